Source: an optimization exercise on an open RTL-to-GDS flow (aim: small area, a short achievable clock period and few clock cycles per item). Production flows keep margins and buffers that such runs may drop.
RTL that was checked went through simulation tests only; none was proved equivalent to the original.
The runs stand in the order in which they began. Some may have run side by side, so a run need not build on the results above it, and the first need not be the original design.
Not every run is shown, and edits may drop behaviour that the tests do not exercise.
The RTL of runs 2 to 5, 10 to 15, 19, 21 and 28 was laid out without a check of its function.

==> flow/run.sh <==
#!/bin/bash
# synth_recipe.tcl (not shown) runs the flow's synth.tcl, then flattens the netlist and writes it again
# the make line also repeats each setting of config.mk as NAME=value (left out here)
make -C /OpenROAD-flow-scripts/flow DESIGN_CONFIG=/design/flow/config.mk WORK_HOME=/design/flow/orfs CLKGATE_MAP_FILE= SYNTH_SCRIPT=/design/flow/synth_recipe.tcl finish
==> flow/config.mk <==
export PLATFORM = sky130hd
export DESIGN_NAME = ml_accel
export DESIGN_NICKNAME = ml_accel
export VERILOG_FILES = /design/flow/design.v
export SDC_FILE = /design/flow/constraint.sdc
export NUM_CORES = 4
export LEC_CHECK = 0
export CAP_MARGIN = 20
export CORE_MARGIN = 2
export CORE_UTILIZATION = 40
export SLEW_MARGIN = 20
==> flow/constraint.sdc <==
create_clock -name core_clock -period 10.0 [get_ports {clk}]
set_input_delay 2.0000 -clock core_clock [delete_from_list [all_inputs] [get_ports {clk}]]
set_output_delay 2.0000 -clock core_clock [all_outputs]
set_load 0.01 [all_outputs]
==> flow/design.v <==
module ml_accel(
    input wire clk,
    input wire rst,
    input wire w_en,  
    input wire r_en,  
    input wire [5:0] addr,  
    input wire [31:0] w_data,  
    output reg [31:0] r_data,  
    output reg done  
    );
    reg [31:0] vec_a [0:3];
    reg [31:0] vec_b [0:3];
    reg [31:0] result;
    parameter IDLE = 2'b00;
    parameter COMPUTE = 2'b01;
    parameter DONE = 2'b10;
    reg [1:0] state, next_state;
    always @(posedge clk or posedge rst) begin
        if (rst)
            state <= IDLE;
        else
            state <= next_state;
    end
    always @(*) begin
        case (state)
            IDLE: next_state = (w_en && addr == 6'h20) ? COMPUTE : IDLE;
            COMPUTE: next_state = DONE;
            DONE: next_state = IDLE;    
            default: next_state = IDLE;
        endcase
    end
    always @(posedge clk) begin
        if (rst) begin
            result <= 32'd0;
            done <= 1'b0;
        end
        else begin
            case (state)
                COMPUTE: begin
                    result <= vec_a[0]*vec_b[0] + vec_a[1]*vec_b[1] + vec_a[2]*vec_b[2] + vec_a[3]*vec_b[3];
                    done <= 1'b1;
                end
                DONE: begin
                    done <= 1'b0;
                end
            endcase
        end
    end
    always @(posedge clk) begin
        if(w_en) begin
            case (addr)
                8'h00: vec_a[0] <= w_data;
                8'h04: vec_a[1] <= w_data;
                8'h08: vec_a[2] <= w_data;
                8'h0C: vec_a[3] <= w_data;
                8'h10: vec_b[0] <= w_data;
                8'h14: vec_b[1] <= w_data;
                8'h18: vec_b[2] <= w_data;
                8'h1C: vec_b[3] <= w_data;
            endcase
        end
    end
    always @(*) begin
        if (r_en && addr == 6'h24)
            r_data = result;
        else
            r_data = 32'd0;
    end
endmodule
==> results of run 1 <==
-- worst max-delay path, delay by kind of cell, from the launching register on --
kind | cells | cell delay [ps]
buffers and inverters | 6 | 580
AO/OA/AOI/OAI | 1 | 220
XOR/XNOR | 9 | 2070
adder cells (fa/ha/maj) | 11 | 5890
flip-flops | 1 | 630
AND/OR/NAND/NOR | 1 | 150
-- synthesized netlist by cell type, types with 2 or more instances --
library cell,number
a31oi_1,4
clkbuf_1,329
a21oi_1,24
dfrtp_1,2
and2_1,920
edfxtp_1,256
xnor3_1,3
nand3_1,4
nand3b_1,4
xor2_1,43
nor3_1,4
o21ai_0,13
inv_1,2036
dfxtp_1,33
nor4_1,2
or4_1,3
mux2i_1,19
and3_1,3
buf_2,20
fa_1,1799
o31ai_1,2
a21o_1,16
o21a_1,2
a21oi_2,2
ha_1,495
a211oi_1,7
xnor2_1,228
a22o_1,2
nand2b_1,6
nor2_1,51
nor2b_1,3
buf_1,8
o21bai_1,2
nand2_1,1235
or3_1,3
-- state kept, by name (all words and copies together) (netlist names) --
signal  cells
done        1
result     32
state       2
vec_a     128
vec_b     128
-- cell families after synthesis --
kind of cell / Yosys count
AND/OR/NAND/NOR: 2243
AO/OA/AOI/OAI: 87
flip-flops: 291
adder cells (fa/ha/maj): 2294
XOR/XNOR: 274
multiplexers: 19
buffers and inverters: 2394
-- metal layers --
metal | track usage | vias to the layer above | wire (microns)
met5 | 0 | - | 0
met1 | 0.3363 | 26280 | 93550
li1 | - | 21430 | -
met4 | 0.09242 | 0 | 10270
met3 | 0.03072 | 337 | 14890
met2 | 0.4228 | 1728 | 110800
-- how the worst max path moves through the flow --
stage	slack [ps]	depth (start not counted)	end	from
6_report	350	28	result[31]$_SDFFE_PP0P_	vec_b[0][14]$_DFFE_PP_
5_1_grt	-0.2	29	result[30]$_SDFFE_PP0P_	vec_a[0][12]$_DFFE_PP_
4_1_cts	250	29	result[31]$_SDFFE_PP0P_	vec_b[2][1]$_DFFE_PP_
3_5_place_dp	320	29	result[31]$_SDFFE_PP0P_	vec_b[2][1]$_DFFE_PP_
3_3_place_gp	350	29	result[31]$_SDFFE_PP0P_	vec_b[2][1]$_DFFE_PP_
2_1_floorplan	1180	31	result[30]$_SDFFE_PP0P_	vec_b[3][3]$_DFFE_PP_
-- cells in the final DEF (no fill, tap or decap), types with 13 or more instances in the layout --
master and n:
fa_1 1799, and2_1 920, clkdlybuf4s50_1 71, o21ai_0 13, xor2_1 43, nand2_1 1235, mux2i_1 19, clkbuf_16 39
dfxtp_1 33, buf_12 28, a21o_1 16, xnor2_1 228, buf_4 206, inv_1 2036, nor2_1 43, ha_1 494
a21oi_1 23, edfxtp_1 256
-- final cells by class --
cell class,count,area (sq um),area share
antenna,1,2.502,0.00003140
clock buffer,47,1016,0.01275
clock inverter,24,251.5,0.003156
inverter,2036,7642,0.09590
multi-input combinational,4917,56320,0.7067
sequential,291,8398,0.1054
tap,2464,3083,0.03869
timing repair buffer,319,2979,0.03738
-- per-stage QoR --
stage | setup slack, ps | area, sq um | util
finish | 347.5 | 79690 | 0.4353
global route | -0.1856 | 79690 | 0.4353
floorplan | 1179 | 73660 | -
CTS | 249.9 | 79050 | 0.4318
global placement | 349.0 | 77780 | 0.4248
detailed placement | 321.6 | 77780 | 0.4249
-- repair_timing --
item | CTS | global route
buffers inserted | 0 | 44
resized for setup | 0 | 3
setup endpoints to repair | 0 | 4
hold buffers | 0 | 0
==> flow_summary_export.csv, run 1 <==
group,metric,value,unit
yosys,syn_area,73660,sq um
global_route,grt_pass1_vias,54380,
drt,wl,229.6,mm
timing,hold_viol,0,
timing,finClkSkew,52.38,ps
drt,vias,49780,
setup_path,cpMostUsedCell,"fa_1",
timing,slew_headroom,0.1928,
timing,finalCritPeriodShare,0.9653,
worst_hold_path,hold_end,"result[26]$_SDFFE_PP0P_",
floorplanning,start_util,0.4024,
setup_path,cp_slowest_stage_delay,630,ps
floorplanning,die_h,433.1,microns
floorplanning,dieArea,187600,sq um
global_route,grt_use_total,0.2522,
yosys,synth_area_leaders,"fa_1 49%, edfxtp_1 10%, inv_1 10%, ha_1 8.4%, and2_1 7.8%",
setup_path,critical-path-slowest-cell,"edfxtp_1",
yosys,synth_top_cell_by_area,"fa_1",
setup_path,regToRegSetupSlack,350,ps
floorplanning,die_x,433.1,microns
timing,report.final.slew_viol_count,0,
layout,drive_gt1_frac,0.04283,
setup_path,critPathRequiredTime,10520,ps
floorplanning,pin_count,75,
drt,post_drt_wl_per_cell,22.73,microns
timing,holdWs,466.7,ps
yosys,yosys.area_share.xor_xnor,0.03314,
clock_network,numCtsBuffers,39,
floorplanning,core,183100,sq um
clock_network,cts.path.max_buffers,3,
setup_path,reg2reg_depth,28,
clock_network,root_buffer,"clkbuf_16",
clock_network,htreeDepth,2,
yosys,synth-async-reset-ratio,0.006873,
yosys,ys.flop_type,"edfxtp_1",
layout,fin_cells,10100,
setup_path,end_kind,"flop",
placed_design,gp_congestion,0.9604,
drt,drtAntennaViolNets,0,
yosys,ys_warn_count,3,
clock_network,numClockSinks,291,
yosys,ys_types,54,
yosys,synth_top_area_share,0.4889,
global_route,grt_pass1_wl,348.3,mm
worst_hold_path,hold_depth,2,
timing,fin_crit,9653,ps
timing,setup_tns,0,ps
yosys,synth_cells,7602,
yosys,synth_mux_area_frac,0.002582,
clock_network,clk_latency,640,ps
setup_path,reg2reg_to,"result[31]$_SDFFE_PP0P_",
global_route,grt_remaining_overflow,0,
placed_design,dp_cells,9981,
clock_network,cts_tree,"done",
yosys,avgSynthCellArea,9.690,sq um
placed_design,io_buffer_count,74,
yosys,synth_compound_area_frac,0.007983,
timing,fmax,0.1036,GHz
yosys,synth_top_family_by_area,"adder cells",
floorplanning,num_rows,157,
clock_network,clkTransAtPathRegs,60,ps
global_route,grt_start_max_net_pins,40,
drt,via_per_inst,4.929,
yosys,synthAdderAreaFrac,0.5730,
drt,drc,0,
setup_path,r2r-start,"vec_b[0][14]$_DFFE_PP_",
drt,dr.pass1.iters,6,
layout,fillCellCount,17970,
placed_design,place_hpwl,196.5,mm
setup_path,worstPathArrival,10170,ps
setup_path,cp-start-kind,"flop",
global_route,antenna_found_initial,4,
timing,finalSetupViolCount,0,
yosys,ys_seq_elements,291,
yosys,synth-simple-area-share,0.1470,
drt,drtIter0Drc,3768,
timing,worst_pin_slew,1207,ps
flow_run,maxCapViolations,0,
yosys,synth-edff-count,256,
worst_hold_path,min_path_type,"reg2reg",
layout,area_delta_synth_final,8.185,%
outcome,status,"complete, no violations",
setup_path,path_max_fanout,12,
setup_path,timing_worst_setup_path_type,"reg2reg",
layout,nets,9940,
worst_hold_path,min-delay-start,"result[26]$_SDFFE_PP0P_",
yosys,ys_seq_area_frac,0.1140,
Testbench counts, summed over its fixed seeds: cycles 34,962, items 4,000.
Power of run 1 is not shown: the default activity estimate is doubtful for this run.
==> run 2: changes to the inputs <==
==> flow/design.v (replaced) <==
module ml_accel(
    input wire clk,
    input wire rst,
    input wire w_en,
    input wire r_en,
    input wire [5:0] addr,
    input wire [31:0] w_data,
    output reg [31:0] r_data,
    output reg done
    );
    reg [31:0] vec_a [0:3];
    reg [31:0] vec_b [0:3];
    reg [3:0] va, vb;           
    reg [31:0] diff;            
    reg [31:0] other;           
    reg [31:0] acc;             
    reg [31:0] result;          
    wire [1:0] idx = addr[3:2];
    wire vec_wr = w_en && !addr[5] && addr[1:0] == 2'b00;
    wire start  = w_en && addr == 6'h20;
    wire [31:0] a_sel = vec_a[idx] & {32{va[idx]}};
    wire [31:0] b_sel = vec_b[idx] & {32{vb[idx]}};
    wire [31:0] old_v = addr[4] ? b_sel : a_sel;
    wire [31:0] oth_v = addr[4] ? a_sel : b_sel;
    wire [31:0] acc_next = acc + diff * other;
    always @(posedge clk) begin
        if (w_en) begin
            case (addr)
                6'h00: vec_a[0] <= w_data;
                6'h04: vec_a[1] <= w_data;
                6'h08: vec_a[2] <= w_data;
                6'h0C: vec_a[3] <= w_data;
                6'h10: vec_b[0] <= w_data;
                6'h14: vec_b[1] <= w_data;
                6'h18: vec_b[2] <= w_data;
                6'h1C: vec_b[3] <= w_data;
            endcase
        end
    end
    always @(posedge clk) begin
        diff  <= vec_wr ? (w_data - old_v) : 32'd0;
        other <= oth_v;
    end
    always @(posedge clk or posedge rst) begin
        if (rst) begin
            va <= 4'd0;
            vb <= 4'd0;
            acc <= 32'd0;
            result <= 32'd0;
            done <= 1'b0;
        end else begin
            if (vec_wr) begin
                if (addr[4]) vb[idx] <= 1'b1;
                else         va[idx] <= 1'b1;
            end
            acc <= acc_next;
            if (start) result <= acc_next;
            done <= start;
        end
    end
    always @(*) begin
        if (r_en && addr == 6'h24)
            r_data = result;
        else
            r_data = 32'd0;
    end
endmodule
==> run 2 against run 1 <==
- first-iteration DRC count fell by 60%
- critical path depth fell by 5
- global-route usage fell by 4.1 points
- clock-buffer cell count rose by 9
- flip-flop and latch count rose by 102
- final area fell by 55%
- register-to-register slack improved by 1400 ps
- fmax rose by 17%
- setup slack improved by 1400 ps
- final cell count fell by 60%
- non-clock buffer count fell by 206
- die area fell by 56%
- critical path type unchanged
==> flow_summary_export.csv, run 2 <==
group,metric,value,unit
drt,drtAntennaViolNets,0,
drt,vias,20600,
global_route,use_met2,0.3611,
setup_path,end_kind,"flop",
yosys,synth_top_family_by_area,"adder cells",
yosys,ys_seq_elements,393,
yosys,yosysMostFrequentCell,"inv_1",
setup_path,r2r-start,"other[2]$_DFF_P_",
layout,drive_gt1_frac,0.07771,
layout,insertedDiodeCount,0,
timing,report.final.slew_viol_count,0,
setup_path,reg2reg_depth,23,
clock_network,clk_latency,610,ps
placed_design,io_buffer_count,74,
clock_network,cts_tree,"done",
clock_network,ctsHoldBuffers,0,
yosys,synth-async-reset-ratio,0.1858,
layout,fillCellCount,7449,
timing,worst_pin_slew,1111,ps
floorplanning,num_rows,104,
timing,finClkSkew,42.94,ps
layout,area_delta_synth_final,10.14,%
yosys,ys_warn_count,3,
setup_path,critical-path-slowest-cell,"dfxtp_1",
timing,finalCritPeriodShare,0.8237,
clock_network,cts.path.max_buffers,3,
timing,rsz0062_at_grt,"false",
clock_network,postCtsSetupBuffers,0,
drt,drc,0,
setup_path,timing_worst_setup_path_type,"reg2reg",
floorplanning,die_x,288.6,microns
yosys,synth_top_cell_by_area,"fa_1",
clock_network,numClockSinks,393,
global_route,antenna_found_initial,2,
yosys,synthAdderAreaFrac,0.3312,
setup_path,critPathRequiredTime,10470,ps
floorplanning,pin_count,75,
yosys,synth_mux_area_frac,0.05706,
setup_path,regToRegSetupSlack,1760,ps
setup_path,crit_buf_inv,6,
yosys,syn_area,32390,sq um
drt,dr.pass1.iters,7,
global_route,grt_busiest_layer,"met2",
drt,wl,85.23,mm
setup_path,cpMostUsedCell,"fa_1",
yosys,ys_top_cells_by_count,"484 x inv_1, 439 x fa_1, 345 x nand2_1",
global_route,grt_start_max_net_pins,76,
drt,drtIter0Drc,1490,
outcome,status,"complete, no violations",
setup_path,path_cells,"and2_1 -> fa_1 -> fa_1 -> fa_1 -> inv_1 -> fa_1 -> inv_1 -> fa_1 -> inv_1 -> fa_1 -> inv_1 -> fa_1 -> inv_1 -> fa_1 -> inv_1 -> ha_1 -> a211o_1 -> or4_1 -> or3_4 -> a211o_1 -> a311oi_2 -> xor2_1 -> mux2_2",
timing,fmax,0.1214,GHz
worst_hold_path,min-delay-start,"result[13]$_DFFE_PP0P_",
global_route,grt_use_met3,0.02899,
floorplanning,die_h,288.6,microns
global_route,grt_use_total,0.2112,
clock_network,root_buffer,"clkbuf_16",
yosys,avgSynthCellArea,11.18,sq um
setup_path,cp_slowest_stage_delay,1050,ps
worst_hold_path,min_path_type,"reg2reg",
yosys,yosys.area_share.xor_xnor,0.02855,
yosys,synth_cells,2898,
timing,slew_headroom,0.2585,
placed_design,dpl_worst_slack,1812,ps
floorplanning,start_util,0.4034,
timing,setup_tns,0,ps
layout,layout_common_cells,"483 x inv_1, 439 x fa_1, 345 x nand2_1, 309 x and2_1, 256 x edfxtp_1",
floorplanning,core,80290,sq um
timing,finalSetupViolCount,0,
timing,hold_viol,0,
global_route,grt_use_met1,0.2743,
yosys,synth_area_leaders,"fa_1 27%, edfxtp_1 24%, ha_1 6.0%, and2_1 6.0%, dfrtp_1 5.6%",
setup_path,worstPathArrival,8710,ps
timing,worst_slack,1763,ps
placed_design,place_hpwl,64.91,mm
yosys,synth-simple-area-share,0.1305,
layout,final_common_cell,"inv_1",
floorplanning,dieArea,83260,sq um
placed_design,gp_congestion,0.8975,
yosys,synth_compound_area_frac,0.04609,
drt,post_drt_wl_per_cell,21.27,microns
clock_network,htreeDepth,2,
layout,reg_top3,"vec_a: 128 flops, vec_b: 128 flops",
global_route,grt_pass1_wl,132.4,mm
global_route,grt_pass1_vias,22310,
layout,nets,3551,
yosys,ys_types,68,
clock_network,clkTransAtPathRegs,60,ps
setup_path,path_max_fanout,30,
worst_hold_path,hold_end,"result[13]$_DFFE_PP0P_",
yosys,ys.flop_type,"edfxtp_1",
worst_hold_path,hold_depth,2,
drt,via_per_inst,5.140,
timing,fin_crit,8237,ps
clock_network,numCtsBuffers,44,
yosys,synth-edff-count,256,
setup_path,cpLargestDelayFamily,"adder cells",
global_route,grt_remaining_overflow,0,
setup_path,cp-start-kind,"flop",
setup_path,reg2reg_to,"result[31]$_DFFE_PP0P_",
yosys,synth_top_area_share,0.2714,
clock_network,cts_resized,0,
yosys,ys_seq_area_frac,0.3333,
flow_run,maxCapViolations,0,
## run 2: cell count changes in the layout (fill, tap and decap cells not counted), moves of 30 or more
cell / previous run / this run
dfxtp_1: 33 / 64
o21ai_0: 13 / 57
dfrtp_1: 2 / 73
and2_1: 920 / 309
nand2_1: 1235 / 345
fa_1: 1799 / 439
inv_1: 2036 / 483
xnor2_1: 228 / 73
buf_4: 206 / 41
mux4_2: 0 / 66
ha_1: 494 / 155
nand3_1: 4 / 44
nor2_1: 43 / 73
## run 2: final cells by class
class | instances | area (sq um) | share of cell area
clock buffers | 56 | 1177 | 0.03301
inverters | 486 | 1826 | 0.05118
multi-input cells | 1877 | 19280 | 0.5405
clock inverters | 22 | 244.0 | 0.006840
flip-flops and latches | 393 | 10800 | 0.3026
well taps | 1060 | 1326 | 0.03718
repair buffers | 113 | 1023 | 0.02869
## run 2: through the flow
step	util	area [sq um]	std cells	hold WS, ps
6_report	0.4443	35670	4007	462.4
4_1_cts	0.4443	35670	4007	468.6
2_1_floorplan	-	32390	2898	433.7
3_5_place_dp	0.4266	34250	3929	454.3
3_3_place_gp	0.4266	34250	3929	446.9
5_1_grt	0.4443	35670	4007	486.2
## run 2: worst max path at each step
stage / start / endpoint / slack, ps / cells after the start
6_report: other[2]$_DFF_P_ / result[31]$_DFFE_PP0P_ / 1760 / 23
3_3_place_gp: other[2]$_DFF_P_ / result[31]$_DFFE_PP0P_ / 1890 / 23
5_1_grt: other[2]$_DFF_P_ / result[31]$_DFFE_PP0P_ / 1490 / 23
4_1_cts: other[2]$_DFF_P_ / result[31]$_DFFE_PP0P_ / 1820 / 23
3_5_place_dp: other[2]$_DFF_P_ / result[31]$_DFFE_PP0P_ / 1810 / 23
2_1_floorplan: other[4]$_DFF_P_ / result[31]$_DFFE_PP0P_ / 2580 / 26
## run 2: kinds of logic after synthesis
logic type	Yosys count
AOI/OAI and AO/OA	229
xor gates and xnor gates	104
adders and majority gates	594
buffers and inverters	628
DFF	393
muxes	99
and+or+nand+nor	851
## run 2: layer usage
metal / vias up / share of wire / routed length, microns
li1: 9245 / - / -
met2: 519 / 0.50 / 42640
met4: 2 / 0.038 / 3266
met5: - / 0.00011 / 9
met3: 132 / 0.047 / 4019
met1: 10700 / 0.41 / 35290
## run 2: worst register-to-register path, cell delays in order, from the launching register on
cell and delay [ps]:
dfxtp_1 1050, and2_1 290, fa_1 410, fa_1 460, fa_1 500, inv_1 60, fa_1 540, inv_1 50
fa_1 500, inv_1 60, fa_1 530, inv_1 60, fa_1 480, inv_1 60, fa_1 490, inv_1 50
ha_1 360, a211o_1 310, or4_1 390, or3_4 360, a211o_1 390, a311oi_2 330, xor2_1 120, mux2_2 270
Power of run 2 is not shown: the default activity estimate is doubtful for this run.
==> run 3: changes to the inputs <==
==> flow/design.v (replaced) <==
module ml_accel(
    input wire clk,
    input wire rst,
    input wire w_en,
    input wire r_en,
    input wire [5:0] addr,
    input wire [31:0] w_data,
    output reg [31:0] r_data,
    output reg done
    );
    reg [31:0] vec_a [0:3];
    reg [31:0] vec_b [0:3];
    reg [3:0] va, vb;           
    reg [31:0] diff;            
    reg [31:0] other;           
    reg [31:0] acc_s, acc_c;    
    reg [31:0] result;          
    wire [1:0] idx = addr[3:2];
    wire vec_wr = w_en && !addr[5] && addr[1:0] == 2'b00;
    wire start  = w_en && addr == 6'h20;
    wire [31:0] a_sel = vec_a[idx] & {32{va[idx]}};
    wire [31:0] b_sel = vec_b[idx] & {32{vb[idx]}};
    wire [31:0] old_v = addr[4] ? b_sel : a_sel;
    wire [31:0] oth_v = addr[4] ? a_sel : b_sel;
    wire [31:0] sum_s, sum_c;
    wire bo0 = other[0] ^ 1'b0;
    wire bt0 = (other[1] & ~other[0] & ~1'b0) | (~other[1] & other[0] & 1'b0);
    wire bn0 = other[1];
    wire pp0_0 = (bo0 & diff[0]) ^ bn0;
    wire pp0_1 = ((bo0 & diff[1]) | (bt0 & diff[0])) ^ bn0;
    wire pp0_2 = ((bo0 & diff[2]) | (bt0 & diff[1])) ^ bn0;
    wire pp0_3 = ((bo0 & diff[3]) | (bt0 & diff[2])) ^ bn0;
    wire pp0_4 = ((bo0 & diff[4]) | (bt0 & diff[3])) ^ bn0;
    wire pp0_5 = ((bo0 & diff[5]) | (bt0 & diff[4])) ^ bn0;
    wire pp0_6 = ((bo0 & diff[6]) | (bt0 & diff[5])) ^ bn0;
    wire pp0_7 = ((bo0 & diff[7]) | (bt0 & diff[6])) ^ bn0;
    wire pp0_8 = ((bo0 & diff[8]) | (bt0 & diff[7])) ^ bn0;
    wire pp0_9 = ((bo0 & diff[9]) | (bt0 & diff[8])) ^ bn0;
    wire pp0_10 = ((bo0 & diff[10]) | (bt0 & diff[9])) ^ bn0;
    wire pp0_11 = ((bo0 & diff[11]) | (bt0 & diff[10])) ^ bn0;
    wire pp0_12 = ((bo0 & diff[12]) | (bt0 & diff[11])) ^ bn0;
    wire pp0_13 = ((bo0 & diff[13]) | (bt0 & diff[12])) ^ bn0;
    wire pp0_14 = ((bo0 & diff[14]) | (bt0 & diff[13])) ^ bn0;
    wire pp0_15 = ((bo0 & diff[15]) | (bt0 & diff[14])) ^ bn0;
    wire pp0_16 = ((bo0 & diff[16]) | (bt0 & diff[15])) ^ bn0;
    wire pp0_17 = ((bo0 & diff[17]) | (bt0 & diff[16])) ^ bn0;
    wire pp0_18 = ((bo0 & diff[18]) | (bt0 & diff[17])) ^ bn0;
    wire pp0_19 = ((bo0 & diff[19]) | (bt0 & diff[18])) ^ bn0;
    wire pp0_20 = ((bo0 & diff[20]) | (bt0 & diff[19])) ^ bn0;
    wire pp0_21 = ((bo0 & diff[21]) | (bt0 & diff[20])) ^ bn0;
    wire pp0_22 = ((bo0 & diff[22]) | (bt0 & diff[21])) ^ bn0;
    wire pp0_23 = ((bo0 & diff[23]) | (bt0 & diff[22])) ^ bn0;
    wire pp0_24 = ((bo0 & diff[24]) | (bt0 & diff[23])) ^ bn0;
    wire pp0_25 = ((bo0 & diff[25]) | (bt0 & diff[24])) ^ bn0;
    wire pp0_26 = ((bo0 & diff[26]) | (bt0 & diff[25])) ^ bn0;
    wire pp0_27 = ((bo0 & diff[27]) | (bt0 & diff[26])) ^ bn0;
    wire pp0_28 = ((bo0 & diff[28]) | (bt0 & diff[27])) ^ bn0;
    wire pp0_29 = ((bo0 & diff[29]) | (bt0 & diff[28])) ^ bn0;
    wire pp0_30 = ((bo0 & diff[30]) | (bt0 & diff[29])) ^ bn0;
    wire pp0_31 = ((bo0 & diff[31]) | (bt0 & diff[30])) ^ bn0;
    wire bo1 = other[2] ^ other[1];
    wire bt1 = (other[3] & ~other[2] & ~other[1]) | (~other[3] & other[2] & other[1]);
    wire bn1 = other[3];
    wire pp1_0 = (bo1 & diff[0]) ^ bn1;
    wire pp1_1 = ((bo1 & diff[1]) | (bt1 & diff[0])) ^ bn1;
    wire pp1_2 = ((bo1 & diff[2]) | (bt1 & diff[1])) ^ bn1;
    wire pp1_3 = ((bo1 & diff[3]) | (bt1 & diff[2])) ^ bn1;
    wire pp1_4 = ((bo1 & diff[4]) | (bt1 & diff[3])) ^ bn1;
    wire pp1_5 = ((bo1 & diff[5]) | (bt1 & diff[4])) ^ bn1;
    wire pp1_6 = ((bo1 & diff[6]) | (bt1 & diff[5])) ^ bn1;
    wire pp1_7 = ((bo1 & diff[7]) | (bt1 & diff[6])) ^ bn1;
    wire pp1_8 = ((bo1 & diff[8]) | (bt1 & diff[7])) ^ bn1;
    wire pp1_9 = ((bo1 & diff[9]) | (bt1 & diff[8])) ^ bn1;
    wire pp1_10 = ((bo1 & diff[10]) | (bt1 & diff[9])) ^ bn1;
    wire pp1_11 = ((bo1 & diff[11]) | (bt1 & diff[10])) ^ bn1;
    wire pp1_12 = ((bo1 & diff[12]) | (bt1 & diff[11])) ^ bn1;
    wire pp1_13 = ((bo1 & diff[13]) | (bt1 & diff[12])) ^ bn1;
    wire pp1_14 = ((bo1 & diff[14]) | (bt1 & diff[13])) ^ bn1;
    wire pp1_15 = ((bo1 & diff[15]) | (bt1 & diff[14])) ^ bn1;
    wire pp1_16 = ((bo1 & diff[16]) | (bt1 & diff[15])) ^ bn1;
    wire pp1_17 = ((bo1 & diff[17]) | (bt1 & diff[16])) ^ bn1;
    wire pp1_18 = ((bo1 & diff[18]) | (bt1 & diff[17])) ^ bn1;
    wire pp1_19 = ((bo1 & diff[19]) | (bt1 & diff[18])) ^ bn1;
    wire pp1_20 = ((bo1 & diff[20]) | (bt1 & diff[19])) ^ bn1;
    wire pp1_21 = ((bo1 & diff[21]) | (bt1 & diff[20])) ^ bn1;
    wire pp1_22 = ((bo1 & diff[22]) | (bt1 & diff[21])) ^ bn1;
    wire pp1_23 = ((bo1 & diff[23]) | (bt1 & diff[22])) ^ bn1;
    wire pp1_24 = ((bo1 & diff[24]) | (bt1 & diff[23])) ^ bn1;
    wire pp1_25 = ((bo1 & diff[25]) | (bt1 & diff[24])) ^ bn1;
    wire pp1_26 = ((bo1 & diff[26]) | (bt1 & diff[25])) ^ bn1;
    wire pp1_27 = ((bo1 & diff[27]) | (bt1 & diff[26])) ^ bn1;
    wire pp1_28 = ((bo1 & diff[28]) | (bt1 & diff[27])) ^ bn1;
    wire pp1_29 = ((bo1 & diff[29]) | (bt1 & diff[28])) ^ bn1;
    wire bo2 = other[4] ^ other[3];
    wire bt2 = (other[5] & ~other[4] & ~other[3]) | (~other[5] & other[4] & other[3]);
    wire bn2 = other[5];
    wire pp2_0 = (bo2 & diff[0]) ^ bn2;
    wire pp2_1 = ((bo2 & diff[1]) | (bt2 & diff[0])) ^ bn2;
    wire pp2_2 = ((bo2 & diff[2]) | (bt2 & diff[1])) ^ bn2;
    wire pp2_3 = ((bo2 & diff[3]) | (bt2 & diff[2])) ^ bn2;
    wire pp2_4 = ((bo2 & diff[4]) | (bt2 & diff[3])) ^ bn2;
    wire pp2_5 = ((bo2 & diff[5]) | (bt2 & diff[4])) ^ bn2;
    wire pp2_6 = ((bo2 & diff[6]) | (bt2 & diff[5])) ^ bn2;
    wire pp2_7 = ((bo2 & diff[7]) | (bt2 & diff[6])) ^ bn2;
    wire pp2_8 = ((bo2 & diff[8]) | (bt2 & diff[7])) ^ bn2;
    wire pp2_9 = ((bo2 & diff[9]) | (bt2 & diff[8])) ^ bn2;
    wire pp2_10 = ((bo2 & diff[10]) | (bt2 & diff[9])) ^ bn2;
    wire pp2_11 = ((bo2 & diff[11]) | (bt2 & diff[10])) ^ bn2;
    wire pp2_12 = ((bo2 & diff[12]) | (bt2 & diff[11])) ^ bn2;
    wire pp2_13 = ((bo2 & diff[13]) | (bt2 & diff[12])) ^ bn2;
    wire pp2_14 = ((bo2 & diff[14]) | (bt2 & diff[13])) ^ bn2;
    wire pp2_15 = ((bo2 & diff[15]) | (bt2 & diff[14])) ^ bn2;
    wire pp2_16 = ((bo2 & diff[16]) | (bt2 & diff[15])) ^ bn2;
    wire pp2_17 = ((bo2 & diff[17]) | (bt2 & diff[16])) ^ bn2;
    wire pp2_18 = ((bo2 & diff[18]) | (bt2 & diff[17])) ^ bn2;
    wire pp2_19 = ((bo2 & diff[19]) | (bt2 & diff[18])) ^ bn2;
    wire pp2_20 = ((bo2 & diff[20]) | (bt2 & diff[19])) ^ bn2;
    wire pp2_21 = ((bo2 & diff[21]) | (bt2 & diff[20])) ^ bn2;
    wire pp2_22 = ((bo2 & diff[22]) | (bt2 & diff[21])) ^ bn2;
    wire pp2_23 = ((bo2 & diff[23]) | (bt2 & diff[22])) ^ bn2;
    wire pp2_24 = ((bo2 & diff[24]) | (bt2 & diff[23])) ^ bn2;
    wire pp2_25 = ((bo2 & diff[25]) | (bt2 & diff[24])) ^ bn2;
    wire pp2_26 = ((bo2 & diff[26]) | (bt2 & diff[25])) ^ bn2;
    wire pp2_27 = ((bo2 & diff[27]) | (bt2 & diff[26])) ^ bn2;
    wire bo3 = other[6] ^ other[5];
    wire bt3 = (other[7] & ~other[6] & ~other[5]) | (~other[7] & other[6] & other[5]);
    wire bn3 = other[7];
    wire pp3_0 = (bo3 & diff[0]) ^ bn3;
    wire pp3_1 = ((bo3 & diff[1]) | (bt3 & diff[0])) ^ bn3;
    wire pp3_2 = ((bo3 & diff[2]) | (bt3 & diff[1])) ^ bn3;
    wire pp3_3 = ((bo3 & diff[3]) | (bt3 & diff[2])) ^ bn3;
    wire pp3_4 = ((bo3 & diff[4]) | (bt3 & diff[3])) ^ bn3;
    wire pp3_5 = ((bo3 & diff[5]) | (bt3 & diff[4])) ^ bn3;
    wire pp3_6 = ((bo3 & diff[6]) | (bt3 & diff[5])) ^ bn3;
    wire pp3_7 = ((bo3 & diff[7]) | (bt3 & diff[6])) ^ bn3;
    wire pp3_8 = ((bo3 & diff[8]) | (bt3 & diff[7])) ^ bn3;
    wire pp3_9 = ((bo3 & diff[9]) | (bt3 & diff[8])) ^ bn3;
    wire pp3_10 = ((bo3 & diff[10]) | (bt3 & diff[9])) ^ bn3;
    wire pp3_11 = ((bo3 & diff[11]) | (bt3 & diff[10])) ^ bn3;
    wire pp3_12 = ((bo3 & diff[12]) | (bt3 & diff[11])) ^ bn3;
    wire pp3_13 = ((bo3 & diff[13]) | (bt3 & diff[12])) ^ bn3;
    wire pp3_14 = ((bo3 & diff[14]) | (bt3 & diff[13])) ^ bn3;
    wire pp3_15 = ((bo3 & diff[15]) | (bt3 & diff[14])) ^ bn3;
    wire pp3_16 = ((bo3 & diff[16]) | (bt3 & diff[15])) ^ bn3;
    wire pp3_17 = ((bo3 & diff[17]) | (bt3 & diff[16])) ^ bn3;
    wire pp3_18 = ((bo3 & diff[18]) | (bt3 & diff[17])) ^ bn3;
    wire pp3_19 = ((bo3 & diff[19]) | (bt3 & diff[18])) ^ bn3;
    wire pp3_20 = ((bo3 & diff[20]) | (bt3 & diff[19])) ^ bn3;
    wire pp3_21 = ((bo3 & diff[21]) | (bt3 & diff[20])) ^ bn3;
    wire pp3_22 = ((bo3 & diff[22]) | (bt3 & diff[21])) ^ bn3;
    wire pp3_23 = ((bo3 & diff[23]) | (bt3 & diff[22])) ^ bn3;
    wire pp3_24 = ((bo3 & diff[24]) | (bt3 & diff[23])) ^ bn3;
    wire pp3_25 = ((bo3 & diff[25]) | (bt3 & diff[24])) ^ bn3;
    wire bo4 = other[8] ^ other[7];
    wire bt4 = (other[9] & ~other[8] & ~other[7]) | (~other[9] & other[8] & other[7]);
    wire bn4 = other[9];
    wire pp4_0 = (bo4 & diff[0]) ^ bn4;
    wire pp4_1 = ((bo4 & diff[1]) | (bt4 & diff[0])) ^ bn4;
    wire pp4_2 = ((bo4 & diff[2]) | (bt4 & diff[1])) ^ bn4;
    wire pp4_3 = ((bo4 & diff[3]) | (bt4 & diff[2])) ^ bn4;
    wire pp4_4 = ((bo4 & diff[4]) | (bt4 & diff[3])) ^ bn4;
    wire pp4_5 = ((bo4 & diff[5]) | (bt4 & diff[4])) ^ bn4;
    wire pp4_6 = ((bo4 & diff[6]) | (bt4 & diff[5])) ^ bn4;
    wire pp4_7 = ((bo4 & diff[7]) | (bt4 & diff[6])) ^ bn4;
    wire pp4_8 = ((bo4 & diff[8]) | (bt4 & diff[7])) ^ bn4;
    wire pp4_9 = ((bo4 & diff[9]) | (bt4 & diff[8])) ^ bn4;
    wire pp4_10 = ((bo4 & diff[10]) | (bt4 & diff[9])) ^ bn4;
    wire pp4_11 = ((bo4 & diff[11]) | (bt4 & diff[10])) ^ bn4;
    wire pp4_12 = ((bo4 & diff[12]) | (bt4 & diff[11])) ^ bn4;
    wire pp4_13 = ((bo4 & diff[13]) | (bt4 & diff[12])) ^ bn4;
    wire pp4_14 = ((bo4 & diff[14]) | (bt4 & diff[13])) ^ bn4;
    wire pp4_15 = ((bo4 & diff[15]) | (bt4 & diff[14])) ^ bn4;
    wire pp4_16 = ((bo4 & diff[16]) | (bt4 & diff[15])) ^ bn4;
    wire pp4_17 = ((bo4 & diff[17]) | (bt4 & diff[16])) ^ bn4;
    wire pp4_18 = ((bo4 & diff[18]) | (bt4 & diff[17])) ^ bn4;
    wire pp4_19 = ((bo4 & diff[19]) | (bt4 & diff[18])) ^ bn4;
    wire pp4_20 = ((bo4 & diff[20]) | (bt4 & diff[19])) ^ bn4;
    wire pp4_21 = ((bo4 & diff[21]) | (bt4 & diff[20])) ^ bn4;
    wire pp4_22 = ((bo4 & diff[22]) | (bt4 & diff[21])) ^ bn4;
    wire pp4_23 = ((bo4 & diff[23]) | (bt4 & diff[22])) ^ bn4;
    wire bo5 = other[10] ^ other[9];
    wire bt5 = (other[11] & ~other[10] & ~other[9]) | (~other[11] & other[10] & other[9]);
    wire bn5 = other[11];
    wire pp5_0 = (bo5 & diff[0]) ^ bn5;
    wire pp5_1 = ((bo5 & diff[1]) | (bt5 & diff[0])) ^ bn5;
    wire pp5_2 = ((bo5 & diff[2]) | (bt5 & diff[1])) ^ bn5;
    wire pp5_3 = ((bo5 & diff[3]) | (bt5 & diff[2])) ^ bn5;
    wire pp5_4 = ((bo5 & diff[4]) | (bt5 & diff[3])) ^ bn5;
    wire pp5_5 = ((bo5 & diff[5]) | (bt5 & diff[4])) ^ bn5;
    wire pp5_6 = ((bo5 & diff[6]) | (bt5 & diff[5])) ^ bn5;
    wire pp5_7 = ((bo5 & diff[7]) | (bt5 & diff[6])) ^ bn5;
    wire pp5_8 = ((bo5 & diff[8]) | (bt5 & diff[7])) ^ bn5;
    wire pp5_9 = ((bo5 & diff[9]) | (bt5 & diff[8])) ^ bn5;
    wire pp5_10 = ((bo5 & diff[10]) | (bt5 & diff[9])) ^ bn5;
    wire pp5_11 = ((bo5 & diff[11]) | (bt5 & diff[10])) ^ bn5;
    wire pp5_12 = ((bo5 & diff[12]) | (bt5 & diff[11])) ^ bn5;
    wire pp5_13 = ((bo5 & diff[13]) | (bt5 & diff[12])) ^ bn5;
    wire pp5_14 = ((bo5 & diff[14]) | (bt5 & diff[13])) ^ bn5;
    wire pp5_15 = ((bo5 & diff[15]) | (bt5 & diff[14])) ^ bn5;
    wire pp5_16 = ((bo5 & diff[16]) | (bt5 & diff[15])) ^ bn5;
    wire pp5_17 = ((bo5 & diff[17]) | (bt5 & diff[16])) ^ bn5;
    wire pp5_18 = ((bo5 & diff[18]) | (bt5 & diff[17])) ^ bn5;
    wire pp5_19 = ((bo5 & diff[19]) | (bt5 & diff[18])) ^ bn5;
    wire pp5_20 = ((bo5 & diff[20]) | (bt5 & diff[19])) ^ bn5;
    wire pp5_21 = ((bo5 & diff[21]) | (bt5 & diff[20])) ^ bn5;
    wire bo6 = other[12] ^ other[11];
    wire bt6 = (other[13] & ~other[12] & ~other[11]) | (~other[13] & other[12] & other[11]);
    wire bn6 = other[13];
    wire pp6_0 = (bo6 & diff[0]) ^ bn6;
    wire pp6_1 = ((bo6 & diff[1]) | (bt6 & diff[0])) ^ bn6;
    wire pp6_2 = ((bo6 & diff[2]) | (bt6 & diff[1])) ^ bn6;
    wire pp6_3 = ((bo6 & diff[3]) | (bt6 & diff[2])) ^ bn6;
    wire pp6_4 = ((bo6 & diff[4]) | (bt6 & diff[3])) ^ bn6;
    wire pp6_5 = ((bo6 & diff[5]) | (bt6 & diff[4])) ^ bn6;
    wire pp6_6 = ((bo6 & diff[6]) | (bt6 & diff[5])) ^ bn6;
    wire pp6_7 = ((bo6 & diff[7]) | (bt6 & diff[6])) ^ bn6;
    wire pp6_8 = ((bo6 & diff[8]) | (bt6 & diff[7])) ^ bn6;
    wire pp6_9 = ((bo6 & diff[9]) | (bt6 & diff[8])) ^ bn6;
    wire pp6_10 = ((bo6 & diff[10]) | (bt6 & diff[9])) ^ bn6;
    wire pp6_11 = ((bo6 & diff[11]) | (bt6 & diff[10])) ^ bn6;
    wire pp6_12 = ((bo6 & diff[12]) | (bt6 & diff[11])) ^ bn6;
    wire pp6_13 = ((bo6 & diff[13]) | (bt6 & diff[12])) ^ bn6;
    wire pp6_14 = ((bo6 & diff[14]) | (bt6 & diff[13])) ^ bn6;
    wire pp6_15 = ((bo6 & diff[15]) | (bt6 & diff[14])) ^ bn6;
    wire pp6_16 = ((bo6 & diff[16]) | (bt6 & diff[15])) ^ bn6;
    wire pp6_17 = ((bo6 & diff[17]) | (bt6 & diff[16])) ^ bn6;
    wire pp6_18 = ((bo6 & diff[18]) | (bt6 & diff[17])) ^ bn6;
    wire pp6_19 = ((bo6 & diff[19]) | (bt6 & diff[18])) ^ bn6;
    wire bo7 = other[14] ^ other[13];
    wire bt7 = (other[15] & ~other[14] & ~other[13]) | (~other[15] & other[14] & other[13]);
    wire bn7 = other[15];
    wire pp7_0 = (bo7 & diff[0]) ^ bn7;
    wire pp7_1 = ((bo7 & diff[1]) | (bt7 & diff[0])) ^ bn7;
    wire pp7_2 = ((bo7 & diff[2]) | (bt7 & diff[1])) ^ bn7;
    wire pp7_3 = ((bo7 & diff[3]) | (bt7 & diff[2])) ^ bn7;
    wire pp7_4 = ((bo7 & diff[4]) | (bt7 & diff[3])) ^ bn7;
    wire pp7_5 = ((bo7 & diff[5]) | (bt7 & diff[4])) ^ bn7;
    wire pp7_6 = ((bo7 & diff[6]) | (bt7 & diff[5])) ^ bn7;
    wire pp7_7 = ((bo7 & diff[7]) | (bt7 & diff[6])) ^ bn7;
    wire pp7_8 = ((bo7 & diff[8]) | (bt7 & diff[7])) ^ bn7;
    wire pp7_9 = ((bo7 & diff[9]) | (bt7 & diff[8])) ^ bn7;
    wire pp7_10 = ((bo7 & diff[10]) | (bt7 & diff[9])) ^ bn7;
    wire pp7_11 = ((bo7 & diff[11]) | (bt7 & diff[10])) ^ bn7;
    wire pp7_12 = ((bo7 & diff[12]) | (bt7 & diff[11])) ^ bn7;
    wire pp7_13 = ((bo7 & diff[13]) | (bt7 & diff[12])) ^ bn7;
    wire pp7_14 = ((bo7 & diff[14]) | (bt7 & diff[13])) ^ bn7;
    wire pp7_15 = ((bo7 & diff[15]) | (bt7 & diff[14])) ^ bn7;
    wire pp7_16 = ((bo7 & diff[16]) | (bt7 & diff[15])) ^ bn7;
    wire pp7_17 = ((bo7 & diff[17]) | (bt7 & diff[16])) ^ bn7;
    wire bo8 = other[16] ^ other[15];
    wire bt8 = (other[17] & ~other[16] & ~other[15]) | (~other[17] & other[16] & other[15]);
    wire bn8 = other[17];
    wire pp8_0 = (bo8 & diff[0]) ^ bn8;
    wire pp8_1 = ((bo8 & diff[1]) | (bt8 & diff[0])) ^ bn8;
    wire pp8_2 = ((bo8 & diff[2]) | (bt8 & diff[1])) ^ bn8;
    wire pp8_3 = ((bo8 & diff[3]) | (bt8 & diff[2])) ^ bn8;
    wire pp8_4 = ((bo8 & diff[4]) | (bt8 & diff[3])) ^ bn8;
    wire pp8_5 = ((bo8 & diff[5]) | (bt8 & diff[4])) ^ bn8;
    wire pp8_6 = ((bo8 & diff[6]) | (bt8 & diff[5])) ^ bn8;
    wire pp8_7 = ((bo8 & diff[7]) | (bt8 & diff[6])) ^ bn8;
    wire pp8_8 = ((bo8 & diff[8]) | (bt8 & diff[7])) ^ bn8;
    wire pp8_9 = ((bo8 & diff[9]) | (bt8 & diff[8])) ^ bn8;
    wire pp8_10 = ((bo8 & diff[10]) | (bt8 & diff[9])) ^ bn8;
    wire pp8_11 = ((bo8 & diff[11]) | (bt8 & diff[10])) ^ bn8;
    wire pp8_12 = ((bo8 & diff[12]) | (bt8 & diff[11])) ^ bn8;
    wire pp8_13 = ((bo8 & diff[13]) | (bt8 & diff[12])) ^ bn8;
    wire pp8_14 = ((bo8 & diff[14]) | (bt8 & diff[13])) ^ bn8;
    wire pp8_15 = ((bo8 & diff[15]) | (bt8 & diff[14])) ^ bn8;
    wire bo9 = other[18] ^ other[17];
    wire bt9 = (other[19] & ~other[18] & ~other[17]) | (~other[19] & other[18] & other[17]);
    wire bn9 = other[19];
    wire pp9_0 = (bo9 & diff[0]) ^ bn9;
    wire pp9_1 = ((bo9 & diff[1]) | (bt9 & diff[0])) ^ bn9;
    wire pp9_2 = ((bo9 & diff[2]) | (bt9 & diff[1])) ^ bn9;
    wire pp9_3 = ((bo9 & diff[3]) | (bt9 & diff[2])) ^ bn9;
    wire pp9_4 = ((bo9 & diff[4]) | (bt9 & diff[3])) ^ bn9;
    wire pp9_5 = ((bo9 & diff[5]) | (bt9 & diff[4])) ^ bn9;
    wire pp9_6 = ((bo9 & diff[6]) | (bt9 & diff[5])) ^ bn9;
    wire pp9_7 = ((bo9 & diff[7]) | (bt9 & diff[6])) ^ bn9;
    wire pp9_8 = ((bo9 & diff[8]) | (bt9 & diff[7])) ^ bn9;
    wire pp9_9 = ((bo9 & diff[9]) | (bt9 & diff[8])) ^ bn9;
    wire pp9_10 = ((bo9 & diff[10]) | (bt9 & diff[9])) ^ bn9;
    wire pp9_11 = ((bo9 & diff[11]) | (bt9 & diff[10])) ^ bn9;
    wire pp9_12 = ((bo9 & diff[12]) | (bt9 & diff[11])) ^ bn9;
    wire pp9_13 = ((bo9 & diff[13]) | (bt9 & diff[12])) ^ bn9;
    wire bo10 = other[20] ^ other[19];
    wire bt10 = (other[21] & ~other[20] & ~other[19]) | (~other[21] & other[20] & other[19]);
    wire bn10 = other[21];
    wire pp10_0 = (bo10 & diff[0]) ^ bn10;
    wire pp10_1 = ((bo10 & diff[1]) | (bt10 & diff[0])) ^ bn10;
    wire pp10_2 = ((bo10 & diff[2]) | (bt10 & diff[1])) ^ bn10;
    wire pp10_3 = ((bo10 & diff[3]) | (bt10 & diff[2])) ^ bn10;
    wire pp10_4 = ((bo10 & diff[4]) | (bt10 & diff[3])) ^ bn10;
    wire pp10_5 = ((bo10 & diff[5]) | (bt10 & diff[4])) ^ bn10;
    wire pp10_6 = ((bo10 & diff[6]) | (bt10 & diff[5])) ^ bn10;
    wire pp10_7 = ((bo10 & diff[7]) | (bt10 & diff[6])) ^ bn10;
    wire pp10_8 = ((bo10 & diff[8]) | (bt10 & diff[7])) ^ bn10;
    wire pp10_9 = ((bo10 & diff[9]) | (bt10 & diff[8])) ^ bn10;
    wire pp10_10 = ((bo10 & diff[10]) | (bt10 & diff[9])) ^ bn10;
    wire pp10_11 = ((bo10 & diff[11]) | (bt10 & diff[10])) ^ bn10;
    wire bo11 = other[22] ^ other[21];
    wire bt11 = (other[23] & ~other[22] & ~other[21]) | (~other[23] & other[22] & other[21]);
    wire bn11 = other[23];
    wire pp11_0 = (bo11 & diff[0]) ^ bn11;
    wire pp11_1 = ((bo11 & diff[1]) | (bt11 & diff[0])) ^ bn11;
    wire pp11_2 = ((bo11 & diff[2]) | (bt11 & diff[1])) ^ bn11;
    wire pp11_3 = ((bo11 & diff[3]) | (bt11 & diff[2])) ^ bn11;
    wire pp11_4 = ((bo11 & diff[4]) | (bt11 & diff[3])) ^ bn11;
    wire pp11_5 = ((bo11 & diff[5]) | (bt11 & diff[4])) ^ bn11;
    wire pp11_6 = ((bo11 & diff[6]) | (bt11 & diff[5])) ^ bn11;
    wire pp11_7 = ((bo11 & diff[7]) | (bt11 & diff[6])) ^ bn11;
    wire pp11_8 = ((bo11 & diff[8]) | (bt11 & diff[7])) ^ bn11;
    wire pp11_9 = ((bo11 & diff[9]) | (bt11 & diff[8])) ^ bn11;
    wire bo12 = other[24] ^ other[23];
    wire bt12 = (other[25] & ~other[24] & ~other[23]) | (~other[25] & other[24] & other[23]);
    wire bn12 = other[25];
    wire pp12_0 = (bo12 & diff[0]) ^ bn12;
    wire pp12_1 = ((bo12 & diff[1]) | (bt12 & diff[0])) ^ bn12;
    wire pp12_2 = ((bo12 & diff[2]) | (bt12 & diff[1])) ^ bn12;
    wire pp12_3 = ((bo12 & diff[3]) | (bt12 & diff[2])) ^ bn12;
    wire pp12_4 = ((bo12 & diff[4]) | (bt12 & diff[3])) ^ bn12;
    wire pp12_5 = ((bo12 & diff[5]) | (bt12 & diff[4])) ^ bn12;
    wire pp12_6 = ((bo12 & diff[6]) | (bt12 & diff[5])) ^ bn12;
    wire pp12_7 = ((bo12 & diff[7]) | (bt12 & diff[6])) ^ bn12;
    wire bo13 = other[26] ^ other[25];
    wire bt13 = (other[27] & ~other[26] & ~other[25]) | (~other[27] & other[26] & other[25]);
    wire bn13 = other[27];
    wire pp13_0 = (bo13 & diff[0]) ^ bn13;
    wire pp13_1 = ((bo13 & diff[1]) | (bt13 & diff[0])) ^ bn13;
    wire pp13_2 = ((bo13 & diff[2]) | (bt13 & diff[1])) ^ bn13;
    wire pp13_3 = ((bo13 & diff[3]) | (bt13 & diff[2])) ^ bn13;
    wire pp13_4 = ((bo13 & diff[4]) | (bt13 & diff[3])) ^ bn13;
    wire pp13_5 = ((bo13 & diff[5]) | (bt13 & diff[4])) ^ bn13;
    wire bo14 = other[28] ^ other[27];
    wire bt14 = (other[29] & ~other[28] & ~other[27]) | (~other[29] & other[28] & other[27]);
    wire bn14 = other[29];
    wire pp14_0 = (bo14 & diff[0]) ^ bn14;
    wire pp14_1 = ((bo14 & diff[1]) | (bt14 & diff[0])) ^ bn14;
    wire pp14_2 = ((bo14 & diff[2]) | (bt14 & diff[1])) ^ bn14;
    wire pp14_3 = ((bo14 & diff[3]) | (bt14 & diff[2])) ^ bn14;
    wire bo15 = other[30] ^ other[29];
    wire bt15 = (other[31] & ~other[30] & ~other[29]) | (~other[31] & other[30] & other[29]);
    wire bn15 = other[31];
    wire pp15_0 = (bo15 & diff[0]) ^ bn15;
    wire pp15_1 = ((bo15 & diff[1]) | (bt15 & diff[0])) ^ bn15;
    wire hs1 = pp0_20 ^ pp1_18;
    wire hc2 = pp0_20 & pp1_18;
    wire hs3 = pp0_21 ^ pp1_19;
    wire hc4 = pp0_21 & pp1_19;
    wire fs5 = pp0_22 ^ pp1_20 ^ pp2_18;
    wire fc6 = (pp0_22 & pp1_20) | (pp0_22 & pp2_18) | (pp1_20 & pp2_18);
    wire hs7 = pp3_16 ^ pp4_14;
    wire hc8 = pp3_16 & pp4_14;
    wire fs9 = pp0_23 ^ pp1_21 ^ pp2_19;
    wire fc10 = (pp0_23 & pp1_21) | (pp0_23 & pp2_19) | (pp1_21 & pp2_19);
    wire hs11 = pp3_17 ^ pp4_15;
    wire hc12 = pp3_17 & pp4_15;
    wire fs13 = pp0_24 ^ pp1_22 ^ pp2_20;
    wire fc14 = (pp0_24 & pp1_22) | (pp0_24 & pp2_20) | (pp1_22 & pp2_20);
    wire fs15 = pp3_18 ^ pp4_16 ^ pp5_14;
    wire fc16 = (pp3_18 & pp4_16) | (pp3_18 & pp5_14) | (pp4_16 & pp5_14);
    wire hs17 = pp6_12 ^ pp7_10;
    wire hc18 = pp6_12 & pp7_10;
    wire fs19 = pp0_25 ^ pp1_23 ^ pp2_21;
    wire fc20 = (pp0_25 & pp1_23) | (pp0_25 & pp2_21) | (pp1_23 & pp2_21);
    wire fs21 = pp3_19 ^ pp4_17 ^ pp5_15;
    wire fc22 = (pp3_19 & pp4_17) | (pp3_19 & pp5_15) | (pp4_17 & pp5_15);
    wire hs23 = pp6_13 ^ pp7_11;
    wire hc24 = pp6_13 & pp7_11;
    wire fs25 = pp0_26 ^ pp1_24 ^ pp2_22;
    wire fc26 = (pp0_26 & pp1_24) | (pp0_26 & pp2_22) | (pp1_24 & pp2_22);
    wire fs27 = pp3_20 ^ pp4_18 ^ pp5_16;
    wire fc28 = (pp3_20 & pp4_18) | (pp3_20 & pp5_16) | (pp4_18 & pp5_16);
    wire fs29 = pp6_14 ^ pp7_12 ^ pp8_10;
    wire fc30 = (pp6_14 & pp7_12) | (pp6_14 & pp8_10) | (pp7_12 & pp8_10);
    wire hs31 = pp9_8 ^ pp10_6;
    wire hc32 = pp9_8 & pp10_6;
    wire fs33 = pp0_27 ^ pp1_25 ^ pp2_23;
    wire fc34 = (pp0_27 & pp1_25) | (pp0_27 & pp2_23) | (pp1_25 & pp2_23);
    wire fs35 = pp3_21 ^ pp4_19 ^ pp5_17;
    wire fc36 = (pp3_21 & pp4_19) | (pp3_21 & pp5_17) | (pp4_19 & pp5_17);
    wire fs37 = pp6_15 ^ pp7_13 ^ pp8_11;
    wire fc38 = (pp6_15 & pp7_13) | (pp6_15 & pp8_11) | (pp7_13 & pp8_11);
    wire hs39 = pp9_9 ^ pp10_7;
    wire hc40 = pp9_9 & pp10_7;
    wire fs41 = pp0_28 ^ pp1_26 ^ pp2_24;
    wire fc42 = (pp0_28 & pp1_26) | (pp0_28 & pp2_24) | (pp1_26 & pp2_24);
    wire fs43 = pp3_22 ^ pp4_20 ^ pp5_18;
    wire fc44 = (pp3_22 & pp4_20) | (pp3_22 & pp5_18) | (pp4_20 & pp5_18);
    wire fs45 = pp6_16 ^ pp7_14 ^ pp8_12;
    wire fc46 = (pp6_16 & pp7_14) | (pp6_16 & pp8_12) | (pp7_14 & pp8_12);
    wire fs47 = pp9_10 ^ pp10_8 ^ pp11_6;
    wire fc48 = (pp9_10 & pp10_8) | (pp9_10 & pp11_6) | (pp10_8 & pp11_6);
    wire hs49 = pp12_4 ^ pp13_2;
    wire hc50 = pp12_4 & pp13_2;
    wire fs51 = pp0_29 ^ pp1_27 ^ pp2_25;
    wire fc52 = (pp0_29 & pp1_27) | (pp0_29 & pp2_25) | (pp1_27 & pp2_25);
    wire fs53 = pp3_23 ^ pp4_21 ^ pp5_19;
    wire fc54 = (pp3_23 & pp4_21) | (pp3_23 & pp5_19) | (pp4_21 & pp5_19);
    wire fs55 = pp6_17 ^ pp7_15 ^ pp8_13;
    wire fc56 = (pp6_17 & pp7_15) | (pp6_17 & pp8_13) | (pp7_15 & pp8_13);
    wire fs57 = pp9_11 ^ pp10_9 ^ pp11_7;
    wire fc58 = (pp9_11 & pp10_9) | (pp9_11 & pp11_7) | (pp10_9 & pp11_7);
    wire hs59 = pp12_5 ^ pp13_3;
    wire hc60 = pp12_5 & pp13_3;
    wire fs61 = pp0_30 ^ pp1_28 ^ pp2_26;
    wire fc62 = (pp0_30 & pp1_28) | (pp0_30 & pp2_26) | (pp1_28 & pp2_26);
    wire fs63 = pp3_24 ^ pp4_22 ^ pp5_20;
    wire fc64 = (pp3_24 & pp4_22) | (pp3_24 & pp5_20) | (pp4_22 & pp5_20);
    wire fs65 = pp6_18 ^ pp7_16 ^ pp8_14;
    wire fc66 = (pp6_18 & pp7_16) | (pp6_18 & pp8_14) | (pp7_16 & pp8_14);
    wire fs67 = pp9_12 ^ pp10_10 ^ pp11_8;
    wire fc68 = (pp9_12 & pp10_10) | (pp9_12 & pp11_8) | (pp10_10 & pp11_8);
    wire fs69 = pp12_6 ^ pp13_4 ^ pp14_2;
    wire fc70 = (pp12_6 & pp13_4) | (pp12_6 & pp14_2) | (pp13_4 & pp14_2);
    wire hs71 = pp15_0 ^ bn15;
    wire hc72 = pp15_0 & bn15;
    wire fs73 = pp0_31 ^ pp1_29 ^ pp2_27;
    wire fs75 = pp3_25 ^ pp4_23 ^ pp5_21;
    wire fs77 = pp6_19 ^ pp7_17 ^ pp8_15;
    wire fs79 = pp9_13 ^ pp10_11 ^ pp11_9;
    wire fs81 = pp12_7 ^ pp13_5 ^ pp14_3;
    wire hs83 = pp15_1 ^ acc_s[31];
    wire hs85 = pp0_12 ^ pp1_10;
    wire hc86 = pp0_12 & pp1_10;
    wire hs87 = pp0_13 ^ pp1_11;
    wire hc88 = pp0_13 & pp1_11;
    wire fs89 = pp0_14 ^ pp1_12 ^ pp2_10;
    wire fc90 = (pp0_14 & pp1_12) | (pp0_14 & pp2_10) | (pp1_12 & pp2_10);
    wire hs91 = pp3_8 ^ pp4_6;
    wire hc92 = pp3_8 & pp4_6;
    wire fs93 = pp0_15 ^ pp1_13 ^ pp2_11;
    wire fc94 = (pp0_15 & pp1_13) | (pp0_15 & pp2_11) | (pp1_13 & pp2_11);
    wire hs95 = pp3_9 ^ pp4_7;
    wire hc96 = pp3_9 & pp4_7;
    wire fs97 = pp0_16 ^ pp1_14 ^ pp2_12;
    wire fc98 = (pp0_16 & pp1_14) | (pp0_16 & pp2_12) | (pp1_14 & pp2_12);
    wire fs99 = pp3_10 ^ pp4_8 ^ pp5_6;
    wire fc100 = (pp3_10 & pp4_8) | (pp3_10 & pp5_6) | (pp4_8 & pp5_6);
    wire hs101 = pp6_4 ^ pp7_2;
    wire hc102 = pp6_4 & pp7_2;
    wire fs103 = pp0_17 ^ pp1_15 ^ pp2_13;
    wire fc104 = (pp0_17 & pp1_15) | (pp0_17 & pp2_13) | (pp1_15 & pp2_13);
    wire fs105 = pp3_11 ^ pp4_9 ^ pp5_7;
    wire fc106 = (pp3_11 & pp4_9) | (pp3_11 & pp5_7) | (pp4_9 & pp5_7);
    wire hs107 = pp6_5 ^ pp7_3;
    wire hc108 = pp6_5 & pp7_3;
    wire fs109 = pp0_18 ^ pp1_16 ^ pp2_14;
    wire fc110 = (pp0_18 & pp1_16) | (pp0_18 & pp2_14) | (pp1_16 & pp2_14);
    wire fs111 = pp3_12 ^ pp4_10 ^ pp5_8;
    wire fc112 = (pp3_12 & pp4_10) | (pp3_12 & pp5_8) | (pp4_10 & pp5_8);
    wire fs113 = pp6_6 ^ pp7_4 ^ pp8_2;
    wire fc114 = (pp6_6 & pp7_4) | (pp6_6 & pp8_2) | (pp7_4 & pp8_2);
    wire hs115 = pp9_0 ^ bn9;
    wire hc116 = pp9_0 & bn9;
    wire fs117 = pp0_19 ^ pp1_17 ^ pp2_15;
    wire fc118 = (pp0_19 & pp1_17) | (pp0_19 & pp2_15) | (pp1_17 & pp2_15);
    wire fs119 = pp3_13 ^ pp4_11 ^ pp5_9;
    wire fc120 = (pp3_13 & pp4_11) | (pp3_13 & pp5_9) | (pp4_11 & pp5_9);
    wire fs121 = pp6_7 ^ pp7_5 ^ pp8_3;
    wire fc122 = (pp6_7 & pp7_5) | (pp6_7 & pp8_3) | (pp7_5 & pp8_3);
    wire hs123 = pp9_1 ^ acc_s[19];
    wire hc124 = pp9_1 & acc_s[19];
    wire fs125 = hs1 ^ pp2_16 ^ pp3_14;
    wire fc126 = (hs1 & pp2_16) | (hs1 & pp3_14) | (pp2_16 & pp3_14);
    wire fs127 = pp4_12 ^ pp5_10 ^ pp6_8;
    wire fc128 = (pp4_12 & pp5_10) | (pp4_12 & pp6_8) | (pp5_10 & pp6_8);
    wire fs129 = pp7_6 ^ pp8_4 ^ pp9_2;
    wire fc130 = (pp7_6 & pp8_4) | (pp7_6 & pp9_2) | (pp8_4 & pp9_2);
    wire fs131 = pp10_0 ^ bn10 ^ acc_s[20];
    wire fc132 = (pp10_0 & bn10) | (pp10_0 & acc_s[20]) | (bn10 & acc_s[20]);
    wire fs133 = hs3 ^ pp2_17 ^ pp3_15;
    wire fc134 = (hs3 & pp2_17) | (hs3 & pp3_15) | (pp2_17 & pp3_15);
    wire fs135 = pp4_13 ^ pp5_11 ^ pp6_9;
    wire fc136 = (pp4_13 & pp5_11) | (pp4_13 & pp6_9) | (pp5_11 & pp6_9);
    wire fs137 = pp7_7 ^ pp8_5 ^ pp9_3;
    wire fc138 = (pp7_7 & pp8_5) | (pp7_7 & pp9_3) | (pp8_5 & pp9_3);
    wire fs139 = pp10_1 ^ acc_s[21] ^ acc_c[21];
    wire fc140 = (pp10_1 & acc_s[21]) | (pp10_1 & acc_c[21]) | (acc_s[21] & acc_c[21]);
    wire fs141 = fs5 ^ hs7 ^ pp5_12;
    wire fc142 = (fs5 & hs7) | (fs5 & pp5_12) | (hs7 & pp5_12);
    wire fs143 = pp6_10 ^ pp7_8 ^ pp8_6;
    wire fc144 = (pp6_10 & pp7_8) | (pp6_10 & pp8_6) | (pp7_8 & pp8_6);
    wire fs145 = pp9_4 ^ pp10_2 ^ pp11_0;
    wire fc146 = (pp9_4 & pp10_2) | (pp9_4 & pp11_0) | (pp10_2 & pp11_0);
    wire fs147 = bn11 ^ acc_s[22] ^ acc_c[22];
    wire fc148 = (bn11 & acc_s[22]) | (bn11 & acc_c[22]) | (acc_s[22] & acc_c[22]);
    wire fs149 = fs9 ^ hs11 ^ pp5_13;
    wire fc150 = (fs9 & hs11) | (fs9 & pp5_13) | (hs11 & pp5_13);
    wire fs151 = pp6_11 ^ pp7_9 ^ pp8_7;
    wire fc152 = (pp6_11 & pp7_9) | (pp6_11 & pp8_7) | (pp7_9 & pp8_7);
    wire fs153 = pp9_5 ^ pp10_3 ^ pp11_1;
    wire fc154 = (pp9_5 & pp10_3) | (pp9_5 & pp11_1) | (pp10_3 & pp11_1);
    wire fs155 = acc_s[23] ^ acc_c[23] ^ fc6;
    wire fc156 = (acc_s[23] & acc_c[23]) | (acc_s[23] & fc6) | (acc_c[23] & fc6);
    wire fs157 = fs13 ^ fs15 ^ hs17;
    wire fc158 = (fs13 & fs15) | (fs13 & hs17) | (fs15 & hs17);
    wire fs159 = pp8_8 ^ pp9_6 ^ pp10_4;
    wire fc160 = (pp8_8 & pp9_6) | (pp8_8 & pp10_4) | (pp9_6 & pp10_4);
    wire fs161 = pp11_2 ^ pp12_0 ^ bn12;
    wire fc162 = (pp11_2 & pp12_0) | (pp11_2 & bn12) | (pp12_0 & bn12);
    wire fs163 = acc_s[24] ^ acc_c[24] ^ fc10;
    wire fc164 = (acc_s[24] & acc_c[24]) | (acc_s[24] & fc10) | (acc_c[24] & fc10);
    wire fs165 = fs19 ^ fs21 ^ hs23;
    wire fc166 = (fs19 & fs21) | (fs19 & hs23) | (fs21 & hs23);
    wire fs167 = pp8_9 ^ pp9_7 ^ pp10_5;
    wire fc168 = (pp8_9 & pp9_7) | (pp8_9 & pp10_5) | (pp9_7 & pp10_5);
    wire fs169 = pp11_3 ^ pp12_1 ^ acc_s[25];
    wire fc170 = (pp11_3 & pp12_1) | (pp11_3 & acc_s[25]) | (pp12_1 & acc_s[25]);
    wire fs171 = acc_c[25] ^ fc14 ^ fc16;
    wire fc172 = (acc_c[25] & fc14) | (acc_c[25] & fc16) | (fc14 & fc16);
    wire fs173 = fs25 ^ fs27 ^ fs29;
    wire fc174 = (fs25 & fs27) | (fs25 & fs29) | (fs27 & fs29);
    wire fs175 = hs31 ^ pp11_4 ^ pp12_2;
    wire fc176 = (hs31 & pp11_4) | (hs31 & pp12_2) | (pp11_4 & pp12_2);
    wire fs177 = pp13_0 ^ bn13 ^ acc_s[26];
    wire fc178 = (pp13_0 & bn13) | (pp13_0 & acc_s[26]) | (bn13 & acc_s[26]);
    wire fs179 = acc_c[26] ^ fc20 ^ fc22;
    wire fc180 = (acc_c[26] & fc20) | (acc_c[26] & fc22) | (fc20 & fc22);
    wire fs181 = fs33 ^ fs35 ^ fs37;
    wire fc182 = (fs33 & fs35) | (fs33 & fs37) | (fs35 & fs37);
    wire fs183 = hs39 ^ pp11_5 ^ pp12_3;
    wire fc184 = (hs39 & pp11_5) | (hs39 & pp12_3) | (pp11_5 & pp12_3);
    wire fs185 = pp13_1 ^ acc_s[27] ^ acc_c[27];
    wire fc186 = (pp13_1 & acc_s[27]) | (pp13_1 & acc_c[27]) | (acc_s[27] & acc_c[27]);
    wire fs187 = fc26 ^ fc28 ^ fc30;
    wire fc188 = (fc26 & fc28) | (fc26 & fc30) | (fc28 & fc30);
    wire fs189 = fs41 ^ fs43 ^ fs45;
    wire fc190 = (fs41 & fs43) | (fs41 & fs45) | (fs43 & fs45);
    wire fs191 = fs47 ^ hs49 ^ pp14_0;
    wire fc192 = (fs47 & hs49) | (fs47 & pp14_0) | (hs49 & pp14_0);
    wire fs193 = bn14 ^ acc_s[28] ^ acc_c[28];
    wire fc194 = (bn14 & acc_s[28]) | (bn14 & acc_c[28]) | (acc_s[28] & acc_c[28]);
    wire fs195 = fc34 ^ fc36 ^ fc38;
    wire fc196 = (fc34 & fc36) | (fc34 & fc38) | (fc36 & fc38);
    wire fs197 = fs51 ^ fs53 ^ fs55;
    wire fc198 = (fs51 & fs53) | (fs51 & fs55) | (fs53 & fs55);
    wire fs199 = fs57 ^ hs59 ^ pp14_1;
    wire fc200 = (fs57 & hs59) | (fs57 & pp14_1) | (hs59 & pp14_1);
    wire fs201 = acc_s[29] ^ acc_c[29] ^ fc42;
    wire fc202 = (acc_s[29] & acc_c[29]) | (acc_s[29] & fc42) | (acc_c[29] & fc42);
    wire fs203 = fc44 ^ fc46 ^ fc48;
    wire fc204 = (fc44 & fc46) | (fc44 & fc48) | (fc46 & fc48);
    wire fs205 = fs61 ^ fs63 ^ fs65;
    wire fc206 = (fs61 & fs63) | (fs61 & fs65) | (fs63 & fs65);
    wire fs207 = fs67 ^ fs69 ^ hs71;
    wire fc208 = (fs67 & fs69) | (fs67 & hs71) | (fs69 & hs71);
    wire fs209 = acc_s[30] ^ acc_c[30] ^ fc52;
    wire fc210 = (acc_s[30] & acc_c[30]) | (acc_s[30] & fc52) | (acc_c[30] & fc52);
    wire fs211 = fc54 ^ fc56 ^ fc58;
    wire fc212 = (fc54 & fc56) | (fc54 & fc58) | (fc56 & fc58);
    wire fs213 = fs73 ^ fs75 ^ fs77;
    wire fs215 = fs79 ^ fs81 ^ hs83;
    wire fs217 = acc_c[31] ^ fc62 ^ fc64;
    wire fs219 = fc66 ^ fc68 ^ fc70;
    wire hs221 = pp0_6 ^ pp1_4;
    wire hc222 = pp0_6 & pp1_4;
    wire hs223 = pp0_7 ^ pp1_5;
    wire hc224 = pp0_7 & pp1_5;
    wire fs225 = pp0_8 ^ pp1_6 ^ pp2_4;
    wire fc226 = (pp0_8 & pp1_6) | (pp0_8 & pp2_4) | (pp1_6 & pp2_4);
    wire hs227 = pp3_2 ^ pp4_0;
    wire hc228 = pp3_2 & pp4_0;
    wire fs229 = pp0_9 ^ pp1_7 ^ pp2_5;
    wire fc230 = (pp0_9 & pp1_7) | (pp0_9 & pp2_5) | (pp1_7 & pp2_5);
    wire hs231 = pp3_3 ^ pp4_1;
    wire hc232 = pp3_3 & pp4_1;
    wire fs233 = pp0_10 ^ pp1_8 ^ pp2_6;
    wire fc234 = (pp0_10 & pp1_8) | (pp0_10 & pp2_6) | (pp1_8 & pp2_6);
    wire fs235 = pp3_4 ^ pp4_2 ^ pp5_0;
    wire fc236 = (pp3_4 & pp4_2) | (pp3_4 & pp5_0) | (pp4_2 & pp5_0);
    wire hs237 = bn5 ^ acc_s[10];
    wire hc238 = bn5 & acc_s[10];
    wire fs239 = pp0_11 ^ pp1_9 ^ pp2_7;
    wire fc240 = (pp0_11 & pp1_9) | (pp0_11 & pp2_7) | (pp1_9 & pp2_7);
    wire fs241 = pp3_5 ^ pp4_3 ^ pp5_1;
    wire fc242 = (pp3_5 & pp4_3) | (pp3_5 & pp5_1) | (pp4_3 & pp5_1);
    wire hs243 = acc_s[11] ^ acc_c[11];
    wire hc244 = acc_s[11] & acc_c[11];
    wire fs245 = hs85 ^ pp2_8 ^ pp3_6;
    wire fc246 = (hs85 & pp2_8) | (hs85 & pp3_6) | (pp2_8 & pp3_6);
    wire fs247 = pp4_4 ^ pp5_2 ^ pp6_0;
    wire fc248 = (pp4_4 & pp5_2) | (pp4_4 & pp6_0) | (pp5_2 & pp6_0);
    wire fs249 = bn6 ^ acc_s[12] ^ acc_c[12];
    wire fc250 = (bn6 & acc_s[12]) | (bn6 & acc_c[12]) | (acc_s[12] & acc_c[12]);
    wire fs251 = hs87 ^ pp2_9 ^ pp3_7;
    wire fc252 = (hs87 & pp2_9) | (hs87 & pp3_7) | (pp2_9 & pp3_7);
    wire fs253 = pp4_5 ^ pp5_3 ^ pp6_1;
    wire fc254 = (pp4_5 & pp5_3) | (pp4_5 & pp6_1) | (pp5_3 & pp6_1);
    wire fs255 = acc_s[13] ^ acc_c[13] ^ hc86;
    wire fc256 = (acc_s[13] & acc_c[13]) | (acc_s[13] & hc86) | (acc_c[13] & hc86);
    wire fs257 = fs89 ^ hs91 ^ pp5_4;
    wire fc258 = (fs89 & hs91) | (fs89 & pp5_4) | (hs91 & pp5_4);
    wire fs259 = pp6_2 ^ pp7_0 ^ bn7;
    wire fc260 = (pp6_2 & pp7_0) | (pp6_2 & bn7) | (pp7_0 & bn7);
    wire fs261 = acc_s[14] ^ acc_c[14] ^ hc88;
    wire fc262 = (acc_s[14] & acc_c[14]) | (acc_s[14] & hc88) | (acc_c[14] & hc88);
    wire fs263 = fs93 ^ hs95 ^ pp5_5;
    wire fc264 = (fs93 & hs95) | (fs93 & pp5_5) | (hs95 & pp5_5);
    wire fs265 = pp6_3 ^ pp7_1 ^ acc_s[15];
    wire fc266 = (pp6_3 & pp7_1) | (pp6_3 & acc_s[15]) | (pp7_1 & acc_s[15]);
    wire fs267 = acc_c[15] ^ fc90 ^ hc92;
    wire fc268 = (acc_c[15] & fc90) | (acc_c[15] & hc92) | (fc90 & hc92);
    wire fs269 = fs97 ^ fs99 ^ hs101;
    wire fc270 = (fs97 & fs99) | (fs97 & hs101) | (fs99 & hs101);
    wire fs271 = pp8_0 ^ bn8 ^ acc_s[16];
    wire fc272 = (pp8_0 & bn8) | (pp8_0 & acc_s[16]) | (bn8 & acc_s[16]);
    wire fs273 = acc_c[16] ^ fc94 ^ hc96;
    wire fc274 = (acc_c[16] & fc94) | (acc_c[16] & hc96) | (fc94 & hc96);
    wire fs275 = fs103 ^ fs105 ^ hs107;
    wire fc276 = (fs103 & fs105) | (fs103 & hs107) | (fs105 & hs107);
    wire fs277 = pp8_1 ^ acc_s[17] ^ acc_c[17];
    wire fc278 = (pp8_1 & acc_s[17]) | (pp8_1 & acc_c[17]) | (acc_s[17] & acc_c[17]);
    wire fs279 = fc98 ^ fc100 ^ hc102;
    wire fc280 = (fc98 & fc100) | (fc98 & hc102) | (fc100 & hc102);
    wire fs281 = fs109 ^ fs111 ^ fs113;
    wire fc282 = (fs109 & fs111) | (fs109 & fs113) | (fs111 & fs113);
    wire fs283 = hs115 ^ acc_s[18] ^ acc_c[18];
    wire fc284 = (hs115 & acc_s[18]) | (hs115 & acc_c[18]) | (acc_s[18] & acc_c[18]);
    wire fs285 = fc104 ^ fc106 ^ hc108;
    wire fc286 = (fc104 & fc106) | (fc104 & hc108) | (fc106 & hc108);
    wire fs287 = fs117 ^ fs119 ^ fs121;
    wire fc288 = (fs117 & fs119) | (fs117 & fs121) | (fs119 & fs121);
    wire fs289 = hs123 ^ acc_c[19] ^ fc110;
    wire fc290 = (hs123 & acc_c[19]) | (hs123 & fc110) | (acc_c[19] & fc110);
    wire fs291 = fc112 ^ fc114 ^ hc116;
    wire fc292 = (fc112 & fc114) | (fc112 & hc116) | (fc114 & hc116);
    wire fs293 = fs125 ^ fs127 ^ fs129;
    wire fc294 = (fs125 & fs127) | (fs125 & fs129) | (fs127 & fs129);
    wire fs295 = fs131 ^ acc_c[20] ^ fc118;
    wire fc296 = (fs131 & acc_c[20]) | (fs131 & fc118) | (acc_c[20] & fc118);
    wire fs297 = fc120 ^ fc122 ^ hc124;
    wire fc298 = (fc120 & fc122) | (fc120 & hc124) | (fc122 & hc124);
    wire fs299 = fs133 ^ fs135 ^ fs137;
    wire fc300 = (fs133 & fs135) | (fs133 & fs137) | (fs135 & fs137);
    wire fs301 = fs139 ^ hc2 ^ fc126;
    wire fc302 = (fs139 & hc2) | (fs139 & fc126) | (hc2 & fc126);
    wire fs303 = fc128 ^ fc130 ^ fc132;
    wire fc304 = (fc128 & fc130) | (fc128 & fc132) | (fc130 & fc132);
    wire fs305 = fs141 ^ fs143 ^ fs145;
    wire fc306 = (fs141 & fs143) | (fs141 & fs145) | (fs143 & fs145);
    wire fs307 = fs147 ^ hc4 ^ fc134;
    wire fc308 = (fs147 & hc4) | (fs147 & fc134) | (hc4 & fc134);
    wire fs309 = fc136 ^ fc138 ^ fc140;
    wire fc310 = (fc136 & fc138) | (fc136 & fc140) | (fc138 & fc140);
    wire fs311 = fs149 ^ fs151 ^ fs153;
    wire fc312 = (fs149 & fs151) | (fs149 & fs153) | (fs151 & fs153);
    wire fs313 = fs155 ^ hc8 ^ fc142;
    wire fc314 = (fs155 & hc8) | (fs155 & fc142) | (hc8 & fc142);
    wire fs315 = fc144 ^ fc146 ^ fc148;
    wire fc316 = (fc144 & fc146) | (fc144 & fc148) | (fc146 & fc148);
    wire fs317 = fs157 ^ fs159 ^ fs161;
    wire fc318 = (fs157 & fs159) | (fs157 & fs161) | (fs159 & fs161);
    wire fs319 = fs163 ^ hc12 ^ fc150;
    wire fc320 = (fs163 & hc12) | (fs163 & fc150) | (hc12 & fc150);
    wire fs321 = fc152 ^ fc154 ^ fc156;
    wire fc322 = (fc152 & fc154) | (fc152 & fc156) | (fc154 & fc156);
    wire fs323 = fs165 ^ fs167 ^ fs169;
    wire fc324 = (fs165 & fs167) | (fs165 & fs169) | (fs167 & fs169);
    wire fs325 = fs171 ^ hc18 ^ fc158;
    wire fc326 = (fs171 & hc18) | (fs171 & fc158) | (hc18 & fc158);
    wire fs327 = fc160 ^ fc162 ^ fc164;
    wire fc328 = (fc160 & fc162) | (fc160 & fc164) | (fc162 & fc164);
    wire fs329 = fs173 ^ fs175 ^ fs177;
    wire fc330 = (fs173 & fs175) | (fs173 & fs177) | (fs175 & fs177);
    wire fs331 = fs179 ^ hc24 ^ fc166;
    wire fc332 = (fs179 & hc24) | (fs179 & fc166) | (hc24 & fc166);
    wire fs333 = fc168 ^ fc170 ^ fc172;
    wire fc334 = (fc168 & fc170) | (fc168 & fc172) | (fc170 & fc172);
    wire fs335 = fs181 ^ fs183 ^ fs185;
    wire fc336 = (fs181 & fs183) | (fs181 & fs185) | (fs183 & fs185);
    wire fs337 = fs187 ^ hc32 ^ fc174;
    wire fc338 = (fs187 & hc32) | (fs187 & fc174) | (hc32 & fc174);
    wire fs339 = fc176 ^ fc178 ^ fc180;
    wire fc340 = (fc176 & fc178) | (fc176 & fc180) | (fc178 & fc180);
    wire fs341 = fs189 ^ fs191 ^ fs193;
    wire fc342 = (fs189 & fs191) | (fs189 & fs193) | (fs191 & fs193);
    wire fs343 = fs195 ^ hc40 ^ fc182;
    wire fc344 = (fs195 & hc40) | (fs195 & fc182) | (hc40 & fc182);
    wire fs345 = fc184 ^ fc186 ^ fc188;
    wire fc346 = (fc184 & fc186) | (fc184 & fc188) | (fc186 & fc188);
    wire fs347 = fs197 ^ fs199 ^ fs201;
    wire fc348 = (fs197 & fs199) | (fs197 & fs201) | (fs199 & fs201);
    wire fs349 = fs203 ^ hc50 ^ fc190;
    wire fc350 = (fs203 & hc50) | (fs203 & fc190) | (hc50 & fc190);
    wire fs351 = fc192 ^ fc194 ^ fc196;
    wire fc352 = (fc192 & fc194) | (fc192 & fc196) | (fc194 & fc196);
    wire fs353 = fs205 ^ fs207 ^ fs209;
    wire fc354 = (fs205 & fs207) | (fs205 & fs209) | (fs207 & fs209);
    wire fs355 = fs211 ^ hc60 ^ fc198;
    wire fc356 = (fs211 & hc60) | (fs211 & fc198) | (hc60 & fc198);
    wire fs357 = fc200 ^ fc202 ^ fc204;
    wire fc358 = (fc200 & fc202) | (fc200 & fc204) | (fc202 & fc204);
    wire fs359 = fs213 ^ fs215 ^ fs217;
    wire fs361 = fs219 ^ hc72 ^ fc206;
    wire fs363 = fc208 ^ fc210 ^ fc212;
    wire hs365 = pp0_2 ^ pp1_0;
    wire hc366 = pp0_2 & pp1_0;
    wire hs367 = pp0_3 ^ pp1_1;
    wire hc368 = pp0_3 & pp1_1;
    wire fs369 = pp0_4 ^ pp1_2 ^ pp2_0;
    wire fc370 = (pp0_4 & pp1_2) | (pp0_4 & pp2_0) | (pp1_2 & pp2_0);
    wire hs371 = bn2 ^ acc_s[4];
    wire hc372 = bn2 & acc_s[4];
    wire fs373 = pp0_5 ^ pp1_3 ^ pp2_1;
    wire fc374 = (pp0_5 & pp1_3) | (pp0_5 & pp2_1) | (pp1_3 & pp2_1);
    wire hs375 = acc_s[5] ^ acc_c[5];
    wire hc376 = acc_s[5] & acc_c[5];
    wire fs377 = hs221 ^ pp2_2 ^ pp3_0;
    wire fc378 = (hs221 & pp2_2) | (hs221 & pp3_0) | (pp2_2 & pp3_0);
    wire fs379 = bn3 ^ acc_s[6] ^ acc_c[6];
    wire fc380 = (bn3 & acc_s[6]) | (bn3 & acc_c[6]) | (acc_s[6] & acc_c[6]);
    wire fs381 = hs223 ^ pp2_3 ^ pp3_1;
    wire fc382 = (hs223 & pp2_3) | (hs223 & pp3_1) | (pp2_3 & pp3_1);
    wire fs383 = acc_s[7] ^ acc_c[7] ^ hc222;
    wire fc384 = (acc_s[7] & acc_c[7]) | (acc_s[7] & hc222) | (acc_c[7] & hc222);
    wire fs385 = fs225 ^ hs227 ^ bn4;
    wire fc386 = (fs225 & hs227) | (fs225 & bn4) | (hs227 & bn4);
    wire fs387 = acc_s[8] ^ acc_c[8] ^ hc224;
    wire fc388 = (acc_s[8] & acc_c[8]) | (acc_s[8] & hc224) | (acc_c[8] & hc224);
    wire fs389 = fs229 ^ hs231 ^ acc_s[9];
    wire fc390 = (fs229 & hs231) | (fs229 & acc_s[9]) | (hs231 & acc_s[9]);
    wire fs391 = acc_c[9] ^ fc226 ^ hc228;
    wire fc392 = (acc_c[9] & fc226) | (acc_c[9] & hc228) | (fc226 & hc228);
    wire fs393 = fs233 ^ fs235 ^ hs237;
    wire fc394 = (fs233 & fs235) | (fs233 & hs237) | (fs235 & hs237);
    wire fs395 = acc_c[10] ^ fc230 ^ hc232;
    wire fc396 = (acc_c[10] & fc230) | (acc_c[10] & hc232) | (fc230 & hc232);
    wire fs397 = fs239 ^ fs241 ^ hs243;
    wire fc398 = (fs239 & fs241) | (fs239 & hs243) | (fs241 & hs243);
    wire fs399 = fc234 ^ fc236 ^ hc238;
    wire fc400 = (fc234 & fc236) | (fc234 & hc238) | (fc236 & hc238);
    wire fs401 = fs245 ^ fs247 ^ fs249;
    wire fc402 = (fs245 & fs247) | (fs245 & fs249) | (fs247 & fs249);
    wire fs403 = fc240 ^ fc242 ^ hc244;
    wire fc404 = (fc240 & fc242) | (fc240 & hc244) | (fc242 & hc244);
    wire fs405 = fs251 ^ fs253 ^ fs255;
    wire fc406 = (fs251 & fs253) | (fs251 & fs255) | (fs253 & fs255);
    wire fs407 = fc246 ^ fc248 ^ fc250;
    wire fc408 = (fc246 & fc248) | (fc246 & fc250) | (fc248 & fc250);
    wire fs409 = fs257 ^ fs259 ^ fs261;
    wire fc410 = (fs257 & fs259) | (fs257 & fs261) | (fs259 & fs261);
    wire fs411 = fc252 ^ fc254 ^ fc256;
    wire fc412 = (fc252 & fc254) | (fc252 & fc256) | (fc254 & fc256);
    wire fs413 = fs263 ^ fs265 ^ fs267;
    wire fc414 = (fs263 & fs265) | (fs263 & fs267) | (fs265 & fs267);
    wire fs415 = fc258 ^ fc260 ^ fc262;
    wire fc416 = (fc258 & fc260) | (fc258 & fc262) | (fc260 & fc262);
    wire fs417 = fs269 ^ fs271 ^ fs273;
    wire fc418 = (fs269 & fs271) | (fs269 & fs273) | (fs271 & fs273);
    wire fs419 = fc264 ^ fc266 ^ fc268;
    wire fc420 = (fc264 & fc266) | (fc264 & fc268) | (fc266 & fc268);
    wire fs421 = fs275 ^ fs277 ^ fs279;
    wire fc422 = (fs275 & fs277) | (fs275 & fs279) | (fs277 & fs279);
    wire fs423 = fc270 ^ fc272 ^ fc274;
    wire fc424 = (fc270 & fc272) | (fc270 & fc274) | (fc272 & fc274);
    wire fs425 = fs281 ^ fs283 ^ fs285;
    wire fc426 = (fs281 & fs283) | (fs281 & fs285) | (fs283 & fs285);
    wire fs427 = fc276 ^ fc278 ^ fc280;
    wire fc428 = (fc276 & fc278) | (fc276 & fc280) | (fc278 & fc280);
    wire fs429 = fs287 ^ fs289 ^ fs291;
    wire fc430 = (fs287 & fs289) | (fs287 & fs291) | (fs289 & fs291);
    wire fs431 = fc282 ^ fc284 ^ fc286;
    wire fc432 = (fc282 & fc284) | (fc282 & fc286) | (fc284 & fc286);
    wire fs433 = fs293 ^ fs295 ^ fs297;
    wire fc434 = (fs293 & fs295) | (fs293 & fs297) | (fs295 & fs297);
    wire fs435 = fc288 ^ fc290 ^ fc292;
    wire fc436 = (fc288 & fc290) | (fc288 & fc292) | (fc290 & fc292);
    wire fs437 = fs299 ^ fs301 ^ fs303;
    wire fc438 = (fs299 & fs301) | (fs299 & fs303) | (fs301 & fs303);
    wire fs439 = fc294 ^ fc296 ^ fc298;
    wire fc440 = (fc294 & fc296) | (fc294 & fc298) | (fc296 & fc298);
    wire fs441 = fs305 ^ fs307 ^ fs309;
    wire fc442 = (fs305 & fs307) | (fs305 & fs309) | (fs307 & fs309);
    wire fs443 = fc300 ^ fc302 ^ fc304;
    wire fc444 = (fc300 & fc302) | (fc300 & fc304) | (fc302 & fc304);
    wire fs445 = fs311 ^ fs313 ^ fs315;
    wire fc446 = (fs311 & fs313) | (fs311 & fs315) | (fs313 & fs315);
    wire fs447 = fc306 ^ fc308 ^ fc310;
    wire fc448 = (fc306 & fc308) | (fc306 & fc310) | (fc308 & fc310);
    wire fs449 = fs317 ^ fs319 ^ fs321;
    wire fc450 = (fs317 & fs319) | (fs317 & fs321) | (fs319 & fs321);
    wire fs451 = fc312 ^ fc314 ^ fc316;
    wire fc452 = (fc312 & fc314) | (fc312 & fc316) | (fc314 & fc316);
    wire fs453 = fs323 ^ fs325 ^ fs327;
    wire fc454 = (fs323 & fs325) | (fs323 & fs327) | (fs325 & fs327);
    wire fs455 = fc318 ^ fc320 ^ fc322;
    wire fc456 = (fc318 & fc320) | (fc318 & fc322) | (fc320 & fc322);
    wire fs457 = fs329 ^ fs331 ^ fs333;
    wire fc458 = (fs329 & fs331) | (fs329 & fs333) | (fs331 & fs333);
    wire fs459 = fc324 ^ fc326 ^ fc328;
    wire fc460 = (fc324 & fc326) | (fc324 & fc328) | (fc326 & fc328);
    wire fs461 = fs335 ^ fs337 ^ fs339;
    wire fc462 = (fs335 & fs337) | (fs335 & fs339) | (fs337 & fs339);
    wire fs463 = fc330 ^ fc332 ^ fc334;
    wire fc464 = (fc330 & fc332) | (fc330 & fc334) | (fc332 & fc334);
    wire fs465 = fs341 ^ fs343 ^ fs345;
    wire fc466 = (fs341 & fs343) | (fs341 & fs345) | (fs343 & fs345);
    wire fs467 = fc336 ^ fc338 ^ fc340;
    wire fc468 = (fc336 & fc338) | (fc336 & fc340) | (fc338 & fc340);
    wire fs469 = fs347 ^ fs349 ^ fs351;
    wire fc470 = (fs347 & fs349) | (fs347 & fs351) | (fs349 & fs351);
    wire fs471 = fc342 ^ fc344 ^ fc346;
    wire fc472 = (fc342 & fc344) | (fc342 & fc346) | (fc344 & fc346);
    wire fs473 = fs353 ^ fs355 ^ fs357;
    wire fc474 = (fs353 & fs355) | (fs353 & fs357) | (fs355 & fs357);
    wire fs475 = fc348 ^ fc350 ^ fc352;
    wire fc476 = (fc348 & fc350) | (fc348 & fc352) | (fc350 & fc352);
    wire fs477 = fs359 ^ fs361 ^ fs363;
    wire fs479 = fc354 ^ fc356 ^ fc358;
    wire hs481 = pp0_0 ^ bn0;
    wire hc482 = pp0_0 & bn0;
    wire hs483 = pp0_1 ^ acc_s[1];
    wire hc484 = pp0_1 & acc_s[1];
    wire fs485 = hs365 ^ bn1 ^ acc_s[2];
    wire fc486 = (hs365 & bn1) | (hs365 & acc_s[2]) | (bn1 & acc_s[2]);
    wire fs487 = hs367 ^ acc_s[3] ^ acc_c[3];
    wire fc488 = (hs367 & acc_s[3]) | (hs367 & acc_c[3]) | (acc_s[3] & acc_c[3]);
    wire fs489 = fs369 ^ hs371 ^ acc_c[4];
    wire fc490 = (fs369 & hs371) | (fs369 & acc_c[4]) | (hs371 & acc_c[4]);
    wire fs491 = fs373 ^ hs375 ^ fc370;
    wire fc492 = (fs373 & hs375) | (fs373 & fc370) | (hs375 & fc370);
    wire fs493 = fs377 ^ fs379 ^ fc374;
    wire fc494 = (fs377 & fs379) | (fs377 & fc374) | (fs379 & fc374);
    wire fs495 = fs381 ^ fs383 ^ fc378;
    wire fc496 = (fs381 & fs383) | (fs381 & fc378) | (fs383 & fc378);
    wire fs497 = fs385 ^ fs387 ^ fc382;
    wire fc498 = (fs385 & fs387) | (fs385 & fc382) | (fs387 & fc382);
    wire fs499 = fs389 ^ fs391 ^ fc386;
    wire fc500 = (fs389 & fs391) | (fs389 & fc386) | (fs391 & fc386);
    wire fs501 = fs393 ^ fs395 ^ fc390;
    wire fc502 = (fs393 & fs395) | (fs393 & fc390) | (fs395 & fc390);
    wire fs503 = fs397 ^ fs399 ^ fc394;
    wire fc504 = (fs397 & fs399) | (fs397 & fc394) | (fs399 & fc394);
    wire fs505 = fs401 ^ fs403 ^ fc398;
    wire fc506 = (fs401 & fs403) | (fs401 & fc398) | (fs403 & fc398);
    wire fs507 = fs405 ^ fs407 ^ fc402;
    wire fc508 = (fs405 & fs407) | (fs405 & fc402) | (fs407 & fc402);
    wire fs509 = fs409 ^ fs411 ^ fc406;
    wire fc510 = (fs409 & fs411) | (fs409 & fc406) | (fs411 & fc406);
    wire fs511 = fs413 ^ fs415 ^ fc410;
    wire fc512 = (fs413 & fs415) | (fs413 & fc410) | (fs415 & fc410);
    wire fs513 = fs417 ^ fs419 ^ fc414;
    wire fc514 = (fs417 & fs419) | (fs417 & fc414) | (fs419 & fc414);
    wire fs515 = fs421 ^ fs423 ^ fc418;
    wire fc516 = (fs421 & fs423) | (fs421 & fc418) | (fs423 & fc418);
    wire fs517 = fs425 ^ fs427 ^ fc422;
    wire fc518 = (fs425 & fs427) | (fs425 & fc422) | (fs427 & fc422);
    wire fs519 = fs429 ^ fs431 ^ fc426;
    wire fc520 = (fs429 & fs431) | (fs429 & fc426) | (fs431 & fc426);
    wire fs521 = fs433 ^ fs435 ^ fc430;
    wire fc522 = (fs433 & fs435) | (fs433 & fc430) | (fs435 & fc430);
    wire fs523 = fs437 ^ fs439 ^ fc434;
    wire fc524 = (fs437 & fs439) | (fs437 & fc434) | (fs439 & fc434);
    wire fs525 = fs441 ^ fs443 ^ fc438;
    wire fc526 = (fs441 & fs443) | (fs441 & fc438) | (fs443 & fc438);
    wire fs527 = fs445 ^ fs447 ^ fc442;
    wire fc528 = (fs445 & fs447) | (fs445 & fc442) | (fs447 & fc442);
    wire fs529 = fs449 ^ fs451 ^ fc446;
    wire fc530 = (fs449 & fs451) | (fs449 & fc446) | (fs451 & fc446);
    wire fs531 = fs453 ^ fs455 ^ fc450;
    wire fc532 = (fs453 & fs455) | (fs453 & fc450) | (fs455 & fc450);
    wire fs533 = fs457 ^ fs459 ^ fc454;
    wire fc534 = (fs457 & fs459) | (fs457 & fc454) | (fs459 & fc454);
    wire fs535 = fs461 ^ fs463 ^ fc458;
    wire fc536 = (fs461 & fs463) | (fs461 & fc458) | (fs463 & fc458);
    wire fs537 = fs465 ^ fs467 ^ fc462;
    wire fc538 = (fs465 & fs467) | (fs465 & fc462) | (fs467 & fc462);
    wire fs539 = fs469 ^ fs471 ^ fc466;
    wire fc540 = (fs469 & fs471) | (fs469 & fc466) | (fs471 & fc466);
    wire fs541 = fs473 ^ fs475 ^ fc470;
    wire fc542 = (fs473 & fs475) | (fs473 & fc470) | (fs475 & fc470);
    wire fs543 = fs477 ^ fs479 ^ fc474;
    wire hs545 = hs481 ^ acc_s[0];
    wire hc546 = hs481 & acc_s[0];
    wire fs547 = hs483 ^ acc_c[1] ^ hc482;
    wire fc548 = (hs483 & acc_c[1]) | (hs483 & hc482) | (acc_c[1] & hc482);
    wire fs549 = fs485 ^ acc_c[2] ^ hc484;
    wire fc550 = (fs485 & acc_c[2]) | (fs485 & hc484) | (acc_c[2] & hc484);
    wire fs551 = fs487 ^ hc366 ^ fc486;
    wire fc552 = (fs487 & hc366) | (fs487 & fc486) | (hc366 & fc486);
    wire fs553 = fs489 ^ hc368 ^ fc488;
    wire fc554 = (fs489 & hc368) | (fs489 & fc488) | (hc368 & fc488);
    wire fs555 = fs491 ^ hc372 ^ fc490;
    wire fc556 = (fs491 & hc372) | (fs491 & fc490) | (hc372 & fc490);
    wire fs557 = fs493 ^ hc376 ^ fc492;
    wire fc558 = (fs493 & hc376) | (fs493 & fc492) | (hc376 & fc492);
    wire fs559 = fs495 ^ fc380 ^ fc494;
    wire fc560 = (fs495 & fc380) | (fs495 & fc494) | (fc380 & fc494);
    wire fs561 = fs497 ^ fc384 ^ fc496;
    wire fc562 = (fs497 & fc384) | (fs497 & fc496) | (fc384 & fc496);
    wire fs563 = fs499 ^ fc388 ^ fc498;
    wire fc564 = (fs499 & fc388) | (fs499 & fc498) | (fc388 & fc498);
    wire fs565 = fs501 ^ fc392 ^ fc500;
    wire fc566 = (fs501 & fc392) | (fs501 & fc500) | (fc392 & fc500);
    wire fs567 = fs503 ^ fc396 ^ fc502;
    wire fc568 = (fs503 & fc396) | (fs503 & fc502) | (fc396 & fc502);
    wire fs569 = fs505 ^ fc400 ^ fc504;
    wire fc570 = (fs505 & fc400) | (fs505 & fc504) | (fc400 & fc504);
    wire fs571 = fs507 ^ fc404 ^ fc506;
    wire fc572 = (fs507 & fc404) | (fs507 & fc506) | (fc404 & fc506);
    wire fs573 = fs509 ^ fc408 ^ fc508;
    wire fc574 = (fs509 & fc408) | (fs509 & fc508) | (fc408 & fc508);
    wire fs575 = fs511 ^ fc412 ^ fc510;
    wire fc576 = (fs511 & fc412) | (fs511 & fc510) | (fc412 & fc510);
    wire fs577 = fs513 ^ fc416 ^ fc512;
    wire fc578 = (fs513 & fc416) | (fs513 & fc512) | (fc416 & fc512);
    wire fs579 = fs515 ^ fc420 ^ fc514;
    wire fc580 = (fs515 & fc420) | (fs515 & fc514) | (fc420 & fc514);
    wire fs581 = fs517 ^ fc424 ^ fc516;
    wire fc582 = (fs517 & fc424) | (fs517 & fc516) | (fc424 & fc516);
    wire fs583 = fs519 ^ fc428 ^ fc518;
    wire fc584 = (fs519 & fc428) | (fs519 & fc518) | (fc428 & fc518);
    wire fs585 = fs521 ^ fc432 ^ fc520;
    wire fc586 = (fs521 & fc432) | (fs521 & fc520) | (fc432 & fc520);
    wire fs587 = fs523 ^ fc436 ^ fc522;
    wire fc588 = (fs523 & fc436) | (fs523 & fc522) | (fc436 & fc522);
    wire fs589 = fs525 ^ fc440 ^ fc524;
    wire fc590 = (fs525 & fc440) | (fs525 & fc524) | (fc440 & fc524);
    wire fs591 = fs527 ^ fc444 ^ fc526;
    wire fc592 = (fs527 & fc444) | (fs527 & fc526) | (fc444 & fc526);
    wire fs593 = fs529 ^ fc448 ^ fc528;
    wire fc594 = (fs529 & fc448) | (fs529 & fc528) | (fc448 & fc528);
    wire fs595 = fs531 ^ fc452 ^ fc530;
    wire fc596 = (fs531 & fc452) | (fs531 & fc530) | (fc452 & fc530);
    wire fs597 = fs533 ^ fc456 ^ fc532;
    wire fc598 = (fs533 & fc456) | (fs533 & fc532) | (fc456 & fc532);
    wire fs599 = fs535 ^ fc460 ^ fc534;
    wire fc600 = (fs535 & fc460) | (fs535 & fc534) | (fc460 & fc534);
    wire fs601 = fs537 ^ fc464 ^ fc536;
    wire fc602 = (fs537 & fc464) | (fs537 & fc536) | (fc464 & fc536);
    wire fs603 = fs539 ^ fc468 ^ fc538;
    wire fc604 = (fs539 & fc468) | (fs539 & fc538) | (fc468 & fc538);
    wire fs605 = fs541 ^ fc472 ^ fc540;
    wire fc606 = (fs541 & fc472) | (fs541 & fc540) | (fc472 & fc540);
    wire fs607 = fs543 ^ fc476 ^ fc542;
    assign sum_s[0] = hs545;
    assign sum_c[0] = acc_c[0];
    assign sum_s[1] = fs547;
    assign sum_c[1] = hc546;
    assign sum_s[2] = fs549;
    assign sum_c[2] = fc548;
    assign sum_s[3] = fs551;
    assign sum_c[3] = fc550;
    assign sum_s[4] = fs553;
    assign sum_c[4] = fc552;
    assign sum_s[5] = fs555;
    assign sum_c[5] = fc554;
    assign sum_s[6] = fs557;
    assign sum_c[6] = fc556;
    assign sum_s[7] = fs559;
    assign sum_c[7] = fc558;
    assign sum_s[8] = fs561;
    assign sum_c[8] = fc560;
    assign sum_s[9] = fs563;
    assign sum_c[9] = fc562;
    assign sum_s[10] = fs565;
    assign sum_c[10] = fc564;
    assign sum_s[11] = fs567;
    assign sum_c[11] = fc566;
    assign sum_s[12] = fs569;
    assign sum_c[12] = fc568;
    assign sum_s[13] = fs571;
    assign sum_c[13] = fc570;
    assign sum_s[14] = fs573;
    assign sum_c[14] = fc572;
    assign sum_s[15] = fs575;
    assign sum_c[15] = fc574;
    assign sum_s[16] = fs577;
    assign sum_c[16] = fc576;
    assign sum_s[17] = fs579;
    assign sum_c[17] = fc578;
    assign sum_s[18] = fs581;
    assign sum_c[18] = fc580;
    assign sum_s[19] = fs583;
    assign sum_c[19] = fc582;
    assign sum_s[20] = fs585;
    assign sum_c[20] = fc584;
    assign sum_s[21] = fs587;
    assign sum_c[21] = fc586;
    assign sum_s[22] = fs589;
    assign sum_c[22] = fc588;
    assign sum_s[23] = fs591;
    assign sum_c[23] = fc590;
    assign sum_s[24] = fs593;
    assign sum_c[24] = fc592;
    assign sum_s[25] = fs595;
    assign sum_c[25] = fc594;
    assign sum_s[26] = fs597;
    assign sum_c[26] = fc596;
    assign sum_s[27] = fs599;
    assign sum_c[27] = fc598;
    assign sum_s[28] = fs601;
    assign sum_c[28] = fc600;
    assign sum_s[29] = fs603;
    assign sum_c[29] = fc602;
    assign sum_s[30] = fs605;
    assign sum_c[30] = fc604;
    assign sum_s[31] = fs607;
    assign sum_c[31] = fc606;
    wire [31:0] acc_val = acc_s + acc_c;
    always @(posedge clk) begin
        if (w_en) begin
            case (addr)
                6'h00: vec_a[0] <= w_data;
                6'h04: vec_a[1] <= w_data;
                6'h08: vec_a[2] <= w_data;
                6'h0C: vec_a[3] <= w_data;
                6'h10: vec_b[0] <= w_data;
                6'h14: vec_b[1] <= w_data;
                6'h18: vec_b[2] <= w_data;
                6'h1C: vec_b[3] <= w_data;
            endcase
        end
    end
    always @(posedge clk) begin
        diff  <= vec_wr ? (w_data - old_v) : 32'd0;
        other <= oth_v;
    end
    always @(posedge clk or posedge rst) begin
        if (rst) begin
            va <= 4'd0;
            vb <= 4'd0;
            acc_s <= 32'd0;
            acc_c <= 32'd0;
            result <= 32'd0;
            done <= 1'b0;
        end else begin
            if (vec_wr) begin
                if (addr[4]) vb[idx] <= 1'b1;
                else         va[idx] <= 1'b1;
            end
            acc_s <= sum_s;
            acc_c <= sum_c;
            if (done) result <= acc_val;
            done <= start;
        end
    end
    always @(*) begin
        if (r_en && addr == 6'h24)
            r_data = done ? acc_val : result;
        else
            r_data = 32'd0;
    end
endmodule
==> run 3 against run 2 <==
- non-clock buffer count is 25 higher
- routed wire length is 18% higher
- core utilization is 0.57 points lower
- first-iteration DRC count is 85% higher
- die area is 7.9% higher
- critical endpoint is now r_data[23]
- global-route usage is 1.2 points higher
- via count is 32% higher
- still clean on timing, DRC and antenna
- final cell count is 19% higher
- setup slack better by 1200 ps
- sequential share of layout area is 0.25 points higher
- register-to-register slack better by 2100 ps
- highest routed layer is now met4
- synthesized cell count is 30% higher
==> flow_summary_export.csv, run 3 <==
group,metric,value,unit
drt,post_drt_wl_per_cell,20.96,microns
timing,fin_crit,7032,ps
yosys,synth-simple-area-share,0.1303,
clock_network,clkTransAtPathRegs,60,ps
global_route,grt_use_met1,0.3196,
setup_path,timing_worst_setup_path_type,"in2out",
setup_path,worstPathArrival,5030,ps
setup_path,crit_start,"addr[4]",
layout,reg_top3,"vec_a: 128 flops, vec_b: 128 flops",
timing,rsz0062_at_grt,"false",
global_route,grt_use_total,0.2230,
drt,via_per_inst,5.670,
yosys,ys_top_cells_by_count,"461 x nand2_1, 298 x inv_1, 294 x a21oi_1",
floorplanning,dieArea,89860,sq um
layout,fin_util,0.4386,
layout,final_common_cell,"nand2_1",
clock_network,cts_resized,0,
clock_network,numCtsBuffers,48,
clock_network,postCtsSetupBuffers,0,
global_route,use_met2,0.3522,
yosys,synth_top_family_by_area,"adder cells",
yosys,synth_area_leaders,"edfxtp_1 22%, fa_1 14%, dfrtp_1 7.4%, nand2_1 4.9%, mux4_2 4.2%",
yosys,synth-async-reset-ratio,0.2453,
setup_path,cpLargestDelayFamily,"buffers and inverters",
timing,worst_pin_slew,1075,ps
global_route,grt_pass1_wl,155.9,mm
setup_path,reg2reg_depth,20,
layout,nets,3973,
global_route,grt_pass1_vias,25550,
global_route,grt_remaining_overflow,0,
yosys,synth_top_area_share,0.2197,
setup_path,critPathRequiredTime,8000,ps
setup_path,regToRegSetupSlack,3850,ps
timing,finalSetupViolCount,0,
placed_design,io_buffer_count,74,
outcome,status,"complete, no violations",
layout,insertedDiodeCount,0,
yosys,synth_compound_area_frac,0.1809,
setup_path,cp_slowest_stage_delay,850,ps
drt,drtAntennaViolNets,0,
layout,area_delta_synth_final,8.750,%
yosys,ys.flop_type,"edfxtp_1",
timing,finClkSkew,35.72,ps
setup_path,path_depth,8,
flow_run,maxCapViolations,0,
timing,setup_tns,0,ps
clock_network,clk_latency,640,ps
clock_network,ctsHoldBuffers,0,
floorplanning,die_x,299.8,microns
yosys,ys_seq_area_frac,0.3307,
setup_path,reg2reg_to,"acc_s[31]$_DFF_PP0_",
yosys,ys_types,76,
floorplanning,core,86750,sq um
setup_path,crit_end,"r_data[23]",
placed_design,gp_congestion,0.8908,
drt,drtIter0Drc,2762,
yosys,synth_mux_area_frac,0.05471,
drt,wl,100.2,mm
drt,vias,27120,
clock_network,cts.path.max_buffers,3,
worst_hold_path,min_path_type,"reg2reg",
global_route,grt_use_met3,0.02558,
clock_network,root_buffer,"clkbuf_16",
global_route,grt_busiest_layer,"met2",
floorplanning,start_util,0.4033,
setup_path,cp-start-kind,"input pin",
yosys,synth_cells,3762,
yosys,ys_seq_elements,424,
floorplanning,die_h,299.8,microns
yosys,yosysMostFrequentCell,"nand2_1",
drt,dr.pass1.iters,6,
setup_path,end_kind,"primary output",
yosys,syn_area,34990,sq um
global_route,antenna_found_initial,0,
timing,hold_viol,0,
layout,layout_common_cells,"461 x nand2_1, 296 x inv_1, 294 x a21oi_1, 256 x edfxtp_1, 252 x fa_1",
layout,fillCellCount,8379,
timing,report.final.slew_viol_count,0,
setup_path,path_cells,"buf_2 -> buf_4 -> inv_2 -> buf_4 -> nand2_1 -> or3_2 -> a211oi_1 -> clkdlybuf4s50_1",
yosys,yosys.area_share.xor_xnor,0.03079,
yosys,ys_warn_count,3,
layout,drive_gt1_frac,0.08023,
worst_hold_path,hold_depth,1,
setup_path,path_max_fanout,70,
global_route,grt_start_max_net_pins,132,
setup_path,cpMostUsedCell,"buf_4",
clock_network,htreeDepth,2,
floorplanning,pin_count,75,
setup_path,r2r-start,"other[5]$_DFF_P_",
setup_path,critical-path-slowest-cell,"or3_2",
placed_design,place_hpwl,69.73,mm
timing,slew_headroom,0.2836,
drt,drc,0,
setup_path,crit_buf_inv,5,
clock_network,numClockSinks,424,
timing,fmax,0.1422,GHz
timing,finalCritPeriodShare,0.7032,
yosys,avgSynthCellArea,9.301,sq um
yosys,synth_top_cell_by_area,"edfxtp_1",
yosys,synthAdderAreaFrac,0.2013,
clock_network,cts_tree,"done",
floorplanning,num_rows,108,
yosys,synth-edff-count,256,
[run 3: cell families (layout without fill, tap and decap cells)]
kind of cell | Yosys count | count (layout)
and+or+nand+nor | 1015 | 1015
AOI/OAI and AO/OA | 1002 | 1002
buffers and inverters | 663 | 528
adders and majority gates | 429 | 429
DFF | 424 | 424
xor gates and xnor gates | 123 | 123
muxes | 106 | 106
[run 3: worst min path at each step]
stage	startpoint	to	slack (ps)
after floorplan	va[2]$_DFFE_PP0P_	va[2]$_DFFE_PP0P_	430
after global placement	vb[3]$_DFFE_PP0P_	vb[3]$_DFFE_PP0P_	450
after detailed placement	va[3]$_DFFE_PP0P_	va[3]$_DFFE_PP0P_	450
after CTS	vb[3]$_DFFE_PP0P_	vb[3]$_DFFE_PP0P_	470
after global routing	va[0]$_DFFE_PP0P_	va[0]$_DFFE_PP0P_	490
final	vb[3]$_DFFE_PP0P_	vb[3]$_DFFE_PP0P_	460
[run 3: area by class of cell]
cell class,count,area (sq um),share of cell area
inverters,301,1132,0.02976
flip-flops and latches,424,11610,0.3051
clock buffers,68,1378,0.03620
multi-input cells,2675,20990,0.5515
clock inverters,21,286.5,0.007530
repair buffers,138,1215,0.03193
well taps,1155,1445,0.03798
[run 3: layer usage]
metal / vias to the layer above / wire length, microns
li1: 12810 / -
met1: 13250 / 45150
met4: 0 / 3609
met2: 918 / 45750
met3: 139 / 5736
met5: - / 0
[run 3: per-stage QoR]
step | area [sq um] | worst slack, ps | instances | hold WS (ps)
2_1_floorplan | 34990 | 3410 | 3762 | 433.7
3_3_place_gp | 36380 | 2998 | 4693 | 448.5
3_5_place_dp | 36380 | 2950 | 4693 | 449.1
4_1_cts | 38050 | 2937 | 4782 | 466.9
5_1_grt | 38050 | 2711 | 4782 | 487.7
6_report | 38050 | 2968 | 4782 | 463.4
Power of run 3 is not shown: the default activity estimate is doubtful for this run.
==> run 4: changes to the inputs <==
--- a/flow/config.mk
+++ b/flow/config.mk
@@ -8,4 +8,5 @@
 export CAP_MARGIN = 20
 export CORE_MARGIN = 2
 export CORE_UTILIZATION = 40
+export SETUP_SLACK_MARGIN = 4.5
 export SLEW_MARGIN = 20
==> run 4 against run 3 <==
- final area rose by 3.9%
- setup slack better by 1400 ps
- first-iteration DRC count is 1.1% lower
- area after synthesis stayed put
- core utilization rose by 1.7 points
- final cell count up 1.6%
- hold slack improved by 7.5 ps
- register-to-register slack gained 880 ps
- critical endpoint is now r_data[24]
==> flow_summary_export.csv, run 4 <==
group,metric,value,unit
global_route,grt_start_max_net_pins,102,
yosys,syn_area,34990,sq um
timing,rsz0062_at_grt,"true",
drt,via_per_inst,5.759,
yosys,synth_top_cell_by_area,"edfxtp_1",
floorplanning,pin_count,75,
floorplanning,start_util,0.4033,
layout,final_common_cell,"nand2_1",
timing,worst_pin_slew,1113,ps
outcome,status,"complete, no violations",
global_route,grt_pass1_wl,163.6,mm
yosys,synth-async-reset-ratio,0.2453,
layout,multi_input_area,21540,sq um
placed_design,gp_congestion,0.9028,
drt,drc,0,
flow_run,maxCapViolations,0,
timing,finClkSkew,31.85,ps
yosys,ys_seq_area_frac,0.3307,
global_route,grt_pass1_vias,26830,
clock_network,clkTransAtPathRegs,60,ps
layout,layout.area.seq,11630,sq um
clock_network,root_buffer,"clkbuf_16",
yosys,synth-edff-count,256,
timing,report.final.slew_viol_count,0,
yosys,ys.flop_type,"edfxtp_1",
clock_network,numClockSinks,424,
drt,post_drt_wl_per_cell,21.93,microns
layout,nets,4051,
drt,wl,106.6,mm
yosys,ys_top_cells_by_count,"461 x nand2_1, 298 x inv_1, 294 x a21oi_1",
layout,insertedDiodeCount,0,
clock_network,ctsHoldBuffers,0,
floorplanning,core,86750,sq um
floorplanning,num_rows,108,
floorplanning,dieArea,89860,sq um
clock_network,clk_latency,640,ps
layout,fillCellCount,8287,
timing,hold_viol,0,
clock_network,htreeDepth,2,
layout,fin_area,39520,sq um
clock_network,cts.path.max_buffers,3,
placed_design,io_buffer_count,74,
yosys,synth_area_leaders,"edfxtp_1 22%, fa_1 14%, dfrtp_1 7.4%, nand2_1 4.9%, mux4_2 4.2%",
floorplanning,die_h,299.8,microns
timing,setup_tns,0,ps
setup_path,path_max_fanout,4,
clock_network,cts_tree,"done",
clock_network,numCtsBuffers,47,
placed_design,place_hpwl,70.73,mm
setup_path,end_kind,"primary output",
yosys,ys_types,76,
layout,reg_top3,"vec_a: 128 flops, vec_b: 128 flops",
yosys,synth_cells,3762,
timing,fin_crit,5604,ps
yosys,ys_seq_elements,424,
layout,drive_gt1_frac,0.1285,
floorplanning,die_x,299.8,microns
yosys,avgSynthCellArea,9.301,sq um
setup_path,cp-start-kind,"flop",
setup_path,worstPathArrival,3600,ps
yosys,ys_warn_count,3,
layout,area_delta_synth_final,12.94,%
global_route,grt_use_total,0.2350,
global_route,antenna_found_initial,0,
yosys,synth_top_area_share,0.2197,
worst_hold_path,min_path_type,"reg2reg",
drt,vias,27990,
layout,layout_common_cells,"457 x nand2_1, 291 x a21oi_1, 290 x inv_1, 256 x edfxtp_1, 251 x fa_1",
drt,dr.pass1.iters,6,
timing,slew_headroom,0.2543,
yosys,yosysMostFrequentCell,"nand2_1",
timing,finalCritPeriodShare,0.5604,
drt,drtIter0Drc,2732,
global_route,grt_remaining_overflow,0,
drt,drtAntennaViolNets,0,
placed_design,placed_cell_area,36400,sq um
timing,fmax,0.1784,GHz
timing,finalSetupViolCount,0,
setup_path,timing_worst_setup_path_type,"reg2out",
setup_path,critPathRequiredTime,8000,ps
-- run 4: cell types whose count changed in the layout (fill, tap and decap cells not counted), sizes merged, moves of 2 or more --
cell           before  now
buf                67  163
bufbuf              0    3
clkdlybuf4s15       0    5
clkdlybuf4s50      71   35
clkinvlp            1    8
dlygate4sd2         0    2
inv               304  301
or3                 8   10
-- run 4: worst paths after layout --
kind | from | endpoint | slack [ps] | cells past startpoint
max in group asynchronous | rst | acc_c[31]$_DFF_PP0_ | 6880 | 3
worst max-delay path | acc_c[2]$_DFF_PP0_ | r_data[24] | 4400 | 13
min in group asynchronous | rst | result[0]$_DFF_PP0_ | 1840 | 2
worst min register to register | va[0]$_DFFE_PP0P_ | va[0]$_DFFE_PP0P_ | 470 | 1
worst max register to register | diff[20]$_SDFF_PN0_ | acc_s[31]$_DFF_PP0_ | 4730 | 17
worst min-delay path | va[0]$_DFFE_PP0P_ | va[0]$_DFFE_PP0P_ | 470 | 1
-- run 4: per-stage QoR --
stage | hold WS, ps | utilization | worst slack, ps | cells
2_1_floorplan | 433.7 | - | 4481 | 3762
3_3_place_gp | 448.6 | 0.4195 | 3337 | 4693
3_5_place_dp | 450.1 | 0.4195 | 3266 | 4693
4_1_cts | 472.6 | 0.4474 | 4319 | 4829
5_1_grt | 475.2 | 0.4555 | 4258 | 4860
6_report | 470.9 | 0.4555 | 4396 | 4860
-- run 4: what timing repair did --
item,4_1_cts,5_1_grt
setup buffers,41,29
resized for setup,224,115
pin swaps,25,33
setup endpoints to repair,60,44
cloned,7,2
-- run 4: layout make-up --
cell class	instances	share of cell area
timing repair buffer	213	0.05499
timing repair inverter	1	0.0001266
clock inverter	24	0.007029
tap	1155	0.03657
inverter	301	0.02935
clock buffer	64	0.03264
multi-input combinational	2678	0.5449
sequential	424	0.2943
-- run 4: kinds of logic (layout without fill, tap and decap cells) --
logic type	count (synthesis)	count (layout)	share of synthesized area
mux	106	107	0.05471
compound gates	1002	1002	0.1809
fa+ha+maj	429	429	0.2013
flops	424	424	0.3307
simple gates	1015	1017	0.1303
xor+xnor	123	123	0.03079
buf+inv	663	603	0.07126
-- run 4: routing by layer --
layer,wire (microns),GRT usage,part of all wire
met4,3928,0.07881,0.037
met2,49590,0.3806,0.47
met5,0,0,0
met3,6567,0.02927,0.062
met1,46510,0.3271,0.44
-- run 4: critical path, stage by stage, from the launching register on --
cell and delay, ps:
dfrtp_1 440, ha_4 260, a211oi_4 260, o21ai_2 120, a2111oi_4 430, buf_4 180, o31ai_2 60, buf_4 170
a31oi_4 250, nand2b_1 100, xor2_1 160, mux2_4 280, nor2b_1 130, buf_2 130
Power of run 4 is not shown: the default activity estimate is doubtful for this run.
==> run 5: changes to the inputs <==
--- a/flow/config.mk
+++ b/flow/config.mk
@@ -5,6 +5,7 @@
 export SDC_FILE = /design/flow/constraint.sdc
 export NUM_CORES = 4
 export LEC_CHECK = 0
+export ABC_CLOCK_PERIOD_IN_PS = 5000
 export CAP_MARGIN = 20
 export CORE_MARGIN = 2
 export CORE_UTILIZATION = 40
==> run 5 against run 4 <==
- final cell count did not move
- clock-buffer cell count did not move
- register-to-register slack barely moved
- synthesized cell count did not move
- hold slack did not move
- critical path type unchanged
==> flow_summary_export.csv, run 5 <==
group,metric,value,unit
layout,nets,4051,
global_route,grt_pass1_wl,163.6,mm
yosys,synth_area_leaders,"edfxtp_1 22%, fa_1 14%, dfrtp_1 7.4%, nand2_1 4.9%, mux4_2 4.2%",
clock_network,root_buffer,"clkbuf_16",
setup_path,worstPathArrival,3600,ps
timing,finalCritPeriodShare,0.5604,
global_route,grt_remaining_overflow,0,
layout,final_common_cell,"nand2_1",
placed_design,gp_congestion,0.9028,
yosys,ys_seq_elements,424,
floorplanning,start_util,0.4033,
layout,multi_input_area,21540,sq um
drt,post_drt_wl_per_cell,21.93,microns
floorplanning,core,86750,sq um
flow_run,maxCapViolations,0,
setup_path,cpLargestDelayFamily,"compound AO/OA/AOI/OAI gates",
floorplanning,dieArea,89860,sq um
yosys,synth_top_area_share,0.2197,
yosys,ys_seq_area_frac,0.3307,
clock_network,clk_latency,640,ps
setup_path,critical-path-slowest-cell,"dfrtp_1",
timing,setup_tns,0,ps
drt,drtAntennaViolNets,0,
layout,area_delta_synth_final,12.94,%
layout,fillCellCount,8287,
setup_path,cp-start-kind,"flop",
setup_path,cp_slowest_stage_delay,440,ps
yosys,yosysMostFrequentCell,"nand2_1",
floorplanning,num_rows,108,
clock_network,htreeDepth,2,
clock_network,ctsHoldBuffers,0,
drt,wl,106.6,mm
timing,hold_viol,0,
setup_path,critPathRequiredTime,8000,ps
setup_path,timing_worst_setup_path_type,"reg2out",
floorplanning,die_h,299.8,microns
drt,drc,0,
floorplanning,pin_count,75,
layout,layout.area.seq,11630,sq um
clock_network,numClockSinks,424,
yosys,ys_warn_count,3,
yosys,synth_top_cell_by_area,"edfxtp_1",
layout,layout_common_cells,"457 x nand2_1, 291 x a21oi_1, 290 x inv_1, 256 x edfxtp_1, 251 x fa_1",
outcome,status,"complete, no violations",
yosys,ys_types,76,
setup_path,path_cells,"ha_4 -> a211oi_4 -> o21ai_2 -> a2111oi_4 -> buf_4 -> o31ai_2 -> buf_4 -> a31oi_4 -> nand2b_1 -> xor2_1 -> mux2_4 -> nor2b_1 -> buf_2",
clock_network,clkTransAtPathRegs,60,ps
clock_network,cts_tree,"done",
floorplanning,die_x,299.8,microns
setup_path,cpMostUsedCell,"buf_4",
setup_path,r2r-start,"diff[20]$_SDFF_PN0_",
setup_path,path_max_fanout,4,
global_route,antenna_found_initial,0,
layout,insertedDiodeCount,0,
clock_network,numCtsBuffers,47,
drt,drtIter0Drc,2732,
timing,finClkSkew,31.85,ps
setup_path,end_kind,"primary output",
drt,dr.pass1.iters,6,
drt,via_per_inst,5.759,
yosys,synth-async-reset-ratio,0.2453,
setup_path,crit_buf_inv,3,
timing,finalSetupViolCount,0,
global_route,grt_start_max_net_pins,102,
layout,reg_top3,"vec_a: 128 flops, vec_b: 128 flops",
drt,vias,27990,
global_route,grt_use_total,0.2350,
timing,fin_crit,5604,ps
placed_design,io_buffer_count,74,
timing,rsz0062_at_grt,"true",
yosys,synth-edff-count,256,
layout,drive_gt1_frac,0.1285,
yosys,synth_cells,3762,
placed_design,place_hpwl,70.73,mm
yosys,ys.flop_type,"edfxtp_1",
global_route,grt_pass1_vias,26830,
layout,fin_util,0.4555,
yosys,avgSynthCellArea,9.301,sq um
timing,worst_pin_slew,1113,ps
timing,fmax,0.1784,GHz
yosys,syn_area,34990,sq um
timing,report.final.slew_viol_count,0,
setup_path,crit_start,"acc_c[2]$_DFF_PP0_",
yosys,ys_top_cells_by_count,"461 x nand2_1, 298 x inv_1, 294 x a21oi_1",
clock_network,cts.path.max_buffers,3,
worst_hold_path,min-delay-start,"va[0]$_DFFE_PP0P_",
timing,slew_headroom,0.2543,
worst_hold_path,min_path_type,"reg2reg",
==> run 5: cell counts in the layout (fill, tap and decap cells not counted) <==
Identical to the previous run, type by type.
==> run 5: per-layer routing <==
| metal | wire length [microns] | track usage | vias up |
|---|---|---|---|
| li1 | - | - | 12970 |
| met5 | 0 | 0 | - |
| met1 | 46510 | 0.3271 | 13880 |
| met3 | 6567 | 0.02927 | 169 |
| met4 | 3928 | 0.07881 | 0 |
| met2 | 49590 | 0.3806 | 971 |
==> run 5: layout make-up <==
| type | instances | area share |
|---|---|---|
| Timing Repair Buffer | 213 | 0.05499 |
| Multi-Input combinational cell | 2678 | 0.5449 |
| Clock buffer | 64 | 0.03264 |
| Clock inverter | 24 | 0.007029 |
| Tap cell | 1155 | 0.03657 |
| Timing Repair inverter | 1 | 0.0001266 |
| Sequential cell | 424 | 0.2943 |
| Inverter | 301 | 0.02935 |
==> run 5: cell families after synthesis <==
family / after synthesis / synth area share
buffers and inverters: 663 / 0.07126
xor gates and xnor gates: 123 / 0.03079
DFF: 424 / 0.3307
muxes: 106 / 0.05471
and+or+nand+nor: 1015 / 0.1303
adders and majority gates: 429 / 0.2013
AOI/OAI and AO/OA: 1002 / 0.1809
==> run 5: final timing paths <==
kind                       slack, ps  cells past startpoint                   to
max                             4400                     13           r_data[24]
min                              470                      1    va[0]$_DFFE_PP0P_
max reg2reg                     4730                     17  acc_s[31]$_DFF_PP0_
min reg2reg                      470                      1    va[0]$_DFFE_PP0P_
max in group asynchronous       6880                      3  acc_c[31]$_DFF_PP0_
min in group asynchronous       1840                      2  result[0]$_DFF_PP0_
==> run 5: per-stage QoR <==
step	worst slack, ps	instance area [sq um]	cells	hold slack, ps
6_report	4396	39520	4860	470.9
3_5_place_dp	3266	36400	4693	450.1
5_1_grt	4258	39520	4860	475.2
4_1_cts	4319	38810	4829	472.6
3_3_place_gp	3337	36400	4693	448.6
2_1_floorplan	4481	35020	3762	433.7
==> run 5: timing repair <==
item / in CTS / in global routing
resized for setup: 224 / 115
cloned: 7 / 2
endpoints found under the setup margin: 60 / 44
buffers inserted: 41 / 29
pin swaps: 25 / 33
Power of run 5 is not shown: the default activity estimate is doubtful for this run.
==> run 6: changes to the inputs <==
==> flow/design.v (replaced) <==
module ml_accel(
    input wire clk,
    input wire rst,
    input wire w_en,
    input wire r_en,
    input wire [5:0] addr,
    input wire [31:0] w_data,
    output reg [31:0] r_data,
    output reg done
    );
    reg [31:0] vec_a [0:3];
    reg [31:0] vec_b [0:3];
    reg [3:0] va, vb;           
    reg [31:0] diff;            
    reg [31:0] other;           
    reg [31:0] acc_s, acc_c;    
    reg [31:0] result;          
    wire [1:0] idx = addr[3:2];
    wire vec_wr = w_en && !addr[5] && addr[1:0] == 2'b00;
    wire start  = w_en && addr == 6'h20;
    wire [31:0] a_sel = vec_a[idx] & {32{va[idx]}};
    wire [31:0] b_sel = vec_b[idx] & {32{vb[idx]}};
    wire [31:0] old_v = addr[4] ? b_sel : a_sel;
    wire [31:0] oth_v = addr[4] ? a_sel : b_sel;
    wire [31:0] sum_s, sum_c;
    wire bo0 = other[0] ^ 1'b0;
    wire bt0 = (other[1] & ~other[0] & ~1'b0) | (~other[1] & other[0] & 1'b0);
    wire bn0 = other[1];
    wire pp0_0 = (bo0 & diff[0]) ^ bn0;
    wire pp0_1 = ((bo0 & diff[1]) | (bt0 & diff[0])) ^ bn0;
    wire pp0_2 = ((bo0 & diff[2]) | (bt0 & diff[1])) ^ bn0;
    wire pp0_3 = ((bo0 & diff[3]) | (bt0 & diff[2])) ^ bn0;
    wire pp0_4 = ((bo0 & diff[4]) | (bt0 & diff[3])) ^ bn0;
    wire pp0_5 = ((bo0 & diff[5]) | (bt0 & diff[4])) ^ bn0;
    wire pp0_6 = ((bo0 & diff[6]) | (bt0 & diff[5])) ^ bn0;
    wire pp0_7 = ((bo0 & diff[7]) | (bt0 & diff[6])) ^ bn0;
    wire pp0_8 = ((bo0 & diff[8]) | (bt0 & diff[7])) ^ bn0;
    wire pp0_9 = ((bo0 & diff[9]) | (bt0 & diff[8])) ^ bn0;
    wire pp0_10 = ((bo0 & diff[10]) | (bt0 & diff[9])) ^ bn0;
    wire pp0_11 = ((bo0 & diff[11]) | (bt0 & diff[10])) ^ bn0;
    wire pp0_12 = ((bo0 & diff[12]) | (bt0 & diff[11])) ^ bn0;
    wire pp0_13 = ((bo0 & diff[13]) | (bt0 & diff[12])) ^ bn0;
    wire pp0_14 = ((bo0 & diff[14]) | (bt0 & diff[13])) ^ bn0;
    wire pp0_15 = ((bo0 & diff[15]) | (bt0 & diff[14])) ^ bn0;
    wire pp0_16 = ((bo0 & diff[16]) | (bt0 & diff[15])) ^ bn0;
    wire pp0_17 = ((bo0 & diff[17]) | (bt0 & diff[16])) ^ bn0;
    wire pp0_18 = ((bo0 & diff[18]) | (bt0 & diff[17])) ^ bn0;
    wire pp0_19 = ((bo0 & diff[19]) | (bt0 & diff[18])) ^ bn0;
    wire pp0_20 = ((bo0 & diff[20]) | (bt0 & diff[19])) ^ bn0;
    wire pp0_21 = ((bo0 & diff[21]) | (bt0 & diff[20])) ^ bn0;
    wire pp0_22 = ((bo0 & diff[22]) | (bt0 & diff[21])) ^ bn0;
    wire pp0_23 = ((bo0 & diff[23]) | (bt0 & diff[22])) ^ bn0;
    wire pp0_24 = ((bo0 & diff[24]) | (bt0 & diff[23])) ^ bn0;
    wire pp0_25 = ((bo0 & diff[25]) | (bt0 & diff[24])) ^ bn0;
    wire pp0_26 = ((bo0 & diff[26]) | (bt0 & diff[25])) ^ bn0;
    wire pp0_27 = ((bo0 & diff[27]) | (bt0 & diff[26])) ^ bn0;
    wire pp0_28 = ((bo0 & diff[28]) | (bt0 & diff[27])) ^ bn0;
    wire pp0_29 = ((bo0 & diff[29]) | (bt0 & diff[28])) ^ bn0;
    wire pp0_30 = ((bo0 & diff[30]) | (bt0 & diff[29])) ^ bn0;
    wire pp0_31 = ((bo0 & diff[31]) | (bt0 & diff[30])) ^ bn0;
    wire bo1 = other[2] ^ other[1];
    wire bt1 = (other[3] & ~other[2] & ~other[1]) | (~other[3] & other[2] & other[1]);
    wire bn1 = other[3];
    wire pp1_0 = (bo1 & diff[0]) ^ bn1;
    wire pp1_1 = ((bo1 & diff[1]) | (bt1 & diff[0])) ^ bn1;
    wire pp1_2 = ((bo1 & diff[2]) | (bt1 & diff[1])) ^ bn1;
    wire pp1_3 = ((bo1 & diff[3]) | (bt1 & diff[2])) ^ bn1;
    wire pp1_4 = ((bo1 & diff[4]) | (bt1 & diff[3])) ^ bn1;
    wire pp1_5 = ((bo1 & diff[5]) | (bt1 & diff[4])) ^ bn1;
    wire pp1_6 = ((bo1 & diff[6]) | (bt1 & diff[5])) ^ bn1;
    wire pp1_7 = ((bo1 & diff[7]) | (bt1 & diff[6])) ^ bn1;
    wire pp1_8 = ((bo1 & diff[8]) | (bt1 & diff[7])) ^ bn1;
    wire pp1_9 = ((bo1 & diff[9]) | (bt1 & diff[8])) ^ bn1;
    wire pp1_10 = ((bo1 & diff[10]) | (bt1 & diff[9])) ^ bn1;
    wire pp1_11 = ((bo1 & diff[11]) | (bt1 & diff[10])) ^ bn1;
    wire pp1_12 = ((bo1 & diff[12]) | (bt1 & diff[11])) ^ bn1;
    wire pp1_13 = ((bo1 & diff[13]) | (bt1 & diff[12])) ^ bn1;
    wire pp1_14 = ((bo1 & diff[14]) | (bt1 & diff[13])) ^ bn1;
    wire pp1_15 = ((bo1 & diff[15]) | (bt1 & diff[14])) ^ bn1;
    wire pp1_16 = ((bo1 & diff[16]) | (bt1 & diff[15])) ^ bn1;
    wire pp1_17 = ((bo1 & diff[17]) | (bt1 & diff[16])) ^ bn1;
    wire pp1_18 = ((bo1 & diff[18]) | (bt1 & diff[17])) ^ bn1;
    wire pp1_19 = ((bo1 & diff[19]) | (bt1 & diff[18])) ^ bn1;
    wire pp1_20 = ((bo1 & diff[20]) | (bt1 & diff[19])) ^ bn1;
    wire pp1_21 = ((bo1 & diff[21]) | (bt1 & diff[20])) ^ bn1;
    wire pp1_22 = ((bo1 & diff[22]) | (bt1 & diff[21])) ^ bn1;
    wire pp1_23 = ((bo1 & diff[23]) | (bt1 & diff[22])) ^ bn1;
    wire pp1_24 = ((bo1 & diff[24]) | (bt1 & diff[23])) ^ bn1;
    wire pp1_25 = ((bo1 & diff[25]) | (bt1 & diff[24])) ^ bn1;
    wire pp1_26 = ((bo1 & diff[26]) | (bt1 & diff[25])) ^ bn1;
    wire pp1_27 = ((bo1 & diff[27]) | (bt1 & diff[26])) ^ bn1;
    wire pp1_28 = ((bo1 & diff[28]) | (bt1 & diff[27])) ^ bn1;
    wire pp1_29 = ((bo1 & diff[29]) | (bt1 & diff[28])) ^ bn1;
    wire bo2 = other[4] ^ other[3];
    wire bt2 = (other[5] & ~other[4] & ~other[3]) | (~other[5] & other[4] & other[3]);
    wire bn2 = other[5];
    wire pp2_0 = (bo2 & diff[0]) ^ bn2;
    wire pp2_1 = ((bo2 & diff[1]) | (bt2 & diff[0])) ^ bn2;
    wire pp2_2 = ((bo2 & diff[2]) | (bt2 & diff[1])) ^ bn2;
    wire pp2_3 = ((bo2 & diff[3]) | (bt2 & diff[2])) ^ bn2;
    wire pp2_4 = ((bo2 & diff[4]) | (bt2 & diff[3])) ^ bn2;
    wire pp2_5 = ((bo2 & diff[5]) | (bt2 & diff[4])) ^ bn2;
    wire pp2_6 = ((bo2 & diff[6]) | (bt2 & diff[5])) ^ bn2;
    wire pp2_7 = ((bo2 & diff[7]) | (bt2 & diff[6])) ^ bn2;
    wire pp2_8 = ((bo2 & diff[8]) | (bt2 & diff[7])) ^ bn2;
    wire pp2_9 = ((bo2 & diff[9]) | (bt2 & diff[8])) ^ bn2;
    wire pp2_10 = ((bo2 & diff[10]) | (bt2 & diff[9])) ^ bn2;
    wire pp2_11 = ((bo2 & diff[11]) | (bt2 & diff[10])) ^ bn2;
    wire pp2_12 = ((bo2 & diff[12]) | (bt2 & diff[11])) ^ bn2;
    wire pp2_13 = ((bo2 & diff[13]) | (bt2 & diff[12])) ^ bn2;
    wire pp2_14 = ((bo2 & diff[14]) | (bt2 & diff[13])) ^ bn2;
    wire pp2_15 = ((bo2 & diff[15]) | (bt2 & diff[14])) ^ bn2;
    wire pp2_16 = ((bo2 & diff[16]) | (bt2 & diff[15])) ^ bn2;
    wire pp2_17 = ((bo2 & diff[17]) | (bt2 & diff[16])) ^ bn2;
    wire pp2_18 = ((bo2 & diff[18]) | (bt2 & diff[17])) ^ bn2;
    wire pp2_19 = ((bo2 & diff[19]) | (bt2 & diff[18])) ^ bn2;
    wire pp2_20 = ((bo2 & diff[20]) | (bt2 & diff[19])) ^ bn2;
    wire pp2_21 = ((bo2 & diff[21]) | (bt2 & diff[20])) ^ bn2;
    wire pp2_22 = ((bo2 & diff[22]) | (bt2 & diff[21])) ^ bn2;
    wire pp2_23 = ((bo2 & diff[23]) | (bt2 & diff[22])) ^ bn2;
    wire pp2_24 = ((bo2 & diff[24]) | (bt2 & diff[23])) ^ bn2;
    wire pp2_25 = ((bo2 & diff[25]) | (bt2 & diff[24])) ^ bn2;
    wire pp2_26 = ((bo2 & diff[26]) | (bt2 & diff[25])) ^ bn2;
    wire pp2_27 = ((bo2 & diff[27]) | (bt2 & diff[26])) ^ bn2;
    wire bo3 = other[6] ^ other[5];
    wire bt3 = (other[7] & ~other[6] & ~other[5]) | (~other[7] & other[6] & other[5]);
    wire bn3 = other[7];
    wire pp3_0 = (bo3 & diff[0]) ^ bn3;
    wire pp3_1 = ((bo3 & diff[1]) | (bt3 & diff[0])) ^ bn3;
    wire pp3_2 = ((bo3 & diff[2]) | (bt3 & diff[1])) ^ bn3;
    wire pp3_3 = ((bo3 & diff[3]) | (bt3 & diff[2])) ^ bn3;
    wire pp3_4 = ((bo3 & diff[4]) | (bt3 & diff[3])) ^ bn3;
    wire pp3_5 = ((bo3 & diff[5]) | (bt3 & diff[4])) ^ bn3;
    wire pp3_6 = ((bo3 & diff[6]) | (bt3 & diff[5])) ^ bn3;
    wire pp3_7 = ((bo3 & diff[7]) | (bt3 & diff[6])) ^ bn3;
    wire pp3_8 = ((bo3 & diff[8]) | (bt3 & diff[7])) ^ bn3;
    wire pp3_9 = ((bo3 & diff[9]) | (bt3 & diff[8])) ^ bn3;
    wire pp3_10 = ((bo3 & diff[10]) | (bt3 & diff[9])) ^ bn3;
    wire pp3_11 = ((bo3 & diff[11]) | (bt3 & diff[10])) ^ bn3;
    wire pp3_12 = ((bo3 & diff[12]) | (bt3 & diff[11])) ^ bn3;
    wire pp3_13 = ((bo3 & diff[13]) | (bt3 & diff[12])) ^ bn3;
    wire pp3_14 = ((bo3 & diff[14]) | (bt3 & diff[13])) ^ bn3;
    wire pp3_15 = ((bo3 & diff[15]) | (bt3 & diff[14])) ^ bn3;
    wire pp3_16 = ((bo3 & diff[16]) | (bt3 & diff[15])) ^ bn3;
    wire pp3_17 = ((bo3 & diff[17]) | (bt3 & diff[16])) ^ bn3;
    wire pp3_18 = ((bo3 & diff[18]) | (bt3 & diff[17])) ^ bn3;
    wire pp3_19 = ((bo3 & diff[19]) | (bt3 & diff[18])) ^ bn3;
    wire pp3_20 = ((bo3 & diff[20]) | (bt3 & diff[19])) ^ bn3;
    wire pp3_21 = ((bo3 & diff[21]) | (bt3 & diff[20])) ^ bn3;
    wire pp3_22 = ((bo3 & diff[22]) | (bt3 & diff[21])) ^ bn3;
    wire pp3_23 = ((bo3 & diff[23]) | (bt3 & diff[22])) ^ bn3;
    wire pp3_24 = ((bo3 & diff[24]) | (bt3 & diff[23])) ^ bn3;
    wire pp3_25 = ((bo3 & diff[25]) | (bt3 & diff[24])) ^ bn3;
    wire bo4 = other[8] ^ other[7];
    wire bt4 = (other[9] & ~other[8] & ~other[7]) | (~other[9] & other[8] & other[7]);
    wire bn4 = other[9];
    wire pp4_0 = (bo4 & diff[0]) ^ bn4;
    wire pp4_1 = ((bo4 & diff[1]) | (bt4 & diff[0])) ^ bn4;
    wire pp4_2 = ((bo4 & diff[2]) | (bt4 & diff[1])) ^ bn4;
    wire pp4_3 = ((bo4 & diff[3]) | (bt4 & diff[2])) ^ bn4;
    wire pp4_4 = ((bo4 & diff[4]) | (bt4 & diff[3])) ^ bn4;
    wire pp4_5 = ((bo4 & diff[5]) | (bt4 & diff[4])) ^ bn4;
    wire pp4_6 = ((bo4 & diff[6]) | (bt4 & diff[5])) ^ bn4;
    wire pp4_7 = ((bo4 & diff[7]) | (bt4 & diff[6])) ^ bn4;
    wire pp4_8 = ((bo4 & diff[8]) | (bt4 & diff[7])) ^ bn4;
    wire pp4_9 = ((bo4 & diff[9]) | (bt4 & diff[8])) ^ bn4;
    wire pp4_10 = ((bo4 & diff[10]) | (bt4 & diff[9])) ^ bn4;
    wire pp4_11 = ((bo4 & diff[11]) | (bt4 & diff[10])) ^ bn4;
    wire pp4_12 = ((bo4 & diff[12]) | (bt4 & diff[11])) ^ bn4;
    wire pp4_13 = ((bo4 & diff[13]) | (bt4 & diff[12])) ^ bn4;
    wire pp4_14 = ((bo4 & diff[14]) | (bt4 & diff[13])) ^ bn4;
    wire pp4_15 = ((bo4 & diff[15]) | (bt4 & diff[14])) ^ bn4;
    wire pp4_16 = ((bo4 & diff[16]) | (bt4 & diff[15])) ^ bn4;
    wire pp4_17 = ((bo4 & diff[17]) | (bt4 & diff[16])) ^ bn4;
    wire pp4_18 = ((bo4 & diff[18]) | (bt4 & diff[17])) ^ bn4;
    wire pp4_19 = ((bo4 & diff[19]) | (bt4 & diff[18])) ^ bn4;
    wire pp4_20 = ((bo4 & diff[20]) | (bt4 & diff[19])) ^ bn4;
    wire pp4_21 = ((bo4 & diff[21]) | (bt4 & diff[20])) ^ bn4;
    wire pp4_22 = ((bo4 & diff[22]) | (bt4 & diff[21])) ^ bn4;
    wire pp4_23 = ((bo4 & diff[23]) | (bt4 & diff[22])) ^ bn4;
    wire bo5 = other[10] ^ other[9];
    wire bt5 = (other[11] & ~other[10] & ~other[9]) | (~other[11] & other[10] & other[9]);
    wire bn5 = other[11];
    wire pp5_0 = (bo5 & diff[0]) ^ bn5;
    wire pp5_1 = ((bo5 & diff[1]) | (bt5 & diff[0])) ^ bn5;
    wire pp5_2 = ((bo5 & diff[2]) | (bt5 & diff[1])) ^ bn5;
    wire pp5_3 = ((bo5 & diff[3]) | (bt5 & diff[2])) ^ bn5;
    wire pp5_4 = ((bo5 & diff[4]) | (bt5 & diff[3])) ^ bn5;
    wire pp5_5 = ((bo5 & diff[5]) | (bt5 & diff[4])) ^ bn5;
    wire pp5_6 = ((bo5 & diff[6]) | (bt5 & diff[5])) ^ bn5;
    wire pp5_7 = ((bo5 & diff[7]) | (bt5 & diff[6])) ^ bn5;
    wire pp5_8 = ((bo5 & diff[8]) | (bt5 & diff[7])) ^ bn5;
    wire pp5_9 = ((bo5 & diff[9]) | (bt5 & diff[8])) ^ bn5;
    wire pp5_10 = ((bo5 & diff[10]) | (bt5 & diff[9])) ^ bn5;
    wire pp5_11 = ((bo5 & diff[11]) | (bt5 & diff[10])) ^ bn5;
    wire pp5_12 = ((bo5 & diff[12]) | (bt5 & diff[11])) ^ bn5;
    wire pp5_13 = ((bo5 & diff[13]) | (bt5 & diff[12])) ^ bn5;
    wire pp5_14 = ((bo5 & diff[14]) | (bt5 & diff[13])) ^ bn5;
    wire pp5_15 = ((bo5 & diff[15]) | (bt5 & diff[14])) ^ bn5;
    wire pp5_16 = ((bo5 & diff[16]) | (bt5 & diff[15])) ^ bn5;
    wire pp5_17 = ((bo5 & diff[17]) | (bt5 & diff[16])) ^ bn5;
    wire pp5_18 = ((bo5 & diff[18]) | (bt5 & diff[17])) ^ bn5;
    wire pp5_19 = ((bo5 & diff[19]) | (bt5 & diff[18])) ^ bn5;
    wire pp5_20 = ((bo5 & diff[20]) | (bt5 & diff[19])) ^ bn5;
    wire pp5_21 = ((bo5 & diff[21]) | (bt5 & diff[20])) ^ bn5;
    wire bo6 = other[12] ^ other[11];
    wire bt6 = (other[13] & ~other[12] & ~other[11]) | (~other[13] & other[12] & other[11]);
    wire bn6 = other[13];
    wire pp6_0 = (bo6 & diff[0]) ^ bn6;
    wire pp6_1 = ((bo6 & diff[1]) | (bt6 & diff[0])) ^ bn6;
    wire pp6_2 = ((bo6 & diff[2]) | (bt6 & diff[1])) ^ bn6;
    wire pp6_3 = ((bo6 & diff[3]) | (bt6 & diff[2])) ^ bn6;
    wire pp6_4 = ((bo6 & diff[4]) | (bt6 & diff[3])) ^ bn6;
    wire pp6_5 = ((bo6 & diff[5]) | (bt6 & diff[4])) ^ bn6;
    wire pp6_6 = ((bo6 & diff[6]) | (bt6 & diff[5])) ^ bn6;
    wire pp6_7 = ((bo6 & diff[7]) | (bt6 & diff[6])) ^ bn6;
    wire pp6_8 = ((bo6 & diff[8]) | (bt6 & diff[7])) ^ bn6;
    wire pp6_9 = ((bo6 & diff[9]) | (bt6 & diff[8])) ^ bn6;
    wire pp6_10 = ((bo6 & diff[10]) | (bt6 & diff[9])) ^ bn6;
    wire pp6_11 = ((bo6 & diff[11]) | (bt6 & diff[10])) ^ bn6;
    wire pp6_12 = ((bo6 & diff[12]) | (bt6 & diff[11])) ^ bn6;
    wire pp6_13 = ((bo6 & diff[13]) | (bt6 & diff[12])) ^ bn6;
    wire pp6_14 = ((bo6 & diff[14]) | (bt6 & diff[13])) ^ bn6;
    wire pp6_15 = ((bo6 & diff[15]) | (bt6 & diff[14])) ^ bn6;
    wire pp6_16 = ((bo6 & diff[16]) | (bt6 & diff[15])) ^ bn6;
    wire pp6_17 = ((bo6 & diff[17]) | (bt6 & diff[16])) ^ bn6;
    wire pp6_18 = ((bo6 & diff[18]) | (bt6 & diff[17])) ^ bn6;
    wire pp6_19 = ((bo6 & diff[19]) | (bt6 & diff[18])) ^ bn6;
    wire bo7 = other[14] ^ other[13];
    wire bt7 = (other[15] & ~other[14] & ~other[13]) | (~other[15] & other[14] & other[13]);
    wire bn7 = other[15];
    wire pp7_0 = (bo7 & diff[0]) ^ bn7;
    wire pp7_1 = ((bo7 & diff[1]) | (bt7 & diff[0])) ^ bn7;
    wire pp7_2 = ((bo7 & diff[2]) | (bt7 & diff[1])) ^ bn7;
    wire pp7_3 = ((bo7 & diff[3]) | (bt7 & diff[2])) ^ bn7;
    wire pp7_4 = ((bo7 & diff[4]) | (bt7 & diff[3])) ^ bn7;
    wire pp7_5 = ((bo7 & diff[5]) | (bt7 & diff[4])) ^ bn7;
    wire pp7_6 = ((bo7 & diff[6]) | (bt7 & diff[5])) ^ bn7;
    wire pp7_7 = ((bo7 & diff[7]) | (bt7 & diff[6])) ^ bn7;
    wire pp7_8 = ((bo7 & diff[8]) | (bt7 & diff[7])) ^ bn7;
    wire pp7_9 = ((bo7 & diff[9]) | (bt7 & diff[8])) ^ bn7;
    wire pp7_10 = ((bo7 & diff[10]) | (bt7 & diff[9])) ^ bn7;
    wire pp7_11 = ((bo7 & diff[11]) | (bt7 & diff[10])) ^ bn7;
    wire pp7_12 = ((bo7 & diff[12]) | (bt7 & diff[11])) ^ bn7;
    wire pp7_13 = ((bo7 & diff[13]) | (bt7 & diff[12])) ^ bn7;
    wire pp7_14 = ((bo7 & diff[14]) | (bt7 & diff[13])) ^ bn7;
    wire pp7_15 = ((bo7 & diff[15]) | (bt7 & diff[14])) ^ bn7;
    wire pp7_16 = ((bo7 & diff[16]) | (bt7 & diff[15])) ^ bn7;
    wire pp7_17 = ((bo7 & diff[17]) | (bt7 & diff[16])) ^ bn7;
    wire bo8 = other[16] ^ other[15];
    wire bt8 = (other[17] & ~other[16] & ~other[15]) | (~other[17] & other[16] & other[15]);
    wire bn8 = other[17];
    wire pp8_0 = (bo8 & diff[0]) ^ bn8;
    wire pp8_1 = ((bo8 & diff[1]) | (bt8 & diff[0])) ^ bn8;
    wire pp8_2 = ((bo8 & diff[2]) | (bt8 & diff[1])) ^ bn8;
    wire pp8_3 = ((bo8 & diff[3]) | (bt8 & diff[2])) ^ bn8;
    wire pp8_4 = ((bo8 & diff[4]) | (bt8 & diff[3])) ^ bn8;
    wire pp8_5 = ((bo8 & diff[5]) | (bt8 & diff[4])) ^ bn8;
    wire pp8_6 = ((bo8 & diff[6]) | (bt8 & diff[5])) ^ bn8;
    wire pp8_7 = ((bo8 & diff[7]) | (bt8 & diff[6])) ^ bn8;
    wire pp8_8 = ((bo8 & diff[8]) | (bt8 & diff[7])) ^ bn8;
    wire pp8_9 = ((bo8 & diff[9]) | (bt8 & diff[8])) ^ bn8;
    wire pp8_10 = ((bo8 & diff[10]) | (bt8 & diff[9])) ^ bn8;
    wire pp8_11 = ((bo8 & diff[11]) | (bt8 & diff[10])) ^ bn8;
    wire pp8_12 = ((bo8 & diff[12]) | (bt8 & diff[11])) ^ bn8;
    wire pp8_13 = ((bo8 & diff[13]) | (bt8 & diff[12])) ^ bn8;
    wire pp8_14 = ((bo8 & diff[14]) | (bt8 & diff[13])) ^ bn8;
    wire pp8_15 = ((bo8 & diff[15]) | (bt8 & diff[14])) ^ bn8;
    wire bo9 = other[18] ^ other[17];
    wire bt9 = (other[19] & ~other[18] & ~other[17]) | (~other[19] & other[18] & other[17]);
    wire bn9 = other[19];
    wire pp9_0 = (bo9 & diff[0]) ^ bn9;
    wire pp9_1 = ((bo9 & diff[1]) | (bt9 & diff[0])) ^ bn9;
    wire pp9_2 = ((bo9 & diff[2]) | (bt9 & diff[1])) ^ bn9;
    wire pp9_3 = ((bo9 & diff[3]) | (bt9 & diff[2])) ^ bn9;
    wire pp9_4 = ((bo9 & diff[4]) | (bt9 & diff[3])) ^ bn9;
    wire pp9_5 = ((bo9 & diff[5]) | (bt9 & diff[4])) ^ bn9;
    wire pp9_6 = ((bo9 & diff[6]) | (bt9 & diff[5])) ^ bn9;
    wire pp9_7 = ((bo9 & diff[7]) | (bt9 & diff[6])) ^ bn9;
    wire pp9_8 = ((bo9 & diff[8]) | (bt9 & diff[7])) ^ bn9;
    wire pp9_9 = ((bo9 & diff[9]) | (bt9 & diff[8])) ^ bn9;
    wire pp9_10 = ((bo9 & diff[10]) | (bt9 & diff[9])) ^ bn9;
    wire pp9_11 = ((bo9 & diff[11]) | (bt9 & diff[10])) ^ bn9;
    wire pp9_12 = ((bo9 & diff[12]) | (bt9 & diff[11])) ^ bn9;
    wire pp9_13 = ((bo9 & diff[13]) | (bt9 & diff[12])) ^ bn9;
    wire bo10 = other[20] ^ other[19];
    wire bt10 = (other[21] & ~other[20] & ~other[19]) | (~other[21] & other[20] & other[19]);
    wire bn10 = other[21];
    wire pp10_0 = (bo10 & diff[0]) ^ bn10;
    wire pp10_1 = ((bo10 & diff[1]) | (bt10 & diff[0])) ^ bn10;
    wire pp10_2 = ((bo10 & diff[2]) | (bt10 & diff[1])) ^ bn10;
    wire pp10_3 = ((bo10 & diff[3]) | (bt10 & diff[2])) ^ bn10;
    wire pp10_4 = ((bo10 & diff[4]) | (bt10 & diff[3])) ^ bn10;
    wire pp10_5 = ((bo10 & diff[5]) | (bt10 & diff[4])) ^ bn10;
    wire pp10_6 = ((bo10 & diff[6]) | (bt10 & diff[5])) ^ bn10;
    wire pp10_7 = ((bo10 & diff[7]) | (bt10 & diff[6])) ^ bn10;
    wire pp10_8 = ((bo10 & diff[8]) | (bt10 & diff[7])) ^ bn10;
    wire pp10_9 = ((bo10 & diff[9]) | (bt10 & diff[8])) ^ bn10;
    wire pp10_10 = ((bo10 & diff[10]) | (bt10 & diff[9])) ^ bn10;
    wire pp10_11 = ((bo10 & diff[11]) | (bt10 & diff[10])) ^ bn10;
    wire bo11 = other[22] ^ other[21];
    wire bt11 = (other[23] & ~other[22] & ~other[21]) | (~other[23] & other[22] & other[21]);
    wire bn11 = other[23];
    wire pp11_0 = (bo11 & diff[0]) ^ bn11;
    wire pp11_1 = ((bo11 & diff[1]) | (bt11 & diff[0])) ^ bn11;
    wire pp11_2 = ((bo11 & diff[2]) | (bt11 & diff[1])) ^ bn11;
    wire pp11_3 = ((bo11 & diff[3]) | (bt11 & diff[2])) ^ bn11;
    wire pp11_4 = ((bo11 & diff[4]) | (bt11 & diff[3])) ^ bn11;
    wire pp11_5 = ((bo11 & diff[5]) | (bt11 & diff[4])) ^ bn11;
    wire pp11_6 = ((bo11 & diff[6]) | (bt11 & diff[5])) ^ bn11;
    wire pp11_7 = ((bo11 & diff[7]) | (bt11 & diff[6])) ^ bn11;
    wire pp11_8 = ((bo11 & diff[8]) | (bt11 & diff[7])) ^ bn11;
    wire pp11_9 = ((bo11 & diff[9]) | (bt11 & diff[8])) ^ bn11;
    wire bo12 = other[24] ^ other[23];
    wire bt12 = (other[25] & ~other[24] & ~other[23]) | (~other[25] & other[24] & other[23]);
    wire bn12 = other[25];
    wire pp12_0 = (bo12 & diff[0]) ^ bn12;
    wire pp12_1 = ((bo12 & diff[1]) | (bt12 & diff[0])) ^ bn12;
    wire pp12_2 = ((bo12 & diff[2]) | (bt12 & diff[1])) ^ bn12;
    wire pp12_3 = ((bo12 & diff[3]) | (bt12 & diff[2])) ^ bn12;
    wire pp12_4 = ((bo12 & diff[4]) | (bt12 & diff[3])) ^ bn12;
    wire pp12_5 = ((bo12 & diff[5]) | (bt12 & diff[4])) ^ bn12;
    wire pp12_6 = ((bo12 & diff[6]) | (bt12 & diff[5])) ^ bn12;
    wire pp12_7 = ((bo12 & diff[7]) | (bt12 & diff[6])) ^ bn12;
    wire bo13 = other[26] ^ other[25];
    wire bt13 = (other[27] & ~other[26] & ~other[25]) | (~other[27] & other[26] & other[25]);
    wire bn13 = other[27];
    wire pp13_0 = (bo13 & diff[0]) ^ bn13;
    wire pp13_1 = ((bo13 & diff[1]) | (bt13 & diff[0])) ^ bn13;
    wire pp13_2 = ((bo13 & diff[2]) | (bt13 & diff[1])) ^ bn13;
    wire pp13_3 = ((bo13 & diff[3]) | (bt13 & diff[2])) ^ bn13;
    wire pp13_4 = ((bo13 & diff[4]) | (bt13 & diff[3])) ^ bn13;
    wire pp13_5 = ((bo13 & diff[5]) | (bt13 & diff[4])) ^ bn13;
    wire bo14 = other[28] ^ other[27];
    wire bt14 = (other[29] & ~other[28] & ~other[27]) | (~other[29] & other[28] & other[27]);
    wire bn14 = other[29];
    wire pp14_0 = (bo14 & diff[0]) ^ bn14;
    wire pp14_1 = ((bo14 & diff[1]) | (bt14 & diff[0])) ^ bn14;
    wire pp14_2 = ((bo14 & diff[2]) | (bt14 & diff[1])) ^ bn14;
    wire pp14_3 = ((bo14 & diff[3]) | (bt14 & diff[2])) ^ bn14;
    wire bo15 = other[30] ^ other[29];
    wire bt15 = (other[31] & ~other[30] & ~other[29]) | (~other[31] & other[30] & other[29]);
    wire bn15 = other[31];
    wire pp15_0 = (bo15 & diff[0]) ^ bn15;
    wire pp15_1 = ((bo15 & diff[1]) | (bt15 & diff[0])) ^ bn15;
    wire hs1 = pp0_20 ^ pp1_18;
    wire hc2 = pp0_20 & pp1_18;
    wire hs3 = pp0_21 ^ pp1_19;
    wire hc4 = pp0_21 & pp1_19;
    wire fs5, fc6;
    fa_cell u_fs5 (.a(pp0_22), .b(pp1_20), .c(pp2_18), .s(fs5), .co(fc6));
    wire hs7 = pp3_16 ^ pp4_14;
    wire hc8 = pp3_16 & pp4_14;
    wire fs9, fc10;
    fa_cell u_fs9 (.a(pp0_23), .b(pp1_21), .c(pp2_19), .s(fs9), .co(fc10));
    wire hs11 = pp3_17 ^ pp4_15;
    wire hc12 = pp3_17 & pp4_15;
    wire fs13, fc14;
    fa_cell u_fs13 (.a(pp0_24), .b(pp1_22), .c(pp2_20), .s(fs13), .co(fc14));
    wire fs15, fc16;
    fa_cell u_fs15 (.a(pp3_18), .b(pp4_16), .c(pp5_14), .s(fs15), .co(fc16));
    wire hs17 = pp6_12 ^ pp7_10;
    wire hc18 = pp6_12 & pp7_10;
    wire fs19, fc20;
    fa_cell u_fs19 (.a(pp0_25), .b(pp1_23), .c(pp2_21), .s(fs19), .co(fc20));
    wire fs21, fc22;
    fa_cell u_fs21 (.a(pp3_19), .b(pp4_17), .c(pp5_15), .s(fs21), .co(fc22));
    wire hs23 = pp6_13 ^ pp7_11;
    wire hc24 = pp6_13 & pp7_11;
    wire fs25, fc26;
    fa_cell u_fs25 (.a(pp0_26), .b(pp1_24), .c(pp2_22), .s(fs25), .co(fc26));
    wire fs27, fc28;
    fa_cell u_fs27 (.a(pp3_20), .b(pp4_18), .c(pp5_16), .s(fs27), .co(fc28));
    wire fs29, fc30;
    fa_cell u_fs29 (.a(pp6_14), .b(pp7_12), .c(pp8_10), .s(fs29), .co(fc30));
    wire hs31 = pp9_8 ^ pp10_6;
    wire hc32 = pp9_8 & pp10_6;
    wire fs33, fc34;
    fa_cell u_fs33 (.a(pp0_27), .b(pp1_25), .c(pp2_23), .s(fs33), .co(fc34));
    wire fs35, fc36;
    fa_cell u_fs35 (.a(pp3_21), .b(pp4_19), .c(pp5_17), .s(fs35), .co(fc36));
    wire fs37, fc38;
    fa_cell u_fs37 (.a(pp6_15), .b(pp7_13), .c(pp8_11), .s(fs37), .co(fc38));
    wire hs39 = pp9_9 ^ pp10_7;
    wire hc40 = pp9_9 & pp10_7;
    wire fs41, fc42;
    fa_cell u_fs41 (.a(pp0_28), .b(pp1_26), .c(pp2_24), .s(fs41), .co(fc42));
    wire fs43, fc44;
    fa_cell u_fs43 (.a(pp3_22), .b(pp4_20), .c(pp5_18), .s(fs43), .co(fc44));
    wire fs45, fc46;
    fa_cell u_fs45 (.a(pp6_16), .b(pp7_14), .c(pp8_12), .s(fs45), .co(fc46));
    wire fs47, fc48;
    fa_cell u_fs47 (.a(pp9_10), .b(pp10_8), .c(pp11_6), .s(fs47), .co(fc48));
    wire hs49 = pp12_4 ^ pp13_2;
    wire hc50 = pp12_4 & pp13_2;
    wire fs51, fc52;
    fa_cell u_fs51 (.a(pp0_29), .b(pp1_27), .c(pp2_25), .s(fs51), .co(fc52));
    wire fs53, fc54;
    fa_cell u_fs53 (.a(pp3_23), .b(pp4_21), .c(pp5_19), .s(fs53), .co(fc54));
    wire fs55, fc56;
    fa_cell u_fs55 (.a(pp6_17), .b(pp7_15), .c(pp8_13), .s(fs55), .co(fc56));
    wire fs57, fc58;
    fa_cell u_fs57 (.a(pp9_11), .b(pp10_9), .c(pp11_7), .s(fs57), .co(fc58));
    wire hs59 = pp12_5 ^ pp13_3;
    wire hc60 = pp12_5 & pp13_3;
    wire fs61, fc62;
    fa_cell u_fs61 (.a(pp0_30), .b(pp1_28), .c(pp2_26), .s(fs61), .co(fc62));
    wire fs63, fc64;
    fa_cell u_fs63 (.a(pp3_24), .b(pp4_22), .c(pp5_20), .s(fs63), .co(fc64));
    wire fs65, fc66;
    fa_cell u_fs65 (.a(pp6_18), .b(pp7_16), .c(pp8_14), .s(fs65), .co(fc66));
    wire fs67, fc68;
    fa_cell u_fs67 (.a(pp9_12), .b(pp10_10), .c(pp11_8), .s(fs67), .co(fc68));
    wire fs69, fc70;
    fa_cell u_fs69 (.a(pp12_6), .b(pp13_4), .c(pp14_2), .s(fs69), .co(fc70));
    wire hs71 = pp15_0 ^ bn15;
    wire hc72 = pp15_0 & bn15;
    wire fs73 = pp0_31 ^ pp1_29 ^ pp2_27;
    wire fs75 = pp3_25 ^ pp4_23 ^ pp5_21;
    wire fs77 = pp6_19 ^ pp7_17 ^ pp8_15;
    wire fs79 = pp9_13 ^ pp10_11 ^ pp11_9;
    wire fs81 = pp12_7 ^ pp13_5 ^ pp14_3;
    wire hs83 = pp15_1 ^ acc_s[31];
    wire hs85 = pp0_12 ^ pp1_10;
    wire hc86 = pp0_12 & pp1_10;
    wire hs87 = pp0_13 ^ pp1_11;
    wire hc88 = pp0_13 & pp1_11;
    wire fs89, fc90;
    fa_cell u_fs89 (.a(pp0_14), .b(pp1_12), .c(pp2_10), .s(fs89), .co(fc90));
    wire hs91 = pp3_8 ^ pp4_6;
    wire hc92 = pp3_8 & pp4_6;
    wire fs93, fc94;
    fa_cell u_fs93 (.a(pp0_15), .b(pp1_13), .c(pp2_11), .s(fs93), .co(fc94));
    wire hs95 = pp3_9 ^ pp4_7;
    wire hc96 = pp3_9 & pp4_7;
    wire fs97, fc98;
    fa_cell u_fs97 (.a(pp0_16), .b(pp1_14), .c(pp2_12), .s(fs97), .co(fc98));
    wire fs99, fc100;
    fa_cell u_fs99 (.a(pp3_10), .b(pp4_8), .c(pp5_6), .s(fs99), .co(fc100));
    wire hs101 = pp6_4 ^ pp7_2;
    wire hc102 = pp6_4 & pp7_2;
    wire fs103, fc104;
    fa_cell u_fs103 (.a(pp0_17), .b(pp1_15), .c(pp2_13), .s(fs103), .co(fc104));
    wire fs105, fc106;
    fa_cell u_fs105 (.a(pp3_11), .b(pp4_9), .c(pp5_7), .s(fs105), .co(fc106));
    wire hs107 = pp6_5 ^ pp7_3;
    wire hc108 = pp6_5 & pp7_3;
    wire fs109, fc110;
    fa_cell u_fs109 (.a(pp0_18), .b(pp1_16), .c(pp2_14), .s(fs109), .co(fc110));
    wire fs111, fc112;
    fa_cell u_fs111 (.a(pp3_12), .b(pp4_10), .c(pp5_8), .s(fs111), .co(fc112));
    wire fs113, fc114;
    fa_cell u_fs113 (.a(pp6_6), .b(pp7_4), .c(pp8_2), .s(fs113), .co(fc114));
    wire hs115 = pp9_0 ^ bn9;
    wire hc116 = pp9_0 & bn9;
    wire fs117, fc118;
    fa_cell u_fs117 (.a(pp0_19), .b(pp1_17), .c(pp2_15), .s(fs117), .co(fc118));
    wire fs119, fc120;
    fa_cell u_fs119 (.a(pp3_13), .b(pp4_11), .c(pp5_9), .s(fs119), .co(fc120));
    wire fs121, fc122;
    fa_cell u_fs121 (.a(pp6_7), .b(pp7_5), .c(pp8_3), .s(fs121), .co(fc122));
    wire hs123 = pp9_1 ^ acc_s[19];
    wire hc124 = pp9_1 & acc_s[19];
    wire fs125, fc126;
    fa_cell u_fs125 (.a(hs1), .b(pp2_16), .c(pp3_14), .s(fs125), .co(fc126));
    wire fs127, fc128;
    fa_cell u_fs127 (.a(pp4_12), .b(pp5_10), .c(pp6_8), .s(fs127), .co(fc128));
    wire fs129, fc130;
    fa_cell u_fs129 (.a(pp7_6), .b(pp8_4), .c(pp9_2), .s(fs129), .co(fc130));
    wire fs131, fc132;
    fa_cell u_fs131 (.a(pp10_0), .b(bn10), .c(acc_s[20]), .s(fs131), .co(fc132));
    wire fs133, fc134;
    fa_cell u_fs133 (.a(hs3), .b(pp2_17), .c(pp3_15), .s(fs133), .co(fc134));
    wire fs135, fc136;
    fa_cell u_fs135 (.a(pp4_13), .b(pp5_11), .c(pp6_9), .s(fs135), .co(fc136));
    wire fs137, fc138;
    fa_cell u_fs137 (.a(pp7_7), .b(pp8_5), .c(pp9_3), .s(fs137), .co(fc138));
    wire fs139, fc140;
    fa_cell u_fs139 (.a(pp10_1), .b(acc_s[21]), .c(acc_c[21]), .s(fs139), .co(fc140));
    wire fs141, fc142;
    fa_cell u_fs141 (.a(fs5), .b(hs7), .c(pp5_12), .s(fs141), .co(fc142));
    wire fs143, fc144;
    fa_cell u_fs143 (.a(pp6_10), .b(pp7_8), .c(pp8_6), .s(fs143), .co(fc144));
    wire fs145, fc146;
    fa_cell u_fs145 (.a(pp9_4), .b(pp10_2), .c(pp11_0), .s(fs145), .co(fc146));
    wire fs147, fc148;
    fa_cell u_fs147 (.a(bn11), .b(acc_s[22]), .c(acc_c[22]), .s(fs147), .co(fc148));
    wire fs149, fc150;
    fa_cell u_fs149 (.a(fs9), .b(hs11), .c(pp5_13), .s(fs149), .co(fc150));
    wire fs151, fc152;
    fa_cell u_fs151 (.a(pp6_11), .b(pp7_9), .c(pp8_7), .s(fs151), .co(fc152));
    wire fs153, fc154;
    fa_cell u_fs153 (.a(pp9_5), .b(pp10_3), .c(pp11_1), .s(fs153), .co(fc154));
    wire fs155, fc156;
    fa_cell u_fs155 (.a(acc_s[23]), .b(acc_c[23]), .c(fc6), .s(fs155), .co(fc156));
    wire fs157, fc158;
    fa_cell u_fs157 (.a(fs13), .b(fs15), .c(hs17), .s(fs157), .co(fc158));
    wire fs159, fc160;
    fa_cell u_fs159 (.a(pp8_8), .b(pp9_6), .c(pp10_4), .s(fs159), .co(fc160));
    wire fs161, fc162;
    fa_cell u_fs161 (.a(pp11_2), .b(pp12_0), .c(bn12), .s(fs161), .co(fc162));
    wire fs163, fc164;
    fa_cell u_fs163 (.a(acc_s[24]), .b(acc_c[24]), .c(fc10), .s(fs163), .co(fc164));
    wire fs165, fc166;
    fa_cell u_fs165 (.a(fs19), .b(fs21), .c(hs23), .s(fs165), .co(fc166));
    wire fs167, fc168;
    fa_cell u_fs167 (.a(pp8_9), .b(pp9_7), .c(pp10_5), .s(fs167), .co(fc168));
    wire fs169, fc170;
    fa_cell u_fs169 (.a(pp11_3), .b(pp12_1), .c(acc_s[25]), .s(fs169), .co(fc170));
    wire fs171, fc172;
    fa_cell u_fs171 (.a(acc_c[25]), .b(fc14), .c(fc16), .s(fs171), .co(fc172));
    wire fs173, fc174;
    fa_cell u_fs173 (.a(fs25), .b(fs27), .c(fs29), .s(fs173), .co(fc174));
    wire fs175, fc176;
    fa_cell u_fs175 (.a(hs31), .b(pp11_4), .c(pp12_2), .s(fs175), .co(fc176));
    wire fs177, fc178;
    fa_cell u_fs177 (.a(pp13_0), .b(bn13), .c(acc_s[26]), .s(fs177), .co(fc178));
    wire fs179, fc180;
    fa_cell u_fs179 (.a(acc_c[26]), .b(fc20), .c(fc22), .s(fs179), .co(fc180));
    wire fs181, fc182;
    fa_cell u_fs181 (.a(fs33), .b(fs35), .c(fs37), .s(fs181), .co(fc182));
    wire fs183, fc184;
    fa_cell u_fs183 (.a(hs39), .b(pp11_5), .c(pp12_3), .s(fs183), .co(fc184));
    wire fs185, fc186;
    fa_cell u_fs185 (.a(pp13_1), .b(acc_s[27]), .c(acc_c[27]), .s(fs185), .co(fc186));
    wire fs187, fc188;
    fa_cell u_fs187 (.a(fc26), .b(fc28), .c(fc30), .s(fs187), .co(fc188));
    wire fs189, fc190;
    fa_cell u_fs189 (.a(fs41), .b(fs43), .c(fs45), .s(fs189), .co(fc190));
    wire fs191, fc192;
    fa_cell u_fs191 (.a(fs47), .b(hs49), .c(pp14_0), .s(fs191), .co(fc192));
    wire fs193, fc194;
    fa_cell u_fs193 (.a(bn14), .b(acc_s[28]), .c(acc_c[28]), .s(fs193), .co(fc194));
    wire fs195, fc196;
    fa_cell u_fs195 (.a(fc34), .b(fc36), .c(fc38), .s(fs195), .co(fc196));
    wire fs197, fc198;
    fa_cell u_fs197 (.a(fs51), .b(fs53), .c(fs55), .s(fs197), .co(fc198));
    wire fs199, fc200;
    fa_cell u_fs199 (.a(fs57), .b(hs59), .c(pp14_1), .s(fs199), .co(fc200));
    wire fs201, fc202;
    fa_cell u_fs201 (.a(acc_s[29]), .b(acc_c[29]), .c(fc42), .s(fs201), .co(fc202));
    wire fs203, fc204;
    fa_cell u_fs203 (.a(fc44), .b(fc46), .c(fc48), .s(fs203), .co(fc204));
    wire fs205, fc206;
    fa_cell u_fs205 (.a(fs61), .b(fs63), .c(fs65), .s(fs205), .co(fc206));
    wire fs207, fc208;
    fa_cell u_fs207 (.a(fs67), .b(fs69), .c(hs71), .s(fs207), .co(fc208));
    wire fs209, fc210;
    fa_cell u_fs209 (.a(acc_s[30]), .b(acc_c[30]), .c(fc52), .s(fs209), .co(fc210));
    wire fs211, fc212;
    fa_cell u_fs211 (.a(fc54), .b(fc56), .c(fc58), .s(fs211), .co(fc212));
    wire fs213 = fs73 ^ fs75 ^ fs77;
    wire fs215 = fs79 ^ fs81 ^ hs83;
    wire fs217 = acc_c[31] ^ fc62 ^ fc64;
    wire fs219 = fc66 ^ fc68 ^ fc70;
    wire hs221 = pp0_6 ^ pp1_4;
    wire hc222 = pp0_6 & pp1_4;
    wire hs223 = pp0_7 ^ pp1_5;
    wire hc224 = pp0_7 & pp1_5;
    wire fs225, fc226;
    fa_cell u_fs225 (.a(pp0_8), .b(pp1_6), .c(pp2_4), .s(fs225), .co(fc226));
    wire hs227 = pp3_2 ^ pp4_0;
    wire hc228 = pp3_2 & pp4_0;
    wire fs229, fc230;
    fa_cell u_fs229 (.a(pp0_9), .b(pp1_7), .c(pp2_5), .s(fs229), .co(fc230));
    wire hs231 = pp3_3 ^ pp4_1;
    wire hc232 = pp3_3 & pp4_1;
    wire fs233, fc234;
    fa_cell u_fs233 (.a(pp0_10), .b(pp1_8), .c(pp2_6), .s(fs233), .co(fc234));
    wire fs235, fc236;
    fa_cell u_fs235 (.a(pp3_4), .b(pp4_2), .c(pp5_0), .s(fs235), .co(fc236));
    wire hs237 = bn5 ^ acc_s[10];
    wire hc238 = bn5 & acc_s[10];
    wire fs239, fc240;
    fa_cell u_fs239 (.a(pp0_11), .b(pp1_9), .c(pp2_7), .s(fs239), .co(fc240));
    wire fs241, fc242;
    fa_cell u_fs241 (.a(pp3_5), .b(pp4_3), .c(pp5_1), .s(fs241), .co(fc242));
    wire hs243 = acc_s[11] ^ acc_c[11];
    wire hc244 = acc_s[11] & acc_c[11];
    wire fs245, fc246;
    fa_cell u_fs245 (.a(hs85), .b(pp2_8), .c(pp3_6), .s(fs245), .co(fc246));
    wire fs247, fc248;
    fa_cell u_fs247 (.a(pp4_4), .b(pp5_2), .c(pp6_0), .s(fs247), .co(fc248));
    wire fs249, fc250;
    fa_cell u_fs249 (.a(bn6), .b(acc_s[12]), .c(acc_c[12]), .s(fs249), .co(fc250));
    wire fs251, fc252;
    fa_cell u_fs251 (.a(hs87), .b(pp2_9), .c(pp3_7), .s(fs251), .co(fc252));
    wire fs253, fc254;
    fa_cell u_fs253 (.a(pp4_5), .b(pp5_3), .c(pp6_1), .s(fs253), .co(fc254));
    wire fs255, fc256;
    fa_cell u_fs255 (.a(acc_s[13]), .b(acc_c[13]), .c(hc86), .s(fs255), .co(fc256));
    wire fs257, fc258;
    fa_cell u_fs257 (.a(fs89), .b(hs91), .c(pp5_4), .s(fs257), .co(fc258));
    wire fs259, fc260;
    fa_cell u_fs259 (.a(pp6_2), .b(pp7_0), .c(bn7), .s(fs259), .co(fc260));
    wire fs261, fc262;
    fa_cell u_fs261 (.a(acc_s[14]), .b(acc_c[14]), .c(hc88), .s(fs261), .co(fc262));
    wire fs263, fc264;
    fa_cell u_fs263 (.a(fs93), .b(hs95), .c(pp5_5), .s(fs263), .co(fc264));
    wire fs265, fc266;
    fa_cell u_fs265 (.a(pp6_3), .b(pp7_1), .c(acc_s[15]), .s(fs265), .co(fc266));
    wire fs267, fc268;
    fa_cell u_fs267 (.a(acc_c[15]), .b(fc90), .c(hc92), .s(fs267), .co(fc268));
    wire fs269, fc270;
    fa_cell u_fs269 (.a(fs97), .b(fs99), .c(hs101), .s(fs269), .co(fc270));
    wire fs271, fc272;
    fa_cell u_fs271 (.a(pp8_0), .b(bn8), .c(acc_s[16]), .s(fs271), .co(fc272));
    wire fs273, fc274;
    fa_cell u_fs273 (.a(acc_c[16]), .b(fc94), .c(hc96), .s(fs273), .co(fc274));
    wire fs275, fc276;
    fa_cell u_fs275 (.a(fs103), .b(fs105), .c(hs107), .s(fs275), .co(fc276));
    wire fs277, fc278;
    fa_cell u_fs277 (.a(pp8_1), .b(acc_s[17]), .c(acc_c[17]), .s(fs277), .co(fc278));
    wire fs279, fc280;
    fa_cell u_fs279 (.a(fc98), .b(fc100), .c(hc102), .s(fs279), .co(fc280));
    wire fs281, fc282;
    fa_cell u_fs281 (.a(fs109), .b(fs111), .c(fs113), .s(fs281), .co(fc282));
    wire fs283, fc284;
    fa_cell u_fs283 (.a(hs115), .b(acc_s[18]), .c(acc_c[18]), .s(fs283), .co(fc284));
    wire fs285, fc286;
    fa_cell u_fs285 (.a(fc104), .b(fc106), .c(hc108), .s(fs285), .co(fc286));
    wire fs287, fc288;
    fa_cell u_fs287 (.a(fs117), .b(fs119), .c(fs121), .s(fs287), .co(fc288));
    wire fs289, fc290;
    fa_cell u_fs289 (.a(hs123), .b(acc_c[19]), .c(fc110), .s(fs289), .co(fc290));
    wire fs291, fc292;
    fa_cell u_fs291 (.a(fc112), .b(fc114), .c(hc116), .s(fs291), .co(fc292));
    wire fs293, fc294;
    fa_cell u_fs293 (.a(fs125), .b(fs127), .c(fs129), .s(fs293), .co(fc294));
    wire fs295, fc296;
    fa_cell u_fs295 (.a(fs131), .b(acc_c[20]), .c(fc118), .s(fs295), .co(fc296));
    wire fs297, fc298;
    fa_cell u_fs297 (.a(fc120), .b(fc122), .c(hc124), .s(fs297), .co(fc298));
    wire fs299, fc300;
    fa_cell u_fs299 (.a(fs133), .b(fs135), .c(fs137), .s(fs299), .co(fc300));
    wire fs301, fc302;
    fa_cell u_fs301 (.a(fs139), .b(hc2), .c(fc126), .s(fs301), .co(fc302));
    wire fs303, fc304;
    fa_cell u_fs303 (.a(fc128), .b(fc130), .c(fc132), .s(fs303), .co(fc304));
    wire fs305, fc306;
    fa_cell u_fs305 (.a(fs141), .b(fs143), .c(fs145), .s(fs305), .co(fc306));
    wire fs307, fc308;
    fa_cell u_fs307 (.a(fs147), .b(hc4), .c(fc134), .s(fs307), .co(fc308));
    wire fs309, fc310;
    fa_cell u_fs309 (.a(fc136), .b(fc138), .c(fc140), .s(fs309), .co(fc310));
    wire fs311, fc312;
    fa_cell u_fs311 (.a(fs149), .b(fs151), .c(fs153), .s(fs311), .co(fc312));
    wire fs313, fc314;
    fa_cell u_fs313 (.a(fs155), .b(hc8), .c(fc142), .s(fs313), .co(fc314));
    wire fs315, fc316;
    fa_cell u_fs315 (.a(fc144), .b(fc146), .c(fc148), .s(fs315), .co(fc316));
    wire fs317, fc318;
    fa_cell u_fs317 (.a(fs157), .b(fs159), .c(fs161), .s(fs317), .co(fc318));
    wire fs319, fc320;
    fa_cell u_fs319 (.a(fs163), .b(hc12), .c(fc150), .s(fs319), .co(fc320));
    wire fs321, fc322;
    fa_cell u_fs321 (.a(fc152), .b(fc154), .c(fc156), .s(fs321), .co(fc322));
    wire fs323, fc324;
    fa_cell u_fs323 (.a(fs165), .b(fs167), .c(fs169), .s(fs323), .co(fc324));
    wire fs325, fc326;
    fa_cell u_fs325 (.a(fs171), .b(hc18), .c(fc158), .s(fs325), .co(fc326));
    wire fs327, fc328;
    fa_cell u_fs327 (.a(fc160), .b(fc162), .c(fc164), .s(fs327), .co(fc328));
    wire fs329, fc330;
    fa_cell u_fs329 (.a(fs173), .b(fs175), .c(fs177), .s(fs329), .co(fc330));
    wire fs331, fc332;
    fa_cell u_fs331 (.a(fs179), .b(hc24), .c(fc166), .s(fs331), .co(fc332));
    wire fs333, fc334;
    fa_cell u_fs333 (.a(fc168), .b(fc170), .c(fc172), .s(fs333), .co(fc334));
    wire fs335, fc336;
    fa_cell u_fs335 (.a(fs181), .b(fs183), .c(fs185), .s(fs335), .co(fc336));
    wire fs337, fc338;
    fa_cell u_fs337 (.a(fs187), .b(hc32), .c(fc174), .s(fs337), .co(fc338));
    wire fs339, fc340;
    fa_cell u_fs339 (.a(fc176), .b(fc178), .c(fc180), .s(fs339), .co(fc340));
    wire fs341, fc342;
    fa_cell u_fs341 (.a(fs189), .b(fs191), .c(fs193), .s(fs341), .co(fc342));
    wire fs343, fc344;
    fa_cell u_fs343 (.a(fs195), .b(hc40), .c(fc182), .s(fs343), .co(fc344));
    wire fs345, fc346;
    fa_cell u_fs345 (.a(fc184), .b(fc186), .c(fc188), .s(fs345), .co(fc346));
    wire fs347, fc348;
    fa_cell u_fs347 (.a(fs197), .b(fs199), .c(fs201), .s(fs347), .co(fc348));
    wire fs349, fc350;
    fa_cell u_fs349 (.a(fs203), .b(hc50), .c(fc190), .s(fs349), .co(fc350));
    wire fs351, fc352;
    fa_cell u_fs351 (.a(fc192), .b(fc194), .c(fc196), .s(fs351), .co(fc352));
    wire fs353, fc354;
    fa_cell u_fs353 (.a(fs205), .b(fs207), .c(fs209), .s(fs353), .co(fc354));
    wire fs355, fc356;
    fa_cell u_fs355 (.a(fs211), .b(hc60), .c(fc198), .s(fs355), .co(fc356));
    wire fs357, fc358;
    fa_cell u_fs357 (.a(fc200), .b(fc202), .c(fc204), .s(fs357), .co(fc358));
    wire fs359 = fs213 ^ fs215 ^ fs217;
    wire fs361 = fs219 ^ hc72 ^ fc206;
    wire fs363 = fc208 ^ fc210 ^ fc212;
    wire hs365 = pp0_2 ^ pp1_0;
    wire hc366 = pp0_2 & pp1_0;
    wire hs367 = pp0_3 ^ pp1_1;
    wire hc368 = pp0_3 & pp1_1;
    wire fs369, fc370;
    fa_cell u_fs369 (.a(pp0_4), .b(pp1_2), .c(pp2_0), .s(fs369), .co(fc370));
    wire hs371 = bn2 ^ acc_s[4];
    wire hc372 = bn2 & acc_s[4];
    wire fs373, fc374;
    fa_cell u_fs373 (.a(pp0_5), .b(pp1_3), .c(pp2_1), .s(fs373), .co(fc374));
    wire hs375 = acc_s[5] ^ acc_c[5];
    wire hc376 = acc_s[5] & acc_c[5];
    wire fs377, fc378;
    fa_cell u_fs377 (.a(hs221), .b(pp2_2), .c(pp3_0), .s(fs377), .co(fc378));
    wire fs379, fc380;
    fa_cell u_fs379 (.a(bn3), .b(acc_s[6]), .c(acc_c[6]), .s(fs379), .co(fc380));
    wire fs381, fc382;
    fa_cell u_fs381 (.a(hs223), .b(pp2_3), .c(pp3_1), .s(fs381), .co(fc382));
    wire fs383, fc384;
    fa_cell u_fs383 (.a(acc_s[7]), .b(acc_c[7]), .c(hc222), .s(fs383), .co(fc384));
    wire fs385, fc386;
    fa_cell u_fs385 (.a(fs225), .b(hs227), .c(bn4), .s(fs385), .co(fc386));
    wire fs387, fc388;
    fa_cell u_fs387 (.a(acc_s[8]), .b(acc_c[8]), .c(hc224), .s(fs387), .co(fc388));
    wire fs389, fc390;
    fa_cell u_fs389 (.a(fs229), .b(hs231), .c(acc_s[9]), .s(fs389), .co(fc390));
    wire fs391, fc392;
    fa_cell u_fs391 (.a(acc_c[9]), .b(fc226), .c(hc228), .s(fs391), .co(fc392));
    wire fs393, fc394;
    fa_cell u_fs393 (.a(fs233), .b(fs235), .c(hs237), .s(fs393), .co(fc394));
    wire fs395, fc396;
    fa_cell u_fs395 (.a(acc_c[10]), .b(fc230), .c(hc232), .s(fs395), .co(fc396));
    wire fs397, fc398;
    fa_cell u_fs397 (.a(fs239), .b(fs241), .c(hs243), .s(fs397), .co(fc398));
    wire fs399, fc400;
    fa_cell u_fs399 (.a(fc234), .b(fc236), .c(hc238), .s(fs399), .co(fc400));
    wire fs401, fc402;
    fa_cell u_fs401 (.a(fs245), .b(fs247), .c(fs249), .s(fs401), .co(fc402));
    wire fs403, fc404;
    fa_cell u_fs403 (.a(fc240), .b(fc242), .c(hc244), .s(fs403), .co(fc404));
    wire fs405, fc406;
    fa_cell u_fs405 (.a(fs251), .b(fs253), .c(fs255), .s(fs405), .co(fc406));
    wire fs407, fc408;
    fa_cell u_fs407 (.a(fc246), .b(fc248), .c(fc250), .s(fs407), .co(fc408));
    wire fs409, fc410;
    fa_cell u_fs409 (.a(fs257), .b(fs259), .c(fs261), .s(fs409), .co(fc410));
    wire fs411, fc412;
    fa_cell u_fs411 (.a(fc252), .b(fc254), .c(fc256), .s(fs411), .co(fc412));
    wire fs413, fc414;
    fa_cell u_fs413 (.a(fs263), .b(fs265), .c(fs267), .s(fs413), .co(fc414));
    wire fs415, fc416;
    fa_cell u_fs415 (.a(fc258), .b(fc260), .c(fc262), .s(fs415), .co(fc416));
    wire fs417, fc418;
    fa_cell u_fs417 (.a(fs269), .b(fs271), .c(fs273), .s(fs417), .co(fc418));
    wire fs419, fc420;
    fa_cell u_fs419 (.a(fc264), .b(fc266), .c(fc268), .s(fs419), .co(fc420));
    wire fs421, fc422;
    fa_cell u_fs421 (.a(fs275), .b(fs277), .c(fs279), .s(fs421), .co(fc422));
    wire fs423, fc424;
    fa_cell u_fs423 (.a(fc270), .b(fc272), .c(fc274), .s(fs423), .co(fc424));
    wire fs425, fc426;
    fa_cell u_fs425 (.a(fs281), .b(fs283), .c(fs285), .s(fs425), .co(fc426));
    wire fs427, fc428;
    fa_cell u_fs427 (.a(fc276), .b(fc278), .c(fc280), .s(fs427), .co(fc428));
    wire fs429, fc430;
    fa_cell u_fs429 (.a(fs287), .b(fs289), .c(fs291), .s(fs429), .co(fc430));
    wire fs431, fc432;
    fa_cell u_fs431 (.a(fc282), .b(fc284), .c(fc286), .s(fs431), .co(fc432));
    wire fs433, fc434;
    fa_cell u_fs433 (.a(fs293), .b(fs295), .c(fs297), .s(fs433), .co(fc434));
    wire fs435, fc436;
    fa_cell u_fs435 (.a(fc288), .b(fc290), .c(fc292), .s(fs435), .co(fc436));
    wire fs437, fc438;
    fa_cell u_fs437 (.a(fs299), .b(fs301), .c(fs303), .s(fs437), .co(fc438));
    wire fs439, fc440;
    fa_cell u_fs439 (.a(fc294), .b(fc296), .c(fc298), .s(fs439), .co(fc440));
    wire fs441, fc442;
    fa_cell u_fs441 (.a(fs305), .b(fs307), .c(fs309), .s(fs441), .co(fc442));
    wire fs443, fc444;
    fa_cell u_fs443 (.a(fc300), .b(fc302), .c(fc304), .s(fs443), .co(fc444));
    wire fs445, fc446;
    fa_cell u_fs445 (.a(fs311), .b(fs313), .c(fs315), .s(fs445), .co(fc446));
    wire fs447, fc448;
    fa_cell u_fs447 (.a(fc306), .b(fc308), .c(fc310), .s(fs447), .co(fc448));
    wire fs449, fc450;
    fa_cell u_fs449 (.a(fs317), .b(fs319), .c(fs321), .s(fs449), .co(fc450));
    wire fs451, fc452;
    fa_cell u_fs451 (.a(fc312), .b(fc314), .c(fc316), .s(fs451), .co(fc452));
    wire fs453, fc454;
    fa_cell u_fs453 (.a(fs323), .b(fs325), .c(fs327), .s(fs453), .co(fc454));
    wire fs455, fc456;
    fa_cell u_fs455 (.a(fc318), .b(fc320), .c(fc322), .s(fs455), .co(fc456));
    wire fs457, fc458;
    fa_cell u_fs457 (.a(fs329), .b(fs331), .c(fs333), .s(fs457), .co(fc458));
    wire fs459, fc460;
    fa_cell u_fs459 (.a(fc324), .b(fc326), .c(fc328), .s(fs459), .co(fc460));
    wire fs461, fc462;
    fa_cell u_fs461 (.a(fs335), .b(fs337), .c(fs339), .s(fs461), .co(fc462));
    wire fs463, fc464;
    fa_cell u_fs463 (.a(fc330), .b(fc332), .c(fc334), .s(fs463), .co(fc464));
    wire fs465, fc466;
    fa_cell u_fs465 (.a(fs341), .b(fs343), .c(fs345), .s(fs465), .co(fc466));
    wire fs467, fc468;
    fa_cell u_fs467 (.a(fc336), .b(fc338), .c(fc340), .s(fs467), .co(fc468));
    wire fs469, fc470;
    fa_cell u_fs469 (.a(fs347), .b(fs349), .c(fs351), .s(fs469), .co(fc470));
    wire fs471, fc472;
    fa_cell u_fs471 (.a(fc342), .b(fc344), .c(fc346), .s(fs471), .co(fc472));
    wire fs473, fc474;
    fa_cell u_fs473 (.a(fs353), .b(fs355), .c(fs357), .s(fs473), .co(fc474));
    wire fs475, fc476;
    fa_cell u_fs475 (.a(fc348), .b(fc350), .c(fc352), .s(fs475), .co(fc476));
    wire fs477 = fs359 ^ fs361 ^ fs363;
    wire fs479 = fc354 ^ fc356 ^ fc358;
    wire hs481 = pp0_0 ^ bn0;
    wire hc482 = pp0_0 & bn0;
    wire hs483 = pp0_1 ^ acc_s[1];
    wire hc484 = pp0_1 & acc_s[1];
    wire fs485, fc486;
    fa_cell u_fs485 (.a(hs365), .b(bn1), .c(acc_s[2]), .s(fs485), .co(fc486));
    wire fs487, fc488;
    fa_cell u_fs487 (.a(hs367), .b(acc_s[3]), .c(acc_c[3]), .s(fs487), .co(fc488));
    wire fs489, fc490;
    fa_cell u_fs489 (.a(fs369), .b(hs371), .c(acc_c[4]), .s(fs489), .co(fc490));
    wire fs491, fc492;
    fa_cell u_fs491 (.a(fs373), .b(hs375), .c(fc370), .s(fs491), .co(fc492));
    wire fs493, fc494;
    fa_cell u_fs493 (.a(fs377), .b(fs379), .c(fc374), .s(fs493), .co(fc494));
    wire fs495, fc496;
    fa_cell u_fs495 (.a(fs381), .b(fs383), .c(fc378), .s(fs495), .co(fc496));
    wire fs497, fc498;
    fa_cell u_fs497 (.a(fs385), .b(fs387), .c(fc382), .s(fs497), .co(fc498));
    wire fs499, fc500;
    fa_cell u_fs499 (.a(fs389), .b(fs391), .c(fc386), .s(fs499), .co(fc500));
    wire fs501, fc502;
    fa_cell u_fs501 (.a(fs393), .b(fs395), .c(fc390), .s(fs501), .co(fc502));
    wire fs503, fc504;
    fa_cell u_fs503 (.a(fs397), .b(fs399), .c(fc394), .s(fs503), .co(fc504));
    wire fs505, fc506;
    fa_cell u_fs505 (.a(fs401), .b(fs403), .c(fc398), .s(fs505), .co(fc506));
    wire fs507, fc508;
    fa_cell u_fs507 (.a(fs405), .b(fs407), .c(fc402), .s(fs507), .co(fc508));
    wire fs509, fc510;
    fa_cell u_fs509 (.a(fs409), .b(fs411), .c(fc406), .s(fs509), .co(fc510));
    wire fs511, fc512;
    fa_cell u_fs511 (.a(fs413), .b(fs415), .c(fc410), .s(fs511), .co(fc512));
    wire fs513, fc514;
    fa_cell u_fs513 (.a(fs417), .b(fs419), .c(fc414), .s(fs513), .co(fc514));
    wire fs515, fc516;
    fa_cell u_fs515 (.a(fs421), .b(fs423), .c(fc418), .s(fs515), .co(fc516));
    wire fs517, fc518;
    fa_cell u_fs517 (.a(fs425), .b(fs427), .c(fc422), .s(fs517), .co(fc518));
    wire fs519, fc520;
    fa_cell u_fs519 (.a(fs429), .b(fs431), .c(fc426), .s(fs519), .co(fc520));
    wire fs521, fc522;
    fa_cell u_fs521 (.a(fs433), .b(fs435), .c(fc430), .s(fs521), .co(fc522));
    wire fs523, fc524;
    fa_cell u_fs523 (.a(fs437), .b(fs439), .c(fc434), .s(fs523), .co(fc524));
    wire fs525, fc526;
    fa_cell u_fs525 (.a(fs441), .b(fs443), .c(fc438), .s(fs525), .co(fc526));
    wire fs527, fc528;
    fa_cell u_fs527 (.a(fs445), .b(fs447), .c(fc442), .s(fs527), .co(fc528));
    wire fs529, fc530;
    fa_cell u_fs529 (.a(fs449), .b(fs451), .c(fc446), .s(fs529), .co(fc530));
    wire fs531, fc532;
    fa_cell u_fs531 (.a(fs453), .b(fs455), .c(fc450), .s(fs531), .co(fc532));
    wire fs533, fc534;
    fa_cell u_fs533 (.a(fs457), .b(fs459), .c(fc454), .s(fs533), .co(fc534));
    wire fs535, fc536;
    fa_cell u_fs535 (.a(fs461), .b(fs463), .c(fc458), .s(fs535), .co(fc536));
    wire fs537, fc538;
    fa_cell u_fs537 (.a(fs465), .b(fs467), .c(fc462), .s(fs537), .co(fc538));
    wire fs539, fc540;
    fa_cell u_fs539 (.a(fs469), .b(fs471), .c(fc466), .s(fs539), .co(fc540));
    wire fs541, fc542;
    fa_cell u_fs541 (.a(fs473), .b(fs475), .c(fc470), .s(fs541), .co(fc542));
    wire fs543 = fs477 ^ fs479 ^ fc474;
    wire hs545 = hs481 ^ acc_s[0];
    wire hc546 = hs481 & acc_s[0];
    wire fs547, fc548;
    fa_cell u_fs547 (.a(hs483), .b(acc_c[1]), .c(hc482), .s(fs547), .co(fc548));
    wire fs549, fc550;
    fa_cell u_fs549 (.a(fs485), .b(acc_c[2]), .c(hc484), .s(fs549), .co(fc550));
    wire fs551, fc552;
    fa_cell u_fs551 (.a(fs487), .b(hc366), .c(fc486), .s(fs551), .co(fc552));
    wire fs553, fc554;
    fa_cell u_fs553 (.a(fs489), .b(hc368), .c(fc488), .s(fs553), .co(fc554));
    wire fs555, fc556;
    fa_cell u_fs555 (.a(fs491), .b(hc372), .c(fc490), .s(fs555), .co(fc556));
    wire fs557, fc558;
    fa_cell u_fs557 (.a(fs493), .b(hc376), .c(fc492), .s(fs557), .co(fc558));
    wire fs559, fc560;
    fa_cell u_fs559 (.a(fs495), .b(fc380), .c(fc494), .s(fs559), .co(fc560));
    wire fs561, fc562;
    fa_cell u_fs561 (.a(fs497), .b(fc384), .c(fc496), .s(fs561), .co(fc562));
    wire fs563, fc564;
    fa_cell u_fs563 (.a(fs499), .b(fc388), .c(fc498), .s(fs563), .co(fc564));
    wire fs565, fc566;
    fa_cell u_fs565 (.a(fs501), .b(fc392), .c(fc500), .s(fs565), .co(fc566));
    wire fs567, fc568;
    fa_cell u_fs567 (.a(fs503), .b(fc396), .c(fc502), .s(fs567), .co(fc568));
    wire fs569, fc570;
    fa_cell u_fs569 (.a(fs505), .b(fc400), .c(fc504), .s(fs569), .co(fc570));
    wire fs571, fc572;
    fa_cell u_fs571 (.a(fs507), .b(fc404), .c(fc506), .s(fs571), .co(fc572));
    wire fs573, fc574;
    fa_cell u_fs573 (.a(fs509), .b(fc408), .c(fc508), .s(fs573), .co(fc574));
    wire fs575, fc576;
    fa_cell u_fs575 (.a(fs511), .b(fc412), .c(fc510), .s(fs575), .co(fc576));
    wire fs577, fc578;
    fa_cell u_fs577 (.a(fs513), .b(fc416), .c(fc512), .s(fs577), .co(fc578));
    wire fs579, fc580;
    fa_cell u_fs579 (.a(fs515), .b(fc420), .c(fc514), .s(fs579), .co(fc580));
    wire fs581, fc582;
    fa_cell u_fs581 (.a(fs517), .b(fc424), .c(fc516), .s(fs581), .co(fc582));
    wire fs583, fc584;
    fa_cell u_fs583 (.a(fs519), .b(fc428), .c(fc518), .s(fs583), .co(fc584));
    wire fs585, fc586;
    fa_cell u_fs585 (.a(fs521), .b(fc432), .c(fc520), .s(fs585), .co(fc586));
    wire fs587, fc588;
    fa_cell u_fs587 (.a(fs523), .b(fc436), .c(fc522), .s(fs587), .co(fc588));
    wire fs589, fc590;
    fa_cell u_fs589 (.a(fs525), .b(fc440), .c(fc524), .s(fs589), .co(fc590));
    wire fs591, fc592;
    fa_cell u_fs591 (.a(fs527), .b(fc444), .c(fc526), .s(fs591), .co(fc592));
    wire fs593, fc594;
    fa_cell u_fs593 (.a(fs529), .b(fc448), .c(fc528), .s(fs593), .co(fc594));
    wire fs595, fc596;
    fa_cell u_fs595 (.a(fs531), .b(fc452), .c(fc530), .s(fs595), .co(fc596));
    wire fs597, fc598;
    fa_cell u_fs597 (.a(fs533), .b(fc456), .c(fc532), .s(fs597), .co(fc598));
    wire fs599, fc600;
    fa_cell u_fs599 (.a(fs535), .b(fc460), .c(fc534), .s(fs599), .co(fc600));
    wire fs601, fc602;
    fa_cell u_fs601 (.a(fs537), .b(fc464), .c(fc536), .s(fs601), .co(fc602));
    wire fs603, fc604;
    fa_cell u_fs603 (.a(fs539), .b(fc468), .c(fc538), .s(fs603), .co(fc604));
    wire fs605, fc606;
    fa_cell u_fs605 (.a(fs541), .b(fc472), .c(fc540), .s(fs605), .co(fc606));
    wire fs607 = fs543 ^ fc476 ^ fc542;
    assign sum_s[0] = hs545;
    assign sum_c[0] = acc_c[0];
    assign sum_s[1] = fs547;
    assign sum_c[1] = hc546;
    assign sum_s[2] = fs549;
    assign sum_c[2] = fc548;
    assign sum_s[3] = fs551;
    assign sum_c[3] = fc550;
    assign sum_s[4] = fs553;
    assign sum_c[4] = fc552;
    assign sum_s[5] = fs555;
    assign sum_c[5] = fc554;
    assign sum_s[6] = fs557;
    assign sum_c[6] = fc556;
    assign sum_s[7] = fs559;
    assign sum_c[7] = fc558;
    assign sum_s[8] = fs561;
    assign sum_c[8] = fc560;
    assign sum_s[9] = fs563;
    assign sum_c[9] = fc562;
    assign sum_s[10] = fs565;
    assign sum_c[10] = fc564;
    assign sum_s[11] = fs567;
    assign sum_c[11] = fc566;
    assign sum_s[12] = fs569;
    assign sum_c[12] = fc568;
    assign sum_s[13] = fs571;
    assign sum_c[13] = fc570;
    assign sum_s[14] = fs573;
    assign sum_c[14] = fc572;
    assign sum_s[15] = fs575;
    assign sum_c[15] = fc574;
    assign sum_s[16] = fs577;
    assign sum_c[16] = fc576;
    assign sum_s[17] = fs579;
    assign sum_c[17] = fc578;
    assign sum_s[18] = fs581;
    assign sum_c[18] = fc580;
    assign sum_s[19] = fs583;
    assign sum_c[19] = fc582;
    assign sum_s[20] = fs585;
    assign sum_c[20] = fc584;
    assign sum_s[21] = fs587;
    assign sum_c[21] = fc586;
    assign sum_s[22] = fs589;
    assign sum_c[22] = fc588;
    assign sum_s[23] = fs591;
    assign sum_c[23] = fc590;
    assign sum_s[24] = fs593;
    assign sum_c[24] = fc592;
    assign sum_s[25] = fs595;
    assign sum_c[25] = fc594;
    assign sum_s[26] = fs597;
    assign sum_c[26] = fc596;
    assign sum_s[27] = fs599;
    assign sum_c[27] = fc598;
    assign sum_s[28] = fs601;
    assign sum_c[28] = fc600;
    assign sum_s[29] = fs603;
    assign sum_c[29] = fc602;
    assign sum_s[30] = fs605;
    assign sum_c[30] = fc604;
    assign sum_s[31] = fs607;
    assign sum_c[31] = fc606;
    wire [31:0] acc_val = acc_s + acc_c;
    always @(posedge clk) begin
        if (w_en) begin
            case (addr)
                6'h00: vec_a[0] <= w_data;
                6'h04: vec_a[1] <= w_data;
                6'h08: vec_a[2] <= w_data;
                6'h0C: vec_a[3] <= w_data;
                6'h10: vec_b[0] <= w_data;
                6'h14: vec_b[1] <= w_data;
                6'h18: vec_b[2] <= w_data;
                6'h1C: vec_b[3] <= w_data;
            endcase
        end
    end
    always @(posedge clk) begin
        diff  <= vec_wr ? (w_data - old_v) : 32'd0;
        other <= oth_v;
    end
    always @(posedge clk or posedge rst) begin
        if (rst) begin
            va <= 4'd0;
            vb <= 4'd0;
            acc_s <= 32'd0;
            acc_c <= 32'd0;
            result <= 32'd0;
            done <= 1'b0;
        end else begin
            if (vec_wr) begin
                if (addr[4]) vb[idx] <= 1'b1;
                else         va[idx] <= 1'b1;
            end
            acc_s <= sum_s;
            acc_c <= sum_c;
            if (done) result <= acc_val;
            done <= start;
        end
    end
    always @(*) begin
        if (r_en && addr == 6'h24)
            r_data = done ? acc_val : result;
        else
            r_data = 32'd0;
    end
endmodule
module fa_cell(input wire a, input wire b, input wire c, output wire s, output wire co);
    assign s = a ^ b ^ c;
    assign co = (a & b) | (a & c) | (b & c);
endmodule
==> flow/config.mk (replaced) <==
export PLATFORM = sky130hd
export DESIGN_NAME = ml_accel
export DESIGN_NICKNAME = ml_accel
export VERILOG_FILES = /design/flow/design.v
export SDC_FILE = /design/flow/constraint.sdc
export NUM_CORES = 4
export LEC_CHECK = 0
export ABC_AREA = 1
export CAP_MARGIN = 20
export CORE_MARGIN = 2
export CORE_UTILIZATION = 40
export SETUP_SLACK_MARGIN = 5
export SLEW_MARGIN = 20
export SYNTH_HIERARCHICAL = 1
export SYNTH_MINIMUM_KEEP_SIZE = 0
==> run 6 against run 5 <==
- flip-flop and latch count unchanged
- critical path depth down 2
- critical path type is now in2out
- setup slack better by 300 ps
- global-route usage up 0.28 points
- core utilization up 2.5 points
- via count down 16%
- highest routed layer unchanged
- sequential share of layout area up 3.5 points
- final cell count down 14%
- die area down 15%
- still clean
- clock skew up 24 ps
- register-to-register slack better by 400 ps
==> flow_summary_export.csv, run 6 <==
group,metric,value,unit
outcome,status,"complete, no violations",
layout,nets,3587,
timing,report.final.slew_viol_count,0,
yosys,synth_top_cell_by_area,"edfxtp_1",
layout,layout.area.seq,11600,sq um
setup_path,end_kind,"primary output",
placed_design,place_hpwl,61.29,mm
worst_hold_path,min_path_type,"reg2reg",
timing,finalCritPeriodShare,0.5305,
yosys,synth-edff-count,256,
clock_network,ctsHoldBuffers,0,
layout,drive_gt1_frac,0.1341,
global_route,grt_pass1_vias,23390,
timing,worst_pin_slew,756.4,ps
yosys,ys_types,48,
timing,slew_headroom,0.4958,
drt,drtIter0Drc,2394,
yosys,ys.flop_type,"edfxtp_1",
timing,holdWs,480.2,ps
layout,multi_input_area,17180,sq um
yosys,syn_area,29730,sq um
yosys,synth_top_area_share,0.2586,
clock_network,cts_tree,"done",
yosys,avgSynthCellArea,9.633,sq um
drt,drtAntennaViolNets,0,
placed_design,io_buffer_count,74,
floorplanning,start_util,0.4054,
clock_network,clk_latency,620,ps
layout,layout_common_cells,"591 x nand2_1, 265 x xor2_1, 256 x fa_1, 256 x edfxtp_1, 231 x o22ai_1",
yosys,synth-async-reset-ratio,0.2453,
yosys,synth_area_leaders,"edfxtp_1 26%, fa_1 17%, dfrtp_1 8.8%, xor2_1 7.9%, nand2_1 7.7%",
global_route,grt_use_total,0.2378,
floorplanning,die_x,276.6,microns
floorplanning,num_rows,99,
timing,setup_tns,0,ps
drt,via_per_inst,5.629,
placed_design,gp_congestion,0.9486,
yosys,ys_seq_elements,424,
global_route,antenna_found_initial,2,
setup_path,worstPathArrival,3300,ps
yosys,synth_cells,3086,
layout,area_delta_synth_final,18.53,%
timing,fin_crit,5305,ps
drt,vias,23630,
yosys,yosysMostFrequentCell,"nand2_1",
clock_network,htreeDepth,2,
yosys,ys_warn_count,9,
floorplanning,core,73330,sq um
timing,finClkSkew,55.41,ps
clock_network,clkTransAtPathRegs,60,ps
floorplanning,die_h,276.6,microns
clock_network,numCtsBuffers,48,
global_route,grt_start_max_net_pins,73,
clock_network,root_buffer,"clkbuf_16",
layout,final_common_cell,"nand2_1",
floorplanning,pin_count,75,
yosys,ys_seq_area_frac,0.3892,
timing,rsz0062_at_grt,"true",
setup_path,timing_worst_setup_path_type,"in2out",
flow_run,maxCapViolations,0,
layout,fillCellCount,6795,
clock_network,numClockSinks,424,
timing,hold_viol,0,
timing,finalSetupViolCount,0,
drt,wl,93.01,mm
yosys,ys_top_cells_by_count,"610 x nand2_1, 268 x xor2_1, 257 x fa_1",
setup_path,cp-start-kind,"input pin",
drt,dr.pass1.iters,6,
setup_path,critPathRequiredTime,8000,ps
setup_path,path_max_fanout,8,
global_route,grt_pass1_wl,141.3,mm
layout,reg_top3,"vec_a: 128 flops, vec_b: 128 flops",
drt,drc,0,
floorplanning,dieArea,76520,sq um
timing,fmax,0.1885,GHz
global_route,grt_remaining_overflow,0,
clock_network,cts.path.max_buffers,3,
drt,post_drt_wl_per_cell,22.16,microns
run 6: worst paths after layout:
kind | cells past startpoint | slack, ps | endpoint | from
hold reg to reg | 1 | 480 | va[1]$_DFFE_PP0P_ | va[1]$_DFFE_PP0P_
max in group asynchronous | 3 | 7120 | acc_s[21]$_DFF_PP0_ | rst
min in group asynchronous | 2 | 1740 | result[1]$_DFF_PP0_ | rst
setup / recovery | 11 | 4700 | r_data[2] | addr[4]
setup reg to reg | 15 | 5130 | acc_s[27]$_DFF_PP0_ | other[15]$_DFF_P_
hold / removal | 1 | 480 | va[1]$_DFFE_PP0P_ | va[1]$_DFFE_PP0P_
run 6: per-stage QoR:
step | utilization | std cells | setup WS [ps] | instance area (sq um)
floorplan | - | 3086 | 4945 | 29730
global placement | 0.4284 | 4000 | 3460 | 31420
detailed placement | 0.4284 | 4000 | 3445 | 31420
CTS | 0.4664 | 4149 | 4638 | 34200
global route | 0.4805 | 4196 | 4655 | 35230
finish | 0.4805 | 4197 | 4695 | 35240
run 6: final cells by class:
type | instances | share of cell area
repair buffers | 222 | 0.07151
inverters | 250 | 0.02866
flip-flops and latches | 424 | 0.3292
well taps | 959 | 0.03405
multi-input cells | 2246 | 0.4876
clock buffers | 67 | 0.04044
repair inverters | 5 | 0.0007102
diodes | 1 | 0.00007102
clock inverters | 23 | 0.007812
run 6: per-layer routing:
metal / vias up / routed length (microns) / global-route usage
li1: 10740 / - / -
met1: 11680 / 39080 / 0.3232
met2: 1037 / 43660 / 0.3895
met3: 169 / 7185 / 0.03662
met4: 0 / 3082 / 0.07887
met5: - / 0 / 0
run 6: cells by family (layout without fill, tap and decap cells):
kind of cell	after synthesis	in the layout	synth area share
xor+xnor	280	280	0.08249
simple gates	925	925	0.1281
mux	1	1	0.0003367
flops	424	424	0.3892
buf+inv	416	567	0.05450
fa+ha+maj	348	348	0.2114
compound gates	692	692	0.1340
other cells	0	1	0
run 6: critical path, cell delays in order:
cell and delay (ps):
buf_12 100, buf_16 120, clkinv_8 40, buf_12 90, nand2_4 50, nor2_4 110, nand3_4 160, buf_12 190
buf_16 140, a211oi_2 130, buf_2 170
run 6: Yosys stat by module (local to each module, per instance):
| module | cell area [sq um] | flip-flops and latches | cells inside |
|---|---|---|---|
| ml_accel | 24620 | 424 | 2831 |
| fa_cell | 20.02 | 0 | 1 |
run 6: timing repair:
action / in CTS / in global routing
endpoints found under the setup margin: 95 / 89
resized for setup: 277 / 136
pin swaps: 22 / 41
cloned: 13 / 9
buffers inserted: 46 / 38
Testbench counts for the RTL of run 6, summed over its fixed seeds: cycles 30,962, items 4,000.
Power of run 6 is not shown: the default activity estimate is doubtful for this run.
==> run 7: changes to the inputs <==
--- a/flow/config.mk
+++ b/flow/config.mk
@@ -9,7 +9,7 @@
 export CAP_MARGIN = 20
 export CORE_MARGIN = 2
 export CORE_UTILIZATION = 40
-export SETUP_SLACK_MARGIN = 5
+export SETUP_SLACK_MARGIN = 4.5
 export SLEW_MARGIN = 20
 export SYNTH_HIERARCHICAL = 1
 export SYNTH_MINIMUM_KEEP_SIZE = 0
==> run 7 against run 6 <==
- still clean
- flip-flop and latch count is the same
- setup slack lost 150 ps
- first-iteration DRC count shrank 2.1%
- die area is the same
- final cell count shrank 2.1%
- fmax shrank 2.7%
- largest cell class unchanged
==> flow_summary_export.csv, run 7 <==
group,metric,value,unit
placed_design,io_buffer_count,74,
timing,report.final.slew_viol_count,0,
layout,layout_common_cells,"603 x nand2_1, 268 x xor2_1, 257 x fa_1, 256 x edfxtp_1, 241 x o22ai_1",
floorplanning,start_util,0.4054,
layout,multi_input_area,16670,sq um
drt,vias,23060,
clock_network,cts.path.max_buffers,3,
yosys,syn_area,29730,sq um
placed_design,gp_congestion,0.9486,
yosys,synth_area_leaders,"edfxtp_1 26%, fa_1 17%, dfrtp_1 8.8%, xor2_1 7.9%, nand2_1 7.7%",
yosys,ys_seq_elements,424,
timing,fmax,0.1834,GHz
yosys,synth_cells,3086,
drt,drtAntennaViolNets,0,
worst_hold_path,min_path_type,"reg2reg",
timing,holdWs,469.0,ps
floorplanning,num_rows,99,
clock_network,htreeDepth,2,
setup_path,end_kind,"primary output",
global_route,grt_use_total,0.2330,
yosys,ys_top_cells_by_count,"610 x nand2_1, 268 x xor2_1, 257 x fa_1",
yosys,yosysMostFrequentCell,"nand2_1",
flow_run,maxCapViolations,0,
setup_path,critPathRequiredTime,8000,ps
layout,fin_util,0.4574,
clock_network,root_buffer,"clkbuf_16",
timing,setup_tns,0,ps
layout,area_delta_synth_final,12.82,%
timing,fin_crit,5453,ps
timing,rsz0062_at_grt,"true",
layout,fillCellCount,6954,
yosys,synth-async-reset-ratio,0.2453,
global_route,grt_pass1_vias,23040,
clock_network,clkTransAtPathRegs,60,ps
yosys,ys_types,48,
drt,post_drt_wl_per_cell,21.75,microns
yosys,ys_seq_area_frac,0.3892,
drt,via_per_inst,5.610,
drt,wl,89.39,mm
global_route,grt_remaining_overflow,0,
floorplanning,die_h,276.6,microns
yosys,synth_top_area_share,0.2586,
setup_path,timing_worst_setup_path_type,"in2out",
setup_path,path_max_fanout,16,
global_route,grt_pass1_wl,138.8,mm
setup_path,worstPathArrival,3450,ps
yosys,avgSynthCellArea,9.633,sq um
layout,insertedDiodeCount,0,
yosys,ys.flop_type,"edfxtp_1",
global_route,grt_start_max_net_pins,73,
yosys,synth-edff-count,256,
drt,dr.pass1.iters,6,
layout,final_common_cell,"nand2_1",
timing,slew_headroom,0.2881,
clock_network,numClockSinks,424,
floorplanning,dieArea,76520,sq um
timing,hold_viol,0,
floorplanning,core,73330,sq um
clock_network,numCtsBuffers,48,
floorplanning,die_x,276.6,microns
layout,layout.area.seq,11580,sq um
yosys,ys_warn_count,9,
timing,finClkSkew,53.51,ps
setup_path,cp-start-kind,"input pin",
yosys,synth_top_cell_by_area,"edfxtp_1",
timing,finalSetupViolCount,0,
layout,reg_top3,"vec_a: 128 flops, vec_b: 128 flops",
placed_design,place_hpwl,61.29,mm
outcome,status,"complete, no violations",
layout,nets,3501,
drt,drtIter0Drc,2343,
floorplanning,pin_count,75,
layout,drive_gt1_frac,0.07553,
drt,drc,0,
clock_network,clk_latency,620,ps
timing,finalCritPeriodShare,0.5453,
clock_network,cts_tree,"done",
timing,worst_pin_slew,1067,ps
global_route,antenna_found_initial,1,
## run 7: cell types whose count changed in the layout (fill, tap and decap cells not counted), moves of 15 or more
cell     previous run  this run
buf_6              27        10
nor2_4             29         9
nor2_1            100       120
buf_4              93        45
buf_12             21         4
a21oi_1            99       114
buf_2              19         1
## run 7: logic make-up after synthesis
| group | share of synthesized area |
|---|---|
| compound gates | 0.1340 |
| mux | 0.0003367 |
| fa+ha+maj | 0.2114 |
| buf+inv | 0.05450 |
| flops | 0.3892 |
| simple gates | 0.1281 |
| xor+xnor | 0.08249 |
## run 7: path summary, 6_finish.rpt
check	from	to	slack (ps)	cells past startpoint
hold / removal	result[19]$_DFF_PP0_	result[19]$_DFF_PP0_	470	2
min in group asynchronous	rst	result[1]$_DFF_PP0_	1740	2
setup / recovery	addr[5]	r_data[8]	4550	7
hold reg to reg	result[19]$_DFF_PP0_	result[19]$_DFF_PP0_	470	2
max in group asynchronous	rst	acc_s[21]$_DFF_PP0_	7140	3
setup reg to reg	other[15]$_DFF_P_	acc_s[31]$_DFF_PP0_	4690	21
## run 7: per-layer routing
metal | vias up | share of wire | GRT usage
met5 | - | 0 | 0
met1 | 11330 | 0.43 | 0.3176
li1 | 10570 | - | -
met3 | 162 | 0.069 | 0.03459
met4 | 0 | 0.031 | 0.07678
met2 | 994 | 0.47 | 0.3820
## run 7: modules after synthesis, one instance, submodules excluded
module    cell area, sq um  flip-flops and latches
fa_cell              20.02                       0
ml_accel             24620                     424
## run 7: final cells by class
cell class / instances / area share
Clock inverter: 23 / 0.008207
Timing Repair inverter: 2 / 0.0002984
Multi-Input combinational cell: 2246 / 0.4971
Clock buffer: 67 / 0.04249
Inverter: 250 / 0.02880
Sequential cell: 424 / 0.3452
Tap cell: 959 / 0.03578
Timing Repair Buffer: 139 / 0.04212
## run 7: timing repair
action	in CTS	in global routing
hold endpoints to repair	0	0
gates resized for setup	92	38
pin swaps	1	1
hold buffers	0	0
buffers inserted	5	8
gates cloned	6	1
setup endpoints to repair	73	55
## run 7: metrics by stage
| stage | std cells | setup WS, ps | cell area (sq um) |
|---|---|---|---|
| after global routing | 4110 | 4426 | 33540 |
| after floorplan | 3086 | 4945 | 29730 |
| after CTS | 4101 | 4489 | 33430 |
| after detailed placement | 4000 | 3445 | 31420 |
| final | 4110 | 4547 | 33540 |
| after global placement | 4000 | 3460 | 31420 |
## run 7: critical path: stages
cell and delay [ps]:
clkdlybuf4s50_1 500, nand2_2 90, nor2_4 110, nand3_4 140, buf_12 190, a21oi_1 130, dlygate4sd2_1 280
Power of run 7 is not shown: the default activity estimate is doubtful for this run.
==> run 8: changes to the inputs <==
==> flow/flow/run.sh (new file) <==
#!/bin/bash
# Standard layout, with the port buffers made from buf_2 cells instead of
# the default (a delay-buffer cell that repair cannot resize away).
set -euo pipefail
export BUFFER_PORTS_ARGS="-buffer_cell sky130_fd_sc_hd__buf_2"
bash standard.sh > standard.log 2>&1
==> flow/standard.sh (new file) <==
#!/bin/bash
# synth_recipe.tcl (not shown) runs the flow's synth.tcl, then flattens the netlist and writes it again
# the make line also repeats each setting of config.mk as NAME=value (left out here)
make -C /OpenROAD-flow-scripts/flow DESIGN_CONFIG=/design/flow/config.mk WORK_HOME=/design/flow/orfs CLKGATE_MAP_FILE= SYNTH_SCRIPT=/design/flow/synth_recipe.tcl "${@:-finish}"
removed: flow/run.sh
==> run 8 against run 7 <==
- die area stayed put
- critical endpoint is now r_data[2]
- still clean
- synthesized cell count did not move
- clock-buffer cell count shrank 13
- area after synthesis stayed put
- register-to-register slack improved by 20 ps
- via count shrank 1.5%
- sequential share of layout area up 0.78 points
- fmax rose by 0.25%
==> flow_summary_export.csv, run 8 <==
group,metric,value,unit
outcome,status,"complete, no violations",
timing,finalCritPeriodShare,0.5439,
drt,drtIter0Drc,2121,
floorplanning,dieArea,76520,sq um
global_route,grt_pass1_vias,22110,
yosys,ys_warn_count,9,
drt,post_drt_wl_per_cell,21.38,microns
timing,fmax,0.1838,GHz
layout,fillCellCount,7017,
clock_network,clk_latency,630,ps
timing,report.final.slew_viol_count,0,
layout,final_common_cell,"nand2_1",
floorplanning,die_h,276.6,microns
yosys,yosysMostFrequentCell,"nand2_1",
yosys,synth_top_area_share,0.2586,
floorplanning,num_rows,99,
timing,slew_headroom,0.2117,
clock_network,numClockSinks,424,
layout,area_delta_synth_final,10.36,%
yosys,synth_area_leaders,"edfxtp_1 26%, fa_1 17%, dfrtp_1 8.8%, xor2_1 7.9%, nand2_1 7.7%",
layout,nets,3484,
global_route,grt_use_total,0.2242,
placed_design,io_buffer_count,74,
setup_path,timing_worst_setup_path_type,"in2out",
setup_path,critPathRequiredTime,8000,ps
drt,drc,0,
clock_network,numCtsBuffers,46,
layout,drive_gt1_frac,0.08435,
global_route,antenna_found_initial,1,
flow_run,maxCapViolations,0,
yosys,ys_top_cells_by_count,"610 x nand2_1, 268 x xor2_1, 257 x fa_1",
yosys,avgSynthCellArea,9.633,sq um
timing,finalSetupViolCount,0,
timing,hold_viol,0,
clock_network,cts.path.max_buffers,3,
yosys,ys.flop_type,"edfxtp_1",
setup_path,end_kind,"primary output",
layout,fin_area,32810,sq um
drt,drtAntennaViolNets,0,
timing,holdWs,470.3,ps
drt,dr.pass1.iters,6,
setup_path,cp-start-kind,"input pin",
placed_design,placed_cell_area,31040,sq um
setup_path,worstPathArrival,3440,ps
layout,layout_common_cells,"605 x nand2_1, 268 x xor2_1, 257 x fa_1, 256 x edfxtp_1, 241 x o22ai_1",
floorplanning,pin_count,75,
drt,wl,87.44,mm
clock_network,clkTransAtPathRegs,60,ps
layout,insertedDiodeCount,0,
global_route,grt_start_max_net_pins,98,
timing,setup_tns,0,ps
global_route,grt_pass1_wl,133.5,mm
timing,finClkSkew,37.68,ps
yosys,synth-async-reset-ratio,0.2453,
clock_network,ctsHoldBuffers,0,
floorplanning,core,73330,sq um
layout,reg_top3,"vec_a: 128 flops, vec_b: 128 flops",
yosys,ys_seq_elements,424,
timing,fin_crit,5439,ps
drt,vias,22720,
global_route,grt_remaining_overflow,0,
timing,worst_pin_slew,1181,ps
clock_network,cts_tree,"done",
clock_network,root_buffer,"clkbuf_16",
floorplanning,start_util,0.4054,
worst_hold_path,min_path_type,"reg2reg",
yosys,syn_area,29730,sq um
yosys,synth_top_cell_by_area,"edfxtp_1",
timing,rsz0062_at_grt,"false",
clock_network,htreeDepth,2,
yosys,synth-edff-count,256,
yosys,ys_types,48,
floorplanning,die_x,276.6,microns
placed_design,place_hpwl,60.83,mm
placed_design,gp_congestion,0.9216,
drt,via_per_inst,5.556,
yosys,synth_cells,3086,
yosys,ys_seq_area_frac,0.3892,
setup_path,path_max_fanout,34,
[run 8: cell counts after synthesis]
No cell type changed its count.
[run 8: logic make-up (layout without fill, tap and decap cells)]
kind of cell,Yosys count,count (layout),synth area share
simple gates,925,925,0.1281
compound gates,692,692,0.1340
flops,424,424,0.3892
fa+ha+maj,348,348,0.2114
mux,1,1,0.0003367
xor+xnor,280,280,0.08249
buf+inv,416,460,0.05450
[run 8: worst max-delay path, cell delays in order]
cell       delay (ps)
buf_2             210
buf_16            210
clkinv_16         110
nand2_1            70
nor2_1            110
nand3_1           130
buf_8             200
a211oi_1          200
buf_2             170
[run 8: per-layer routing]
metal	part of all wire	GRT usage	vias to the layer above
met5	0.000080	0	-
met4	0.032	0.07595	2
met3	0.071	0.03501	158
met2	0.47	0.3617	896
met1	0.43	0.3085	11130
li1	-	-	10540
[run 8: modules after synthesis (local to each module, per instance)]
module    cell area, sq um  cells  flip-flops and latches
ml_accel             24620   2831                     424
fa_cell              20.02      1                       0
[run 8: cell type report]
class                      instances  area [sq um]  area share
sequential                       424         11580      0.3530
inverter                         250         979.7     0.02986
tap                              959          1200     0.03657
clock buffer                      54          1202     0.03665
clock inverter                    30         330.3     0.01007
timing repair inverter             1         5.005   0.0001525
timing repair buffer             125         879.6     0.02681
multi-input combinational       2246         16630      0.5069
[run 8: worst paths after layout]
kind | slack, ps | startpoint | depth (start not counted) | to
setup / recovery | 4560 | addr[4] | 9 | r_data[2]
hold / removal | 470 | vb[2]$_DFFE_PP0P_ | 1 | vb[2]$_DFFE_PP0P_
setup reg to reg | 4710 | other[23]$_DFF_P_ | 19 | acc_s[31]$_DFF_PP0_
hold reg to reg | 470 | vb[2]$_DFFE_PP0P_ | 1 | vb[2]$_DFFE_PP0P_
max in group asynchronous | 7220 | rst | 3 | acc_c[23]$_DFF_PP0_
min in group asynchronous | 1450 | rst | 2 | result[1]$_DFF_PP0_
[run 8: metrics by stage]
stage	utilization	instances	worst slack (ps)
2_1_floorplan	-	3086	4945
3_3_place_gp	0.4230	3996	3255
3_5_place_dp	0.4233	3997	3147
4_1_cts	0.4446	4081	4486
5_1_grt	0.4474	4089	4488
6_report	0.4474	4089	4561
[run 8: timing repair]
| item | 4_1_cts | 5_1_grt |
|---|---|---|
| pin swaps | 0 | 1 |
| setup buffers | 0 | 4 |
| resized for setup | 9 | 27 |
| endpoints found under the hold margin | 0 | 0 |
| cloned | 0 | 4 |
| endpoints found under the setup margin | 34 | 49 |
Power of run 8 is not shown: the default activity estimate is doubtful for this run.
==> run 9: changes to the inputs <==
==> flow/run.sh (new file) <==
#!/bin/bash
# synth_recipe.tcl (not shown) runs the flow's synth.tcl, then flattens the netlist and writes it again
# the make line also repeats each setting of config.mk as NAME=value (left out here)
make -C /OpenROAD-flow-scripts/flow DESIGN_CONFIG=/design/flow/config.mk WORK_HOME=/design/flow/orfs CLKGATE_MAP_FILE= SYNTH_SCRIPT=/design/flow/synth_recipe.tcl finish
--- a/flow/config.mk
+++ b/flow/config.mk
@@ -8,7 +8,8 @@
 export ABC_AREA = 1
 export CAP_MARGIN = 20
 export CORE_MARGIN = 2
-export CORE_UTILIZATION = 40
+export CORE_UTILIZATION = 60
+export CTS_BUF_LIST = sky130_fd_sc_hd__clkbuf_4 sky130_fd_sc_hd__clkbuf_8
 export SETUP_SLACK_MARGIN = 4.5
 export SLEW_MARGIN = 20
 export SYNTH_HIERARCHICAL = 1
removed: flow/flow/run.sh
removed: flow/standard.sh
==> run 9 against run 8 <==
- still clean on timing, DRC and antenna
- clock skew rose by 18 ps
- area after synthesis unchanged
- core utilization up 23 points
- routed wire length rose by 4.2%
- flip-flop and latch count did not move
- hold slack improved by 9.5 ps
- non-clock buffer count is 43 higher
- global-route usage rose by 13 points
- largest cell class unchanged
==> flow_summary_export.csv, run 9 <==
group,metric,value,unit
clock_network,cts_tree,"done",
yosys,synth_top_area_share,0.2586,
setup_path,cpLargestDelayFamily,"buffers and inverters",
outcome,status,"complete, no violations",
placed_design,placed_cell_area,31120,sq um
global_route,grt_use_total,0.3579,
yosys,synth-edff-count,256,
drt,drtAntennaViolNets,0,
floorplanning,core,48950,sq um
worst_hold_path,min_path_type,"reg2reg",
drt,wl,91.13,mm
drt,drtIter0Drc,2422,
floorplanning,die_x,226.6,microns
yosys,ys_warn_count,9,
placed_design,dpl_worst_slack,2528,ps
timing,finalCritPeriodShare,0.5496,
yosys,synth_area_leaders,"edfxtp_1 26%, fa_1 17%, dfrtp_1 8.8%, xor2_1 7.9%, nand2_1 7.7%",
setup_path,path_cells,"clkbuf_4 -> clkinvlp_4 -> buf_12 -> nand2_2 -> nor2_4 -> buf_4 -> buf_4 -> buf_12 -> nand3_4 -> buf_4 -> a21oi_2 -> buf_2",
global_route,antenna_found_initial,2,
floorplanning,die_h,226.6,microns
global_route,grt_start_max_net_pins,90,
drt,post_drt_wl_per_cell,23.45,microns
placed_design,place_hpwl,62.66,mm
timing,slew_headroom,0.2206,
global_route,grt_pass1_vias,23880,
yosys,synth_cells,3086,
timing,worst_slack,4504,ps
layout,final_common_cell,"nand2_1",
layout,insertedDiodeCount,0,
flow_run,maxCapViolations,0,
yosys,ys_seq_area_frac,0.3892,
timing,hold_viol,0,
floorplanning,pin_count,75,
floorplanning,dieArea,51340,sq um
layout,drive_gt1_frac,0.1043,
layout,layout_common_cells,"602 x nand2_1, 268 x xor2_1, 257 x fa_1, 256 x edfxtp_1, 240 x o22ai_1",
clock_network,numClockSinks,424,
floorplanning,num_rows,81,
clock_network,numCtsBuffers,73,
layout,fin_area,33370,sq um
drt,via_per_inst,6.208,
global_route,grt_remaining_overflow,0,
clock_network,htreeDepth,3,
clock_network,clk_latency,690,ps
placed_design,io_buffer_count,74,
setup_path,cpMostUsedCell,"buf_4",
layout,area_delta_synth_final,12.26,%
floorplanning,start_util,0.6073,
timing,finalSetupViolCount,0,
clock_network,clkTransAtPathRegs,70,ps
layout,reg_top3,"vec_a: 128 flops, vec_b: 128 flops",
global_route,grt_pass1_wl,138.0,mm
drt,vias,24130,
yosys,ys_types,48,
timing,rsz0062_at_grt,"true",
clock_network,cts.path.max_buffers,3,
drt,dr.pass1.iters,8,
setup_path,path_max_fanout,9,
timing,setup_tns,0,ps
yosys,ys_top_cells_by_count,"610 x nand2_1, 268 x xor2_1, 257 x fa_1",
setup_path,worstPathArrival,3500,ps
timing,fmax,0.1820,GHz
setup_path,critPathRequiredTime,8000,ps
timing,fin_crit,5496,ps
drt,drc,0,
layout,nets,3556,
setup_path,cp_slowest_stage_delay,210,ps
setup_path,cp-start-kind,"input pin",
yosys,ys.flop_type,"edfxtp_1",
yosys,synth_top_cell_by_area,"edfxtp_1",
placed_design,gp_congestion,0.9472,
setup_path,critical-path-slowest-cell,"buf_4",
yosys,yosysMostFrequentCell,"nand2_1",
timing,finClkSkew,55.68,ps
yosys,ys_seq_elements,424,
timing,worst_pin_slew,1168,ps
yosys,avgSynthCellArea,9.633,sq um
yosys,synth-async-reset-ratio,0.2453,
clock_network,root_buffer,"clkbuf_8",
setup_path,end_kind,"primary output",
setup_path,timing_worst_setup_path_type,"in2out",
setup_path,crit_buf_inv,8,
yosys,syn_area,29730,sq um
timing,report.final.slew_viol_count,0,
## run 9: changes by cell type in the layout (fill, tap and decap cells not counted), moves of 7 or more
cell,before,now
clkdlybuf4s15_2,0,8
buf_4,36,73
nor2_2,1,8
a21oi_1,114,105
clkbuf_16,50,2
buf_12,1,9
nor2_1,124,115
clkbuf_4,0,24
clkdlybuf4s50_1,0,37
clkbuf_8,0,78
buf_2,74,13
clkbuf_1,7,0
a21oi_2,1,10
## run 9: worst register-to-register path, cell delays in order, from the launching register on
cell	delay (ps)
dfxtp_1	340
buf_4	430
nor2_1	180
nor2_1	310
clkinvlp_4	240
buf_4	180
o22ai_1	180
xor2_1	250
fa_1	470
fa_1	500
fa_1	530
fa_1	530
fa_1	540
fa_1	480
## run 9: path summary, 6_finish.rpt
kind,slack (ps),endpoint,from,cells past startpoint
hold reg to reg,480,vb[2]$_DFFE_PP0P_,vb[2]$_DFFE_PP0P_,1
hold / removal,480,vb[2]$_DFFE_PP0P_,vb[2]$_DFFE_PP0P_,1
setup reg to reg,4730,acc_s[28]$_DFF_PP0_,other[13]$_DFF_P_,13
setup / recovery,4500,r_data[23],addr[4],12
min in group asynchronous,1770,acc_s[0]$_DFF_PP0_,rst,2
max in group asynchronous,6980,acc_s[22]$_DFF_PP0_,rst,3
## run 9: per-stage QoR
| step | cells | utilization | hold WS, ps |
|---|---|---|---|
| CTS | 3858 | 0.6739 | 474.0 |
| global placement | 3704 | 0.6341 | 457.6 |
| detailed placement | 3707 | 0.6357 | 453.0 |
| finish | 3887 | 0.6818 | 479.8 |
| global route | 3887 | 0.6818 | 484.3 |
| floorplan | 3086 | - | 437.0 |
## run 9: Yosys stat by module, one instance, submodules excluded
module	flip-flops and latches	cell area [sq um]
ml_accel	424	24620
fa_cell	0	20.02
## run 9: repair_timing
item	4_1_cts	5_1_grt
gates resized for setup	129	53
setup buffers	14	26
pin swaps	16	8
endpoints found under the setup margin	76	65
cloned	5	2
hold buffers	0	0
## run 9: cells by family (layout without fill, tap and decap cells)
kind of cell    count (synthesis)  after routing  share of synthesized area
simple gates                  925            928                     0.1281
compound gates                692            692                     0.1340
flops                         424            424                     0.3892
buf+inv                       416            550                    0.05450
fa+ha+maj                     348            348                     0.2114
xor+xnor                      280            280                    0.08249
mux                             1              1                  0.0003367
## run 9: metal layers
| layer | GRT usage | up-vias | wire length [microns] |
|---|---|---|---|
| met1 | 0.4546 | 11770 | 34820 |
| met4 | 0.1783 | 2 | 4468 |
| met3 | 0.07581 | 303 | 8197 |
| met2 | 0.5843 | 1370 | 43630 |
| met5 | 0 | - | 16 |
| li1 | - | 10690 | - |
## run 9: final cells by class
class	count	area, sq um
multi-input cells	2249	16800
fillers	3854	15580
flip-flops and latches	424	11580
repair buffers	168	1649
clock buffers	101	1246
inverters	250	963.4
well taps	664	830.8
clock inverters	31	301.5
Power of run 9 is not shown: the default activity estimate is doubtful for this run.
==> run 10: changes to the inputs <==
--- a/flow/design.v
+++ b/flow/design.v
@@ -15,13 +15,16 @@
     reg [31:0] other;           
     reg [31:0] acc_s, acc_c;    
     reg [31:0] result;          
+    reg        res_ok;          
     wire [1:0] idx = addr[3:2];
     wire vec_wr = w_en && !addr[5] && addr[1:0] == 2'b00;
     wire start  = w_en && addr == 6'h20;
-    wire [31:0] a_sel = vec_a[idx] & {32{va[idx]}};
-    wire [31:0] b_sel = vec_b[idx] & {32{vb[idx]}};
-    wire [31:0] old_v = addr[4] ? b_sel : a_sel;
-    wire [31:0] oth_v = addr[4] ? a_sel : b_sel;
+    wire [1:0] s_idx = addr[3:2] & {2{~addr[5]}};
+    wire       s_b   = addr[4] & ~addr[5];
+    wire [31:0] a_sel = vec_a[s_idx] & {32{va[s_idx]}};
+    wire [31:0] b_sel = vec_b[s_idx] & {32{vb[s_idx]}};
+    wire [31:0] old_v = s_b ? b_sel : a_sel;
+    wire [31:0] oth_v = s_b ? a_sel : b_sel;
     wire [31:0] sum_s, sum_c;
     wire bo0 = other[0] ^ 1'b0;
     wire bt0 = (other[1] & ~other[0] & ~1'b0) | (~other[1] & other[0] & 1'b0);
@@ -1023,7 +1026,7 @@
             vb <= 4'd0;
             acc_s <= 32'd0;
             acc_c <= 32'd0;
-            result <= 32'd0;
+            res_ok <= 1'b0;
             done <= 1'b0;
         end else begin
             if (vec_wr) begin
@@ -1032,12 +1035,15 @@
             end
             acc_s <= sum_s;
             acc_c <= sum_c;
-            if (done) result <= acc_val;
+            if (done) res_ok <= 1'b1;
             done <= start;
         end
     end
+    always @(posedge clk) begin
+        if (done) result <= acc_val;
+    end
     always @(*) begin
-        if (r_en && addr == 6'h24)
+        if (r_en && addr == 6'h24 && (done || res_ok))
             r_data = done ? acc_val : result;
         else
             r_data = 32'd0;
==> flow/flow/run.sh (new file) <==
#!/bin/bash
# Standard layout, with the port buffers made from buf_2 cells instead of
# the default (a delay-buffer cell that repair cannot resize away).
set -euo pipefail
export BUFFER_PORTS_ARGS="-buffer_cell sky130_fd_sc_hd__buf_2"
bash standard.sh > standard.log 2>&1
==> flow/standard.sh (new file) <==
#!/bin/bash
# synth_recipe.tcl (not shown) runs the flow's synth.tcl, then flattens the netlist and writes it again
# the make line also repeats each setting of config.mk as NAME=value (left out here)
make -C /OpenROAD-flow-scripts/flow DESIGN_CONFIG=/design/flow/config.mk WORK_HOME=/design/flow/orfs CLKGATE_MAP_FILE= SYNTH_SCRIPT=/design/flow/synth_recipe.tcl "${@:-finish}"
--- a/flow/config.mk
+++ b/flow/config.mk
@@ -8,8 +8,7 @@
 export ABC_AREA = 1
 export CAP_MARGIN = 20
 export CORE_MARGIN = 2
-export CORE_UTILIZATION = 60
-export CTS_BUF_LIST = sky130_fd_sc_hd__clkbuf_4 sky130_fd_sc_hd__clkbuf_8
+export CORE_UTILIZATION = 40
 export SETUP_SLACK_MARGIN = 4.5
 export SLEW_MARGIN = 20
 export SYNTH_HIERARCHICAL = 1
removed: flow/run.sh
==> run 10 against run 9 <==
- final area decreased by 1.6%
- first-iteration DRC count decreased by 17%
- area after synthesis decreased by 0.45%
- largest cell class unchanged
- hold slack got worse by 35 ps
- core utilization decreased by 23 points
- via count decreased by 7.4%
- non-clock buffer count decreased by 37
- clock-buffer cell count decreased by 44
- critical endpoint is now r_data[2]
==> flow_summary_export.csv, run 10 <==
group,metric,value,unit
yosys,synth-async-reset-ratio,0.1718,
timing,rsz0062_at_grt,"true",
timing,hold_viol,0,
timing,setup_tns,0,ps
floorplanning,die_x,276.0,microns
floorplanning,pin_count,75,
outcome,status,"complete, no violations",
clock_network,cts.path.max_buffers,3,
timing,report.final.slew_viol_count,0,
timing,worst_slack,4705,ps
setup_path,end_kind,"primary output",
clock_network,clkTransAtPathRegs,60,ps
clock_network,root_buffer,"clkbuf_16",
global_route,grt_pass1_vias,22170,
timing,worst_pin_slew,965.1,ps
clock_network,numClockSinks,425,
layout,drive_gt1_frac,0.09315,
drt,dr.pass1.iters,6,
clock_network,cts_tree,"done",
setup_path,cp-start-kind,"input pin",
timing,fmax,0.1888,GHz
floorplanning,dieArea,76180,sq um
layout,reg_top3,"vec_a: 128 flops, vec_b: 128 flops",
layout,fin_cells,4040,
timing,fin_crit,5295,ps
yosys,yosysMostFrequentCell,"nand2_1",
yosys,synth_top_area_share,0.2597,
setup_path,path_max_fanout,32,
clock_network,numCtsBuffers,46,
yosys,synth_top_cell_by_area,"edfxtp_1",
setup_path,timing_worst_setup_path_type,"in2out",
layout,layout_common_cells,"534 x nand2_1, 265 x xor2_1, 257 x fa_1, 256 x edfxtp_1, 240 x o22ai_1",
placed_design,gp_congestion,0.9000,
placed_design,io_buffer_count,74,
layout,fillCellCount,6963,
floorplanning,core,73080,sq um
yosys,ys_seq_area_frac,0.3864,
flow_run,maxCapViolations,0,
global_route,antenna_found_initial,1,
timing,finalSetupViolCount,0,
placed_design,dpl_worst_slack,3751,ps
yosys,avgSynthCellArea,9.764,sq um
layout,final_common_cell,"nand2_1",
timing,holdWs,445.2,ps
drt,wl,84.52,mm
layout,nets,3436,
floorplanning,start_util,0.4050,
timing,finalCritPeriodShare,0.5295,
worst_hold_path,min_path_type,"reg2reg",
global_route,grt_remaining_overflow,0,
yosys,syn_area,29600,sq um
drt,post_drt_wl_per_cell,20.92,microns
setup_path,critPathRequiredTime,8000,ps
setup_path,worstPathArrival,3300,ps
yosys,synth_cells,3031,
drt,drtIter0Drc,2019,
global_route,grt_use_total,0.2167,
placed_design,dp_cells,3936,
timing,slew_headroom,0.3559,
clock_network,clk_latency,640,ps
floorplanning,die_h,276.0,microns
clock_network,ctsHoldBuffers,0,
drt,vias,22340,
drt,drc,0,
yosys,ys_seq_elements,425,
global_route,grt_pass1_wl,129.5,mm
yosys,ys_warn_count,9,
yosys,ys_top_cells_by_count,"542 x nand2_1, 265 x xor2_1, 257 x fa_1",
clock_network,htreeDepth,2,
setup_path,regToRegSetupSlack,4760,ps
timing,finClkSkew,45.61,ps
layout,insertedDiodeCount,0,
layout,area_delta_synth_final,10.91,%
yosys,synth-edff-count,256,
drt,via_per_inst,5.529,
yosys,ys_types,53,
global_route,grt_start_max_net_pins,92,
drt,drtAntennaViolNets,0,
yosys,synth_area_leaders,"edfxtp_1 26%, fa_1 17%, xor2_1 7.8%, nand2_1 6.9%, dfxtp_1 6.5%",
placed_design,place_hpwl,59.76,mm
floorplanning,num_rows,99,
yosys,ys.flop_type,"edfxtp_1",
-- run 10: changes by cell type after synthesis, moves of 17 or more --
cell and delta:
a22oi_1 +41, o21ai_0 -21, dfxtp_1 +32, nand2_1 -68, a31oi_1 -27, nand3_1 +31, o21ai_1 -56, o211ai_1 +17
dfrtp_1 -31
-- run 10: final timing paths --
check,endpoint,startpoint,cells after the start
min reg2reg,res_ok$_DFFE_PP0P_,res_ok$_DFFE_PP0P_,2
max reg2reg,acc_s[31]$_DFF_PP0_,other[3]$_DFF_P_,25
min in group asynchronous,vb[3]$_DFFE_PP0P_,rst,2
max in group asynchronous,acc_c[31]$_DFF_PP0_,rst,3
min,res_ok$_DFFE_PP0P_,res_ok$_DFFE_PP0P_,2
max,r_data[2],addr[3],8
-- run 10: cells by family (layout without fill, tap and decap cells) --
kind of cell	count (synthesis)	after routing	synth area share
and+or+nand+nor	880	880	0.1237
xor gates and xnor gates	282	282	0.08345
adders and majority gates	348	348	0.2123
AOI/OAI and AO/OA	672	672	0.1379
muxes	1	1	0.0003382
buffers and inverters	423	473	0.05589
DFF	425	425	0.3864
-- run 10: timing repair --
action	in CTS	in global routing
setup buffers	0	11
cloned	3	3
endpoints found under the hold margin	0	0
pin swaps	0	2
endpoints found under the setup margin	21	22
resized for setup	17	57
-- run 10: stage by stage --
stage | utilization | area [sq um]
after floorplan | - | 29600
after global placement | 0.4223 | 30860
after detailed placement | 0.4223 | 30860
after CTS | 0.4433 | 32400
after global routing | 0.4492 | 32830
final | 0.4492 | 32830
-- run 10: layer usage --
layer  wire [microns]  GRT usage
met1            36970     0.3004
met2            39100     0.3491
met3             5339    0.03025
met4             3106    0.07482
met5                0          0
-- run 10: worst max-delay path: stages --
cell      delay [ps]
buf_2            110
inv_2             90
nand2_1          200
a21oi_1          180
nand4_1          110
buf_4            250
a211oi_1         190
buf_2            160
-- run 10: per-module statistics from Yosys, one instance, submodules excluded --
module,flip-flops and latches,times used,cell area (sq um)
ml_accel,425,1,24490
fa_cell,0,255,20.02
-- run 10: area by class of cell --
| type | count | area [sq um] | area share |
|---|---|---|---|
| multi-input cells | 2183 | 16660 | 0.5076 |
| flip-flops and latches | 425 | 11450 | 0.3489 |
| clock buffers | 57 | 1234 | 0.03758 |
| well taps | 959 | 1200 | 0.03655 |
| repair buffers | 131 | 1028 | 0.03133 |
| inverters | 256 | 989.7 | 0.03015 |
| clock inverters | 26 | 242.7 | 0.007395 |
| repair inverters | 3 | 15.01 | 0.0004574 |
Power of run 10 is not shown: the default activity estimate is doubtful for this run.
==> run 11: changes to the inputs <==
--- a/flow/config.mk
+++ b/flow/config.mk
@@ -9,6 +9,9 @@
 export CAP_MARGIN = 20
 export CORE_MARGIN = 2
 export CORE_UTILIZATION = 40
+export CTS_BUF_LIST = sky130_fd_sc_hd__clkbuf_8 sky130_fd_sc_hd__clkbuf_16
+export CTS_CLUSTER_DIAMETER = 80
+export CTS_CLUSTER_SIZE = 30
 export SETUP_SLACK_MARGIN = 4.5
 export SLEW_MARGIN = 20
 export SYNTH_HIERARCHICAL = 1
==> run 11 against run 10 <==
- final area shrank 1.6%
- global-route usage shrank 0.19 points
- area after synthesis is the same
- routed wire length shrank 0.28%
- die area is the same
- register-to-register slack lost 50 ps
- critical path type unchanged
==> flow_summary_export.csv, run 11 <==
group,metric,value,unit
outcome,status,"complete, no violations",
timing,hold_viol,0,
drt,wl,84.28,mm
setup_path,cp-start-kind,"input pin",
floorplanning,die_x,276.0,microns
yosys,ys_warn_count,9,
drt,vias,22200,
clock_network,ctsHoldBuffers,0,
layout,drive_gt1_frac,0.08739,
flow_run,maxCapViolations,0,
drt,drtAntennaViolNets,0,
setup_path,critical-path-slowest-cell,"buf_4",
timing,finClkSkew,43.30,ps
setup_path,cpLargestDelayFamily,"buffers and inverters",
global_route,grt_use_total,0.2148,
yosys,ys_seq_elements,425,
layout,fin_util,0.4422,
drt,dr.pass1.iters,5,
layout,insertedDiodeCount,0,
layout,final_common_cell,"nand2_1",
yosys,synth-async-reset-ratio,0.1718,
setup_path,path_max_fanout,32,
timing,rsz0062_at_grt,"true",
setup_path,cp_slowest_stage_delay,250,ps
timing,finalCritPeriodShare,0.5303,
setup_path,cpMostUsedCell,"buf_2",
worst_hold_path,min_path_type,"reg2reg",
layout,nets,3418,
floorplanning,dieArea,76180,sq um
clock_network,clkTransAtPathRegs,80,ps
global_route,grt_pass1_vias,22000,
floorplanning,die_h,276.0,microns
layout,fillCellCount,7010,
yosys,ys_types,53,
placed_design,io_buffer_count,74,
yosys,synth-edff-count,256,
floorplanning,pin_count,75,
yosys,synth_cells,3031,
yosys,synth_top_area_share,0.2597,
yosys,synth_top_cell_by_area,"edfxtp_1",
layout,area_delta_synth_final,9.186,%
yosys,ys_top_cells_by_count,"542 x nand2_1, 265 x xor2_1, 257 x fa_1",
timing,worst_pin_slew,951.8,ps
timing,slew_headroom,0.3648,
drt,post_drt_wl_per_cell,21.05,microns
clock_network,cts_tree,"done",
setup_path,critPathRequiredTime,8000,ps
yosys,ys_seq_area_frac,0.3864,
global_route,grt_start_max_net_pins,92,
placed_design,dp_cells,3936,
floorplanning,start_util,0.4050,
clock_network,clk_latency,640,ps
setup_path,crit_buf_inv,4,
clock_network,numClockSinks,425,
global_route,antenna_found_initial,1,
drt,drc,0,
yosys,avgSynthCellArea,9.764,sq um
yosys,yosysMostFrequentCell,"nand2_1",
drt,via_per_inst,5.546,
floorplanning,num_rows,99,
setup_path,worstPathArrival,3300,ps
yosys,synth_area_leaders,"edfxtp_1 26%, fa_1 17%, xor2_1 7.8%, nand2_1 6.9%, dfxtp_1 6.5%",
yosys,ys.flop_type,"edfxtp_1",
setup_path,end_kind,"primary output",
timing,report.final.slew_viol_count,0,
layout,reg_top3,"vec_a: 128 flops, vec_b: 128 flops",
drt,drtIter0Drc,2247,
clock_network,htreeDepth,1,
placed_design,place_hpwl,59.76,mm
global_route,grt_pass1_wl,129.1,mm
timing,setup_tns,0,ps
clock_network,root_buffer,"clkbuf_16",
timing,finalSetupViolCount,0,
yosys,syn_area,29600,sq um
timing,fmax,0.1886,GHz
layout,layout_common_cells,"533 x nand2_1, 265 x xor2_1, 257 x fa_1, 256 x edfxtp_1, 241 x o22ai_1",
floorplanning,core,73080,sq um
layout,fin_area,32310,sq um
placed_design,placed_cell_area,30860,sq um
setup_path,timing_worst_setup_path_type,"in2out",
placed_design,gp_congestion,0.9000,
clock_network,cts.path.max_buffers,3,
timing,fin_crit,5303,ps
setup_path,path_cells,"buf_2 -> inv_2 -> nand2_1 -> a21oi_1 -> nand4_1 -> buf_4 -> a211oi_1 -> buf_2",
layout,fin_cells,4003,
clock_network,numCtsBuffers,26,
global_route,grt_remaining_overflow,0,
run 11: layout make-up:
type | count | area, sq um | share of cell area
Clock inverter | 18 | 289.0 | 0.008944
Timing Repair inverter | 3 | 15.01 | 0.0004646
Multi-Input combinational cell | 2183 | 16650 | 0.5153
Inverter | 256 | 1001 | 0.03098
Sequential cell | 425 | 11460 | 0.3546
Timing Repair Buffer | 133 | 1051 | 0.03252
Tap cell | 959 | 1200 | 0.03713
Clock buffer | 26 | 650.6 | 0.02013
run 11: repair_timing:
item	CTS	global route
setup buffers	2	9
setup endpoints to repair	21	19
cloned	3	5
pin swaps	0	2
gates resized for setup	21	53
run 11: layer usage:
layer,GRT usage,wire [microns]
met1,0.3005,36970
met2,0.3484,39120
met3,0.02628,5154
met4,0.06810,3030
met5,0,0
run 11: path summary, 6_finish.rpt:
kind / startpoint / endpoint / slack, ps / cells past startpoint
min: result[22]$_DFF_P_ / result[22]$_DFF_P_ / 460 / 2
max reg2reg: other[15]$_DFF_P_ / acc_s[31]$_DFF_PP0_ / 4710 / 24
min reg2reg: result[22]$_DFF_P_ / result[22]$_DFF_P_ / 460 / 2
max: addr[3] / r_data[2] / 4700 / 8
min in group asynchronous: rst / done$_DFF_PP0_ / 1250 / 2
max in group asynchronous: rst / acc_c[27]$_DFF_PP0_ / 7630 / 3
run 11: cells by family (layout without fill, tap and decap cells):
family	count (synthesis)	in the layout	share of synthesized area
mux	1	1	0.0003382
flops	425	425	0.3864
fa+ha+maj	348	348	0.2123
buf+inv	423	436	0.05589
compound gates	672	672	0.1379
simple gates	880	880	0.1237
xor+xnor	282	282	0.08345
run 11: metrics by stage:
step                hold slack (ps)  setup slack, ps
global placement              431.0             3796
global route                  482.6             4414
floorplan                     414.6             5118
finish                        456.0             4697
CTS                           459.8             4424
detailed placement            433.3             3751
run 11: Yosys stat by module (local to each module, per instance):
module | area (sq um) | cells
ml_accel | 24490 | 2776
fa_cell | 20.02 | 1
run 11: tightest hold or removal path, stage by stage (launching register included):
cell and delay [ps]:
dfxtp_1 320, nand2_1 60, nand2_1 50
Power of run 11 is not shown: the default activity estimate is doubtful for this run.
## Run 12: large edit since run 11, in outline
flow/design.v: 1055 -> 1101 lines; modules unchanged: 1
  ml_accel: edited, 1051 -> 1094 lines, shown in part
  x2_cell: new, 3 lines
==> module ml_accel, changes in run 12, first 46 of 1207 lines <==
@@ -10,7 +10,7 @@
     );
     reg [31:0] vec_a [0:3];
     reg [31:0] vec_b [0:3];
-    reg [3:0] va, vb;           
+    reg [3:0]  pv;              
     reg [31:0] diff;            
     reg [31:0] other;           
     reg [31:0] acc_s, acc_c;    
@@ -19,10 +19,11 @@
     wire [1:0] idx = addr[3:2];
     wire vec_wr = w_en && !addr[5] && addr[1:0] == 2'b00;
     wire start  = w_en && addr == 6'h20;
+    wire first  = !pv[idx];
     wire [1:0] s_idx = addr[3:2] & {2{~addr[5]}};
     wire       s_b   = addr[4] & ~addr[5];
-    wire [31:0] a_sel = vec_a[s_idx] & {32{va[s_idx]}};
-    wire [31:0] b_sel = vec_b[s_idx] & {32{vb[s_idx]}};
+    wire [31:0] a_sel = vec_a[s_idx];
+    wire [31:0] b_sel = vec_b[s_idx];
     wire [31:0] old_v = s_b ? b_sel : a_sel;
     wire [31:0] oth_v = s_b ? a_sel : b_sel;
     wire [31:0] sum_s, sum_c;
@@ -346,693 +347,735 @@
     wire bn15 = other[31];
     wire pp15_0 = (bo15 & diff[0]) ^ bn15;
     wire pp15_1 = ((bo15 & diff[1]) | (bt15 & diff[0])) ^ bn15;
-    wire hs1 = pp0_20 ^ pp1_18;
-    wire hc2 = pp0_20 & pp1_18;
-    wire hs3 = pp0_21 ^ pp1_19;
-    wire hc4 = pp0_21 & pp1_19;
+    wire hs1 = bn10 ^ acc_s[20];
+    wire hc2 = bn10 & acc_s[20];
+    wire hs3 = acc_s[21] ^ acc_c[21];
+    wire hc4 = acc_s[21] & acc_c[21];
     wire fs5, fc6;
-    fa_cell u_fs5 (.a(pp0_22), .b(pp1_20), .c(pp2_18), .s(fs5), .co(fc6));
-    wire hs7 = pp3_16 ^ pp4_14;
-    wire hc8 = pp3_16 & pp4_14;
+    fa_cell u_fs5 (.a(bn11), .b(acc_s[22]), .c(acc_c[22]), .s(fs5), .co(fc6));
+    wire hs7 = pp0_22 ^ pp1_20;
+    wire hc8 = pp0_22 & pp1_20;
     wire fs9, fc10;
-    fa_cell u_fs9 (.a(pp0_23), .b(pp1_21), .c(pp2_19), .s(fs9), .co(fc10));
-    wire hs11 = pp3_17 ^ pp4_15;
-    wire hc12 = pp3_17 & pp4_15;
==> module x2_cell as of run 12 <==
module x2_cell(input wire a, input wire b, output wire y);
    assign y = a ^ b;
endmodule
==> run 12 against run 11 <==
- non-clock buffer count fell by 6
- die area rose by 2.4%
- still clean
- sequential share of layout area fell by 0.69 points
- flip-flop and latch count fell by 4
- critical endpoint is now r_data[6]
- global-route usage rose by 0.25 points
- core utilization fell by 0.52 points
- final area rose by 1.0%
- critical path depth fell by 1
- fmax fell by 0.58%
- largest cell class unchanged
- routed wire length rose by 1.1%
- clock skew fell by 1.9 ps
- area after synthesis rose by 2.4%
==> flow_summary_export.csv, run 12 <==
group,metric,value,unit
timing,fmax,0.1875,GHz
clock_network,numClockSinks,421,
clock_network,htreeDepth,1,
yosys,synth_cells,3351,
layout,drive_gt1_frac,0.06653,
setup_path,cpMostUsedCell,"buf_2",
worst_hold_path,min-delay-start,"result[7]$_DFF_P_",
timing,setup_tns,0,ps
timing,finClkSkew,41.43,ps
layout,area_delta_synth_final,7.669,%
drt,vias,22930,
placed_design,dpl_worst_slack,3689,ps
floorplanning,die_h,279.3,microns
worst_hold_path,hold_end,"result[7]$_DFF_P_",
setup_path,reg2reg_depth,11,
setup_path,r2r-start,"other[15]$_DFF_P_",
global_route,grt_remaining_overflow,0,
floorplanning,dieArea,78000,sq um
layout,insertedDiodeCount,0,
clock_network,root_buffer,"clkbuf_16",
drt,drc,0,
yosys,ys_seq_area_frac,0.3740,
floorplanning,die_x,279.3,microns
drt,dr.pass1.iters,5,
setup_path,timing_worst_setup_path_type,"in2out",
yosys,ys.flop_type,"edfxtp_1",
flow_run,maxCapViolations,0,
yosys,ys_seq_elements,421,
setup_path,cp_slowest_stage_delay,340,ps
outcome,status,"complete, no violations",
setup_path,worstPathArrival,3330,ps
placed_design,gp_congestion,0.9201,
setup_path,path_max_fanout,32,
global_route,grt_pass1_vias,22580,
setup_path,critPathRequiredTime,8000,ps
drt,drtIter0Drc,2139,
layout,reg_top3,"vec_a: 128 flops, vec_b: 128 flops",
global_route,grt_use_met3,0.04502,
worst_hold_path,hold_depth,2,
global_route,antenna_found_initial,2,
worst_hold_path,min_path_type,"reg2reg",
drt,via_per_inst,5.305,
drt,post_drt_wl_per_cell,19.72,microns
yosys,synth_top_cell_by_area,"edfxtp_1",
global_route,grt_use_met1,0.2956,
floorplanning,num_rows,100,
floorplanning,start_util,0.4058,
setup_path,reg2reg_to,"acc_s[29]$_DFF_PP0_",
timing,fin_crit,5334,ps
setup_path,critical-path-slowest-cell,"buf_2",
yosys,avgSynthCellArea,9.046,sq um
floorplanning,core,74700,sq um
yosys,synth_area_leaders,"edfxtp_1 25%, fa_1 17%, nand2_1 9.3%, xor2_1 8.2%, dfxtp_1 6.3%",
setup_path,path_cells,"buf_2 -> inv_2 -> nor2_1 -> nand4_1 -> buf_6 -> a211oi_1 -> buf_2",
timing,rsz0062_at_grt,"true",
yosys,synth_top_area_share,0.2536,
placed_design,placed_cell_area,31660,sq um
global_route,grt_busiest_layer,"met2",
global_route,use_met2,0.3499,
timing,report.final.slew_viol_count,0,
yosys,syn_area,30310,sq um
timing,holdWs,451.1,ps
timing,worst_slack,4666,ps
clock_network,numCtsBuffers,25,
clock_network,clk_latency,640,ps
yosys,ys_top_cells_by_count,"749 x nand2_1, 391 x inv_1, 284 x xor2_1",
clock_network,cts_tree,"done",
setup_path,end_kind,"primary output",
global_route,grt_use_total,0.2173,
clock_network,postCtsSetupBuffers,0,
layout,layout_common_cells,"747 x nand2_1, 395 x inv_1, 284 x xor2_1, 262 x o22ai_1, 257 x fa_1",
drt,drtAntennaViolNets,0,
yosys,yosysMostFrequentCell,"nand2_1",
timing,finalCritPeriodShare,0.5334,
timing,hold_viol,0,
timing,worst_pin_slew,1156,ps
floorplanning,pin_count,75,
yosys,synth-async-reset-ratio,0.1639,
placed_design,place_hpwl,59.12,mm
clock_network,cts.path.max_buffers,3,
placed_design,io_buffer_count,74,
setup_path,cp-start-kind,"input pin",
yosys,ys_warn_count,9,
clock_network,clkTransAtPathRegs,70,ps
yosys,synth-edff-count,256,
layout,fin_area,32640,sq um
setup_path,regToRegSetupSlack,4740,ps
layout,final_common_cell,"nand2_1",
layout,nets,3721,
timing,finalSetupViolCount,0,
timing,slew_headroom,0.2283,
global_route,grt_start_max_net_pins,98,
drt,wl,85.23,mm
global_route,grt_pass1_wl,131.6,mm
yosys,ys_types,44,
## run 12: Yosys stat by module (local to each module, per instance)
module	cell area [sq um]	cells inside	times used
ml_accel	24570	2926	1
x2_cell	18.77	5	34
fa_cell	20.02	1	255
## run 12: layout make-up
class	count	area, sq um
fill	7211	42060
inverter	406	1534
timing repair inverter	1	5.005
tap	969	1212
sequential	421	11340
multi-input combinational	2351	16840
clock buffer	26	650.6
clock inverter	20	211.5
timing repair buffer	127	839.6
## run 12: cells by family (layout without fill, tap and decap cells)
| family | after synthesis | count (layout) | share of synthesized area |
|---|---|---|---|
| AND/OR/NAND/NOR | 1135 | 1137 | 0.1491 |
| buffers and inverters | 582 | 580 | 0.07459 |
| other | 1 | 2 | 0.0001237 |
| flip-flops | 421 | 421 | 0.3740 |
| adder cells (fa/ha/maj) | 346 | 346 | 0.2065 |
| AO/OA/AOI/OAI | 581 | 581 | 0.1133 |
| XOR/XNOR | 285 | 285 | 0.08235 |
## run 12: how the worst max path moves through the flow
stage                           start                   to  slack, ps  cells past startpoint
floorplan                     addr[3]           r_data[14]       5190                      6
global placement              addr[4]  diff[30]$_SDFF_PN0_       3760                     22
detailed placement            addr[4]  diff[30]$_SDFF_PN0_       3690                     22
CTS                 other[21]$_DFF_P_  acc_s[31]$_DFF_PP0_       4510                     12
global route                  addr[3]  diff[30]$_SDFF_PN0_       4500                     23
finish                        addr[5]            r_data[6]       4670                      7
## run 12: worst max-delay path: cells and delay by family
family                 cells  cell delay (ps)
and+or+nand+nor            2              230
AOI/OAI and AO/OA          1              240
buffers and inverters      4              850
## run 12: metal layers
| metal | routed length [microns] | part of all wire | up-vias |
|---|---|---|---|
| li1 | - | - | 10940 |
| met1 | 37120 | 0.44 | 10950 |
| met2 | 38830 | 0.46 | 882 |
| met3 | 6605 | 0.077 | 151 |
| met4 | 2672 | 0.031 | 0 |
| met5 | 0 | 0 | - |
## run 12: timing repair
item	4_1_cts	5_1_grt
pin swaps	0	2
cloned	0	3
resized for setup	3	12
hold endpoints to repair	0	0
hold buffers	0	0
setup endpoints to repair	40	25
## run 12: per-stage QoR
step,utilization,instances
2_1_floorplan,-,3352
3_3_place_gp,0.4238,4270
3_5_place_dp,0.4238,4270
4_1_cts,0.4355,4316
5_1_grt,0.4369,4321
6_report,0.4369,4321
Power of run 12 is not shown: the default activity estimate is doubtful for this run.
==> run 13: changes to the inputs <==
--- a/flow/design.v
+++ b/flow/design.v
@@ -10,7 +10,7 @@
     );
     reg [31:0] vec_a [0:3];
     reg [31:0] vec_b [0:3];
-    reg [3:0]  pv;              
+    reg [3:0] va, vb;           
     reg [31:0] diff;            
     reg [31:0] other;           
     reg [31:0] acc_s, acc_c;    
@@ -19,11 +19,10 @@
     wire [1:0] idx = addr[3:2];
     wire vec_wr = w_en && !addr[5] && addr[1:0] == 2'b00;
     wire start  = w_en && addr == 6'h20;
-    wire first  = !pv[idx];
     wire [1:0] s_idx = addr[3:2] & {2{~addr[5]}};
     wire       s_b   = addr[4] & ~addr[5];
-    wire [31:0] a_sel = vec_a[s_idx];
-    wire [31:0] b_sel = vec_b[s_idx];
+    wire [31:0] a_sel = vec_a[s_idx] & {32{va[s_idx]}};
+    wire [31:0] b_sel = vec_b[s_idx] & {32{vb[s_idx]}};
     wire [31:0] old_v = s_b ? b_sel : a_sel;
     wire [31:0] oth_v = s_b ? a_sel : b_sel;
     wire [31:0] sum_s, sum_c;
@@ -983,99 +982,74 @@
     assign sum_c[29] = fc570;
     assign sum_s[30] = fs573;
     assign sum_c[30] = fc572;
-    wire tx575;
-    x2_cell u_tx575 (.a(acc_s[31]), .b(acc_c[31]), .y(tx575));
-    wire tx576;
-    x2_cell u_tx576 (.a(tx575), .b(fc62), .y(tx576));
-    wire tx577;
-    x2_cell u_tx577 (.a(pp0_31), .b(pp1_29), .y(tx577));
-    wire tx578;
-    x2_cell u_tx578 (.a(pp2_27), .b(pp3_25), .y(tx578));
-    wire tx579;
-    x2_cell u_tx579 (.a(pp4_23), .b(pp5_21), .y(tx579));
-    wire tx580;
-    x2_cell u_tx580 (.a(pp6_19), .b(pp7_17), .y(tx580));
-    wire tx581;
-    x2_cell u_tx581 (.a(pp8_15), .b(pp9_13), .y(tx581));
-    wire tx582;
-    x2_cell u_tx582 (.a(pp10_11), .b(pp11_9), .y(tx582));
-    wire tx583;
-    x2_cell u_tx583 (.a(pp12_7), .b(pp13_5), .y(tx583));
-    wire tx584;
-    x2_cell u_tx584 (.a(pp14_3), .b(pp15_1), .y(tx584));
-    wire tx585;
-    x2_cell u_tx585 (.a(tx576), .b(hc72), .y(tx585));
-    wire tx586;
-    x2_cell u_tx586 (.a(tx577), .b(tx578), .y(tx586));
-    wire tx587;
-    x2_cell u_tx587 (.a(tx579), .b(tx580), .y(tx587));
-    wire tx588;
-    x2_cell u_tx588 (.a(tx581), .b(tx582), .y(tx588));
-    wire tx589;
-    x2_cell u_tx589 (.a(tx583), .b(tx584), .y(tx589));
-    wire tx590;
-    x2_cell u_tx590 (.a(fc64), .b(fc66), .y(tx590));
-    wire tx591;
-    x2_cell u_tx591 (.a(fc68), .b(fc70), .y(tx591));
-    wire tx592;
-    x2_cell u_tx592 (.a(fc194), .b(tx585), .y(tx592));
-    wire tx593;
-    x2_cell u_tx593 (.a(tx586), .b(tx587), .y(tx593));
-    wire tx594;
-    x2_cell u_tx594 (.a(tx588), .b(tx589), .y(tx594));
-    wire tx595;
-    x2_cell u_tx595 (.a(tx590), .b(tx591), .y(tx595));
-    wire tx596;
-    x2_cell u_tx596 (.a(tx592), .b(tx593), .y(tx596));
-    wire tx597;
-    x2_cell u_tx597 (.a(tx594), .b(fc196), .y(tx597));
-    wire tx598;
-    x2_cell u_tx598 (.a(fc198), .b(fc200), .y(tx598));
-    wire tx599;
-    x2_cell u_tx599 (.a(fc334), .b(tx595), .y(tx599));
-    wire tx600;
-    x2_cell u_tx600 (.a(tx596), .b(tx597), .y(tx600));
-    wire tx601;
-    x2_cell u_tx601 (.a(tx598), .b(tx599), .y(tx601));
-    wire tx602;
-    x2_cell u_tx602 (.a(fc336), .b(fc338), .y(tx602));
-    wire tx603;
-    x2_cell u_tx603 (.a(tx600), .b(tx601), .y(tx603));
-    wire tx604;
-    x2_cell u_tx604 (.a(tx602), .b(tx603), .y(tx604));
-    wire tx605;
-    x2_cell u_tx605 (.a(fc448), .b(fc450), .y(tx605));
-    wire tx606;
-    x2_cell u_tx606 (.a(tx604), .b(tx605), .y(tx606));
-    wire tx607;
-    x2_cell u_tx607 (.a(fc512), .b(tx606), .y(tx607));
-    wire tx608;
-    x2_cell u_tx608 (.a(tx607), .b(fc574), .y(tx608));
-    assign sum_s[31] = tx608;
+    wire tx575, ty576;
+    fa_cell u_tx575 (.a(acc_s[31]), .b(acc_c[31]), .c(fc62), .s(tx575), .co(ty576));
+    wire tx577, ty578;
+    fa_cell u_tx577 (.a(pp0_31), .b(pp1_29), .c(pp2_27), .s(tx577), .co(ty578));
+    wire tx579, ty580;
+    fa_cell u_tx579 (.a(pp3_25), .b(pp4_23), .c(pp5_21), .s(tx579), .co(ty580));
+    wire tx581, ty582;
+    fa_cell u_tx581 (.a(pp6_19), .b(pp7_17), .c(pp8_15), .s(tx581), .co(ty582));
+    wire tx583, ty584;
+    fa_cell u_tx583 (.a(pp9_13), .b(pp10_11), .c(pp11_9), .s(tx583), .co(ty584));
+    wire tx585, ty586;
+    fa_cell u_tx585 (.a(pp12_7), .b(pp13_5), .c(pp14_3), .s(tx585), .co(ty586));
+    wire tx587, ty588;
+    fa_cell u_tx587 (.a(pp15_1), .b(hc72), .c(tx575), .s(tx587), .co(ty588));
+    wire tx589, ty590;
+    fa_cell u_tx589 (.a(fc64), .b(fc66), .c(fc68), .s(tx589), .co(ty590));
+    wire tx591, ty592;
+    fa_cell u_tx591 (.a(fc70), .b(fc194), .c(tx577), .s(tx591), .co(ty592));
+    wire tx593, ty594;
+    fa_cell u_tx593 (.a(tx579), .b(tx581), .c(tx583), .s(tx593), .co(ty594));
+    wire tx595, ty596;
+    fa_cell u_tx595 (.a(tx585), .b(tx587), .c(fc196), .s(tx595), .co(ty596));
+    wire tx597, ty598;
+    fa_cell u_tx597 (.a(fc198), .b(fc200), .c(fc334), .s(tx597), .co(ty598));
+    wire tx599, ty600;
+    fa_cell u_tx599 (.a(tx589), .b(tx591), .c(tx593), .s(tx599), .co(ty600));
+    wire tx601, ty602;
+    fa_cell u_tx601 (.a(fc336), .b(fc338), .c(tx595), .s(tx601), .co(ty602));
+    wire tx603, ty604;
+    fa_cell u_tx603 (.a(tx597), .b(tx599), .c(fc448), .s(tx603), .co(ty604));
+    wire tx605, ty606;
+    fa_cell u_tx605 (.a(fc450), .b(tx601), .c(fc512), .s(tx605), .co(ty606));
+    wire tx607, ty608;
+    fa_cell u_tx607 (.a(tx603), .b(fc574), .c(tx605), .s(tx607), .co(ty608));
+    assign sum_s[31] = tx607;
     assign sum_c[31] = 1'b0;
     wire [31:0] acc_val = acc_s + acc_c;
-    wire [31:0] wd_a = w_data & {32{~addr[4]}};
-    wire [31:0] wd_b = w_data & {32{addr[4]}};
-    integer i;
     always @(posedge clk) begin
-        for (i = 0; i < 4; i = i + 1) begin
-            if (vec_wr && idx == i && (!addr[4] || first)) vec_a[i] <= wd_a;
-            if (vec_wr && idx == i && (addr[4] || first))  vec_b[i] <= wd_b;
+        if (w_en) begin
+            case (addr)
+                6'h00: vec_a[0] <= w_data;
+                6'h04: vec_a[1] <= w_data;
+                6'h08: vec_a[2] <= w_data;
+                6'h0C: vec_a[3] <= w_data;
+                6'h10: vec_b[0] <= w_data;
+                6'h14: vec_b[1] <= w_data;
+                6'h18: vec_b[2] <= w_data;
+                6'h1C: vec_b[3] <= w_data;
+            endcase
         end
     end
     always @(posedge clk) begin
-        diff  <= (vec_wr && !first) ? (w_data - old_v) : 32'd0;
+        diff  <= vec_wr ? (w_data - old_v) : 32'd0;
         other <= oth_v;
     end
     always @(posedge clk or posedge rst) begin
         if (rst) begin
-            pv <= 4'd0;
+            va <= 4'd0;
+            vb <= 4'd0;
             acc_s <= 32'd0;
             acc_c <= 32'd0;
             res_ok <= 1'b0;
             done <= 1'b0;
         end else begin
-            if (vec_wr) pv[idx] <= 1'b1;
+            if (vec_wr) begin
+                if (addr[4]) vb[idx] <= 1'b1;
+                else         va[idx] <= 1'b1;
+            end
             acc_s <= sum_s;
             acc_c <= sum_c;
             if (done) res_ok <= 1'b1;
@@ -1096,6 +1070,3 @@
     assign s = a ^ b ^ c;
     assign co = (a & b) | (a & c) | (b & c);
 endmodule
-module x2_cell(input wire a, input wire b, output wire y);
-    assign y = a ^ b;
-endmodule
==> run 13 against run 12 <==
- die area down 1.4%
- fmax down 0.36%
- core utilization up 0.081 points
- non-clock buffer count up 2
- critical path depth up 5
- sequential share of layout area up 0.50 points
- critical path type is now reg2reg
- largest cell class unchanged
==> flow_summary_export.csv, run 13 <==
group,metric,value,unit
yosys,ys_seq_elements,425,
floorplanning,die_x,277.3,microns
layout,nets,3484,
placed_design,io_buffer_count,74,
global_route,grt_pass1_wl,130.7,mm
layout,multi_input_area,16760,sq um
clock_network,ctsHoldBuffers,0,
worst_hold_path,hold_end,"res_ok$_DFFE_PP0P_",
timing,report.final.slew_viol_count,0,
timing,hold_viol,0,
timing,worst_pin_slew,942.1,ps
layout,drive_gt1_frac,0.07672,
yosys,synth_top_cell_by_area,"edfxtp_1",
clock_network,root_buffer,"clkbuf_16",
clock_network,cts_tree,"done",
global_route,grt_use_total,0.2173,
placed_design,place_hpwl,59.27,mm
setup_path,timing_worst_setup_path_type,"reg2reg",
setup_path,regToRegSetupSlack,4650,ps
yosys,syn_area,29870,sq um
timing,rsz0062_at_grt,"false",
drt,via_per_inst,5.393,
placed_design,placed_cell_area,31220,sq um
layout,fin_util,0.4377,
layout,fillCellCount,7192,
drt,drtIter0Drc,1800,
worst_hold_path,min_path_type,"reg2reg",
outcome,status,"complete, no violations",
clock_network,clkTransAtPathRegs,90,ps
yosys,synth_area_leaders,"edfxtp_1 26%, fa_1 18%, xor2_1 8.2%, nand2_1 7.3%, dfxtp_1 6.4%",
setup_path,r2r-start,"other[21]$_DFF_P_",
worst_hold_path,hold_depth,1,
global_route,grt_use_met3,0.03403,
clock_network,cts.path.max_buffers,3,
yosys,ys.flop_type,"edfxtp_1",
global_route,use_met2,0.3567,
yosys,avgSynthCellArea,9.649,sq um
yosys,yosysMostFrequentCell,"nand2_1",
drt,dr.pass1.iters,5,
yosys,ys_seq_area_frac,0.3828,
floorplanning,dieArea,76890,sq um
layout,fin_cells,4071,
yosys,ys_top_cells_by_count,"581 x nand2_1, 281 x xor2_1, 277 x inv_1",
clock_network,numClockSinks,425,
flow_run,maxCapViolations,0,
layout,layout_common_cells,"577 x nand2_1, 281 x xor2_1, 280 x inv_1, 274 x fa_1, 256 x edfxtp_1",
layout,fin_area,32480,sq um
timing,fmax,0.1868,GHz
yosys,ys_types,40,
floorplanning,start_util,0.4026,
layout,final_common_cell,"nand2_1",
drt,vias,21950,
setup_path,worstPathArrival,5850,ps
worst_hold_path,min-delay-start,"res_ok$_DFFE_PP0P_",
setup_path,critPathRequiredTime,10500,ps
yosys,synth_top_area_share,0.2573,
drt,post_drt_wl_per_cell,20.64,microns
yosys,synth_cells,3096,
yosys,synth-async-reset-ratio,0.1718,
floorplanning,core,74200,sq um
floorplanning,die_h,277.3,microns
timing,setup_tns,0,ps
yosys,ys_warn_count,9,
layout,reg_top3,"vec_a: 128 flops, vec_b: 128 flops",
global_route,grt_use_met1,0.2991,
timing,finClkSkew,29.16,ps
global_route,grt_busiest_layer,"met2",
setup_path,cp-start-kind,"flop",
drt,drtAntennaViolNets,0,
setup_path,reg2reg_depth,12,
drt,drc,0,
global_route,grt_remaining_overflow,0,
yosys,synth-edff-count,256,
setup_path,end_kind,"flop",
floorplanning,num_rows,100,
timing,slew_headroom,0.3719,
global_route,grt_pass1_vias,21870,
setup_path,path_max_fanout,17,
global_route,antenna_found_initial,1,
setup_path,reg2reg_to,"acc_s[31]$_DFF_PP0_",
timing,finalSetupViolCount,0,
clock_network,htreeDepth,1,
clock_network,clk_latency,650,ps
drt,wl,84.02,mm
layout,area_delta_synth_final,8.716,%
layout,insertedDiodeCount,0,
layout,layout.area.seq,11450,sq um
floorplanning,pin_count,75,
global_route,grt_start_max_net_pins,89,
timing,finalCritPeriodShare,0.5354,
clock_network,numCtsBuffers,29,
timing,fin_crit,5354,ps
placed_design,gp_congestion,0.9418,
placed_design,dp_cells,4013,
## run 13: through the flow
stage / hold slack [ps] / setup slack, ps
after floorplan: 421.4 / 4948
after global placement: 431.0 / 3755
after detailed placement: 434.2 / 3879
after CTS: 455.4 / 4454
after global routing: 474.2 / 4515
final: 454.3 / 4646
## run 13: timing repair
action / 4_1_cts / 5_1_grt
resized for setup: 8 / 24
endpoints found under the hold margin: 0 / 0
pin swaps: 0 / 2
cloned: 0 / 1
endpoints found under the setup margin: 37 / 23
buffers inserted: 0 / 1
## run 13: logic make-up after synthesis
logic type                 share of synthesized area
adders and majority gates                     0.2209
buffers and inverters                        0.06153
AOI/OAI and AO/OA                             0.1229
xor gates and xnor gates                     0.08356
other                                      0.0001255
and+or+nand+nor                               0.1282
DFF                                           0.3828
## run 13: worst max path at each step
stage / slack (ps) / startpoint / depth (start not counted) / endpoint
after floorplan: 4950 / addr[5] / 8 / r_data[10]
after global placement: 3760 / other[17]$_DFF_P_ / 11 / acc_s[31]$_DFF_PP0_
after detailed placement: 3880 / addr[2] / 21 / diff[14]$_SDFF_PN0_
after CTS: 4450 / other[13]$_DFF_P_ / 12 / acc_s[31]$_DFF_PP0_
after global routing: 4510 / addr[5] / 9 / r_data[1]
final: 4650 / other[21]$_DFF_P_ / 12 / acc_s[31]$_DFF_PP0_
## run 13: layout make-up
type,instances,area share
well taps,969,0.03733
flip-flops and latches,425,0.3526
inverters,290,0.03375
repair buffers,129,0.02647
multi-input cells,2204,0.5160
clock buffers,29,0.02234
clock inverters,25,0.01152
## run 13: per-layer routing
| metal | up-vias | wire length [microns] |
|---|---|---|
| li1 | 10380 | - |
| met5 | - | 13 |
| met2 | 731 | 39770 |
| met1 | 10720 | 36820 |
| met4 | 2 | 2289 |
| met3 | 124 | 5123 |
## run 13: critical path, cell delays in order, from the launching register on
cell	delay, ps
dfxtp_1	330
buf_4	300
nor2_1	110
a21oi_1	760
o22ai_1	170
xor2_1	200
fa_1	540
fa_1	470
fa_1	520
fa_1	440
fa_1	510
fa_1	430
fa_1	450
## run 13: Yosys stat by module (local to each module, per instance)
module    area, sq um  flip-flops and latches  copies in the design  cells
ml_accel        24430                     425                     1   2824
fa_cell         20.02                       0                   272      1
Power of run 13 is not shown: the default activity estimate is doubtful for this run.
==> run 14: changes to the inputs <==
--- a/flow/design.v
+++ b/flow/design.v
@@ -12,7 +12,7 @@
     reg [31:0] vec_b [0:3];
     reg [3:0] va, vb;           
     reg [31:0] diff;            
-    reg [31:0] other;           
+    reg [15:0] b_one, b_two, b_neg;  
     reg [31:0] acc_s, acc_c;    
     reg [31:0] result;          
     reg        res_ok;          
@@ -25,10 +25,21 @@
     wire [31:0] b_sel = vec_b[s_idx] & {32{vb[s_idx]}};
     wire [31:0] old_v = s_b ? b_sel : a_sel;
     wire [31:0] oth_v = s_b ? a_sel : b_sel;
+    wire [32:0] oth_x = {oth_v, 1'b0};
+    wire [15:0] bo_v, bt_v, bn_v;
+    genvar g;
+    generate
+        for (g = 0; g < 16; g = g + 1) begin : benc
+            assign bo_v[g] = oth_x[2*g+1] ^ oth_x[2*g];
+            assign bt_v[g] = (oth_x[2*g+2] & ~oth_x[2*g+1] & ~oth_x[2*g]) |
+                             (~oth_x[2*g+2] & oth_x[2*g+1] & oth_x[2*g]);
+            assign bn_v[g] = oth_x[2*g+2];
+        end
+    endgenerate
     wire [31:0] sum_s, sum_c;
-    wire bo0 = other[0] ^ 1'b0;
-    wire bt0 = (other[1] & ~other[0] & ~1'b0) | (~other[1] & other[0] & 1'b0);
-    wire bn0 = other[1];
+    wire bo0 = b_one[0];
+    wire bt0 = b_two[0];
+    wire bn0 = b_neg[0];
     wire pp0_0 = (bo0 & diff[0]) ^ bn0;
     wire pp0_1 = ((bo0 & diff[1]) | (bt0 & diff[0])) ^ bn0;
     wire pp0_2 = ((bo0 & diff[2]) | (bt0 & diff[1])) ^ bn0;
@@ -61,9 +72,9 @@
     wire pp0_29 = ((bo0 & diff[29]) | (bt0 & diff[28])) ^ bn0;
     wire pp0_30 = ((bo0 & diff[30]) | (bt0 & diff[29])) ^ bn0;
     wire pp0_31 = ((bo0 & diff[31]) | (bt0 & diff[30])) ^ bn0;
-    wire bo1 = other[2] ^ other[1];
-    wire bt1 = (other[3] & ~other[2] & ~other[1]) | (~other[3] & other[2] & other[1]);
-    wire bn1 = other[3];
+    wire bo1 = b_one[1];
+    wire bt1 = b_two[1];
+    wire bn1 = b_neg[1];
     wire pp1_0 = (bo1 & diff[0]) ^ bn1;
     wire pp1_1 = ((bo1 & diff[1]) | (bt1 & diff[0])) ^ bn1;
     wire pp1_2 = ((bo1 & diff[2]) | (bt1 & diff[1])) ^ bn1;
@@ -94,9 +105,9 @@
     wire pp1_27 = ((bo1 & diff[27]) | (bt1 & diff[26])) ^ bn1;
     wire pp1_28 = ((bo1 & diff[28]) | (bt1 & diff[27])) ^ bn1;
     wire pp1_29 = ((bo1 & diff[29]) | (bt1 & diff[28])) ^ bn1;
-    wire bo2 = other[4] ^ other[3];
-    wire bt2 = (other[5] & ~other[4] & ~other[3]) | (~other[5] & other[4] & other[3]);
-    wire bn2 = other[5];
+    wire bo2 = b_one[2];
+    wire bt2 = b_two[2];
+    wire bn2 = b_neg[2];
     wire pp2_0 = (bo2 & diff[0]) ^ bn2;
     wire pp2_1 = ((bo2 & diff[1]) | (bt2 & diff[0])) ^ bn2;
     wire pp2_2 = ((bo2 & diff[2]) | (bt2 & diff[1])) ^ bn2;
@@ -125,9 +136,9 @@
     wire pp2_25 = ((bo2 & diff[25]) | (bt2 & diff[24])) ^ bn2;
     wire pp2_26 = ((bo2 & diff[26]) | (bt2 & diff[25])) ^ bn2;
     wire pp2_27 = ((bo2 & diff[27]) | (bt2 & diff[26])) ^ bn2;
-    wire bo3 = other[6] ^ other[5];
-    wire bt3 = (other[7] & ~other[6] & ~other[5]) | (~other[7] & other[6] & other[5]);
-    wire bn3 = other[7];
+    wire bo3 = b_one[3];
+    wire bt3 = b_two[3];
+    wire bn3 = b_neg[3];
     wire pp3_0 = (bo3 & diff[0]) ^ bn3;
     wire pp3_1 = ((bo3 & diff[1]) | (bt3 & diff[0])) ^ bn3;
     wire pp3_2 = ((bo3 & diff[2]) | (bt3 & diff[1])) ^ bn3;
@@ -154,9 +165,9 @@
     wire pp3_23 = ((bo3 & diff[23]) | (bt3 & diff[22])) ^ bn3;
     wire pp3_24 = ((bo3 & diff[24]) | (bt3 & diff[23])) ^ bn3;
     wire pp3_25 = ((bo3 & diff[25]) | (bt3 & diff[24])) ^ bn3;
-    wire bo4 = other[8] ^ other[7];
-    wire bt4 = (other[9] & ~other[8] & ~other[7]) | (~other[9] & other[8] & other[7]);
-    wire bn4 = other[9];
+    wire bo4 = b_one[4];
+    wire bt4 = b_two[4];
+    wire bn4 = b_neg[4];
     wire pp4_0 = (bo4 & diff[0]) ^ bn4;
     wire pp4_1 = ((bo4 & diff[1]) | (bt4 & diff[0])) ^ bn4;
     wire pp4_2 = ((bo4 & diff[2]) | (bt4 & diff[1])) ^ bn4;
@@ -181,9 +192,9 @@
     wire pp4_21 = ((bo4 & diff[21]) | (bt4 & diff[20])) ^ bn4;
     wire pp4_22 = ((bo4 & diff[22]) | (bt4 & diff[21])) ^ bn4;
     wire pp4_23 = ((bo4 & diff[23]) | (bt4 & diff[22])) ^ bn4;
-    wire bo5 = other[10] ^ other[9];
-    wire bt5 = (other[11] & ~other[10] & ~other[9]) | (~other[11] & other[10] & other[9]);
-    wire bn5 = other[11];
+    wire bo5 = b_one[5];
+    wire bt5 = b_two[5];
+    wire bn5 = b_neg[5];
     wire pp5_0 = (bo5 & diff[0]) ^ bn5;
     wire pp5_1 = ((bo5 & diff[1]) | (bt5 & diff[0])) ^ bn5;
     wire pp5_2 = ((bo5 & diff[2]) | (bt5 & diff[1])) ^ bn5;
@@ -206,9 +217,9 @@
     wire pp5_19 = ((bo5 & diff[19]) | (bt5 & diff[18])) ^ bn5;
     wire pp5_20 = ((bo5 & diff[20]) | (bt5 & diff[19])) ^ bn5;
     wire pp5_21 = ((bo5 & diff[21]) | (bt5 & diff[20])) ^ bn5;
-    wire bo6 = other[12] ^ other[11];
-    wire bt6 = (other[13] & ~other[12] & ~other[11]) | (~other[13] & other[12] & other[11]);
-    wire bn6 = other[13];
+    wire bo6 = b_one[6];
+    wire bt6 = b_two[6];
+    wire bn6 = b_neg[6];
     wire pp6_0 = (bo6 & diff[0]) ^ bn6;
     wire pp6_1 = ((bo6 & diff[1]) | (bt6 & diff[0])) ^ bn6;
     wire pp6_2 = ((bo6 & diff[2]) | (bt6 & diff[1])) ^ bn6;
@@ -229,9 +240,9 @@
     wire pp6_17 = ((bo6 & diff[17]) | (bt6 & diff[16])) ^ bn6;
     wire pp6_18 = ((bo6 & diff[18]) | (bt6 & diff[17])) ^ bn6;
     wire pp6_19 = ((bo6 & diff[19]) | (bt6 & diff[18])) ^ bn6;
-    wire bo7 = other[14] ^ other[13];
-    wire bt7 = (other[15] & ~other[14] & ~other[13]) | (~other[15] & other[14] & other[13]);
-    wire bn7 = other[15];
+    wire bo7 = b_one[7];
+    wire bt7 = b_two[7];
+    wire bn7 = b_neg[7];
     wire pp7_0 = (bo7 & diff[0]) ^ bn7;
     wire pp7_1 = ((bo7 & diff[1]) | (bt7 & diff[0])) ^ bn7;
     wire pp7_2 = ((bo7 & diff[2]) | (bt7 & diff[1])) ^ bn7;
@@ -250,9 +261,9 @@
     wire pp7_15 = ((bo7 & diff[15]) | (bt7 & diff[14])) ^ bn7;
     wire pp7_16 = ((bo7 & diff[16]) | (bt7 & diff[15])) ^ bn7;
     wire pp7_17 = ((bo7 & diff[17]) | (bt7 & diff[16])) ^ bn7;
-    wire bo8 = other[16] ^ other[15];
-    wire bt8 = (other[17] & ~other[16] & ~other[15]) | (~other[17] & other[16] & other[15]);
-    wire bn8 = other[17];
+    wire bo8 = b_one[8];
+    wire bt8 = b_two[8];
+    wire bn8 = b_neg[8];
     wire pp8_0 = (bo8 & diff[0]) ^ bn8;
     wire pp8_1 = ((bo8 & diff[1]) | (bt8 & diff[0])) ^ bn8;
     wire pp8_2 = ((bo8 & diff[2]) | (bt8 & diff[1])) ^ bn8;
@@ -269,9 +280,9 @@
     wire pp8_13 = ((bo8 & diff[13]) | (bt8 & diff[12])) ^ bn8;
     wire pp8_14 = ((bo8 & diff[14]) | (bt8 & diff[13])) ^ bn8;
     wire pp8_15 = ((bo8 & diff[15]) | (bt8 & diff[14])) ^ bn8;
-    wire bo9 = other[18] ^ other[17];
-    wire bt9 = (other[19] & ~other[18] & ~other[17]) | (~other[19] & other[18] & other[17]);
-    wire bn9 = other[19];
+    wire bo9 = b_one[9];
+    wire bt9 = b_two[9];
+    wire bn9 = b_neg[9];
     wire pp9_0 = (bo9 & diff[0]) ^ bn9;
     wire pp9_1 = ((bo9 & diff[1]) | (bt9 & diff[0])) ^ bn9;
     wire pp9_2 = ((bo9 & diff[2]) | (bt9 & diff[1])) ^ bn9;
@@ -286,9 +297,9 @@
     wire pp9_11 = ((bo9 & diff[11]) | (bt9 & diff[10])) ^ bn9;
     wire pp9_12 = ((bo9 & diff[12]) | (bt9 & diff[11])) ^ bn9;
     wire pp9_13 = ((bo9 & diff[13]) | (bt9 & diff[12])) ^ bn9;
-    wire bo10 = other[20] ^ other[19];
-    wire bt10 = (other[21] & ~other[20] & ~other[19]) | (~other[21] & other[20] & other[19]);
-    wire bn10 = other[21];
+    wire bo10 = b_one[10];
+    wire bt10 = b_two[10];
+    wire bn10 = b_neg[10];
     wire pp10_0 = (bo10 & diff[0]) ^ bn10;
     wire pp10_1 = ((bo10 & diff[1]) | (bt10 & diff[0])) ^ bn10;
     wire pp10_2 = ((bo10 & diff[2]) | (bt10 & diff[1])) ^ bn10;
@@ -301,9 +312,9 @@
     wire pp10_9 = ((bo10 & diff[9]) | (bt10 & diff[8])) ^ bn10;
     wire pp10_10 = ((bo10 & diff[10]) | (bt10 & diff[9])) ^ bn10;
     wire pp10_11 = ((bo10 & diff[11]) | (bt10 & diff[10])) ^ bn10;
-    wire bo11 = other[22] ^ other[21];
-    wire bt11 = (other[23] & ~other[22] & ~other[21]) | (~other[23] & other[22] & other[21]);
-    wire bn11 = other[23];
+    wire bo11 = b_one[11];
+    wire bt11 = b_two[11];
+    wire bn11 = b_neg[11];
     wire pp11_0 = (bo11 & diff[0]) ^ bn11;
     wire pp11_1 = ((bo11 & diff[1]) | (bt11 & diff[0])) ^ bn11;
     wire pp11_2 = ((bo11 & diff[2]) | (bt11 & diff[1])) ^ bn11;
@@ -314,9 +325,9 @@
     wire pp11_7 = ((bo11 & diff[7]) | (bt11 & diff[6])) ^ bn11;
     wire pp11_8 = ((bo11 & diff[8]) | (bt11 & diff[7])) ^ bn11;
     wire pp11_9 = ((bo11 & diff[9]) | (bt11 & diff[8])) ^ bn11;
-    wire bo12 = other[24] ^ other[23];
-    wire bt12 = (other[25] & ~other[24] & ~other[23]) | (~other[25] & other[24] & other[23]);
-    wire bn12 = other[25];
+    wire bo12 = b_one[12];
+    wire bt12 = b_two[12];
+    wire bn12 = b_neg[12];
     wire pp12_0 = (bo12 & diff[0]) ^ bn12;
     wire pp12_1 = ((bo12 & diff[1]) | (bt12 & diff[0])) ^ bn12;
     wire pp12_2 = ((bo12 & diff[2]) | (bt12 & diff[1])) ^ bn12;
@@ -325,25 +336,25 @@
     wire pp12_5 = ((bo12 & diff[5]) | (bt12 & diff[4])) ^ bn12;
     wire pp12_6 = ((bo12 & diff[6]) | (bt12 & diff[5])) ^ bn12;
     wire pp12_7 = ((bo12 & diff[7]) | (bt12 & diff[6])) ^ bn12;
-    wire bo13 = other[26] ^ other[25];
-    wire bt13 = (other[27] & ~other[26] & ~other[25]) | (~other[27] & other[26] & other[25]);
-    wire bn13 = other[27];
+    wire bo13 = b_one[13];
+    wire bt13 = b_two[13];
+    wire bn13 = b_neg[13];
     wire pp13_0 = (bo13 & diff[0]) ^ bn13;
     wire pp13_1 = ((bo13 & diff[1]) | (bt13 & diff[0])) ^ bn13;
     wire pp13_2 = ((bo13 & diff[2]) | (bt13 & diff[1])) ^ bn13;
     wire pp13_3 = ((bo13 & diff[3]) | (bt13 & diff[2])) ^ bn13;
     wire pp13_4 = ((bo13 & diff[4]) | (bt13 & diff[3])) ^ bn13;
     wire pp13_5 = ((bo13 & diff[5]) | (bt13 & diff[4])) ^ bn13;
-    wire bo14 = other[28] ^ other[27];
-    wire bt14 = (other[29] & ~other[28] & ~other[27]) | (~other[29] & other[28] & other[27]);
-    wire bn14 = other[29];
+    wire bo14 = b_one[14];
+    wire bt14 = b_two[14];
+    wire bn14 = b_neg[14];
     wire pp14_0 = (bo14 & diff[0]) ^ bn14;
     wire pp14_1 = ((bo14 & diff[1]) | (bt14 & diff[0])) ^ bn14;
     wire pp14_2 = ((bo14 & diff[2]) | (bt14 & diff[1])) ^ bn14;
     wire pp14_3 = ((bo14 & diff[3]) | (bt14 & diff[2])) ^ bn14;
-    wire bo15 = other[30] ^ other[29];
-    wire bt15 = (other[31] & ~other[30] & ~other[29]) | (~other[31] & other[30] & other[29]);
-    wire bn15 = other[31];
+    wire bo15 = b_one[15];
+    wire bt15 = b_two[15];
+    wire bn15 = b_neg[15];
     wire pp15_0 = (bo15 & diff[0]) ^ bn15;
     wire pp15_1 = ((bo15 & diff[1]) | (bt15 & diff[0])) ^ bn15;
     wire hs1 = bn10 ^ acc_s[20];
@@ -1035,7 +1046,9 @@
     end
     always @(posedge clk) begin
         diff  <= vec_wr ? (w_data - old_v) : 32'd0;
-        other <= oth_v;
+        b_one <= bo_v;
+        b_two <= bt_v;
+        b_neg <= bn_v;
     end
     always @(posedge clk or posedge rst) begin
         if (rst) begin
==> run 14 against run 13 <==
- clock-buffer cell count did not move
- critical path type is now in2out
- flip-flop and latch count rose by 16
- synthesized cell count up 2.3%
- first-iteration DRC count decreased by 2.9%
==> flow_summary_export.csv, run 14 <==
group,metric,value,unit
floorplanning,start_util,0.4017,
setup_path,timing_worst_setup_path_type,"in2out",
setup_path,crit_start,"addr[5]",
yosys,synth_top_cell_by_area,"edfxtp_1",
clock_network,cts_resized,1,
yosys,synth-async-reset-ratio,0.1655,
global_route,grt_remaining_overflow,0,
setup_path,path_max_fanout,32,
yosys,ys_seq_area_frac,0.3873,
clock_network,cts_tree,"done",
clock_network,htreeDepth,1,
setup_path,reg2reg_depth,10,
timing,fmax,0.1883,GHz
clock_network,numCtsBuffers,26,
floorplanning,die_h,279.5,microns
layout,fillCellCount,7330,
layout,layout_common_cells,"688 x nand2_1, 274 x fa_1, 270 x xor2_1, 265 x inv_1, 256 x edfxtp_1",
clock_network,root_buffer,"clkbuf_16",
yosys,synth-edff-count,256,
layout,drive_gt1_frac,0.07039,
placed_design,gp_congestion,0.9146,
yosys,synth_top_area_share,0.2532,
drt,drc,0,
global_route,grt_pass1_vias,22520,
yosys,synth_area_leaders,"edfxtp_1 25%, fa_1 18%, nand2_1 8.5%, xor2_1 7.8%, dfxtp_1 7.4%",
yosys,ys.flop_type,"edfxtp_1",
clock_network,postCtsSetupBuffers,0,
floorplanning,pin_count,75,
drt,dr.pass1.iters,5,
global_route,antenna_found_initial,1,
yosys,ys_types,45,
yosys,ys_seq_elements,441,
timing,finClkSkew,55.54,ps
setup_path,r2r-start,"b_one[7]$_DFF_P_",
placed_design,placed_cell_area,31710,sq um
drt,post_drt_wl_per_cell,20.79,microns
timing,fin_crit,5310,ps
timing,setup_tns,0,ps
placed_design,place_hpwl,59.70,mm
global_route,grt_start_max_net_pins,74,
timing,rsz0062_at_grt,"false",
worst_hold_path,min_path_type,"reg2reg",
drt,drtAntennaViolNets,0,
timing,finalSetupViolCount,0,
flow_run,maxCapViolations,0,
floorplanning,core,75570,sq um
setup_path,critPathRequiredTime,8000,ps
timing,worst_slack,4690,ps
floorplanning,dieArea,78110,sq um
timing,worst_pin_slew,962.2,ps
outcome,status,"complete, no violations",
layout,area_delta_synth_final,7.584,%
setup_path,cp-start-kind,"input pin",
clock_network,ctsHoldBuffers,0,
timing,report.final.slew_viol_count,0,
yosys,avgSynthCellArea,9.583,sq um
yosys,syn_area,30360,sq um
placed_design,io_buffer_count,74,
layout,reg_top3,"vec_a: 128 flops, vec_b: 128 flops",
clock_network,numClockSinks,441,
global_route,grt_use_total,0.2207,
layout,fin_area,32660,sq um
drt,wl,86.20,mm
yosys,synth_cells,3168,
yosys,ys_top_cells_by_count,"688 x nand2_1, 274 x fa_1, 270 x xor2_1",
setup_path,end_kind,"primary output",
clock_network,clkTransAtPathRegs,80,ps
drt,vias,22430,
floorplanning,die_x,279.5,microns
yosys,ys_warn_count,9,
global_route,grt_pass1_wl,133.5,mm
timing,slew_headroom,0.3578,
timing,hold_viol,0,
layout,final_common_cell,"nand2_1",
clock_network,cts.path.max_buffers,3,
setup_path,worstPathArrival,3310,ps
drt,drtIter0Drc,1747,
placed_design,dpl_worst_slack,4004,ps
clock_network,clk_latency,640,ps
layout,insertedDiodeCount,0,
worst_hold_path,min-delay-start,"res_ok$_DFFE_PP0P_",
floorplanning,num_rows,101,
yosys,yosysMostFrequentCell,"nand2_1",
timing,finalCritPeriodShare,0.5310,
drt,via_per_inst,5.410,
layout,nets,3556,
worst_hold_path,hold_depth,1,
[run 14: Yosys stat by module (local to each module, per instance)]
module	cell area (sq um)	copies in the design	cells inside	flip-flops and latches
ml_accel	24910	1	2896	441
fa_cell	20.02	272	1	0
[run 14: area by class of cell]
cell class	instances	area, sq um	share of cell area
clock inverters	16	197.7	0.006053
flip-flops and latches	441	11760	0.3601
multi-input cells	2269	16890	0.5170
well taps	978	1224	0.03747
repair buffers	127	813.3	0.02490
inverters	286	1074	0.03287
clock buffers	29	703.2	0.02153
[run 14: per-layer routing]
layer / vias up / global-route usage / share of wire
met1: 10950 / 0.3049 / 0.44
met5: - / 0 / 0
met3: 137 / 0.03845 / 0.069
met2: 845 / 0.3595 / 0.47
met4: 0 / 0.05828 / 0.027
li1: 10500 / - / -
[run 14: kinds of logic after synthesis]
kind of cell    share of synthesized area
simple gates                       0.1495
compound gates                    0.09953
buf+inv                           0.05993
flops                              0.3873
fa+ha+maj                          0.2174
xor+xnor                          0.08626
other cells                     0.0001235
[run 14: through the flow]
stage	util	hold WS (ps)	instances
floorplan	-	421.4	3168
global placement	0.4193	431.6	4100
detailed placement	0.4196	435.3	4101
CTS	0.4316	453.7	4146
global route	0.4322	475.7	4146
finish	0.4322	450.8	4146
[run 14: final timing paths]
check / endpoint / slack, ps
hold reg to reg: res_ok$_DFFE_PP0P_ / 450
hold / removal: res_ok$_DFFE_PP0P_ / 450
max in group asynchronous: acc_s[26]$_DFF_PP0_ / 7890
setup / recovery: r_data[12] / 4690
setup reg to reg: acc_s[31]$_DFF_PP0_ / 4830
min in group asynchronous: va[0]$_DFFE_PP0P_ / 1540
[run 14: worst max-delay path: stages]
cell	delay [ps]
clkbuf_4	210
inv_2	100
nor2_1	90
inv_1	80
nor3_4	170
nand3_1	110
buf_6	200
a21oi_1	170
buf_2	160
Power of run 14 is not shown: the default activity estimate is doubtful for this run.
==> run 15: changes to the inputs <==
==> flow/flow/run.sh (replaced) <==
#!/bin/bash
# Standard layout, with two changes to how cells are sized:
#  - the port buffers are buf_2 cells instead of the default (a delay-buffer
#    cell that timing repair cannot resize away);
#  - timing repair may resize a cell to one of a different width.
set -euo pipefail
export BUFFER_PORTS_ARGS="-buffer_cell sky130_fd_sc_hd__buf_2"
bash standard.sh MATCH_CELL_FOOTPRINT=0 finish > standard.log 2>&1
==> run 15 against run 14 <==
- flip-flop and latch count unchanged
- synthesized cell count unchanged
- routed wire length unchanged
- final area unchanged
- global-route usage unchanged
- hold slack unchanged
- critical path type unchanged
==> flow_summary_export.csv, run 15 <==
group,metric,value,unit
yosys,synth-edff-count,256,
placed_design,io_buffer_count,74,
setup_path,cp_slowest_stage_delay,210,ps
clock_network,numCtsBuffers,26,
timing,finClkSkew,55.54,ps
setup_path,cp-start-kind,"input pin",
yosys,synth_top_cell_by_area,"edfxtp_1",
layout,fin_util,0.4322,
drt,drtIter0Drc,1747,
global_route,grt_pass1_vias,22520,
yosys,avgSynthCellArea,9.583,sq um
outcome,status,"complete, no violations",
yosys,ys_seq_area_frac,0.3873,
layout,layout_common_cells,"688 x nand2_1, 274 x fa_1, 270 x xor2_1, 265 x inv_1, 256 x edfxtp_1",
global_route,antenna_found_initial,1,
layout,nets,3556,
timing,fin_crit,5310,ps
setup_path,critPathRequiredTime,8000,ps
placed_design,gp_congestion,0.9146,
setup_path,regToRegSetupSlack,4830,ps
timing,hold_viol,0,
placed_design,dpl_worst_slack,4004,ps
drt,dr.pass1.iters,5,
timing,finalSetupViolCount,0,
setup_path,worstPathArrival,3310,ps
worst_hold_path,min-delay-start,"res_ok$_DFFE_PP0P_",
drt,post_drt_wl_per_cell,20.79,microns
yosys,ys_warn_count,9,
timing,holdWs,450.8,ps
setup_path,reg2reg_to,"acc_s[31]$_DFF_PP0_",
clock_network,cts.path.max_buffers,3,
clock_network,clk_latency,640,ps
layout,area_delta_synth_final,7.584,%
yosys,ys.flop_type,"edfxtp_1",
setup_path,timing_worst_setup_path_type,"in2out",
setup_path,end_kind,"primary output",
floorplanning,start_util,0.4017,
clock_network,clkTransAtPathRegs,80,ps
timing,worst_slack,4690,ps
worst_hold_path,hold_end,"res_ok$_DFFE_PP0P_",
yosys,synth_top_area_share,0.2532,
drt,wl,86.20,mm
layout,fillCellCount,7330,
layout,drive_gt1_frac,0.07039,
floorplanning,num_rows,101,
setup_path,reg2reg_depth,10,
timing,fmax,0.1883,GHz
clock_network,ctsHoldBuffers,0,
global_route,grt_use_total,0.2207,
yosys,ys_top_cells_by_count,"688 x nand2_1, 274 x fa_1, 270 x xor2_1",
placed_design,place_hpwl,59.70,mm
timing,rsz0062_at_grt,"false",
yosys,yosysMostFrequentCell,"nand2_1",
yosys,syn_area,30360,sq um
clock_network,root_buffer,"clkbuf_16",
yosys,synth_area_leaders,"edfxtp_1 25%, fa_1 18%, nand2_1 8.5%, xor2_1 7.8%, dfxtp_1 7.4%",
yosys,ys_types,45,
drt,drtAntennaViolNets,0,
floorplanning,pin_count,75,
drt,drc,0,
worst_hold_path,hold_depth,1,
flow_run,maxCapViolations,0,
global_route,grt_pass1_wl,133.5,mm
clock_network,postCtsSetupBuffers,0,
clock_network,numClockSinks,441,
layout,final_common_cell,"nand2_1",
clock_network,htreeDepth,1,
floorplanning,die_h,279.5,microns
setup_path,r2r-start,"b_one[7]$_DFF_P_",
yosys,synth-async-reset-ratio,0.1655,
timing,worst_pin_slew,962.2,ps
setup_path,path_max_fanout,32,
timing,finalCritPeriodShare,0.5310,
drt,via_per_inst,5.410,
yosys,synth_cells,3168,
global_route,grt_start_max_net_pins,74,
timing,slew_headroom,0.3578,
worst_hold_path,min_path_type,"reg2reg",
floorplanning,core,75570,sq um
timing,report.final.slew_viol_count,0,
layout,reg_top3,"vec_a: 128 flops, vec_b: 128 flops",
floorplanning,dieArea,78110,sq um
layout,insertedDiodeCount,0,
clock_network,cts_tree,"done",
setup_path,critical-path-slowest-cell,"clkbuf_4",
yosys,ys_seq_elements,441,
global_route,grt_remaining_overflow,0,
timing,setup_tns,0,ps
floorplanning,die_x,279.5,microns
setup_path,path_cells,"clkbuf_4 -> inv_2 -> nor2_1 -> inv_1 -> nor3_4 -> nand3_1 -> buf_6 -> a21oi_1 -> buf_2",
drt,vias,22430,
-- run 15: cell counts after synthesis --
No cell type changed its count.
-- run 15: per-module statistics from Yosys, one instance, submodules excluded --
module    area, sq um  times used  cells  flip-flops and latches
fa_cell         20.02         272      1                       0
ml_accel        24910           1   2896                     441
-- run 15: kinds of logic after synthesis --
logic type,Yosys count,synth area share
AO/OA/AOI/OAI,500,0.09953
XOR/XNOR,299,0.08626
adder cells (fa/ha/maj),363,0.2174
buffers and inverters,458,0.05993
flip-flops,441,0.3873
other,1,0.0001235
AND/OR/NAND/NOR,1106,0.1495
-- run 15: cell type report --
class / count / area, sq um / share of cell area
Sequential cell: 441 / 11760 / 0.3601
Clock buffer: 29 / 703.2 / 0.02153
Multi-Input combinational cell: 2269 / 16890 / 0.5170
Inverter: 286 / 1074 / 0.03287
Timing Repair Buffer: 127 / 813.3 / 0.02490
Tap cell: 978 / 1224 / 0.03747
Clock inverter: 16 / 197.7 / 0.006053
-- run 15: worst max path at each step --
| stage | startpoint | endpoint | slack, ps | cells after the start |
|---|---|---|---|---|
| after global routing | addr[3] | diff[30]$_SDFF_PN0_ | 4510 | 25 |
| after detailed placement | addr[3] | diff[20]$_SDFF_PN0_ | 4000 | 27 |
| after global placement | addr[3] | diff[24]$_SDFF_PN0_ | 4080 | 27 |
| after CTS | addr[5] | r_data[12] | 4510 | 9 |
| after floorplan | addr[5] | r_data[10] | 4910 | 8 |
| final | addr[5] | r_data[12] | 4690 | 9 |
-- run 15: critical path: cells and delay by family --
kind | cells | cell delay, ps
AOI/OAI and AO/OA | 1 | 170
and+or+nand+nor | 3 | 370
buffers and inverters | 5 | 750
-- run 15: timing repair --
item                       in CTS  in global routing
hold endpoints to repair        0                  0
setup endpoints to repair      32                 44
pin swaps                       0                  0
gates resized for setup         1                 12
-- run 15: through the flow --
stage | instance area [sq um] | std cells
6_report | 32660 | 4146
5_1_grt | 32660 | 4146
4_1_cts | 32620 | 4146
3_5_place_dp | 31710 | 4101
3_3_place_gp | 31690 | 4100
2_1_floorplan | 30360 | 3168
-- run 15: routing by layer --
metal | track usage | vias to the layer above | routed length [microns]
met5 | 0 | - | 0
met4 | 0.05828 | 0 | 2318
met3 | 0.03845 | 137 | 5980
met2 | 0.3595 | 845 | 40160
met1 | 0.3049 | 10950 | 37740
li1 | - | 10500 | -
Power of run 15 is not shown: the default activity estimate is doubtful for this run.
==> run 16: changes to the inputs <==
--- a/flow/design.v
+++ b/flow/design.v
@@ -1072,14 +1072,26 @@
     always @(posedge clk) begin
         if (done) result <= acc_val;
     end
-    always @(*) begin
-        if (r_en && addr == 6'h24 && (done || res_ok))
-            r_data = done ? acc_val : result;
-        else
-            r_data = 32'd0;
-    end
+    wire [31:0] r_val;
+    rd_port u_rd (.acc_val(acc_val), .result(result), .done(done), .res_ok(res_ok),
+                  .r_en(r_en), .addr(addr), .r_data(r_val));
+    always @(*) r_data = r_val;
 endmodule
 module fa_cell(input wire a, input wire b, input wire c, output wire s, output wire co);
     assign s = a ^ b ^ c;
     assign co = (a & b) | (a & c) | (b & c);
 endmodule
+module rd_port(
+    input wire [31:0] acc_val,
+    input wire [31:0] result,
+    input wire done,
+    input wire res_ok,
+    input wire r_en,
+    input wire [5:0] addr,
+    output wire [31:0] r_data
+    );
+    wire hit = r_en & addr[5] & addr[2] & ~addr[4] & ~addr[3] & ~addr[1] & ~addr[0];
+    wire s_acc = hit & done;
+    wire s_res = hit & ~done & res_ok;
+    assign r_data = ({32{s_acc}} & acc_val) | ({32{s_res}} & result);
+endmodule
==> run 16 against run 15 <==
- clock-buffer cell count is 3 lower
- still clean on timing, DRC and antenna
- final cell count fell by 5.1%
- global-route usage increased by 0.46 points
- fmax fell by 0.55%
- via count is 1.7% lower
- critical endpoint is now r_data[16]
- synthesized cell count is 6.7% lower
- die area fell by 0.29%
- setup slack got worse by 29 ps
- register-to-register slack worse by 70 ps
- flip-flop and latch count unchanged
==> flow_summary_export.csv, run 16 <==
group,metric,value,unit
floorplanning,die_h,279.1,microns
timing,finClkSkew,48.85,ps
drt,via_per_inst,5.600,
drt,dr.pass1.iters,5,
drt,drtIter0Drc,2130,
yosys,ys_types,46,
placed_design,io_buffer_count,74,
timing,rsz0062_at_grt,"false",
flow_run,maxCapViolations,0,
drt,wl,88.53,mm
drt,vias,22040,
drt,drc,0,
worst_hold_path,hold_end,"vb[0]$_DFFE_PP0P_",
placed_design,gp_congestion,0.9247,
timing,report.final.slew_viol_count,0,
setup_path,reg2reg_depth,10,
clock_network,cts_tree,"done",
yosys,ys_seq_area_frac,0.3990,
floorplanning,num_rows,100,
yosys,synth-edff-count,288,
yosys,synth-async-reset-ratio,0.1655,
worst_hold_path,min-delay-start,"vb[0]$_DFFE_PP0P_",
floorplanning,pin_count,75,
setup_path,cp-start-kind,"input pin",
yosys,synth_area_leaders,"edfxtp_1 29%, fa_1 18%, xor2_1 8.1%, nand2_1 6.1%, dfrtp_1 6.0%",
global_route,grt_pass1_vias,21940,
setup_path,regToRegSetupSlack,4760,ps
layout,area_delta_synth_final,7.676,%
worst_hold_path,hold_depth,2,
clock_network,root_buffer,"clkbuf_16",
layout,fillCellCount,7074,
timing,hold_viol,0,
timing,fmax,0.1873,GHz
clock_network,numCtsBuffers,26,
yosys,avgSynthCellArea,10.24,sq um
placed_design,place_hpwl,60.51,mm
yosys,synth_cells,2955,
timing,worst_pin_slew,1076,ps
setup_path,reg2reg_to,"acc_s[31]$_DFF_PP0_",
layout,reg_top3,"vec_a: 128 flops, vec_b: 128 flops",
setup_path,worstPathArrival,3340,ps
layout,final_common_cell,"nand2_1",
setup_path,path_max_fanout,16,
timing,setup_tns,0,ps
clock_network,htreeDepth,1,
yosys,synth_top_cell_by_area,"edfxtp_1",
timing,finalSetupViolCount,0,
floorplanning,core,74700,sq um
clock_network,cts.path.max_buffers,3,
global_route,grt_start_max_net_pins,82,
setup_path,end_kind,"primary output",
layout,drive_gt1_frac,0.08561,
drt,drtAntennaViolNets,0,
clock_network,clkTransAtPathRegs,90,ps
global_route,antenna_found_initial,3,
global_route,grt_use_total,0.2254,
layout,layout_common_cells,"491 x nand2_1, 288 x edfxtp_1, 281 x xor2_1, 274 x fa_1, 254 x o22ai_1",
timing,finalCritPeriodShare,0.5339,
setup_path,critPathRequiredTime,8000,ps
clock_network,numClockSinks,441,
floorplanning,start_util,0.4052,
yosys,ys_seq_elements,441,
timing,slew_headroom,0.2818,
layout,insertedDiodeCount,0,
worst_hold_path,min_path_type,"reg2reg",
yosys,syn_area,30270,sq um
yosys,ys_top_cells_by_count,"492 x nand2_1, 288 x edfxtp_1, 281 x xor2_1",
yosys,ys.flop_type,"edfxtp_1",
drt,post_drt_wl_per_cell,22.49,microns
clock_network,ctsHoldBuffers,0,
yosys,yosysMostFrequentCell,"nand2_1",
global_route,grt_remaining_overflow,0,
clock_network,clk_latency,650,ps
setup_path,r2r-start,"b_one[6]$_DFF_P_",
outcome,status,"complete, no violations",
layout,nets,3352,
floorplanning,dieArea,77890,sq um
floorplanning,die_x,279.1,microns
yosys,ys_warn_count,9,
global_route,grt_pass1_wl,135.0,mm
setup_path,timing_worst_setup_path_type,"in2out",
timing,fin_crit,5339,ps
yosys,synth_top_area_share,0.2857,
## run 16: cell families after synthesis
kind of cell / synth area share
other cells: 0.0001239
flops: 0.3990
simple gates: 0.1387
compound gates: 0.1043
mux: 0.0006614
fa+ha+maj: 0.2180
xor+xnor: 0.08941
buf+inv: 0.04977
## run 16: what timing repair did
| action | CTS | global route |
|---|---|---|
| endpoints found under the setup margin | 32 | 23 |
| buffers inserted | 6 | 0 |
| gates cloned | 3 | 3 |
| gates resized for setup | 2 | 7 |
| pin swaps | 4 | 1 |
## run 16: how the worst max path moves through the flow
stage,start,endpoint,cells past startpoint
after floorplan,addr[5],vec_a[3][0]$_DFFE_PP_,4
after global placement,addr[2],diff[20]$_SDFF_PN0_,23
after detailed placement,addr[2],diff[20]$_SDFF_PN0_,23
after CTS,acc_c[0]$_DFF_PP0_,r_data[30],14
after global routing,addr[5],r_data[1],9
final,addr[5],r_data[16],9
## run 16: final cells by class
type | instances | area (sq um) | share of cell area
clock buffer | 26 | 650.6 | 0.01996
clock inverter | 22 | 281.5 | 0.008638
inverter | 178 | 675.6 | 0.02073
multi-input combinational | 2166 | 16820 | 0.5161
sequential | 441 | 12080 | 0.3707
tap | 969 | 1212 | 0.03720
timing repair buffer | 133 | 865.8 | 0.02657
timing repair inverter | 1 | 5.005 | 0.0001536
## run 16: Yosys stat by module (local to each module, per instance)
module	area, sq um	copies in the design	flip-flops and latches
fa_cell	20.02	272	0
ml_accel	24190	1	441
rd_port	631.9	1	0
## run 16: critical path: stages
cell	delay, ps
buf_2	270
nand2_1	80
inv_1	70
nand2_2	220
nor2_8	190
buf_12	150
nand3_1	70
nand2_1	130
buf_2	130
## run 16: layer usage
layer / vias to the layer above / GRT usage / part of all wire / wire [microns]
met2: 874 / 0.3641 / 0.47 / 41500
met1: 10860 / 0.3126 / 0.43 / 37960
met3: 152 / 0.03640 / 0.071 / 6303
li1: 10150 / - / - / -
met5: - / 0 / 0.00046 / 41
met4: 6 / 0.06603 / 0.031 / 2720
## run 16: metrics by stage
stage	setup WS, ps	util	hold slack [ps]	cells	cell area, sq um
floorplan	4914	-	427.4	2955	30270
global placement	4045	0.4214	445.4	3875	31480
detailed placement	3976	0.4214	447.2	3875	31480
CTS	4554	0.4353	468.4	3932	32510
global route	4520	0.4363	487.4	3936	32590
finish	4661	0.4363	464.2	3936	32590
Testbench counts for the RTL of run 16, summed over its fixed seeds: cycles 30,962, items 4,000.
Power of run 16 is not shown: the default activity estimate is doubtful for this run.
==> run 17: changes to the inputs <==
--- a/flow/config.mk
+++ b/flow/config.mk
@@ -12,7 +12,7 @@
 export CTS_BUF_LIST = sky130_fd_sc_hd__clkbuf_8 sky130_fd_sc_hd__clkbuf_16
 export CTS_CLUSTER_DIAMETER = 80
 export CTS_CLUSTER_SIZE = 30
-export SETUP_SLACK_MARGIN = 4.5
+export SETUP_SLACK_MARGIN = 5.0
 export SLEW_MARGIN = 20
 export SYNTH_HIERARCHICAL = 1
 export SYNTH_MINIMUM_KEEP_SIZE = 0
==> run 17 against run 16 <==
- critical path depth shrank 1
- clock skew down 4.5 ps
- clock-buffer cell count up 2
- flip-flop and latch count did not move
- routed wire length increased by 2.9%
- sequential share of layout area is 0.86 points lower
- critical path type unchanged
- register-to-register slack improved by 410 ps
- via count rose by 1.5%
- global-route usage up 0.42 points
- first-iteration DRC count is 1.5% higher
==> flow_summary_export.csv, run 17 <==
group,metric,value,unit
floorplanning,start_util,0.4052,
floorplanning,die_h,279.1,microns
yosys,synth-async-reset-ratio,0.1655,
yosys,ys_seq_area_frac,0.3990,
setup_path,worstPathArrival,3050,ps
setup_path,critPathRequiredTime,8000,ps
floorplanning,dieArea,77890,sq um
yosys,syn_area,30270,sq um
global_route,grt_pass1_wl,137.5,mm
global_route,grt_use_total,0.2296,
placed_design,dp_cells,3874,
drt,drc,0,
drt,drtAntennaViolNets,0,
placed_design,place_hpwl,60.41,mm
yosys,synth_cells,2955,
global_route,antenna_found_initial,4,
timing,setup_tns,0,ps
clock_network,clk_latency,630,ps
drt,wl,91.10,mm
timing,finClkSkew,44.38,ps
layout,reg_top3,"vec_a: 128 flops, vec_b: 128 flops",
drt,dr.pass1.iters,6,
yosys,yosysMostFrequentCell,"nand2_1",
drt,vias,22380,
setup_path,path_max_fanout,8,
yosys,synth_top_area_share,0.2857,
timing,report.final.slew_viol_count,0,
setup_path,cp_slowest_stage_delay,190,ps
setup_path,crit_buf_inv,3,
yosys,ys_types,46,
setup_path,cp-start-kind,"input pin",
yosys,avgSynthCellArea,10.24,sq um
clock_network,root_buffer,"clkbuf_16",
timing,hold_viol,0,
yosys,ys_top_cells_by_count,"492 x nand2_1, 288 x edfxtp_1, 281 x xor2_1",
clock_network,cts.path.max_buffers,3,
clock_network,clkTransAtPathRegs,70,ps
worst_hold_path,min_path_type,"reg2reg",
global_route,grt_pass1_vias,22550,
timing,slew_headroom,0.3135,
layout,drive_gt1_frac,0.1216,
setup_path,critical-path-slowest-cell,"nor2_8",
timing,finalCritPeriodShare,0.5052,
placed_design,io_buffer_count,74,
layout,fin_area,33380,sq um
clock_network,numCtsBuffers,26,
outcome,status,"complete, no violations",
clock_network,cts_tree,"done",
global_route,grt_start_max_net_pins,82,
floorplanning,core,74700,sq um
timing,fmax,0.1980,GHz
yosys,ys.flop_type,"edfxtp_1",
yosys,synth_area_leaders,"edfxtp_1 29%, fa_1 18%, xor2_1 8.1%, nand2_1 6.1%, dfrtp_1 6.0%",
clock_network,htreeDepth,1,
timing,fin_crit,5052,ps
setup_path,cpLargestDelayFamily,"simple AND/OR/NAND/NOR gates",
flow_run,maxCapViolations,0,
drt,via_per_inst,5.648,
layout,fillCellCount,7037,
drt,drtIter0Drc,2163,
layout,final_common_cell,"nand2_1",
placed_design,placed_cell_area,31470,sq um
floorplanning,num_rows,100,
floorplanning,die_x,279.1,microns
layout,area_delta_synth_final,10.27,%
placed_design,gp_congestion,0.9601,
setup_path,end_kind,"primary output",
drt,post_drt_wl_per_cell,22.99,microns
layout,nets,3382,
yosys,synth-edff-count,288,
timing,rsz0062_at_grt,"true",
yosys,synth_top_cell_by_area,"edfxtp_1",
clock_network,ctsHoldBuffers,0,
setup_path,timing_worst_setup_path_type,"in2out",
layout,fin_cells,3963,
yosys,ys_warn_count,9,
yosys,ys_seq_elements,441,
global_route,grt_remaining_overflow,0,
layout,layout_common_cells,"479 x nand2_1, 288 x edfxtp_1, 279 x xor2_1, 273 x fa_1, 254 x o22ai_1",
setup_path,path_cells,"buf_8 -> nor2_4 -> nand2_8 -> nor2_8 -> clkbuf_16 -> nand3_1 -> nand2_2 -> buf_6",
timing,finalSetupViolCount,0,
floorplanning,pin_count,75,
clock_network,numClockSinks,441,
timing,worst_pin_slew,1029,ps
[run 17: cell counts after synthesis]
Identical to the previous run, type by type.
[run 17: per-module statistics from Yosys (local to each module, per instance)]
| module | flip-flops and latches | copies in the design | cells | area, sq um |
|---|---|---|---|---|
| fa_cell | 0 | 272 | 1 | 20.02 |
| ml_accel | 441 | 1 | 2565 | 24190 |
| rd_port | 0 | 1 | 118 | 631.9 |
[run 17: layer usage]
metal  wire (microns)  share of wire  GRT usage
met3             7004          0.077    0.04468
met4             2903          0.032    0.06879
met2            42470           0.47     0.3696
met5               24        0.00026          0
met1            38690           0.42     0.3141
[run 17: path summary, 6_finish.rpt]
path	endpoint	start	depth (start not counted)	slack (ps)
max in group asynchronous	acc_s[30]$_DFF_PP0_	rst	3	7830
min in group asynchronous	va[1]$_DFFE_PP0P_	rst	3	1540
worst max register to register	acc_s[31]$_DFF_PP0_	b_two[7]$_DFF_P_	10	5170
worst min-delay path	vb[0]$_DFFE_PP0P_	vb[0]$_DFFE_PP0P_	2	460
worst min register to register	vb[0]$_DFFE_PP0P_	vb[0]$_DFFE_PP0P_	2	460
worst max-delay path	r_data[7]	addr[0]	8	4950
[run 17: final cells by class]
class	instances	area (sq um)	area share
repair buffers	159	1230	0.03685
clock buffers	28	700.7	0.02099
inverters	178	701.9	0.02103
diodes	1	2.502	0.00007497
well taps	969	1212	0.03632
multi-input cells	2170	17240	0.5164
clock inverters	16	203.9	0.006110
repair inverters	1	5.005	0.0001499
flip-flops and latches	441	12090	0.3621
[run 17: cell families after synthesis]
group                      Yosys count  synth area share
buffers and inverters              353           0.04977
adders and majority gates          363            0.2180
other                                1         0.0001239
xor gates and xnor gates           309           0.08941
DFF                                441            0.3990
muxes                                2         0.0006614
AOI/OAI and AO/OA                  520            0.1043
and+or+nand+nor                    966            0.1387
[run 17: through the flow]
stage / hold slack, ps / util / worst slack [ps]
global route: 480.7 / 0.4469 / 4855
CTS: 462.8 / 0.4385 / 4905
finish: 460.9 / 0.4469 / 4948
detailed placement: 445.4 / 0.4214 / 3866
global placement: 450.3 / 0.4214 / 3986
floorplan: 427.4 / - / 5289
[run 17: timing repair]
item                                    4_1_cts  5_1_grt
cloned                                        7        6
setup buffers                                11       20
pin swaps                                    19       35
resized for setup                            54       98
endpoints found under the setup margin       54       55
[run 17: worst reg2reg max path, cell delays in order, from the launching register on]
cell and delay [ps]:
dfxtp_1 360, clkinvlp_4 410, o22ai_1 310, xor2_1 230, fa_1 490, fa_1 570, fa_1 440, fa_1 480
fa_1 520, fa_1 430, fa_1 450
Power of run 17 is not shown: the default activity estimate is doubtful for this run.
==> run 18: changes to the inputs <==
--- a/flow/config.mk
+++ b/flow/config.mk
@@ -12,7 +12,7 @@
 export CTS_BUF_LIST = sky130_fd_sc_hd__clkbuf_8 sky130_fd_sc_hd__clkbuf_16
 export CTS_CLUSTER_DIAMETER = 80
 export CTS_CLUSTER_SIZE = 30
-export SETUP_SLACK_MARGIN = 5.0
+export SETUP_SLACK_MARGIN = 4.8
 export SLEW_MARGIN = 20
 export SYNTH_HIERARCHICAL = 1
 export SYNTH_MINIMUM_KEEP_SIZE = 0
==> run 18 against run 17 <==
- highest routed layer unchanged
- critical path depth is 1 higher
- setup slack worse by 46 ps
- critical endpoint is now r_data[16]
- non-clock buffer count is 23 lower
- largest cell class unchanged
- critical path type unchanged
==> flow_summary_export.csv, run 18 <==
group,metric,value,unit
yosys,ys_seq_area_frac,0.3990,
clock_network,clkTransAtPathRegs,90,ps
timing,rsz0062_at_grt,"false",
worst_hold_path,min-delay-start,"vb[0]$_DFFE_PP0P_",
setup_path,cpMostUsedCell,"nand2_1",
timing,setup_tns,0,ps
layout,final_common_cell,"nand2_1",
drt,via_per_inst,5.594,
layout,area_delta_synth_final,8.089,%
timing,fmax,0.1962,GHz
drt,drtAntennaViolNets,0,
setup_path,path_max_fanout,16,
global_route,grt_use_total,0.2270,
clock_network,htreeDepth,1,
timing,hold_viol,0,
yosys,synth_area_leaders,"edfxtp_1 29%, fa_1 18%, xor2_1 8.1%, nand2_1 6.1%, dfrtp_1 6.0%",
yosys,synth_compound_area_frac,0.1043,
yosys,synth-async-reset-ratio,0.1655,
placed_design,io_buffer_count,74,
yosys,synth_cells,2955,
layout,insertedDiodeCount,0,
global_route,grt_pass1_wl,135.9,mm
yosys,ys_seq_elements,441,
clock_network,root_buffer,"clkbuf_16",
yosys,synth_top_area_share,0.2857,
yosys,ys_top_cells_by_count,"492 x nand2_1, 288 x edfxtp_1, 281 x xor2_1",
timing,slew_headroom,0.2873,
yosys,yosys.area_share.xor_xnor,0.08941,
placed_design,place_hpwl,60.51,mm
drt,dr.pass1.iters,7,
placed_design,placed_cell_area,31480,sq um
yosys,yosysMostFrequentCell,"nand2_1",
yosys,ys_types,46,
outcome,status,"complete, no violations",
floorplanning,pin_count,75,
layout,fin_area,32720,sq um
drt,wl,88.68,mm
floorplanning,dieArea,77890,sq um
drt,vias,22030,
worst_hold_path,min_path_type,"reg2reg",
layout,fin_cells,3939,
setup_path,cp_slowest_stage_delay,150,ps
timing,worst_pin_slew,1068,ps
setup_path,crit_start,"addr[5]",
global_route,antenna_found_initial,3,
setup_path,critical-path-slowest-cell,"nor2_8",
yosys,synth-edff-count,288,
setup_path,reg2reg_to,"acc_s[31]$_DFF_PP0_",
clock_network,numClockSinks,441,
placed_design,gp_congestion,0.9247,
clock_network,numCtsBuffers,26,
timing,finClkSkew,50.82,ps
setup_path,worstPathArrival,3100,ps
yosys,avgSynthCellArea,10.24,sq um
clock_network,ctsHoldBuffers,0,
clock_network,clk_latency,650,ps
yosys,ys.flop_type,"edfxtp_1",
flow_run,maxCapViolations,0,
floorplanning,start_util,0.4052,
setup_path,regToRegSetupSlack,4950,ps
setup_path,timing_worst_setup_path_type,"in2out",
clock_network,cts.path.max_buffers,3,
setup_path,path_cells,"buf_6 -> nand2_1 -> inv_1 -> nand2_4 -> nor2_8 -> buf_12 -> nand3_1 -> nand2_1 -> buf_2",
placed_design,dp_cells,3875,
yosys,synth-simple-area-share,0.1387,
setup_path,crit_end,"r_data[16]",
setup_path,r2r-start,"b_two[7]$_DFF_P_",
layout,layout_common_cells,"487 x nand2_1, 288 x edfxtp_1, 280 x xor2_1, 273 x fa_1, 254 x o22ai_1",
global_route,grt_start_max_net_pins,83,
yosys,synth_mux_area_frac,0.0006614,
layout,reg_top3,"vec_a: 128 flops, vec_b: 128 flops",
setup_path,end_kind,"primary output",
timing,finalSetupViolCount,0,
setup_path,critPathRequiredTime,8000,ps
yosys,synthAdderAreaFrac,0.2180,
clock_network,cts_tree,"done",
yosys,syn_area,30270,sq um
yosys,ys_warn_count,9,
setup_path,crit_buf_inv,4,
yosys,synth_top_cell_by_area,"edfxtp_1",
timing,finalCritPeriodShare,0.5098,
timing,fin_crit,5098,ps
global_route,grt_remaining_overflow,0,
global_route,grt_pass1_vias,22010,
layout,nets,3355,
timing,report.final.slew_viol_count,0,
yosys,synth_top_family_by_area,"adder cells",
setup_path,path_depth,9,
floorplanning,die_x,279.1,microns
layout,drive_gt1_frac,0.09360,
drt,drtIter0Drc,2088,
setup_path,cp-start-kind,"input pin",
setup_path,cpLargestDelayFamily,"simple AND/OR/NAND/NOR gates",
setup_path,reg2reg_depth,10,
drt,post_drt_wl_per_cell,22.51,microns
floorplanning,die_h,279.1,microns
drt,drc,0,
floorplanning,core,74700,sq um
floorplanning,num_rows,100,
run 18: cell counts after synthesis:
Identical to the previous run, type by type.
run 18: through the flow:
stage | hold WS, ps | worst slack [ps] | util
after global routing | 487.4 | 4802 | 0.4380
after global placement | 445.4 | 4045 | 0.4214
after floorplan | 427.4 | 4914 | -
final | 463.8 | 4902 | 0.4380
after detailed placement | 447.2 | 3976 | 0.4214
after CTS | 468.4 | 4808 | 0.4357
run 18: worst min-delay path by stage:
stage | cells after the start | endpoint | slack (ps)
finish | 2 | vb[0]$_DFFE_PP0P_ | 460
global route | 1 | res_ok$_DFFE_PP0P_ | 490
CTS | 2 | vb[0]$_DFFE_PP0P_ | 470
detailed placement | 2 | vb[0]$_DFFE_PP0P_ | 450
global placement | 2 | vb[2]$_DFFE_PP0P_ | 450
floorplan | 2 | va[3]$_DFFE_PP0P_ | 430
run 18: cells by family after synthesis:
family / count (synthesis)
adders and majority gates: 363
buffers and inverters: 353
muxes: 2
xor gates and xnor gates: 309
other: 1
DFF: 441
AOI/OAI and AO/OA: 520
and+or+nand+nor: 966
run 18: final cells by class:
cell class,count,area [sq um]
fillers,7070,41980
multi-input cells,2166,16890
flip-flops and latches,441,12080
well taps,969,1212
repair buffers,136,907.1
inverters,178,690.7
clock buffers,26,650.6
clock inverters,22,281.5
repair inverters,1,5.005
run 18: metal layers:
| layer | track usage | wire [microns] | vias to the layer above |
|---|---|---|---|
| met2 | 0.3668 | 41400 | 865 |
| li1 | - | - | 10150 |
| met1 | 0.3139 | 38000 | 10840 |
| met5 | 0 | 41 | - |
| met4 | 0.06645 | 2914 | 6 |
| met3 | 0.03807 | 6330 | 178 |
run 18: what timing repair did:
| item | CTS | global route |
|---|---|---|
| pin swaps | 5 | 3 |
| setup endpoints to repair | 43 | 53 |
| buffers inserted | 6 | 3 |
| resized for setup | 8 | 35 |
| cloned | 5 | 1 |
run 18: modules after synthesis, one instance, submodules excluded:
module,times used,flops+latches,cells inside,area [sq um]
fa_cell,272,0,1,20.02
ml_accel,1,441,2565,24190
rd_port,1,0,118,631.9
run 18: worst reg2reg max path: stages (launching register included):
cell	delay, ps
dfxtp_1	320
clkinv_1	580
o22ai_1	380
xor2_1	250
fa_1	480
fa_1	580
fa_1	440
fa_1	470
fa_1	510
fa_1	430
fa_1	450
Power of run 18 is not shown: the default activity estimate is doubtful for this run.
==> run 19: changes to the inputs <==
--- a/flow/design.v
+++ b/flow/design.v
@@ -1090,8 +1090,23 @@
     input wire [5:0] addr,
     output wire [31:0] r_data
     );
-    wire hit = r_en & addr[5] & addr[2] & ~addr[4] & ~addr[3] & ~addr[1] & ~addr[0];
-    wire s_acc = hit & done;
-    wire s_res = hit & ~done & res_ok;
-    assign r_data = ({32{s_acc}} & acc_val) | ({32{s_res}} & result);
+    wire p, q;
+    rd_dec_p u_p (.r_en(r_en), .a5(addr[5]), .a2(addr[2]), .a4(addr[4]), .y(p));
+    rd_dec_q u_q (.a3(addr[3]), .a1(addr[1]), .a0(addr[0]), .y(q));
+    wire [31:0] val = done ? acc_val : (result & {32{res_ok}});
+    genvar k;
+    generate
+        for (k = 0; k < 32; k = k + 1) begin : bits
+            rd_and3 u_and (.a(val[k]), .b(p), .c(q), .y(r_data[k]));
+        end
+    endgenerate
+endmodule
+module rd_dec_p(input wire r_en, input wire a5, input wire a2, input wire a4, output wire y);
+    assign y = r_en & a5 & a2 & ~a4;
+endmodule
+module rd_dec_q(input wire a3, input wire a1, input wire a0, output wire y);
+    assign y = ~(a3 | a1 | a0);
+endmodule
+module rd_and3(input wire a, input wire b, input wire c, output wire y);
+    assign y = a & b & c;
 endmodule
==> run 19 against run 18 <==
- area after synthesis grew 1.3%
- via count grew 2.0%
- routed wire length fell by 1.1%
- fmax barely moved
- die area rose by 1.3%
- sequential share of layout area fell by 0.76 points
- flip-flop and latch count unchanged
- final cell count grew 3.9%
==> flow_summary_export.csv, run 19 <==
group,metric,value,unit
floorplanning,die_x,280.9,microns
setup_path,cpMostUsedCell,"fa_1",
yosys,synth-edff-count,288,
global_route,antenna_found_initial,1,
drt,drtIter0Drc,2184,
global_route,grt_pass1_wl,135.7,mm
timing,fmax,0.1962,GHz
layout,fin_cells,4094,
placed_design,dpl_worst_slack,3978,ps
yosys,ys.flop_type,"edfxtp_1",
setup_path,timing_worst_setup_path_type,"reg2reg",
timing,report.final.slew_viol_count,0,
setup_path,cp_slowest_stage_delay,600,ps
setup_path,critical-path-slowest-cell,"clkinv_1",
timing,fin_crit,5096,ps
worst_hold_path,min-delay-start,"vb[1]$_DFFE_PP0P_",
drt,via_per_inst,5.488,
global_route,grt_pass1_vias,22450,
floorplanning,die_h,280.9,microns
yosys,synth_area_leaders,"edfxtp_1 28%, fa_1 18%, xor2_1 8.0%, nand2_1 6.8%, dfrtp_1 6.0%",
layout,nets,3452,
timing,hold_viol,0,
yosys,synth_top_area_share,0.2820,
floorplanning,start_util,0.4038,
yosys,ys_warn_count,9,
yosys,ys_types,47,
setup_path,regToRegSetupSlack,4900,ps
setup_path,end_kind,"flop",
setup_path,crit_buf_inv,1,
clock_network,htreeDepth,1,
placed_design,gp_congestion,0.9246,
clock_network,root_buffer,"clkbuf_16",
outcome,status,"complete, no violations",
setup_path,crit_start,"diff[13]$_SDFF_PN0_",
setup_path,r2r-start,"diff[13]$_SDFF_PN0_",
layout,insertedDiodeCount,0,
drt,dr.pass1.iters,6,
floorplanning,dieArea,78900,sq um
floorplanning,pin_count,75,
timing,rsz0062_at_grt,"true",
setup_path,critPathRequiredTime,10470,ps
drt,post_drt_wl_per_cell,21.41,microns
clock_network,numCtsBuffers,27,
yosys,synth-async-reset-ratio,0.1655,
setup_path,crit_end,"acc_s[31]$_DFF_PP0_",
drt,drc,0,
yosys,synth_cells,3048,
setup_path,cpLargestDelayFamily,"adder cells",
global_route,grt_use_total,0.2232,
layout,drive_gt1_frac,0.1136,
timing,finalCritPeriodShare,0.5096,
floorplanning,num_rows,101,
flow_run,maxCapViolations,0,
placed_design,dp_cells,4032,
setup_path,reg2reg_depth,10,
clock_network,numClockSinks,441,
layout,layout_common_cells,"550 x nand2_1, 288 x edfxtp_1, 280 x xor2_1, 273 x fa_1, 254 x o22ai_1",
yosys,avgSynthCellArea,10.06,sq um
layout,reg_top3,"vec_a: 128 flops, vec_b: 128 flops",
placed_design,place_hpwl,60.64,mm
global_route,grt_remaining_overflow,0,
timing,setup_tns,0,ps
timing,slew_headroom,0.3783,
timing,finClkSkew,38.11,ps
drt,drtAntennaViolNets,0,
yosys,ys_top_cells_by_count,"557 x nand2_1, 288 x edfxtp_1, 281 x xor2_1",
setup_path,path_depth,10,
layout,final_common_cell,"nand2_1",
drt,vias,22470,
yosys,synth_top_cell_by_area,"edfxtp_1",
global_route,grt_start_max_net_pins,75,
setup_path,reg2reg_to,"acc_s[31]$_DFF_PP0_",
yosys,ys_seq_area_frac,0.3938,
floorplanning,core,75950,sq um
setup_path,path_cells,"clkinv_1 -> o22ai_1 -> xor2_1 -> fa_1 -> fa_1 -> fa_1 -> fa_1 -> fa_1 -> fa_1 -> fa_1",
clock_network,clkTransAtPathRegs,90,ps
timing,finalSetupViolCount,0,
layout,area_delta_synth_final,8.918,%
clock_network,clk_latency,640,ps
clock_network,cts.path.max_buffers,3,
setup_path,cp-start-kind,"flop",
yosys,ys_seq_elements,441,
clock_network,ctsHoldBuffers,0,
worst_hold_path,min_path_type,"reg2reg",
timing,worst_pin_slew,931.5,ps
clock_network,cts_tree,"done",
drt,wl,87.67,mm
setup_path,worstPathArrival,5570,ps
placed_design,io_buffer_count,74,
yosys,syn_area,30670,sq um
setup_path,path_max_fanout,19,
yosys,yosysMostFrequentCell,"nand2_1",
timing,worst_slack,4904,ps
[run 19: final cells by class]
| type | instances | area [sq um] |
|---|---|---|
| Sequential cell | 441 | 12080 |
| Tap cell | 1030 | 1289 |
| Inverter | 212 | 820.8 |
| Timing Repair Buffer | 141 | 954.7 |
| Clock inverter | 18 | 262.8 |
| Fill cell | 7247 | 42540 |
| Clock buffer | 28 | 700.7 |
| Multi-Input combinational cell | 2224 | 17300 |
[run 19: worst min path at each step]
stage | to | slack [ps] | cells past startpoint
6_report | vb[1]$_DFFE_PP0P_ | 460 | 2
5_1_grt | vb[0]$_DFFE_PP0P_ | 500 | 2
4_1_cts | vb[0]$_DFFE_PP0P_ | 470 | 2
3_5_place_dp | vb[0]$_DFFE_PP0P_ | 450 | 2
3_3_place_gp | va[2]$_DFFE_PP0P_ | 450 | 2
2_1_floorplan | va[3]$_DFFE_PP0P_ | 430 | 2
[run 19: Yosys stat by module (local to each module, per instance)]
module	cells inside	times used	flops+latches
ml_accel	2565	1	441
rd_port	107	1	0
fa_cell	1	272	0
rd_dec_p	4	1	0
rd_dec_q	4	1	0
rd_and3	3	32	0
[run 19: cells by family (layout without fill, tap and decap cells)]
| logic type | count (synthesis) | after routing | synth area share |
|---|---|---|---|
| and+or+nand+nor | 1028 | 1029 | 0.1460 |
| AOI/OAI and AO/OA | 520 | 520 | 0.1030 |
| DFF | 441 | 441 | 0.3938 |
| buffers and inverters | 384 | 399 | 0.05308 |
| adders and majority gates | 363 | 363 | 0.2152 |
| xor gates and xnor gates | 309 | 309 | 0.08824 |
| muxes | 2 | 2 | 0.0006528 |
| other | 1 | 1 | 0.0001223 |
[run 19: per-layer routing]
| metal | routed length [microns] | vias to the layer above | GRT usage |
|---|---|---|---|
| met1 | 37740 | 11040 | 0.3082 |
| met3 | 6370 | 151 | 0.03758 |
| li1 | - | 10360 | - |
| met4 | 2461 | 2 | 0.05540 |
| met2 | 41080 | 914 | 0.3654 |
| met5 | 12 | - | 0 |
[run 19: repair_timing]
action / CTS / global route
gates resized for setup: 15 / 75
buffers inserted: 3 / 11
endpoints found under the setup margin: 43 / 54
endpoints found under the hold margin: 0 / 0
cloned: 1 / 0
pin swaps: 2 / 15
[run 19: per-stage QoR]
| step | cell area (sq um) | hold slack [ps] | utilization |
|---|---|---|---|
| 2_1_floorplan | 30670 | 427.4 | - |
| 3_3_place_gp | 31960 | 448.2 | 0.4208 |
| 3_5_place_dp | 31970 | 447.3 | 0.4209 |
| 4_1_cts | 33020 | 466.4 | 0.4347 |
| 5_1_grt | 33400 | 497.8 | 0.4398 |
| 6_report | 33400 | 460.8 | 0.4398 |
[run 19: worst min-delay path, stage by stage, from the launching register on]
cell and delay [ps]:
dfrtp_1 320, inv_1 50, o21ai_0 60
Power of run 19 is not shown: the default activity estimate is doubtful for this run.
==> run 20: changes to the inputs <==
--- a/flow/design.v
+++ b/flow/design.v
@@ -1090,23 +1090,8 @@
     input wire [5:0] addr,
     output wire [31:0] r_data
     );
-    wire p, q;
-    rd_dec_p u_p (.r_en(r_en), .a5(addr[5]), .a2(addr[2]), .a4(addr[4]), .y(p));
-    rd_dec_q u_q (.a3(addr[3]), .a1(addr[1]), .a0(addr[0]), .y(q));
-    wire [31:0] val = done ? acc_val : (result & {32{res_ok}});
-    genvar k;
-    generate
-        for (k = 0; k < 32; k = k + 1) begin : bits
-            rd_and3 u_and (.a(val[k]), .b(p), .c(q), .y(r_data[k]));
-        end
-    endgenerate
-endmodule
-module rd_dec_p(input wire r_en, input wire a5, input wire a2, input wire a4, output wire y);
-    assign y = r_en & a5 & a2 & ~a4;
-endmodule
-module rd_dec_q(input wire a3, input wire a1, input wire a0, output wire y);
-    assign y = ~(a3 | a1 | a0);
-endmodule
-module rd_and3(input wire a, input wire b, input wire c, output wire y);
-    assign y = a & b & c;
+    wire hit = r_en & addr[5] & addr[2] & ~addr[4] & ~addr[3] & ~addr[1] & ~addr[0];
+    wire s_acc = hit & done;
+    wire s_res = hit & ~done & res_ok;
+    assign r_data = ({32{s_acc}} & acc_val) | ({32{s_res}} & result);
 endmodule
--- a/flow/config.mk
+++ b/flow/config.mk
@@ -12,7 +12,7 @@
 export CTS_BUF_LIST = sky130_fd_sc_hd__clkbuf_8 sky130_fd_sc_hd__clkbuf_16
 export CTS_CLUSTER_DIAMETER = 80
 export CTS_CLUSTER_SIZE = 30
-export SETUP_SLACK_MARGIN = 4.8
+export SETUP_SLACK_MARGIN = 4.9
 export SLEW_MARGIN = 20
 export SYNTH_HIERARCHICAL = 1
 export SYNTH_MINIMUM_KEEP_SIZE = 0
==> run 20 against run 19 <==
- flip-flop and latch count unchanged
- routed wire length up 1.5%
- core utilization up 0.24 points
- global-route usage up 0.39 points
- still clean on timing, DRC and antenna
- synthesized cell count down 3.1%
- area after synthesis down 1.3%
- register-to-register slack better by 220 ps
- via count down 1.6%
- final cell count down 3.5%
- fmax about the same
- critical path type is now in2out
==> flow_summary_export.csv, run 20 <==
group,metric,value,unit
clock_network,numCtsBuffers,26,
yosys,synth_cells,2955,
yosys,avgSynthCellArea,10.24,sq um
layout,final_common_cell,"nand2_1",
yosys,synth_top_cell_by_area,"edfxtp_1",
clock_network,numClockSinks,441,
yosys,synth_area_leaders,"edfxtp_1 29%, fa_1 18%, xor2_1 8.1%, nand2_1 6.1%, dfrtp_1 6.0%",
placed_design,io_buffer_count,74,
timing,finClkSkew,51.21,ps
global_route,grt_pass1_wl,136.0,mm
drt,drc,0,
setup_path,reg2reg_to,"acc_s[31]$_DFF_PP0_",
drt,vias,22110,
setup_path,path_max_fanout,8,
setup_path,regToRegSetupSlack,5120,ps
drt,dr.pass1.iters,6,
setup_path,timing_worst_setup_path_type,"in2out",
yosys,ys.flop_type,"edfxtp_1",
global_route,grt_use_total,0.2271,
clock_network,clk_latency,650,ps
setup_path,worstPathArrival,3090,ps
layout,insertedDiodeCount,0,
drt,via_per_inst,5.595,
clock_network,cts_tree,"done",
floorplanning,num_rows,100,
global_route,grt_remaining_overflow,0,
layout,layout_common_cells,"482 x nand2_1, 288 x edfxtp_1, 279 x xor2_1, 273 x fa_1, 254 x o22ai_1",
clock_network,cts.path.max_buffers,3,
placed_design,placed_cell_area,31480,sq um
placed_design,gp_congestion,0.9247,
drt,post_drt_wl_per_cell,22.52,microns
layout,area_delta_synth_final,9.123,%
timing,setup_tns,0,ps
outcome,status,"complete, no violations",
clock_network,root_buffer,"clkbuf_16",
timing,fmax,0.1964,GHz
layout,fin_area,33030,sq um
clock_network,htreeDepth,1,
layout,reg_top3,"vec_a: 128 flops, vec_b: 128 flops",
floorplanning,core,74700,sq um
floorplanning,die_x,279.1,microns
yosys,ys_types,46,
yosys,ys_top_cells_by_count,"492 x nand2_1, 288 x edfxtp_1, 281 x xor2_1",
timing,holdWs,463.9,ps
timing,finalCritPeriodShare,0.5093,
worst_hold_path,min_path_type,"reg2reg",
clock_network,clkTransAtPathRegs,90,ps
yosys,synth-edff-count,288,
drt,wl,88.99,mm
setup_path,critPathRequiredTime,8000,ps
yosys,synth-async-reset-ratio,0.1655,
setup_path,reg2reg_depth,10,
flow_run,maxCapViolations,0,
timing,rsz0062_at_grt,"true",
layout,nets,3368,
placed_design,place_hpwl,60.51,mm
yosys,ys_seq_area_frac,0.3990,
global_route,grt_start_max_net_pins,83,
timing,hold_viol,0,
yosys,syn_area,30270,sq um
floorplanning,pin_count,75,
worst_hold_path,hold_end,"vb[0]$_DFFE_PP0P_",
layout,drive_gt1_frac,0.1063,
floorplanning,start_util,0.4052,
setup_path,crit_start,"addr[0]",
timing,finalSetupViolCount,0,
timing,worst_pin_slew,1117,ps
yosys,ys_seq_elements,441,
floorplanning,die_h,279.1,microns
worst_hold_path,hold_depth,2,
setup_path,end_kind,"primary output",
timing,slew_headroom,0.2546,
layout,fillCellCount,7017,
global_route,grt_pass1_vias,22010,
yosys,yosysMostFrequentCell,"nand2_1",
setup_path,r2r-start,"diff[12]$_SDFF_PN0_",
yosys,synth_top_area_share,0.2857,
floorplanning,dieArea,77890,sq um
layout,layout.area.seq,12090,sq um
worst_hold_path,min-delay-start,"vb[0]$_DFFE_PP0P_",
drt,drtAntennaViolNets,0,
setup_path,cp-start-kind,"input pin",
global_route,antenna_found_initial,3,
drt,drtIter0Drc,2211,
layout,multi_input_area,17030,sq um
yosys,ys_warn_count,9,
timing,report.final.slew_viol_count,0,
timing,fin_crit,5093,ps
==> run 20: worst max path at each step <==
stage,to,slack [ps],cells past startpoint
after floorplan,vec_a[3][0]$_DFFE_PP_,4910,4
after global placement,diff[20]$_SDFF_PN0_,4050,23
after detailed placement,diff[20]$_SDFF_PN0_,3980,23
after CTS,r_data[5],4870,8
after global routing,r_data[13],4870,8
final,r_data[13],4910,8
==> run 20: logic make-up (layout without fill, tap and decap cells) <==
group,count (synthesis),after routing,synth area share
other,1,1,0.0001239
XOR/XNOR,309,309,0.08941
adder cells (fa/ha/maj),363,363,0.2180
buffers and inverters,353,376,0.04977
AO/OA/AOI/OAI,520,520,0.1043
multiplexers,2,2,0.0006614
flip-flops,441,441,0.3990
AND/OR/NAND/NOR,966,971,0.1387
==> run 20: routing by layer <==
metal / up-vias / global-route usage / wire length, microns
li1: 10170 / - / -
met1: 10870 / 0.3150 / 37990
met2: 904 / 0.3661 / 41450
met3: 159 / 0.03799 / 6776
met4: 6 / 0.06645 / 2733
met5: - / 0 / 41
==> run 20: cell type report <==
cell class,count,share of cell area
clock buffer,26,0.01970
clock inverter,22,0.008523
inverter,178,0.02114
multi-input combinational,2166,0.5156
sequential,441,0.3659
tap,969,0.03671
timing repair buffer,149,0.03227
timing repair inverter,1,0.0001515
==> run 20: worst max-delay path: stages <==
cell and delay (ps):
buf_6 100, nor2_4 160, nand2_8 120, nor2_8 200, clkbuf_16 180, nand3_1 70
nand2_1 110, buf_2 140
==> run 20: modules after synthesis, one instance, submodules excluded <==
module | cell area (sq um) | times used | cells inside | flip-flops and latches
fa_cell | 20.02 | 272 | 1 | 0
ml_accel | 24190 | 1 | 2565 | 441
rd_port | 631.9 | 1 | 118 | 0
==> run 20: repair_timing <==
| action | CTS | global route |
|---|---|---|
| hold buffers | 0 | 0 |
| pin swaps | 8 | 16 |
| setup endpoints to repair | 45 | 53 |
| gates cloned | 5 | 2 |
| buffers inserted | 7 | 14 |
| resized for setup | 23 | 66 |
==> run 20: stage by stage <==
step / std cells / setup WS, ps / util
floorplan: 2955 / 4914 / -
global route: 3952 / 4875 / 0.4422
detailed placement: 3875 / 3976 / 0.4214
finish: 3952 / 4907 / 0.4422
CTS: 3935 / 4873 / 0.4366
global placement: 3875 / 4045 / 0.4214
Testbench counts for the RTL of run 20, summed over its fixed seeds: cycles 30,962, items 4,000.
Power of run 20 is not shown: the default activity estimate is doubtful for this run.
==> run 21: changes to the inputs <==
--- a/flow/design.v
+++ b/flow/design.v
@@ -1091,7 +1091,6 @@
     output wire [31:0] r_data
     );
     wire hit = r_en & addr[5] & addr[2] & ~addr[4] & ~addr[3] & ~addr[1] & ~addr[0];
-    wire s_acc = hit & done;
-    wire s_res = hit & ~done & res_ok;
-    assign r_data = ({32{s_acc}} & acc_val) | ({32{s_res}} & result);
+    wire [31:0] val = done ? acc_val : (result & {32{res_ok}});
+    assign r_data = {32{hit}} & val;
 endmodule
--- a/flow/config.mk
+++ b/flow/config.mk
@@ -12,7 +12,7 @@
 export CTS_BUF_LIST = sky130_fd_sc_hd__clkbuf_8 sky130_fd_sc_hd__clkbuf_16
 export CTS_CLUSTER_DIAMETER = 80
 export CTS_CLUSTER_SIZE = 30
-export SETUP_SLACK_MARGIN = 4.9
+export SETUP_SLACK_MARGIN = 4.8
 export SLEW_MARGIN = 20
 export SYNTH_HIERARCHICAL = 1
 export SYNTH_MINIMUM_KEEP_SIZE = 0
==> run 21 against run 20 <==
- core utilization down 0.45 points
- critical path depth up 2
- largest cell class unchanged
- critical endpoint is now acc_s[31]$_DFF_PP0_
- hold slack better by 7.7 ps
- synthesized cell count up 3.2%
==> flow_summary_export.csv, run 21 <==
group,metric,value,unit
outcome,status,"complete, no violations",
floorplanning,start_util,0.4032,
clock_network,clk_latency,630,ps
global_route,grt_use_total,0.2216,
global_route,grt_remaining_overflow,0,
yosys,ys_types,45,
timing,worst_slack,4903,ps
timing,fin_crit,5097,ps
yosys,synth_top_area_share,0.2834,
yosys,yosysMostFrequentCell,"nand2_1",
timing,finalSetupViolCount,0,
drt,via_per_inst,5.540,
placed_design,io_buffer_count,74,
timing,finClkSkew,35.94,ps
yosys,ys_seq_area_frac,0.3957,
global_route,grt_pass1_wl,134.4,mm
timing,setup_tns,0,ps
worst_hold_path,min_path_type,"reg2reg",
floorplanning,die_h,280.2,microns
global_route,grt_pass1_vias,22150,
clock_network,clkTransAtPathRegs,100,ps
timing,worst_pin_slew,1068,ps
layout,area_delta_synth_final,8.552,%
yosys,synth_top_cell_by_area,"edfxtp_1",
timing,fmax,0.1962,GHz
drt,dr.pass1.iters,8,
floorplanning,pin_count,75,
timing,slew_headroom,0.2873,
floorplanning,num_rows,101,
placed_design,place_hpwl,59.72,mm
global_route,antenna_found_initial,4,
clock_network,numClockSinks,441,
placed_design,placed_cell_area,31690,sq um
clock_network,cts_tree,"done",
layout,drive_gt1_frac,0.09608,
floorplanning,core,75700,sq um
floorplanning,die_x,280.2,microns
yosys,synth-edff-count,288,
layout,nets,3448,
clock_network,htreeDepth,1,
layout,layout_common_cells,"518 x nand2_1, 288 x edfxtp_1, 280 x xor2_1, 273 x fa_1, 254 x o22ai_1",
timing,hold_viol,0,
worst_hold_path,hold_depth,2,
placed_design,gp_congestion,0.9350,
setup_path,timing_worst_setup_path_type,"reg2reg",
yosys,ys_top_cells_by_count,"526 x nand2_1, 288 x edfxtp_1, 281 x xor2_1",
yosys,synth_cells,3051,
drt,vias,22380,
setup_path,end_kind,"flop",
clock_network,numCtsBuffers,27,
yosys,avgSynthCellArea,10.00,sq um
drt,drtAntennaViolNets,0,
drt,post_drt_wl_per_cell,21.73,microns
setup_path,reg2reg_depth,10,
yosys,ys.flop_type,"edfxtp_1",
placed_design,dpl_worst_slack,3942,ps
clock_network,cts.path.max_buffers,3,
drt,wl,87.80,mm
setup_path,worstPathArrival,5590,ps
timing,rsz0062_at_grt,"true",
yosys,ys_warn_count,9,
layout,final_common_cell,"nand2_1",
setup_path,path_max_fanout,17,
drt,drc,0,
yosys,synth-async-reset-ratio,0.1655,
layout,fin_area,33130,sq um
timing,report.final.slew_viol_count,0,
drt,drtIter0Drc,2054,
clock_network,ctsHoldBuffers,0,
timing,finalCritPeriodShare,0.5097,
setup_path,cp-start-kind,"flop",
layout,fin_util,0.4377,
yosys,synth_area_leaders,"edfxtp_1 28%, fa_1 18%, xor2_1 8.1%, nand2_1 6.5%, dfrtp_1 6.0%",
setup_path,critPathRequiredTime,10500,ps
yosys,syn_area,30520,sq um
floorplanning,dieArea,78530,sq um
global_route,grt_start_max_net_pins,99,
layout,reg_top3,"vec_a: 128 flops, vec_b: 128 flops",
clock_network,root_buffer,"clkbuf_16",
yosys,ys_seq_elements,441,
flow_run,maxCapViolations,0,
run 21: kinds of logic after synthesis:
logic type | after synthesis | synth area share
adders and majority gates | 363 | 0.2162
buffers and inverters | 386 | 0.05391
AOI/OAI and AO/OA | 520 | 0.1035
xor gates and xnor gates | 309 | 0.08867
and+or+nand+nor | 1029 | 0.1413
DFF | 441 | 0.3957
other | 1 | 0.0001229
muxes | 2 | 0.0006560
run 21: metal layers:
metal	vias to the layer above	routed length, microns	GRT usage
met5	-	27	0
met4	4	2494	0.06349
met3	170	6296	0.03381
met2	890	40950	0.3595
met1	10980	38030	0.3081
li1	10340	-	-
run 21: per-module statistics from Yosys (local to each module, per instance):
module,flops+latches,cell area (sq um),copies in the design,cells
fa_cell,0,20.02,272,1
ml_accel,441,24190,1,2565
rd_port,0,883.3,1,214
run 21: cell type report:
cell class,count,area [sq um]
fill,7247,42570
multi-input combinational,2227,17110
sequential,441,12080
tap,978,1224
timing repair buffer,134,884.6
inverter,211,810.8
clock buffer,27,675.6
clock inverter,19,336.6
timing repair inverter,1,5.005
antenna,2,5.005
run 21: worst paths after layout:
check | start | end | slack (ps)
max | b_two[7]$_DFF_P_ | acc_s[31]$_DFF_PP0_ | 4900
min | va[2]$_DFFE_PP0P_ | va[2]$_DFFE_PP0P_ | 470
max reg2reg | b_two[7]$_DFF_P_ | acc_s[31]$_DFF_PP0_ | 4900
min reg2reg | va[2]$_DFFE_PP0P_ | va[2]$_DFFE_PP0P_ | 470
max in group asynchronous | rst | acc_s[27]$_DFF_PP0_ | 7960
min in group asynchronous | rst | vb[3]$_DFFE_PP0P_ | 1390
run 21: repair_timing:
item,CTS,global route
resized for setup,12,58
endpoints found under the setup margin,43,51
buffers inserted,1,10
pin swaps,3,17
gates cloned,1,3
run 21: stage by stage:
step	hold WS, ps	cells
2_1_floorplan	427.4	3051
3_3_place_gp	450.1	3975
3_5_place_dp	450.1	3975
4_1_cts	475.0	4023
5_1_grt	503.5	4039
6_report	471.6	4040
run 21: critical path, cell delays in order (launching register included):
cell,delay [ps]
dfxtp_1,320
clkinv_1,570
o22ai_1,380
xor2_1,270
fa_1,500
fa_1,580
fa_1,450
fa_1,480
fa_1,520
fa_1,430
fa_1,450
Power of run 21 is not shown: the default activity estimate is doubtful for this run.
==> run 22: changes to the inputs <==
--- a/flow/design.v
+++ b/flow/design.v
@@ -1091,6 +1091,7 @@
     output wire [31:0] r_data
     );
     wire hit = r_en & addr[5] & addr[2] & ~addr[4] & ~addr[3] & ~addr[1] & ~addr[0];
-    wire [31:0] val = done ? acc_val : (result & {32{res_ok}});
-    assign r_data = {32{hit}} & val;
+    wire s_acc = hit & done;
+    wire s_res = hit & ~done & res_ok;
+    assign r_data = ({32{s_acc}} & acc_val) | ({32{s_res}} & result);
 endmodule
--- a/flow/config.mk
+++ b/flow/config.mk
@@ -8,10 +8,12 @@
 export ABC_AREA = 1
 export CAP_MARGIN = 20
 export CORE_MARGIN = 2
-export CORE_UTILIZATION = 40
+export CORE_UTILIZATION = 55
 export CTS_BUF_LIST = sky130_fd_sc_hd__clkbuf_8 sky130_fd_sc_hd__clkbuf_16
 export CTS_CLUSTER_DIAMETER = 80
 export CTS_CLUSTER_SIZE = 30
+export GPL_TIMING_DRIVEN = 0
+export PLACE_DENSITY = 0.7
 export SETUP_SLACK_MARGIN = 4.8
 export SLEW_MARGIN = 20
 export SYNTH_HIERARCHICAL = 1
==> run 22 against run 21 <==
- sequential share of layout area increased by 0.16 points
- highest routed layer is now met4
- die area is 28% lower
- core utilization grew 17 points
- critical endpoint unchanged
==> flow_summary_export.csv, run 22 <==
group,metric,value,unit
outcome,status,"complete, no violations",
yosys,syn_area,30270,sq um
timing,worst_slack,4852,ps
placed_design,io_buffer_count,74,
drt,drtAntennaViolNets,0,
layout,area_delta_synth_final,8.920,%
global_route,grt_remaining_overflow,0,
clock_network,htreeDepth,1,
yosys,yosysMostFrequentCell,"nand2_1",
worst_hold_path,min_path_type,"reg2reg",
drt,vias,23570,
timing,report.final.slew_viol_count,0,
yosys,ys_seq_elements,441,
floorplanning,num_rows,85,
floorplanning,die_x,238.6,microns
yosys,synth_cells,2955,
clock_network,numCtsBuffers,27,
drt,wl_met1,39.96,mm
global_route,grt_start_max_net_pins,56,
global_route,grt_use_total,0.3719,
drt,wl_met3,8.889,mm
drt,drtIter0Drc,2757,
drt,post_drt_wl_per_cell,27.61,microns
yosys,synth_top_area_share,0.2857,
clock_network,clk_latency,650,ps
floorplanning,start_util,0.5592,
clock_network,clkTransAtPathRegs,100,ps
layout,reg_top3,"vec_a: 128 flops, vec_b: 128 flops",
setup_path,path_cells,"inv_1 -> clkbuf_1 -> o22ai_1 -> xor2_1 -> fa_1 -> fa_1 -> fa_1 -> fa_1 -> fa_1 -> fa_1 -> fa_1",
layout,layout_common_cells,"490 x nand2_1, 288 x edfxtp_1, 277 x xor2_1, 273 x fa_1, 254 x o22ai_1",
placed_design,gp_congestion,1.067,
setup_path,path_max_fanout,10,
placed_design,dpl_worst_slack,4210,ps
timing,worst_pin_slew,1089,ps
yosys,ys_warn_count,9,
drt,top_layer_used,"met4",
timing,fmax,0.1943,GHz
yosys,synth-async-reset-ratio,0.1655,
setup_path,end_kind,"flop",
drt,via_per_inst,6.200,
yosys,synth_area_leaders,"edfxtp_1 29%, fa_1 18%, xor2_1 8.1%, nand2_1 6.1%, dfrtp_1 6.0%",
floorplanning,die_h,238.6,microns
timing,finClkSkew,50.77,ps
yosys,synth-edff-count,288,
floorplanning,dieArea,56930,sq um
yosys,synth_top_cell_by_area,"edfxtp_1",
placed_design,place_hpwl,82.36,mm
layout,final_common_cell,"nand2_1",
yosys,ys_seq_area_frac,0.3990,
timing,slew_headroom,0.2743,
placed_design,dp_cells,3737,
clock_network,cts.path.max_buffers,3,
setup_path,critical-path-slowest-cell,"clkbuf_1",
clock_network,ctsHoldBuffers,0,
drt,drc,0,
setup_path,cp_slowest_stage_delay,640,ps
yosys,ys_types,46,
layout,fin_util,0.6090,
timing,hold_viol,0,
layout,nets,3487,
setup_path,timing_worst_setup_path_type,"reg2reg",
timing,setup_tns,0,ps
layout,fin_cells,3801,
global_route,grt_pass1_wl,152.8,mm
yosys,ys_top_cells_by_count,"492 x nand2_1, 288 x edfxtp_1, 281 x xor2_1",
floorplanning,pin_count,75,
floorplanning,core,54130,sq um
flow_run,maxCapViolations,0,
layout,drive_gt1_frac,0.1012,
clock_network,numClockSinks,441,
drt,wl,105.0,mm
drt,dr.pass1.iters,6,
setup_path,critPathRequiredTime,10490,ps
setup_path,worstPathArrival,5630,ps
timing,finalCritPeriodShare,0.5148,
setup_path,cpMostUsedCell,"fa_1",
timing,fin_crit,5148,ps
setup_path,cp-start-kind,"flop",
clock_network,cts_tree,"done",
drt,routed-wl-met2,49.04,mm
clock_network,root_buffer,"clkbuf_16",
timing,finalSetupViolCount,0,
global_route,grt_pass1_vias,23620,
global_route,antenna_found_initial,1,
yosys,avgSynthCellArea,10.24,sq um
yosys,ys.flop_type,"edfxtp_1",
timing,rsz0062_at_grt,"true",
run 22: area by class of cell:
class | instances | area [sq um]
clock buffer | 28 | 689.4
fill | 4622 | 21160
clock inverter | 22 | 274.0
antenna | 2 | 5.005
tap | 696 | 870.8
timing repair buffer | 97 | 650.6
sequential | 441 | 12080
multi-input combinational | 2162 | 16820
inverter | 178 | 695.7
buffer | 175 | 880.8
run 22: logic make-up after synthesis:
group / synth area share
other: 0.0001239
adders and majority gates: 0.2180
muxes: 0.0006614
xor gates and xnor gates: 0.08941
buffers and inverters: 0.04977
and+or+nand+nor: 0.1387
DFF: 0.3990
AOI/OAI and AO/OA: 0.1043
run 22: per-module statistics from Yosys (local to each module, per instance):
module / copies in the design / cells / flops+latches / cell area (sq um)
ml_accel: 1 / 2565 / 441 / 24190
fa_cell: 272 / 1 / 0 / 20.02
rd_port: 1 / 118 / 0 / 631.9
run 22: worst max-delay path: cells and delay by family (launching register included):
kind                       cells  cell delay, ps
buffers and inverters          2             770
xor gates and xnor gates       1             270
AOI/OAI and AO/OA              1             220
DFF                            1             320
adders and majority gates      7            3410
run 22: worst paths after layout:
check | cells past startpoint | end | start | slack (ps)
worst max-delay path | 11 | acc_s[31]$_DFF_PP0_ | diff[11]$_SDFF_PN0_ | 4850
worst min-delay path | 2 | vb[1]$_DFFE_PP0P_ | vb[1]$_DFFE_PP0P_ | 470
worst max register to register | 11 | acc_s[31]$_DFF_PP0_ | diff[11]$_SDFF_PN0_ | 4850
worst min register to register | 2 | vb[1]$_DFFE_PP0P_ | vb[1]$_DFFE_PP0P_ | 470
max in group asynchronous | 3 | acc_c[27]$_DFF_PP0_ | rst | 8060
min in group asynchronous | 2 | va[1]$_DFFE_PP0P_ | rst | 1290
run 22: stage by stage:
step / hold slack [ps] / area (sq um)
finish: 474.7 / 32970
global route: 487.1 / 32960
CTS: 480.1 / 32770
detailed placement: 455.6 / 31770
global placement: 443.1 / 31510
floorplan: 427.4 / 30270
run 22: timing repair:
action                                 4_1_cts  5_1_grt
setup endpoints to repair                   16       23
buffers inserted                             0       11
endpoints found under the hold margin        0        0
cloned                                       0        1
pin swaps                                    0        4
gates resized for setup                     30       65
run 22: routing by layer:
| layer | GRT usage | up-vias |
|---|---|---|
| li1 | - | 10430 |
| met1 | 0.4693 | 11540 |
| met2 | 0.6067 | 1306 |
| met3 | 0.06848 | 299 |
| met4 | 0.2097 | 0 |
| met5 | 0 | - |
Testbench counts for the RTL of run 22, summed over its fixed seeds: cycles 30,962, items 4,000.
Power of run 22 is not shown: the default activity estimate is doubtful for this run.
==> run 23: changes to the inputs <==
--- a/flow/config.mk
+++ b/flow/config.mk
@@ -12,9 +12,8 @@
 export CTS_BUF_LIST = sky130_fd_sc_hd__clkbuf_8 sky130_fd_sc_hd__clkbuf_16
 export CTS_CLUSTER_DIAMETER = 80
 export CTS_CLUSTER_SIZE = 30
-export GPL_TIMING_DRIVEN = 0
 export PLACE_DENSITY = 0.7
-export SETUP_SLACK_MARGIN = 4.8
+export SETUP_SLACK_MARGIN = 4.7
 export SLEW_MARGIN = 20
 export SYNTH_HIERARCHICAL = 1
 export SYNTH_MINIMUM_KEEP_SIZE = 0
==> run 23 against run 22 <==
- fmax is 2.0% lower
- final area is 2.4% lower
- flip-flop and latch count stayed put
- setup slack worse by 100 ps
- sequential share of layout area is 0.90 points higher
- area after synthesis stayed put
- global-route usage is 6.2 points lower
- core utilization is 1.4 points lower
- register-to-register slack hardly changed
- clock-buffer cell count is 2 lower
- via count is 3.7% lower
- critical path type is now reg2out
- largest cell class unchanged
==> flow_summary_export.csv, run 23 <==
group,metric,value,unit
yosys,synth_compound_area_frac,0.1043,
yosys,ys_warn_count,9,
layout,final_common_cell,"nand2_1",
timing,finalCritPeriodShare,0.5252,
floorplanning,pin_count,75,
yosys,synth_top_area_share,0.2857,
yosys,avgSynthCellArea,10.24,sq um
setup_path,reg2reg_depth,10,
timing,fmax,0.1904,GHz
timing,slew_headroom,0.2272,
flow_run,maxCapViolations,0,
yosys,synth-async-reset-ratio,0.1655,
drt,drtIter0Drc,2210,
timing,finClkSkew,37.52,ps
global_route,grt_pass1_wl,135.0,mm
placed_design,io_buffer_count,74,
yosys,synth_top_cell_by_area,"edfxtp_1",
worst_hold_path,hold_depth,2,
global_route,grt_pass1_vias,22830,
setup_path,end_kind,"primary output",
floorplanning,start_util,0.5592,
layout,drive_gt1_frac,0.08463,
yosys,yosys.area_share.xor_xnor,0.08941,
timing,report.final.slew_viol_count,0,
timing,worst_pin_slew,1158,ps
layout,reg_top3,"vec_a: 128 flops, vec_b: 128 flops",
outcome,status,"complete, no violations",
yosys,synth-edff-count,288,
clock_network,cts.path.max_buffers,3,
floorplanning,dieArea,56930,sq um
layout,insertedDiodeCount,0,
floorplanning,die_x,238.6,microns
global_route,antenna_found_initial,1,
yosys,synth_top_family_by_area,"adder cells",
yosys,syn_area,30270,sq um
global_route,grt_start_max_net_pins,76,
global_route,grt_use_total,0.3100,
clock_network,root_buffer,"clkbuf_16",
setup_path,critPathRequiredTime,8000,ps
setup_path,cp-start-kind,"flop",
drt,via_per_inst,6.221,
timing,finalSetupViolCount,0,
drt,vias,22710,
timing,holdWs,474.4,ps
yosys,synthAdderAreaFrac,0.2180,
timing,fin_crit,5252,ps
yosys,synth_area_leaders,"edfxtp_1 29%, fa_1 18%, xor2_1 8.1%, nand2_1 6.1%, dfrtp_1 6.0%",
clock_network,numCtsBuffers,25,
floorplanning,core,54130,sq um
placed_design,place_hpwl,60.64,mm
floorplanning,num_rows,85,
drt,drtAntennaViolNets,0,
layout,area_delta_synth_final,6.333,%
clock_network,htreeDepth,1,
clock_network,numClockSinks,441,
placed_design,gp_congestion,0.9709,
drt,dr.pass1.iters,5,
drt,post_drt_wl_per_cell,24.00,microns
yosys,ys_seq_elements,441,
yosys,synth_cells,2955,
yosys,ys_seq_area_frac,0.3990,
setup_path,worstPathArrival,3250,ps
timing,setup_tns,0,ps
yosys,synth-simple-area-share,0.1387,
yosys,synth_mux_area_frac,0.0006614,
global_route,grt_remaining_overflow,0,
floorplanning,die_h,238.6,microns
layout,nets,3345,
timing,rsz0062_at_grt,"false",
clock_network,clk_latency,630,ps
yosys,ys.flop_type,"edfxtp_1",
clock_network,clkTransAtPathRegs,100,ps
setup_path,path_max_fanout,4,
setup_path,timing_worst_setup_path_type,"reg2out",
yosys,yosysMostFrequentCell,"nand2_1",
worst_hold_path,min_path_type,"reg2reg",
yosys,ys_top_cells_by_count,"492 x nand2_1, 288 x edfxtp_1, 281 x xor2_1",
layout,layout_common_cells,"490 x nand2_1, 288 x edfxtp_1, 281 x xor2_1, 274 x fa_1, 254 x o22ai_1",
yosys,ys_types,46,
timing,hold_viol,0,
drt,wl,87.62,mm
drt,drc,0,
clock_network,cts_tree,"done",
run 23: final timing paths:
check,startpoint,to,slack [ps]
worst max-delay path,acc_s[24]$_DFF_PP0_,r_data[30],4750
worst min-delay path,vb[1]$_DFFE_PP0P_,vb[1]$_DFFE_PP0P_,470
worst max register to register,diff[14]$_SDFF_PN0_,acc_s[31]$_DFF_PP0_,4850
worst min register to register,vb[1]$_DFFE_PP0P_,vb[1]$_DFFE_PP0P_,470
max in group asynchronous,rst,acc_c[29]$_DFF_PP0_,7570
min in group asynchronous,rst,vb[1]$_DFFE_PP0P_,1340
run 23: per-layer routing:
metal,part of all wire,track usage,vias up
met5,0.00017,0,-
met1,0.40,0.4169,11170
met3,0.086,0.05312,215
met4,0.042,0.1174,2
li1,-,-,10140
met2,0.47,0.5064,1186
run 23: per-stage QoR:
stage               setup slack (ps)  cell area, sq um  std cells    util
floorplan                       4914             30270       2955       -
global placement                4044             31100       3598  0.5746
detailed placement              3933             31100       3598  0.5746
CTS                             4723             32120       3649  0.5934
global route                    4703             32190       3650  0.5946
finish                          4748             32190       3650  0.5946
run 23: logic make-up (layout without fill, tap and decap cells):
group	after synthesis	in the layout
AND/OR/NAND/NOR	966	972
AO/OA/AOI/OAI	520	520
flip-flops	441	441
adder cells (fa/ha/maj)	363	363
buffers and inverters	353	346
XOR/XNOR	309	309
multiplexers	2	2
other	1	1
run 23: area by class of cell:
class | count | area, sq um
Clock buffer | 26 | 650.6
Sequential cell | 441 | 12080
Inverter | 178 | 686.9
Clock inverter | 15 | 259.0
Timing Repair Buffer | 127 | 794.5
Fill cell | 4570 | 21950
Multi-Input combinational cell | 2167 | 16840
Tap cell | 696 | 870.8
run 23: what timing repair did:
| action | CTS | global route |
|---|---|---|
| pin swaps | 6 | 1 |
| buffers inserted | 5 | 0 |
| hold buffers | 0 | 0 |
| setup endpoints to repair | 43 | 45 |
| gates cloned | 5 | 1 |
| resized for setup | 4 | 15 |
run 23: per-module statistics from Yosys, one instance, submodules excluded:
module,cells inside,times used,cell area (sq um)
fa_cell,1,272,20.02
ml_accel,2565,1,24190
rd_port,118,1,631.9
run 23: critical path: stages, from the launching register on:
cell and delay, ps:
dfrtp_1 470, ha_1 470, nand2_1 210, o21ai_0 520
nand2_1 110, nand3_1 180, a21oi_1 70, nand2_1 100
xor2_1 220, nand3_1 100, nand2_1 90, buf_2 120
Power of run 23 is not shown: the default activity estimate is doubtful for this run.
==> run 24: changes to the inputs <==
--- a/flow/config.mk
+++ b/flow/config.mk
@@ -13,7 +13,8 @@
 export CTS_CLUSTER_DIAMETER = 80
 export CTS_CLUSTER_SIZE = 30
 export PLACE_DENSITY = 0.7
-export SETUP_SLACK_MARGIN = 4.7
+export SETUP_SLACK_MARGIN = 4.8
 export SLEW_MARGIN = 20
 export SYNTH_HIERARCHICAL = 1
 export SYNTH_MINIMUM_KEEP_SIZE = 0
+export TNS_END_PERCENT = 10
==> run 24 against run 23 <==
- still clean
- global-route usage about the same
- clock-buffer cell count unchanged
- first-iteration DRC count down 3.0%
- area after synthesis unchanged
- hold slack worse by 1.1 ps
- non-clock buffer count up 2
- die area unchanged
- core utilization up 0.093 points
- critical path type is now in2out
- critical endpoint is now r_data[16]
==> flow_summary_export.csv, run 24 <==
group,metric,value,unit
floorplanning,start_util,0.5592,
setup_path,r2r-start,"diff[12]$_SDFF_PN0_",
setup_path,cp-start-kind,"input pin",
drt,drc,0,
yosys,synth_mux_area_frac,0.0006614,
clock_network,numCtsBuffers,25,
yosys,synth-async-reset-ratio,0.1655,
timing,worst_pin_slew,1161,ps
yosys,synth_top_cell_by_area,"edfxtp_1",
yosys,synth-edff-count,288,
timing,fmax,0.1945,GHz
setup_path,end_kind,"primary output",
drt,wl,87.53,mm
yosys,ys_top_cells_by_count,"492 x nand2_1, 288 x edfxtp_1, 281 x xor2_1",
drt,via_per_inst,6.210,
drt,drtAntennaViolNets,0,
clock_network,cts_tree,"done",
yosys,synth-simple-area-share,0.1387,
global_route,grt_pass1_wl,135.1,mm
yosys,ys_seq_elements,441,
yosys,ys_seq_area_frac,0.3990,
timing,slew_headroom,0.2252,
layout,nets,3347,
setup_path,timing_worst_setup_path_type,"in2out",
global_route,grt_use_total,0.3100,
timing,finalCritPeriodShare,0.5142,
layout,drive_gt1_frac,0.08559,
yosys,yosys.area_share.xor_xnor,0.08941,
yosys,synthAdderAreaFrac,0.2180,
drt,drtIter0Drc,2144,
layout,reg_top3,"vec_a: 128 flops, vec_b: 128 flops",
drt,dr.pass1.iters,8,
setup_path,critPathRequiredTime,8000,ps
floorplanning,pin_count,75,
clock_network,numClockSinks,441,
floorplanning,die_x,238.6,microns
global_route,antenna_found_initial,1,
timing,fin_crit,5142,ps
placed_design,io_buffer_count,74,
worst_hold_path,min-delay-start,"vb[1]$_DFFE_PP0P_",
yosys,ys.flop_type,"edfxtp_1",
global_route,grt_remaining_overflow,0,
layout,layout_common_cells,"490 x nand2_1, 288 x edfxtp_1, 281 x xor2_1, 274 x fa_1, 254 x o22ai_1",
placed_design,place_hpwl,60.64,mm
layout,final_common_cell,"nand2_1",
yosys,synth_cells,2955,
layout,area_delta_synth_final,6.498,%
yosys,ys_types,46,
yosys,synth_area_leaders,"edfxtp_1 29%, fa_1 18%, xor2_1 8.1%, nand2_1 6.1%, dfrtp_1 6.0%",
setup_path,worstPathArrival,3140,ps
timing,finClkSkew,39.67,ps
yosys,syn_area,30270,sq um
clock_network,ctsHoldBuffers,0,
yosys,synth_compound_area_frac,0.1043,
timing,finalSetupViolCount,0,
setup_path,crit_start,"addr[5]",
yosys,synth_top_family_by_area,"adder cells",
clock_network,clkTransAtPathRegs,100,ps
timing,hold_viol,0,
worst_hold_path,min_path_type,"reg2reg",
placed_design,gp_congestion,0.9709,
drt,post_drt_wl_per_cell,23.97,microns
timing,setup_tns,0,ps
global_route,grt_start_max_net_pins,76,
global_route,grt_pass1_vias,22840,
layout,insertedDiodeCount,0,
outcome,status,"complete, no violations",
flow_run,maxCapViolations,0,
drt,vias,22680,
clock_network,root_buffer,"clkbuf_16",
timing,report.final.slew_viol_count,0,
floorplanning,die_h,238.6,microns
clock_network,clk_latency,630,ps
yosys,avgSynthCellArea,10.24,sq um
yosys,yosysMostFrequentCell,"nand2_1",
setup_path,path_max_fanout,9,
floorplanning,core,54130,sq um
timing,rsz0062_at_grt,"true",
floorplanning,dieArea,56930,sq um
yosys,synth_top_area_share,0.2857,
clock_network,htreeDepth,1,
clock_network,cts.path.max_buffers,3,
floorplanning,num_rows,85,
yosys,ys_warn_count,9,
-- run 24: area by class of cell --
class                           count  area (sq um)
Clock buffer                       26         650.6
Inverter                          178         690.7
Sequential cell                   441         12080
Multi-Input combinational cell   2167         16850
Fill cell                        4567         21900
Clock inverter                     15         259.0
Tap cell                          696         870.8
Timing Repair Buffer              129         828.3
-- run 24: what timing repair did --
item	CTS	global route
gates resized for setup	6	20
pin swaps	5	1
endpoints found under the setup margin	45	52
setup buffers	5	2
cloned	5	1
-- run 24: routing by layer --
metal	vias up	wire [microns]	part of all wire	GRT usage
li1	10130	-	-	-
met1	11160	35110	0.40	0.4171
met2	1176	41500	0.47	0.5063
met3	213	7172	0.082	0.05312
met4	2	3735	0.043	0.1174
met5	-	13	0.00015	0
-- run 24: logic make-up (layout without fill, tap and decap cells) --
kind of cell	Yosys count	count (layout)
adder cells (fa/ha/maj)	363	363
AND/OR/NAND/NOR	966	972
AO/OA/AOI/OAI	520	520
XOR/XNOR	309	309
flip-flops	441	441
buffers and inverters	353	348
other	1	1
multiplexers	2	2
-- run 24: modules after synthesis (local to each module, per instance) --
| module | cells inside | times used | flip-flops and latches | cell area, sq um |
|---|---|---|---|---|
| fa_cell | 1 | 272 | 0 | 20.02 |
| ml_accel | 2565 | 1 | 441 | 24190 |
| rd_port | 118 | 1 | 0 | 631.9 |
-- run 24: metrics by stage --
| step | cell area (sq um) | util | hold WS, ps | setup slack (ps) | cells |
|---|---|---|---|---|---|
| floorplan | 30270 | - | 427.4 | 4914 | 2955 |
| global placement | 31100 | 0.5746 | 439.2 | 4044 | 3598 |
| detailed placement | 31100 | 0.5746 | 446.9 | 3933 | 3598 |
| CTS | 32140 | 0.5937 | 471.3 | 4762 | 3649 |
| global route | 32240 | 0.5955 | 503.6 | 4718 | 3652 |
| finish | 32240 | 0.5955 | 473.4 | 4858 | 3652 |
-- run 24: final timing paths --
path | depth (start not counted) | end | slack [ps]
max in group asynchronous | 3 | acc_c[29]$_DFF_PP0_ | 7600
setup reg to reg | 10 | acc_s[31]$_DFF_PP0_ | 4900
min in group asynchronous | 2 | vb[1]$_DFFE_PP0P_ | 1330
hold / removal | 2 | vb[1]$_DFFE_PP0P_ | 470
hold reg to reg | 2 | vb[1]$_DFFE_PP0P_ | 470
setup / recovery | 9 | r_data[16] | 4860
-- run 24: critical path, cell delays in order --
cell and delay (ps):
buf_4 200, nand2_1 70, inv_1 100, nand2_4 140, nor2_4 130, buf_4 170
nand3_1 70, nand2_1 120, buf_2 130
Power of run 24 is not shown: the default activity estimate is doubtful for this run.
==> run 25: changes to the inputs <==
--- a/flow/config.mk
+++ b/flow/config.mk
@@ -13,7 +13,7 @@
 export CTS_CLUSTER_DIAMETER = 80
 export CTS_CLUSTER_SIZE = 30
 export PLACE_DENSITY = 0.7
-export SETUP_SLACK_MARGIN = 4.8
+export SETUP_SLACK_MARGIN = 5
 export SLEW_MARGIN = 20
 export SYNTH_HIERARCHICAL = 1
 export SYNTH_MINIMUM_KEEP_SIZE = 0
==> run 25 against run 24 <==
- still clean
- via count increased by 0.97%
- clock-buffer cell count unchanged
- die area unchanged
- setup slack improved by 78 ps
- register-to-register slack improved by 160 ps
- flip-flop and latch count unchanged
- area after synthesis unchanged
- first-iteration DRC count increased by 22%
- hold slack got worse by 3.8 ps
- core utilization increased by 0.77 points
- fmax increased by 1.5%
- critical path type unchanged
- critical endpoint is now r_data[12]
==> flow_summary_export.csv, run 25 <==
group,metric,value,unit
global_route,grt_use_total,0.3112,
timing,fmax,0.1975,GHz
floorplanning,die_x,238.6,microns
clock_network,numCtsBuffers,26,
timing,hold_viol,0,
layout,final_common_cell,"nand2_1",
clock_network,numClockSinks,441,
floorplanning,pin_count,75,
yosys,synth_top_cell_by_area,"edfxtp_1",
setup_path,path_max_fanout,8,
timing,finalCritPeriodShare,0.5064,
timing,fin_crit,5064,ps
timing,rsz0062_at_grt,"true",
setup_path,cp_slowest_stage_delay,150,ps
global_route,grt_remaining_overflow,0,
layout,fin_util,0.6032,
yosys,synth_cells,2955,
setup_path,cp-start-kind,"input pin",
drt,via_per_inst,6.238,
clock_network,ctsHoldBuffers,0,
yosys,ys.flop_type,"edfxtp_1",
yosys,yosysMostFrequentCell,"nand2_1",
timing,worst_pin_slew,1088,ps
floorplanning,dieArea,56930,sq um
layout,nets,3359,
setup_path,crit_buf_inv,3,
timing,setup_tns,0,ps
drt,dr.pass1.iters,6,
setup_path,end_kind,"primary output",
floorplanning,die_h,238.6,microns
layout,area_delta_synth_final,7.875,%
drt,wl,88.99,mm
setup_path,timing_worst_setup_path_type,"in2out",
clock_network,cts_tree,"done",
yosys,synth-async-reset-ratio,0.1655,
worst_hold_path,min_path_type,"reg2reg",
placed_design,io_buffer_count,74,
flow_run,maxCapViolations,0,
yosys,ys_seq_area_frac,0.3990,
global_route,antenna_found_initial,2,
floorplanning,start_util,0.5592,
drt,drtIter0Drc,2610,
yosys,ys_seq_elements,441,
clock_network,htreeDepth,1,
yosys,ys_types,46,
setup_path,path_cells,"buf_2 -> nor2_4 -> nand2_8 -> nor2_4 -> buf_6 -> nand3_1 -> nand2_1 -> buf_2",
setup_path,r2r-start,"diff[12]$_SDFF_PN0_",
drt,vias,22900,
setup_path,crit_start,"addr[1]",
placed_design,place_hpwl,60.89,mm
layout,fillCellCount,4441,
clock_network,cts.path.max_buffers,3,
setup_path,worstPathArrival,3060,ps
yosys,synth_top_area_share,0.2857,
setup_path,critical-path-slowest-cell,"nor2_4",
outcome,status,"complete, no violations",
drt,drc,0,
layout,drive_gt1_frac,0.1022,
drt,post_drt_wl_per_cell,24.24,microns
floorplanning,core,54130,sq um
clock_network,root_buffer,"clkbuf_16",
clock_network,clk_latency,650,ps
yosys,ys_warn_count,9,
timing,slew_headroom,0.2737,
timing,finClkSkew,56.64,ps
global_route,grt_pass1_wl,135.3,mm
yosys,synth-edff-count,288,
floorplanning,num_rows,85,
layout,reg_top3,"vec_a: 128 flops, vec_b: 128 flops",
setup_path,critPathRequiredTime,8000,ps
global_route,grt_start_max_net_pins,82,
yosys,synth_area_leaders,"edfxtp_1 29%, fa_1 18%, xor2_1 8.1%, nand2_1 6.1%, dfrtp_1 6.0%",
yosys,syn_area,30270,sq um
yosys,ys_top_cells_by_count,"492 x nand2_1, 288 x edfxtp_1, 281 x xor2_1",
yosys,avgSynthCellArea,10.24,sq um
timing,report.final.slew_viol_count,0,
placed_design,gp_congestion,0.9961,
setup_path,cpLargestDelayFamily,"simple AND/OR/NAND/NOR gates",
timing,finalSetupViolCount,0,
layout,layout_common_cells,"487 x nand2_1, 288 x edfxtp_1, 279 x xor2_1, 273 x fa_1, 254 x o22ai_1",
clock_network,clkTransAtPathRegs,110,ps
worst_hold_path,min-delay-start,"vb[0]$_DFFE_PP0P_",
global_route,grt_pass1_vias,22660,
drt,drtAntennaViolNets,0,
[run 25: changes by cell type in the layout (fill, tap and decap cells not counted), moves of 3 or more]
cell,change
ha_2,+10
nand3_1,-11
nand3_2,+11
nand2_1,-3
clkinvlp_4,+3
nand2_2,+3
buf_2,-3
inv_1,+3
buf_6,+4
ha_1,-10
buf_12,+8
[run 25: kinds of logic after synthesis]
kind of cell,count (synthesis),share of synthesized area
AND/OR/NAND/NOR,966,0.1387
XOR/XNOR,309,0.08941
other,1,0.0001239
multiplexers,2,0.0006614
flip-flops,441,0.3990
AO/OA/AOI/OAI,520,0.1043
adder cells (fa/ha/maj),363,0.2180
buffers and inverters,353,0.04977
[run 25: path summary, 6_finish.rpt]
path | slack, ps | endpoint | cells after the start
max | 4940 | r_data[12] | 8
min | 470 | vb[0]$_DFFE_PP0P_ | 2
max reg2reg | 5060 | acc_s[31]$_DFF_PP0_ | 10
min reg2reg | 470 | vb[0]$_DFFE_PP0P_ | 2
max in group asynchronous | 7560 | acc_s[29]$_DFF_PP0_ | 3
min in group asynchronous | 1320 | vb[2]$_DFFE_PP0P_ | 2
[run 25: metal layers]
layer	GRT usage	up-vias	part of all wire
li1	-	10170	-
met3	0.05127	231	0.088
met1	0.4192	11220	0.40
met2	0.5123	1275	0.48
met4	0.1108	2	0.040
met5	0	-	0.00016
[run 25: through the flow]
step                worst slack [ps]  std cells  hold slack [ps]  area [sq um]
detailed placement              3976       3599            450.5         31150
finish                          4936       3671            469.6         32650
global route                    4882       3671            482.6         32650
CTS                             4953       3660            475.5         32360
floorplan                       5289       2955            427.4         30270
global placement                4075       3596            444.1         31090
[run 25: worst reg2reg max path: stages, from the launching register on]
cell	delay [ps]
dfxtp_1	400
clkinvlp_4	450
o22ai_1	360
xor2_1	230
fa_1	460
fa_1	560
fa_1	440
fa_1	480
fa_1	520
fa_1	430
fa_1	460
[run 25: cell type report]
cell class                      instances  area, sq um  share of cell area
Antenna cell                            1        2.502          0.00007664
Sequential cell                       441        12080              0.3701
Clock inverter                         22        282.8            0.008660
Tap cell                              696        870.8             0.02667
Inverter                              178        701.9             0.02150
Timing Repair Buffer                  139         1020             0.03123
Clock buffer                           26        650.6             0.01993
Multi-Input combinational cell       2168        17040              0.5219
[run 25: repair_timing]
item	CTS	global route
gates resized for setup	39	58
pin swaps	12	14
setup buffers	7	8
cloned	6	2
setup endpoints to repair	51	56
[run 25: modules after synthesis (local to each module, per instance)]
module	cell area [sq um]	flops+latches	cells
ml_accel	24190	441	2565
rd_port	631.9	0	118
fa_cell	20.02	0	1
Power of run 25 is not shown: the default activity estimate is doubtful for this run.
==> run 26: changes to the inputs <==
--- a/flow/config.mk
+++ b/flow/config.mk
@@ -13,8 +13,7 @@
 export CTS_CLUSTER_DIAMETER = 80
 export CTS_CLUSTER_SIZE = 30
 export PLACE_DENSITY = 0.7
-export SETUP_SLACK_MARGIN = 5
+export SETUP_SLACK_MARGIN = 4.8
 export SLEW_MARGIN = 20
 export SYNTH_HIERARCHICAL = 1
 export SYNTH_MINIMUM_KEEP_SIZE = 0
-export TNS_END_PERCENT = 10
==> run 26 against run 25 <==
- clock skew decreased by 22 ps
- fmax is 0.42% lower
- highest routed layer is now met4
- critical path type is now reg2out
- final area decreased by 1.1%
- via count fell by 0.73%
- register-to-register slack got worse by 140 ps
- die area stayed put
- first-iteration DRC count down 17%
==> flow_summary_export.csv, run 26 <==
group,metric,value,unit
yosys,syn_area,30270,sq um
setup_path,critical-path-slowest-cell,"ha_1",
layout,fillCellCount,4562,
placed_design,gp_congestion,0.9709,
yosys,ys_seq_area_frac,0.3990,
yosys,synth_top_family_by_area,"adder cells",
drt,drtAntennaViolNets,0,
global_route,grt_start_max_net_pins,76,
yosys,synth_area_leaders,"edfxtp_1 29%, fa_1 18%, xor2_1 8.1%, nand2_1 6.1%, dfrtp_1 6.0%",
global_route,grt_pass1_vias,22850,
timing,finalCritPeriodShare,0.5086,
drt,drc,0,
clock_network,htreeDepth,1,
timing,worst_pin_slew,1156,ps
clock_network,clkTransAtPathRegs,100,ps
yosys,yosys.area_share.xor_xnor,0.08941,
placed_design,io_buffer_count,74,
placed_design,place_hpwl,60.64,mm
floorplanning,start_util,0.5592,
setup_path,end_kind,"primary output",
clock_network,numClockSinks,441,
floorplanning,die_h,238.6,microns
layout,fin_util,0.5963,
worst_hold_path,min_path_type,"reg2reg",
timing,fin_crit,5086,ps
timing,finClkSkew,34.91,ps
yosys,yosysMostFrequentCell,"nand2_1",
drt,vias,22730,
clock_network,ctsHoldBuffers,0,
floorplanning,core,54130,sq um
outcome,status,"complete, no violations",
drt,post_drt_wl_per_cell,23.93,microns
setup_path,crit_buf_inv,1,
clock_network,cts.path.max_buffers,3,
timing,rsz0062_at_grt,"true",
drt,drtIter0Drc,2175,
setup_path,cp-start-kind,"flop",
global_route,grt_use_total,0.3101,
yosys,synth-edff-count,288,
timing,setup_tns,0,ps
setup_path,crit_start,"acc_s[21]$_DFF_PP0_",
yosys,synth_cells,2955,
setup_path,cpMostUsedCell,"nand2_1",
setup_path,cp_slowest_stage_delay,440,ps
floorplanning,pin_count,75,
yosys,synth_top_cell_by_area,"edfxtp_1",
setup_path,timing_worst_setup_path_type,"reg2out",
setup_path,path_cells,"ha_1 -> a21oi_1 -> o21ai_0 -> nand2_1 -> o2111ai_1 -> a21oi_1 -> nand3_1 -> nand2_1 -> nand3_1 -> nand2_1 -> buf_2",
layout,area_delta_synth_final,6.634,%
layout,nets,3350,
timing,slew_headroom,0.2281,
timing,finalSetupViolCount,0,
global_route,antenna_found_initial,1,
yosys,ys.flop_type,"edfxtp_1",
yosys,synth_compound_area_frac,0.1043,
clock_network,cts_tree,"done",
timing,fmax,0.1966,GHz
yosys,synth-simple-area-share,0.1387,
layout,fin_cells,3656,
yosys,avgSynthCellArea,10.24,sq um
drt,wl,87.50,mm
floorplanning,die_x,238.6,microns
global_route,grt_pass1_wl,135.1,mm
global_route,grt_remaining_overflow,0,
yosys,synth_top_area_share,0.2857,
drt,via_per_inst,6.218,
yosys,synth_mux_area_frac,0.0006614,
layout,final_common_cell,"nand2_1",
clock_network,numCtsBuffers,25,
floorplanning,dieArea,56930,sq um
layout,layout_common_cells,"489 x nand2_1, 288 x edfxtp_1, 281 x xor2_1, 274 x fa_1, 254 x o22ai_1",
setup_path,path_max_fanout,6,
placed_design,dp_cells,3598,
setup_path,r2r-start,"diff[12]$_SDFF_PN0_",
floorplanning,num_rows,85,
layout,drive_gt1_frac,0.08821,
timing,hold_viol,0,
drt,dr.pass1.iters,8,
setup_path,cpLargestDelayFamily,"compound AO/OA/AOI/OAI gates",
worst_hold_path,min-delay-start,"vb[1]$_DFFE_PP0P_",
yosys,synth-async-reset-ratio,0.1655,
clock_network,root_buffer,"clkbuf_16",
setup_path,worstPathArrival,3090,ps
clock_network,clk_latency,630,ps
yosys,ys_seq_elements,441,
layout,reg_top3,"vec_a: 128 flops, vec_b: 128 flops",
yosys,ys_types,46,
yosys,ys_top_cells_by_count,"492 x nand2_1, 288 x edfxtp_1, 281 x xor2_1",
yosys,ys_warn_count,9,
setup_path,critPathRequiredTime,8000,ps
flow_run,maxCapViolations,0,
timing,report.final.slew_viol_count,0,
yosys,synthAdderAreaFrac,0.2180,
==> run 26: worst min-delay path: stages (launching register included) <==
cell     delay, ps
dfrtp_1        330
inv_1           50
o21ai_0         60
==> run 26: per-stage QoR <==
stage          hold WS, ps  area [sq um]  worst slack, ps
4_1_cts              471.3         32150             4807
3_3_place_gp         439.2         31100             4044
5_1_grt              503.6         32270             4768
2_1_floorplan        427.4         30270             4914
6_report             469.2         32280             4914
3_5_place_dp         446.9         31100             3933
==> run 26: path summary, 6_finish.rpt <==
kind	end	slack, ps	cells after the start
hold / removal	vb[1]$_DFFE_PP0P_	470	2
max in group asynchronous	acc_c[29]$_DFF_PP0_	7590	3
hold reg to reg	vb[1]$_DFFE_PP0P_	470	2
setup / recovery	r_data[28]	4910	11
setup reg to reg	acc_s[31]$_DFF_PP0_	4920	10
min in group asynchronous	vb[1]$_DFFE_PP0P_	1340	2
==> run 26: what timing repair did <==
action | 4_1_cts | 5_1_grt
setup buffers | 5 | 5
gates cloned | 5 | 1
endpoints found under the setup margin | 45 | 47
pin swaps | 5 | 2
gates resized for setup | 10 | 22
==> run 26: final cells by class <==
class / instances / area [sq um] / share of cell area
repair buffers: 132 / 842.1 / 0.02609
well taps: 696 / 870.8 / 0.02698
flip-flops and latches: 441 / 12080 / 0.3743
clock buffers: 26 / 650.6 / 0.02016
inverters: 178 / 698.2 / 0.02163
multi-input cells: 2167 / 16870 / 0.5227
diodes: 1 / 2.502 / 0.00007753
clock inverters: 15 / 259.0 / 0.008024
==> run 26: Yosys stat by module, one instance, submodules excluded <==
module | cells | copies in the design | area, sq um
ml_accel | 2565 | 1 | 24190
fa_cell | 1 | 272 | 20.02
rd_port | 118 | 1 | 631.9
==> run 26: logic make-up (layout without fill, tap and decap cells) <==
family                   after synthesis  count (layout)
multiplexers                           2               2
buffers and inverters                353             351
flip-flops                           441             441
adder cells (fa/ha/maj)              363             363
AO/OA/AOI/OAI                        520             520
XOR/XNOR                             309             309
other                                  1               2
AND/OR/NAND/NOR                      966             972
==> run 26: per-layer routing <==
metal / vias up / wire [microns] / GRT usage
li1: 10120 / - / -
met1: 11200 / 34640 / 0.4171
met5: - / 0 / 0
met3: 206 / 7736 / 0.05312
met2: 1200 / 41430 / 0.5065
met4: 0 / 3685 / 0.1174
Power of run 26 is not shown: the default activity estimate is doubtful for this run.
==> run 27: changes to the inputs <==
--- a/flow/config.mk
+++ b/flow/config.mk
@@ -6,7 +6,7 @@
 export NUM_CORES = 4
 export LEC_CHECK = 0
 export ABC_AREA = 1
-export CAP_MARGIN = 20
+export CAP_MARGIN = 5
 export CORE_MARGIN = 2
 export CORE_UTILIZATION = 55
 export CTS_BUF_LIST = sky130_fd_sc_hd__clkbuf_8 sky130_fd_sc_hd__clkbuf_16
@@ -14,6 +14,6 @@
 export CTS_CLUSTER_SIZE = 30
 export PLACE_DENSITY = 0.7
 export SETUP_SLACK_MARGIN = 4.8
-export SLEW_MARGIN = 20
+export SLEW_MARGIN = 5
 export SYNTH_HIERARCHICAL = 1
 export SYNTH_MINIMUM_KEEP_SIZE = 0
==> run 27 against run 26 <==
- still clean
- final area did not move
- sequential share of layout area did not move
- area after synthesis stayed put
- hold slack is the same
- fmax stayed put
- flip-flop and latch count stayed put
- routed wire length unchanged
- setup slack is the same
- core utilization is the same
==> flow_summary_export.csv, run 27 <==
group,metric,value,unit
layout,fin_area,32280,sq um
floorplanning,die_x,238.6,microns
clock_network,cts_tree,"done",
layout,area_delta_synth_final,6.634,%
setup_path,end_kind,"primary output",
floorplanning,die_h,238.6,microns
drt,dr.pass1.iters,8,
placed_design,io_buffer_count,74,
drt,post_drt_wl_per_cell,23.93,microns
yosys,syn_area,30270,sq um
yosys,synth_top_family_by_area,"adder cells",
yosys,avgSynthCellArea,10.24,sq um
yosys,yosysMostFrequentCell,"nand2_1",
clock_network,numCtsBuffers,25,
yosys,synth_mux_area_frac,0.0006614,
timing,finalSetupViolCount,0,
timing,fin_crit,5086,ps
floorplanning,core,54130,sq um
timing,finalCritPeriodShare,0.5086,
yosys,synth_compound_area_frac,0.1043,
yosys,ys_top_cells_by_count,"492 x nand2_1, 288 x edfxtp_1, 281 x xor2_1",
setup_path,cp-start-kind,"flop",
floorplanning,pin_count,75,
clock_network,htreeDepth,1,
placed_design,gp_congestion,0.9709,
yosys,synth-simple-area-share,0.1387,
drt,drc,0,
timing,setup_tns,0,ps
setup_path,timing_worst_setup_path_type,"reg2out",
yosys,ys.flop_type,"edfxtp_1",
yosys,synthAdderAreaFrac,0.2180,
layout,reg_top3,"vec_a: 128 flops, vec_b: 128 flops",
layout,nets,3350,
setup_path,critPathRequiredTime,8000,ps
yosys,synth-async-reset-ratio,0.1655,
global_route,antenna_found_initial,1,
setup_path,worstPathArrival,3090,ps
yosys,ys_seq_area_frac,0.3990,
yosys,synth_top_cell_by_area,"edfxtp_1",
global_route,grt_pass1_wl,135.1,mm
drt,drtAntennaViolNets,0,
global_route,grt_start_max_net_pins,76,
floorplanning,start_util,0.5592,
timing,slew_headroom,0.2281,
outcome,status,"complete, no violations",
setup_path,path_max_fanout,6,
clock_network,clk_latency,630,ps
yosys,synth_cells,2955,
floorplanning,num_rows,85,
global_route,grt_remaining_overflow,0,
layout,final_common_cell,"nand2_1",
drt,drtIter0Drc,2175,
layout,layout_common_cells,"489 x nand2_1, 288 x edfxtp_1, 281 x xor2_1, 274 x fa_1, 254 x o22ai_1",
yosys,yosys.area_share.xor_xnor,0.08941,
timing,fmax,0.1966,GHz
floorplanning,dieArea,56930,sq um
drt,via_per_inst,6.218,
yosys,synth_top_area_share,0.2857,
global_route,grt_pass1_vias,22850,
yosys,synth_area_leaders,"edfxtp_1 29%, fa_1 18%, xor2_1 8.1%, nand2_1 6.1%, dfrtp_1 6.0%",
worst_hold_path,min_path_type,"reg2reg",
clock_network,numClockSinks,441,
flow_run,maxCapViolations,0,
placed_design,placed_cell_area,31100,sq um
yosys,ys_warn_count,9,
clock_network,ctsHoldBuffers,0,
yosys,ys_seq_elements,441,
drt,wl,87.50,mm
yosys,synth-edff-count,288,
layout,drive_gt1_frac,0.08821,
timing,worst_pin_slew,1156,ps
timing,rsz0062_at_grt,"true",
yosys,ys_types,46,
clock_network,clkTransAtPathRegs,100,ps
global_route,grt_use_total,0.3101,
timing,finClkSkew,34.91,ps
placed_design,place_hpwl,60.64,mm
timing,report.final.slew_viol_count,0,
clock_network,cts.path.max_buffers,3,
timing,hold_viol,0,
clock_network,root_buffer,"clkbuf_16",
drt,vias,22730,
## run 27: cell counts in the layout (fill, tap and decap cells not counted)
Identical to the previous run, type by type.
## run 27: cells by family after synthesis
group	after synthesis
simple gates	966
compound gates	520
flops	441
fa+ha+maj	363
buf+inv	353
xor+xnor	309
mux	2
other cells	1
## run 27: per-layer routing
| metal | GRT usage | part of all wire | up-vias |
|---|---|---|---|
| met5 | 0 | 0 | - |
| met4 | 0.1174 | 0.042 | 0 |
| met3 | 0.05312 | 0.088 | 206 |
| met2 | 0.5065 | 0.47 | 1200 |
| met1 | 0.4171 | 0.40 | 11200 |
| li1 | - | - | 10120 |
## run 27: final timing paths
| kind | startpoint | endpoint | slack [ps] | cells after the start |
|---|---|---|---|---|
| hold / removal | vb[1]$_DFFE_PP0P_ | vb[1]$_DFFE_PP0P_ | 470 | 2 |
| hold reg to reg | vb[1]$_DFFE_PP0P_ | vb[1]$_DFFE_PP0P_ | 470 | 2 |
| setup / recovery | acc_s[21]$_DFF_PP0_ | r_data[28] | 4910 | 11 |
| max in group asynchronous | rst | acc_c[29]$_DFF_PP0_ | 7590 | 3 |
| min in group asynchronous | rst | vb[1]$_DFFE_PP0P_ | 1340 | 2 |
| setup reg to reg | diff[12]$_SDFF_PN0_ | acc_s[31]$_DFF_PP0_ | 4920 | 10 |
## run 27: timing repair
item,in CTS,in global routing
cloned,5,1
setup endpoints to repair,45,47
pin swaps,5,2
gates resized for setup,10,22
setup buffers,5,5
## run 27: critical path: stages, from the launching register on
cell and delay (ps):
dfrtp_1 370, ha_1 440, a21oi_1 340, o21ai_0 250
nand2_1 130, o2111ai_1 210, a21oi_1 220, nand3_1 90
nand2_1 120, nand3_1 80, nand2_1 110, buf_2 130
## run 27: area by class of cell
class	count	area (sq um)
Antenna cell	1	2.502
Multi-Input combinational cell	2167	16870
Clock inverter	15	259.0
Timing Repair Buffer	132	842.1
Tap cell	696	870.8
Fill cell	4562	21860
Sequential cell	441	12080
Clock buffer	26	650.6
Inverter	178	698.2
## run 27: metrics by stage
stage / cells / hold WS (ps) / setup slack [ps] / utilization
global placement: 3598 / 439.2 / 4044 / 0.5746
CTS: 3649 / 471.3 / 4807 / 0.5939
finish: 3656 / 469.2 / 4914 / 0.5963
global route: 3655 / 503.6 / 4768 / 0.5962
detailed placement: 3598 / 446.9 / 3933 / 0.5746
floorplan: 2955 / 427.4 / 4914 / -
## run 27: Yosys stat by module (local to each module, per instance)
module	cells	cell area, sq um	flip-flops and latches	copies in the design
rd_port	118	631.9	0	1
ml_accel	2565	24190	441	1
fa_cell	1	20.02	0	272
Power of run 27 is not shown: the default activity estimate is doubtful for this run.
==> run 28: changes to the inputs <==
--- a/flow/design.v
+++ b/flow/design.v
@@ -1045,9 +1045,9 @@
         end
     end
     always @(posedge clk) begin
-        diff  <= vec_wr ? (w_data - old_v) : 32'd0;
-        b_one <= bo_v;
-        b_two <= bt_v;
+        diff  <= w_data - old_v;
+        b_one <= bo_v & {16{vec_wr}};
+        b_two <= bt_v & {16{vec_wr}};
         b_neg <= bn_v;
     end
     always @(posedge clk or posedge rst) begin
--- a/flow/config.mk
+++ b/flow/config.mk
@@ -6,7 +6,7 @@
 export NUM_CORES = 4
 export LEC_CHECK = 0
 export ABC_AREA = 1
-export CAP_MARGIN = 5
+export CAP_MARGIN = 20
 export CORE_MARGIN = 2
 export CORE_UTILIZATION = 55
 export CTS_BUF_LIST = sky130_fd_sc_hd__clkbuf_8 sky130_fd_sc_hd__clkbuf_16
@@ -14,6 +14,6 @@
 export CTS_CLUSTER_SIZE = 30
 export PLACE_DENSITY = 0.7
 export SETUP_SLACK_MARGIN = 4.8
-export SLEW_MARGIN = 5
+export SLEW_MARGIN = 20
 export SYNTH_HIERARCHICAL = 1
 export SYNTH_MINIMUM_KEEP_SIZE = 0
==> run 28 against run 27 <==
- still clean
- fmax is 1.4% lower
- sequential share of layout area is 0.74 points lower
- flip-flop and latch count stayed put
==> flow_summary_export.csv, run 28 <==
group,metric,value,unit
layout,fillCellCount,4667,
drt,dr.pass1.iters,7,
clock_network,numClockSinks,441,
clock_network,ctsHoldBuffers,0,
floorplanning,dieArea,57650,sq um
clock_network,cts.path.max_buffers,3,
floorplanning,pin_count,75,
layout,drive_gt1_frac,0.07864,
placed_design,gp_congestion,0.9469,
clock_network,clkTransAtPathRegs,110,ps
yosys,synth_cells,3087,
clock_network,clk_latency,640,ps
global_route,grt_start_max_net_pins,92,
global_route,grt_pass1_wl,139.9,mm
timing,slew_headroom,0.2532,
floorplanning,die_h,240.1,microns
clock_network,htreeDepth,1,
yosys,yosysMostFrequentCell,"nand2_1",
drt,drc,0,
worst_hold_path,min_path_type,"reg2reg",
drt,drtIter0Drc,2689,
yosys,ys_top_cells_by_count,"551 x nand2_1, 293 x xor2_1, 288 x edfxtp_1",
placed_design,io_buffer_count,74,
drt,wl,93.18,mm
clock_network,cts_tree,"done",
timing,worst_pin_slew,1119,ps
timing,fmax,0.1940,GHz
global_route,grt_use_total,0.3236,
floorplanning,num_rows,86,
yosys,synth-edff-count,288,
yosys,ys_warn_count,9,
setup_path,cp-start-kind,"input pin",
drt,via_per_inst,6.119,
clock_network,root_buffer,"clkbuf_16",
drt,post_drt_wl_per_cell,24.28,microns
clock_network,numCtsBuffers,27,
yosys,syn_area,30660,sq um
setup_path,critPathRequiredTime,8000,ps
yosys,ys_types,47,
layout,reg_top3,"vec_a: 128 flops, vec_b: 128 flops",
yosys,synth_area_leaders,"edfxtp_1 28%, fa_1 18%, xor2_1 8.4%, nand2_1 6.7%, dfrtp_1 6.0%",
layout,final_common_cell,"nand2_1",
timing,rsz0062_at_grt,"true",
timing,finClkSkew,29.41,ps
yosys,ys_seq_area_frac,0.3939,
timing,report.final.slew_viol_count,0,
timing,finalCritPeriodShare,0.5156,
timing,finalSetupViolCount,0,
layout,insertedDiodeCount,0,
floorplanning,start_util,0.5565,
setup_path,path_max_fanout,8,
global_route,grt_pass1_vias,23120,
floorplanning,core,55090,sq um
flow_run,maxCapViolations,0,
yosys,synth-async-reset-ratio,0.1655,
drt,vias,23480,
yosys,synth_top_area_share,0.2821,
outcome,status,"complete, no violations",
timing,setup_tns,0,ps
layout,area_delta_synth_final,7.419,%
setup_path,regToRegSetupSlack,4880,ps
yosys,ys_seq_elements,441,
placed_design,place_hpwl,66.28,mm
global_route,grt_remaining_overflow,0,
setup_path,timing_worst_setup_path_type,"in2out",
layout,nets,3476,
yosys,synth_top_cell_by_area,"edfxtp_1",
setup_path,end_kind,"primary output",
drt,drtAntennaViolNets,0,
setup_path,worstPathArrival,3160,ps
floorplanning,die_x,240.1,microns
global_route,antenna_found_initial,0,
yosys,ys.flop_type,"edfxtp_1",
layout,layout_common_cells,"546 x nand2_1, 292 x xor2_1, 288 x edfxtp_1, 274 x fa_1, 254 x o22ai_1",
timing,fin_crit,5156,ps
yosys,avgSynthCellArea,9.932,sq um
timing,hold_viol,0,
run 28: cell types whose count changed in the layout (fill, tap and decap cells not counted), sizes merged, moves of 16 or more:
cell / delta
a31oi: -16
or2: +30
nand4: +32
a22oi: -45
nor2: +82
nand2: +37
run 28: per-module statistics from Yosys (local to each module, per instance):
module    flops+latches  copies in the design
ml_accel            441                     1
fa_cell               0                   272
rd_port               0                     1
run 28: final timing paths:
| check | from | end | cells past startpoint |
|---|---|---|---|
| worst max-delay path | addr[3] | r_data[1] | 8 |
| max in group asynchronous | rst | acc_c[30]$_DFF_PP0_ | 3 |
| worst max register to register | diff[13]$_DFF_P_ | acc_s[31]$_DFF_PP0_ | 10 |
| worst min register to register | vb[3]$_DFFE_PP0P_ | vb[3]$_DFFE_PP0P_ | 2 |
| worst min-delay path | vb[3]$_DFFE_PP0P_ | vb[3]$_DFFE_PP0P_ | 2 |
| min in group asynchronous | rst | acc_c[1]$_DFF_PP0_ | 2 |
run 28: routing by layer:
metal,GRT usage,wire [microns]
met2,0.5420,44410
met4,0.1519,5166
met3,0.04822,7458
met1,0.4156,36150
met5,0,0
run 28: kinds of logic after synthesis:
logic type	after synthesis	synth area share
fa+ha+maj	363	0.2152
other cells	1	0.0001223
compound gates	449	0.08819
buf+inv	370	0.05056
simple gates	1151	0.1629
flops	441	0.3939
xor+xnor	312	0.08912
run 28: worst max-delay path, cell delays in order:
cell	delay (ps)
buf_2	180
nor2_4	160
nand2_8	120
nor2_4	190
buf_2	190
nand3_1	80
nand2_1	90
buf_2	130
run 28: area by class of cell:
cell class	count	area (sq um)	area share
tap	748	935.9	0.02842
sequential	441	12080	0.3669
timing repair buffer	132	933.4	0.02834
multi-input combinational	2282	17240	0.5236
inverter	187	726.9	0.02207
clock inverter	21	336.6	0.01022
clock buffer	27	675.6	0.02051
run 28: timing repair:
item	4_1_cts	5_1_grt
resized for setup	15	25
setup endpoints to repair	58	57
pin swaps	5	6
hold endpoints to repair	0	0
setup buffers	7	5
gates cloned	5	2
run 28: metrics by stage:
step	cell area, sq um	hold WS, ps	worst slack (ps)	instances	util
2_1_floorplan	30660	427.4	5266	3087	-
3_3_place_gp	31510	454.6	3529	3766	0.5719
3_5_place_dp	31530	449.7	3488	3767	0.5724
4_1_cts	32710	474.7	4803	3827	0.5937
5_1_grt	32940	499.3	4787	3838	0.5978
6_report	32940	476.3	4844	3838	0.5978
Power of run 28 is not shown: the default activity estimate is doubtful for this run.
==> run 29: changes to the inputs <==
--- a/flow/design.v
+++ b/flow/design.v
@@ -1045,9 +1045,9 @@
         end
     end
     always @(posedge clk) begin
-        diff  <= w_data - old_v;
-        b_one <= bo_v & {16{vec_wr}};
-        b_two <= bt_v & {16{vec_wr}};
+        diff  <= vec_wr ? (w_data - old_v) : 32'd0;
+        b_one <= bo_v;
+        b_two <= bt_v;
         b_neg <= bn_v;
     end
     always @(posedge clk or posedge rst) begin
--- a/flow/config.mk
+++ b/flow/config.mk
@@ -8,11 +8,11 @@
 export ABC_AREA = 1
 export CAP_MARGIN = 20
 export CORE_MARGIN = 2
-export CORE_UTILIZATION = 55
+export CORE_UTILIZATION = 65
 export CTS_BUF_LIST = sky130_fd_sc_hd__clkbuf_8 sky130_fd_sc_hd__clkbuf_16
 export CTS_CLUSTER_DIAMETER = 80
 export CTS_CLUSTER_SIZE = 30
-export PLACE_DENSITY = 0.7
+export PLACE_DENSITY = 0.8
 export SETUP_SLACK_MARGIN = 4.8
 export SLEW_MARGIN = 20
 export SYNTH_HIERARCHICAL = 1
==> run 29 against run 28 <==
- still clean
- synthesized cell count fell by 4.3%
- area after synthesis fell by 1.3%
- flip-flop and latch count did not move
- hold slack barely moved
==> flow_summary_export.csv, run 29 <==
group,metric,value,unit
clock_network,cts.path.max_buffers,3,
layout,reg_top3,"vec_a: 128 flops, vec_b: 128 flops",
yosys,ys_warn_count,9,
floorplanning,num_rows,79,
yosys,synth-async-reset-ratio,0.1655,
yosys,ys_seq_elements,441,
floorplanning,dieArea,48310,sq um
timing,report.final.slew_viol_count,0,
floorplanning,pin_count,75,
timing,hold_viol,0,
timing,slew_headroom,0.3531,
global_route,grt_use_total,0.3678,
placed_design,dpl_worst_slack,3926,ps
floorplanning,core,46260,sq um
drt,via_per_inst,6.531,
layout,nets,3350,
drt,post_drt_wl_per_cell,24.55,microns
layout,layout_common_cells,"487 x nand2_1, 288 x edfxtp_1, 280 x xor2_1, 273 x fa_1, 254 x o22ai_1",
placed_design,io_buffer_count,74,
drt,drtAntennaViolNets,0,
yosys,avgSynthCellArea,10.24,sq um
clock_network,clkTransAtPathRegs,100,ps
timing,fmax,0.1946,GHz
global_route,grt_pass1_vias,23750,
clock_network,numCtsBuffers,25,
yosys,syn_area,30270,sq um
clock_network,root_buffer,"clkbuf_16",
yosys,ys.flop_type,"edfxtp_1",
worst_hold_path,min_path_type,"reg2reg",
yosys,ys_seq_area_frac,0.3990,
layout,final_common_cell,"nand2_1",
drt,drc,0,
yosys,ys_top_cells_by_count,"492 x nand2_1, 288 x edfxtp_1, 281 x xor2_1",
placed_design,place_hpwl,60.27,mm
floorplanning,die_h,219.8,microns
yosys,synth-edff-count,288,
setup_path,path_max_fanout,8,
yosys,synth_top_cell_by_area,"edfxtp_1",
setup_path,timing_worst_setup_path_type,"in2out",
timing,worst_pin_slew,969.3,ps
timing,setup_tns,0,ps
timing,finalCritPeriodShare,0.5138,
yosys,synth_area_leaders,"edfxtp_1 29%, fa_1 18%, xor2_1 8.1%, nand2_1 6.1%, dfrtp_1 6.0%",
floorplanning,start_util,0.6543,
drt,wl,87.71,mm
drt,dr.pass1.iters,7,
timing,holdWs,475.8,ps
layout,fin_util,0.6985,
floorplanning,die_x,219.8,microns
setup_path,critPathRequiredTime,8000,ps
placed_design,gp_congestion,0.9904,
global_route,antenna_found_initial,2,
timing,worst_slack,4862,ps
global_route,grt_start_max_net_pins,82,
flow_run,maxCapViolations,0,
layout,drive_gt1_frac,0.09143,
layout,area_delta_synth_final,6.746,%
outcome,status,"complete, no violations",
timing,finClkSkew,30.29,ps
yosys,ys_types,46,
drt,drtIter0Drc,2847,
setup_path,end_kind,"primary output",
drt,vias,23330,
clock_network,numClockSinks,441,
timing,rsz0062_at_grt,"false",
setup_path,worstPathArrival,3140,ps
clock_network,htreeDepth,1,
yosys,synth_top_area_share,0.2857,
timing,finalSetupViolCount,0,
yosys,yosysMostFrequentCell,"nand2_1",
yosys,synth_cells,2955,
timing,fin_crit,5138,ps
global_route,grt_pass1_wl,134.8,mm
clock_network,clk_latency,620,ps
clock_network,cts_tree,"done",
setup_path,cp-start-kind,"input pin",
global_route,grt_remaining_overflow,0,
run 29: changes by cell type after synthesis, sizes merged, moves of 7 or more:
cell | before | now
a21oi | 89 | 96
a22oi | 0 | 45
a31oi | 15 | 31
a41oi | 13 | 1
inv | 171 | 162
nand2 | 554 | 517
nand4 | 69 | 37
nor2 | 247 | 165
or2 | 33 | 3
xnor2 | 19 | 28
xor2 | 293 | 281
run 29: cell type report:
type / count / area [sq um]
Fill cell: 3368 / 13950
Antenna cell: 1 / 2.502
Clock buffer: 25 / 625.6
Tap cell: 607 / 759.5
Sequential cell: 441 / 12080
Inverter: 178 / 690.7
Timing Repair Buffer: 132 / 923.4
Multi-Input combinational cell: 2167 / 16920
Clock inverter: 21 / 306.5
run 29: modules after synthesis, one instance, submodules excluded:
module    cell area (sq um)  cells inside  flip-flops and latches  copies in the design
ml_accel              24190          2565                     441                     1
rd_port               631.9           118                       0                     1
fa_cell               20.02             1                       0                   272
run 29: final timing paths:
path                                    from             endpoint  slack (ps)  depth (start not counted)
setup / recovery                     addr[5]           r_data[19]        4860                          9
hold / removal             vb[3]$_DFFE_PP0P_    vb[3]$_DFFE_PP0P_         480                          2
setup reg to reg            b_two[7]$_DFF_P_  acc_s[31]$_DFF_PP0_        4870                         10
hold reg to reg            vb[3]$_DFFE_PP0P_    vb[3]$_DFFE_PP0P_         480                          2
max in group asynchronous                rst  acc_c[30]$_DFF_PP0_        7680                          3
min in group asynchronous                rst    va[3]$_DFFE_PP0P_        1630                          3
run 29: metal layers:
layer,track usage,routed length (microns),share of wire
met2,0.5990,41540,0.47
met5,0,13,0.00015
met3,0.07357,8904,0.10
met4,0.1729,4609,0.053
met1,0.4768,32640,0.37
run 29: critical path: stages:
cell	delay, ps
buf_6	150
nand2_1	70
inv_1	90
nand2_4	150
nor2_4	160
buf_4	180
nand3_1	70
nand2_1	120
buf_2	140
run 29: per-stage QoR:
| step | instance area (sq um) | instances |
|---|---|---|
| 2_1_floorplan | 30270 | 2955 |
| 3_3_place_gp | 30940 | 3502 |
| 3_5_place_dp | 30940 | 3502 |
| 4_1_cts | 32060 | 3562 |
| 5_1_grt | 32310 | 3572 |
| 6_report | 32310 | 3572 |
run 29: cell families (layout without fill, tap and decap cells):
| logic type | count (synthesis) | in the layout | share of synthesized area |
|---|---|---|---|
| buffers and inverters | 353 | 356 | 0.04977 |
| adder cells (fa/ha/maj) | 363 | 363 | 0.2180 |
| other | 1 | 2 | 0.0001239 |
| AO/OA/AOI/OAI | 520 | 520 | 0.1043 |
| AND/OR/NAND/NOR | 966 | 972 | 0.1387 |
| XOR/XNOR | 309 | 309 | 0.08941 |
| multiplexers | 2 | 2 | 0.0006614 |
| flip-flops | 441 | 441 | 0.3990 |
run 29: timing repair:
item / CTS / global route
hold buffers: 0 / 0
gates cloned: 6 / 0
setup buffers: 8 / 4
setup endpoints to repair: 45 / 50
pin swaps: 7 / 5
gates resized for setup: 12 / 31
Testbench counts for the RTL of run 29, summed over its fixed seeds: cycles 30,962, items 4,000.
Power of run 29 is not shown: the default activity estimate is doubtful for this run.
==> run 30: changes to the inputs <==
--- a/flow/config.mk
+++ b/flow/config.mk
@@ -8,11 +8,12 @@
 export ABC_AREA = 1
 export CAP_MARGIN = 20
 export CORE_MARGIN = 2
-export CORE_UTILIZATION = 65
+export CORE_UTILIZATION = 55
 export CTS_BUF_LIST = sky130_fd_sc_hd__clkbuf_8 sky130_fd_sc_hd__clkbuf_16
 export CTS_CLUSTER_DIAMETER = 80
 export CTS_CLUSTER_SIZE = 30
-export PLACE_DENSITY = 0.8
+export GPL_ROUTABILITY_DRIVEN = 0
+export PLACE_DENSITY = 0.7
 export SETUP_SLACK_MARGIN = 4.8
 export SLEW_MARGIN = 20
 export SYNTH_HIERARCHICAL = 1
==> run 30 against run 29 <==
- critical path depth shrank 1
- area after synthesis is the same
- critical endpoint is now r_data[11]
- first-iteration DRC count is 10% lower
- register-to-register slack improved by 60 ps
- non-clock buffer count is 5 lower
- synthesized cell count unchanged
- largest cell class unchanged
- die area increased by 18%
- clock skew up 33 ps
- core utilization decreased by 10 points
==> flow_summary_export.csv, run 30 <==
group,metric,value,unit
yosys,ys_seq_area_frac,0.3990,
floorplanning,num_rows,85,
yosys,synth_top_cell_by_area,"edfxtp_1",
timing,finalSetupViolCount,0,
placed_design,place_hpwl,57.56,mm
timing,worst_pin_slew,1109,ps
drt,wl,84.70,mm
drt,wl_met1,33.19,mm
setup_path,cpMostUsedCell,"nand2_1",
yosys,synth_top_family_by_area,"adder cells",
layout,nets,3346,
yosys,ys_top_cells_by_count,"492 x nand2_1, 288 x edfxtp_1, 281 x xor2_1",
yosys,ys_seq_elements,441,
yosys,synthAdderAreaFrac,0.2180,
drt,wl_met3,8.063,mm
yosys,synth-simple-area-share,0.1387,
drt,drtIter0Drc,2554,
yosys,yosys.area_share.xor_xnor,0.08941,
drt,dr.pass1.iters,6,
yosys,synth_cells,2955,
layout,final_common_cell,"nand2_1",
global_route,grt_pass1_wl,131.9,mm
clock_network,clkTransAtPathRegs,110,ps
setup_path,worstPathArrival,3080,ps
yosys,synth-async-reset-ratio,0.1655,
floorplanning,die_x,238.6,microns
drt,post_drt_wl_per_cell,23.19,microns
worst_hold_path,min_path_type,"reg2reg",
outcome,status,"complete, no violations",
yosys,synth_mux_area_frac,0.0006614,
yosys,avgSynthCellArea,10.24,sq um
yosys,syn_area,30270,sq um
timing,setup_tns,0,ps
drt,vias,23100,
clock_network,clk_latency,640,ps
global_route,grt_start_max_net_pins,82,
clock_network,cts.path.max_buffers,3,
timing,finClkSkew,63.37,ps
yosys,ys_warn_count,9,
floorplanning,die_h,238.6,microns
yosys,synth_compound_area_frac,0.1043,
clock_network,numClockSinks,441,
yosys,ys_types,46,
setup_path,path_max_fanout,8,
timing,slew_headroom,0.2595,
layout,drive_gt1_frac,0.08728,
timing,fin_crit,5079,ps
drt,top_layer_used,"met4",
clock_network,cts_tree,"done",
drt,routed-wl-met2,39.88,mm
yosys,synth_area_leaders,"edfxtp_1 29%, fa_1 18%, xor2_1 8.1%, nand2_1 6.1%, dfrtp_1 6.0%",
setup_path,end_kind,"primary output",
yosys,yosysMostFrequentCell,"nand2_1",
layout,reg_top3,"vec_a: 128 flops, vec_b: 128 flops",
setup_path,cp-start-kind,"input pin",
global_route,grt_use_total,0.2991,
setup_path,cp_slowest_stage_delay,240,ps
flow_run,maxCapViolations,0,
clock_network,ctsHoldBuffers,0,
global_route,grt_pass1_vias,23370,
drt,drtAntennaViolNets,0,
drt,drc,0,
setup_path,critPathRequiredTime,8000,ps
yosys,ys.flop_type,"edfxtp_1",
clock_network,numCtsBuffers,26,
floorplanning,dieArea,56930,sq um
layout,layout_common_cells,"490 x nand2_1, 288 x edfxtp_1, 280 x xor2_1, 273 x fa_1, 254 x o22ai_1",
floorplanning,pin_count,75,
yosys,synth-edff-count,288,
clock_network,htreeDepth,1,
global_route,grt_remaining_overflow,0,
layout,area_delta_synth_final,7.019,%
timing,hold_viol,0,
floorplanning,start_util,0.5592,
yosys,synth_top_area_share,0.2857,
timing,report.final.slew_viol_count,0,
clock_network,root_buffer,"clkbuf_16",
setup_path,path_cells,"buf_6 -> nand2_1 -> inv_1 -> nand2_4 -> nor2_8 -> nand3_1 -> nand2_1 -> buf_2",
timing,finalCritPeriodShare,0.5079,
global_route,antenna_found_initial,1,
placed_design,io_buffer_count,74,
setup_path,timing_worst_setup_path_type,"in2out",
setup_path,crit_buf_inv,3,
setup_path,cpLargestDelayFamily,"simple AND/OR/NAND/NOR gates",
floorplanning,core,54130,sq um
setup_path,critical-path-slowest-cell,"nor2_8",
timing,fmax,0.1969,GHz
timing,rsz0062_at_grt,"true",
drt,via_per_inst,6.324,
run 30: tightest hold or removal path, stage by stage, from the launching register on:
cell and delay, ps:
dfrtp_1 330, inv_1 50, o21ai_0 60
run 30: area by class of cell:
cell class | instances | area [sq um]
Antenna cell | 1 | 2.502
Clock buffer | 26 | 650.6
Clock inverter | 17 | 391.6
Fill cell | 4422 | 21740
Inverter | 178 | 686.9
Multi-Input combinational cell | 2167 | 16880
Sequential cell | 441 | 12080
Tap cell | 696 | 870.8
Timing Repair Buffer | 127 | 833.3
run 30: logic make-up after synthesis:
| family | Yosys count |
|---|---|
| AND/OR/NAND/NOR | 966 |
| AO/OA/AOI/OAI | 520 |
| flip-flops | 441 |
| adder cells (fa/ha/maj) | 363 |
| buffers and inverters | 353 |
| XOR/XNOR | 309 |
| multiplexers | 2 |
| other | 1 |
run 30: modules after synthesis (local to each module, per instance):
module    cells inside  area, sq um
rd_port            118        631.9
fa_cell              1        20.02
ml_accel          2565        24190
run 30: routing by layer:
layer,up-vias,track usage
li1,10130,-
met1,11380,0.3964
met2,1334,0.4872
met3,261,0.06005
met4,0,0.1153
met5,-,0
run 30: stage by stage:
| stage | hold WS [ps] | worst slack (ps) | utilization | area, sq um | std cells |
|---|---|---|---|---|---|
| floorplan | 427.4 | 4914 | - | 30270 | 2955 |
| global placement | 451.7 | 4080 | 0.5740 | 31070 | 3594 |
| detailed placement | 446.8 | 3956 | 0.5740 | 31070 | 3594 |
| CTS | 471.4 | 4823 | 0.5959 | 32260 | 3647 |
| global route | 506.1 | 4785 | 0.5984 | 32390 | 3652 |
| finish | 470.4 | 4921 | 0.5984 | 32390 | 3653 |
run 30: worst paths after layout:
check / from / end / slack, ps / cells past startpoint
min reg2reg: vb[1]$_DFFE_PP0P_ / vb[1]$_DFFE_PP0P_ / 470 / 2
min in group asynchronous: rst / va[3]$_DFFE_PP0P_ / 1640 / 3
max in group asynchronous: rst / acc_s[19]$_DFF_PP0_ / 7640 / 3
max: addr[5] / r_data[11] / 4920 / 8
max reg2reg: b_two[7]$_DFF_P_ / acc_s[31]$_DFF_PP0_ / 4930 / 10
min: vb[1]$_DFFE_PP0P_ / vb[1]$_DFFE_PP0P_ / 470 / 2
run 30: repair_timing:
action                                  in CTS  in global routing
endpoints found under the hold margin        0                  0
setup buffers                                5                  2
gates cloned                                 5                  1
pin swaps                                    5                  3
endpoints found under the setup margin      43                 54
resized for setup                            9                 22
Power of run 30 is not shown: the default activity estimate is doubtful for this run.

-- re-timing with driven ports --
How much do the figures lean on ideal ports? The routed layouts below were timed once more, with nothing changed but the port constraints. Step 1 assumes that a clkbuf_16 drives the clock port and a buf_2 every other input. Step 2 moves the port delays by t, midway between the first and last clock arrival at a register: inputs arrive t later, outputs are due t later. That takes back most of the time a late clock gives input paths. a / b / c = no drivers / after step 1 / after step 2; a / b = the first two.
run	shift t [ns]	slack for setup (ns)	pins driven straight from the clock port
run 1	0.691	0.347 / 0.347 / 0.347	1
run 2	0.653	1.763 / 1.763 / 1.763	1
run 3	0.683	2.968 / 2.949 / 2.949	1
run 4	0.691	4.396 / 4.329 / 3.903	1
run 5	0.691	4.396 / 4.329 / 3.903	1
run 6	0.654	4.695 / 4.647 / 4.516	1
run 7	0.655	4.547 / 4.513 / 4.114	1
run 8	0.673	4.561 / 4.539 / 4.378	1
run 9	0.724	4.504 / 4.481 / 4.227	1
run 10	0.675	4.705 / 4.685 / 4.210	1
run 11	0.680	4.697 / 4.677 / 4.216	1
run 12	0.677	4.666 / 4.643 / 4.306	1
run 13	0.698	4.646 / 4.646 / 4.268	1
run 14	0.673	4.690 / 4.666 / 4.198	1
run 15	0.673	4.690 / 4.666 / 4.198	1
run 16	0.685	4.661 / 4.640 / 4.320	1
run 17	0.670	4.948 / 4.910 / 4.575	1
run 18	0.685	4.902 / 4.859 / 4.519	1
run 19	0.680	4.904 / 4.881 / 4.540	1
run 20	0.682	4.907 / 4.877 / 4.481	1
run 21	0.677	4.903 / 4.887 / 4.540	1
run 22	0.691	4.852 / 4.852 / 4.344	1
run 23	0.664	4.748 / 4.691 / 4.412	1
run 24	0.667	4.858 / 4.831 / 4.432	1
run 25	0.672	4.936 / 4.884 / 4.483	1
run 26	0.665	4.914 / 4.857 / 4.441	1
run 27	0.665	4.914 / 4.857 / 4.441	1
run 28	0.682	4.844 / 4.804 / 4.359	1
run 29	0.669	4.862 / 4.824 / 4.419	1
run 30	0.669	4.921 / 4.883 / 4.401	1
After both steps every run listed still meets setup and hold. For run 30, which loses most, drivers alone change the setup slack by -0.038 ns; drivers and shift together by -0.520 ns.
